Background: an optimization exercise with open tools, aiming at small area. Do not read the settings as production practice. At most, simulation tests tie the RTL to the original design; equivalence was not proved. The runs stand in the order in which they began. Some may have run side by side, so a run need not build on the results above it, and the first need not be the original design. The series may have gaps, and a smaller design here may also do less where the tests do not look. Function not checked in runs 9 to 11: the RTL went through the layout flow alone.

==> flow/design.v <==
module LCD_driver(
    input system_clk, rst, run,
    input [31:0] score,
    output reg LCD_RW, LCD_EN, LCD_RS, LCD_RST,
    output reg [7:0] LCD_DATA
);
    reg [3:0] state;
    reg [17:0] counter;
    reg [5:0] DATA_INDEX;
    wire [7:0] DATA;
    LCDM_Table LT(
        .table_index(DATA_INDEX),
        .data_out(DATA)
    );
    reg [7:0] score_ascii [0:9];
    integer i;
    reg [31:0] temp;
    always @(score) begin
        temp = score;
        for(i=9; i>=0; i=i-1) begin
            score_ascii[i] = (temp%10) + 8'h30;
            temp = temp/10;
        end
    end
    reg [3:0] SCORE_ASCII_INDEX;
    always @(posedge system_clk) begin
        if(rst) begin
            LCD_DATA <= 8'd0;
            LCD_RW <= 1'b1;
            LCD_EN <= 1'b1;
            LCD_RS <= 1'b0;
            state <= 4'd0;
            counter <= 18'd0;
            DATA_INDEX <= 6'd0;
            LCD_RST <= 1'd1;
            SCORE_ASCII_INDEX <= 4'd0;
        end
        else begin
            case(state)
                4'd0: begin
                    if(run && DATA_INDEX < 6'd32) begin
                        state <= 4'd4;
                    end
                    else if(DATA_INDEX == 6'd32)
                        state <= 4'd4;
                    else if(DATA_INDEX == 6'd38 && SCORE_ASCII_INDEX == 4'd10) begin
                        state <= 4'd4;
                        SCORE_ASCII_INDEX <= 4'd0;
                    end
                    else
                        state <= 4'd1;
                    LCD_RST <= 1'd0;
                end
                4'd1: begin
                    LCD_EN <= 1'b1;
                    LCD_RS <= 1'b1;
                    LCD_RW <= 1'b0;
                    LCD_RST <= 1'b0;
                    if(DATA_INDEX < 6'd38)
                        LCD_DATA <= DATA[7:0];
                    else
                        LCD_DATA <= score_ascii[SCORE_ASCII_INDEX];
                    state <= 4'd2;
                end
                4'd2: begin
                    if(counter < 18'd1) counter <= counter + 18'd1;
                    else state <= 4'd3;
                end
                4'd3: begin
                    LCD_EN <= 1'b0;
                    counter <= 18'd0;
                    if(DATA_INDEX < 6'd38)
                        DATA_INDEX <= DATA_INDEX + 6'd1;
                    else if(SCORE_ASCII_INDEX < 4'd10)
                        SCORE_ASCII_INDEX <= SCORE_ASCII_INDEX + 4'd1;
                    state <= 4'd0;
                end
                4'd4: begin
                    if(run) begin
                        state <= 4'd1;
                        LCD_RST <= 1'b1;
                        DATA_INDEX <= 6'd32;
                    end
                    else state <= 4'd4;
                end
            endcase
        end
    end
endmodule
module LCDM_Table(
    input [5:0] table_index,
    output reg [7:0] data_out
);
    always @(table_index) begin
        case(table_index) 
            6'd0: data_out = 8'h28;  
            6'd1: data_out = 8'h45;  
            6'd2: data_out = 8'h4C;  
            6'd3: data_out = 8'h4C;  
            6'd4: data_out = 8'h4F;  
            6'd5: data_out = 8'h01;  
            6'd6: data_out = 8'h5F;  
            6'd7: data_out = 8'h5F;  
            6'd8: data_out = 8'h5F;  
            6'd9: data_out = 8'h5F;  
            6'd10: data_out = 8'h5F;  
            6'd11: data_out = 8'h5F;  
            6'd12: data_out = 8'h5F;  
            6'd13: data_out = 8'h5F;  
            6'd14: data_out = 8'h5F;  
            6'd15: data_out = 8'h5F;  
            6'd16: data_out = 8'h30;  
            6'd17: data_out = 8'h52;  
            6'd18: data_out = 8'h45;  
            6'd19: data_out = 8'h53;  
            6'd20: data_out = 8'h53;  
            6'd21: data_out = 8'h5F;  
            6'd22: data_out = 8'h52;  
            6'd23: data_out = 8'h55;  
            6'd24: data_out = 8'h4E;  
            6'd25: data_out = 8'h01;  
            6'd26: data_out = 8'h5F;  
            6'd27: data_out = 8'h5F;  
            6'd28: data_out = 8'h5F;  
            6'd29: data_out = 8'h5F;  
            6'd30: data_out = 8'h5F;  
            6'd31: data_out = 8'h5F;  
            6'd32: data_out = 8'h33;  
            6'd33: data_out = 8'h43;  
            6'd34: data_out = 8'h4F;  
            6'd35: data_out = 8'h52;  
            6'd36: data_out = 8'h45;  
            6'd37: data_out = 8'h1A;  
            default: data_out = 8'h00;
        endcase
    end
endmodule
==> flow/run.sh <==
#!/bin/bash
# synth_recipe.tcl (not shown) runs the flow's synth.tcl, then flattens the netlist and writes it again
# the make line also repeats each setting of config.mk as NAME=value (left out here)
make -C /OpenROAD-flow-scripts/flow DESIGN_CONFIG=/design/flow/config.mk WORK_HOME=/design/flow/orfs CLKGATE_MAP_FILE= SYNTH_SCRIPT=/design/flow/synth_recipe.tcl finish
==> flow/config.mk <==
export PLATFORM = sky130hd
export DESIGN_NAME = LCD_driver
export DESIGN_NICKNAME = LCD_driver
export VERILOG_FILES = /design/flow/design.v
export SDC_FILE = /design/flow/constraint.sdc
export NUM_CORES = 4
export LEC_CHECK = 0
export CAP_MARGIN = 20
export CORE_MARGIN = 2
export CORE_UTILIZATION = 40
export SLEW_MARGIN = 20
==> flow/constraint.sdc <==
create_clock -name core_clock -period 30.0 [get_ports {system_clk}]
set_input_delay 6.0000 -clock core_clock [delete_from_list [all_inputs] [get_ports {system_clk}]]
set_output_delay 6.0000 -clock core_clock [all_outputs]
set_load 0.01 [all_outputs]
==> flow_metrics.env, run 1 <==
export IMPL_status="finished clean"
export IMPL_io_pins=47
export IMPL_synth_seq_area_share_pct=3.39
export IMPL_multiInputGateArea_um2=25700
export IMPL_area_growth_synth_to_final_pct=-0.419
export IMPL_chipWidth_um=276
export IMPL_tns_ns=0
export IMPL_critPathBufInv=6
export IMPL_period_minus_slack_ns=28.13
export IMPL_nFillCells=7671
export IMPL_synth_mux_area_share_pct=3.70
export IMPL_synth_compound_area_share_pct=47.1
export IMPL_clock_latency_ns=0.29
export IMPL_grt_overflow_total=0
export IMPL_htreeDepth=2
export IMPL_drtIter0Drc=3596
export IMPL_cts_max_path_buffers=2
export IMPL_synth_top_family_by_area="compound AO/OA/AOI/OAI gates"
export IMPL_fin_worst_skew_ns=0.00269
export IMPL_synth_seq_cells=50
export IMPL_critPathLaunchType="input port"
export IMPL_clock_sinks=50
export IMPL_grt_max_degree=35
export IMPL_cts_made_buffers=5
export IMPL_crit_top_cell="nand2_1"
export IMPL_async_reset_ff_share_pct=0
export IMPL_cts_root_buffer="clkbuf_16"
export IMPL_dr_pass1_iters=6
export IMPL_antenna_found_initial=2
export IMPL_cpPeakStageDelay_ns=1.15
export IMPL_crit_required_ns=30.21
export IMPL_tightest_slew_ns=1.14
export IMPL_post_route_drc_count=0
export IMPL_gp_congestion=0.907
export IMPL_crit_path_end_kind="flip-flop"
export IMPL_synth_edf_count=0
export IMPL_rsz0062_at_grt="false"
export IMPL_relSlewSlack_pct=24.0
export IMPL_vias=33000
export IMPL_syn_area_per_cell_um2=6.98
export IMPL_cap_violations=0
export IMPL_rows=99
export IMPL_worst_path_max_delay_cell="clkdlybuf4s50_1"
export IMPL_drt_wl_total_um=87500
export IMPL_wl_per_cell_um=17.6
export IMPL_netlist_instances=4237
export IMPL_crit_type="input port to flip-flop"
export IMPL_grt_usage_pct=21.7
export IMPL_cts_hold_buf=0
export IMPL_coreArea_um2=73100
export IMPL_synth_flop_cell="dfxtp_1"
export IMPL_hp_class="flip-flop to flip-flop"
export IMPL_synth_distinct_cells=196
export IMPL_final_min_period_over_clock_period_pct=93.8
export IMPL_grt_first_pass_wirelength_um=146000
export IMPL_hold_violations=0
export IMPL_synthXorXnorAreaFrac_pct=4.68
export IMPL_synthSimpleGateAreaFrac_pct=28.5
export IMPL_drive_above_1_share_pct=13.9
export IMPL_yosysWarnings=3
export IMPL_slew_violations=0
export IMPL_grt_pass1_vias=28900
export IMPL_path_max_fanout=29
export IMPL_max_freq_ghz=0.0356
export IMPL_syn_nets=4319
export IMPL_die_area_um2=76100
export IMPL_vias_per_cell=6.64
export IMPL_drtAntennaViolNets=0
export IMPL_synth_area_um2=29600
export IMPL_chipHeight_um=276
export IMPL_cts_tree="built"
export IMPL_nets=4097
export IMPL_seq_area_um2=1000
export IMPL_synthAdderAreaFrac_pct=2.65
export IMPL_dp_hpwl_um=64400
export IMPL_setup_viol=0
export IMPL_cp_arrival_ns=28.34
export IMPL_crit_family="compound AO/OA/AOI/OAI gates"
export IMPL_start_util_pct=40.5
export IMPL_path_clk_slew_ns=0.06
export IMPL_io_buffers=46
==> kinds of logic (layout without fill, tap and decap cells) <==
logic type      after synthesis  after routing
compound gates             1806           1806
xor+xnor                    151            151
fa+ha+maj                    66             66
buf+inv                     454            233
flops                        50             50
mux                          99             99
other cells                   0              2
simple gates               1611           1611
==> registers in the layout (all words and copies together), names as in the netlist <==
name / flops
LCD_DATA: 8
LCD_RW: 1
state: 3
DATA_INDEX: 6
DATA: 7
LCD_RS: 1
counter: 18
SCORE_ASCII_INDEX: 4
LCD_RST: 1
LCD_EN: 1
==> area by class of cell <==
cell class | instances | area share [%]
Multi-Input combinational cell | 3733 | 87.3
Sequential cell | 50 | 3.40
Inverter | 115 | 1.48
Timing Repair Buffer | 110 | 3.23
Tap cell | 959 | 4.08
Antenna cell | 2 | 0.0170
Clock inverter | 1 | 0.0170
Clock buffer | 7 | 0.485
==> through the flow <==
step                      area [um2]  hold WS [ns]  cells  worst slack [ns]  util (%)
final                          29400         0.450   4977              1.87      40.3
after global routing           29400         0.478   4977           0.00128      40.3
after CTS                      29400         0.454   4969              1.87      40.2
after detailed placement       29200         0.439   4961              1.64      40.0
after global placement         29200         0.434   4961              2.27      40.0
after floorplan                29600         0.438   4237              7.36         -
==> what timing repair did <==
action                     in CTS  in global routing
resized for setup               0                  5
setup endpoints to repair       0                  6
setup buffers                   0                  5
==> path summary, 6_finish.rpt <==
kind	slack, ns	to	from	cells past startpoint
setup / recovery	1.87	LCD_DATA[6]$_SDFFE_PP0P_	score[26]	75
hold / removal	0.45	LCD_DATA[3]$_SDFFE_PP0P_	LCD_DATA[3]$_SDFFE_PP0P_	2
setup reg to reg	26.69	LCD_DATA[6]$_SDFFE_PP0P_	SCORE_ASCII_INDEX[0]$_SDFFE_PP0P_	14
hold reg to reg	0.45	LCD_DATA[3]$_SDFFE_PP0P_	LCD_DATA[3]$_SDFFE_PP0P_	2
==> placed cells by master, fill, tap and decap left out, drive strengths merged, types with 32 or more instances in the layout <==
cell type	instances
nand2	407
nor2	393
a21oi	346
o21ai	318
nor3	188
nand3	178
xnor2	133
a211oi	123
inv	105
o211ai	94
a31oi	90
mux2i	75
and2	68
buf	64
a21o	64
nor4	62
and3	58
nand4	53
o21a	52
dfxtp	50
o22ai	50
o31ai	49
or3	49
ha	47
o221ai	46
clkdlybuf4s50	44
o2111ai	39
a221oi	39
or2	39
a2111oi	37
a211o	35
o311ai	32
==> metal layers <==
layer	global-route usage, %	part of all wire [%]	vias to the layer above
met2	33.8	44	1109
met1	33.2	50	15600
li1	-	-	16200
met3	1.10	5.3	64
met4	2.72	0.78	0
met5	0	0	-
==> cell usage after synthesis (all sizes together) (46+ instances only) <==
| master | number | area share [%] |
|---|---|---|
| o22ai | 50 | 1.2 |
| ha | 47 | 2.0 |
| o211ai | 94 | 2.7 |
| a211oi | 123 | 3.6 |
| nand4 | 53 | 1.2 |
| nand3 | 178 | 3.2 |
| buf | 140 | 4.0 |
| a21o | 64 | 1.8 |
| mux2i | 75 | 2.6 |
| inv | 105 | 1.4 |
| and3 | 58 | 1.4 |
| clkbuf | 194 | 4.3 |
| xnor2 | 133 | 4.1 |
| o21a | 52 | 1.4 |
| o21ai | 318 | 5.6 |
| dfxtp | 50 | 3.4 |
| or3 | 49 | 1.2 |
| and2 | 68 | 1.5 |
| a21oi | 346 | 6.3 |
| nand2 | 407 | 5.5 |
| o31ai | 49 | 1.5 |
| o221ai | 46 | 1.5 |
| nor2 | 393 | 5.5 |
| a31oi | 90 | 2.2 |
| nor4 | 62 | 1.5 |
| nor3 | 188 | 3.5 |
==> worst reg2reg max path, cell delays in order (launching register included) <==
cell      delay (ns)
dfxtp_1         0.36
inv_1           0.10
ha_1            0.26
o21ai_0         0.15
a22oi_1         0.42
o221ai_1        0.25
a221oi_1        0.29
o21ai_0         0.17
a221oi_1        0.44
a21o_1          0.20
ha_1            0.16
xnor2_1         0.07
o21ai_0         0.15
nand2_1         0.07
a21oi_1         0.14
Power of run 1 is left out: the tool's default activity adds up to more than one toggle a clock period on the data nets, which glitch-free logic cannot reach.
==> run 2: changes to the inputs <==
==> flow/design.v (replaced) <==
module LCD_driver(
    input system_clk, rst, run,
    input [31:0] score,
    output LCD_RW,
    output reg LCD_EN, LCD_RS, LCD_RST,
    output reg [7:0] LCD_DATA
);
    localparam S0 = 3'd0, S1 = 3'd1, S1J = 3'd5, S2A = 3'd2, S2B = 3'd3, S3 = 3'd4, S4 = 3'd6;
    reg [2:0] st;
    reg [5:0] idx;    
    reg [3:0] dreg;   
    wire [3:0] dig;
    LCD_conv conv(.x(score), .k(~idx[3:0]), .d(dig));
    wire ld  = (st == S1);
    wire ldj = (st == S1J);
    wire go4 = (run & ~idx[5]) | (idx[5] & (idx[4] | (idx[3:0] == 4'd0)));
    assign LCD_RW = ~LCD_RS;
    always @(posedge system_clk) begin
        LCD_RST <= rst | ((st == S4) & run);
        LCD_EN  <= rst | ld | ldj | (LCD_EN & ~(st == S3));
        LCD_RS  <= ~rst & (LCD_RS | ld | ldj);
        if (ld) dreg <= dig;
        if (rst) begin
            st <= S0;
            idx <= 6'd0;
        end else begin
            case (st)
                S0:  st <= go4 ? S4 : S1;
                S1:  begin st <= S2A; idx <= idx + 6'd1; end
                S1J: begin st <= S2A; idx <= 6'd33; end
                S2A: st <= S2B;
                S2B: st <= S3;
                S3:  st <= S0;
                S4:  st <= run ? S1J : S4;
                default: st <= 3'bxxx;
            endcase
        end
    end
    always @* begin
        case (idx)
            6'd0:  LCD_DATA = 8'h00;
            6'd1:  LCD_DATA = 8'h28;  
            6'd2:  LCD_DATA = 8'h45;  
            6'd3:  LCD_DATA = 8'h4C;  
            6'd4:  LCD_DATA = 8'h4C;  
            6'd5:  LCD_DATA = 8'h4F;  
            6'd6:  LCD_DATA = 8'h01;  
            6'd7, 6'd8, 6'd9, 6'd10, 6'd11, 6'd12, 6'd13, 6'd14, 6'd15, 6'd16:
                   LCD_DATA = 8'h5F;  
            6'd17: LCD_DATA = 8'h30;  
            6'd18: LCD_DATA = 8'h52;  
            6'd19: LCD_DATA = 8'h45;  
            6'd20: LCD_DATA = 8'h53;  
            6'd21: LCD_DATA = 8'h53;  
            6'd22: LCD_DATA = 8'h5F;  
            6'd23: LCD_DATA = 8'h52;  
            6'd24: LCD_DATA = 8'h55;  
            6'd25: LCD_DATA = 8'h4E;  
            6'd26: LCD_DATA = 8'h01;  
            6'd27, 6'd28, 6'd29, 6'd30, 6'd31, 6'd32:
                   LCD_DATA = 8'h5F;  
            6'd33: LCD_DATA = 8'h33;  
            6'd34: LCD_DATA = 8'h43;  
            6'd35: LCD_DATA = 8'h4F;  
            6'd36: LCD_DATA = 8'h52;  
            6'd37: LCD_DATA = 8'h45;  
            6'd38: LCD_DATA = 8'h1A;  
            default: LCD_DATA = {4'h3, dreg};
        endcase
    end
endmodule
module LCD_conv(input [31:0] x, input [3:0] k, output reg [3:0] d);
  wire [31:0] y0;
  wire [28:0] y1;
  wire [25:0] y2;
  wire [22:0] y3;
  wire [18:0] y4;
  wire [15:0] y5;
  wire [12:0] y6;
  wire [8:0] y7;
  wire [5:0] y8;
  wire [2:0] y9;
  assign y0 = x;
  wire [2:0] s_0_31; wire q_0_31;
  LCD_m5 c1(.s(3'd0), .y(y0[31]), .q(q_0_31), .o(s_0_31));
  wire [2:0] s_0_30; wire q_0_30;
  LCD_m5 c2(.s(s_0_31), .y(y0[30]), .q(q_0_30), .o(s_0_30));
  wire [2:0] s_0_29; wire q_0_29;
  LCD_m5 c3(.s(s_0_30), .y(y0[29]), .q(q_0_29), .o(s_0_29));
  wire [2:0] s_0_28; wire q_0_28;
  LCD_m5 c4(.s(s_0_29), .y(y0[28]), .q(q_0_28), .o(s_0_28));
  wire [2:0] s_0_27; wire q_0_27;
  LCD_m5 c5(.s(s_0_28), .y(y0[27]), .q(q_0_27), .o(s_0_27));
  wire [2:0] s_0_26; wire q_0_26;
  LCD_m5 c6(.s(s_0_27), .y(y0[26]), .q(q_0_26), .o(s_0_26));
  wire [2:0] s_0_25; wire q_0_25;
  LCD_m5 c7(.s(s_0_26), .y(y0[25]), .q(q_0_25), .o(s_0_25));
  wire [2:0] s_0_24; wire q_0_24;
  LCD_m5 c8(.s(s_0_25), .y(y0[24]), .q(q_0_24), .o(s_0_24));
  wire [2:0] s_0_23; wire q_0_23;
  LCD_m5 c9(.s(s_0_24), .y(y0[23]), .q(q_0_23), .o(s_0_23));
  wire [2:0] s_0_22; wire q_0_22;
  LCD_m5 c10(.s(s_0_23), .y(y0[22]), .q(q_0_22), .o(s_0_22));
  wire [2:0] s_0_21; wire q_0_21;
  LCD_m5 c11(.s(s_0_22), .y(y0[21]), .q(q_0_21), .o(s_0_21));
  wire [2:0] s_0_20; wire q_0_20;
  LCD_m5 c12(.s(s_0_21), .y(y0[20]), .q(q_0_20), .o(s_0_20));
  wire [2:0] s_0_19; wire q_0_19;
  LCD_m5 c13(.s(s_0_20), .y(y0[19]), .q(q_0_19), .o(s_0_19));
  wire [2:0] s_0_18; wire q_0_18;
  LCD_m5 c14(.s(s_0_19), .y(y0[18]), .q(q_0_18), .o(s_0_18));
  wire [2:0] s_0_17; wire q_0_17;
  LCD_m5 c15(.s(s_0_18), .y(y0[17]), .q(q_0_17), .o(s_0_17));
  wire [2:0] s_0_16; wire q_0_16;
  LCD_m5 c16(.s(s_0_17), .y(y0[16]), .q(q_0_16), .o(s_0_16));
  wire [2:0] s_0_15; wire q_0_15;
  LCD_m5 c17(.s(s_0_16), .y(y0[15]), .q(q_0_15), .o(s_0_15));
  wire [2:0] s_0_14; wire q_0_14;
  LCD_m5 c18(.s(s_0_15), .y(y0[14]), .q(q_0_14), .o(s_0_14));
  wire [2:0] s_0_13; wire q_0_13;
  LCD_m5 c19(.s(s_0_14), .y(y0[13]), .q(q_0_13), .o(s_0_13));
  wire [2:0] s_0_12; wire q_0_12;
  LCD_m5 c20(.s(s_0_13), .y(y0[12]), .q(q_0_12), .o(s_0_12));
  wire [2:0] s_0_11; wire q_0_11;
  LCD_m5 c21(.s(s_0_12), .y(y0[11]), .q(q_0_11), .o(s_0_11));
  wire [2:0] s_0_10; wire q_0_10;
  LCD_m5 c22(.s(s_0_11), .y(y0[10]), .q(q_0_10), .o(s_0_10));
  wire [2:0] s_0_9; wire q_0_9;
  LCD_m5 c23(.s(s_0_10), .y(y0[9]), .q(q_0_9), .o(s_0_9));
  wire [2:0] s_0_8; wire q_0_8;
  LCD_m5 c24(.s(s_0_9), .y(y0[8]), .q(q_0_8), .o(s_0_8));
  wire [2:0] s_0_7; wire q_0_7;
  LCD_m5 c25(.s(s_0_8), .y(y0[7]), .q(q_0_7), .o(s_0_7));
  wire [2:0] s_0_6; wire q_0_6;
  LCD_m5 c26(.s(s_0_7), .y(y0[6]), .q(q_0_6), .o(s_0_6));
  wire [2:0] s_0_5; wire q_0_5;
  LCD_m5 c27(.s(s_0_6), .y(y0[5]), .q(q_0_5), .o(s_0_5));
  wire [2:0] s_0_4; wire q_0_4;
  LCD_m5 c28(.s(s_0_5), .y(y0[4]), .q(q_0_4), .o(s_0_4));
  wire [2:0] s_0_3; wire q_0_3;
  LCD_m5 c29(.s(s_0_4), .y(y0[3]), .q(q_0_3), .o(s_0_3));
  wire [2:0] s_0_2; wire q_0_2;
  LCD_m5 c30(.s(s_0_3), .y(y0[2]), .q(q_0_2), .o(s_0_2));
  wire [2:0] s_0_1; wire q_0_1;
  LCD_m5 c31(.s(s_0_2), .y(y0[1]), .q(q_0_1), .o(s_0_1));
  assign y1[0] = q_0_1;
  assign y1[1] = q_0_2;
  assign y1[2] = q_0_3;
  assign y1[3] = q_0_4;
  assign y1[4] = q_0_5;
  assign y1[5] = q_0_6;
  assign y1[6] = q_0_7;
  assign y1[7] = q_0_8;
  assign y1[8] = q_0_9;
  assign y1[9] = q_0_10;
  assign y1[10] = q_0_11;
  assign y1[11] = q_0_12;
  assign y1[12] = q_0_13;
  assign y1[13] = q_0_14;
  assign y1[14] = q_0_15;
  assign y1[15] = q_0_16;
  assign y1[16] = q_0_17;
  assign y1[17] = q_0_18;
  assign y1[18] = q_0_19;
  assign y1[19] = q_0_20;
  assign y1[20] = q_0_21;
  assign y1[21] = q_0_22;
  assign y1[22] = q_0_23;
  assign y1[23] = q_0_24;
  assign y1[24] = q_0_25;
  assign y1[25] = q_0_26;
  assign y1[26] = q_0_27;
  assign y1[27] = q_0_28;
  assign y1[28] = q_0_29;
  wire [3:0] r0 = {s_0_1, y0[0]};
  wire [2:0] s_1_28; wire q_1_28;
  LCD_m5 c32(.s(3'd0), .y(y1[28]), .q(q_1_28), .o(s_1_28));
  wire [2:0] s_1_27; wire q_1_27;
  LCD_m5 c33(.s(s_1_28), .y(y1[27]), .q(q_1_27), .o(s_1_27));
  wire [2:0] s_1_26; wire q_1_26;
  LCD_m5 c34(.s(s_1_27), .y(y1[26]), .q(q_1_26), .o(s_1_26));
  wire [2:0] s_1_25; wire q_1_25;
  LCD_m5 c35(.s(s_1_26), .y(y1[25]), .q(q_1_25), .o(s_1_25));
  wire [2:0] s_1_24; wire q_1_24;
  LCD_m5 c36(.s(s_1_25), .y(y1[24]), .q(q_1_24), .o(s_1_24));
  wire [2:0] s_1_23; wire q_1_23;
  LCD_m5 c37(.s(s_1_24), .y(y1[23]), .q(q_1_23), .o(s_1_23));
  wire [2:0] s_1_22; wire q_1_22;
  LCD_m5 c38(.s(s_1_23), .y(y1[22]), .q(q_1_22), .o(s_1_22));
  wire [2:0] s_1_21; wire q_1_21;
  LCD_m5 c39(.s(s_1_22), .y(y1[21]), .q(q_1_21), .o(s_1_21));
  wire [2:0] s_1_20; wire q_1_20;
  LCD_m5 c40(.s(s_1_21), .y(y1[20]), .q(q_1_20), .o(s_1_20));
  wire [2:0] s_1_19; wire q_1_19;
  LCD_m5 c41(.s(s_1_20), .y(y1[19]), .q(q_1_19), .o(s_1_19));
  wire [2:0] s_1_18; wire q_1_18;
  LCD_m5 c42(.s(s_1_19), .y(y1[18]), .q(q_1_18), .o(s_1_18));
  wire [2:0] s_1_17; wire q_1_17;
  LCD_m5 c43(.s(s_1_18), .y(y1[17]), .q(q_1_17), .o(s_1_17));
  wire [2:0] s_1_16; wire q_1_16;
  LCD_m5 c44(.s(s_1_17), .y(y1[16]), .q(q_1_16), .o(s_1_16));
  wire [2:0] s_1_15; wire q_1_15;
  LCD_m5 c45(.s(s_1_16), .y(y1[15]), .q(q_1_15), .o(s_1_15));
  wire [2:0] s_1_14; wire q_1_14;
  LCD_m5 c46(.s(s_1_15), .y(y1[14]), .q(q_1_14), .o(s_1_14));
  wire [2:0] s_1_13; wire q_1_13;
  LCD_m5 c47(.s(s_1_14), .y(y1[13]), .q(q_1_13), .o(s_1_13));
  wire [2:0] s_1_12; wire q_1_12;
  LCD_m5 c48(.s(s_1_13), .y(y1[12]), .q(q_1_12), .o(s_1_12));
  wire [2:0] s_1_11; wire q_1_11;
  LCD_m5 c49(.s(s_1_12), .y(y1[11]), .q(q_1_11), .o(s_1_11));
  wire [2:0] s_1_10; wire q_1_10;
  LCD_m5 c50(.s(s_1_11), .y(y1[10]), .q(q_1_10), .o(s_1_10));
  wire [2:0] s_1_9; wire q_1_9;
  LCD_m5 c51(.s(s_1_10), .y(y1[9]), .q(q_1_9), .o(s_1_9));
  wire [2:0] s_1_8; wire q_1_8;
  LCD_m5 c52(.s(s_1_9), .y(y1[8]), .q(q_1_8), .o(s_1_8));
  wire [2:0] s_1_7; wire q_1_7;
  LCD_m5 c53(.s(s_1_8), .y(y1[7]), .q(q_1_7), .o(s_1_7));
  wire [2:0] s_1_6; wire q_1_6;
  LCD_m5 c54(.s(s_1_7), .y(y1[6]), .q(q_1_6), .o(s_1_6));
  wire [2:0] s_1_5; wire q_1_5;
  LCD_m5 c55(.s(s_1_6), .y(y1[5]), .q(q_1_5), .o(s_1_5));
  wire [2:0] s_1_4; wire q_1_4;
  LCD_m5 c56(.s(s_1_5), .y(y1[4]), .q(q_1_4), .o(s_1_4));
  wire [2:0] s_1_3; wire q_1_3;
  LCD_m5 c57(.s(s_1_4), .y(y1[3]), .q(q_1_3), .o(s_1_3));
  wire [2:0] s_1_2; wire q_1_2;
  LCD_m5 c58(.s(s_1_3), .y(y1[2]), .q(q_1_2), .o(s_1_2));
  wire [2:0] s_1_1; wire q_1_1;
  LCD_m5 c59(.s(s_1_2), .y(y1[1]), .q(q_1_1), .o(s_1_1));
  assign y2[0] = q_1_1;
  assign y2[1] = q_1_2;
  assign y2[2] = q_1_3;
  assign y2[3] = q_1_4;
  assign y2[4] = q_1_5;
  assign y2[5] = q_1_6;
  assign y2[6] = q_1_7;
  assign y2[7] = q_1_8;
  assign y2[8] = q_1_9;
  assign y2[9] = q_1_10;
  assign y2[10] = q_1_11;
  assign y2[11] = q_1_12;
  assign y2[12] = q_1_13;
  assign y2[13] = q_1_14;
  assign y2[14] = q_1_15;
  assign y2[15] = q_1_16;
  assign y2[16] = q_1_17;
  assign y2[17] = q_1_18;
  assign y2[18] = q_1_19;
  assign y2[19] = q_1_20;
  assign y2[20] = q_1_21;
  assign y2[21] = q_1_22;
  assign y2[22] = q_1_23;
  assign y2[23] = q_1_24;
  assign y2[24] = q_1_25;
  assign y2[25] = q_1_26;
  wire [3:0] r1 = {s_1_1, y1[0]};
  wire [2:0] s_2_25; wire q_2_25;
  LCD_m5 c60(.s(3'd0), .y(y2[25]), .q(q_2_25), .o(s_2_25));
  wire [2:0] s_2_24; wire q_2_24;
  LCD_m5 c61(.s(s_2_25), .y(y2[24]), .q(q_2_24), .o(s_2_24));
  wire [2:0] s_2_23; wire q_2_23;
  LCD_m5 c62(.s(s_2_24), .y(y2[23]), .q(q_2_23), .o(s_2_23));
  wire [2:0] s_2_22; wire q_2_22;
  LCD_m5 c63(.s(s_2_23), .y(y2[22]), .q(q_2_22), .o(s_2_22));
  wire [2:0] s_2_21; wire q_2_21;
  LCD_m5 c64(.s(s_2_22), .y(y2[21]), .q(q_2_21), .o(s_2_21));
  wire [2:0] s_2_20; wire q_2_20;
  LCD_m5 c65(.s(s_2_21), .y(y2[20]), .q(q_2_20), .o(s_2_20));
  wire [2:0] s_2_19; wire q_2_19;
  LCD_m5 c66(.s(s_2_20), .y(y2[19]), .q(q_2_19), .o(s_2_19));
  wire [2:0] s_2_18; wire q_2_18;
  LCD_m5 c67(.s(s_2_19), .y(y2[18]), .q(q_2_18), .o(s_2_18));
  wire [2:0] s_2_17; wire q_2_17;
  LCD_m5 c68(.s(s_2_18), .y(y2[17]), .q(q_2_17), .o(s_2_17));
  wire [2:0] s_2_16; wire q_2_16;
  LCD_m5 c69(.s(s_2_17), .y(y2[16]), .q(q_2_16), .o(s_2_16));
  wire [2:0] s_2_15; wire q_2_15;
  LCD_m5 c70(.s(s_2_16), .y(y2[15]), .q(q_2_15), .o(s_2_15));
  wire [2:0] s_2_14; wire q_2_14;
  LCD_m5 c71(.s(s_2_15), .y(y2[14]), .q(q_2_14), .o(s_2_14));
  wire [2:0] s_2_13; wire q_2_13;
  LCD_m5 c72(.s(s_2_14), .y(y2[13]), .q(q_2_13), .o(s_2_13));
  wire [2:0] s_2_12; wire q_2_12;
  LCD_m5 c73(.s(s_2_13), .y(y2[12]), .q(q_2_12), .o(s_2_12));
  wire [2:0] s_2_11; wire q_2_11;
  LCD_m5 c74(.s(s_2_12), .y(y2[11]), .q(q_2_11), .o(s_2_11));
  wire [2:0] s_2_10; wire q_2_10;
  LCD_m5 c75(.s(s_2_11), .y(y2[10]), .q(q_2_10), .o(s_2_10));
  wire [2:0] s_2_9; wire q_2_9;
  LCD_m5 c76(.s(s_2_10), .y(y2[9]), .q(q_2_9), .o(s_2_9));
  wire [2:0] s_2_8; wire q_2_8;
  LCD_m5 c77(.s(s_2_9), .y(y2[8]), .q(q_2_8), .o(s_2_8));
  wire [2:0] s_2_7; wire q_2_7;
  LCD_m5 c78(.s(s_2_8), .y(y2[7]), .q(q_2_7), .o(s_2_7));
  wire [2:0] s_2_6; wire q_2_6;
  LCD_m5 c79(.s(s_2_7), .y(y2[6]), .q(q_2_6), .o(s_2_6));
  wire [2:0] s_2_5; wire q_2_5;
  LCD_m5 c80(.s(s_2_6), .y(y2[5]), .q(q_2_5), .o(s_2_5));
  wire [2:0] s_2_4; wire q_2_4;
  LCD_m5 c81(.s(s_2_5), .y(y2[4]), .q(q_2_4), .o(s_2_4));
  wire [2:0] s_2_3; wire q_2_3;
  LCD_m5 c82(.s(s_2_4), .y(y2[3]), .q(q_2_3), .o(s_2_3));
  wire [2:0] s_2_2; wire q_2_2;
  LCD_m5 c83(.s(s_2_3), .y(y2[2]), .q(q_2_2), .o(s_2_2));
  wire [2:0] s_2_1; wire q_2_1;
  LCD_m5 c84(.s(s_2_2), .y(y2[1]), .q(q_2_1), .o(s_2_1));
  assign y3[0] = q_2_1;
  assign y3[1] = q_2_2;
  assign y3[2] = q_2_3;
  assign y3[3] = q_2_4;
  assign y3[4] = q_2_5;
  assign y3[5] = q_2_6;
  assign y3[6] = q_2_7;
  assign y3[7] = q_2_8;
  assign y3[8] = q_2_9;
  assign y3[9] = q_2_10;
  assign y3[10] = q_2_11;
  assign y3[11] = q_2_12;
  assign y3[12] = q_2_13;
  assign y3[13] = q_2_14;
  assign y3[14] = q_2_15;
  assign y3[15] = q_2_16;
  assign y3[16] = q_2_17;
  assign y3[17] = q_2_18;
  assign y3[18] = q_2_19;
  assign y3[19] = q_2_20;
  assign y3[20] = q_2_21;
  assign y3[21] = q_2_22;
  assign y3[22] = q_2_23;
  wire [3:0] r2 = {s_2_1, y2[0]};
  wire [2:0] s_3_22; wire q_3_22;
  LCD_m5 c85(.s(3'd0), .y(y3[22]), .q(q_3_22), .o(s_3_22));
  wire [2:0] s_3_21; wire q_3_21;
  LCD_m5 c86(.s(s_3_22), .y(y3[21]), .q(q_3_21), .o(s_3_21));
  wire [2:0] s_3_20; wire q_3_20;
  LCD_m5 c87(.s(s_3_21), .y(y3[20]), .q(q_3_20), .o(s_3_20));
  wire [2:0] s_3_19; wire q_3_19;
  LCD_m5 c88(.s(s_3_20), .y(y3[19]), .q(q_3_19), .o(s_3_19));
  wire [2:0] s_3_18; wire q_3_18;
  LCD_m5 c89(.s(s_3_19), .y(y3[18]), .q(q_3_18), .o(s_3_18));
  wire [2:0] s_3_17; wire q_3_17;
  LCD_m5 c90(.s(s_3_18), .y(y3[17]), .q(q_3_17), .o(s_3_17));
  wire [2:0] s_3_16; wire q_3_16;
  LCD_m5 c91(.s(s_3_17), .y(y3[16]), .q(q_3_16), .o(s_3_16));
  wire [2:0] s_3_15; wire q_3_15;
  LCD_m5 c92(.s(s_3_16), .y(y3[15]), .q(q_3_15), .o(s_3_15));
  wire [2:0] s_3_14; wire q_3_14;
  LCD_m5 c93(.s(s_3_15), .y(y3[14]), .q(q_3_14), .o(s_3_14));
  wire [2:0] s_3_13; wire q_3_13;
  LCD_m5 c94(.s(s_3_14), .y(y3[13]), .q(q_3_13), .o(s_3_13));
  wire [2:0] s_3_12; wire q_3_12;
  LCD_m5 c95(.s(s_3_13), .y(y3[12]), .q(q_3_12), .o(s_3_12));
  wire [2:0] s_3_11; wire q_3_11;
  LCD_m5 c96(.s(s_3_12), .y(y3[11]), .q(q_3_11), .o(s_3_11));
  wire [2:0] s_3_10; wire q_3_10;
  LCD_m5 c97(.s(s_3_11), .y(y3[10]), .q(q_3_10), .o(s_3_10));
  wire [2:0] s_3_9; wire q_3_9;
  LCD_m5 c98(.s(s_3_10), .y(y3[9]), .q(q_3_9), .o(s_3_9));
  wire [2:0] s_3_8; wire q_3_8;
  LCD_m5 c99(.s(s_3_9), .y(y3[8]), .q(q_3_8), .o(s_3_8));
  wire [2:0] s_3_7; wire q_3_7;
  LCD_m5 c100(.s(s_3_8), .y(y3[7]), .q(q_3_7), .o(s_3_7));
  wire [2:0] s_3_6; wire q_3_6;
  LCD_m5 c101(.s(s_3_7), .y(y3[6]), .q(q_3_6), .o(s_3_6));
  wire [2:0] s_3_5; wire q_3_5;
  LCD_m5 c102(.s(s_3_6), .y(y3[5]), .q(q_3_5), .o(s_3_5));
  wire [2:0] s_3_4; wire q_3_4;
  LCD_m5 c103(.s(s_3_5), .y(y3[4]), .q(q_3_4), .o(s_3_4));
  wire [2:0] s_3_3; wire q_3_3;
  LCD_m5 c104(.s(s_3_4), .y(y3[3]), .q(q_3_3), .o(s_3_3));
  wire [2:0] s_3_2; wire q_3_2;
  LCD_m5 c105(.s(s_3_3), .y(y3[2]), .q(q_3_2), .o(s_3_2));
  wire [2:0] s_3_1; wire q_3_1;
  LCD_m5 c106(.s(s_3_2), .y(y3[1]), .q(q_3_1), .o(s_3_1));
  assign y4[0] = q_3_1;
  assign y4[1] = q_3_2;
  assign y4[2] = q_3_3;
  assign y4[3] = q_3_4;
  assign y4[4] = q_3_5;
  assign y4[5] = q_3_6;
  assign y4[6] = q_3_7;
  assign y4[7] = q_3_8;
  assign y4[8] = q_3_9;
  assign y4[9] = q_3_10;
  assign y4[10] = q_3_11;
  assign y4[11] = q_3_12;
  assign y4[12] = q_3_13;
  assign y4[13] = q_3_14;
  assign y4[14] = q_3_15;
  assign y4[15] = q_3_16;
  assign y4[16] = q_3_17;
  assign y4[17] = q_3_18;
  assign y4[18] = q_3_19;
  wire [3:0] r3 = {s_3_1, y3[0]};
  wire [2:0] s_4_18; wire q_4_18;
  LCD_m5 c107(.s(3'd0), .y(y4[18]), .q(q_4_18), .o(s_4_18));
  wire [2:0] s_4_17; wire q_4_17;
  LCD_m5 c108(.s(s_4_18), .y(y4[17]), .q(q_4_17), .o(s_4_17));
  wire [2:0] s_4_16; wire q_4_16;
  LCD_m5 c109(.s(s_4_17), .y(y4[16]), .q(q_4_16), .o(s_4_16));
  wire [2:0] s_4_15; wire q_4_15;
  LCD_m5 c110(.s(s_4_16), .y(y4[15]), .q(q_4_15), .o(s_4_15));
  wire [2:0] s_4_14; wire q_4_14;
  LCD_m5 c111(.s(s_4_15), .y(y4[14]), .q(q_4_14), .o(s_4_14));
  wire [2:0] s_4_13; wire q_4_13;
  LCD_m5 c112(.s(s_4_14), .y(y4[13]), .q(q_4_13), .o(s_4_13));
  wire [2:0] s_4_12; wire q_4_12;
  LCD_m5 c113(.s(s_4_13), .y(y4[12]), .q(q_4_12), .o(s_4_12));
  wire [2:0] s_4_11; wire q_4_11;
  LCD_m5 c114(.s(s_4_12), .y(y4[11]), .q(q_4_11), .o(s_4_11));
  wire [2:0] s_4_10; wire q_4_10;
  LCD_m5 c115(.s(s_4_11), .y(y4[10]), .q(q_4_10), .o(s_4_10));
  wire [2:0] s_4_9; wire q_4_9;
  LCD_m5 c116(.s(s_4_10), .y(y4[9]), .q(q_4_9), .o(s_4_9));
  wire [2:0] s_4_8; wire q_4_8;
  LCD_m5 c117(.s(s_4_9), .y(y4[8]), .q(q_4_8), .o(s_4_8));
  wire [2:0] s_4_7; wire q_4_7;
  LCD_m5 c118(.s(s_4_8), .y(y4[7]), .q(q_4_7), .o(s_4_7));
  wire [2:0] s_4_6; wire q_4_6;
  LCD_m5 c119(.s(s_4_7), .y(y4[6]), .q(q_4_6), .o(s_4_6));
  wire [2:0] s_4_5; wire q_4_5;
  LCD_m5 c120(.s(s_4_6), .y(y4[5]), .q(q_4_5), .o(s_4_5));
  wire [2:0] s_4_4; wire q_4_4;
  LCD_m5 c121(.s(s_4_5), .y(y4[4]), .q(q_4_4), .o(s_4_4));
  wire [2:0] s_4_3; wire q_4_3;
  LCD_m5 c122(.s(s_4_4), .y(y4[3]), .q(q_4_3), .o(s_4_3));
  wire [2:0] s_4_2; wire q_4_2;
  LCD_m5 c123(.s(s_4_3), .y(y4[2]), .q(q_4_2), .o(s_4_2));
  wire [2:0] s_4_1; wire q_4_1;
  LCD_m5 c124(.s(s_4_2), .y(y4[1]), .q(q_4_1), .o(s_4_1));
  assign y5[0] = q_4_1;
  assign y5[1] = q_4_2;
  assign y5[2] = q_4_3;
  assign y5[3] = q_4_4;
  assign y5[4] = q_4_5;
  assign y5[5] = q_4_6;
  assign y5[6] = q_4_7;
  assign y5[7] = q_4_8;
  assign y5[8] = q_4_9;
  assign y5[9] = q_4_10;
  assign y5[10] = q_4_11;
  assign y5[11] = q_4_12;
  assign y5[12] = q_4_13;
  assign y5[13] = q_4_14;
  assign y5[14] = q_4_15;
  assign y5[15] = q_4_16;
  wire [3:0] r4 = {s_4_1, y4[0]};
  wire [2:0] s_5_15; wire q_5_15;
  LCD_m5 c125(.s(3'd0), .y(y5[15]), .q(q_5_15), .o(s_5_15));
  wire [2:0] s_5_14; wire q_5_14;
  LCD_m5 c126(.s(s_5_15), .y(y5[14]), .q(q_5_14), .o(s_5_14));
  wire [2:0] s_5_13; wire q_5_13;
  LCD_m5 c127(.s(s_5_14), .y(y5[13]), .q(q_5_13), .o(s_5_13));
  wire [2:0] s_5_12; wire q_5_12;
  LCD_m5 c128(.s(s_5_13), .y(y5[12]), .q(q_5_12), .o(s_5_12));
  wire [2:0] s_5_11; wire q_5_11;
  LCD_m5 c129(.s(s_5_12), .y(y5[11]), .q(q_5_11), .o(s_5_11));
  wire [2:0] s_5_10; wire q_5_10;
  LCD_m5 c130(.s(s_5_11), .y(y5[10]), .q(q_5_10), .o(s_5_10));
  wire [2:0] s_5_9; wire q_5_9;
  LCD_m5 c131(.s(s_5_10), .y(y5[9]), .q(q_5_9), .o(s_5_9));
  wire [2:0] s_5_8; wire q_5_8;
  LCD_m5 c132(.s(s_5_9), .y(y5[8]), .q(q_5_8), .o(s_5_8));
  wire [2:0] s_5_7; wire q_5_7;
  LCD_m5 c133(.s(s_5_8), .y(y5[7]), .q(q_5_7), .o(s_5_7));
  wire [2:0] s_5_6; wire q_5_6;
  LCD_m5 c134(.s(s_5_7), .y(y5[6]), .q(q_5_6), .o(s_5_6));
  wire [2:0] s_5_5; wire q_5_5;
  LCD_m5 c135(.s(s_5_6), .y(y5[5]), .q(q_5_5), .o(s_5_5));
  wire [2:0] s_5_4; wire q_5_4;
  LCD_m5 c136(.s(s_5_5), .y(y5[4]), .q(q_5_4), .o(s_5_4));
  wire [2:0] s_5_3; wire q_5_3;
  LCD_m5 c137(.s(s_5_4), .y(y5[3]), .q(q_5_3), .o(s_5_3));
  wire [2:0] s_5_2; wire q_5_2;
  LCD_m5 c138(.s(s_5_3), .y(y5[2]), .q(q_5_2), .o(s_5_2));
  wire [2:0] s_5_1; wire q_5_1;
  LCD_m5 c139(.s(s_5_2), .y(y5[1]), .q(q_5_1), .o(s_5_1));
  assign y6[0] = q_5_1;
  assign y6[1] = q_5_2;
  assign y6[2] = q_5_3;
  assign y6[3] = q_5_4;
  assign y6[4] = q_5_5;
  assign y6[5] = q_5_6;
  assign y6[6] = q_5_7;
  assign y6[7] = q_5_8;
  assign y6[8] = q_5_9;
  assign y6[9] = q_5_10;
  assign y6[10] = q_5_11;
  assign y6[11] = q_5_12;
  assign y6[12] = q_5_13;
  wire [3:0] r5 = {s_5_1, y5[0]};
  wire [2:0] s_6_12; wire q_6_12;
  LCD_m5 c140(.s(3'd0), .y(y6[12]), .q(q_6_12), .o(s_6_12));
  wire [2:0] s_6_11; wire q_6_11;
  LCD_m5 c141(.s(s_6_12), .y(y6[11]), .q(q_6_11), .o(s_6_11));
  wire [2:0] s_6_10; wire q_6_10;
  LCD_m5 c142(.s(s_6_11), .y(y6[10]), .q(q_6_10), .o(s_6_10));
  wire [2:0] s_6_9; wire q_6_9;
  LCD_m5 c143(.s(s_6_10), .y(y6[9]), .q(q_6_9), .o(s_6_9));
  wire [2:0] s_6_8; wire q_6_8;
  LCD_m5 c144(.s(s_6_9), .y(y6[8]), .q(q_6_8), .o(s_6_8));
  wire [2:0] s_6_7; wire q_6_7;
  LCD_m5 c145(.s(s_6_8), .y(y6[7]), .q(q_6_7), .o(s_6_7));
  wire [2:0] s_6_6; wire q_6_6;
  LCD_m5 c146(.s(s_6_7), .y(y6[6]), .q(q_6_6), .o(s_6_6));
  wire [2:0] s_6_5; wire q_6_5;
  LCD_m5 c147(.s(s_6_6), .y(y6[5]), .q(q_6_5), .o(s_6_5));
  wire [2:0] s_6_4; wire q_6_4;
  LCD_m5 c148(.s(s_6_5), .y(y6[4]), .q(q_6_4), .o(s_6_4));
  wire [2:0] s_6_3; wire q_6_3;
  LCD_m5 c149(.s(s_6_4), .y(y6[3]), .q(q_6_3), .o(s_6_3));
  wire [2:0] s_6_2; wire q_6_2;
  LCD_m5 c150(.s(s_6_3), .y(y6[2]), .q(q_6_2), .o(s_6_2));
  wire [2:0] s_6_1; wire q_6_1;
  LCD_m5 c151(.s(s_6_2), .y(y6[1]), .q(q_6_1), .o(s_6_1));
  assign y7[0] = q_6_1;
  assign y7[1] = q_6_2;
  assign y7[2] = q_6_3;
  assign y7[3] = q_6_4;
  assign y7[4] = q_6_5;
  assign y7[5] = q_6_6;
  assign y7[6] = q_6_7;
  assign y7[7] = q_6_8;
  assign y7[8] = q_6_9;
  wire [3:0] r6 = {s_6_1, y6[0]};
  wire [2:0] s_7_8; wire q_7_8;
  LCD_m5 c152(.s(3'd0), .y(y7[8]), .q(q_7_8), .o(s_7_8));
  wire [2:0] s_7_7; wire q_7_7;
  LCD_m5 c153(.s(s_7_8), .y(y7[7]), .q(q_7_7), .o(s_7_7));
  wire [2:0] s_7_6; wire q_7_6;
  LCD_m5 c154(.s(s_7_7), .y(y7[6]), .q(q_7_6), .o(s_7_6));
  wire [2:0] s_7_5; wire q_7_5;
  LCD_m5 c155(.s(s_7_6), .y(y7[5]), .q(q_7_5), .o(s_7_5));
  wire [2:0] s_7_4; wire q_7_4;
  LCD_m5 c156(.s(s_7_5), .y(y7[4]), .q(q_7_4), .o(s_7_4));
  wire [2:0] s_7_3; wire q_7_3;
  LCD_m5 c157(.s(s_7_4), .y(y7[3]), .q(q_7_3), .o(s_7_3));
  wire [2:0] s_7_2; wire q_7_2;
  LCD_m5 c158(.s(s_7_3), .y(y7[2]), .q(q_7_2), .o(s_7_2));
  wire [2:0] s_7_1; wire q_7_1;
  LCD_m5 c159(.s(s_7_2), .y(y7[1]), .q(q_7_1), .o(s_7_1));
  assign y8[0] = q_7_1;
  assign y8[1] = q_7_2;
  assign y8[2] = q_7_3;
  assign y8[3] = q_7_4;
  assign y8[4] = q_7_5;
  assign y8[5] = q_7_6;
  wire [3:0] r7 = {s_7_1, y7[0]};
  wire [2:0] s_8_5; wire q_8_5;
  LCD_m5 c160(.s(3'd0), .y(y8[5]), .q(q_8_5), .o(s_8_5));
  wire [2:0] s_8_4; wire q_8_4;
  LCD_m5 c161(.s(s_8_5), .y(y8[4]), .q(q_8_4), .o(s_8_4));
  wire [2:0] s_8_3; wire q_8_3;
  LCD_m5 c162(.s(s_8_4), .y(y8[3]), .q(q_8_3), .o(s_8_3));
  wire [2:0] s_8_2; wire q_8_2;
  LCD_m5 c163(.s(s_8_3), .y(y8[2]), .q(q_8_2), .o(s_8_2));
  wire [2:0] s_8_1; wire q_8_1;
  LCD_m5 c164(.s(s_8_2), .y(y8[1]), .q(q_8_1), .o(s_8_1));
  assign y9[0] = q_8_1;
  assign y9[1] = q_8_2;
  assign y9[2] = q_8_3;
  wire [3:0] r8 = {s_8_1, y8[0]};
  wire [3:0] r9 = y9;
  always @* begin
    case (k)
      4'd0: d = r0;
      4'd1: d = r1;
      4'd2: d = r2;
      4'd3: d = r3;
      4'd4: d = r4;
      4'd5: d = r5;
      4'd6: d = r6;
      4'd7: d = r7;
      4'd8: d = r8;
      4'd9: d = r9;
      default: d = 4'bxxxx;
    endcase
  end
endmodule
module LCD_m5(input [2:0] s, input y, output q, output [2:0] o);
  assign q = s[2] | (s[1] & (s[0] | y));
  assign o[2] = (s[1] & ~s[0] & ~y) | (s[2] & y);
  assign o[1] = (s[0] & (~s[1] | y)) | (s[2] & ~y);
  assign o[0] = y ? ~(s[2] | s[1]) : (s[2] | (s[1] & s[0]));
endmodule
--- a/flow/config.mk
+++ b/flow/config.mk
@@ -5,6 +5,7 @@
 export SDC_FILE = /design/flow/constraint.sdc
 export NUM_CORES = 4
 export LEC_CHECK = 0
+export ABC_AREA = 1
 export CAP_MARGIN = 20
 export CORE_MARGIN = 2
 export CORE_UTILIZATION = 40
==> run 2 against run 1 <==
- sequential cell count down 34
- die area shrank 53%
- still clean
- first-iteration DRC count decreased by 82%
- final area decreased by 50%
- largest cell class unchanged
- via count fell by 49%
- core utilization is 3.5 points higher
- hold slack better by 0.016 ns
- sequential share of layout area shrank 0.95 points
- highest routed layer unchanged
- wire length decreased by 64%
- clock skew increased by 0.0034 ns
- global-route usage is 4.5 points lower
==> flow_metrics.env, run 2 <==
export IMPL_post_dp_cell_area_um2=14600
export IMPL_grt_usage_pct=17.2
export IMPL_final_common_cell="nand2_1"
export IMPL_syn_nets=3010
export IMPL_chipWidth_um=188
export IMPL_start_util_pct=40.5
export IMPL_cap_violations=0
export IMPL_vias=16800
export IMPL_cp_arrival_ns=14.51
export IMPL_max_freq_ghz=0.0688
export IMPL_fin_worst_skew_ns=0.00605
export IMPL_path_clk_slew_ns=0.05
export IMPL_synth_area_leaders="nand2_1 (38%), nand2_2 (13%), nand3_1 (13%)"
export IMPL_final_min_period_over_clock_period_pct=48.4
export IMPL_vias_per_cell=4.85
export IMPL_post_cts_resized=0
export IMPL_synth_flop_cell="dfxtp_1"
export IMPL_clock_latency_ns=0.25
export IMPL_io_pins=47
export IMPL_syn_area_per_cell_um2=4.57
export IMPL_io_buffers=45
export IMPL_cts_root_buffer="clkbuf_16"
export IMPL_nets=3059
export IMPL_netlist_instances=2971
export IMPL_area_growth_synth_to_final_pct=8.04
export IMPL_chipHeight_um=188
export IMPL_nFillCells=3741
export IMPL_synth_largest_area_cell="nand2_1"
export IMPL_die_area_um2=35500
export IMPL_period_minus_slack_ns=14.53
export IMPL_cts_max_path_buffers=2
export IMPL_synth_distinct_cells=48
export IMPL_crit_path_end_kind="flip-flop"
export IMPL_post_route_drc_count=0
export IMPL_regMostFlops="idx"
export IMPL_gp_congestion=0.878
export IMPL_final_area_um2=14700
export IMPL_dp_hpwl_um=27100
export IMPL_cts_made_buffers=3
export IMPL_drt_wl_total_um=31300
export IMPL_cts_tree="built"
export IMPL_final_cell_mix="nand2_1 (1362), nand3_1 (343), nand2_2 (291)"
export IMPL_crit_required_ns=29.98
export IMPL_tns_ns=0
export IMPL_synth_seq_cells=16
export IMPL_synth_seq_area_share_pct=2.65
export IMPL_slew_violations=0
export IMPL_grt_pass1_vias=14600
export IMPL_wl_per_cell_um=9.03
export IMPL_drtAntennaViolNets=0
export IMPL_antenna_cells=0
export IMPL_synth_common_cells="nand2_1 (1362), nand3_1 (343), nand2_2 (291), nor2_1 (242), inv_1 (212)"
export IMPL_rows=67
export IMPL_grt_max_degree=10
export IMPL_yosysWarnings=2
export IMPL_synth_area_um2=13600
export IMPL_synth_edf_count=4
export IMPL_relSlewSlack_pct=66.9
export IMPL_grt_first_pass_wirelength_um=56900
export IMPL_synthDominantCellAreaShare_pct=37.6
export IMPL_crit_type="input port to flip-flop"
export IMPL_async_reset_ff_share_pct=0
export IMPL_coreArea_um2=33500
export IMPL_critPathLaunchType="input port"
export IMPL_worst_path_max_delay_cell="clkdlybuf4s50_1"
export IMPL_setup_viol=0
export IMPL_dr_pass1_iters=6
export IMPL_clock_sinks=16
export IMPL_drive_above_1_share_pct=19.0
export IMPL_grt_overflow_total=0
export IMPL_cpPeakStageDelay_ns=0.50
export IMPL_antenna_found_initial=0
export IMPL_post_route_util_pct=43.8
export IMPL_status="finished clean"
export IMPL_yosysMostFrequentCell="nand2_1"
export IMPL_cts_hold_buf=0
export IMPL_drtIter0Drc=652
export IMPL_hold_violations=0
export IMPL_rsz0062_at_grt="false"
export IMPL_hp_class="flip-flop to flip-flop"
export IMPL_htreeDepth=1
export IMPL_tightest_slew_ns=0.491
export IMPL_path_max_fanout=6
export IMPL_largest_reg_flops=6
export IMPL_crit_top_cell="nand2_1"
export IMPL_cts_setup_buffers=0
## run 2: cell count changes after synthesis, sizes merged, moves of 87 or more
cell and change:
a211oi -121, a31oi -87, inv +286, o21ai -218, nor2 -120, o211ai -90
a21oi -272, xnor2 -133, nand3 +190, clkbuf -194, nand2 +1256, nor3 -180
buf -139
## run 2: path summary, 6_finish.rpt
path	from	to	slack, ns	depth (start not counted)
hold / removal	LCD_RS$_DFF_P_	LCD_RS$_DFF_P_	0.47	2
setup reg to reg	idx[0]$_SDFFE_PP0N_	dreg[2]$_DFFE_PP_	27.83	9
hold reg to reg	LCD_RS$_DFF_P_	LCD_RS$_DFF_P_	0.47	2
setup / recovery	score[28]	dreg[1]$_DFFE_PP_	15.47	78
## run 2: cells by family after synthesis
logic type / synth area share, %
flip-flops: 2.65
AND/OR/NAND/NOR: 76.7
adder cells (fa/ha/maj): 0.368
other: 0.0276
buffers and inverters: 11.1
AO/OA/AOI/OAI: 9.13
## run 2: final cells by class
type / instances / area, um2 / area share (%)
multi-input combinational: 2558 / 11700 / 79.8
inverter: 396 / 1500 / 10.2
tap: 448 / 561 / 3.82
timing repair buffer: 45 / 450 / 3.07
sequential: 16 / 360 / 2.45
clock buffer: 4 / 88.8 / 0.605
## run 2: metrics by stage
step | cells | worst slack [ns] | hold WS (ns)
after floorplan | 2971 | 17.09 | 0.463
after global placement | 3463 | 15.46 | 0.456
after detailed placement | 3463 | 15.28 | 0.467
after CTS | 3467 | 15.52 | 0.474
after global routing | 3467 | 14.15 | 0.507
final | 3467 | 15.47 | 0.467
## run 2: routing by layer
| metal | wire [um] | vias to the layer above | track usage, % |
|---|---|---|---|
| met1 | 16200 | 7252 | 23.0 |
| li1 | - | 9384 | - |
| met3 | 498 | 15 | 0.186 |
| met4 | 112 | 0 | 1.41 |
| met2 | 14400 | 176 | 31.9 |
| met5 | 0 | - | 0 |
## run 2: critical path: cells and delay by family
kind | cells | cell delay, ns
simple gates | 68 | 6.92
compound gates | 3 | 0.56
buf+inv | 7 | 1.03
Power of run 2 is left out for the same reason.
==> run 3: changes to the inputs <==
--- a/flow/config.mk
+++ b/flow/config.mk
@@ -5,7 +5,6 @@
 export SDC_FILE = /design/flow/constraint.sdc
 export NUM_CORES = 4
 export LEC_CHECK = 0
-export ABC_AREA = 1
 export CAP_MARGIN = 20
 export CORE_MARGIN = 2
 export CORE_UTILIZATION = 40
==> run 3 against run 2 <==
- sequential cell count unchanged
- core utilization down 2.4 points
- via count up 57%
- final area up 49%
- highest routed layer unchanged
- global-route usage up 4.5 points
- cell count up 12%
- largest cell class unchanged
==> flow_metrics.env, run 3 <==
export IMPL_cpPeakStageDelay_ns=0.90
export IMPL_place_inst=3885
export IMPL_cp_arrival_ns=21.39
export IMPL_io_buffers=45
export IMPL_cts_tree="built"
export IMPL_max_freq_ghz=0.0470
export IMPL_hp_start="LCD_EN$_DFF_P_"
export IMPL_crit_path_end_kind="flip-flop"
export IMPL_seq_area_um2=360
export IMPL_relSlewSlack_pct=30.0
export IMPL_synth_largest_area_cell="nor2_1"
export IMPL_period_minus_slack_ns=21.30
export IMPL_crit_required_ns=30.09
export IMPL_cts_made_buffers=3
export IMPL_fin_worst_skew_ns=0.00584
export IMPL_slew_violations=0
export IMPL_dp_slack_ns=8.68
export IMPL_coreArea_um2=52900
export IMPL_drtAntennaViolNets=0
export IMPL_yosysMostFrequentCell="nor2_1"
export IMPL_drive_above_1_share_pct=7.90
export IMPL_vias_per_cell=6.80
export IMPL_chipHeight_um=236
export IMPL_critPathLaunchType="input port"
export IMPL_hp_class="flip-flop to flip-flop"
export IMPL_chipWidth_um=236
export IMPL_reg2reg_slack_ns=26.69
export IMPL_tightest_slew_ns=1.05
export IMPL_io_pins=47
export IMPL_async_reset_ff_share_pct=0
export IMPL_reg2reg_depth=8
export IMPL_worst_path_max_delay_cell="clkdlybuf4s50_1"
export IMPL_grt_overflow_total=0
export IMPL_syn_nets=3435
export IMPL_cap_violations=0
export IMPL_regMostFlops="idx"
export IMPL_r2r_end="dreg[3]$_DFFE_PP_"
export IMPL_synth_seq_cells=16
export IMPL_final_cell_mix="nor2_1 (344), nand2_1 (333), a21oi_1 (252)"
export IMPL_synth_distinct_cells=151
export IMPL_largest_reg_flops=6
export IMPL_path_max_fanout=32
export IMPL_post_route_drc_count=0
export IMPL_r2r_start="idx[0]$_SDFFE_PP0N_"
export IMPL_post_cts_resized=0
export IMPL_die_area_um2=55600
export IMPL_dr_pass1_iters=6
export IMPL_syn_area_per_cell_um2=6.32
export IMPL_grt_first_pass_wirelength_um=110000
export IMPL_synthDominantCellAreaShare_pct=6.01
export IMPL_cts_setup_buffers=0
export IMPL_wl_per_cell_um=16.7
export IMPL_clock_latency_ns=0.25
export IMPL_setup_viol=0
export IMPL_synth_area_leaders="nor2_1 (6.0%), a21oi_1 (5.9%), nand2_1 (5.8%)"
export IMPL_path_clk_slew_ns=0.05
export IMPL_grt_usage_pct=21.7
export IMPL_nets=3241
export IMPL_final_min_period_over_clock_period_pct=71.0
export IMPL_drtIter0Drc=2836
export IMPL_synth_edf_count=4
export IMPL_rows=84
export IMPL_crit_type="input port to flip-flop"
export IMPL_rsz0062_at_grt="false"
export IMPL_grt_pass1_vias=22700
export IMPL_cts_hold_buf=0
export IMPL_yosysWarnings=2
export IMPL_synth_flop_cell="dfxtp_1"
export IMPL_nFillCells=5579
export IMPL_htreeDepth=1
export IMPL_final_common_cell="nor2_1"
export IMPL_antenna_found_initial=0
export IMPL_synth_common_cells="nor2_1 (344), nand2_1 (333), a21oi_1 (253), o21ai_0 (196), clkbuf_1 (163)"
export IMPL_hold_depth=2
export IMPL_drt_wl_total_um=64800
export IMPL_synth_seq_area_share_pct=1.68
export IMPL_netlist_instances=3396
export IMPL_dp_hpwl_um=46900
export IMPL_status="finished clean"
export IMPL_synth_area_um2=21500
export IMPL_cts_root_buffer="clkbuf_16"
export IMPL_antenna_cells=0
export IMPL_timing_final_ws_setup_ns=8.70
export IMPL_cts_max_path_buffers=2
export IMPL_clock_sinks=16
export IMPL_min_to="LCD_EN$_DFF_P_"
export IMPL_hold_violations=0
export IMPL_area_growth_synth_to_final_pct=1.84
export IMPL_multiInputGateArea_um2=19600
export IMPL_gp_congestion=0.889
export IMPL_final_cells=3889
export IMPL_vias=26500
export IMPL_start_util_pct=40.6
export IMPL_tns_ns=0
export IMPL_grt_max_degree=33
-- run 3: cell types whose count changed after synthesis, moves of 73 or more --
cell,delta
nor2_1,+102
nand2_1,-1029
clkbuf_1,+163
a21oi_1,+187
nand2_2,-287
buf_2,+79
a211oi_1,+73
o21ai_0,+164
inv_2,-176
nor3_1,+151
nand3_1,-190
inv_1,-154
-- run 3: how the worst max path moves through the flow --
stage | from | to | slack, ns | cells past startpoint
after floorplan | score[26] | dreg[3]$_DFFE_PP_ | 12.92 | 47
after global placement | score[26] | dreg[1]$_DFFE_PP_ | 8.97 | 41
after detailed placement | score[26] | dreg[2]$_DFFE_PP_ | 8.68 | 44
after CTS | score[26] | dreg[2]$_DFFE_PP_ | 8.93 | 43
after global routing | score[29] | dreg[2]$_DFFE_PP_ | 7.10 | 44
final | score[31] | dreg[2]$_DFFE_PP_ | 8.70 | 44
-- run 3: layer usage --
metal  GRT usage [%]  vias to the layer above  share of wire (%)
met4            3.30                        0                1.0
met2            36.1                      938                 47
met5               0                        -                  0
met1            31.5                    12300                 48
li1                -                    13100                  -
met3           0.657                       76                4.8
-- run 3: layout make-up --
cell class,count,share of cell area [%]
multi-input combinational,3039,89.8
tap,688,3.94
clock buffer,4,0.406
inverter,67,1.15
timing repair buffer,75,3.09
sequential,16,1.65
-- run 3: worst max-delay path: cells and delay by family --
kind | cells | cell delay, ns
muxes | 2 | 0.57
AOI/OAI and AO/OA | 26 | 9.29
xor gates and xnor gates | 1 | 0.30
and+or+nand+nor | 12 | 3.79
adders and majority gates | 1 | 0.38
buffers and inverters | 2 | 1.03
-- run 3: cell families after synthesis --
kind of cell | Yosys count | synth area share [%]
adder cells (fa/ha/maj) | 37 | 1.82
AND/OR/NAND/NOR | 1409 | 33.0
multiplexers | 61 | 2.94
XOR/XNOR | 37 | 1.51
other | 1 | 0.0175
buffers and inverters | 341 | 6.98
flip-flops | 16 | 1.68
AO/OA/AOI/OAI | 1494 | 52.1
-- run 3: metrics by stage --
stage / hold slack (ns) / utilization (%) / cell area, um2
6_report: 0.467 / 41.4 / 21900
2_1_floorplan: 0.480 / - / 21500
3_3_place_gp: 0.454 / 41.2 / 21800
4_1_cts: 0.467 / 41.4 / 21900
3_5_place_dp: 0.460 / 41.2 / 21800
5_1_grt: 0.493 / 41.4 / 21900
Power of run 3 is left out for the same reason.
==> run 4: changes to the inputs <==
==> flow/flow/run.sh (new file) <==
#!/bin/bash
set -euo pipefail
W=$(pwd)
cat > "$W/area_synth.tcl" <<EOT
proc abc {args} {
  set i [lsearch -exact \$args -script]
  if {\$i >= 0} { lset args [expr {\$i + 1}] {$W/flow/area.abc} }
  yosys abc {*}\$args
}
source {$W/synth_recipe.tcl}
EOT
bash standard.sh SYNTH_SCRIPT="$W/area_synth.tcl" finish > "$W/standard_flow.log" 2>&1
==> flow/flow/area.abc (new file) <==
strash
balance -l
resub -K 6 -l
rewrite -l
resub -K 6 -N 2 -l
refactor -l
resub -K 8 -l
balance -l
resub -K 8 -N 2 -l
rewrite -l
resub -K 10 -l
rewrite -z -l
resub -K 10 -N 2 -l
balance -l
resub -K 12 -l
refactor -z -l
resub -K 12 -N 2 -l
rewrite -z -l
balance -l
balance -l
resub -K 6 -l
rewrite -l
resub -K 6 -N 2 -l
refactor -l
resub -K 8 -l
balance -l
resub -K 8 -N 2 -l
rewrite -l
resub -K 10 -l
rewrite -z -l
resub -K 10 -N 2 -l
balance -l
resub -K 12 -l
refactor -z -l
resub -K 12 -N 2 -l
rewrite -z -l
balance -l
dch -f
amap
topo
==> flow/standard.sh (new file) <==
#!/bin/bash
# synth_recipe.tcl (not shown) runs the flow's synth.tcl, then flattens the netlist and writes it again
# the make line also repeats each setting of config.mk as NAME=value (left out here)
make -C /OpenROAD-flow-scripts/flow DESIGN_CONFIG=/design/flow/config.mk WORK_HOME=/design/flow/orfs CLKGATE_MAP_FILE= SYNTH_SCRIPT=/design/flow/synth_recipe.tcl "${@:-finish}"
--- a/flow/config.mk
+++ b/flow/config.mk
@@ -5,6 +5,7 @@
 export SDC_FILE = /design/flow/constraint.sdc
 export NUM_CORES = 4
 export LEC_CHECK = 0
+export ABC_AREA = 1
 export CAP_MARGIN = 20
 export CORE_MARGIN = 2
 export CORE_UTILIZATION = 40
removed: flow/run.sh
==> run 4 against run 3 <==
- synthesized area is 67% lower
- final area is 60% lower
- cell count fell by 57%
- largest cell class unchanged
- critical endpoint unchanged
- non-clock buffer count increased by 36
- still clean on timing, DRC and antenna
==> flow_metrics.env, run 4 <==
export IMPL_status="finished clean"
export IMPL_critPathBufInv=41
export IMPL_synth_seq_area_share_pct=5.01
export IMPL_vias_per_cell=5.51
export IMPL_regMostFlops="idx"
export IMPL_die_area_um2=19100
export IMPL_nets=1496
export IMPL_tightest_slew_ns=0.753
export IMPL_hp_class="flip-flop to flip-flop"
export IMPL_synth_flop_cell="dfxtp_1"
export IMPL_final_cell_mix="nor2_1 (360), clkinv_1 (214), o22a_1 (154)"
export IMPL_final_cells=1685
export IMPL_gp_congestion=0.850
export IMPL_final_common_cell="nor2_1"
export IMPL_cts_tree="built"
export IMPL_critPathLaunchType="input port"
export IMPL_area_growth_synth_to_final_pct=22.5
export IMPL_cp_arrival_ns=27.21
export IMPL_cap_violations=0
export IMPL_yosysMostFrequentCell="nor2_1"
export IMPL_coreArea_um2=17800
export IMPL_vias=9292
export IMPL_post_route_drc_count=0
export IMPL_synth_distinct_cells=40
export IMPL_synth_seq_cells=16
export IMPL_rows=49
export IMPL_synth_largest_area_cell="nor2_1"
export IMPL_multiInputGateArea_um2=6280
export IMPL_async_reset_ff_share_pct=0
export IMPL_grt_pass1_vias=8237
export IMPL_nFillCells=1926
export IMPL_synthDominantCellAreaShare_pct=18.9
export IMPL_chipHeight_um=138
export IMPL_cts_made_buffers=3
export IMPL_synth_common_cells="nor2_1 (362), clkinv_1 (226), o22a_1 (154), o21ai_0 (148), o22ai_1 (87)"
export IMPL_setup_viol=0
export IMPL_clock_latency_ns=0.25
export IMPL_path_max_fanout=5
export IMPL_worst_path_max_delay_cell="clkdlybuf4s50_1"
export IMPL_grt_first_pass_wirelength_um=32200
export IMPL_netlist_instances=1342
export IMPL_chipWidth_um=138
export IMPL_antenna_cells=0
export IMPL_dr_pass1_iters=6
export IMPL_relSlewSlack_pct=49.4
export IMPL_start_util_pct=40.4
export IMPL_fin_worst_skew_ns=0.00476
export IMPL_drive_above_1_share_pct=10.6
export IMPL_grt_overflow_total=0
export IMPL_hold_violations=0
export IMPL_path_clk_slew_ns=0.05
export IMPL_dp_hpwl_um=15500
export IMPL_cts_root_buffer="clkbuf_16"
export IMPL_grt_usage_pct=18.1
export IMPL_crit_required_ns=30.00
export IMPL_tns_ns=0
export IMPL_synth_area_um2=7190
export IMPL_htreeDepth=1
export IMPL_drt_wl_total_um=18400
export IMPL_cts_max_path_buffers=2
export IMPL_final_min_period_over_clock_period_pct=90.7
export IMPL_drtAntennaViolNets=0
export IMPL_slew_violations=0
export IMPL_period_minus_slack_ns=27.21
export IMPL_largest_reg_flops=6
export IMPL_synth_area_leaders="nor2_1 (19%), o22a_1 (19%), clkinv_1 (12%)"
export IMPL_grt_max_degree=12
export IMPL_clock_sinks=16
export IMPL_syn_area_per_cell_um2=5.36
export IMPL_crit_path_end_kind="flip-flop"
export IMPL_seq_area_um2=360
export IMPL_io_buffers=45
export IMPL_crit_top_cell="clkinv_1"
export IMPL_crit_family="compound AO/OA/AOI/OAI gates"
export IMPL_antenna_found_initial=0
export IMPL_wl_per_cell_um=10.9
export IMPL_syn_nets=1381
export IMPL_max_freq_ghz=0.0368
export IMPL_place_inst=1670
export IMPL_io_pins=47
export IMPL_cpPeakStageDelay_ns=0.49
export IMPL_drtIter0Drc=353
export IMPL_yosysWarnings=2
export IMPL_synth_edf_count=4
export IMPL_crit_type="input port to flip-flop"
-- run 4: tightest hold or removal path, delay by kind of cell, from the launching register on --
family | cells | cell delay [ns]
buffers and inverters | 1 | 0.05
AO/OA/AOI/OAI | 1 | 0.05
flip-flops | 1 | 0.31
-- run 4: layout make-up --
| type | instances | area share [%] |
|---|---|---|
| sequential | 16 | 4.09 |
| timing repair buffer | 111 | 10.7 |
| clock inverter | 1 | 0.0426 |
| clock buffer | 3 | 0.853 |
| multi-input combinational | 1099 | 71.4 |
| tap | 229 | 3.25 |
| inverter | 226 | 9.63 |
-- run 4: worst paths after layout --
check	from	endpoint	cells past startpoint	slack, ns
worst max-delay path	score[31]	dreg[2]$_DFFE_PP_	155	2.79
worst min-delay path	LCD_RS$_DFF_P_	LCD_RS$_DFF_P_	2	0.46
worst max register to register	idx[3]$_SDFFE_PP0N_	dreg[3]$_DFFE_PP_	10	27.15
worst min register to register	LCD_RS$_DFF_P_	LCD_RS$_DFF_P_	2	0.46
-- run 4: repair_timing --
action,CTS,global route
hold buffers,0,0
endpoints found under the setup margin,4,4
pin swaps,0,8
buffers inserted,0,11
gates resized for setup,30,155
-- run 4: through the flow --
| stage | setup WS [ns] | hold WS, ns | cell area [um2] | utilization (%) |
|---|---|---|---|---|
| 6_report | 2.79 | 0.464 | 8800 | 49.5 |
| 5_1_grt | -0.205 | 0.491 | 8800 | 49.5 |
| 4_1_cts | 0.0364 | 0.472 | 8410 | 47.3 |
| 3_5_place_dp | -1.91 | 0.458 | 8330 | 46.8 |
| 3_3_place_gp | -1.26 | 0.459 | 8330 | 46.8 |
| 2_1_floorplan | 0.139 | 0.466 | 7190 | - |
-- run 4: cell families (layout without fill, tap and decap cells) --
| family | Yosys count | after routing | synth area share [%] |
|---|---|---|---|
| compound gates | 523 | 523 | 48.4 |
| fa+ha+maj | 4 | 4 | 0.696 |
| buf+inv | 227 | 341 | 11.9 |
| flops | 16 | 16 | 5.01 |
| other cells | 1 | 1 | 0.0522 |
| simple gates | 571 | 571 | 33.9 |
-- run 4: routing by layer --
layer / GRT usage, % / vias to the layer above / wire [um]
met5: 0 / - / 0
met4: 2.36 / 0 / 177
met3: 0.520 / 16 / 272
met2: 37.2 / 84 / 9640
met1: 21.1 / 4164 / 8360
li1: - / 5028 / -
Power of run 4 is left out for the same reason.
==> run 5: changes to the inputs <==
==> flow/design.v (replaced) <==
module LCD_driver(
    input system_clk, rst, run,
    input [31:0] score,
    output LCD_RW,
    output reg LCD_EN, LCD_RS, LCD_RST,
    output reg [7:0] LCD_DATA
);
    localparam S0 = 3'd0, S1 = 3'd1, S1J = 3'd5, S2A = 3'd2, S2B = 3'd3, S3 = 3'd4, S4 = 3'd6;
    reg [2:0] st;
    reg [5:0] idx;    
    reg [3:0] dreg;   
    wire [3:0] dig;
    LCD_conv conv(.x(score), .k(~idx[3:0]), .d(dig));
    wire ld  = (st == S1);
    wire ldj = (st == S1J);
    wire go4 = (run & ~idx[5]) | (idx[5] & (idx[4] | (idx[3:0] == 4'd0)));
    assign LCD_RW = ~LCD_RS;
    always @(posedge system_clk) begin
        LCD_RST <= rst | ((st == S4) & run);
        LCD_EN  <= rst | ld | ldj | (LCD_EN & ~(st == S3));
        LCD_RS  <= ~rst & (LCD_RS | ld | ldj);
        if (ld) dreg <= dig;
        if (rst) begin
            st <= S0;
            idx <= 6'd0;
        end else begin
            case (st)
                S0:  st <= go4 ? S4 : S1;
                S1:  begin st <= S2A; idx <= idx + 6'd1; end
                S1J: begin st <= S2A; idx <= 6'd33; end
                S2A: st <= S2B;
                S2B: st <= S3;
                S3:  st <= S0;
                S4:  st <= run ? S1J : S4;
                default: st <= 3'bxxx;
            endcase
        end
    end
    always @* begin
        case (idx)
            6'd0:  LCD_DATA = 8'h00;
            6'd1:  LCD_DATA = 8'h28;  
            6'd2:  LCD_DATA = 8'h45;  
            6'd3:  LCD_DATA = 8'h4C;  
            6'd4:  LCD_DATA = 8'h4C;  
            6'd5:  LCD_DATA = 8'h4F;  
            6'd6:  LCD_DATA = 8'h01;  
            6'd7, 6'd8, 6'd9, 6'd10, 6'd11, 6'd12, 6'd13, 6'd14, 6'd15, 6'd16:
                   LCD_DATA = 8'h5F;  
            6'd17: LCD_DATA = 8'h30;  
            6'd18: LCD_DATA = 8'h52;  
            6'd19: LCD_DATA = 8'h45;  
            6'd20: LCD_DATA = 8'h53;  
            6'd21: LCD_DATA = 8'h53;  
            6'd22: LCD_DATA = 8'h5F;  
            6'd23: LCD_DATA = 8'h52;  
            6'd24: LCD_DATA = 8'h55;  
            6'd25: LCD_DATA = 8'h4E;  
            6'd26: LCD_DATA = 8'h01;  
            6'd27, 6'd28, 6'd29, 6'd30, 6'd31, 6'd32:
                   LCD_DATA = 8'h5F;  
            6'd33: LCD_DATA = 8'h33;  
            6'd34: LCD_DATA = 8'h43;  
            6'd35: LCD_DATA = 8'h4F;  
            6'd36: LCD_DATA = 8'h52;  
            6'd37: LCD_DATA = 8'h45;  
            6'd38: LCD_DATA = 8'h1A;  
            default: LCD_DATA = {4'h3, dreg};
        endcase
    end
endmodule
module LCD_conv(input [31:0] x, input [3:0] k, output reg [3:0] d);
  wire [31:0] y0;
  wire [28:0] y1;
  wire [25:0] y2;
  wire [22:0] y3;
  wire [18:0] y4;
  wire [15:0] y5;
  wire [12:0] y6;
  wire [8:0] y7;
  wire [5:0] y8;
  wire [2:0] y9;
  assign y0 = x;
  wire [2:0] s_0_30;
  LCD_e5 e0(.b(y0[31:30]), .s(s_0_30));
  wire [2:0] s_0_29; wire q_0_29;
  LCD_m5 c1(.s(s_0_30), .y(y0[29]), .q(q_0_29), .o(s_0_29));
  wire [2:0] s_0_28; wire q_0_28;
  LCD_m5 c2(.s(s_0_29), .y(y0[28]), .q(q_0_28), .o(s_0_28));
  wire [2:0] s_0_27; wire q_0_27;
  LCD_m5 c3(.s(s_0_28), .y(y0[27]), .q(q_0_27), .o(s_0_27));
  wire [2:0] s_0_26; wire q_0_26;
  LCD_m5 c4(.s(s_0_27), .y(y0[26]), .q(q_0_26), .o(s_0_26));
  wire [2:0] s_0_25; wire q_0_25;
  LCD_m5 c5(.s(s_0_26), .y(y0[25]), .q(q_0_25), .o(s_0_25));
  wire [2:0] s_0_24; wire q_0_24;
  LCD_m5 c6(.s(s_0_25), .y(y0[24]), .q(q_0_24), .o(s_0_24));
  wire [2:0] s_0_23; wire q_0_23;
  LCD_m5 c7(.s(s_0_24), .y(y0[23]), .q(q_0_23), .o(s_0_23));
  wire [2:0] s_0_22; wire q_0_22;
  LCD_m5 c8(.s(s_0_23), .y(y0[22]), .q(q_0_22), .o(s_0_22));
  wire [2:0] s_0_21; wire q_0_21;
  LCD_m5 c9(.s(s_0_22), .y(y0[21]), .q(q_0_21), .o(s_0_21));
  wire [2:0] s_0_20; wire q_0_20;
  LCD_m5 c10(.s(s_0_21), .y(y0[20]), .q(q_0_20), .o(s_0_20));
  wire [2:0] s_0_19; wire q_0_19;
  LCD_m5 c11(.s(s_0_20), .y(y0[19]), .q(q_0_19), .o(s_0_19));
  wire [2:0] s_0_18; wire q_0_18;
  LCD_m5 c12(.s(s_0_19), .y(y0[18]), .q(q_0_18), .o(s_0_18));
  wire [2:0] s_0_17; wire q_0_17;
  LCD_m5 c13(.s(s_0_18), .y(y0[17]), .q(q_0_17), .o(s_0_17));
  wire [2:0] s_0_16; wire q_0_16;
  LCD_m5 c14(.s(s_0_17), .y(y0[16]), .q(q_0_16), .o(s_0_16));
  wire [2:0] s_0_15; wire q_0_15;
  LCD_m5 c15(.s(s_0_16), .y(y0[15]), .q(q_0_15), .o(s_0_15));
  wire [2:0] s_0_14; wire q_0_14;
  LCD_m5 c16(.s(s_0_15), .y(y0[14]), .q(q_0_14), .o(s_0_14));
  wire [2:0] s_0_13; wire q_0_13;
  LCD_m5 c17(.s(s_0_14), .y(y0[13]), .q(q_0_13), .o(s_0_13));
  wire [2:0] s_0_12; wire q_0_12;
  LCD_m5 c18(.s(s_0_13), .y(y0[12]), .q(q_0_12), .o(s_0_12));
  wire [2:0] s_0_11; wire q_0_11;
  LCD_m5 c19(.s(s_0_12), .y(y0[11]), .q(q_0_11), .o(s_0_11));
  wire [2:0] s_0_10; wire q_0_10;
  LCD_m5 c20(.s(s_0_11), .y(y0[10]), .q(q_0_10), .o(s_0_10));
  wire [2:0] s_0_9; wire q_0_9;
  LCD_m5 c21(.s(s_0_10), .y(y0[9]), .q(q_0_9), .o(s_0_9));
  wire [2:0] s_0_8; wire q_0_8;
  LCD_m5 c22(.s(s_0_9), .y(y0[8]), .q(q_0_8), .o(s_0_8));
  wire [2:0] s_0_7; wire q_0_7;
  LCD_m5 c23(.s(s_0_8), .y(y0[7]), .q(q_0_7), .o(s_0_7));
  wire [2:0] s_0_6; wire q_0_6;
  LCD_m5 c24(.s(s_0_7), .y(y0[6]), .q(q_0_6), .o(s_0_6));
  wire [2:0] s_0_5; wire q_0_5;
  LCD_m5 c25(.s(s_0_6), .y(y0[5]), .q(q_0_5), .o(s_0_5));
  wire [2:0] s_0_4; wire q_0_4;
  LCD_m5 c26(.s(s_0_5), .y(y0[4]), .q(q_0_4), .o(s_0_4));
  wire [2:0] s_0_3; wire q_0_3;
  LCD_m5 c27(.s(s_0_4), .y(y0[3]), .q(q_0_3), .o(s_0_3));
  wire [2:0] s_0_2; wire q_0_2;
  LCD_m5 c28(.s(s_0_3), .y(y0[2]), .q(q_0_2), .o(s_0_2));
  wire [2:0] s_0_1; wire q_0_1;
  LCD_m5 c29(.s(s_0_2), .y(y0[1]), .q(q_0_1), .o(s_0_1));
  assign y1[0] = q_0_1;
  assign y1[1] = q_0_2;
  assign y1[2] = q_0_3;
  assign y1[3] = q_0_4;
  assign y1[4] = q_0_5;
  assign y1[5] = q_0_6;
  assign y1[6] = q_0_7;
  assign y1[7] = q_0_8;
  assign y1[8] = q_0_9;
  assign y1[9] = q_0_10;
  assign y1[10] = q_0_11;
  assign y1[11] = q_0_12;
  assign y1[12] = q_0_13;
  assign y1[13] = q_0_14;
  assign y1[14] = q_0_15;
  assign y1[15] = q_0_16;
  assign y1[16] = q_0_17;
  assign y1[17] = q_0_18;
  assign y1[18] = q_0_19;
  assign y1[19] = q_0_20;
  assign y1[20] = q_0_21;
  assign y1[21] = q_0_22;
  assign y1[22] = q_0_23;
  assign y1[23] = q_0_24;
  assign y1[24] = q_0_25;
  assign y1[25] = q_0_26;
  assign y1[26] = q_0_27;
  assign y1[27] = q_0_28;
  assign y1[28] = q_0_29;
  wire [2:0] f0 = s_0_1;
  wire [2:0] s_1_27;
  LCD_e5 e1(.b(y1[28:27]), .s(s_1_27));
  wire [2:0] s_1_26; wire q_1_26;
  LCD_m5 c30(.s(s_1_27), .y(y1[26]), .q(q_1_26), .o(s_1_26));
  wire [2:0] s_1_25; wire q_1_25;
  LCD_m5 c31(.s(s_1_26), .y(y1[25]), .q(q_1_25), .o(s_1_25));
  wire [2:0] s_1_24; wire q_1_24;
  LCD_m5 c32(.s(s_1_25), .y(y1[24]), .q(q_1_24), .o(s_1_24));
  wire [2:0] s_1_23; wire q_1_23;
  LCD_m5 c33(.s(s_1_24), .y(y1[23]), .q(q_1_23), .o(s_1_23));
  wire [2:0] s_1_22; wire q_1_22;
  LCD_m5 c34(.s(s_1_23), .y(y1[22]), .q(q_1_22), .o(s_1_22));
  wire [2:0] s_1_21; wire q_1_21;
  LCD_m5 c35(.s(s_1_22), .y(y1[21]), .q(q_1_21), .o(s_1_21));
  wire [2:0] s_1_20; wire q_1_20;
  LCD_m5 c36(.s(s_1_21), .y(y1[20]), .q(q_1_20), .o(s_1_20));
  wire [2:0] s_1_19; wire q_1_19;
  LCD_m5 c37(.s(s_1_20), .y(y1[19]), .q(q_1_19), .o(s_1_19));
  wire [2:0] s_1_18; wire q_1_18;
  LCD_m5 c38(.s(s_1_19), .y(y1[18]), .q(q_1_18), .o(s_1_18));
  wire [2:0] s_1_17; wire q_1_17;
  LCD_m5 c39(.s(s_1_18), .y(y1[17]), .q(q_1_17), .o(s_1_17));
  wire [2:0] s_1_16; wire q_1_16;
  LCD_m5 c40(.s(s_1_17), .y(y1[16]), .q(q_1_16), .o(s_1_16));
  wire [2:0] s_1_15; wire q_1_15;
  LCD_m5 c41(.s(s_1_16), .y(y1[15]), .q(q_1_15), .o(s_1_15));
  wire [2:0] s_1_14; wire q_1_14;
  LCD_m5 c42(.s(s_1_15), .y(y1[14]), .q(q_1_14), .o(s_1_14));
  wire [2:0] s_1_13; wire q_1_13;
  LCD_m5 c43(.s(s_1_14), .y(y1[13]), .q(q_1_13), .o(s_1_13));
  wire [2:0] s_1_12; wire q_1_12;
  LCD_m5 c44(.s(s_1_13), .y(y1[12]), .q(q_1_12), .o(s_1_12));
  wire [2:0] s_1_11; wire q_1_11;
  LCD_m5 c45(.s(s_1_12), .y(y1[11]), .q(q_1_11), .o(s_1_11));
  wire [2:0] s_1_10; wire q_1_10;
  LCD_m5 c46(.s(s_1_11), .y(y1[10]), .q(q_1_10), .o(s_1_10));
  wire [2:0] s_1_9; wire q_1_9;
  LCD_m5 c47(.s(s_1_10), .y(y1[9]), .q(q_1_9), .o(s_1_9));
  wire [2:0] s_1_8; wire q_1_8;
  LCD_m5 c48(.s(s_1_9), .y(y1[8]), .q(q_1_8), .o(s_1_8));
  wire [2:0] s_1_7; wire q_1_7;
  LCD_m5 c49(.s(s_1_8), .y(y1[7]), .q(q_1_7), .o(s_1_7));
  wire [2:0] s_1_6; wire q_1_6;
  LCD_m5 c50(.s(s_1_7), .y(y1[6]), .q(q_1_6), .o(s_1_6));
  wire [2:0] s_1_5; wire q_1_5;
  LCD_m5 c51(.s(s_1_6), .y(y1[5]), .q(q_1_5), .o(s_1_5));
  wire [2:0] s_1_4; wire q_1_4;
  LCD_m5 c52(.s(s_1_5), .y(y1[4]), .q(q_1_4), .o(s_1_4));
  wire [2:0] s_1_3; wire q_1_3;
  LCD_m5 c53(.s(s_1_4), .y(y1[3]), .q(q_1_3), .o(s_1_3));
  wire [2:0] s_1_2; wire q_1_2;
  LCD_m5 c54(.s(s_1_3), .y(y1[2]), .q(q_1_2), .o(s_1_2));
  wire [2:0] s_1_1; wire q_1_1;
  LCD_m5 c55(.s(s_1_2), .y(y1[1]), .q(q_1_1), .o(s_1_1));
  assign y2[0] = q_1_1;
  assign y2[1] = q_1_2;
  assign y2[2] = q_1_3;
  assign y2[3] = q_1_4;
  assign y2[4] = q_1_5;
  assign y2[5] = q_1_6;
  assign y2[6] = q_1_7;
  assign y2[7] = q_1_8;
  assign y2[8] = q_1_9;
  assign y2[9] = q_1_10;
  assign y2[10] = q_1_11;
  assign y2[11] = q_1_12;
  assign y2[12] = q_1_13;
  assign y2[13] = q_1_14;
  assign y2[14] = q_1_15;
  assign y2[15] = q_1_16;
  assign y2[16] = q_1_17;
  assign y2[17] = q_1_18;
  assign y2[18] = q_1_19;
  assign y2[19] = q_1_20;
  assign y2[20] = q_1_21;
  assign y2[21] = q_1_22;
  assign y2[22] = q_1_23;
  assign y2[23] = q_1_24;
  assign y2[24] = q_1_25;
  assign y2[25] = q_1_26;
  wire [2:0] f1 = s_1_1;
  wire [2:0] s_2_24;
  LCD_e5 e2(.b(y2[25:24]), .s(s_2_24));
  wire [2:0] s_2_23; wire q_2_23;
  LCD_m5 c56(.s(s_2_24), .y(y2[23]), .q(q_2_23), .o(s_2_23));
  wire [2:0] s_2_22; wire q_2_22;
  LCD_m5 c57(.s(s_2_23), .y(y2[22]), .q(q_2_22), .o(s_2_22));
  wire [2:0] s_2_21; wire q_2_21;
  LCD_m5 c58(.s(s_2_22), .y(y2[21]), .q(q_2_21), .o(s_2_21));
  wire [2:0] s_2_20; wire q_2_20;
  LCD_m5 c59(.s(s_2_21), .y(y2[20]), .q(q_2_20), .o(s_2_20));
  wire [2:0] s_2_19; wire q_2_19;
  LCD_m5 c60(.s(s_2_20), .y(y2[19]), .q(q_2_19), .o(s_2_19));
  wire [2:0] s_2_18; wire q_2_18;
  LCD_m5 c61(.s(s_2_19), .y(y2[18]), .q(q_2_18), .o(s_2_18));
  wire [2:0] s_2_17; wire q_2_17;
  LCD_m5 c62(.s(s_2_18), .y(y2[17]), .q(q_2_17), .o(s_2_17));
  wire [2:0] s_2_16; wire q_2_16;
  LCD_m5 c63(.s(s_2_17), .y(y2[16]), .q(q_2_16), .o(s_2_16));
  wire [2:0] s_2_15; wire q_2_15;
  LCD_m5 c64(.s(s_2_16), .y(y2[15]), .q(q_2_15), .o(s_2_15));
  wire [2:0] s_2_14; wire q_2_14;
  LCD_m5 c65(.s(s_2_15), .y(y2[14]), .q(q_2_14), .o(s_2_14));
  wire [2:0] s_2_13; wire q_2_13;
  LCD_m5 c66(.s(s_2_14), .y(y2[13]), .q(q_2_13), .o(s_2_13));
  wire [2:0] s_2_12; wire q_2_12;
  LCD_m5 c67(.s(s_2_13), .y(y2[12]), .q(q_2_12), .o(s_2_12));
  wire [2:0] s_2_11; wire q_2_11;
  LCD_m5 c68(.s(s_2_12), .y(y2[11]), .q(q_2_11), .o(s_2_11));
  wire [2:0] s_2_10; wire q_2_10;
  LCD_m5 c69(.s(s_2_11), .y(y2[10]), .q(q_2_10), .o(s_2_10));
  wire [2:0] s_2_9; wire q_2_9;
  LCD_m5 c70(.s(s_2_10), .y(y2[9]), .q(q_2_9), .o(s_2_9));
  wire [2:0] s_2_8; wire q_2_8;
  LCD_m5 c71(.s(s_2_9), .y(y2[8]), .q(q_2_8), .o(s_2_8));
  wire [2:0] s_2_7; wire q_2_7;
  LCD_m5 c72(.s(s_2_8), .y(y2[7]), .q(q_2_7), .o(s_2_7));
  wire [2:0] s_2_6; wire q_2_6;
  LCD_m5 c73(.s(s_2_7), .y(y2[6]), .q(q_2_6), .o(s_2_6));
  wire [2:0] s_2_5; wire q_2_5;
  LCD_m5 c74(.s(s_2_6), .y(y2[5]), .q(q_2_5), .o(s_2_5));
  wire [2:0] s_2_4; wire q_2_4;
  LCD_m5 c75(.s(s_2_5), .y(y2[4]), .q(q_2_4), .o(s_2_4));
  wire [2:0] s_2_3; wire q_2_3;
  LCD_m5 c76(.s(s_2_4), .y(y2[3]), .q(q_2_3), .o(s_2_3));
  wire [2:0] s_2_2; wire q_2_2;
  LCD_m5 c77(.s(s_2_3), .y(y2[2]), .q(q_2_2), .o(s_2_2));
  wire [2:0] s_2_1; wire q_2_1;
  LCD_m5 c78(.s(s_2_2), .y(y2[1]), .q(q_2_1), .o(s_2_1));
  assign y3[0] = q_2_1;
  assign y3[1] = q_2_2;
  assign y3[2] = q_2_3;
  assign y3[3] = q_2_4;
  assign y3[4] = q_2_5;
  assign y3[5] = q_2_6;
  assign y3[6] = q_2_7;
  assign y3[7] = q_2_8;
  assign y3[8] = q_2_9;
  assign y3[9] = q_2_10;
  assign y3[10] = q_2_11;
  assign y3[11] = q_2_12;
  assign y3[12] = q_2_13;
  assign y3[13] = q_2_14;
  assign y3[14] = q_2_15;
  assign y3[15] = q_2_16;
  assign y3[16] = q_2_17;
  assign y3[17] = q_2_18;
  assign y3[18] = q_2_19;
  assign y3[19] = q_2_20;
  assign y3[20] = q_2_21;
  assign y3[21] = q_2_22;
  assign y3[22] = q_2_23;
  wire [2:0] f2 = s_2_1;
  wire [2:0] s_3_21;
  LCD_e5 e3(.b(y3[22:21]), .s(s_3_21));
  wire [2:0] s_3_20; wire q_3_20;
  LCD_m5 c79(.s(s_3_21), .y(y3[20]), .q(q_3_20), .o(s_3_20));
  wire [2:0] s_3_19; wire q_3_19;
  LCD_m5 c80(.s(s_3_20), .y(y3[19]), .q(q_3_19), .o(s_3_19));
  wire [2:0] s_3_18; wire q_3_18;
  LCD_m5 c81(.s(s_3_19), .y(y3[18]), .q(q_3_18), .o(s_3_18));
  wire [2:0] s_3_17; wire q_3_17;
  LCD_m5 c82(.s(s_3_18), .y(y3[17]), .q(q_3_17), .o(s_3_17));
  wire [2:0] s_3_16; wire q_3_16;
  LCD_m5 c83(.s(s_3_17), .y(y3[16]), .q(q_3_16), .o(s_3_16));
  wire [2:0] s_3_15; wire q_3_15;
  LCD_m5 c84(.s(s_3_16), .y(y3[15]), .q(q_3_15), .o(s_3_15));
  wire [2:0] s_3_14; wire q_3_14;
  LCD_m5 c85(.s(s_3_15), .y(y3[14]), .q(q_3_14), .o(s_3_14));
  wire [2:0] s_3_13; wire q_3_13;
  LCD_m5 c86(.s(s_3_14), .y(y3[13]), .q(q_3_13), .o(s_3_13));
  wire [2:0] s_3_12; wire q_3_12;
  LCD_m5 c87(.s(s_3_13), .y(y3[12]), .q(q_3_12), .o(s_3_12));
  wire [2:0] s_3_11; wire q_3_11;
  LCD_m5 c88(.s(s_3_12), .y(y3[11]), .q(q_3_11), .o(s_3_11));
  wire [2:0] s_3_10; wire q_3_10;
  LCD_m5 c89(.s(s_3_11), .y(y3[10]), .q(q_3_10), .o(s_3_10));
  wire [2:0] s_3_9; wire q_3_9;
  LCD_m5 c90(.s(s_3_10), .y(y3[9]), .q(q_3_9), .o(s_3_9));
  wire [2:0] s_3_8; wire q_3_8;
  LCD_m5 c91(.s(s_3_9), .y(y3[8]), .q(q_3_8), .o(s_3_8));
  wire [2:0] s_3_7; wire q_3_7;
  LCD_m5 c92(.s(s_3_8), .y(y3[7]), .q(q_3_7), .o(s_3_7));
  wire [2:0] s_3_6; wire q_3_6;
  LCD_m5 c93(.s(s_3_7), .y(y3[6]), .q(q_3_6), .o(s_3_6));
  wire [2:0] s_3_5; wire q_3_5;
  LCD_m5 c94(.s(s_3_6), .y(y3[5]), .q(q_3_5), .o(s_3_5));
  wire [2:0] s_3_4; wire q_3_4;
  LCD_m5 c95(.s(s_3_5), .y(y3[4]), .q(q_3_4), .o(s_3_4));
  wire [2:0] s_3_3; wire q_3_3;
  LCD_m5 c96(.s(s_3_4), .y(y3[3]), .q(q_3_3), .o(s_3_3));
  wire [2:0] s_3_2; wire q_3_2;
  LCD_m5 c97(.s(s_3_3), .y(y3[2]), .q(q_3_2), .o(s_3_2));
  wire [2:0] s_3_1; wire q_3_1;
  LCD_m5 c98(.s(s_3_2), .y(y3[1]), .q(q_3_1), .o(s_3_1));
  assign y4[0] = q_3_1;
  assign y4[1] = q_3_2;
  assign y4[2] = q_3_3;
  assign y4[3] = q_3_4;
  assign y4[4] = q_3_5;
  assign y4[5] = q_3_6;
  assign y4[6] = q_3_7;
  assign y4[7] = q_3_8;
  assign y4[8] = q_3_9;
  assign y4[9] = q_3_10;
  assign y4[10] = q_3_11;
  assign y4[11] = q_3_12;
  assign y4[12] = q_3_13;
  assign y4[13] = q_3_14;
  assign y4[14] = q_3_15;
  assign y4[15] = q_3_16;
  assign y4[16] = q_3_17;
  assign y4[17] = q_3_18;
  assign y4[18] = q_3_19;
  wire [2:0] f3 = s_3_1;
  wire [2:0] s_4_17;
  LCD_e5 e4(.b(y4[18:17]), .s(s_4_17));
  wire [2:0] s_4_16; wire q_4_16;
  LCD_m5 c99(.s(s_4_17), .y(y4[16]), .q(q_4_16), .o(s_4_16));
  wire [2:0] s_4_15; wire q_4_15;
  LCD_m5 c100(.s(s_4_16), .y(y4[15]), .q(q_4_15), .o(s_4_15));
  wire [2:0] s_4_14; wire q_4_14;
  LCD_m5 c101(.s(s_4_15), .y(y4[14]), .q(q_4_14), .o(s_4_14));
  wire [2:0] s_4_13; wire q_4_13;
  LCD_m5 c102(.s(s_4_14), .y(y4[13]), .q(q_4_13), .o(s_4_13));
  wire [2:0] s_4_12; wire q_4_12;
  LCD_m5 c103(.s(s_4_13), .y(y4[12]), .q(q_4_12), .o(s_4_12));
  wire [2:0] s_4_11; wire q_4_11;
  LCD_m5 c104(.s(s_4_12), .y(y4[11]), .q(q_4_11), .o(s_4_11));
  wire [2:0] s_4_10; wire q_4_10;
  LCD_m5 c105(.s(s_4_11), .y(y4[10]), .q(q_4_10), .o(s_4_10));
  wire [2:0] s_4_9; wire q_4_9;
  LCD_m5 c106(.s(s_4_10), .y(y4[9]), .q(q_4_9), .o(s_4_9));
  wire [2:0] s_4_8; wire q_4_8;
  LCD_m5 c107(.s(s_4_9), .y(y4[8]), .q(q_4_8), .o(s_4_8));
  wire [2:0] s_4_7; wire q_4_7;
  LCD_m5 c108(.s(s_4_8), .y(y4[7]), .q(q_4_7), .o(s_4_7));
  wire [2:0] s_4_6; wire q_4_6;
  LCD_m5 c109(.s(s_4_7), .y(y4[6]), .q(q_4_6), .o(s_4_6));
  wire [2:0] s_4_5; wire q_4_5;
  LCD_m5 c110(.s(s_4_6), .y(y4[5]), .q(q_4_5), .o(s_4_5));
  wire [2:0] s_4_4; wire q_4_4;
  LCD_m5 c111(.s(s_4_5), .y(y4[4]), .q(q_4_4), .o(s_4_4));
  wire [2:0] s_4_3; wire q_4_3;
  LCD_m5 c112(.s(s_4_4), .y(y4[3]), .q(q_4_3), .o(s_4_3));
  wire [2:0] s_4_2; wire q_4_2;
  LCD_m5 c113(.s(s_4_3), .y(y4[2]), .q(q_4_2), .o(s_4_2));
  wire [2:0] s_4_1; wire q_4_1;
  LCD_m5 c114(.s(s_4_2), .y(y4[1]), .q(q_4_1), .o(s_4_1));
  assign y5[0] = q_4_1;
  assign y5[1] = q_4_2;
  assign y5[2] = q_4_3;
  assign y5[3] = q_4_4;
  assign y5[4] = q_4_5;
  assign y5[5] = q_4_6;
  assign y5[6] = q_4_7;
  assign y5[7] = q_4_8;
  assign y5[8] = q_4_9;
  assign y5[9] = q_4_10;
  assign y5[10] = q_4_11;
  assign y5[11] = q_4_12;
  assign y5[12] = q_4_13;
  assign y5[13] = q_4_14;
  assign y5[14] = q_4_15;
  assign y5[15] = q_4_16;
  wire [2:0] f4 = s_4_1;
  wire [2:0] s_5_14;
  LCD_e5 e5(.b(y5[15:14]), .s(s_5_14));
  wire [2:0] s_5_13; wire q_5_13;
  LCD_m5 c115(.s(s_5_14), .y(y5[13]), .q(q_5_13), .o(s_5_13));
  wire [2:0] s_5_12; wire q_5_12;
  LCD_m5 c116(.s(s_5_13), .y(y5[12]), .q(q_5_12), .o(s_5_12));
  wire [2:0] s_5_11; wire q_5_11;
  LCD_m5 c117(.s(s_5_12), .y(y5[11]), .q(q_5_11), .o(s_5_11));
  wire [2:0] s_5_10; wire q_5_10;
  LCD_m5 c118(.s(s_5_11), .y(y5[10]), .q(q_5_10), .o(s_5_10));
  wire [2:0] s_5_9; wire q_5_9;
  LCD_m5 c119(.s(s_5_10), .y(y5[9]), .q(q_5_9), .o(s_5_9));
  wire [2:0] s_5_8; wire q_5_8;
  LCD_m5 c120(.s(s_5_9), .y(y5[8]), .q(q_5_8), .o(s_5_8));
  wire [2:0] s_5_7; wire q_5_7;
  LCD_m5 c121(.s(s_5_8), .y(y5[7]), .q(q_5_7), .o(s_5_7));
  wire [2:0] s_5_6; wire q_5_6;
  LCD_m5 c122(.s(s_5_7), .y(y5[6]), .q(q_5_6), .o(s_5_6));
  wire [2:0] s_5_5; wire q_5_5;
  LCD_m5 c123(.s(s_5_6), .y(y5[5]), .q(q_5_5), .o(s_5_5));
  wire [2:0] s_5_4; wire q_5_4;
  LCD_m5 c124(.s(s_5_5), .y(y5[4]), .q(q_5_4), .o(s_5_4));
  wire [2:0] s_5_3; wire q_5_3;
  LCD_m5 c125(.s(s_5_4), .y(y5[3]), .q(q_5_3), .o(s_5_3));
  wire [2:0] s_5_2; wire q_5_2;
  LCD_m5 c126(.s(s_5_3), .y(y5[2]), .q(q_5_2), .o(s_5_2));
  wire [2:0] s_5_1; wire q_5_1;
  LCD_m5 c127(.s(s_5_2), .y(y5[1]), .q(q_5_1), .o(s_5_1));
  assign y6[0] = q_5_1;
  assign y6[1] = q_5_2;
  assign y6[2] = q_5_3;
  assign y6[3] = q_5_4;
  assign y6[4] = q_5_5;
  assign y6[5] = q_5_6;
  assign y6[6] = q_5_7;
  assign y6[7] = q_5_8;
  assign y6[8] = q_5_9;
  assign y6[9] = q_5_10;
  assign y6[10] = q_5_11;
  assign y6[11] = q_5_12;
  assign y6[12] = q_5_13;
  wire [2:0] f5 = s_5_1;
  wire [2:0] s_6_11;
  LCD_e5 e6(.b(y6[12:11]), .s(s_6_11));
  wire [2:0] s_6_10; wire q_6_10;
  LCD_m5 c128(.s(s_6_11), .y(y6[10]), .q(q_6_10), .o(s_6_10));
  wire [2:0] s_6_9; wire q_6_9;
  LCD_m5 c129(.s(s_6_10), .y(y6[9]), .q(q_6_9), .o(s_6_9));
  wire [2:0] s_6_8; wire q_6_8;
  LCD_m5 c130(.s(s_6_9), .y(y6[8]), .q(q_6_8), .o(s_6_8));
  wire [2:0] s_6_7; wire q_6_7;
  LCD_m5 c131(.s(s_6_8), .y(y6[7]), .q(q_6_7), .o(s_6_7));
  wire [2:0] s_6_6; wire q_6_6;
  LCD_m5 c132(.s(s_6_7), .y(y6[6]), .q(q_6_6), .o(s_6_6));
  wire [2:0] s_6_5; wire q_6_5;
  LCD_m5 c133(.s(s_6_6), .y(y6[5]), .q(q_6_5), .o(s_6_5));
  wire [2:0] s_6_4; wire q_6_4;
  LCD_m5 c134(.s(s_6_5), .y(y6[4]), .q(q_6_4), .o(s_6_4));
  wire [2:0] s_6_3; wire q_6_3;
  LCD_m5 c135(.s(s_6_4), .y(y6[3]), .q(q_6_3), .o(s_6_3));
  wire [2:0] s_6_2; wire q_6_2;
  LCD_m5 c136(.s(s_6_3), .y(y6[2]), .q(q_6_2), .o(s_6_2));
  wire [2:0] s_6_1; wire q_6_1;
  LCD_m5 c137(.s(s_6_2), .y(y6[1]), .q(q_6_1), .o(s_6_1));
  assign y7[0] = q_6_1;
  assign y7[1] = q_6_2;
  assign y7[2] = q_6_3;
  assign y7[3] = q_6_4;
  assign y7[4] = q_6_5;
  assign y7[5] = q_6_6;
  assign y7[6] = q_6_7;
  assign y7[7] = q_6_8;
  assign y7[8] = q_6_9;
  wire [2:0] f6 = s_6_1;
  wire [2:0] s_7_7;
  LCD_e5 e7(.b(y7[8:7]), .s(s_7_7));
  wire [2:0] s_7_6; wire q_7_6;
  LCD_m5 c138(.s(s_7_7), .y(y7[6]), .q(q_7_6), .o(s_7_6));
  wire [2:0] s_7_5; wire q_7_5;
  LCD_m5 c139(.s(s_7_6), .y(y7[5]), .q(q_7_5), .o(s_7_5));
  wire [2:0] s_7_4; wire q_7_4;
  LCD_m5 c140(.s(s_7_5), .y(y7[4]), .q(q_7_4), .o(s_7_4));
  wire [2:0] s_7_3; wire q_7_3;
  LCD_m5 c141(.s(s_7_4), .y(y7[3]), .q(q_7_3), .o(s_7_3));
  wire [2:0] s_7_2; wire q_7_2;
  LCD_m5 c142(.s(s_7_3), .y(y7[2]), .q(q_7_2), .o(s_7_2));
  wire [2:0] s_7_1; wire q_7_1;
  LCD_m5 c143(.s(s_7_2), .y(y7[1]), .q(q_7_1), .o(s_7_1));
  assign y8[0] = q_7_1;
  assign y8[1] = q_7_2;
  assign y8[2] = q_7_3;
  assign y8[3] = q_7_4;
  assign y8[4] = q_7_5;
  assign y8[5] = q_7_6;
  wire [2:0] f7 = s_7_1;
  wire [2:0] s_8_4;
  LCD_e5 e8(.b(y8[5:4]), .s(s_8_4));
  wire [2:0] s_8_3; wire q_8_3;
  LCD_m5 c144(.s(s_8_4), .y(y8[3]), .q(q_8_3), .o(s_8_3));
  wire [2:0] s_8_2; wire q_8_2;
  LCD_m5 c145(.s(s_8_3), .y(y8[2]), .q(q_8_2), .o(s_8_2));
  wire [2:0] s_8_1; wire q_8_1;
  LCD_m5 c146(.s(s_8_2), .y(y8[1]), .q(q_8_1), .o(s_8_1));
  assign y9[0] = q_8_1;
  assign y9[1] = q_8_2;
  assign y9[2] = q_8_3;
  wire [2:0] f8 = s_8_1;
  reg [2:0] fs; reg fb;
  always @* begin
    case (k)
      4'd0: begin fs = f0; fb = y0[0]; end
      4'd1: begin fs = f1; fb = y1[0]; end
      4'd2: begin fs = f2; fb = y2[0]; end
      4'd3: begin fs = f3; fb = y3[0]; end
      4'd4: begin fs = f4; fb = y4[0]; end
      4'd5: begin fs = f5; fb = y5[0]; end
      4'd6: begin fs = f6; fb = y6[0]; end
      4'd7: begin fs = f7; fb = y7[0]; end
      4'd8: begin fs = f8; fb = y8[0]; end
      default: begin fs = {1'b0, y9[2:1]}; fb = y9[0]; end
    endcase
  end
  wire [2:0] fr;
  LCD_d5 dd(.c(fs), .r(fr));
  always @* d = (k == 4'd9) ? y9 : {fr, fb};
endmodule
module LCD_m5(input [2:0] s, input y, output q, output [2:0] o);
  assign q = (s[2]) | (y & s[1]);
  assign o[0] = (~y & s[2]) | (y & ~s[1] & ~s[2]);
  assign o[1] = (~y & s[0] & ~s[2]) | (y & s[0] & s[2]);
  assign o[2] = (~s[0] & s[2]) | (~y & s[1]) | (y & s[0] & ~s[2]);
endmodule
module LCD_e5(input [1:0] b, output [2:0] s);
  assign s[0] = (b[0]);
  assign s[1] = (~b[0] & b[1]);
  assign s[2] = (b[0] & b[1]);
endmodule
module LCD_d5(input [2:0] c, output [2:0] r);
  assign r[0] = (c[0]);
  assign r[1] = (c[1]) | (c[0] & c[2]);
  assign r[2] = (~c[0] & c[2]);
endmodule
==> run 5 against run 4 <==
- hold slack worse by 0.014 ns
- critical path depth is 31 lower
- sequential cell count stayed put
- final area is 14% lower
- synthesized area is 12% lower
- core utilization is 0.069 points lower
- sequential share of layout area is 0.67 points higher
- largest cell class unchanged
==> flow_metrics.env, run 5 <==
export IMPL_netlist_instances=1228
export IMPL_yosysWarnings=2
export IMPL_io_pins=47
export IMPL_synth_top_family_by_area="compound AO/OA/AOI/OAI gates"
export IMPL_vias_per_cell=5.49
export IMPL_final_common_cell="nor2_1"
export IMPL_drtAntennaViolNets=0
export IMPL_drtIter0Drc=440
export IMPL_place_inst=1488
export IMPL_tightest_slew_ns=0.992
export IMPL_crit_required_ns=30.00
export IMPL_path_clk_slew_ns=0.05
export IMPL_setup_viol=0
export IMPL_clock_latency_ns=0.25
export IMPL_grtUsageMet2_pct=28.6
export IMPL_chipHeight_um=129
export IMPL_dr_pass1_iters=5
export IMPL_fin_worst_skew_ns=0.00130
export IMPL_htreeDepth=1
export IMPL_path_max_fanout=5
export IMPL_synth_distinct_cells=50
export IMPL_cts_root_buffer="clkbuf_16"
export IMPL_vias=8258
export IMPL_cap_violations=0
export IMPL_chipWidth_um=129
export IMPL_final_area_um2=7570
export IMPL_worst_path_max_delay_cell="clkdlybuf4s50_1"
export IMPL_cp_arrival_ns=27.34
export IMPL_hp_start="LCD_RS$_DFF_P_"
export IMPL_dp_hpwl_um=13100
export IMPL_antenna_cells=0
export IMPL_wl_per_cell_um=10.6
export IMPL_critPathLaunchType="input port"
export IMPL_reg2reg_depth=14
export IMPL_drt_wl_total_um=16000
export IMPL_met3_usage_pct=0.661
export IMPL_syn_nets=1267
export IMPL_cpPeakStageDelay_ns=0.54
export IMPL_synth_area_um2=6300
export IMPL_synth_edf_count=4
export IMPL_area_growth_synth_to_final_pct=20.3
export IMPL_gp_congestion=0.922
export IMPL_nets=1333
export IMPL_clock_sinks=16
export IMPL_timing_final_ws_setup_ns=2.66
export IMPL_rows=45
export IMPL_start_util_pct=41.1
export IMPL_crit_family="compound AO/OA/AOI/OAI gates"
export IMPL_grt_max_degree=10
export IMPL_grt_overflow_total=0
export IMPL_synthXorXnorAreaFrac_pct=0
export IMPL_dp_slack_ns=-0.439
export IMPL_hold_violations=0
export IMPL_grt_first_pass_wirelength_um=27500
export IMPL_period_minus_slack_ns=27.34
export IMPL_multiInputGateArea_um2=5430
export IMPL_grt_usage_pct=18.3
export IMPL_synth_flop_cell="dfxtp_1"
export IMPL_gr_max_usage_layer="met2"
export IMPL_crit_top_cell="o21ai_0"
export IMPL_critPathBufInv=22
export IMPL_synthAdderAreaFrac_pct=0.795
export IMPL_seq_area_um2=360
export IMPL_cts_made_buffers=3
export IMPL_hold_depth=2
export IMPL_min_to="LCD_RS$_DFF_P_"
export IMPL_r2r_end="dreg[0]$_DFFE_PP_"
export IMPL_final_cells=1504
export IMPL_reg2reg_slack_ns=26.90
export IMPL_status="finished clean"
export IMPL_synth_common_cells="nor2_1 (230), clkinv_1 (227), o21ai_0 (214), nand2_1 (125), a21oi_1 (111)"
export IMPL_grtUsageMet1_pct=28.6
export IMPL_coreArea_um2=15300
export IMPL_antenna_found_initial=0
export IMPL_synthDominantCellAreaShare_pct=17.0
export IMPL_nFillCells=1676
export IMPL_crit_path_end_kind="flip-flop"
export IMPL_synthSimpleGateAreaFrac_pct=29.6
export IMPL_yosysMostFrequentCell="nor2_1"
export IMPL_crit_type="input port to flip-flop"
export IMPL_cts_max_path_buffers=2
export IMPL_final_cell_mix="nor2_1 (227), clkinv_1 (225), o21ai_0 (160)"
export IMPL_synth_largest_area_cell="o21ai_0"
export IMPL_synth_mux_area_share_pct=0
export IMPL_synth_seq_area_share_pct=5.72
export IMPL_grt_pass1_vias=6700
export IMPL_r2r_start="idx[0]$_SDFFE_PP0N_"
export IMPL_post_route_drc_count=0
export IMPL_async_reset_ff_share_pct=0
export IMPL_cts_hold_buf=0
export IMPL_hp_class="flip-flop to flip-flop"
export IMPL_relSlewSlack_pct=33.1
export IMPL_post_dp_cell_area_um2=7040
export IMPL_startpoint="score[31]"
export IMPL_final_min_period_over_clock_period_pct=91.1
export IMPL_synth_seq_cells=16
export IMPL_synth_area_leaders="o21ai_0 (17%), nor2_1 (14%), clkinv_1 (14%)"
export IMPL_syn_area_per_cell_um2=5.13
export IMPL_largest_reg_flops=6
export IMPL_synth_compound_area_share_pct=50.1
export IMPL_die_area_um2=16800
export IMPL_regMostFlops="idx"
export IMPL_max_freq_ghz=0.0366
export IMPL_tns_ns=0
export IMPL_drive_above_1_share_pct=7.12
export IMPL_slew_violations=0
export IMPL_io_buffers=45
export IMPL_cts_tree="built"
run 5: final cells by class:
cell class | instances | share of cell area (%)
Inverter | 227 | 11.3
Multi-Input combinational cell | 984 | 71.7
Clock buffer | 4 | 1.17
Tap cell | 211 | 3.49
Sequential cell | 16 | 4.76
Timing Repair Buffer | 62 | 7.63
run 5: logic make-up after synthesis:
kind of cell	Yosys count
other	1
buffers and inverters	228
adders and majority gates	4
and+or+nand+nor	446
DFF	16
AOI/OAI and AO/OA	533
run 5: worst register-to-register path: stages (launching register included):
cell and delay, ns:
dfxtp_1 0.34, clkinv_1 0.10, ha_1 0.15, clkinv_1 0.12, nor2_1 0.22, clkinv_1 0.18
o2111ai_1 0.19, nor2_1 0.13, nor2_1 0.16, clkinv_1 0.16, a211oi_1 0.27, o221ai_1 0.15
a2111oi_1 0.36, o221a_1 0.28, a31oi_1 0.05
run 5: worst max path at each step:
stage / endpoint / depth (start not counted)
floorplan: dreg[2]$_DFFE_PP_ / 111
global placement: dreg[0]$_DFFE_PP_ / 109
detailed placement: dreg[2]$_DFFE_PP_ / 111
CTS: dreg[2]$_DFFE_PP_ / 115
global route: dreg[2]$_DFFE_PP_ / 127
finish: dreg[2]$_DFFE_PP_ / 124
run 5: metal layers:
metal | up-vias | part of all wire [%]
li1 | 4548 | -
met1 | 3560 | 55
met2 | 134 | 41
met3 | 16 | 3.0
met4 | 0 | 0.70
met5 | - | 0
run 5: repair_timing:
action	4_1_cts	5_1_grt
pin swaps	0	10
resized for setup	4	132
setup endpoints to repair	4	4
hold endpoints to repair	0	0
setup buffers	0	12
run 5: per-stage QoR:
stage                     utilization [%]  hold WS [ns]
after floorplan                         -         0.490
after global placement               46.0         0.441
after detailed placement             46.0         0.447
after CTS                            46.6         0.456
after global routing                 49.5         0.467
final                                49.5         0.450
Power of run 5 is left out for the same reason.
==> run 6: changes to the inputs <==
--- a/flow/flow/run.sh
+++ b/flow/flow/run.sh
@@ -9,4 +9,4 @@
 }
 source {$W/synth_recipe.tcl}
 EOT
-bash standard.sh SYNTH_SCRIPT="$W/area_synth.tcl" finish > "$W/standard_flow.log" 2>&1
+bash standard.sh SYNTH_SCRIPT="$W/area_synth.tcl" "BUFFER_PORTS_ARGS=-buffer_cell sky130_fd_sc_hd__buf_1" finish > "$W/standard_flow.log" 2>&1
--- a/flow/config.mk
+++ b/flow/config.mk
@@ -9,4 +9,5 @@
 export CAP_MARGIN = 20
 export CORE_MARGIN = 2
 export CORE_UTILIZATION = 40
+export CTS_BUF_LIST = sky130_fd_sc_hd__clkbuf_4
 export SLEW_MARGIN = 20
==> run 6 against run 5 <==
- synthesized area unchanged
- via count decreased by 1.3%
- non-clock buffer count decreased by 6
- hold slack improved by 0.016 ns
- count of clock-buffer cells in the layout decreased by 1
==> flow_metrics.env, run 6 <==
export IMPL_status="finished clean"
export IMPL_synthDominantCellAreaShare_pct=17.0
export IMPL_slew_violations=0
export IMPL_syn_nets=1267
export IMPL_start_util_pct=41.1
export IMPL_synth_largest_area_cell="o21ai_0"
export IMPL_setup_viol=0
export IMPL_reg2reg_depth=14
export IMPL_crit_top_cell="nand2_1"
export IMPL_synth_area_leaders="o21ai_0 (17%), nor2_1 (14%), clkinv_1 (14%)"
export IMPL_antenna_cells=0
export IMPL_io_buffers=45
export IMPL_chipWidth_um=129
export IMPL_grt_overflow_total=0
export IMPL_r2r_start="idx[1]$_SDFFE_PP0N_"
export IMPL_final_min_period_over_clock_period_pct=91.2
export IMPL_cpPeakStageDelay_ns=0.36
export IMPL_cts_root_buffer="clkbuf_4"
export IMPL_syn_area_per_cell_um2=5.13
export IMPL_area_growth_synth_to_final_pct=14.0
export IMPL_timing_final_ws_setup_ns=2.65
export IMPL_grt_pass1_vias=6773
export IMPL_nets=1327
export IMPL_largest_reg_flops=6
export IMPL_worst_path_max_delay_cell="o211ai_1"
export IMPL_drive_above_1_share_pct=6.45
export IMPL_relSlewSlack_pct=39.4
export IMPL_yosysWarnings=2
export IMPL_hold_violations=0
export IMPL_grt_usage_pct=18.1
export IMPL_synth_common_cells="nor2_1 (230), clkinv_1 (227), o21ai_0 (214), nand2_1 (125), a21oi_1 (111)"
export IMPL_cts_max_path_buffers=2
export IMPL_synth_distinct_cells=50
export IMPL_grt_first_pass_wirelength_um=27400
export IMPL_dp_slack_ns=-0.448
export IMPL_cp_arrival_ns=27.41
export IMPL_cap_violations=0
export IMPL_fin_worst_skew_ns=0.00158
export IMPL_final_common_cell="nor2_1"
export IMPL_cts_hold_buf=0
export IMPL_cts_tree="built"
export IMPL_gp_congestion=0.898
export IMPL_cts_made_buffers=3
export IMPL_chipHeight_um=129
export IMPL_min_to="LCD_RS$_DFF_P_"
export IMPL_r2r_end="dreg[0]$_DFFE_PP_"
export IMPL_die_area_um2=16800
export IMPL_io_pins=47
export IMPL_wl_per_cell_um=10.4
export IMPL_tightest_slew_ns=0.897
export IMPL_synth_edf_count=4
export IMPL_coreArea_um2=15300
export IMPL_drtIter0Drc=453
export IMPL_clock_sinks=16
export IMPL_crit_path_end_kind="flip-flop"
export IMPL_max_freq_ghz=0.0366
export IMPL_synth_flop_cell="dfxtp_1"
export IMPL_post_route_drc_count=0
export IMPL_dr_pass1_iters=5
export IMPL_clock_latency_ns=0.30
export IMPL_grt_max_degree=10
export IMPL_reg2reg_slack_ns=26.76
export IMPL_crit_required_ns=30.06
export IMPL_path_clk_slew_ns=0.10
export IMPL_drt_wl_total_um=15500
export IMPL_drtAntennaViolNets=0
export IMPL_path_max_fanout=5
export IMPL_crit_type="input port to flip-flop"
export IMPL_synth_seq_area_share_pct=5.72
export IMPL_regMostFlops="idx"
export IMPL_hp_class="flip-flop to flip-flop"
export IMPL_vias_per_cell=5.44
export IMPL_synth_area_um2=6300
export IMPL_hp_start="LCD_RS$_DFF_P_"
export IMPL_yosysMostFrequentCell="nor2_1"
export IMPL_hold_depth=2
export IMPL_final_cell_mix="nor2_1 (227), clkinv_1 (225), o21ai_0 (158)"
export IMPL_htreeDepth=1
export IMPL_netlist_instances=1228
export IMPL_rows=45
export IMPL_vias=8150
export IMPL_post_route_util_pct=46.9
export IMPL_synth_seq_cells=16
export IMPL_async_reset_ff_share_pct=0
export IMPL_dp_hpwl_um=12800
export IMPL_period_minus_slack_ns=27.35
export IMPL_critPathLaunchType="input port"
export IMPL_antenna_found_initial=0
[run 6: cell count changes in the layout (fill, tap and decap cells not counted), sizes merged]
cell and change:
buf +39, clkbuf -1, clkdlybuf4s50 -45, inv +1
[run 6: cells by family after synthesis]
logic type / after synthesis / synth area share, %
other: 1 / 0.0595
and+or+nand+nor: 446 / 29.6
DFF: 16 / 5.72
AOI/OAI and AO/OA: 533 / 50.1
buffers and inverters: 228 / 13.6
adders and majority gates: 4 / 0.795
[run 6: cell type report]
cell class	instances	area, um2
flip-flops and latches	16	360
fillers	1727	8140
clock buffers	3	22.5
multi-input cells	984	5430
well taps	211	264
inverters	227	852
clock inverters	1	3.75
repair buffers	56	251
[run 6: how the worst max path moves through the flow]
stage | from | to | cells after the start
floorplan | score[31] | dreg[2]$_DFFE_PP_ | 111
global placement | score[31] | dreg[2]$_DFFE_PP_ | 111
detailed placement | score[31] | dreg[2]$_DFFE_PP_ | 111
CTS | score[31] | dreg[2]$_DFFE_PP_ | 113
global route | score[31] | dreg[2]$_DFFE_PP_ | 130
finish | score[31] | dreg[2]$_DFFE_PP_ | 130
[run 6: worst max-delay path: cells and delay by family]
kind,cells,cell delay (ns)
AND/OR/NAND/NOR,44,7.41
AO/OA/AOI/OAI,68,11.71
buffers and inverters,18,2.27
[run 6: stage by stage]
step                      TNS, ns  area (um2)  cells  hold slack (ns)
after floorplan                 0        6300   1228            0.490
after global placement     -0.454        6730   1484            0.443
after CTS                       0        6760   1488            0.467
after global routing       -0.815        7180   1498            0.486
final                           0        7180   1498            0.465
after detailed placement    -1.26        6730   1484            0.449
[run 6: repair_timing]
item,in CTS,in global routing
endpoints found under the hold margin,0,0
resized for setup,2,134
pin swaps,0,9
setup buffers,0,10
setup endpoints to repair,3,4
[run 6: layer usage]
metal	track usage, %	vias to the layer above	share of wire [%]
met5	0	-	0
met4	2.85	0	0.86
met3	0.413	12	2.4
met2	29.7	107	43
met1	26.9	3524	54
li1	-	4507	-
Power of run 6 is left out for the same reason.
==> run 7: changes to the inputs <==
--- a/flow/config.mk
+++ b/flow/config.mk
@@ -8,6 +8,7 @@
 export ABC_AREA = 1
 export CAP_MARGIN = 20
 export CORE_MARGIN = 2
-export CORE_UTILIZATION = 40
+export CORE_UTILIZATION = 75
 export CTS_BUF_LIST = sky130_fd_sc_hd__clkbuf_4
+export PLACE_DENSITY = 0.85
 export SLEW_MARGIN = 20
==> run 7 against run 6 <==
- still clean on timing, DRC and antenna
- fmax decreased by 4.1%
- first-iteration DRC count increased by 33%
- synthesized cell count unchanged
- global-route usage increased by 15 points
- via count increased by 7.3%
- final area decreased by 3.3%
- core utilization increased by 38 points
- setup slack got worse by 1.2 ns
==> flow_metrics.env, run 7 <==
export IMPL_period_minus_slack_ns=28.52
export IMPL_vias=8747
export IMPL_chipHeight_um=95.6
export IMPL_largest_reg_flops=6
export IMPL_r2r_start="idx[0]$_SDFFE_PP0N_"
export IMPL_regMostFlops="idx"
export IMPL_yosysMostFrequentCell="nor2_1"
export IMPL_antenna_found_initial=0
export IMPL_synth_area_leaders="o21ai_0 (17%), nor2_1 (14%), clkinv_1 (14%)"
export IMPL_gp_congestion=0.920
export IMPL_grt_first_pass_wirelength_um=26000
export IMPL_drtIter0Drc=602
export IMPL_io_buffers=45
export IMPL_final_common_cell="nor2_1"
export IMPL_synth_largest_area_cell="o21ai_0"
export IMPL_post_route_drc_count=0
export IMPL_syn_nets=1267
export IMPL_coreArea_um2=8180
export IMPL_reg2reg_depth=14
export IMPL_max_freq_ghz=0.0351
export IMPL_dr_pass1_iters=6
export IMPL_area_growth_synth_to_final_pct=10.3
export IMPL_crit_type="input port to flip-flop"
export IMPL_cpPeakStageDelay_ns=0.37
export IMPL_tns_ns=0
export IMPL_htreeDepth=1
export IMPL_die_area_um2=9150
export IMPL_hold_depth=2
export IMPL_slew_violations=0
export IMPL_synthDominantCellAreaShare_pct=17.0
export IMPL_vias_per_cell=6.31
export IMPL_rows=33
export IMPL_nFillCells=587
export IMPL_crit_top_cell="o21ai_1"
export IMPL_timing_final_ws_setup_ns=1.48
export IMPL_path_clk_slew_ns=0.11
export IMPL_fin_worst_skew_ns=0.00529
export IMPL_final_cell_mix="nor2_1 (228), clkinv_1 (226), o21ai_0 (160)"
export IMPL_io_pins=47
export IMPL_r2r_end="dreg[0]$_DFFE_PP_"
export IMPL_setup_viol=0
export IMPL_cts_max_path_buffers=2
export IMPL_status="finished clean"
export IMPL_hold_violations=0
export IMPL_drt_wl_total_um=17400
export IMPL_synth_flop_cell="dfxtp_1"
export IMPL_dp_hpwl_um=13100
export IMPL_grt_pass1_vias=6717
export IMPL_synth_distinct_cells=50
export IMPL_cp_arrival_ns=28.58
export IMPL_relSlewSlack_pct=40.6
export IMPL_dp_slack_ns=-0.402
export IMPL_crit_required_ns=30.06
export IMPL_nets=1321
export IMPL_reg2reg_slack_ns=26.83
export IMPL_chipWidth_um=95.6
export IMPL_grt_overflow_total=0
export IMPL_syn_area_per_cell_um2=5.13
export IMPL_clock_sinks=16
export IMPL_antenna_cells=0
export IMPL_synth_edf_count=4
export IMPL_grt_usage_pct=32.7
export IMPL_async_reset_ff_share_pct=0
export IMPL_hp_start="LCD_RS$_DFF_P_"
export IMPL_hp_class="flip-flop to flip-flop"
export IMPL_synth_seq_cells=16
export IMPL_cap_violations=0
export IMPL_drtAntennaViolNets=0
export IMPL_tightest_slew_ns=0.880
export IMPL_drive_above_1_share_pct=5.23
export IMPL_wl_per_cell_um=12.5
export IMPL_yosysWarnings=2
export IMPL_min_to="LCD_RS$_DFF_P_"
export IMPL_critPathLaunchType="input port"
export IMPL_final_min_period_over_clock_period_pct=95.1
export IMPL_cts_tree="built"
export IMPL_crit_path_end_kind="flip-flop"
export IMPL_start_util_pct=77.0
export IMPL_netlist_instances=1228
export IMPL_seq_area_um2=360
export IMPL_synth_common_cells="nor2_1 (230), clkinv_1 (227), o21ai_0 (214), nand2_1 (125), a21oi_1 (111)"
export IMPL_multiInputGateArea_um2=5370
export IMPL_path_max_fanout=5
export IMPL_grt_max_degree=10
export IMPL_worst_path_max_delay_cell="nor4_2"
export IMPL_synth_area_um2=6300
export IMPL_cts_made_buffers=3
export IMPL_cts_root_buffer="clkbuf_4"
export IMPL_clock_latency_ns=0.31
export IMPL_synth_seq_area_share_pct=5.72
## run 7: cell types whose count changed in the layout (fill, tap and decap cells not counted), sizes merged
cell / delta
buf: -6
inv: -1
clkinv: +1
## run 7: critical path: cells and delay by family
kind	cells	cell delay (ns)
compound gates	68	13.04
buf+inv	16	2.34
simple gates	41	7.20
## run 7: layout make-up
type / count / share of cell area (%)
clock buffer: 3 / 0.324
clock inverter: 1 / 0.0540
inverter: 227 / 12.3
multi-input combinational: 984 / 77.3
sequential: 16 / 5.19
tap: 105 / 1.89
timing repair buffer: 50 / 2.97
## run 7: timing repair
item	CTS	global route
hold buffers	0	0
cloned	0	0
buffers inserted	0	5
endpoints found under the hold margin	0	0
gates resized for setup	2	121
setup endpoints to repair	4	4
pin swaps	0	6
## run 7: how the worst max path moves through the flow
stage                     startpoint                end  slack (ns)  cells after the start
after floorplan            score[31]  dreg[2]$_DFFE_PP_        3.75                    111
after global routing       score[31]  dreg[0]$_DFFE_PP_       -0.46                    132
after CTS                  score[31]  dreg[0]$_DFFE_PP_        0.07                    109
final                      score[31]  dreg[2]$_DFFE_PP_        1.48                    125
after global placement     score[31]  dreg[2]$_DFFE_PP_        0.35                    111
after detailed placement   score[31]  dreg[0]$_DFFE_PP_       -0.40                    109
## run 7: kinds of logic after synthesis
group	count (synthesis)	synth area share (%)
AO/OA/AOI/OAI	533	50.1
adder cells (fa/ha/maj)	4	0.795
buffers and inverters	228	13.6
flip-flops	16	5.72
other	1	0.0595
AND/OR/NAND/NOR	446	29.6
## run 7: metal layers
metal / track usage [%] / up-vias / share of wire, %
met2: 57.5 / 344 / 46
met3: 2.21 / 49 / 6.0
met4: 7.14 / 0 / 1.7
met1: 43.6 / 3864 / 46
li1: - / 4490 / -
met5: 0 / - / 0
## run 7: stage by stage
stage	hold WS, ns	utilization (%)	cells	area, um2
floorplan	0.490	-	1228	6300
global placement	0.442	80.6	1377	6590
detailed placement	0.486	80.6	1377	6590
CTS	0.499	81.0	1381	6620
global route	0.546	85.0	1386	6950
finish	0.506	85.0	1386	6950
Power of run 7 is left out for the same reason.
==> run 8: changes to the inputs <==
--- a/flow/config.mk
+++ b/flow/config.mk
@@ -8,7 +8,7 @@
 export ABC_AREA = 1
 export CAP_MARGIN = 20
 export CORE_MARGIN = 2
-export CORE_UTILIZATION = 75
+export CORE_UTILIZATION = 60
 export CTS_BUF_LIST = sky130_fd_sc_hd__clkbuf_4
-export PLACE_DENSITY = 0.85
+export PLACE_DENSITY = 0.7
 export SLEW_MARGIN = 20
==> run 8 against run 7 <==
- still clean on timing, DRC and antenna
- synthesized cell count unchanged
- wire length fell by 11%
- global-route usage down 6.7 points
- final area about the same
- clock skew is 0.0044 ns lower
- first-iteration DRC count fell by 22%
- die area rose by 24%
- critical path depth is 2 lower
- sequential cell count stayed put
- synthesized area did not move
==> flow_metrics.env, run 8 <==
export IMPL_die_area_um2=11300
export IMPL_grt_overflow_total=0
export IMPL_path_clk_slew_ns=0.10
export IMPL_synth_common_cells="nor2_1 (230), clkinv_1 (227), o21ai_0 (214), nand2_1 (125), a21oi_1 (111)"
export IMPL_grt_max_degree=10
export IMPL_drive_above_1_share_pct=4.52
export IMPL_hold_violations=0
export IMPL_fin_worst_skew_ns=0.000855
export IMPL_vias=8188
export IMPL_regMostFlops="idx"
export IMPL_rows=37
export IMPL_status="finished clean"
export IMPL_netlist_instances=1228
export IMPL_synth_area_um2=6300
export IMPL_wl_per_cell_um=10.9
export IMPL_period_minus_slack_ns=27.71
export IMPL_cts_hold_buf=0
export IMPL_nets=1324
export IMPL_critPathLaunchType="input port"
export IMPL_max_freq_ghz=0.0361
export IMPL_cts_max_path_buffers=2
export IMPL_largest_reg_flops=6
export IMPL_synth_seq_area_share_pct=5.72
export IMPL_clock_sinks=16
export IMPL_antenna_found_initial=0
export IMPL_synth_distinct_cells=50
export IMPL_start_util_pct=61.3
export IMPL_final_min_period_over_clock_period_pct=92.4
export IMPL_relSlewSlack_pct=41.4
export IMPL_cts_root_buffer="clkbuf_4"
export IMPL_drtAntennaViolNets=0
export IMPL_crit_type="input port to flip-flop"
export IMPL_area_growth_synth_to_final_pct=10.3
export IMPL_coreArea_um2=10300
export IMPL_cts_tree="built"
export IMPL_synth_flop_cell="dfxtp_1"
export IMPL_whs_ns=0.469
export IMPL_crit_path_end_kind="flip-flop"
export IMPL_cpPeakStageDelay_ns=0.47
export IMPL_io_buffers=45
export IMPL_synth_edf_count=4
export IMPL_vias_per_cell=5.77
export IMPL_gp_congestion=0.962
export IMPL_dp_hpwl_um=12700
export IMPL_tightest_slew_ns=0.868
export IMPL_hp_class="flip-flop to flip-flop"
export IMPL_dr_pass1_iters=5
export IMPL_antenna_cells=0
export IMPL_clock_latency_ns=0.30
export IMPL_cts_made_buffers=3
export IMPL_yosysMostFrequentCell="nor2_1"
export IMPL_grt_first_pass_wirelength_um=26600
export IMPL_synth_largest_area_cell="o21ai_0"
export IMPL_synth_area_leaders="o21ai_0 (17%), nor2_1 (14%), clkinv_1 (14%)"
export IMPL_setup_viol=0
export IMPL_path_max_fanout=5
export IMPL_final_common_cell="nor2_1"
export IMPL_slew_violations=0
export IMPL_synth_seq_cells=16
export IMPL_chipWidth_um=106
export IMPL_cp_arrival_ns=27.76
export IMPL_worst_path_max_delay_cell="a2111oi_0"
export IMPL_syn_nets=1267
export IMPL_reg2reg_slack_ns=26.89
export IMPL_crit_required_ns=30.06
export IMPL_synthDominantCellAreaShare_pct=17.0
export IMPL_syn_area_per_cell_um2=5.13
export IMPL_final_cell_mix="nor2_1 (230), clkinv_1 (226), o21ai_0 (164)"
export IMPL_crit_top_cell="nand2_1"
export IMPL_htreeDepth=1
export IMPL_chipHeight_um=106
export IMPL_grt_usage_pct=26.0
export IMPL_post_route_drc_count=0
export IMPL_cap_violations=0
export IMPL_drtIter0Drc=470
export IMPL_grt_pass1_vias=6700
export IMPL_io_pins=47
export IMPL_drt_wl_total_um=15500
export IMPL_async_reset_ff_share_pct=0
export IMPL_yosysWarnings=2
## run 8: worst paths after layout
path                             from                end  cells after the start
hold / removal         LCD_RS$_DFF_P_     LCD_RS$_DFF_P_                      2
setup / recovery            score[31]  dreg[2]$_DFFE_PP_                    123
hold reg to reg        LCD_RS$_DFF_P_     LCD_RS$_DFF_P_                      2
setup reg to reg  idx[0]$_SDFFE_PP0N_  dreg[0]$_DFFE_PP_                     14
## run 8: cell families (layout without fill, tap and decap cells)
logic type	Yosys count	after routing	share of synthesized area, %
buffers and inverters	228	284	13.6
adder cells (fa/ha/maj)	4	4	0.795
AND/OR/NAND/NOR	446	446	29.6
AO/OA/AOI/OAI	533	533	50.1
other	1	1	0.0595
flip-flops	16	16	5.72
## run 8: critical path: cells and delay by family
| family | cells | cell delay (ns) |
|---|---|---|
| buffers and inverters | 15 | 2.00 |
| AO/OA/AOI/OAI | 71 | 13.27 |
| AND/OR/NAND/NOR | 37 | 6.47 |
## run 8: what timing repair did
action,in CTS,in global routing
hold endpoints to repair,0,0
setup endpoints to repair,4,4
resized for setup,3,100
pin swaps,0,7
setup buffers,0,7
## run 8: cell type report
cell class	instances	area, um2
Fill cell	1105	3330
Clock buffer	3	22.5
Tap cell	136	170
Inverter	227	852
Clock inverter	1	3.75
Timing Repair Buffer	53	229
Multi-Input combinational cell	984	5310
Sequential cell	16	360
## run 8: per-layer routing
metal / wire, um / GRT usage [%] / part of all wire [%]
met1: 8240 / 37.4 / 53
met2: 6720 / 44.4 / 43
met3: 475 / 0.797 / 3.1
met4: 87 / 2.97 / 0.56
met5: 0 / 0 / 0
## run 8: through the flow
| step | cells | TNS, ns | worst slack, ns | cell area (um2) | utilization (%) |
|---|---|---|---|---|---|
| 6_report | 1420 | 0 | 2.29 | 6940 | 67.6 |
| 3_5_place_dp | 1409 | -1.51 | -0.464 | 6640 | 64.6 |
| 5_1_grt | 1420 | -0.294 | -0.163 | 6940 | 67.6 |
| 4_1_cts | 1413 | 0 | 0.0590 | 6670 | 64.9 |
| 2_1_floorplan | 1228 | 0 | 3.75 | 6300 | - |
| 3_3_place_gp | 1409 | -0.382 | -0.209 | 6640 | 64.6 |
Power of run 8 is left out for the same reason.
==> run 9: changes to the inputs <==
--- a/flow/design.v
+++ b/flow/design.v
@@ -1,33 +1,34 @@
 module LCD_driver(
     input system_clk, rst, run,
     input [31:0] score,
-    output LCD_RW,
-    output reg LCD_EN, LCD_RS, LCD_RST,
-    output reg [7:0] LCD_DATA
+    output LCD_RW, LCD_EN, LCD_RS, LCD_RST,
+    output [7:0] LCD_DATA
 );
-    localparam S0 = 3'd0, S1 = 3'd1, S1J = 3'd5, S2A = 3'd2, S2B = 3'd3, S3 = 3'd4, S4 = 3'd6;
+    localparam S0 = 3'd2, S1 = 3'd4, S1J = 3'd0, S2A = 3'd6, S2B = 3'd3, S3 = 3'd7, S4 = 3'd5;
     reg [2:0] st;
-    reg [5:0] idx;    
+    reg [5:0] cnt;
     reg [3:0] dreg;   
     wire [3:0] dig;
-    LCD_conv conv(.x(score), .k(~idx[3:0]), .d(dig));
-    wire ld  = (st == S1);
-    wire ldj = (st == S1J);
-    wire go4 = (run & ~idx[5]) | (idx[5] & (idx[4] | (idx[3:0] == 4'd0)));
-    assign LCD_RW = ~LCD_RS;
+    wire [3:0] k = ~cnt[3:0];   
+    LCD_conv conv(.x(score), .k(k), .d(dig));
+    wire fresh = (~cnt[0] & ~cnt[1] & ~cnt[2] & ~cnt[3] & ~cnt[4] & ~cnt[5]);
+    assign LCD_RS  = ~fresh;
+    assign LCD_RW  = fresh;
+    assign LCD_EN  = fresh | (st == S2A) | (st == S2B) | (st == S3);
+    assign LCD_RST = (fresh & (st == S0)) | (st == S1J);
+    wire welcome = (~cnt[5]);
+    wire page_end = (~cnt[0] & ~cnt[1] & ~cnt[2] & ~cnt[3] & cnt[5]);
+    wire go4 = (run & welcome) | page_end;
     always @(posedge system_clk) begin
-        LCD_RST <= rst | ((st == S4) & run);
-        LCD_EN  <= rst | ld | ldj | (LCD_EN & ~(st == S3));
-        LCD_RS  <= ~rst & (LCD_RS | ld | ldj);
-        if (ld) dreg <= dig;
+        if (st == S1) dreg <= dig;
         if (rst) begin
             st <= S0;
-            idx <= 6'd0;
+            cnt <= 6'd0;
         end else begin
             case (st)
                 S0:  st <= go4 ? S4 : S1;
-                S1:  begin st <= S2A; idx <= idx + 6'd1; end
-                S1J: begin st <= S2A; idx <= 6'd33; end
+                S1:  begin st <= S2A; cnt <= cnt + 6'd1; end
+                S1J: begin st <= S2A; cnt <= 6'd33; end
                 S2A: st <= S2B;
                 S2B: st <= S3;
                 S3:  st <= S0;
@@ -36,38 +37,16 @@
             endcase
         end
     end
-    always @* begin
-        case (idx)
-            6'd0:  LCD_DATA = 8'h00;
-            6'd1:  LCD_DATA = 8'h28;  
-            6'd2:  LCD_DATA = 8'h45;  
-            6'd3:  LCD_DATA = 8'h4C;  
-            6'd4:  LCD_DATA = 8'h4C;  
-            6'd5:  LCD_DATA = 8'h4F;  
-            6'd6:  LCD_DATA = 8'h01;  
-            6'd7, 6'd8, 6'd9, 6'd10, 6'd11, 6'd12, 6'd13, 6'd14, 6'd15, 6'd16:
-                   LCD_DATA = 8'h5F;  
-            6'd17: LCD_DATA = 8'h30;  
-            6'd18: LCD_DATA = 8'h52;  
-            6'd19: LCD_DATA = 8'h45;  
-            6'd20: LCD_DATA = 8'h53;  
-            6'd21: LCD_DATA = 8'h53;  
-            6'd22: LCD_DATA = 8'h5F;  
-            6'd23: LCD_DATA = 8'h52;  
-            6'd24: LCD_DATA = 8'h55;  
-            6'd25: LCD_DATA = 8'h4E;  
-            6'd26: LCD_DATA = 8'h01;  
-            6'd27, 6'd28, 6'd29, 6'd30, 6'd31, 6'd32:
-                   LCD_DATA = 8'h5F;  
-            6'd33: LCD_DATA = 8'h33;  
-            6'd34: LCD_DATA = 8'h43;  
-            6'd35: LCD_DATA = 8'h4F;  
-            6'd36: LCD_DATA = 8'h52;  
-            6'd37: LCD_DATA = 8'h45;  
-            6'd38: LCD_DATA = 8'h1A;  
-            default: LCD_DATA = {4'h3, dreg};
-        endcase
-    end
+    wire show_digit = (cnt[3] & cnt[5]) | (cnt[4] & cnt[5]) | (cnt[0] & cnt[1] & cnt[2] & cnt[5]);
+    wire [6:0] tbl;
+    assign tbl[0] = (cnt[3] & ~cnt[4]) | (~cnt[2] & cnt[5]) | (cnt[1] & cnt[3]) | (~cnt[0] & ~cnt[1] & cnt[4]) | (cnt[0] & ~cnt[1] & cnt[2]) | (~cnt[0] & cnt[1] & cnt[2] & ~cnt[5]) | (cnt[0] & cnt[2] & ~cnt[4]) | (~cnt[0] & cnt[1] & ~cnt[2] & ~cnt[4]) | (cnt[0] & cnt[1] & ~cnt[2] & cnt[4]);
+    assign tbl[1] = (cnt[3] & ~cnt[4]) | (cnt[2] & cnt[4]) | (~cnt[0] & cnt[5]) | (cnt[0] & cnt[3]) | (~cnt[2] & cnt[5]) | (cnt[0] & cnt[2] & ~cnt[5]) | (~cnt[0] & ~cnt[3] & cnt[4]);
+    assign tbl[2] = (cnt[3] & ~cnt[4]) | (cnt[0] & cnt[3]) | (cnt[0] & cnt[2] & ~cnt[4]) | (cnt[0] & cnt[1] & ~cnt[2]) | (~cnt[1] & cnt[3]) | (~cnt[0] & cnt[1] & cnt[2] & cnt[4]) | (~cnt[1] & cnt[2] & ~cnt[4] & ~cnt[5]) | (~cnt[0] & ~cnt[1] & ~cnt[2] & cnt[5]) | (cnt[1] & ~cnt[2] & ~cnt[4] & ~cnt[5]) | (~cnt[0] & ~cnt[1] & ~cnt[2] & cnt[4]);
+    assign tbl[3] = (cnt[3] & ~cnt[4]) | (cnt[0] & cnt[3]) | (cnt[0] & ~cnt[4] & ~cnt[5]) | (cnt[2] & cnt[3]) | (cnt[1] & cnt[2] & cnt[5]) | (cnt[0] & cnt[1] & cnt[5]) | (~cnt[1] & cnt[2] & ~cnt[4] & ~cnt[5]) | (~cnt[0] & ~cnt[1] & ~cnt[2] & cnt[5]) | (~cnt[0] & cnt[1] & cnt[2] & cnt[4]) | (~cnt[0] & ~cnt[1] & ~cnt[2] & ~cnt[3] & cnt[4]);
+    assign tbl[4] = (cnt[3] & ~cnt[4]) | (cnt[2] & cnt[4]) | (~cnt[1] & ~cnt[3] & cnt[4]) | (~cnt[0] & ~cnt[1] & cnt[5]) | (cnt[0] & cnt[1] & cnt[2]) | (~cnt[0] & ~cnt[1] & cnt[4]) | (cnt[1] & cnt[2] & cnt[5]) | (~cnt[0] & ~cnt[3] & cnt[4]) | (~cnt[1] & ~cnt[2] & cnt[5]) | (cnt[0] & cnt[1] & cnt[3]);
+    assign tbl[5] = (cnt[0] & ~cnt[1] & ~cnt[2] & ~cnt[3]);
+    assign tbl[6] = (~cnt[1] & cnt[2]) | (cnt[0] & cnt[1]) | (cnt[3] & ~cnt[4]) | (cnt[1] & ~cnt[2] & ~cnt[3]) | (~cnt[1] & cnt[3]) | (cnt[2] & cnt[4]) | (~cnt[0] & ~cnt[2] & cnt[5]) | (~cnt[0] & ~cnt[1] & cnt[4]);
+    assign LCD_DATA = show_digit ? {4'h3, dreg} : {1'b0, tbl};
 endmodule
 module LCD_conv(input [31:0] x, input [3:0] k, output reg [3:0] d);
   wire [31:0] y0;
--- a/flow/config.mk
+++ b/flow/config.mk
@@ -11,4 +11,5 @@
 export CORE_UTILIZATION = 60
 export CTS_BUF_LIST = sky130_fd_sc_hd__clkbuf_4
 export PLACE_DENSITY = 0.7
+export SETUP_SLACK_MARGIN = -1.0
 export SLEW_MARGIN = 20
==> run 9 against run 8 <==
- critical path type unchanged
- sequential share of layout area down 0.95 points
- first-iteration DRC count up 4.7%
- largest cell class unchanged
- cell count up 2.5%
- fmax down 2.1%
- sequential cell count down 3
- clock skew up 0.0095 ns
==> flow_metrics.env, run 9 <==
export IMPL_final_area_um2=7090
export IMPL_dr_pass1_iters=5
export IMPL_final_common_cell="nor2_1"
export IMPL_synth_seq_cells=13
export IMPL_worst_path_max_delay_cell="o32ai_1"
export IMPL_htreeDepth=1
export IMPL_drt_wl_total_um=16000
export IMPL_nets=1362
export IMPL_critPathLaunchType="input port"
export IMPL_yosysWarnings=2
export IMPL_synth_common_cells="nor2_1 (270), clkinv_1 (235), o21ai_0 (187), nand2_1 (116), a21oi_1 (76)"
export IMPL_synth_largest_area_cell="nor2_1"
export IMPL_die_area_um2=11700
export IMPL_cts_tree="built"
export IMPL_final_cell_mix="nor2_1 (270), clkinv_1 (228), o21ai_0 (176)"
export IMPL_yosysMostFrequentCell="nor2_1"
export IMPL_crit_path_end_kind="flip-flop"
export IMPL_drive_above_1_share_pct=3.33
export IMPL_max_freq_ghz=0.0353
export IMPL_path_max_fanout=7
export IMPL_io_buffers=45
export IMPL_grt_first_pass_wirelength_um=27000
export IMPL_tightest_slew_ns=0.759
export IMPL_drtAntennaViolNets=0
export IMPL_cpPeakStageDelay_ns=0.46
export IMPL_regMostFlops="cnt"
export IMPL_synth_flop_cell="dfxtp_1"
export IMPL_area_growth_synth_to_final_pct=9.11
export IMPL_drtIter0Drc=492
export IMPL_path_clk_slew_ns=0.09
export IMPL_vias=8450
export IMPL_vias_per_cell=5.80
export IMPL_post_dp_cell_area_um2=6830
export IMPL_clock_latency_ns=0.29
export IMPL_clock_sinks=13
export IMPL_seq_area_um2=300
export IMPL_syn_area_per_cell_um2=5.15
export IMPL_slew_violations=0
export IMPL_antenna_cells=0
export IMPL_synthDominantCellAreaShare_pct=15.6
export IMPL_grt_max_degree=14
export IMPL_synth_edf_count=4
export IMPL_io_pins=47
export IMPL_antenna_found_initial=0
export IMPL_hp_class="flip-flop to flip-flop"
export IMPL_cts_hold_buf=0
export IMPL_cts_made_buffers=3
export IMPL_final_min_period_over_clock_period_pct=94.3
export IMPL_synth_seq_area_share_pct=4.62
export IMPL_relSlewSlack_pct=48.9
export IMPL_fin_worst_skew_ns=0.0104
export IMPL_post_route_drc_count=0
export IMPL_crit_required_ns=30.04
export IMPL_cp_arrival_ns=28.33
export IMPL_cts_root_buffer="clkbuf_4"
export IMPL_status="finished clean"
export IMPL_netlist_instances=1262
export IMPL_async_reset_ff_share_pct=0
export IMPL_hold_violations=0
export IMPL_crit_top_cell="nor2_1"
export IMPL_synth_area_leaders="nor2_1 (16%), o21ai_0 (14%), clkinv_1 (14%)"
export IMPL_dp_hpwl_um=13000
export IMPL_grt_usage_pct=26.0
export IMPL_grt_overflow_total=0
export IMPL_rows=37
export IMPL_wl_per_cell_um=11.0
export IMPL_coreArea_um2=10400
export IMPL_synth_area_um2=6490
export IMPL_nFillCells=1090
export IMPL_multiInputGateArea_um2=5460
export IMPL_crit_type="input port to flip-flop"
export IMPL_start_util_pct=62.3
export IMPL_chipWidth_um=108
export IMPL_syn_nets=1303
export IMPL_grt_pass1_vias=6835
export IMPL_chipHeight_um=108
export IMPL_period_minus_slack_ns=28.29
export IMPL_gp_congestion=0.992
export IMPL_cts_max_path_buffers=2
export IMPL_cap_violations=0
export IMPL_setup_viol=0
export IMPL_synth_distinct_cells=47
export IMPL_largest_reg_flops=6
==> run 9: cells by family (layout without fill, tap and decap cells) <==
kind of cell / count (synthesis) / count (layout) / share of synthesized area, %
AO/OA/AOI/OAI: 514 / 514 / 48.8
adder cells (fa/ha/maj): 6 / 6 / 1.16
buffers and inverters: 236 / 294 / 13.7
flip-flops: 13 / 13 / 4.62
other: 1 / 1 / 0.0577
AND/OR/NAND/NOR: 492 / 492 / 31.7
==> run 9: worst paths after layout <==
check                            from                end  slack, ns  cells after the start
setup / recovery            score[30]  dreg[2]$_DFFE_PN_       1.71                    123
hold / removal       st[2]$_SDFF_PP0_   st[2]$_SDFF_PP0_       0.51                      1
setup reg to reg  cnt[3]$_SDFFE_PP0P_  dreg[2]$_DFFE_PN_      26.91                      9
hold reg to reg      st[2]$_SDFF_PP0_   st[2]$_SDFF_PP0_       0.51                      1
==> run 9: worst max-delay path, delay by kind of cell <==
kind	cells	cell delay, ns
simple gates	39	4.80
compound gates	61	14.52
buf+inv	23	3.02
==> run 9: final cells by class <==
cell class              count  area share (%)
well taps                 136            2.40
repair buffers             55            3.44
flip-flops and latches     13            4.24
inverters                 235            12.4
multi-input cells        1013            77.0
clock buffers               4           0.424
==> run 9: what timing repair did <==
action,in CTS,in global routing
resized for setup,0,44
endpoints found under the setup margin,0,4
setup buffers,0,10
==> run 9: per-stage QoR <==
step	util, %	setup TNS, ns	setup WS [ns]	hold slack [ns]	std cells
CTS	65.8	0	0.382	0.520	1446
floorplan	-	0	3.68	0.456	1262
global placement	65.5	0	0.579	0.489	1442
global route	68.0	-4.93	-1.40	0.552	1456
finish	68.0	0	1.71	0.511	1456
detailed placement	65.5	0	0.224	0.497	1442
==> run 9: layer usage <==
| layer | vias up | part of all wire (%) | GRT usage [%] |
|---|---|---|---|
| met3 | 16 | 3.4 | 1.15 |
| met5 | - | 0 | 0 |
| li1 | 4663 | - | - |
| met4 | 0 | 0.75 | 2.84 |
| met2 | 162 | 43 | 44.0 |
| met1 | 3609 | 53 | 37.6 |
Power of run 9 is left out for the same reason.
==> run 10: changes to the inputs <==
--- a/flow/config.mk
+++ b/flow/config.mk
@@ -11,5 +11,5 @@
 export CORE_UTILIZATION = 60
 export CTS_BUF_LIST = sky130_fd_sc_hd__clkbuf_4
 export PLACE_DENSITY = 0.7
-export SETUP_SLACK_MARGIN = -1.0
+export SETUP_SLACK_MARGIN = -1.5
 export SLEW_MARGIN = 20
==> run 10 against run 9 <==
- clock skew shrank 0.0018 ns
- non-clock buffer count fell by 2
- global-route usage is the same
- largest cell class unchanged
==> flow_metrics.env, run 10 <==
export IMPL_io_buffers=45
export IMPL_grt_pass1_vias=6835
export IMPL_status="finished clean"
export IMPL_wl_per_cell_um=11.0
export IMPL_die_area_um2=11700
export IMPL_rows=37
export IMPL_post_route_drc_count=0
export IMPL_chipWidth_um=108
export IMPL_cp_arrival_ns=28.72
export IMPL_max_freq_ghz=0.0349
export IMPL_crit_path_end_kind="flip-flop"
export IMPL_crit_required_ns=30.04
export IMPL_cap_violations=0
export IMPL_synth_distinct_cells=47
export IMPL_synth_flop_cell="dfxtp_1"
export IMPL_relSlewSlack_pct=48.3
export IMPL_cts_made_buffers=3
export IMPL_cpPeakStageDelay_ns=0.48
export IMPL_path_max_fanout=7
export IMPL_final_common_cell="nor2_1"
export IMPL_io_pins=47
export IMPL_largest_reg_flops=6
export IMPL_critPathLaunchType="input port"
export IMPL_drtAntennaViolNets=0
export IMPL_synth_area_leaders="nor2_1 (16%), o21ai_0 (14%), clkinv_1 (14%)"
export IMPL_regMostFlops="cnt"
export IMPL_cts_max_path_buffers=2
export IMPL_period_minus_slack_ns=28.68
export IMPL_cts_root_buffer="clkbuf_4"
export IMPL_synth_common_cells="nor2_1 (270), clkinv_1 (235), o21ai_0 (187), nand2_1 (116), a21oi_1 (76)"
export IMPL_gp_congestion=0.992
export IMPL_start_util_pct=62.3
export IMPL_nets=1360
export IMPL_syn_area_per_cell_um2=5.15
export IMPL_dp_hpwl_um=13000
export IMPL_synth_edf_count=4
export IMPL_final_area_um2=7040
export IMPL_clock_latency_ns=0.29
export IMPL_grt_first_pass_wirelength_um=27000
export IMPL_path_clk_slew_ns=0.08
export IMPL_hp_class="flip-flop to flip-flop"
export IMPL_yosysWarnings=2
export IMPL_drt_wl_total_um=16000
export IMPL_antenna_found_initial=0
export IMPL_vias_per_cell=5.81
export IMPL_drive_above_1_share_pct=2.81
export IMPL_drtIter0Drc=548
export IMPL_timing_final_ws_setup_ns=1.32
export IMPL_setup_viol=0
export IMPL_dp_slack_ns=0.224
export IMPL_grt_overflow_total=0
export IMPL_worst_path_max_delay_cell="o31ai_1"
export IMPL_grt_max_degree=14
export IMPL_htreeDepth=1
export IMPL_synth_seq_area_share_pct=4.62
export IMPL_crit_type="input port to flip-flop"
export IMPL_coreArea_um2=10400
export IMPL_area_growth_synth_to_final_pct=8.42
export IMPL_final_min_period_over_clock_period_pct=95.6
export IMPL_netlist_instances=1262
export IMPL_final_cell_mix="nor2_1 (270), clkinv_1 (230), o21ai_0 (178)"
export IMPL_chipHeight_um=108
export IMPL_dr_pass1_iters=5
export IMPL_crit_top_cell="nor2_1"
export IMPL_post_dp_cell_area_um2=6830
export IMPL_cts_tree="built"
export IMPL_fin_worst_skew_ns=0.00858
export IMPL_grt_usage_pct=26.0
export IMPL_yosysMostFrequentCell="nor2_1"
export IMPL_hold_violations=0
export IMPL_async_reset_ff_share_pct=0
export IMPL_clock_sinks=13
export IMPL_tightest_slew_ns=0.767
export IMPL_synth_largest_area_cell="nor2_1"
export IMPL_syn_nets=1303
export IMPL_antenna_cells=0
export IMPL_vias=8454
export IMPL_synth_area_um2=6490
export IMPL_slew_violations=0
export IMPL_cts_hold_buf=0
export IMPL_synthDominantCellAreaShare_pct=15.6
export IMPL_synth_seq_cells=13
==> run 10: cell counts after synthesis <==
Identical to the previous run, type by type.
==> run 10: worst max-delay path: cells and delay by family <==
kind	cells	cell delay, ns
compound gates	62	15.33
buf+inv	21	2.85
simple gates	37	4.56
==> run 10: cell type report <==
cell class	instances	area, um2
clock buffer	4	30.0
fill	1094	3380
inverter	235	882
multi-input combinational	1013	5430
sequential	13	300
tap	136	170
timing repair buffer	53	229
==> run 10: path summary, 6_finish.rpt <==
check	start	end	slack (ns)	cells after the start
max	score[30]	dreg[2]$_DFFE_PN_	1.32	120
min	st[2]$_SDFF_PP0_	st[2]$_SDFF_PP0_	0.51	1
max reg2reg	cnt[3]$_SDFFE_PP0P_	dreg[2]$_DFFE_PN_	26.92	9
min reg2reg	st[2]$_SDFF_PP0_	st[2]$_SDFF_PP0_	0.51	1
==> run 10: what timing repair did <==
item	4_1_cts	5_1_grt
endpoints found under the setup margin	0	4
setup buffers	0	8
resized for setup	0	35
==> run 10: cells by family after synthesis <==
group | synth area share, %
AOI/OAI and AO/OA | 48.8
adders and majority gates | 1.16
buffers and inverters | 13.7
DFF | 4.62
other | 0.0577
and+or+nand+nor | 31.7
==> run 10: per-layer routing <==
| layer | GRT usage [%] | wire [um] | vias up |
|---|---|---|---|
| met5 | 0 | 0 | - |
| met4 | 2.84 | 108 | 0 |
| met3 | 1.15 | 559 | 13 |
| met2 | 44.0 | 6910 | 165 |
| met1 | 37.6 | 8390 | 3616 |
| li1 | - | - | 4660 |
==> run 10: stage by stage <==
step | TNS (ns) | util [%] | hold slack [ns] | instances
floorplan | 0 | - | 0.456 | 1262
global placement | 0 | 65.5 | 0.489 | 1442
detailed placement | 0 | 65.5 | 0.497 | 1442
CTS | 0 | 65.8 | 0.520 | 1446
global route | -6.61 | 67.6 | 0.552 | 1454
finish | 0 | 67.6 | 0.511 | 1454
Power of run 10 is left out for the same reason.
==> run 11: changes to the inputs <==
--- a/flow/design.v
+++ b/flow/design.v
@@ -544,17 +544,17 @@
 endmodule
 module LCD_m5(input [2:0] s, input y, output q, output [2:0] o);
   assign q = (s[2]) | (y & s[1]);
-  assign o[0] = (~y & s[2]) | (y & ~s[1] & ~s[2]);
-  assign o[1] = (~y & s[0] & ~s[2]) | (y & s[0] & s[2]);
-  assign o[2] = (~s[0] & s[2]) | (~y & s[1]) | (y & s[0] & ~s[2]);
+  assign o[0] = (~s[1] & s[2]) | (y & ~s[0] & ~s[1]) | (~y & s[0] & ~s[1]);
+  assign o[1] = (~y & s[0]) | (y & s[2]);
+  assign o[2] = (~y & s[1]) | (s[1] & s[2]) | (y & s[0] & ~s[1]);
 endmodule
 module LCD_e5(input [1:0] b, output [2:0] s);
-  assign s[0] = (b[0]);
+  assign s[0] = (~b[0] & b[1]) | (b[0] & ~b[1]);
   assign s[1] = (~b[0] & b[1]);
   assign s[2] = (b[0] & b[1]);
 endmodule
 module LCD_d5(input [2:0] c, output [2:0] r);
-  assign r[0] = (c[0]);
-  assign r[1] = (c[1]) | (c[0] & c[2]);
-  assign r[2] = (~c[0] & c[2]);
+  assign r[0] = (~c[1] & c[2]) | (c[0] & ~c[1]);
+  assign r[1] = (~c[1] & c[2]) | (c[0] & c[1]);
+  assign r[2] = (c[1] & c[2]);
 endmodule
--- a/flow/config.mk
+++ b/flow/config.mk
@@ -11,5 +11,4 @@
 export CORE_UTILIZATION = 60
 export CTS_BUF_LIST = sky130_fd_sc_hd__clkbuf_4
 export PLACE_DENSITY = 0.7
-export SETUP_SLACK_MARGIN = -1.5
 export SLEW_MARGIN = 20
==> run 11 against run 10 <==
- sequential cell count did not move
- setup slack better by 9.6 ns
- via count is 3.4% higher
- non-clock buffer count decreased by 7
- critical path depth down 50
- cell count rose by 4.7%
- clock skew fell by 0.0031 ns
- global-route usage fell by 2.2 points
- wire length down 5.5%
==> flow_metrics.env, run 11 <==
export IMPL_fin_worst_skew_ns=0.00552
export IMPL_nets=1439
export IMPL_rsz0062_at_grt="false"
export IMPL_clock_sinks=13
export IMPL_netlist_instances=1330
export IMPL_drive_above_1_share_pct=0.363
export IMPL_worst_path_max_delay_cell="nor4_1"
export IMPL_synth_area_um2=6890
export IMPL_syn_area_per_cell_um2=5.18
export IMPL_synthAdderAreaFrac_pct=4.36
export IMPL_synthXorXnorAreaFrac_pct=0
export IMPL_rows=39
export IMPL_area_growth_synth_to_final_pct=5.48
export IMPL_cts_hold_buf=0
export IMPL_synth_flop_cell="dfxtp_1"
export IMPL_dr_pass1_iters=5
export IMPL_cp_arrival_ns=19.12
export IMPL_dp_hpwl_um=13000
export IMPL_tightest_slew_ns=0.588
export IMPL_antenna_found_initial=0
export IMPL_synth_mux_area_share_pct=0
export IMPL_synth_seq_area_share_pct=4.36
export IMPL_crit_path_end_kind="flip-flop"
export IMPL_drtIter0Drc=356
export IMPL_synth_largest_area_cell="nor2_1"
export IMPL_period_minus_slack_ns=19.07
export IMPL_drt_wl_total_um=15100
export IMPL_crit_required_ns=30.05
export IMPL_htreeDepth=1
export IMPL_antenna_cells=0
export IMPL_synthDominantCellAreaShare_pct=20.0
export IMPL_die_area_um2=12400
export IMPL_final_common_cell="nor2_1"
export IMPL_post_route_drc_count=0
export IMPL_synth_area_leaders="nor2_1 (20%), o21ai_0 (18%), o21a_1 (13%)"
export IMPL_drtAntennaViolNets=0
export IMPL_path_max_fanout=5
export IMPL_io_pins=47
export IMPL_async_reset_ff_share_pct=0
export IMPL_cts_setup_buffers=0
export IMPL_path_clk_slew_ns=0.09
export IMPL_critPathLaunchType="input port"
export IMPL_grt_first_pass_wirelength_um=27400
export IMPL_cpPeakStageDelay_ns=0.34
export IMPL_synth_edf_count=4
export IMPL_largest_reg_flops=6
export IMPL_vias=8744
export IMPL_synth_top_family_by_area="compound AO/OA/AOI/OAI gates"
export IMPL_cts_root_buffer="clkbuf_4"
export IMPL_hold_violations=0
export IMPL_hp_class="flip-flop to flip-flop"
export IMPL_yosysMostFrequentCell="nor2_1"
export IMPL_crit_top_cell="nor2_1"
export IMPL_grt_overflow_total=0
export IMPL_yosysWarnings=2
export IMPL_final_cell_mix="nor2_1 (368), o21ai_0 (251), nor3_1 (142)"
export IMPL_chipWidth_um=111
export IMPL_relSlewSlack_pct=60.7
export IMPL_setup_viol=0
export IMPL_cts_max_path_buffers=2
export IMPL_io_buffers=45
export IMPL_synth_seq_cells=13
export IMPL_coreArea_um2=11300
export IMPL_grt_pass1_vias=7393
export IMPL_regMostFlops="cnt"
export IMPL_syn_nets=1389
export IMPL_multiInputGateArea_um2=6220
export IMPL_nFillCells=1198
export IMPL_synth_compound_area_share_pct=43.3
export IMPL_gp_congestion=0.948
export IMPL_synth_distinct_cells=44
export IMPL_grt_usage_pct=23.8
export IMPL_clock_latency_ns=0.29
export IMPL_status="finished clean"
export IMPL_seq_area_um2=300
export IMPL_chipHeight_um=111
export IMPL_grt_max_degree=18
export IMPL_slew_violations=0
export IMPL_crit_type="input port to flip-flop"
export IMPL_max_freq_ghz=0.0524
export IMPL_start_util_pct=60.9
export IMPL_synth_common_cells="nor2_1 (368), o21ai_0 (251), nor3_1 (142), nand2_1 (136), o21a_1 (118)"
export IMPL_cts_tree="built"
export IMPL_synthSimpleGateAreaFrac_pct=42.5
export IMPL_wl_per_cell_um=9.91
export IMPL_post_cts_resized=0
export IMPL_vias_per_cell=5.75
export IMPL_final_min_period_over_clock_period_pct=63.6
export IMPL_cap_violations=0
export IMPL_tns_ns=0
export IMPL_cts_made_buffers=3
-- run 11: final timing paths --
kind                                          start           endpoint  slack, ns  cells after the start
worst min register to register     st[2]$_SDFF_PP0_   st[2]$_SDFF_PP0_       0.50                      1
worst max-delay path                      score[30]  dreg[2]$_DFFE_PN_      10.93                     70
worst min-delay path               st[2]$_SDFF_PP0_   st[2]$_SDFF_PP0_       0.50                      1
worst max register to register  cnt[2]$_SDFFE_PP0P_  dreg[1]$_DFFE_PN_      26.74                     13
-- run 11: cell families (layout without fill, tap and decap cells) --
kind of cell,Yosys count,in the layout
AO/OA/AOI/OAI,494,494
AND/OR/NAND/NOR,699,699
flip-flops,13,13
buffers and inverters,99,148
other,1,1
adder cells (fa/ha/maj),24,24
-- run 11: final cells by class --
type	instances	share of cell area, %
sequential	13	4.13
tap	143	2.46
clock buffer	4	0.413
multi-input combinational	1218	85.5
timing repair buffer	46	2.43
inverter	98	5.06
-- run 11: critical path: cells and delay by family --
| family | cells | cell delay, ns |
|---|---|---|
| buffers and inverters | 3 | 0.34 |
| and+or+nand+nor | 53 | 10.24 |
| adders and majority gates | 1 | 0.33 |
| AOI/OAI and AO/OA | 13 | 2.20 |
-- run 11: routing by layer --
metal	GRT usage (%)	routed length (um)	vias to the layer above
met5	0	0	-
met4	2.72	95	0
met3	1.53	365	14
met2	46.2	7120	100
met1	29.4	7510	3740
li1	-	-	4890
-- run 11: per-stage QoR --
stage | area, um2 | utilization, % | hold slack, ns | setup slack [ns] | cells
5_1_grt | 7270 | 64.2 | 0.540 | 8.89 | 1522
3_3_place_gp | 7240 | 64.0 | 0.491 | 10.95 | 1518
4_1_cts | 7270 | 64.2 | 0.511 | 10.97 | 1522
3_5_place_dp | 7240 | 64.0 | 0.491 | 10.75 | 1518
6_report | 7270 | 64.2 | 0.505 | 10.93 | 1522
2_1_floorplan | 6890 | - | 0.456 | 12.31 | 1330
Power of run 11 is left out for the same reason.
==> run 12: changes to the inputs <==
--- a/flow/design.v
+++ b/flow/design.v
@@ -2,33 +2,30 @@
     input system_clk, rst, run,
     input [31:0] score,
     output LCD_RW, LCD_EN, LCD_RS, LCD_RST,
-    output [7:0] LCD_DATA
+    output reg [7:0] LCD_DATA
 );
-    localparam S0 = 3'd2, S1 = 3'd4, S1J = 3'd0, S2A = 3'd6, S2B = 3'd3, S3 = 3'd7, S4 = 3'd5;
+    localparam S0 = 3'd0, S1 = 3'd1, S1J = 3'd5, S2A = 3'd2, S2B = 3'd3, S3 = 3'd4, S4 = 3'd6;
     reg [2:0] st;
-    reg [5:0] cnt;
+    reg [5:0] idx;
     reg [3:0] dreg;   
     wire [3:0] dig;
-    wire [3:0] k = ~cnt[3:0];   
-    LCD_conv conv(.x(score), .k(k), .d(dig));
-    wire fresh = (~cnt[0] & ~cnt[1] & ~cnt[2] & ~cnt[3] & ~cnt[4] & ~cnt[5]);
+    LCD_conv conv(.x(score), .k(~idx[3:0]), .d(dig));
+    wire fresh = (idx == 6'd0);
     assign LCD_RS  = ~fresh;
     assign LCD_RW  = fresh;
     assign LCD_EN  = fresh | (st == S2A) | (st == S2B) | (st == S3);
     assign LCD_RST = (fresh & (st == S0)) | (st == S1J);
-    wire welcome = (~cnt[5]);
-    wire page_end = (~cnt[0] & ~cnt[1] & ~cnt[2] & ~cnt[3] & cnt[5]);
-    wire go4 = (run & welcome) | page_end;
+    wire go4 = (run & ~idx[5]) | (idx[5] & (idx[4] | (idx[3:0] == 4'd0)));
     always @(posedge system_clk) begin
         if (st == S1) dreg <= dig;
         if (rst) begin
             st <= S0;
-            cnt <= 6'd0;
+            idx <= 6'd0;
         end else begin
             case (st)
                 S0:  st <= go4 ? S4 : S1;
-                S1:  begin st <= S2A; cnt <= cnt + 6'd1; end
-                S1J: begin st <= S2A; cnt <= 6'd33; end
+                S1:  begin st <= S2A; idx <= idx + 6'd1; end
+                S1J: begin st <= S2A; idx <= 6'd33; end
                 S2A: st <= S2B;
                 S2B: st <= S3;
                 S3:  st <= S0;
@@ -37,16 +34,38 @@
             endcase
         end
     end
-    wire show_digit = (cnt[3] & cnt[5]) | (cnt[4] & cnt[5]) | (cnt[0] & cnt[1] & cnt[2] & cnt[5]);
-    wire [6:0] tbl;
-    assign tbl[0] = (cnt[3] & ~cnt[4]) | (~cnt[2] & cnt[5]) | (cnt[1] & cnt[3]) | (~cnt[0] & ~cnt[1] & cnt[4]) | (cnt[0] & ~cnt[1] & cnt[2]) | (~cnt[0] & cnt[1] & cnt[2] & ~cnt[5]) | (cnt[0] & cnt[2] & ~cnt[4]) | (~cnt[0] & cnt[1] & ~cnt[2] & ~cnt[4]) | (cnt[0] & cnt[1] & ~cnt[2] & cnt[4]);
-    assign tbl[1] = (cnt[3] & ~cnt[4]) | (cnt[2] & cnt[4]) | (~cnt[0] & cnt[5]) | (cnt[0] & cnt[3]) | (~cnt[2] & cnt[5]) | (cnt[0] & cnt[2] & ~cnt[5]) | (~cnt[0] & ~cnt[3] & cnt[4]);
-    assign tbl[2] = (cnt[3] & ~cnt[4]) | (cnt[0] & cnt[3]) | (cnt[0] & cnt[2] & ~cnt[4]) | (cnt[0] & cnt[1] & ~cnt[2]) | (~cnt[1] & cnt[3]) | (~cnt[0] & cnt[1] & cnt[2] & cnt[4]) | (~cnt[1] & cnt[2] & ~cnt[4] & ~cnt[5]) | (~cnt[0] & ~cnt[1] & ~cnt[2] & cnt[5]) | (cnt[1] & ~cnt[2] & ~cnt[4] & ~cnt[5]) | (~cnt[0] & ~cnt[1] & ~cnt[2] & cnt[4]);
-    assign tbl[3] = (cnt[3] & ~cnt[4]) | (cnt[0] & cnt[3]) | (cnt[0] & ~cnt[4] & ~cnt[5]) | (cnt[2] & cnt[3]) | (cnt[1] & cnt[2] & cnt[5]) | (cnt[0] & cnt[1] & cnt[5]) | (~cnt[1] & cnt[2] & ~cnt[4] & ~cnt[5]) | (~cnt[0] & ~cnt[1] & ~cnt[2] & cnt[5]) | (~cnt[0] & cnt[1] & cnt[2] & cnt[4]) | (~cnt[0] & ~cnt[1] & ~cnt[2] & ~cnt[3] & cnt[4]);
-    assign tbl[4] = (cnt[3] & ~cnt[4]) | (cnt[2] & cnt[4]) | (~cnt[1] & ~cnt[3] & cnt[4]) | (~cnt[0] & ~cnt[1] & cnt[5]) | (cnt[0] & cnt[1] & cnt[2]) | (~cnt[0] & ~cnt[1] & cnt[4]) | (cnt[1] & cnt[2] & cnt[5]) | (~cnt[0] & ~cnt[3] & cnt[4]) | (~cnt[1] & ~cnt[2] & cnt[5]) | (cnt[0] & cnt[1] & cnt[3]);
-    assign tbl[5] = (cnt[0] & ~cnt[1] & ~cnt[2] & ~cnt[3]);
-    assign tbl[6] = (~cnt[1] & cnt[2]) | (cnt[0] & cnt[1]) | (cnt[3] & ~cnt[4]) | (cnt[1] & ~cnt[2] & ~cnt[3]) | (~cnt[1] & cnt[3]) | (cnt[2] & cnt[4]) | (~cnt[0] & ~cnt[2] & cnt[5]) | (~cnt[0] & ~cnt[1] & cnt[4]);
-    assign LCD_DATA = show_digit ? {4'h3, dreg} : {1'b0, tbl};
+    always @* begin
+        case (idx)
+            6'd0:  LCD_DATA = 8'h00;
+            6'd1:  LCD_DATA = 8'h28;  
+            6'd2:  LCD_DATA = 8'h45;  
+            6'd3:  LCD_DATA = 8'h4C;  
+            6'd4:  LCD_DATA = 8'h4C;  
+            6'd5:  LCD_DATA = 8'h4F;  
+            6'd6:  LCD_DATA = 8'h01;  
+            6'd7, 6'd8, 6'd9, 6'd10, 6'd11, 6'd12, 6'd13, 6'd14, 6'd15, 6'd16:
+                   LCD_DATA = 8'h5F;  
+            6'd17: LCD_DATA = 8'h30;  
+            6'd18: LCD_DATA = 8'h52;  
+            6'd19: LCD_DATA = 8'h45;  
+            6'd20: LCD_DATA = 8'h53;  
+            6'd21: LCD_DATA = 8'h53;  
+            6'd22: LCD_DATA = 8'h5F;  
+            6'd23: LCD_DATA = 8'h52;  
+            6'd24: LCD_DATA = 8'h55;  
+            6'd25: LCD_DATA = 8'h4E;  
+            6'd26: LCD_DATA = 8'h01;  
+            6'd27, 6'd28, 6'd29, 6'd30, 6'd31, 6'd32:
+                   LCD_DATA = 8'h5F;  
+            6'd33: LCD_DATA = 8'h33;  
+            6'd34: LCD_DATA = 8'h43;  
+            6'd35: LCD_DATA = 8'h4F;  
+            6'd36: LCD_DATA = 8'h52;  
+            6'd37: LCD_DATA = 8'h45;  
+            6'd38: LCD_DATA = 8'h1A;  
+            default: LCD_DATA = {4'h3, dreg};
+        endcase
+    end
 endmodule
 module LCD_conv(input [31:0] x, input [3:0] k, output reg [3:0] d);
   wire [31:0] y0;
@@ -544,17 +563,17 @@
 endmodule
 module LCD_m5(input [2:0] s, input y, output q, output [2:0] o);
   assign q = (s[2]) | (y & s[1]);
-  assign o[0] = (~s[1] & s[2]) | (y & ~s[0] & ~s[1]) | (~y & s[0] & ~s[1]);
-  assign o[1] = (~y & s[0]) | (y & s[2]);
-  assign o[2] = (~y & s[1]) | (s[1] & s[2]) | (y & s[0] & ~s[1]);
+  assign o[0] = (~y & s[2]) | (y & ~s[1] & ~s[2]);
+  assign o[1] = (~y & s[0] & ~s[2]) | (y & s[0] & s[2]);
+  assign o[2] = (~s[0] & s[2]) | (~y & s[1]) | (y & s[0] & ~s[2]);
 endmodule
 module LCD_e5(input [1:0] b, output [2:0] s);
-  assign s[0] = (~b[0] & b[1]) | (b[0] & ~b[1]);
+  assign s[0] = (b[0]);
   assign s[1] = (~b[0] & b[1]);
   assign s[2] = (b[0] & b[1]);
 endmodule
 module LCD_d5(input [2:0] c, output [2:0] r);
-  assign r[0] = (~c[1] & c[2]) | (c[0] & ~c[1]);
-  assign r[1] = (~c[1] & c[2]) | (c[0] & c[1]);
-  assign r[2] = (c[1] & c[2]);
+  assign r[0] = (c[0]);
+  assign r[1] = (c[1]) | (c[0] & c[2]);
+  assign r[2] = (~c[0] & c[2]);
 endmodule
--- a/flow/config.mk
+++ b/flow/config.mk
@@ -11,4 +11,5 @@
 export CORE_UTILIZATION = 60
 export CTS_BUF_LIST = sky130_fd_sc_hd__clkbuf_4
 export PLACE_DENSITY = 0.7
+export SETUP_SLACK_MARGIN = -1.0
 export SLEW_MARGIN = 20
==> run 12 against run 11 <==
- sequential cell count did not move
- non-clock buffer count grew 4
- fmax decreased by 33%
- critical path type unchanged
- highest routed layer unchanged
==> flow_metrics.env, run 12 <==
export IMPL_grt_pass1_vias=6775
export IMPL_largest_reg_flops=6
export IMPL_chipHeight_um=106
export IMPL_slew_violations=0
export IMPL_tightest_slew_ns=0.908
export IMPL_setup_viol=0
export IMPL_chipWidth_um=106
export IMPL_hp_class="flip-flop to flip-flop"
export IMPL_hold_violations=0
export IMPL_regMostFlops="idx"
export IMPL_syn_nets=1246
export IMPL_whs_ns=0.515
export IMPL_critPathLaunchType="input port"
export IMPL_syn_area_per_cell_um2=5.14
export IMPL_grt_max_degree=9
export IMPL_crit_path_end_kind="flip-flop"
export IMPL_netlist_instances=1207
export IMPL_antenna_found_initial=0
export IMPL_grt_usage_pct=26.1
export IMPL_synth_seq_area_share_pct=4.84
export IMPL_clock_sinks=13
export IMPL_io_pins=47
export IMPL_crit_type="input port to flip-flop"
export IMPL_rows=37
export IMPL_synth_compound_area_share_pct=51.3
export IMPL_cpPeakStageDelay_ns=0.38
export IMPL_final_common_cell="clkinv_1"
export IMPL_nFillCells=1075
export IMPL_cts_made_buffers=3
export IMPL_start_util_pct=60.9
export IMPL_synthAdderAreaFrac_pct=0.807
export IMPL_drt_wl_total_um=15400
export IMPL_cts_tree="built"
export IMPL_wl_per_cell_um=11.1
export IMPL_synthDominantCellAreaShare_pct=16.6
export IMPL_drtAntennaViolNets=0
export IMPL_max_freq_ghz=0.0351
export IMPL_vias=8232
export IMPL_clock_latency_ns=0.29
export IMPL_cts_hold_buf=0
export IMPL_synth_area_leaders="o21ai_0 (17%), clkinv_1 (14%), nor2_1 (13%)"
export IMPL_final_cell_mix="clkinv_1 (223), nor2_1 (216), o21ai_0 (163)"
export IMPL_die_area_um2=11200
export IMPL_crit_top_cell="o21ai_1"
export IMPL_period_minus_slack_ns=28.51
export IMPL_synthXorXnorAreaFrac_pct=0
export IMPL_nets=1300
export IMPL_crit_required_ns=30.04
export IMPL_dr_pass1_iters=6
export IMPL_yosysWarnings=2
export IMPL_crit_family="compound AO/OA/AOI/OAI gates"
export IMPL_grt_overflow_total=0
export IMPL_area_growth_synth_to_final_pct=9.51
export IMPL_relSlewSlack_pct=38.7
export IMPL_drtIter0Drc=557
export IMPL_vias_per_cell=5.90
export IMPL_cp_arrival_ns=28.55
export IMPL_synth_flop_cell="dfxtp_1"
export IMPL_synth_distinct_cells=48
export IMPL_gp_congestion=0.949
export IMPL_post_route_drc_count=0
export IMPL_dp_hpwl_um=12600
export IMPL_cap_violations=0
export IMPL_worst_path_max_delay_cell="or3_1"
export IMPL_path_clk_slew_ns=0.10
export IMPL_final_min_period_over_clock_period_pct=95.0
export IMPL_synth_common_cells="clkinv_1 (224), nor2_1 (218), o21ai_0 (205), nand2_1 (115), a21oi_1 (108)"
export IMPL_synth_largest_area_cell="o21ai_0"
export IMPL_critPathBufInv=16
export IMPL_cts_root_buffer="clkbuf_4"
export IMPL_yosysMostFrequentCell="clkinv_1"
export IMPL_fin_worst_skew_ns=0.0124
export IMPL_htreeDepth=1
export IMPL_synth_edf_count=4
export IMPL_antenna_cells=0
export IMPL_io_buffers=45
export IMPL_async_reset_ff_share_pct=0
export IMPL_cts_max_path_buffers=2
export IMPL_grt_first_pass_wirelength_um=26600
export IMPL_synth_top_family_by_area="compound AO/OA/AOI/OAI gates"
export IMPL_synth_area_um2=6200
export IMPL_synthSimpleGateAreaFrac_pct=29.3
export IMPL_synth_seq_cells=13
export IMPL_path_max_fanout=7
export IMPL_synth_mux_area_share_pct=0
export IMPL_status="finished clean"
export IMPL_coreArea_um2=10200
export IMPL_drive_above_1_share_pct=3.97
-- run 12: cell types whose count changed after synthesis, sizes merged, moves of 24 or more --
cell | previous run | this run
clkinv | 98 | 224
a31oi | 7 | 31
o21a | 118 | 20
a21oi | 39 | 108
o22ai | 29 | 67
o21ai | 251 | 205
nor2 | 368 | 218
nor3 | 142 | 19
-- run 12: final cells by class --
| type | instances | area [um2] | share of cell area, % |
|---|---|---|---|
| clock buffers | 4 | 30.0 | 0.442 |
| inverters | 224 | 841 | 12.4 |
| multi-input cells | 969 | 5240 | 77.2 |
| flip-flops and latches | 13 | 300 | 4.42 |
| well taps | 136 | 170 | 2.51 |
| repair buffers | 50 | 208 | 3.06 |
-- run 12: path summary, 6_finish.rpt --
path / slack (ns) / depth (start not counted) / from / to
setup reg to reg: 26.65 / 14 / idx[0]$_SDFFE_PP0P_ / dreg[0]$_DFFE_PP_
hold / removal: 0.51 / 2 / st[1]$_SDFF_PP0_ / st[2]$_SDFF_PP0_
setup / recovery: 1.49 / 123 / score[31] / dreg[2]$_DFFE_PP_
hold reg to reg: 0.51 / 2 / st[1]$_SDFF_PP0_ / st[2]$_SDFF_PP0_
-- run 12: through the flow --
step           setup TNS (ns)  setup WS [ns]  util, %  instance area [um2]  cells
6_report                    0           1.49     66.6                 6790   1396
5_1_grt                 -4.60          -1.31     66.6                 6790   1396
4_1_cts                 -2.64         -0.934     64.5                 6570   1392
3_5_place_dp            -3.60          -1.19     64.2                 6540   1388
3_3_place_gp            -2.35         -0.781     64.2                 6540   1388
2_1_floorplan               0           3.03        -                 6200   1207
-- run 12: what timing repair did --
item                                    4_1_cts  5_1_grt
endpoints found under the setup margin        1        4
setup buffers                                 0        4
pin swaps                                     0        4
gates resized for setup                       1       90
-- run 12: cells by family after synthesis --
| kind of cell | after synthesis |
|---|---|
| AOI/OAI and AO/OA | 536 |
| adders and majority gates | 4 |
| buffers and inverters | 225 |
| DFF | 13 |
| other | 1 |
| and+or+nand+nor | 428 |
-- run 12: worst reg2reg max path, stage by stage (launching register included) --
cell and delay, ns:
dfxtp_1 0.35, clkinv_1 0.10, ha_1 0.20, clkinv_1 0.10, nor2_1 0.21, clkinv_1 0.20
o2111ai_1 0.20, nor4_1 0.13, nor2_1 0.22, clkinv_1 0.13, a2111oi_0 0.45, o221ai_1 0.21
a311oi_1 0.28, o21ai_0 0.15, o32a_1 0.19
-- run 12: layer usage --
metal / GRT usage, % / vias up / routed length [um]
li1: - / 4461 / -
met1: 37.2 / 3583 / 8010
met2: 44.8 / 171 / 6710
met3: 0.866 / 17 / 590
met4: 3.67 / 0 / 145
met5: 0 / - / 0
Power of run 12 is left out for the same reason.
==> run 13: changes to the inputs <==
==> flow/design.v (replaced) <==
module LCD_driver(
    input system_clk, rst, run,
    input [31:0] score,
    output LCD_RW, LCD_EN, LCD_RS, LCD_RST,
    output reg [7:0] LCD_DATA
);
    localparam S0 = 3'd0, S1 = 3'd1, S1J = 3'd5, S2A = 3'd2, S2B = 3'd3, S3 = 3'd4, S4 = 3'd6;
    reg [2:0] st;
    reg [5:0] idx;
    reg [3:0] dreg;   
    wire [3:0] dig;
    LCD_conv conv(.x(score), .k(~idx[3:0]), .d(dig));
    wire fresh = (idx == 6'd0);
    assign LCD_RS  = ~fresh;
    assign LCD_RW  = fresh;
    assign LCD_EN  = fresh | (st == S2A) | (st == S2B) | (st == S3);
    assign LCD_RST = (fresh & (st == S0)) | (st == S1J);
    wire go4 = (run & ~idx[5]) | (idx[5] & (idx[4] | (idx[3:0] == 4'd0)));
    always @(posedge system_clk) begin
        if (st == S1) dreg <= dig;
        if (rst) begin
            st <= S0;
            idx <= 6'd0;
        end else begin
            case (st)
                S0:  st <= go4 ? S4 : S1;
                S1:  begin st <= S2A; idx <= idx + 6'd1; end
                S1J: begin st <= S2A; idx <= 6'd33; end
                S2A: st <= S2B;
                S2B: st <= S3;
                S3:  st <= S0;
                S4:  st <= run ? S1J : S4;
                default: st <= 3'bxxx;
            endcase
        end
    end
    always @* begin
        case (idx)
            6'd0:  LCD_DATA = 8'h00;
            6'd1:  LCD_DATA = 8'h28;  
            6'd2:  LCD_DATA = 8'h45;  
            6'd3:  LCD_DATA = 8'h4C;  
            6'd4:  LCD_DATA = 8'h4C;  
            6'd5:  LCD_DATA = 8'h4F;  
            6'd6:  LCD_DATA = 8'h01;  
            6'd7, 6'd8, 6'd9, 6'd10, 6'd11, 6'd12, 6'd13, 6'd14, 6'd15, 6'd16:
                   LCD_DATA = 8'h5F;  
            6'd17: LCD_DATA = 8'h30;  
            6'd18: LCD_DATA = 8'h52;  
            6'd19: LCD_DATA = 8'h45;  
            6'd20: LCD_DATA = 8'h53;  
            6'd21: LCD_DATA = 8'h53;  
            6'd22: LCD_DATA = 8'h5F;  
            6'd23: LCD_DATA = 8'h52;  
            6'd24: LCD_DATA = 8'h55;  
            6'd25: LCD_DATA = 8'h4E;  
            6'd26: LCD_DATA = 8'h01;  
            6'd27, 6'd28, 6'd29, 6'd30, 6'd31, 6'd32:
                   LCD_DATA = 8'h5F;  
            6'd33: LCD_DATA = 8'h33;  
            6'd34: LCD_DATA = 8'h43;  
            6'd35: LCD_DATA = 8'h4F;  
            6'd36: LCD_DATA = 8'h52;  
            6'd37: LCD_DATA = 8'h45;  
            6'd38: LCD_DATA = 8'h1A;  
            default: LCD_DATA = {4'h3, dreg};
        endcase
    end
endmodule
module LCD_conv(input [31:0] x, input [3:0] k, output reg [3:0] d);
  wire [31:0] y0;
  wire [28:0] y1;
  wire [25:0] y2;
  wire [22:0] y3;
  wire [18:0] y4;
  wire [15:0] y5;
  wire [12:0] y6;
  wire [8:0] y7;
  wire [5:0] y8;
  wire [2:0] y9;
  assign y0 = x;
  wire [2:0] s_0_30;
  LCD_e5 e0(.b(y0[31:30]), .s(s_0_30));
  wire [2:0] s_0_29; wire q_0_29;
  LCD_m5 c0_29(.s(s_0_30), .y(y0[29]), .q(q_0_29), .o(s_0_29));
  wire [2:0] s_0_28; wire q_0_28;
  LCD_m5 c0_28(.s(s_0_29), .y(y0[28]), .q(q_0_28), .o(s_0_28));
  wire [2:0] s_0_27; wire q_0_27;
  LCD_m5 c0_27(.s(s_0_28), .y(y0[27]), .q(q_0_27), .o(s_0_27));
  wire [2:0] s_0_26; wire q_0_26;
  LCD_m5 c0_26(.s(s_0_27), .y(y0[26]), .q(q_0_26), .o(s_0_26));
  wire [2:0] s_0_25; wire q_0_25;
  LCD_m5 c0_25(.s(s_0_26), .y(y0[25]), .q(q_0_25), .o(s_0_25));
  wire [2:0] s_0_24; wire q_0_24;
  LCD_m5 c0_24(.s(s_0_25), .y(y0[24]), .q(q_0_24), .o(s_0_24));
  wire [2:0] s_0_23; wire q_0_23;
  LCD_m5 c0_23(.s(s_0_24), .y(y0[23]), .q(q_0_23), .o(s_0_23));
  wire [2:0] s_0_22; wire q_0_22;
  LCD_m5 c0_22(.s(s_0_23), .y(y0[22]), .q(q_0_22), .o(s_0_22));
  wire [2:0] s_0_21; wire q_0_21;
  LCD_m5 c0_21(.s(s_0_22), .y(y0[21]), .q(q_0_21), .o(s_0_21));
  wire [2:0] s_0_20; wire q_0_20;
  LCD_m5 c0_20(.s(s_0_21), .y(y0[20]), .q(q_0_20), .o(s_0_20));
  wire [2:0] s_0_19; wire q_0_19;
  LCD_m5 c0_19(.s(s_0_20), .y(y0[19]), .q(q_0_19), .o(s_0_19));
  wire [2:0] s_0_18; wire q_0_18;
  LCD_m5 c0_18(.s(s_0_19), .y(y0[18]), .q(q_0_18), .o(s_0_18));
  wire [2:0] s_0_17; wire q_0_17;
  LCD_m5 c0_17(.s(s_0_18), .y(y0[17]), .q(q_0_17), .o(s_0_17));
  wire [2:0] s_0_16; wire q_0_16;
  LCD_m5 c0_16(.s(s_0_17), .y(y0[16]), .q(q_0_16), .o(s_0_16));
  wire [2:0] s_0_15; wire q_0_15;
  LCD_m5 c0_15(.s(s_0_16), .y(y0[15]), .q(q_0_15), .o(s_0_15));
  wire [2:0] s_0_14; wire q_0_14;
  LCD_m5 c0_14(.s(s_0_15), .y(y0[14]), .q(q_0_14), .o(s_0_14));
  wire [2:0] s_0_13; wire q_0_13;
  LCD_m5 c0_13(.s(s_0_14), .y(y0[13]), .q(q_0_13), .o(s_0_13));
  wire [2:0] s_0_12; wire q_0_12;
  LCD_m5 c0_12(.s(s_0_13), .y(y0[12]), .q(q_0_12), .o(s_0_12));
  wire [2:0] s_0_11; wire q_0_11;
  LCD_m5 c0_11(.s(s_0_12), .y(y0[11]), .q(q_0_11), .o(s_0_11));
  wire [2:0] s_0_10; wire q_0_10;
  LCD_m5 c0_10(.s(s_0_11), .y(y0[10]), .q(q_0_10), .o(s_0_10));
  wire [2:0] s_0_9; wire q_0_9;
  LCD_m5 c0_9(.s(s_0_10), .y(y0[9]), .q(q_0_9), .o(s_0_9));
  wire [2:0] s_0_8; wire q_0_8;
  LCD_m5 c0_8(.s(s_0_9), .y(y0[8]), .q(q_0_8), .o(s_0_8));
  wire [2:0] s_0_7; wire q_0_7;
  LCD_m5 c0_7(.s(s_0_8), .y(y0[7]), .q(q_0_7), .o(s_0_7));
  wire [2:0] s_0_6; wire q_0_6;
  LCD_m5 c0_6(.s(s_0_7), .y(y0[6]), .q(q_0_6), .o(s_0_6));
  wire [2:0] s_0_5; wire q_0_5;
  LCD_m5 c0_5(.s(s_0_6), .y(y0[5]), .q(q_0_5), .o(s_0_5));
  wire [2:0] s_0_4; wire q_0_4;
  LCD_m5 c0_4(.s(s_0_5), .y(y0[4]), .q(q_0_4), .o(s_0_4));
  wire [2:0] s_0_3; wire q_0_3;
  LCD_m5 c0_3(.s(s_0_4), .y(y0[3]), .q(q_0_3), .o(s_0_3));
  wire [2:0] s_0_2; wire q_0_2;
  LCD_m5 c0_2(.s(s_0_3), .y(y0[2]), .q(q_0_2), .o(s_0_2));
  wire [2:0] last_o_0; wire q_0_1;
  LCD_m5 c0_1(.s(s_0_2), .y(y0[1]), .q(q_0_1), .o(last_o_0));
  assign y1[0] = q_0_1;
  assign y1[1] = q_0_2;
  assign y1[2] = q_0_3;
  assign y1[3] = q_0_4;
  assign y1[4] = q_0_5;
  assign y1[5] = q_0_6;
  assign y1[6] = q_0_7;
  assign y1[7] = q_0_8;
  assign y1[8] = q_0_9;
  assign y1[9] = q_0_10;
  assign y1[10] = q_0_11;
  assign y1[11] = q_0_12;
  assign y1[12] = q_0_13;
  assign y1[13] = q_0_14;
  assign y1[14] = q_0_15;
  assign y1[15] = q_0_16;
  assign y1[16] = q_0_17;
  assign y1[17] = q_0_18;
  assign y1[18] = q_0_19;
  assign y1[19] = q_0_20;
  assign y1[20] = q_0_21;
  assign y1[21] = q_0_22;
  assign y1[22] = q_0_23;
  assign y1[23] = q_0_24;
  assign y1[24] = q_0_25;
  assign y1[25] = q_0_26;
  assign y1[26] = q_0_27;
  assign y1[27] = q_0_28;
  assign y1[28] = q_0_29;
  wire [2:0] pen0 = s_0_2;
  wire [2:0] s_1_27;
  LCD_e5 e1(.b(y1[28:27]), .s(s_1_27));
  wire [2:0] s_1_26; wire q_1_26;
  LCD_m5 c1_26(.s(s_1_27), .y(y1[26]), .q(q_1_26), .o(s_1_26));
  wire [2:0] s_1_25; wire q_1_25;
  LCD_m5 c1_25(.s(s_1_26), .y(y1[25]), .q(q_1_25), .o(s_1_25));
  wire [2:0] s_1_24; wire q_1_24;
  LCD_m5 c1_24(.s(s_1_25), .y(y1[24]), .q(q_1_24), .o(s_1_24));
  wire [2:0] s_1_23; wire q_1_23;
  LCD_m5 c1_23(.s(s_1_24), .y(y1[23]), .q(q_1_23), .o(s_1_23));
  wire [2:0] s_1_22; wire q_1_22;
  LCD_m5 c1_22(.s(s_1_23), .y(y1[22]), .q(q_1_22), .o(s_1_22));
  wire [2:0] s_1_21; wire q_1_21;
  LCD_m5 c1_21(.s(s_1_22), .y(y1[21]), .q(q_1_21), .o(s_1_21));
  wire [2:0] s_1_20; wire q_1_20;
  LCD_m5 c1_20(.s(s_1_21), .y(y1[20]), .q(q_1_20), .o(s_1_20));
  wire [2:0] s_1_19; wire q_1_19;
  LCD_m5 c1_19(.s(s_1_20), .y(y1[19]), .q(q_1_19), .o(s_1_19));
  wire [2:0] s_1_18; wire q_1_18;
  LCD_m5 c1_18(.s(s_1_19), .y(y1[18]), .q(q_1_18), .o(s_1_18));
  wire [2:0] s_1_17; wire q_1_17;
  LCD_m5 c1_17(.s(s_1_18), .y(y1[17]), .q(q_1_17), .o(s_1_17));
  wire [2:0] s_1_16; wire q_1_16;
  LCD_m5 c1_16(.s(s_1_17), .y(y1[16]), .q(q_1_16), .o(s_1_16));
  wire [2:0] s_1_15; wire q_1_15;
  LCD_m5 c1_15(.s(s_1_16), .y(y1[15]), .q(q_1_15), .o(s_1_15));
  wire [2:0] s_1_14; wire q_1_14;
  LCD_m5 c1_14(.s(s_1_15), .y(y1[14]), .q(q_1_14), .o(s_1_14));
  wire [2:0] s_1_13; wire q_1_13;
  LCD_m5 c1_13(.s(s_1_14), .y(y1[13]), .q(q_1_13), .o(s_1_13));
  wire [2:0] s_1_12; wire q_1_12;
  LCD_m5 c1_12(.s(s_1_13), .y(y1[12]), .q(q_1_12), .o(s_1_12));
  wire [2:0] s_1_11; wire q_1_11;
  LCD_m5 c1_11(.s(s_1_12), .y(y1[11]), .q(q_1_11), .o(s_1_11));
  wire [2:0] s_1_10; wire q_1_10;
  LCD_m5 c1_10(.s(s_1_11), .y(y1[10]), .q(q_1_10), .o(s_1_10));
  wire [2:0] s_1_9; wire q_1_9;
  LCD_m5 c1_9(.s(s_1_10), .y(y1[9]), .q(q_1_9), .o(s_1_9));
  wire [2:0] s_1_8; wire q_1_8;
  LCD_m5 c1_8(.s(s_1_9), .y(y1[8]), .q(q_1_8), .o(s_1_8));
  wire [2:0] s_1_7; wire q_1_7;
  LCD_m5 c1_7(.s(s_1_8), .y(y1[7]), .q(q_1_7), .o(s_1_7));
  wire [2:0] s_1_6; wire q_1_6;
  LCD_m5 c1_6(.s(s_1_7), .y(y1[6]), .q(q_1_6), .o(s_1_6));
  wire [2:0] s_1_5; wire q_1_5;
  LCD_m5 c1_5(.s(s_1_6), .y(y1[5]), .q(q_1_5), .o(s_1_5));
  wire [2:0] s_1_4; wire q_1_4;
  LCD_m5 c1_4(.s(s_1_5), .y(y1[4]), .q(q_1_4), .o(s_1_4));
  wire [2:0] s_1_3; wire q_1_3;
  LCD_m5 c1_3(.s(s_1_4), .y(y1[3]), .q(q_1_3), .o(s_1_3));
  wire [2:0] s_1_2; wire q_1_2;
  LCD_m5 c1_2(.s(s_1_3), .y(y1[2]), .q(q_1_2), .o(s_1_2));
  wire [2:0] last_o_1; wire q_1_1;
  LCD_m5 c1_1(.s(s_1_2), .y(y1[1]), .q(q_1_1), .o(last_o_1));
  assign y2[0] = q_1_1;
  assign y2[1] = q_1_2;
  assign y2[2] = q_1_3;
  assign y2[3] = q_1_4;
  assign y2[4] = q_1_5;
  assign y2[5] = q_1_6;
  assign y2[6] = q_1_7;
  assign y2[7] = q_1_8;
  assign y2[8] = q_1_9;
  assign y2[9] = q_1_10;
  assign y2[10] = q_1_11;
  assign y2[11] = q_1_12;
  assign y2[12] = q_1_13;
  assign y2[13] = q_1_14;
  assign y2[14] = q_1_15;
  assign y2[15] = q_1_16;
  assign y2[16] = q_1_17;
  assign y2[17] = q_1_18;
  assign y2[18] = q_1_19;
  assign y2[19] = q_1_20;
  assign y2[20] = q_1_21;
  assign y2[21] = q_1_22;
  assign y2[22] = q_1_23;
  assign y2[23] = q_1_24;
  assign y2[24] = q_1_25;
  assign y2[25] = q_1_26;
  wire [2:0] pen1 = s_1_2;
  wire [2:0] s_2_24;
  LCD_e5 e2(.b(y2[25:24]), .s(s_2_24));
  wire [2:0] s_2_23; wire q_2_23;
  LCD_m5 c2_23(.s(s_2_24), .y(y2[23]), .q(q_2_23), .o(s_2_23));
  wire [2:0] s_2_22; wire q_2_22;
  LCD_m5 c2_22(.s(s_2_23), .y(y2[22]), .q(q_2_22), .o(s_2_22));
  wire [2:0] s_2_21; wire q_2_21;
  LCD_m5 c2_21(.s(s_2_22), .y(y2[21]), .q(q_2_21), .o(s_2_21));
  wire [2:0] s_2_20; wire q_2_20;
  LCD_m5 c2_20(.s(s_2_21), .y(y2[20]), .q(q_2_20), .o(s_2_20));
  wire [2:0] s_2_19; wire q_2_19;
  LCD_m5 c2_19(.s(s_2_20), .y(y2[19]), .q(q_2_19), .o(s_2_19));
  wire [2:0] s_2_18; wire q_2_18;
  LCD_m5 c2_18(.s(s_2_19), .y(y2[18]), .q(q_2_18), .o(s_2_18));
  wire [2:0] s_2_17; wire q_2_17;
  LCD_m5 c2_17(.s(s_2_18), .y(y2[17]), .q(q_2_17), .o(s_2_17));
  wire [2:0] s_2_16; wire q_2_16;
  LCD_m5 c2_16(.s(s_2_17), .y(y2[16]), .q(q_2_16), .o(s_2_16));
  wire [2:0] s_2_15; wire q_2_15;
  LCD_m5 c2_15(.s(s_2_16), .y(y2[15]), .q(q_2_15), .o(s_2_15));
  wire [2:0] s_2_14; wire q_2_14;
  LCD_m5 c2_14(.s(s_2_15), .y(y2[14]), .q(q_2_14), .o(s_2_14));
  wire [2:0] s_2_13; wire q_2_13;
  LCD_m5 c2_13(.s(s_2_14), .y(y2[13]), .q(q_2_13), .o(s_2_13));
  wire [2:0] s_2_12; wire q_2_12;
  LCD_m5 c2_12(.s(s_2_13), .y(y2[12]), .q(q_2_12), .o(s_2_12));
  wire [2:0] s_2_11; wire q_2_11;
  LCD_m5 c2_11(.s(s_2_12), .y(y2[11]), .q(q_2_11), .o(s_2_11));
  wire [2:0] s_2_10; wire q_2_10;
  LCD_m5 c2_10(.s(s_2_11), .y(y2[10]), .q(q_2_10), .o(s_2_10));
  wire [2:0] s_2_9; wire q_2_9;
  LCD_m5 c2_9(.s(s_2_10), .y(y2[9]), .q(q_2_9), .o(s_2_9));
  wire [2:0] s_2_8; wire q_2_8;
  LCD_m5 c2_8(.s(s_2_9), .y(y2[8]), .q(q_2_8), .o(s_2_8));
  wire [2:0] s_2_7; wire q_2_7;
  LCD_m5 c2_7(.s(s_2_8), .y(y2[7]), .q(q_2_7), .o(s_2_7));
  wire [2:0] s_2_6; wire q_2_6;
  LCD_m5 c2_6(.s(s_2_7), .y(y2[6]), .q(q_2_6), .o(s_2_6));
  wire [2:0] s_2_5; wire q_2_5;
  LCD_m5 c2_5(.s(s_2_6), .y(y2[5]), .q(q_2_5), .o(s_2_5));
  wire [2:0] s_2_4; wire q_2_4;
  LCD_m5 c2_4(.s(s_2_5), .y(y2[4]), .q(q_2_4), .o(s_2_4));
  wire [2:0] s_2_3; wire q_2_3;
  LCD_m5 c2_3(.s(s_2_4), .y(y2[3]), .q(q_2_3), .o(s_2_3));
  wire [2:0] s_2_2; wire q_2_2;
  LCD_m5 c2_2(.s(s_2_3), .y(y2[2]), .q(q_2_2), .o(s_2_2));
  wire [2:0] last_o_2; wire q_2_1;
  LCD_m5 c2_1(.s(s_2_2), .y(y2[1]), .q(q_2_1), .o(last_o_2));
  assign y3[0] = q_2_1;
  assign y3[1] = q_2_2;
  assign y3[2] = q_2_3;
  assign y3[3] = q_2_4;
  assign y3[4] = q_2_5;
  assign y3[5] = q_2_6;
  assign y3[6] = q_2_7;
  assign y3[7] = q_2_8;
  assign y3[8] = q_2_9;
  assign y3[9] = q_2_10;
  assign y3[10] = q_2_11;
  assign y3[11] = q_2_12;
  assign y3[12] = q_2_13;
  assign y3[13] = q_2_14;
  assign y3[14] = q_2_15;
  assign y3[15] = q_2_16;
  assign y3[16] = q_2_17;
  assign y3[17] = q_2_18;
  assign y3[18] = q_2_19;
  assign y3[19] = q_2_20;
  assign y3[20] = q_2_21;
  assign y3[21] = q_2_22;
  assign y3[22] = q_2_23;
  wire [2:0] pen2 = s_2_2;
  wire [2:0] s_3_21;
  LCD_e5 e3(.b(y3[22:21]), .s(s_3_21));
  wire [2:0] s_3_20; wire q_3_20;
  LCD_m5 c3_20(.s(s_3_21), .y(y3[20]), .q(q_3_20), .o(s_3_20));
  wire [2:0] s_3_19; wire q_3_19;
  LCD_m5 c3_19(.s(s_3_20), .y(y3[19]), .q(q_3_19), .o(s_3_19));
  wire [2:0] s_3_18; wire q_3_18;
  LCD_m5 c3_18(.s(s_3_19), .y(y3[18]), .q(q_3_18), .o(s_3_18));
  wire [2:0] s_3_17; wire q_3_17;
  LCD_m5 c3_17(.s(s_3_18), .y(y3[17]), .q(q_3_17), .o(s_3_17));
  wire [2:0] s_3_16; wire q_3_16;
  LCD_m5 c3_16(.s(s_3_17), .y(y3[16]), .q(q_3_16), .o(s_3_16));
  wire [2:0] s_3_15; wire q_3_15;
  LCD_m5 c3_15(.s(s_3_16), .y(y3[15]), .q(q_3_15), .o(s_3_15));
  wire [2:0] s_3_14; wire q_3_14;
  LCD_m5 c3_14(.s(s_3_15), .y(y3[14]), .q(q_3_14), .o(s_3_14));
  wire [2:0] s_3_13; wire q_3_13;
  LCD_m5 c3_13(.s(s_3_14), .y(y3[13]), .q(q_3_13), .o(s_3_13));
  wire [2:0] s_3_12; wire q_3_12;
  LCD_m5 c3_12(.s(s_3_13), .y(y3[12]), .q(q_3_12), .o(s_3_12));
  wire [2:0] s_3_11; wire q_3_11;
  LCD_m5 c3_11(.s(s_3_12), .y(y3[11]), .q(q_3_11), .o(s_3_11));
  wire [2:0] s_3_10; wire q_3_10;
  LCD_m5 c3_10(.s(s_3_11), .y(y3[10]), .q(q_3_10), .o(s_3_10));
  wire [2:0] s_3_9; wire q_3_9;
  LCD_m5 c3_9(.s(s_3_10), .y(y3[9]), .q(q_3_9), .o(s_3_9));
  wire [2:0] s_3_8; wire q_3_8;
  LCD_m5 c3_8(.s(s_3_9), .y(y3[8]), .q(q_3_8), .o(s_3_8));
  wire [2:0] s_3_7; wire q_3_7;
  LCD_m5 c3_7(.s(s_3_8), .y(y3[7]), .q(q_3_7), .o(s_3_7));
  wire [2:0] s_3_6; wire q_3_6;
  LCD_m5 c3_6(.s(s_3_7), .y(y3[6]), .q(q_3_6), .o(s_3_6));
  wire [2:0] s_3_5; wire q_3_5;
  LCD_m5 c3_5(.s(s_3_6), .y(y3[5]), .q(q_3_5), .o(s_3_5));
  wire [2:0] s_3_4; wire q_3_4;
  LCD_m5 c3_4(.s(s_3_5), .y(y3[4]), .q(q_3_4), .o(s_3_4));
  wire [2:0] s_3_3; wire q_3_3;
  LCD_m5 c3_3(.s(s_3_4), .y(y3[3]), .q(q_3_3), .o(s_3_3));
  wire [2:0] s_3_2; wire q_3_2;
  LCD_m5 c3_2(.s(s_3_3), .y(y3[2]), .q(q_3_2), .o(s_3_2));
  wire [2:0] last_o_3; wire q_3_1;
  LCD_m5 c3_1(.s(s_3_2), .y(y3[1]), .q(q_3_1), .o(last_o_3));
  assign y4[0] = q_3_1;
  assign y4[1] = q_3_2;
  assign y4[2] = q_3_3;
  assign y4[3] = q_3_4;
  assign y4[4] = q_3_5;
  assign y4[5] = q_3_6;
  assign y4[6] = q_3_7;
  assign y4[7] = q_3_8;
  assign y4[8] = q_3_9;
  assign y4[9] = q_3_10;
  assign y4[10] = q_3_11;
  assign y4[11] = q_3_12;
  assign y4[12] = q_3_13;
  assign y4[13] = q_3_14;
  assign y4[14] = q_3_15;
  assign y4[15] = q_3_16;
  assign y4[16] = q_3_17;
  assign y4[17] = q_3_18;
  assign y4[18] = q_3_19;
  wire [2:0] pen3 = s_3_2;
  wire [2:0] s_4_17;
  LCD_e5 e4(.b(y4[18:17]), .s(s_4_17));
  wire [2:0] s_4_16; wire q_4_16;
  LCD_m5 c4_16(.s(s_4_17), .y(y4[16]), .q(q_4_16), .o(s_4_16));
  wire [2:0] s_4_15; wire q_4_15;
  LCD_m5 c4_15(.s(s_4_16), .y(y4[15]), .q(q_4_15), .o(s_4_15));
  wire [2:0] s_4_14; wire q_4_14;
  LCD_m5 c4_14(.s(s_4_15), .y(y4[14]), .q(q_4_14), .o(s_4_14));
  wire [2:0] s_4_13; wire q_4_13;
  LCD_m5 c4_13(.s(s_4_14), .y(y4[13]), .q(q_4_13), .o(s_4_13));
  wire [2:0] s_4_12; wire q_4_12;
  LCD_m5 c4_12(.s(s_4_13), .y(y4[12]), .q(q_4_12), .o(s_4_12));
  wire [2:0] s_4_11; wire q_4_11;
  LCD_m5 c4_11(.s(s_4_12), .y(y4[11]), .q(q_4_11), .o(s_4_11));
  wire [2:0] s_4_10; wire q_4_10;
  LCD_m5 c4_10(.s(s_4_11), .y(y4[10]), .q(q_4_10), .o(s_4_10));
  wire [2:0] s_4_9; wire q_4_9;
  LCD_m5 c4_9(.s(s_4_10), .y(y4[9]), .q(q_4_9), .o(s_4_9));
  wire [2:0] s_4_8; wire q_4_8;
  LCD_m5 c4_8(.s(s_4_9), .y(y4[8]), .q(q_4_8), .o(s_4_8));
  wire [2:0] s_4_7; wire q_4_7;
  LCD_m5 c4_7(.s(s_4_8), .y(y4[7]), .q(q_4_7), .o(s_4_7));
  wire [2:0] s_4_6; wire q_4_6;
  LCD_m5 c4_6(.s(s_4_7), .y(y4[6]), .q(q_4_6), .o(s_4_6));
  wire [2:0] s_4_5; wire q_4_5;
  LCD_m5 c4_5(.s(s_4_6), .y(y4[5]), .q(q_4_5), .o(s_4_5));
  wire [2:0] s_4_4; wire q_4_4;
  LCD_m5 c4_4(.s(s_4_5), .y(y4[4]), .q(q_4_4), .o(s_4_4));
  wire [2:0] s_4_3; wire q_4_3;
  LCD_m5 c4_3(.s(s_4_4), .y(y4[3]), .q(q_4_3), .o(s_4_3));
  wire [2:0] s_4_2; wire q_4_2;
  LCD_m5 c4_2(.s(s_4_3), .y(y4[2]), .q(q_4_2), .o(s_4_2));
  wire [2:0] last_o_4; wire q_4_1;
  LCD_m5 c4_1(.s(s_4_2), .y(y4[1]), .q(q_4_1), .o(last_o_4));
  assign y5[0] = q_4_1;
  assign y5[1] = q_4_2;
  assign y5[2] = q_4_3;
  assign y5[3] = q_4_4;
  assign y5[4] = q_4_5;
  assign y5[5] = q_4_6;
  assign y5[6] = q_4_7;
  assign y5[7] = q_4_8;
  assign y5[8] = q_4_9;
  assign y5[9] = q_4_10;
  assign y5[10] = q_4_11;
  assign y5[11] = q_4_12;
  assign y5[12] = q_4_13;
  assign y5[13] = q_4_14;
  assign y5[14] = q_4_15;
  assign y5[15] = q_4_16;
  wire [2:0] pen4 = s_4_2;
  wire [2:0] s_5_14;
  LCD_e5 e5(.b(y5[15:14]), .s(s_5_14));
  wire [2:0] s_5_13; wire q_5_13;
  LCD_m5 c5_13(.s(s_5_14), .y(y5[13]), .q(q_5_13), .o(s_5_13));
  wire [2:0] s_5_12; wire q_5_12;
  LCD_m5 c5_12(.s(s_5_13), .y(y5[12]), .q(q_5_12), .o(s_5_12));
  wire [2:0] s_5_11; wire q_5_11;
  LCD_m5 c5_11(.s(s_5_12), .y(y5[11]), .q(q_5_11), .o(s_5_11));
  wire [2:0] s_5_10; wire q_5_10;
  LCD_m5 c5_10(.s(s_5_11), .y(y5[10]), .q(q_5_10), .o(s_5_10));
  wire [2:0] s_5_9; wire q_5_9;
  LCD_m5 c5_9(.s(s_5_10), .y(y5[9]), .q(q_5_9), .o(s_5_9));
  wire [2:0] s_5_8; wire q_5_8;
  LCD_m5 c5_8(.s(s_5_9), .y(y5[8]), .q(q_5_8), .o(s_5_8));
  wire [2:0] s_5_7; wire q_5_7;
  LCD_m5 c5_7(.s(s_5_8), .y(y5[7]), .q(q_5_7), .o(s_5_7));
  wire [2:0] s_5_6; wire q_5_6;
  LCD_m5 c5_6(.s(s_5_7), .y(y5[6]), .q(q_5_6), .o(s_5_6));
  wire [2:0] s_5_5; wire q_5_5;
  LCD_m5 c5_5(.s(s_5_6), .y(y5[5]), .q(q_5_5), .o(s_5_5));
  wire [2:0] s_5_4; wire q_5_4;
  LCD_m5 c5_4(.s(s_5_5), .y(y5[4]), .q(q_5_4), .o(s_5_4));
  wire [2:0] s_5_3; wire q_5_3;
  LCD_m5 c5_3(.s(s_5_4), .y(y5[3]), .q(q_5_3), .o(s_5_3));
  wire [2:0] s_5_2; wire q_5_2;
  LCD_m5 c5_2(.s(s_5_3), .y(y5[2]), .q(q_5_2), .o(s_5_2));
  wire [2:0] last_o_5; wire q_5_1;
  LCD_m5 c5_1(.s(s_5_2), .y(y5[1]), .q(q_5_1), .o(last_o_5));
  assign y6[0] = q_5_1;
  assign y6[1] = q_5_2;
  assign y6[2] = q_5_3;
  assign y6[3] = q_5_4;
  assign y6[4] = q_5_5;
  assign y6[5] = q_5_6;
  assign y6[6] = q_5_7;
  assign y6[7] = q_5_8;
  assign y6[8] = q_5_9;
  assign y6[9] = q_5_10;
  assign y6[10] = q_5_11;
  assign y6[11] = q_5_12;
  assign y6[12] = q_5_13;
  wire [2:0] pen5 = s_5_2;
  wire [2:0] s_6_11;
  LCD_e5 e6(.b(y6[12:11]), .s(s_6_11));
  wire [2:0] s_6_10; wire q_6_10;
  LCD_m5 c6_10(.s(s_6_11), .y(y6[10]), .q(q_6_10), .o(s_6_10));
  wire [2:0] s_6_9; wire q_6_9;
  LCD_m5 c6_9(.s(s_6_10), .y(y6[9]), .q(q_6_9), .o(s_6_9));
  wire [2:0] s_6_8; wire q_6_8;
  LCD_m5 c6_8(.s(s_6_9), .y(y6[8]), .q(q_6_8), .o(s_6_8));
  wire [2:0] s_6_7; wire q_6_7;
  LCD_m5 c6_7(.s(s_6_8), .y(y6[7]), .q(q_6_7), .o(s_6_7));
  wire [2:0] s_6_6; wire q_6_6;
  LCD_m5 c6_6(.s(s_6_7), .y(y6[6]), .q(q_6_6), .o(s_6_6));
  wire [2:0] s_6_5; wire q_6_5;
  LCD_m5 c6_5(.s(s_6_6), .y(y6[5]), .q(q_6_5), .o(s_6_5));
  wire [2:0] s_6_4; wire q_6_4;
  LCD_m5 c6_4(.s(s_6_5), .y(y6[4]), .q(q_6_4), .o(s_6_4));
  wire [2:0] s_6_3; wire q_6_3;
  LCD_m5 c6_3(.s(s_6_4), .y(y6[3]), .q(q_6_3), .o(s_6_3));
  wire [2:0] s_6_2; wire q_6_2;
  LCD_m5 c6_2(.s(s_6_3), .y(y6[2]), .q(q_6_2), .o(s_6_2));
  wire [2:0] last_o_6; wire q_6_1;
  LCD_m5 c6_1(.s(s_6_2), .y(y6[1]), .q(q_6_1), .o(last_o_6));
  assign y7[0] = q_6_1;
  assign y7[1] = q_6_2;
  assign y7[2] = q_6_3;
  assign y7[3] = q_6_4;
  assign y7[4] = q_6_5;
  assign y7[5] = q_6_6;
  assign y7[6] = q_6_7;
  assign y7[7] = q_6_8;
  assign y7[8] = q_6_9;
  wire [2:0] pen6 = s_6_2;
  wire [2:0] s_7_7;
  LCD_e5 e7(.b(y7[8:7]), .s(s_7_7));
  wire [2:0] s_7_6; wire q_7_6;
  LCD_m5 c7_6(.s(s_7_7), .y(y7[6]), .q(q_7_6), .o(s_7_6));
  wire [2:0] s_7_5; wire q_7_5;
  LCD_m5 c7_5(.s(s_7_6), .y(y7[5]), .q(q_7_5), .o(s_7_5));
  wire [2:0] s_7_4; wire q_7_4;
  LCD_m5 c7_4(.s(s_7_5), .y(y7[4]), .q(q_7_4), .o(s_7_4));
  wire [2:0] s_7_3; wire q_7_3;
  LCD_m5 c7_3(.s(s_7_4), .y(y7[3]), .q(q_7_3), .o(s_7_3));
  wire [2:0] s_7_2; wire q_7_2;
  LCD_m5 c7_2(.s(s_7_3), .y(y7[2]), .q(q_7_2), .o(s_7_2));
  wire [2:0] last_o_7; wire q_7_1;
  LCD_m5 c7_1(.s(s_7_2), .y(y7[1]), .q(q_7_1), .o(last_o_7));
  assign y8[0] = q_7_1;
  assign y8[1] = q_7_2;
  assign y8[2] = q_7_3;
  assign y8[3] = q_7_4;
  assign y8[4] = q_7_5;
  assign y8[5] = q_7_6;
  wire [2:0] pen7 = s_7_2;
  wire [2:0] s_8_4;
  LCD_e5 e8(.b(y8[5:4]), .s(s_8_4));
  wire [2:0] s_8_3; wire q_8_3;
  LCD_m5 c8_3(.s(s_8_4), .y(y8[3]), .q(q_8_3), .o(s_8_3));
  wire [2:0] s_8_2; wire q_8_2;
  LCD_m5 c8_2(.s(s_8_3), .y(y8[2]), .q(q_8_2), .o(s_8_2));
  wire [2:0] last_o_8; wire q_8_1;
  LCD_m5 c8_1(.s(s_8_2), .y(y8[1]), .q(q_8_1), .o(last_o_8));
  assign y9[0] = q_8_1;
  assign y9[1] = q_8_2;
  assign y9[2] = q_8_3;
  wire [2:0] pen8 = s_8_2;
  wire [2:0] pen9;
  LCD_e5 e9(.b({1'b0, y9[2]}), .s(pen9));
  reg [2:0] ms; reg my1, my0;
  always @* begin
    case (k)
      4'd0: begin ms = pen0; my1 = y0[1]; my0 = y0[0]; end
      4'd1: begin ms = pen1; my1 = y1[1]; my0 = y1[0]; end
      4'd2: begin ms = pen2; my1 = y2[1]; my0 = y2[0]; end
      4'd3: begin ms = pen3; my1 = y3[1]; my0 = y3[0]; end
      4'd4: begin ms = pen4; my1 = y4[1]; my0 = y4[0]; end
      4'd5: begin ms = pen5; my1 = y5[1]; my0 = y5[0]; end
      4'd6: begin ms = pen6; my1 = y6[1]; my0 = y6[0]; end
      4'd7: begin ms = pen7; my1 = y7[1]; my0 = y7[0]; end
      4'd8: begin ms = pen8; my1 = y8[1]; my0 = y8[0]; end
      4'd9: begin ms = pen9; my1 = y9[1]; my0 = y9[0]; end
      default: begin ms = 3'bxxx; my1 = 1'bx; my0 = 1'bx; end
    endcase
  end
  wire [2:0] fs, fr; wire unused_q;
  LCD_m5 cl(.s(ms), .y(my1), .q(unused_q), .o(fs));
  LCD_d5 dd(.c(fs), .r(fr));
  always @* d = {fr, my0};
endmodule
module LCD_m5(input [2:0] s, input y, output q, output [2:0] o);
  assign q = (s[2]) | (y & s[1]);
  assign o[0] = (~y & s[2]) | (y & ~s[1] & ~s[2]);
  assign o[1] = (~y & s[0] & ~s[2]) | (y & s[0] & s[2]);
  assign o[2] = (~s[0] & s[2]) | (~y & s[1]) | (y & s[0] & ~s[2]);
endmodule
module LCD_e5(input [1:0] b, output [2:0] s);
  assign s[0] = (b[0]);
  assign s[1] = (~b[0] & b[1]);
  assign s[2] = (b[0] & b[1]);
endmodule
module LCD_d5(input [2:0] c, output [2:0] r);
  assign r[0] = (c[0]);
  assign r[1] = (c[1]) | (c[0] & c[2]);
  assign r[2] = (~c[0] & c[2]);
endmodule
--- a/flow/config.mk
+++ b/flow/config.mk
@@ -11,5 +11,5 @@
 export CORE_UTILIZATION = 60
 export CTS_BUF_LIST = sky130_fd_sc_hd__clkbuf_4
 export PLACE_DENSITY = 0.7
-export SETUP_SLACK_MARGIN = -1.0
+export SETUP_SLACK_MARGIN = -1.5
 export SLEW_MARGIN = 20
==> run 13 against run 12 <==
- setup slack improved by 0.35 ns
- critical path type unchanged
- cell count increased by 1.1%
- largest cell class unchanged
- hold slack got worse by 0.014 ns
- critical path depth increased by 29
- core utilization increased by 0.33 points
- global-route usage increased by 0.35 points
- highest routed layer unchanged
- still clean
==> flow_metrics.env, run 13 <==
export IMPL_critPathLaunchType="input port"
export IMPL_synth_edf_count=4
export IMPL_cts_max_path_buffers=2
export IMPL_io_pins=47
export IMPL_cts_hold_buf=0
export IMPL_path_clk_slew_ns=0.09
export IMPL_async_reset_ff_share_pct=0
export IMPL_io_buffers=45
export IMPL_antenna_cells=0
export IMPL_gp_congestion=0.990
export IMPL_cp_arrival_ns=28.19
export IMPL_synth_seq_area_share_pct=4.87
export IMPL_reg2reg_depth=14
export IMPL_synth_compound_area_share_pct=44.6
export IMPL_cts_tree="built"
export IMPL_dp_hpwl_um=12400
export IMPL_top_layer="met4"
export IMPL_grt_usage_pct=26.5
export IMPL_setup_viol=0
export IMPL_synth_flop_cell="dfxtp_1"
export IMPL_netlist_instances=1217
export IMPL_area_growth_synth_to_final_pct=10.0
export IMPL_synth_mux_area_share_pct=0
export IMPL_yosysMostFrequentCell="nor2_1"
export IMPL_synth_seq_cells=13
export IMPL_crit_required_ns=30.04
export IMPL_rows=37
export IMPL_cpPeakStageDelay_ns=0.37
export IMPL_final_cell_mix="nor2_1 (279), clkinv_1 (236), o21ai_0 (178)"
export IMPL_htreeDepth=1
export IMPL_grt_max_degree=10
export IMPL_r2r_start="idx[0]$_SDFFE_PP0P_"
export IMPL_hp_class="flip-flop to flip-flop"
export IMPL_relSlewSlack_pct=41.1
export IMPL_synth_top_family_by_area="compound AO/OA/AOI/OAI gates"
export IMPL_drtAntennaViolNets=0
export IMPL_coreArea_um2=10100
export IMPL_synth_largest_area_cell="nor2_1"
export IMPL_grt_first_pass_wirelength_um=26700
export IMPL_nFillCells=1066
export IMPL_path_max_fanout=7
export IMPL_wl_met1_um=7840
export IMPL_wl_per_cell_um=10.6
export IMPL_cts_made_buffers=3
export IMPL_grt_overflow_total=0
export IMPL_vias=8045
export IMPL_synth_common_cells="nor2_1 (280), clkinv_1 (241), o21ai_0 (196), nand2_1 (93), a21oi_1 (59)"
export IMPL_synthDominantCellAreaShare_pct=17.0
export IMPL_post_route_drc_count=0
export IMPL_post_dp_cell_area_um2=6510
export IMPL_largest_reg_flops=6
export IMPL_dr_pass1_iters=5
export IMPL_hold_depth=2
export IMPL_wl_met3_um=542
export IMPL_synthAdderAreaFrac_pct=0.811
export IMPL_drive_above_1_share_pct=3.84
export IMPL_final_min_period_over_clock_period_pct=93.9
export IMPL_vias_per_cell=5.70
export IMPL_cap_violations=0
export IMPL_start_util_pct=60.9
export IMPL_crit_path_end_kind="flip-flop"
export IMPL_max_freq_ghz=0.0355
export IMPL_crit_top_cell="clkinv_1"
export IMPL_die_area_um2=11100
export IMPL_startpoint="score[31]"
export IMPL_syn_area_per_cell_um2=5.07
export IMPL_crit_type="input port to flip-flop"
export IMPL_synthXorXnorAreaFrac_pct=0
export IMPL_period_minus_slack_ns=28.16
export IMPL_worst_path_max_delay_cell="o31ai_2"
export IMPL_status="finished clean"
export IMPL_hold_violations=0
export IMPL_drt_wl_total_um=14900
export IMPL_syn_nets=1256
export IMPL_dr_wl_met2_um=6460
export IMPL_final_area_um2=6790
export IMPL_clock_sinks=13
export IMPL_antenna_found_initial=0
export IMPL_tightest_slew_ns=0.875
export IMPL_fin_worst_skew_ns=0.00342
export IMPL_min_to="st[2]$_SDFF_PP0_"
export IMPL_synth_area_um2=6170
export IMPL_cts_root_buffer="clkbuf_4"
export IMPL_synth_distinct_cells=50
export IMPL_grt_pass1_vias=6805
export IMPL_chipWidth_um=105
export IMPL_reg2reg_slack_ns=26.43
export IMPL_yosysWarnings=2
export IMPL_slew_violations=0
export IMPL_final_common_cell="nor2_1"
export IMPL_r2r_end="dreg[2]$_DFFE_PP_"
export IMPL_hp_start="st[1]$_SDFF_PP0_"
export IMPL_clock_latency_ns=0.30
export IMPL_synthSimpleGateAreaFrac_pct=34.8
export IMPL_chipHeight_um=105
export IMPL_regMostFlops="idx"
export IMPL_synth_area_leaders="nor2_1 (17%), o21ai_0 (16%), clkinv_1 (15%)"
export IMPL_nets=1315
export IMPL_drtIter0Drc=400
-- run 13: cell types whose count changed after synthesis, sizes merged, moves of 13 or more --
cell,change
nand2,-22
o22ai,-26
nor2,+62
a21oi,-49
nor2b,+13
clkinv,+17
a31oi,+13
-- run 13: worst max-delay path by stage --
stage	end	slack [ns]	cells after the start
final	dreg[2]$_DFFE_PP_	1.84	152
after global routing	dreg[2]$_DFFE_PP_	-1.66	152
after CTS	dreg[2]$_DFFE_PP_	0.62	151
after detailed placement	dreg[2]$_DFFE_PP_	0.45	151
after global placement	dreg[2]$_DFFE_PP_	0.70	151
after floorplan	dreg[2]$_DFFE_PP_	4.08	150
-- run 13: cell families after synthesis --
family | Yosys count
AOI/OAI and AO/OA | 456
DFF | 13
and+or+nand+nor | 501
buffers and inverters | 242
other | 1
adders and majority gates | 4
-- run 13: per-stage QoR --
step / hold WS [ns] / cells / utilization [%] / TNS, ns / setup WS, ns
6_report: 0.501 / 1411 / 67.0 / 0 / 1.84
5_1_grt: 0.524 / 1411 / 67.0 / -5.87 / -1.66
4_1_cts: 0.505 / 1402 / 64.5 / 0 / 0.619
3_5_place_dp: 0.486 / 1398 / 64.2 / 0 / 0.453
3_3_place_gp: 0.489 / 1398 / 64.2 / 0 / 0.696
2_1_floorplan: 0.460 / 1217 / - / 0 / 4.08
-- run 13: repair_timing --
item / 4_1_cts / 5_1_grt
endpoints found under the setup margin: 0 / 4
resized for setup: 0 / 57
setup buffers: 0 / 9
-- run 13: critical path, delay by kind of cell --
family,cells,cell delay [ns]
compound gates,75,13.48
buf+inv,44,4.88
simple gates,33,3.82
-- run 13: cell type report --
cell class              instances  area [um2]  share of cell area, %
multi-input cells             962        5140                   75.7
inverters                     241         905                   13.3
flip-flops and latches         13         300                   4.42
repair buffers                 55         245                   3.61
well taps                     136         170                   2.51
clock buffers                   3        22.5                  0.332
clock inverters                 1        5.00                 0.0737
-- run 13: metal layers --
layer  GRT usage [%]  vias to the layer above
li1                -                     4413
met1            37.7                     3482
met5               0                        -
met4            3.62                        0
met2            44.9                      141
met3            1.55                        9
Power of run 13 is left out for the same reason.
==> run 14: changes to the inputs <==
--- a/flow/config.mk
+++ b/flow/config.mk
@@ -11,5 +11,5 @@
 export CORE_UTILIZATION = 60
 export CTS_BUF_LIST = sky130_fd_sc_hd__clkbuf_4
 export PLACE_DENSITY = 0.7
-export SETUP_SLACK_MARGIN = -1.5
+export SETUP_SLACK_MARGIN = -2.0
 export SLEW_MARGIN = 20
==> run 14 against run 13 <==
- still clean
- via count grew 0.34%
- critical path depth shrank 37
- clock skew grew 0.0017 ns
- fmax shrank 2.1%
- core utilization shrank 0.41 points
- hold slack gained 0.0026 ns
- count of clock-buffer cells in the layout is the same
- wire length shrank 0.36%
- register-to-register slack lost 0.05 ns
- cell count shrank 0.14%
- sequential cell count is the same
- first-iteration DRC count grew 4.0%
- critical path type unchanged
==> flow_metrics.env, run 14 <==
export IMPL_synthDominantCellAreaShare_pct=17.0
export IMPL_multiInputGateArea_um2=5120
export IMPL_start_util_pct=60.9
export IMPL_crit_type="input port to flip-flop"
export IMPL_path_clk_slew_ns=0.09
export IMPL_hold_violations=0
export IMPL_vias_per_cell=5.73
export IMPL_min_to="st[2]$_SDFF_PP0_"
export IMPL_syn_area_per_cell_um2=5.07
export IMPL_critPathLaunchType="input port"
export IMPL_drive_above_1_share_pct=3.06
export IMPL_grtUsageMet2_pct=44.9
export IMPL_synth_common_cells="nor2_1 (280), clkinv_1 (241), o21ai_0 (196), nand2_1 (93), a21oi_1 (59)"
export IMPL_period_minus_slack_ns=28.75
export IMPL_path_max_fanout=5
export IMPL_nets=1313
export IMPL_rows=37
export IMPL_worst_path_max_delay_cell="o41ai_2"
export IMPL_final_common_cell="nor2_1"
export IMPL_clock_latency_ns=0.30
export IMPL_dp_slack_ns=0.453
export IMPL_area_growth_synth_to_final_pct=9.35
export IMPL_drt_wl_total_um=14900
export IMPL_cts_root_buffer="clkbuf_4"
export IMPL_synth_edf_count=4
export IMPL_grt_max_degree=10
export IMPL_tns_ns=0
export IMPL_met3_usage_pct=1.55
export IMPL_max_freq_ghz=0.0348
export IMPL_regMostFlops="idx"
export IMPL_gp_congestion=0.990
export IMPL_whs_ns=0.504
export IMPL_grt_usage_pct=26.5
export IMPL_largest_reg_flops=6
export IMPL_synth_largest_area_cell="nor2_1"
export IMPL_cts_made_buffers=3
export IMPL_chipHeight_um=105
export IMPL_post_dp_cell_area_um2=6510
export IMPL_critPathBufInv=18
export IMPL_chipWidth_um=105
export IMPL_synth_area_leaders="nor2_1 (17%), o21ai_0 (16%), clkinv_1 (15%)"
export IMPL_crit_family="compound AO/OA/AOI/OAI gates"
export IMPL_status="finished clean"
export IMPL_gr_max_usage_layer="met2"
export IMPL_synth_flop_cell="dfxtp_1"
export IMPL_hp_start="st[1]$_SDFF_PP0_"
export IMPL_slew_violations=0
export IMPL_r2r_start="idx[0]$_SDFFE_PP0P_"
export IMPL_fin_worst_skew_ns=0.00509
export IMPL_die_area_um2=11100
export IMPL_synth_distinct_cells=50
export IMPL_crit_required_ns=30.04
export IMPL_seq_area_um2=300
export IMPL_synth_area_um2=6170
export IMPL_relSlewSlack_pct=42.9
export IMPL_cp_arrival_ns=28.79
export IMPL_netlist_instances=1217
export IMPL_dr_pass1_iters=6
export IMPL_synth_seq_cells=13
export IMPL_syn_nets=1256
export IMPL_cap_violations=0
export IMPL_grtUsageMet1_pct=37.7
export IMPL_io_pins=47
export IMPL_grt_overflow_total=0
export IMPL_cts_max_path_buffers=2
export IMPL_htreeDepth=1
export IMPL_setup_viol=0
export IMPL_coreArea_um2=10100
export IMPL_async_reset_ff_share_pct=0
export IMPL_grt_pass1_vias=6805
export IMPL_reg2reg_slack_ns=26.38
export IMPL_yosysWarnings=2
export IMPL_nFillCells=1072
export IMPL_wl_per_cell_um=10.6
export IMPL_hp_class="flip-flop to flip-flop"
export IMPL_vias=8072
export IMPL_timing_final_ws_setup_ns=1.25
export IMPL_drtIter0Drc=416
export IMPL_cpPeakStageDelay_ns=0.44
export IMPL_cts_tree="built"
export IMPL_tightest_slew_ns=0.849
export IMPL_reg2reg_depth=15
export IMPL_crit_top_cell="o21ai_0"
export IMPL_final_min_period_over_clock_period_pct=95.8
export IMPL_r2r_end="dreg[2]$_DFFE_PP_"
export IMPL_yosysMostFrequentCell="nor2_1"
export IMPL_grt_first_pass_wirelength_um=26700
export IMPL_crit_path_end_kind="flip-flop"
export IMPL_dp_hpwl_um=12400
export IMPL_drtAntennaViolNets=0
export IMPL_clock_sinks=13
export IMPL_antenna_cells=0
export IMPL_io_buffers=45
export IMPL_antenna_found_initial=0
export IMPL_post_route_drc_count=0
export IMPL_final_cell_mix="nor2_1 (279), clkinv_1 (239), o21ai_0 (185)"
export IMPL_synth_seq_area_share_pct=4.87
export IMPL_final_area_um2=6750
export IMPL_hold_depth=2
run 14: changes by cell type in the layout (fill, tap and decap cells not counted):
cell,delta
a211oi_2,-1
a31oi_1,+2
o21ai_2,-1
a211oi_1,+1
clkinv_1,+3
o31ai_2,-1
inv_2,-3
o21ai_1,-6
o21ai_0,+7
buf_4,-2
a31oi_2,-2
o31ai_1,+1
run 14: worst max-delay path by stage:
stage,from,end,slack (ns),cells past startpoint
6_report,score[29],dreg[2]$_DFFE_PP_,1.25,115
5_1_grt,score[29],dreg[2]$_DFFE_PP_,-2.24,152
4_1_cts,score[31],dreg[2]$_DFFE_PP_,0.62,151
3_5_place_dp,score[31],dreg[2]$_DFFE_PP_,0.45,151
3_3_place_gp,score[31],dreg[2]$_DFFE_PP_,0.70,151
2_1_floorplan,score[29],dreg[2]$_DFFE_PP_,4.08,150
run 14: cell families (layout without fill, tap and decap cells):
group	count (synthesis)	count (layout)	share of synthesized area, %
adders and majority gates	4	4	0.811
buffers and inverters	242	298	14.8
other	1	1	0.0608
AOI/OAI and AO/OA	456	456	44.6
DFF	13	13	4.87
and+or+nand+nor	501	501	34.8
run 14: final cells by class:
cell class | instances | share of cell area, %
repair buffers | 53 | 3.41
flip-flops and latches | 13 | 4.45
inverters | 241 | 13.4
multi-input cells | 962 | 75.8
clock buffers | 3 | 0.334
clock inverters | 1 | 0.0742
well taps | 136 | 2.52
run 14: timing repair:
action / CTS / global route
setup endpoints to repair: 0 / 4
setup buffers: 0 / 7
resized for setup: 0 / 42
hold buffers: 0 / 0
run 14: stage by stage:
step / cells / util [%]
2_1_floorplan: 1217 / -
3_3_place_gp: 1398 / 64.2
3_5_place_dp: 1398 / 64.2
4_1_cts: 1402 / 64.5
5_1_grt: 1409 / 66.6
6_report: 1409 / 66.6
run 14: layer usage:
metal  up-vias  part of all wire [%]
met3        17                   3.8
li1       4402                     -
met1      3494                    53
met4         0                  0.75
met5         -                     0
met2       159                    43
run 14: worst register-to-register path: stages (launching register included):
cell       delay [ns]
dfxtp_1          0.35
clkinv_1         0.10
ha_1             0.19
clkinv_1         0.13
nor2_1           0.32
clkinv_1         0.23
nand4_1          0.16
nor3_1           0.13
clkinv_1         0.15
o221ai_1         0.13
a2111oi_1        0.52
o2111ai_1        0.18
o21ai_0          0.14
clkinv_1         0.13
a222oi_1         0.37
o32ai_1          0.12
Power of run 14 is left out for the same reason.
==> run 15: changes to the inputs <==
--- a/flow/config.mk
+++ b/flow/config.mk
@@ -10,6 +10,6 @@
 export CORE_MARGIN = 2
 export CORE_UTILIZATION = 60
 export CTS_BUF_LIST = sky130_fd_sc_hd__clkbuf_4
-export PLACE_DENSITY = 0.7
+export PLACE_DENSITY = 0.85
 export SETUP_SLACK_MARGIN = -2.0
 export SLEW_MARGIN = 20
==> run 15 against run 14 <==
- sequential cell count unchanged
- synthesized cell count unchanged
- highest routed layer unchanged
- cell count down 0.14%
- clock skew down 0.0036 ns
- fmax down 1.3%
==> flow_metrics.env, run 15 <==
export IMPL_place_inst=1397
export IMPL_dp_slack_ns=0.496
export IMPL_post_route_drc_count=0
export IMPL_vias=8262
export IMPL_startpoint="score[29]"
export IMPL_grt_pass1_vias=6892
export IMPL_path_max_fanout=5
export IMPL_tightest_slew_ns=0.805
export IMPL_synth_seq_area_share_pct=4.87
export IMPL_clock_sinks=13
export IMPL_cap_violations=0
export IMPL_grt_overflow_total=0
export IMPL_nFillCells=968
export IMPL_synth_edf_count=4
export IMPL_fin_worst_skew_ns=0.00151
export IMPL_final_cells=1407
export IMPL_grt_max_degree=10
export IMPL_chipWidth_um=105
export IMPL_gp_congestion=1.02
export IMPL_seq_area_um2=300
export IMPL_syn_area_per_cell_um2=5.07
export IMPL_chipHeight_um=105
export IMPL_final_min_period_over_clock_period_pct=97.1
export IMPL_yosysMostFrequentCell="nor2_1"
export IMPL_hp_start="st[1]$_SDFF_PP0_"
export IMPL_final_cell_mix="nor2_1 (280), clkinv_1 (241), o21ai_0 (188)"
export IMPL_drive_above_1_share_pct=2.44
export IMPL_dr_pass1_iters=6
export IMPL_drtIter0Drc=610
export IMPL_drtAntennaViolNets=0
export IMPL_dp_hpwl_um=12300
export IMPL_io_buffers=45
export IMPL_clock_latency_ns=0.29
export IMPL_coreArea_um2=10100
export IMPL_netlist_instances=1217
export IMPL_synth_seq_cells=13
export IMPL_grt_first_pass_wirelength_um=26200
export IMPL_vias_per_cell=5.87
export IMPL_r2r_start="idx[0]$_SDFFE_PP0P_"
export IMPL_max_freq_ghz=0.0343
export IMPL_cts_made_buffers=3
export IMPL_cpPeakStageDelay_ns=0.39
export IMPL_worst_path_max_delay_cell="o31ai_2"
export IMPL_wl_per_cell_um=10.8
export IMPL_grt_usage_pct=25.7
export IMPL_antenna_found_initial=0
export IMPL_setup_viol=0
export IMPL_crit_top_cell="clkinv_1"
export IMPL_critPathLaunchType="input port"
export IMPL_synth_largest_area_cell="nor2_1"
export IMPL_relSlewSlack_pct=45.9
export IMPL_io_pins=47
export IMPL_start_util_pct=60.9
export IMPL_status="finished clean"
export IMPL_crit_required_ns=30.04
export IMPL_crit_path_end_kind="flip-flop"
export IMPL_synth_flop_cell="dfxtp_1"
export IMPL_yosysWarnings=2
export IMPL_htreeDepth=1
export IMPL_synth_distinct_cells=50
export IMPL_reg2reg_slack_ns=26.37
export IMPL_area_growth_synth_to_final_pct=8.72
export IMPL_hp_class="flip-flop to flip-flop"
export IMPL_nets=1311
export IMPL_synth_common_cells="nor2_1 (280), clkinv_1 (241), o21ai_0 (196), nand2_1 (93), a21oi_1 (59)"
export IMPL_cts_root_buffer="clkbuf_4"
export IMPL_antenna_cells=0
export IMPL_final_common_cell="nor2_1"
export IMPL_die_area_um2=11100
export IMPL_synth_area_um2=6170
export IMPL_drt_wl_total_um=15200
export IMPL_regMostFlops="idx"
export IMPL_period_minus_slack_ns=29.14
export IMPL_whs_ns=0.517
export IMPL_timing_final_ws_setup_ns=0.860
export IMPL_syn_nets=1256
export IMPL_cts_tree="built"
export IMPL_tns_ns=0
export IMPL_rows=37
export IMPL_cp_arrival_ns=29.18
export IMPL_multiInputGateArea_um2=5090
export IMPL_async_reset_ff_share_pct=0
export IMPL_cts_max_path_buffers=2
export IMPL_path_clk_slew_ns=0.09
export IMPL_hold_violations=0
export IMPL_crit_type="input port to flip-flop"
export IMPL_slew_violations=0
export IMPL_synthDominantCellAreaShare_pct=17.0
export IMPL_synth_area_leaders="nor2_1 (17%), o21ai_0 (16%), clkinv_1 (15%)"
export IMPL_largest_reg_flops=6
==> run 15: cell counts after synthesis <==
No cell type changed its count.
==> run 15: layout make-up <==
| class | count | share of cell area (%) |
|---|---|---|
| clock buffers | 3 | 0.336 |
| clock inverters | 1 | 0.0746 |
| inverters | 241 | 13.5 |
| multi-input cells | 962 | 75.9 |
| flip-flops and latches | 13 | 4.48 |
| well taps | 136 | 2.54 |
| repair buffers | 51 | 3.21 |
==> run 15: critical path: cells and delay by family <==
kind                   cells  cell delay, ns
AO/OA/AOI/OAI             75           13.97
buffers and inverters     44            5.19
AND/OR/NAND/NOR           33            4.00
==> run 15: timing repair <==
action | 4_1_cts | 5_1_grt
endpoints found under the setup margin | 0 | 4
buffers inserted | 0 | 6
hold buffers | 0 | 0
gates resized for setup | 0 | 31
==> run 15: metrics by stage <==
stage                     utilization, %  instance area [um2]
final                               66.2                 6710
after CTS                           64.4                 6530
after global routing                66.2                 6710
after global placement              64.1                 6500
after detailed placement            64.1                 6500
after floorplan                        -                 6170
==> run 15: final timing paths <==
kind	end	cells after the start
max	dreg[2]$_DFFE_PP_	152
min	st[2]$_SDFF_PP0_	2
max reg2reg	dreg[2]$_DFFE_PP_	14
min reg2reg	st[2]$_SDFF_PP0_	2
==> run 15: cells by family after synthesis <==
family	synth area share, %
buf+inv	14.8
fa+ha+maj	0.811
compound gates	44.6
flops	4.87
simple gates	34.8
other cells	0.0608
==> run 15: metal layers <==
metal	GRT usage, %	up-vias	part of all wire [%]
met4	2.38	0	0.39
met2	45.9	224	46
met1	34.8	3616	48
met3	2.10	12	5.3
met5	0	-	0
li1	-	4410	-
Power of run 15 is left out for the same reason.
==> run 16: changes to the inputs <==
==> flow/design.v (replaced) <==
module LCD_driver(
    input system_clk, rst, run,
    input [31:0] score,
    output LCD_RW, LCD_EN, LCD_RS, LCD_RST,
    output reg [7:0] LCD_DATA
);
    localparam S0 = 3'd0, S1 = 3'd1, S1J = 3'd5, S2A = 3'd2, S2B = 3'd3, S3 = 3'd4, S4 = 3'd6;
    reg [2:0] st;
    reg [5:0] idx;
    reg [3:0] dreg;
    wire [3:0] dig;
    wire [2:0] dhi;
    LCD_conv conv(.x(score), .k(~idx[3:0]), .d(dig));
    LCD_d5 dd(.c(dreg[3:1]), .r(dhi));
    wire fresh = (idx == 6'd0);
    assign LCD_RS  = ~fresh;
    assign LCD_RW  = fresh;
    assign LCD_EN  = fresh | (st == S2A) | (st == S2B) | (st == S3);
    assign LCD_RST = (fresh & (st == S0)) | (st == S1J);
    wire go4 = (run & ~idx[5]) | (idx[5] & (idx[4] | (idx[3:0] == 4'd0)));
    always @(posedge system_clk) begin
        if (st == S1) dreg <= dig;
        if (rst) begin
            st <= S0;
            idx <= 6'd0;
        end else begin
            case (st)
                S0:  st <= go4 ? S4 : S1;
                S1:  begin st <= S2A; idx <= idx + 6'd1; end
                S1J: begin st <= S2A; idx <= 6'd33; end
                S2A: st <= S2B;
                S2B: st <= S3;
                S3:  st <= S0;
                S4:  st <= run ? S1J : S4;
                default: st <= 3'bxxx;
            endcase
        end
    end
    always @* begin
        case (idx)
            6'd0:  LCD_DATA = 8'h00;
            6'd1:  LCD_DATA = 8'h28;  
            6'd2:  LCD_DATA = 8'h45;  
            6'd3:  LCD_DATA = 8'h4C;  
            6'd4:  LCD_DATA = 8'h4C;  
            6'd5:  LCD_DATA = 8'h4F;  
            6'd6:  LCD_DATA = 8'h01;  
            6'd7, 6'd8, 6'd9, 6'd10, 6'd11, 6'd12, 6'd13, 6'd14, 6'd15, 6'd16:
                   LCD_DATA = 8'h5F;  
            6'd17: LCD_DATA = 8'h30;  
            6'd18: LCD_DATA = 8'h52;  
            6'd19: LCD_DATA = 8'h45;  
            6'd20: LCD_DATA = 8'h53;  
            6'd21: LCD_DATA = 8'h53;  
            6'd22: LCD_DATA = 8'h5F;  
            6'd23: LCD_DATA = 8'h52;  
            6'd24: LCD_DATA = 8'h55;  
            6'd25: LCD_DATA = 8'h4E;  
            6'd26: LCD_DATA = 8'h01;  
            6'd27, 6'd28, 6'd29, 6'd30, 6'd31, 6'd32:
                   LCD_DATA = 8'h5F;  
            6'd33: LCD_DATA = 8'h33;  
            6'd34: LCD_DATA = 8'h43;  
            6'd35: LCD_DATA = 8'h4F;  
            6'd36: LCD_DATA = 8'h52;  
            6'd37: LCD_DATA = 8'h45;  
            6'd38: LCD_DATA = 8'h1A;  
            default: LCD_DATA = {4'h3, dhi, dreg[0]};
        endcase
    end
endmodule
module LCD_conv(input [31:0] x, input [3:0] k, output reg [3:0] d);
    wire [31:0] y0;
    wire [28:0] y1;
    wire [25:0] y2;
    wire [22:0] y3;
    wire [18:0] y4;
    wire [15:0] y5;
    wire [12:0] y6;
    wire [8:0] y7;
    wire [5:0] y8;
    wire [2:0] y9;
    assign y0 = x;
    wire [2:0] s_0_30;
    LCD_e5 e0(.b(y0[31:30]), .s(s_0_30));
    wire [2:0] s_0_29; wire q_0_29;
    LCD_m5 c0_29(.s(s_0_30), .y(y0[29]), .q(q_0_29), .o(s_0_29));
    wire [2:0] s_0_28; wire q_0_28;
    LCD_m5 c0_28(.s(s_0_29), .y(y0[28]), .q(q_0_28), .o(s_0_28));
    wire [2:0] s_0_27; wire q_0_27;
    LCD_m5 c0_27(.s(s_0_28), .y(y0[27]), .q(q_0_27), .o(s_0_27));
    wire [2:0] s_0_26; wire q_0_26;
    LCD_m5 c0_26(.s(s_0_27), .y(y0[26]), .q(q_0_26), .o(s_0_26));
    wire [2:0] s_0_25; wire q_0_25;
    LCD_m5 c0_25(.s(s_0_26), .y(y0[25]), .q(q_0_25), .o(s_0_25));
    wire [2:0] s_0_24; wire q_0_24;
    LCD_m5 c0_24(.s(s_0_25), .y(y0[24]), .q(q_0_24), .o(s_0_24));
    wire [2:0] s_0_23; wire q_0_23;
    LCD_m5 c0_23(.s(s_0_24), .y(y0[23]), .q(q_0_23), .o(s_0_23));
    wire [2:0] s_0_22; wire q_0_22;
    LCD_m5 c0_22(.s(s_0_23), .y(y0[22]), .q(q_0_22), .o(s_0_22));
    wire [2:0] s_0_21; wire q_0_21;
    LCD_m5 c0_21(.s(s_0_22), .y(y0[21]), .q(q_0_21), .o(s_0_21));
    wire [2:0] s_0_20; wire q_0_20;
    LCD_m5 c0_20(.s(s_0_21), .y(y0[20]), .q(q_0_20), .o(s_0_20));
    wire [2:0] s_0_19; wire q_0_19;
    LCD_m5 c0_19(.s(s_0_20), .y(y0[19]), .q(q_0_19), .o(s_0_19));
    wire [2:0] s_0_18; wire q_0_18;
    LCD_m5 c0_18(.s(s_0_19), .y(y0[18]), .q(q_0_18), .o(s_0_18));
    wire [2:0] s_0_17; wire q_0_17;
    LCD_m5 c0_17(.s(s_0_18), .y(y0[17]), .q(q_0_17), .o(s_0_17));
    wire [2:0] s_0_16; wire q_0_16;
    LCD_m5 c0_16(.s(s_0_17), .y(y0[16]), .q(q_0_16), .o(s_0_16));
    wire [2:0] s_0_15; wire q_0_15;
    LCD_m5 c0_15(.s(s_0_16), .y(y0[15]), .q(q_0_15), .o(s_0_15));
    wire [2:0] s_0_14; wire q_0_14;
    LCD_m5 c0_14(.s(s_0_15), .y(y0[14]), .q(q_0_14), .o(s_0_14));
    wire [2:0] s_0_13; wire q_0_13;
    LCD_m5 c0_13(.s(s_0_14), .y(y0[13]), .q(q_0_13), .o(s_0_13));
    wire [2:0] s_0_12; wire q_0_12;
    LCD_m5 c0_12(.s(s_0_13), .y(y0[12]), .q(q_0_12), .o(s_0_12));
    wire [2:0] s_0_11; wire q_0_11;
    LCD_m5 c0_11(.s(s_0_12), .y(y0[11]), .q(q_0_11), .o(s_0_11));
    wire [2:0] s_0_10; wire q_0_10;
    LCD_m5 c0_10(.s(s_0_11), .y(y0[10]), .q(q_0_10), .o(s_0_10));
    wire [2:0] s_0_9; wire q_0_9;
    LCD_m5 c0_9(.s(s_0_10), .y(y0[9]), .q(q_0_9), .o(s_0_9));
    wire [2:0] s_0_8; wire q_0_8;
    LCD_m5 c0_8(.s(s_0_9), .y(y0[8]), .q(q_0_8), .o(s_0_8));
    wire [2:0] s_0_7; wire q_0_7;
    LCD_m5 c0_7(.s(s_0_8), .y(y0[7]), .q(q_0_7), .o(s_0_7));
    wire [2:0] s_0_6; wire q_0_6;
    LCD_m5 c0_6(.s(s_0_7), .y(y0[6]), .q(q_0_6), .o(s_0_6));
    wire [2:0] s_0_5; wire q_0_5;
    LCD_m5 c0_5(.s(s_0_6), .y(y0[5]), .q(q_0_5), .o(s_0_5));
    wire [2:0] s_0_4; wire q_0_4;
    LCD_m5 c0_4(.s(s_0_5), .y(y0[4]), .q(q_0_4), .o(s_0_4));
    wire [2:0] s_0_3; wire q_0_3;
    LCD_m5 c0_3(.s(s_0_4), .y(y0[3]), .q(q_0_3), .o(s_0_3));
    wire [2:0] s_0_2; wire q_0_2;
    LCD_m5 c0_2(.s(s_0_3), .y(y0[2]), .q(q_0_2), .o(s_0_2));
    wire [2:0] last_o_0; wire q_0_1;   
    LCD_m5 c0_1(.s(s_0_2), .y(y0[1]), .q(q_0_1), .o(last_o_0));
    assign y1[0] = q_0_1;
    assign y1[1] = q_0_2;
    assign y1[2] = q_0_3;
    assign y1[3] = q_0_4;
    assign y1[4] = q_0_5;
    assign y1[5] = q_0_6;
    assign y1[6] = q_0_7;
    assign y1[7] = q_0_8;
    assign y1[8] = q_0_9;
    assign y1[9] = q_0_10;
    assign y1[10] = q_0_11;
    assign y1[11] = q_0_12;
    assign y1[12] = q_0_13;
    assign y1[13] = q_0_14;
    assign y1[14] = q_0_15;
    assign y1[15] = q_0_16;
    assign y1[16] = q_0_17;
    assign y1[17] = q_0_18;
    assign y1[18] = q_0_19;
    assign y1[19] = q_0_20;
    assign y1[20] = q_0_21;
    assign y1[21] = q_0_22;
    assign y1[22] = q_0_23;
    assign y1[23] = q_0_24;
    assign y1[24] = q_0_25;
    assign y1[25] = q_0_26;
    assign y1[26] = q_0_27;
    assign y1[27] = q_0_28;
    assign y1[28] = q_0_29;
    wire [2:0] pen0 = s_0_2;
    wire [2:0] s_1_27;
    LCD_e5 e1(.b(y1[28:27]), .s(s_1_27));
    wire [2:0] s_1_26; wire q_1_26;
    LCD_m5 c1_26(.s(s_1_27), .y(y1[26]), .q(q_1_26), .o(s_1_26));
    wire [2:0] s_1_25; wire q_1_25;
    LCD_m5 c1_25(.s(s_1_26), .y(y1[25]), .q(q_1_25), .o(s_1_25));
    wire [2:0] s_1_24; wire q_1_24;
    LCD_m5 c1_24(.s(s_1_25), .y(y1[24]), .q(q_1_24), .o(s_1_24));
    wire [2:0] s_1_23; wire q_1_23;
    LCD_m5 c1_23(.s(s_1_24), .y(y1[23]), .q(q_1_23), .o(s_1_23));
    wire [2:0] s_1_22; wire q_1_22;
    LCD_m5 c1_22(.s(s_1_23), .y(y1[22]), .q(q_1_22), .o(s_1_22));
    wire [2:0] s_1_21; wire q_1_21;
    LCD_m5 c1_21(.s(s_1_22), .y(y1[21]), .q(q_1_21), .o(s_1_21));
    wire [2:0] s_1_20; wire q_1_20;
    LCD_m5 c1_20(.s(s_1_21), .y(y1[20]), .q(q_1_20), .o(s_1_20));
    wire [2:0] s_1_19; wire q_1_19;
    LCD_m5 c1_19(.s(s_1_20), .y(y1[19]), .q(q_1_19), .o(s_1_19));
    wire [2:0] s_1_18; wire q_1_18;
    LCD_m5 c1_18(.s(s_1_19), .y(y1[18]), .q(q_1_18), .o(s_1_18));
    wire [2:0] s_1_17; wire q_1_17;
    LCD_m5 c1_17(.s(s_1_18), .y(y1[17]), .q(q_1_17), .o(s_1_17));
    wire [2:0] s_1_16; wire q_1_16;
    LCD_m5 c1_16(.s(s_1_17), .y(y1[16]), .q(q_1_16), .o(s_1_16));
    wire [2:0] s_1_15; wire q_1_15;
    LCD_m5 c1_15(.s(s_1_16), .y(y1[15]), .q(q_1_15), .o(s_1_15));
    wire [2:0] s_1_14; wire q_1_14;
    LCD_m5 c1_14(.s(s_1_15), .y(y1[14]), .q(q_1_14), .o(s_1_14));
    wire [2:0] s_1_13; wire q_1_13;
    LCD_m5 c1_13(.s(s_1_14), .y(y1[13]), .q(q_1_13), .o(s_1_13));
    wire [2:0] s_1_12; wire q_1_12;
    LCD_m5 c1_12(.s(s_1_13), .y(y1[12]), .q(q_1_12), .o(s_1_12));
    wire [2:0] s_1_11; wire q_1_11;
    LCD_m5 c1_11(.s(s_1_12), .y(y1[11]), .q(q_1_11), .o(s_1_11));
    wire [2:0] s_1_10; wire q_1_10;
    LCD_m5 c1_10(.s(s_1_11), .y(y1[10]), .q(q_1_10), .o(s_1_10));
    wire [2:0] s_1_9; wire q_1_9;
    LCD_m5 c1_9(.s(s_1_10), .y(y1[9]), .q(q_1_9), .o(s_1_9));
    wire [2:0] s_1_8; wire q_1_8;
    LCD_m5 c1_8(.s(s_1_9), .y(y1[8]), .q(q_1_8), .o(s_1_8));
    wire [2:0] s_1_7; wire q_1_7;
    LCD_m5 c1_7(.s(s_1_8), .y(y1[7]), .q(q_1_7), .o(s_1_7));
    wire [2:0] s_1_6; wire q_1_6;
    LCD_m5 c1_6(.s(s_1_7), .y(y1[6]), .q(q_1_6), .o(s_1_6));
    wire [2:0] s_1_5; wire q_1_5;
    LCD_m5 c1_5(.s(s_1_6), .y(y1[5]), .q(q_1_5), .o(s_1_5));
    wire [2:0] s_1_4; wire q_1_4;
    LCD_m5 c1_4(.s(s_1_5), .y(y1[4]), .q(q_1_4), .o(s_1_4));
    wire [2:0] s_1_3; wire q_1_3;
    LCD_m5 c1_3(.s(s_1_4), .y(y1[3]), .q(q_1_3), .o(s_1_3));
    wire [2:0] s_1_2; wire q_1_2;
    LCD_m5 c1_2(.s(s_1_3), .y(y1[2]), .q(q_1_2), .o(s_1_2));
    wire [2:0] last_o_1; wire q_1_1;   
    LCD_m5 c1_1(.s(s_1_2), .y(y1[1]), .q(q_1_1), .o(last_o_1));
    assign y2[0] = q_1_1;
    assign y2[1] = q_1_2;
    assign y2[2] = q_1_3;
    assign y2[3] = q_1_4;
    assign y2[4] = q_1_5;
    assign y2[5] = q_1_6;
    assign y2[6] = q_1_7;
    assign y2[7] = q_1_8;
    assign y2[8] = q_1_9;
    assign y2[9] = q_1_10;
    assign y2[10] = q_1_11;
    assign y2[11] = q_1_12;
    assign y2[12] = q_1_13;
    assign y2[13] = q_1_14;
    assign y2[14] = q_1_15;
    assign y2[15] = q_1_16;
    assign y2[16] = q_1_17;
    assign y2[17] = q_1_18;
    assign y2[18] = q_1_19;
    assign y2[19] = q_1_20;
    assign y2[20] = q_1_21;
    assign y2[21] = q_1_22;
    assign y2[22] = q_1_23;
    assign y2[23] = q_1_24;
    assign y2[24] = q_1_25;
    assign y2[25] = q_1_26;
    wire [2:0] pen1 = s_1_2;
    wire [2:0] s_2_24;
    LCD_e5 e2(.b(y2[25:24]), .s(s_2_24));
    wire [2:0] s_2_23; wire q_2_23;
    LCD_m5 c2_23(.s(s_2_24), .y(y2[23]), .q(q_2_23), .o(s_2_23));
    wire [2:0] s_2_22; wire q_2_22;
    LCD_m5 c2_22(.s(s_2_23), .y(y2[22]), .q(q_2_22), .o(s_2_22));
    wire [2:0] s_2_21; wire q_2_21;
    LCD_m5 c2_21(.s(s_2_22), .y(y2[21]), .q(q_2_21), .o(s_2_21));
    wire [2:0] s_2_20; wire q_2_20;
    LCD_m5 c2_20(.s(s_2_21), .y(y2[20]), .q(q_2_20), .o(s_2_20));
    wire [2:0] s_2_19; wire q_2_19;
    LCD_m5 c2_19(.s(s_2_20), .y(y2[19]), .q(q_2_19), .o(s_2_19));
    wire [2:0] s_2_18; wire q_2_18;
    LCD_m5 c2_18(.s(s_2_19), .y(y2[18]), .q(q_2_18), .o(s_2_18));
    wire [2:0] s_2_17; wire q_2_17;
    LCD_m5 c2_17(.s(s_2_18), .y(y2[17]), .q(q_2_17), .o(s_2_17));
    wire [2:0] s_2_16; wire q_2_16;
    LCD_m5 c2_16(.s(s_2_17), .y(y2[16]), .q(q_2_16), .o(s_2_16));
    wire [2:0] s_2_15; wire q_2_15;
    LCD_m5 c2_15(.s(s_2_16), .y(y2[15]), .q(q_2_15), .o(s_2_15));
    wire [2:0] s_2_14; wire q_2_14;
    LCD_m5 c2_14(.s(s_2_15), .y(y2[14]), .q(q_2_14), .o(s_2_14));
    wire [2:0] s_2_13; wire q_2_13;
    LCD_m5 c2_13(.s(s_2_14), .y(y2[13]), .q(q_2_13), .o(s_2_13));
    wire [2:0] s_2_12; wire q_2_12;
    LCD_m5 c2_12(.s(s_2_13), .y(y2[12]), .q(q_2_12), .o(s_2_12));
    wire [2:0] s_2_11; wire q_2_11;
    LCD_m5 c2_11(.s(s_2_12), .y(y2[11]), .q(q_2_11), .o(s_2_11));
    wire [2:0] s_2_10; wire q_2_10;
    LCD_m5 c2_10(.s(s_2_11), .y(y2[10]), .q(q_2_10), .o(s_2_10));
    wire [2:0] s_2_9; wire q_2_9;
    LCD_m5 c2_9(.s(s_2_10), .y(y2[9]), .q(q_2_9), .o(s_2_9));
    wire [2:0] s_2_8; wire q_2_8;
    LCD_m5 c2_8(.s(s_2_9), .y(y2[8]), .q(q_2_8), .o(s_2_8));
    wire [2:0] s_2_7; wire q_2_7;
    LCD_m5 c2_7(.s(s_2_8), .y(y2[7]), .q(q_2_7), .o(s_2_7));
    wire [2:0] s_2_6; wire q_2_6;
    LCD_m5 c2_6(.s(s_2_7), .y(y2[6]), .q(q_2_6), .o(s_2_6));
    wire [2:0] s_2_5; wire q_2_5;
    LCD_m5 c2_5(.s(s_2_6), .y(y2[5]), .q(q_2_5), .o(s_2_5));
    wire [2:0] s_2_4; wire q_2_4;
    LCD_m5 c2_4(.s(s_2_5), .y(y2[4]), .q(q_2_4), .o(s_2_4));
    wire [2:0] s_2_3; wire q_2_3;
    LCD_m5 c2_3(.s(s_2_4), .y(y2[3]), .q(q_2_3), .o(s_2_3));
    wire [2:0] s_2_2; wire q_2_2;
    LCD_m5 c2_2(.s(s_2_3), .y(y2[2]), .q(q_2_2), .o(s_2_2));
    wire [2:0] last_o_2; wire q_2_1;   
    LCD_m5 c2_1(.s(s_2_2), .y(y2[1]), .q(q_2_1), .o(last_o_2));
    assign y3[0] = q_2_1;
    assign y3[1] = q_2_2;
    assign y3[2] = q_2_3;
    assign y3[3] = q_2_4;
    assign y3[4] = q_2_5;
    assign y3[5] = q_2_6;
    assign y3[6] = q_2_7;
    assign y3[7] = q_2_8;
    assign y3[8] = q_2_9;
    assign y3[9] = q_2_10;
    assign y3[10] = q_2_11;
    assign y3[11] = q_2_12;
    assign y3[12] = q_2_13;
    assign y3[13] = q_2_14;
    assign y3[14] = q_2_15;
    assign y3[15] = q_2_16;
    assign y3[16] = q_2_17;
    assign y3[17] = q_2_18;
    assign y3[18] = q_2_19;
    assign y3[19] = q_2_20;
    assign y3[20] = q_2_21;
    assign y3[21] = q_2_22;
    assign y3[22] = q_2_23;
    wire [2:0] pen2 = s_2_2;
    wire [2:0] s_3_21;
    LCD_e5 e3(.b(y3[22:21]), .s(s_3_21));
    wire [2:0] s_3_20; wire q_3_20;
    LCD_m5 c3_20(.s(s_3_21), .y(y3[20]), .q(q_3_20), .o(s_3_20));
    wire [2:0] s_3_19; wire q_3_19;
    LCD_m5 c3_19(.s(s_3_20), .y(y3[19]), .q(q_3_19), .o(s_3_19));
    wire [2:0] s_3_18; wire q_3_18;
    LCD_m5 c3_18(.s(s_3_19), .y(y3[18]), .q(q_3_18), .o(s_3_18));
    wire [2:0] s_3_17; wire q_3_17;
    LCD_m5 c3_17(.s(s_3_18), .y(y3[17]), .q(q_3_17), .o(s_3_17));
    wire [2:0] s_3_16; wire q_3_16;
    LCD_m5 c3_16(.s(s_3_17), .y(y3[16]), .q(q_3_16), .o(s_3_16));
    wire [2:0] s_3_15; wire q_3_15;
    LCD_m5 c3_15(.s(s_3_16), .y(y3[15]), .q(q_3_15), .o(s_3_15));
    wire [2:0] s_3_14; wire q_3_14;
    LCD_m5 c3_14(.s(s_3_15), .y(y3[14]), .q(q_3_14), .o(s_3_14));
    wire [2:0] s_3_13; wire q_3_13;
    LCD_m5 c3_13(.s(s_3_14), .y(y3[13]), .q(q_3_13), .o(s_3_13));
    wire [2:0] s_3_12; wire q_3_12;
    LCD_m5 c3_12(.s(s_3_13), .y(y3[12]), .q(q_3_12), .o(s_3_12));
    wire [2:0] s_3_11; wire q_3_11;
    LCD_m5 c3_11(.s(s_3_12), .y(y3[11]), .q(q_3_11), .o(s_3_11));
    wire [2:0] s_3_10; wire q_3_10;
    LCD_m5 c3_10(.s(s_3_11), .y(y3[10]), .q(q_3_10), .o(s_3_10));
    wire [2:0] s_3_9; wire q_3_9;
    LCD_m5 c3_9(.s(s_3_10), .y(y3[9]), .q(q_3_9), .o(s_3_9));
    wire [2:0] s_3_8; wire q_3_8;
    LCD_m5 c3_8(.s(s_3_9), .y(y3[8]), .q(q_3_8), .o(s_3_8));
    wire [2:0] s_3_7; wire q_3_7;
    LCD_m5 c3_7(.s(s_3_8), .y(y3[7]), .q(q_3_7), .o(s_3_7));
    wire [2:0] s_3_6; wire q_3_6;
    LCD_m5 c3_6(.s(s_3_7), .y(y3[6]), .q(q_3_6), .o(s_3_6));
    wire [2:0] s_3_5; wire q_3_5;
    LCD_m5 c3_5(.s(s_3_6), .y(y3[5]), .q(q_3_5), .o(s_3_5));
    wire [2:0] s_3_4; wire q_3_4;
    LCD_m5 c3_4(.s(s_3_5), .y(y3[4]), .q(q_3_4), .o(s_3_4));
    wire [2:0] s_3_3; wire q_3_3;
    LCD_m5 c3_3(.s(s_3_4), .y(y3[3]), .q(q_3_3), .o(s_3_3));
    wire [2:0] s_3_2; wire q_3_2;
    LCD_m5 c3_2(.s(s_3_3), .y(y3[2]), .q(q_3_2), .o(s_3_2));
    wire [2:0] last_o_3; wire q_3_1;   
    LCD_m5 c3_1(.s(s_3_2), .y(y3[1]), .q(q_3_1), .o(last_o_3));
    assign y4[0] = q_3_1;
    assign y4[1] = q_3_2;
    assign y4[2] = q_3_3;
    assign y4[3] = q_3_4;
    assign y4[4] = q_3_5;
    assign y4[5] = q_3_6;
    assign y4[6] = q_3_7;
    assign y4[7] = q_3_8;
    assign y4[8] = q_3_9;
    assign y4[9] = q_3_10;
    assign y4[10] = q_3_11;
    assign y4[11] = q_3_12;
    assign y4[12] = q_3_13;
    assign y4[13] = q_3_14;
    assign y4[14] = q_3_15;
    assign y4[15] = q_3_16;
    assign y4[16] = q_3_17;
    assign y4[17] = q_3_18;
    assign y4[18] = q_3_19;
    wire [2:0] pen3 = s_3_2;
    wire [2:0] s_4_17;
    LCD_e5 e4(.b(y4[18:17]), .s(s_4_17));
    wire [2:0] s_4_16; wire q_4_16;
    LCD_m5 c4_16(.s(s_4_17), .y(y4[16]), .q(q_4_16), .o(s_4_16));
    wire [2:0] s_4_15; wire q_4_15;
    LCD_m5 c4_15(.s(s_4_16), .y(y4[15]), .q(q_4_15), .o(s_4_15));
    wire [2:0] s_4_14; wire q_4_14;
    LCD_m5 c4_14(.s(s_4_15), .y(y4[14]), .q(q_4_14), .o(s_4_14));
    wire [2:0] s_4_13; wire q_4_13;
    LCD_m5 c4_13(.s(s_4_14), .y(y4[13]), .q(q_4_13), .o(s_4_13));
    wire [2:0] s_4_12; wire q_4_12;
    LCD_m5 c4_12(.s(s_4_13), .y(y4[12]), .q(q_4_12), .o(s_4_12));
    wire [2:0] s_4_11; wire q_4_11;
    LCD_m5 c4_11(.s(s_4_12), .y(y4[11]), .q(q_4_11), .o(s_4_11));
    wire [2:0] s_4_10; wire q_4_10;
    LCD_m5 c4_10(.s(s_4_11), .y(y4[10]), .q(q_4_10), .o(s_4_10));
    wire [2:0] s_4_9; wire q_4_9;
    LCD_m5 c4_9(.s(s_4_10), .y(y4[9]), .q(q_4_9), .o(s_4_9));
    wire [2:0] s_4_8; wire q_4_8;
    LCD_m5 c4_8(.s(s_4_9), .y(y4[8]), .q(q_4_8), .o(s_4_8));
    wire [2:0] s_4_7; wire q_4_7;
    LCD_m5 c4_7(.s(s_4_8), .y(y4[7]), .q(q_4_7), .o(s_4_7));
    wire [2:0] s_4_6; wire q_4_6;
    LCD_m5 c4_6(.s(s_4_7), .y(y4[6]), .q(q_4_6), .o(s_4_6));
    wire [2:0] s_4_5; wire q_4_5;
    LCD_m5 c4_5(.s(s_4_6), .y(y4[5]), .q(q_4_5), .o(s_4_5));
    wire [2:0] s_4_4; wire q_4_4;
    LCD_m5 c4_4(.s(s_4_5), .y(y4[4]), .q(q_4_4), .o(s_4_4));
    wire [2:0] s_4_3; wire q_4_3;
    LCD_m5 c4_3(.s(s_4_4), .y(y4[3]), .q(q_4_3), .o(s_4_3));
    wire [2:0] s_4_2; wire q_4_2;
    LCD_m5 c4_2(.s(s_4_3), .y(y4[2]), .q(q_4_2), .o(s_4_2));
    wire [2:0] last_o_4; wire q_4_1;   
    LCD_m5 c4_1(.s(s_4_2), .y(y4[1]), .q(q_4_1), .o(last_o_4));
    assign y5[0] = q_4_1;
    assign y5[1] = q_4_2;
    assign y5[2] = q_4_3;
    assign y5[3] = q_4_4;
    assign y5[4] = q_4_5;
    assign y5[5] = q_4_6;
    assign y5[6] = q_4_7;
    assign y5[7] = q_4_8;
    assign y5[8] = q_4_9;
    assign y5[9] = q_4_10;
    assign y5[10] = q_4_11;
    assign y5[11] = q_4_12;
    assign y5[12] = q_4_13;
    assign y5[13] = q_4_14;
    assign y5[14] = q_4_15;
    assign y5[15] = q_4_16;
    wire [2:0] pen4 = s_4_2;
    wire [2:0] s_5_14;
    LCD_e5 e5(.b(y5[15:14]), .s(s_5_14));
    wire [2:0] s_5_13; wire q_5_13;
    LCD_m5 c5_13(.s(s_5_14), .y(y5[13]), .q(q_5_13), .o(s_5_13));
    wire [2:0] s_5_12; wire q_5_12;
    LCD_m5 c5_12(.s(s_5_13), .y(y5[12]), .q(q_5_12), .o(s_5_12));
    wire [2:0] s_5_11; wire q_5_11;
    LCD_m5 c5_11(.s(s_5_12), .y(y5[11]), .q(q_5_11), .o(s_5_11));
    wire [2:0] s_5_10; wire q_5_10;
    LCD_m5 c5_10(.s(s_5_11), .y(y5[10]), .q(q_5_10), .o(s_5_10));
    wire [2:0] s_5_9; wire q_5_9;
    LCD_m5 c5_9(.s(s_5_10), .y(y5[9]), .q(q_5_9), .o(s_5_9));
    wire [2:0] s_5_8; wire q_5_8;
    LCD_m5 c5_8(.s(s_5_9), .y(y5[8]), .q(q_5_8), .o(s_5_8));
    wire [2:0] s_5_7; wire q_5_7;
    LCD_m5 c5_7(.s(s_5_8), .y(y5[7]), .q(q_5_7), .o(s_5_7));
    wire [2:0] s_5_6; wire q_5_6;
    LCD_m5 c5_6(.s(s_5_7), .y(y5[6]), .q(q_5_6), .o(s_5_6));
    wire [2:0] s_5_5; wire q_5_5;
    LCD_m5 c5_5(.s(s_5_6), .y(y5[5]), .q(q_5_5), .o(s_5_5));
    wire [2:0] s_5_4; wire q_5_4;
    LCD_m5 c5_4(.s(s_5_5), .y(y5[4]), .q(q_5_4), .o(s_5_4));
    wire [2:0] s_5_3; wire q_5_3;
    LCD_m5 c5_3(.s(s_5_4), .y(y5[3]), .q(q_5_3), .o(s_5_3));
    wire [2:0] s_5_2; wire q_5_2;
    LCD_m5 c5_2(.s(s_5_3), .y(y5[2]), .q(q_5_2), .o(s_5_2));
    wire [2:0] last_o_5; wire q_5_1;   
    LCD_m5 c5_1(.s(s_5_2), .y(y5[1]), .q(q_5_1), .o(last_o_5));
    assign y6[0] = q_5_1;
    assign y6[1] = q_5_2;
    assign y6[2] = q_5_3;
    assign y6[3] = q_5_4;
    assign y6[4] = q_5_5;
    assign y6[5] = q_5_6;
    assign y6[6] = q_5_7;
    assign y6[7] = q_5_8;
    assign y6[8] = q_5_9;
    assign y6[9] = q_5_10;
    assign y6[10] = q_5_11;
    assign y6[11] = q_5_12;
    assign y6[12] = q_5_13;
    wire [2:0] pen5 = s_5_2;
    wire [2:0] s_6_11;
    LCD_e5 e6(.b(y6[12:11]), .s(s_6_11));
    wire [2:0] s_6_10; wire q_6_10;
    LCD_m5 c6_10(.s(s_6_11), .y(y6[10]), .q(q_6_10), .o(s_6_10));
    wire [2:0] s_6_9; wire q_6_9;
    LCD_m5 c6_9(.s(s_6_10), .y(y6[9]), .q(q_6_9), .o(s_6_9));
    wire [2:0] s_6_8; wire q_6_8;
    LCD_m5 c6_8(.s(s_6_9), .y(y6[8]), .q(q_6_8), .o(s_6_8));
    wire [2:0] s_6_7; wire q_6_7;
    LCD_m5 c6_7(.s(s_6_8), .y(y6[7]), .q(q_6_7), .o(s_6_7));
    wire [2:0] s_6_6; wire q_6_6;
    LCD_m5 c6_6(.s(s_6_7), .y(y6[6]), .q(q_6_6), .o(s_6_6));
    wire [2:0] s_6_5; wire q_6_5;
    LCD_m5 c6_5(.s(s_6_6), .y(y6[5]), .q(q_6_5), .o(s_6_5));
    wire [2:0] s_6_4; wire q_6_4;
    LCD_m5 c6_4(.s(s_6_5), .y(y6[4]), .q(q_6_4), .o(s_6_4));
    wire [2:0] s_6_3; wire q_6_3;
    LCD_m5 c6_3(.s(s_6_4), .y(y6[3]), .q(q_6_3), .o(s_6_3));
    wire [2:0] s_6_2; wire q_6_2;
    LCD_m5 c6_2(.s(s_6_3), .y(y6[2]), .q(q_6_2), .o(s_6_2));
    wire [2:0] last_o_6; wire q_6_1;   
    LCD_m5 c6_1(.s(s_6_2), .y(y6[1]), .q(q_6_1), .o(last_o_6));
    assign y7[0] = q_6_1;
    assign y7[1] = q_6_2;
    assign y7[2] = q_6_3;
    assign y7[3] = q_6_4;
    assign y7[4] = q_6_5;
    assign y7[5] = q_6_6;
    assign y7[6] = q_6_7;
    assign y7[7] = q_6_8;
    assign y7[8] = q_6_9;
    wire [2:0] pen6 = s_6_2;
    wire [2:0] s_7_7;
    LCD_e5 e7(.b(y7[8:7]), .s(s_7_7));
    wire [2:0] s_7_6; wire q_7_6;
    LCD_m5 c7_6(.s(s_7_7), .y(y7[6]), .q(q_7_6), .o(s_7_6));
    wire [2:0] s_7_5; wire q_7_5;
    LCD_m5 c7_5(.s(s_7_6), .y(y7[5]), .q(q_7_5), .o(s_7_5));
    wire [2:0] s_7_4; wire q_7_4;
    LCD_m5 c7_4(.s(s_7_5), .y(y7[4]), .q(q_7_4), .o(s_7_4));
    wire [2:0] s_7_3; wire q_7_3;
    LCD_m5 c7_3(.s(s_7_4), .y(y7[3]), .q(q_7_3), .o(s_7_3));
    wire [2:0] s_7_2; wire q_7_2;
    LCD_m5 c7_2(.s(s_7_3), .y(y7[2]), .q(q_7_2), .o(s_7_2));
    wire [2:0] last_o_7; wire q_7_1;   
    LCD_m5 c7_1(.s(s_7_2), .y(y7[1]), .q(q_7_1), .o(last_o_7));
    assign y8[0] = q_7_1;
    assign y8[1] = q_7_2;
    assign y8[2] = q_7_3;
    assign y8[3] = q_7_4;
    assign y8[4] = q_7_5;
    assign y8[5] = q_7_6;
    wire [2:0] pen7 = s_7_2;
    wire [2:0] s_8_4;
    LCD_e5 e8(.b(y8[5:4]), .s(s_8_4));
    wire [2:0] s_8_3; wire q_8_3;
    LCD_m5 c8_3(.s(s_8_4), .y(y8[3]), .q(q_8_3), .o(s_8_3));
    wire [2:0] s_8_2; wire q_8_2;
    LCD_m5 c8_2(.s(s_8_3), .y(y8[2]), .q(q_8_2), .o(s_8_2));
    wire [2:0] last_o_8; wire q_8_1;   
    LCD_m5 c8_1(.s(s_8_2), .y(y8[1]), .q(q_8_1), .o(last_o_8));
    assign y9[0] = q_8_1;
    assign y9[1] = q_8_2;
    assign y9[2] = q_8_3;
    wire [2:0] pen8 = s_8_2;
    wire [2:0] pen9;
    LCD_e5 e9(.b({1'b0, y9[2]}), .s(pen9));
    reg [2:0] ms; reg my1, my0;
    always @* begin
        case (k)
            4'd0: begin ms = pen0; my1 = y0[1]; my0 = y0[0]; end
            4'd1: begin ms = pen1; my1 = y1[1]; my0 = y1[0]; end
            4'd2: begin ms = pen2; my1 = y2[1]; my0 = y2[0]; end
            4'd3: begin ms = pen3; my1 = y3[1]; my0 = y3[0]; end
            4'd4: begin ms = pen4; my1 = y4[1]; my0 = y4[0]; end
            4'd5: begin ms = pen5; my1 = y5[1]; my0 = y5[0]; end
            4'd6: begin ms = pen6; my1 = y6[1]; my0 = y6[0]; end
            4'd7: begin ms = pen7; my1 = y7[1]; my0 = y7[0]; end
            4'd8: begin ms = pen8; my1 = y8[1]; my0 = y8[0]; end
            4'd9: begin ms = pen9; my1 = y9[1]; my0 = y9[0]; end
            default: begin ms = 3'bxxx; my1 = 1'bx; my0 = 1'bx; end
        endcase
    end
    wire [2:0] fs; wire unused_q;
    LCD_m5 cl(.s(ms), .y(my1), .q(unused_q), .o(fs));
    always @* d = {fs, my0};
endmodule
module LCD_m5(input [2:0] s, input y, output q, output [2:0] o);
    assign q = (s[2]) | (y & s[1]);
    assign o[0] = (~y & s[2]) | (y & ~s[1] & ~s[2]);
    assign o[1] = (~y & s[0] & ~s[2]) | (y & s[0] & s[2]);
    assign o[2] = (~s[0] & s[2]) | (~y & s[1]) | (y & s[0] & ~s[2]);
endmodule
module LCD_e5(input [1:0] b, output [2:0] s);
    assign s[0] = (b[0]);
    assign s[1] = (~b[0] & b[1]);
    assign s[2] = (b[0] & b[1]);
endmodule
module LCD_d5(input [2:0] c, output [2:0] r);
    assign r[0] = (c[0]);
    assign r[1] = (c[1]) | (c[0] & c[2]);
    assign r[2] = (~c[0] & c[2]);
endmodule
--- a/flow/config.mk
+++ b/flow/config.mk
@@ -10,6 +10,6 @@
 export CORE_MARGIN = 2
 export CORE_UTILIZATION = 60
 export CTS_BUF_LIST = sky130_fd_sc_hd__clkbuf_4
-export PLACE_DENSITY = 0.85
+export PLACE_DENSITY = 0.7
 export SETUP_SLACK_MARGIN = -2.0
 export SLEW_MARGIN = 20
==> run 16 against run 15 <==
- still clean on timing, DRC and antenna
- non-clock buffer count is 3 higher
- via count is 3.7% lower
- hold slack better by 0.0020 ns
- sequential share of layout area about the same
- synthesized area fell by 0.22%
- cell count unchanged
- wire length down 2.8%
- core utilization increased by 1.8 points
- setup slack improved by 0.33 ns
- first-iteration DRC count decreased by 38%
- fmax rose by 1.1%
- critical path depth down 31
- critical endpoint is now dreg[3]$_DFFE_PP_
==> flow_metrics.env, run 16 <==
export IMPL_drt_wl_total_um=14800
export IMPL_yosysWarnings=2
export IMPL_synth_area_um2=6160
export IMPL_die_area_um2=11100
export IMPL_crit_type="input port to flip-flop"
export IMPL_synth_common_cells="nor2_1 (285), clkinv_1 (238), o21ai_0 (196), nand2_1 (89), a21oi_1 (58)"
export IMPL_synth_flop_cell="dfxtp_1"
export IMPL_hold_violations=0
export IMPL_cp_arrival_ns=28.84
export IMPL_cts_made_buffers=3
export IMPL_drtIter0Drc=378
export IMPL_largest_reg_flops=6
export IMPL_post_route_util_pct=68.0
export IMPL_htreeDepth=1
export IMPL_rows=36
export IMPL_gp_congestion=0.916
export IMPL_clock_latency_ns=0.28
export IMPL_cts_root_buffer="clkbuf_4"
export IMPL_relSlewSlack_pct=43.8
export IMPL_syn_nets=1256
export IMPL_vias=7957
export IMPL_regMostFlops="idx"
export IMPL_nets=1314
export IMPL_start_util_pct=62.4
export IMPL_antenna_cells=0
export IMPL_chipWidth_um=105
export IMPL_syn_area_per_cell_um2=5.06
export IMPL_coreArea_um2=9860
export IMPL_tns_ns=0
export IMPL_drive_above_1_share_pct=2.75
export IMPL_drtAntennaViolNets=0
export IMPL_antenna_found_initial=0
export IMPL_area_growth_synth_to_final_pct=8.94
export IMPL_grt_usage_pct=25.6
export IMPL_crit_top_cell="clkinv_1"
export IMPL_final_cell_mix="nor2_1 (285), clkinv_1 (237), o21ai_0 (190)"
export IMPL_synth_edf_count=4
export IMPL_tightest_slew_ns=0.832
export IMPL_synthDominantCellAreaShare_pct=17.4
export IMPL_final_min_period_over_clock_period_pct=96.0
export IMPL_crit_required_ns=30.03
export IMPL_clock_sinks=13
export IMPL_cts_max_path_buffers=2
export IMPL_cpPeakStageDelay_ns=0.58
export IMPL_synth_seq_cells=13
export IMPL_grt_max_degree=10
export IMPL_grt_pass1_vias=6863
export IMPL_vias_per_cell=5.66
export IMPL_post_dp_cell_area_um2=6490
export IMPL_whs_ns=0.519
export IMPL_io_pins=47
export IMPL_post_route_drc_count=0
export IMPL_setup_viol=0
export IMPL_critPathLaunchType="input port"
export IMPL_synth_seq_area_share_pct=4.88
export IMPL_status="finished clean"
export IMPL_final_area_um2=6710
export IMPL_yosysMostFrequentCell="nor2_1"
export IMPL_cts_tree="built"
export IMPL_path_clk_slew_ns=0.08
export IMPL_async_reset_ff_share_pct=0
export IMPL_synth_distinct_cells=48
export IMPL_grt_overflow_total=0
export IMPL_crit_path_end_kind="flip-flop"
export IMPL_final_common_cell="nor2_1"
export IMPL_dp_hpwl_um=12200
export IMPL_io_buffers=45
export IMPL_cap_violations=0
export IMPL_period_minus_slack_ns=28.81
export IMPL_hp_class="flip-flop to flip-flop"
export IMPL_wl_per_cell_um=10.5
export IMPL_synth_largest_area_cell="nor2_1"
export IMPL_dr_pass1_iters=5
export IMPL_grt_first_pass_wirelength_um=26200
export IMPL_worst_path_max_delay_cell="o41ai_1"
export IMPL_slew_violations=0
export IMPL_max_freq_ghz=0.0347
export IMPL_path_max_fanout=5
export IMPL_netlist_instances=1217
export IMPL_cts_hold_buf=0
export IMPL_synth_area_leaders="nor2_1 (17%), o21ai_0 (16%), clkinv_1 (15%)"
export IMPL_chipHeight_um=105
export IMPL_fin_worst_skew_ns=0.00674
==> run 16: cell count changes in the layout (fill, tap and decap cells not counted), sizes merged, moves of 3 or more <==
| cell | change |
|---|---|
| o31ai | +3 |
| clkinv | -5 |
| nor3 | +7 |
| nor2 | +5 |
| nand2 | -4 |
| buf | +3 |
==> run 16: final timing paths <==
kind                             from  cells past startpoint  slack, ns                 to
hold reg to reg      st[1]$_SDFF_PP0_                      2       0.52   st[2]$_SDFF_PP0_
setup reg to reg  idx[2]$_SDFFE_PP0P_                     12      26.74  dreg[3]$_DFFE_PP_
hold / removal       st[1]$_SDFF_PP0_                      2       0.52   st[2]$_SDFF_PP0_
setup / recovery            score[29]                    121       1.19  dreg[3]$_DFFE_PP_
==> run 16: logic make-up after synthesis <==
logic type,count (synthesis),share of synthesized area (%)
compound gates,451,44.1
fa+ha+maj,4,0.813
buf+inv,239,14.6
flops,13,4.88
other cells,1,0.0609
simple gates,509,35.5
==> run 16: routing by layer <==
| layer | track usage (%) | up-vias | wire, um |
|---|---|---|---|
| li1 | - | 4405 | - |
| met1 | 35.2 | 3436 | 7990 |
| met2 | 45.4 | 108 | 6320 |
| met3 | 1.67 | 8 | 422 |
| met4 | 2.19 | 0 | 49 |
| met5 | 0 | - | 0 |
==> run 16: cell type report <==
cell class	count	area [um2]
clock buffers	4	30.0
fillers	1019	3160
inverters	238	893
multi-input cells	965	5080
flip-flops and latches	13	300
well taps	133	166
repair buffers	54	238
==> run 16: worst max-delay path, delay by kind of cell <==
family / cells / cell delay [ns]
AND/OR/NAND/NOR: 42 / 6.58
AO/OA/AOI/OAI: 56 / 13.21
buffers and inverters: 23 / 3.01
==> run 16: repair_timing <==
item	CTS	global route
setup endpoints to repair	0	4
setup buffers	0	9
gates resized for setup	0	29
==> run 16: through the flow <==
| step | instances | setup slack, ns |
|---|---|---|
| detailed placement | 1394 | 0.286 |
| global placement | 1394 | 0.741 |
| finish | 1407 | 1.19 |
| floorplan | 1217 | 4.10 |
| global route | 1407 | -2.26 |
| CTS | 1398 | 0.418 |
Power of run 16 is left out for the same reason.
==> run 17: changes to the inputs <==
--- a/flow/flow/run.sh
+++ b/flow/flow/run.sh
@@ -9,4 +9,4 @@
 }
 source {$W/synth_recipe.tcl}
 EOT
-bash standard.sh SYNTH_SCRIPT="$W/area_synth.tcl" "BUFFER_PORTS_ARGS=-buffer_cell sky130_fd_sc_hd__buf_1" finish > "$W/standard_flow.log" 2>&1
+bash standard.sh SYNTH_SCRIPT="$W/area_synth.tcl" "BUFFER_PORTS_ARGS=-buffer_cell sky130_fd_sc_hd__buf_1" SETUP_SLACK_MARGIN=-2.5 finish > "$W/standard_flow.log" 2>&1
--- a/flow/config.mk
+++ b/flow/config.mk
@@ -11,5 +11,4 @@
 export CORE_UTILIZATION = 60
 export CTS_BUF_LIST = sky130_fd_sc_hd__clkbuf_4
 export PLACE_DENSITY = 0.7
-export SETUP_SLACK_MARGIN = -2.0
 export SLEW_MARGIN = 20
==> run 17 against run 16 <==
- setup slack got worse by 0.21 ns
- critical path depth rose by 31
- clock skew barely moved
- critical endpoint unchanged
- die area did not move
- cell count fell by 0.36%
- synthesized cell count did not move
- count of clock-buffer cells in the layout did not move
- sequential share of layout area barely moved
==> flow_metrics.env, run 17 <==
export IMPL_status="finished clean"
export IMPL_final_cell_mix="nor2_1 (285), clkinv_1 (238), o21ai_0 (192)"
export IMPL_critPathBufInv=44
export IMPL_crit_top_cell="clkinv_1"
export IMPL_max_freq_ghz=0.0345
export IMPL_drtIter0Drc=399
export IMPL_worst_path_max_delay_cell="o31ai_2"
export IMPL_crit_path_end_kind="flip-flop"
export IMPL_chipHeight_um=105
export IMPL_coreArea_um2=9860
export IMPL_die_area_um2=11100
export IMPL_dp_hpwl_um=12200
export IMPL_synth_flop_cell="dfxtp_1"
export IMPL_regMostFlops="idx"
export IMPL_netlist_instances=1217
export IMPL_nets=1309
export IMPL_slew_violations=0
export IMPL_area_growth_synth_to_final_pct=8.13
export IMPL_path_max_fanout=5
export IMPL_dp_slack_ns=0.286
export IMPL_wl_per_cell_um=10.5
export IMPL_crit_family="compound AO/OA/AOI/OAI gates"
export IMPL_drive_above_1_share_pct=2.21
export IMPL_tightest_slew_ns=0.821
export IMPL_synth_seq_area_share_pct=4.88
export IMPL_min_to="st[2]$_SDFF_PP0_"
export IMPL_synth_common_cells="nor2_1 (285), clkinv_1 (238), o21ai_0 (196), nand2_1 (89), a21oi_1 (58)"
export IMPL_fin_worst_skew_ns=0.00660
export IMPL_io_buffers=45
export IMPL_yosysMostFrequentCell="nor2_1"
export IMPL_gp_congestion=0.916
export IMPL_antenna_found_initial=0
export IMPL_r2r_end="dreg[3]$_DFFE_PP_"
export IMPL_grt_max_degree=10
export IMPL_synth_area_leaders="nor2_1 (17%), o21ai_0 (16%), clkinv_1 (15%)"
export IMPL_chipWidth_um=105
export IMPL_grt_usage_pct=25.6
export IMPL_final_common_cell="nor2_1"
export IMPL_htreeDepth=1
export IMPL_post_route_drc_count=0
export IMPL_grt_pass1_vias=6863
export IMPL_synth_area_um2=6160
export IMPL_drtAntennaViolNets=0
export IMPL_synth_edf_count=4
export IMPL_cts_tree="built"
export IMPL_synth_distinct_cells=48
export IMPL_grt_overflow_total=0
export IMPL_largest_reg_flops=6
export IMPL_cts_made_buffers=3
export IMPL_clock_sinks=13
export IMPL_start_util_pct=62.4
export IMPL_vias=7921
export IMPL_cts_root_buffer="clkbuf_4"
export IMPL_clock_latency_ns=0.28
export IMPL_async_reset_ff_share_pct=0
export IMPL_syn_nets=1256
export IMPL_hp_start="st[1]$_SDFF_PP0_"
export IMPL_path_clk_slew_ns=0.08
export IMPL_timing_final_ws_setup_ns=0.985
export IMPL_final_min_period_over_clock_period_pct=96.7
export IMPL_crit_required_ns=30.03
export IMPL_critPathLaunchType="input port"
export IMPL_synth_seq_cells=13
export IMPL_cts_max_path_buffers=2
export IMPL_hold_depth=2
export IMPL_hold_violations=0
export IMPL_synthDominantCellAreaShare_pct=17.4
export IMPL_syn_area_per_cell_um2=5.06
export IMPL_vias_per_cell=5.65
export IMPL_yosysWarnings=2
export IMPL_dr_pass1_iters=5
export IMPL_r2r_start="idx[3]$_SDFFE_PP0P_"
export IMPL_hp_class="flip-flop to flip-flop"
export IMPL_reg2reg_depth=12
export IMPL_antenna_cells=0
export IMPL_cp_arrival_ns=29.04
export IMPL_setup_viol=0
export IMPL_crit_type="input port to flip-flop"
export IMPL_synth_largest_area_cell="nor2_1"
export IMPL_cpPeakStageDelay_ns=0.38
export IMPL_grt_first_pass_wirelength_um=26200
export IMPL_io_pins=47
export IMPL_cts_hold_buf=0
export IMPL_relSlewSlack_pct=44.6
export IMPL_rows=36
export IMPL_period_minus_slack_ns=29.01
export IMPL_drt_wl_total_um=14700
export IMPL_reg2reg_slack_ns=26.73
export IMPL_cap_violations=0
## run 17: cell counts after synthesis
No cell type changed its count.
## run 17: cell type report
| type | instances | area, um2 |
|---|---|---|
| multi-input combinational | 965 | 5070 |
| tap | 133 | 166 |
| timing repair buffer | 49 | 200 |
| sequential | 13 | 300 |
| inverter | 238 | 893 |
| clock buffer | 4 | 30.0 |
| fill | 1023 | 3210 |
## run 17: logic make-up after synthesis
logic type                 synth area share (%)
other                                    0.0609
AOI/OAI and AO/OA                          44.1
and+or+nand+nor                            35.5
buffers and inverters                      14.6
adders and majority gates                 0.813
DFF                                        4.88
## run 17: metal layers
| metal | track usage [%] | share of wire [%] |
|---|---|---|
| met1 | 35.2 | 54 |
| met3 | 1.67 | 3.0 |
| met4 | 2.19 | 0.33 |
| met5 | 0 | 0 |
| met2 | 45.4 | 43 |
## run 17: worst max-delay path by stage
stage,cells after the start,slack (ns),start,endpoint
after detailed placement,151,0.29,score[31],dreg[3]$_DFFE_PP_
after floorplan,150,4.10,score[29],dreg[3]$_DFFE_PP_
after CTS,151,0.42,score[31],dreg[3]$_DFFE_PP_
final,152,0.99,score[29],dreg[3]$_DFFE_PP_
after global routing,152,-2.60,score[29],dreg[3]$_DFFE_PP_
after global placement,151,0.74,score[31],dreg[3]$_DFFE_PP_
## run 17: tightest hold or removal path, delay by kind of cell (launching register included)
kind	cells	cell delay, ns
and+or+nand+nor	1	0.07
AOI/OAI and AO/OA	1	0.08
DFF	1	0.32
## run 17: timing repair
action,CTS,global route
gates resized for setup,0,24
setup buffers,0,4
setup endpoints to repair,0,4
## run 17: stage by stage
stage / cells / utilization (%) / area, um2 / hold slack, ns / TNS [ns]
2_1_floorplan: 1217 / - / 6160 / 0.460 / 0
3_3_place_gp: 1394 / 65.8 / 6490 / 0.501 / 0
3_5_place_dp: 1394 / 65.8 / 6490 / 0.497 / 0
4_1_cts: 1398 / 66.1 / 6520 / 0.511 / 0
5_1_grt: 1402 / 67.5 / 6660 / 0.531 / -9.85
6_report: 1402 / 67.5 / 6660 / 0.519 / 0
Power of run 17 is left out for the same reason.
==> run 18: changes to the inputs <==
==> flow/flow/run.sh (replaced) <==
#!/bin/bash
set -euo pipefail
W=$(pwd)
cat > "$W/area_synth.tcl" <<EOT
proc abc {args} {
  set i [lsearch -exact \$args -script]
  if {\$i >= 0} { lset args [expr {\$i + 1}] {$W/flow/area.abc} }
  yosys abc {*}\$args
}
source {$W/synth_recipe.tcl}
EOT
bash standard.sh SYNTH_SCRIPT="$W/area_synth.tcl" "BUFFER_PORTS_ARGS=-buffer_cell sky130_fd_sc_hd__buf_1" SETUP_SLACK_MARGIN=-2.0 finish > "$W/standard_flow.log" 2>&1
--- a/flow/flow/area.abc
+++ b/flow/flow/area.abc
@@ -36,5 +36,5 @@
 rewrite -z -l
 balance -l
 dch -f
-amap
+amap -x
 topo
==> run 18 against run 17 <==
- synthesized cell count fell by 3.1%
- critical path depth fell by 28
- register-to-register slack got worse by 0.07 ns
- via count fell by 2.6%
- synthesized area fell by 1.7%
- non-clock buffer count fell by 4
- clock skew fell by 0.0047 ns
- die area fell by 1.7%
- final area fell by 2.8%
- cell count fell by 3.0%
==> flow_metrics.env, run 18 <==
export IMPL_drtIter0Drc=446
export IMPL_post_route_drc_count=0
export IMPL_cts_max_path_buffers=2
export IMPL_tightest_slew_ns=0.815
export IMPL_dp_hpwl_um=11600
export IMPL_reg2reg_slack_ns=26.66
export IMPL_crit_family="compound AO/OA/AOI/OAI gates"
export IMPL_fin_worst_skew_ns=0.00187
export IMPL_path_max_fanout=7
export IMPL_grt_overflow_total=0
export IMPL_chipWidth_um=104
export IMPL_hold_depth=2
export IMPL_async_reset_ff_share_pct=0
export IMPL_cts_made_buffers=3
export IMPL_hold_violations=0
export IMPL_r2r_end="dreg[3]$_DFFE_PP_"
export IMPL_synth_common_cells="nor2_1 (249), clkinv_1 (197), o21ai_0 (185), nand2_1 (113), a21oi_1 (75)"
export IMPL_synth_seq_cells=13
export IMPL_setup_viol=0
export IMPL_cp_arrival_ns=28.53
export IMPL_cpPeakStageDelay_ns=0.61
export IMPL_area_growth_synth_to_final_pct=6.95
export IMPL_synth_distinct_cells=48
export IMPL_cts_tree="built"
export IMPL_max_freq_ghz=0.0351
export IMPL_yosysMostFrequentCell="nor2_1"
export IMPL_rows=36
export IMPL_start_util_pct=61.9
export IMPL_synth_top_family_by_area="compound AO/OA/AOI/OAI gates"
export IMPL_coreArea_um2=9770
export IMPL_die_area_um2=10900
export IMPL_r2r_start="idx[3]$_SDFFE_PP0P_"
export IMPL_syn_area_per_cell_um2=5.13
export IMPL_largest_reg_flops=6
export IMPL_synth_largest_area_cell="nor2_1"
export IMPL_grt_first_pass_wirelength_um=25800
export IMPL_hp_class="flip-flop to flip-flop"
export IMPL_dr_pass1_iters=5
export IMPL_io_buffers=45
export IMPL_netlist_instances=1179
export IMPL_nets=1267
export IMPL_hp_start="st[1]$_SDFF_PP0_"
export IMPL_crit_required_ns=30.04
export IMPL_grt_usage_pct=25.6
export IMPL_reg2reg_depth=12
export IMPL_synth_mux_area_share_pct=0
export IMPL_final_min_period_over_clock_period_pct=95.0
export IMPL_antenna_found_initial=0
export IMPL_final_common_cell="nor2_1"
export IMPL_synth_flop_cell="dfxtp_1"
export IMPL_cts_root_buffer="clkbuf_4"
export IMPL_grt_pass1_vias=6481
export IMPL_critPathBufInv=24
export IMPL_status="finished clean"
export IMPL_syn_nets=1218
export IMPL_synthDominantCellAreaShare_pct=15.4
export IMPL_synthXorXnorAreaFrac_pct=0
export IMPL_synthAdderAreaFrac_pct=0.827
export IMPL_clock_latency_ns=0.28
export IMPL_synth_compound_area_share_pct=45.3
export IMPL_gp_congestion=0.917
export IMPL_drive_above_1_share_pct=1.30
export IMPL_synth_area_leaders="nor2_1 (15%), o21ai_0 (15%), clkinv_1 (12%)"
export IMPL_grt_max_degree=11
export IMPL_nFillCells=1017
export IMPL_synthSimpleGateAreaFrac_pct=36.5
export IMPL_io_pins=47
export IMPL_regMostFlops="idx"
export IMPL_htreeDepth=1
export IMPL_min_to="st[2]$_SDFF_PP0_"
export IMPL_drt_wl_total_um=14000
export IMPL_seq_area_um2=300
export IMPL_synth_seq_area_share_pct=4.96
export IMPL_drtAntennaViolNets=0
export IMPL_synth_area_um2=6050
export IMPL_vias=7719
export IMPL_multiInputGateArea_um2=5070
export IMPL_relSlewSlack_pct=44.9
export IMPL_worst_path_max_delay_cell="o41ai_1"
export IMPL_tns_ns=0
export IMPL_whs_ns=0.503
export IMPL_chipHeight_um=104
export IMPL_slew_violations=0
export IMPL_crit_top_cell="clkinv_1"
export IMPL_synth_edf_count=4
export IMPL_wl_per_cell_um=10.3
export IMPL_final_cell_mix="nor2_1 (249), clkinv_1 (197), o21ai_0 (167)"
export IMPL_path_clk_slew_ns=0.08
export IMPL_cts_setup_buffers=0
export IMPL_crit_path_end_kind="flip-flop"
export IMPL_antenna_cells=0
export IMPL_period_minus_slack_ns=28.49
export IMPL_vias_per_cell=5.68
export IMPL_critPathLaunchType="input port"
export IMPL_yosysWarnings=2
export IMPL_cap_violations=0
export IMPL_crit_type="input port to flip-flop"
export IMPL_clock_sinks=13
## run 18: changes by cell type in the layout (fill, tap and decap cells not counted), sizes merged, moves of 3 or more
cell	change
clkinv	-41
nor2	-36
nand2	+24
a21oi	+17
o21ai	-11
a31oi	-9
or2	+7
o21a	+5
nor2b	+4
buf	-3
## run 18: metal layers
| layer | up-vias | routed length, um | GRT usage [%] | share of wire, % |
|---|---|---|---|---|
| met5 | - | 0 | 0 | 0 |
| met4 | 0 | 53 | 2.32 | 0.38 |
| met3 | 8 | 438 | 0.689 | 3.1 |
| met2 | 129 | 6020 | 43.7 | 43 |
| met1 | 3296 | 7490 | 37.0 | 53 |
| li1 | 4286 | - | - | - |
## run 18: layout make-up
class                      count  share of cell area [%]
clock buffer                   4                   0.464
multi-input combinational    968                    78.3
inverter                     197                    11.4
timing repair buffer          45                    2.61
tap                          133                    2.57
sequential                    13                    4.64
## run 18: cell families (layout without fill, tap and decap cells)
logic type | Yosys count | in the layout
adders and majority gates | 4 | 4
other | 1 | 1
DFF | 13 | 13
buffers and inverters | 198 | 246
and+or+nand+nor | 508 | 508
AOI/OAI and AO/OA | 455 | 455
## run 18: worst max path at each step
| stage | start | to | slack (ns) | cells past startpoint |
|---|---|---|---|---|
| 6_report | score[31] | dreg[3]$_DFFE_PP_ | 1.51 | 124 |
| 5_1_grt | score[31] | dreg[3]$_DFFE_PP_ | -2.05 | 126 |
| 2_1_floorplan | score[29] | dreg[3]$_DFFE_PP_ | 3.79 | 107 |
| 3_5_place_dp | score[31] | dreg[3]$_DFFE_PP_ | -0.21 | 108 |
| 3_3_place_gp | score[31] | dreg[3]$_DFFE_PP_ | 0.37 | 108 |
| 4_1_cts | score[31] | dreg[3]$_DFFE_PP_ | 0.05 | 108 |
## run 18: stage by stage
stage                     area (um2)  util, %  instances  worst slack, ns
final                           6470     66.2       1360             1.51
after global routing            6470     66.2       1360            -2.05
after CTS                       6410     65.6       1360           0.0525
after detailed placement        6380     65.3       1356           -0.207
after global placement          6380     65.3       1356            0.373
after floorplan                 6050        -       1179             3.79
## run 18: what timing repair did
action / 4_1_cts / 5_1_grt
hold buffers: 0 / 0
gates resized for setup: 0 / 30
endpoints found under the setup margin: 0 / 4
## run 18: worst min-delay path: stages (launching register included)
cell and delay [ns]:
dfxtp_1 0.32, nand3_1 0.06, a31oi_1 0.08
Power of run 18 is left out for the same reason.
==> run 19: changes to the inputs <==
==> flow/flow/run.sh (replaced) <==
#!/bin/bash
set -euo pipefail
W=$(pwd)
cat > "$W/area_synth.tcl" <<EOT
proc abc {args} {
  set i [lsearch -exact \$args -script]
  if {\$i >= 0} { lset args [expr {\$i + 1}] {$W/flow/area.abc} }
  yosys abc {*}\$args
}
source {$W/synth_recipe.tcl}
EOT
bash standard.sh SYNTH_SCRIPT="$W/area_synth.tcl" "BUFFER_PORTS_ARGS=-buffer_cell sky130_fd_sc_hd__buf_1" SETUP_SLACK_MARGIN=-2.5 finish > "$W/standard_flow.log" 2>&1
==> run 19 against run 18 <==
- still clean on timing, DRC and antenna
- hold slack hardly changed
- fmax is 0.80% lower
- wire length is 0.29% lower
- setup slack worse by 0.23 ns
- synthesized cell count stayed put
- sequential cell count stayed put
- non-clock buffer count stayed put
- core utilization is 0.36 points lower
- register-to-register slack hardly changed
- sequential share of layout area hardly changed
- cell count stayed put
- global-route usage stayed put
- critical path type unchanged
- critical endpoint unchanged
==> flow_metrics.env, run 19 <==
export IMPL_netlist_instances=1179
export IMPL_grt_max_degree=11
export IMPL_vias=7674
export IMPL_cts_tree="built"
export IMPL_antenna_cells=0
export IMPL_cts_setup_buffers=0
export IMPL_crit_required_ns=30.04
export IMPL_largest_reg_flops=6
export IMPL_setup_viol=0
export IMPL_crit_top_cell="o21ai_0"
export IMPL_status="finished clean"
export IMPL_synthDominantCellAreaShare_pct=15.4
export IMPL_die_area_um2=10900
export IMPL_worst_path_max_delay_cell="o41ai_1"
export IMPL_slew_violations=0
export IMPL_grt_first_pass_wirelength_um=25800
export IMPL_tns_ns=0
export IMPL_crit_family="compound AO/OA/AOI/OAI gates"
export IMPL_path_max_fanout=7
export IMPL_synth_distinct_cells=48
export IMPL_drtAntennaViolNets=0
export IMPL_drtIter0Drc=436
export IMPL_max_freq_ghz=0.0348
export IMPL_htreeDepth=1
export IMPL_async_reset_ff_share_pct=0
export IMPL_cts_made_buffers=3
export IMPL_hold_violations=0
export IMPL_final_cells=1360
export IMPL_place_inst=1356
export IMPL_dr_pass1_iters=5
export IMPL_hp_class="flip-flop to flip-flop"
export IMPL_rows=36
export IMPL_cts_hold_buf=0
export IMPL_synth_edf_count=4
export IMPL_relSlewSlack_pct=40.1
export IMPL_synth_area_um2=6050
export IMPL_io_pins=47
export IMPL_synth_seq_area_share_pct=4.96
export IMPL_regMostFlops="idx"
export IMPL_cp_arrival_ns=28.76
export IMPL_crit_type="input port to flip-flop"
export IMPL_vias_per_cell=5.64
export IMPL_period_minus_slack_ns=28.71
export IMPL_syn_nets=1218
export IMPL_clock_latency_ns=0.29
export IMPL_drive_above_1_share_pct=0.733
export IMPL_synth_common_cells="nor2_1 (249), clkinv_1 (197), o21ai_0 (185), nand2_1 (113), a21oi_1 (75)"
export IMPL_final_cell_mix="nor2_1 (249), clkinv_1 (197), o21ai_0 (173)"
export IMPL_gp_congestion=0.917
export IMPL_chipHeight_um=104
export IMPL_cts_max_path_buffers=2
export IMPL_io_buffers=45
export IMPL_fin_worst_skew_ns=0.00192
export IMPL_reg2reg_slack_ns=26.66
export IMPL_synth_seq_cells=13
export IMPL_start_util_pct=61.9
export IMPL_cts_root_buffer="clkbuf_4"
export IMPL_path_clk_slew_ns=0.08
export IMPL_critPathBufInv=16
export IMPL_post_route_drc_count=0
export IMPL_final_min_period_over_clock_period_pct=95.7
export IMPL_tightest_slew_ns=0.887
export IMPL_synth_area_leaders="nor2_1 (15%), o21ai_0 (15%), clkinv_1 (12%)"
export IMPL_synth_largest_area_cell="nor2_1"
export IMPL_nets=1267
export IMPL_clock_sinks=13
export IMPL_antenna_found_initial=0
export IMPL_synth_flop_cell="dfxtp_1"
export IMPL_cpPeakStageDelay_ns=0.60
export IMPL_area_growth_synth_to_final_pct=6.37
export IMPL_critPathLaunchType="input port"
export IMPL_yosysMostFrequentCell="nor2_1"
export IMPL_grt_overflow_total=0
export IMPL_cap_violations=0
export IMPL_final_common_cell="nor2_1"
export IMPL_grt_usage_pct=25.6
export IMPL_chipWidth_um=104
export IMPL_yosysWarnings=2
export IMPL_grt_pass1_vias=6481
export IMPL_post_route_util_pct=65.9
export IMPL_nFillCells=1020
export IMPL_wl_per_cell_um=10.3
export IMPL_syn_area_per_cell_um2=5.13
export IMPL_drt_wl_total_um=14000
export IMPL_crit_path_end_kind="flip-flop"
export IMPL_dp_hpwl_um=11600
export IMPL_coreArea_um2=9770
-- run 19: worst paths after layout --
check	from	endpoint	cells after the start
setup reg to reg	idx[2]$_SDFFE_PP0P_	dreg[3]$_DFFE_PP_	12
setup / recovery	score[31]	dreg[3]$_DFFE_PP_	112
hold / removal	st[1]$_SDFF_PP0_	st[2]$_SDFF_PP0_	2
hold reg to reg	st[1]$_SDFF_PP0_	st[2]$_SDFF_PP0_	2
-- run 19: per-layer routing --
layer	GRT usage (%)	wire, um
met5	0	0
met4	2.32	51
met3	0.689	457
met2	43.7	5990
met1	37.0	7470
-- run 19: layout make-up --
type / count / area, um2 / share of cell area, %
inverters: 197 / 739 / 11.5
well taps: 133 / 166 / 2.59
flip-flops and latches: 13 / 300 / 4.66
clock buffers: 4 / 30.0 / 0.466
multi-input cells: 968 / 5030 / 78.2
repair buffers: 45 / 169 / 2.62
-- run 19: worst register-to-register path, delay by kind of cell, from the launching register on --
| family | cells | cell delay (ns) |
|---|---|---|
| buffers and inverters | 2 | 0.49 |
| flip-flops | 1 | 0.46 |
| AND/OR/NAND/NOR | 6 | 1.05 |
| AO/OA/AOI/OAI | 4 | 1.09 |
-- run 19: stage by stage --
| step | hold slack (ns) | setup WS (ns) | cell area, um2 |
|---|---|---|---|
| 3_3_place_gp | 0.491 | 0.373 | 6380 |
| 4_1_cts | 0.497 | 0.0525 | 6410 |
| 3_5_place_dp | 0.490 | -0.207 | 6380 |
| 2_1_floorplan | 0.460 | 3.79 | 6050 |
| 5_1_grt | 0.547 | -2.54 | 6440 |
| 6_report | 0.503 | 1.29 | 6440 |
-- run 19: cells by family (layout without fill, tap and decap cells) --
logic type / count (synthesis) / count (layout) / share of synthesized area [%]
adder cells (fa/ha/maj): 4 / 4 / 0.827
buffers and inverters: 198 / 246 / 12.3
AO/OA/AOI/OAI: 455 / 455 / 45.3
AND/OR/NAND/NOR: 508 / 508 / 36.5
other: 1 / 1 / 0.0620
flip-flops: 13 / 13 / 4.96
-- run 19: timing repair --
action	CTS	global route
hold endpoints to repair	0	0
resized for setup	0	17
setup endpoints to repair	0	4
Power of run 19 is left out for the same reason.
==> run 20: changes to the inputs <==
--- a/flow/flow/run.sh
+++ b/flow/flow/run.sh
@@ -1,4 +1,5 @@
 #!/bin/bash
+
 set -euo pipefail
 W=$(pwd)
 cat > "$W/area_synth.tcl" <<EOT
==> run 20 against run 19 <==
- critical path depth unchanged
- register-to-register slack about the same
- still clean on timing, DRC and antenna
- non-clock buffer count did not move
- critical endpoint unchanged
==> flow_metrics.env, run 20 <==
export IMPL_cp_arrival_ns=28.76
export IMPL_critPathLaunchType="input port"
export IMPL_synth_seq_cells=13
export IMPL_coreArea_um2=9770
export IMPL_worst_path_max_delay_cell="o41ai_1"
export IMPL_start_util_pct=61.9
export IMPL_syn_nets=1218
export IMPL_startpoint="score[31]"
export IMPL_hp_class="flip-flop to flip-flop"
export IMPL_chipHeight_um=104
export IMPL_syn_area_per_cell_um2=5.13
export IMPL_vias=7674
export IMPL_tns_ns=0
export IMPL_synth_flop_cell="dfxtp_1"
export IMPL_final_min_period_over_clock_period_pct=95.7
export IMPL_drtAntennaViolNets=0
export IMPL_antenna_cells=0
export IMPL_yosysWarnings=2
export IMPL_final_common_cell="nor2_1"
export IMPL_reg2reg_slack_ns=26.66
export IMPL_crit_path_end_kind="flip-flop"
export IMPL_grt_overflow_total=0
export IMPL_max_freq_ghz=0.0348
export IMPL_relSlewSlack_pct=40.1
export IMPL_clock_sinks=13
export IMPL_hold_violations=0
export IMPL_whs_ns=0.503
export IMPL_dp_hpwl_um=11600
export IMPL_gp_congestion=0.917
export IMPL_wl_per_cell_um=10.3
export IMPL_rows=36
export IMPL_synth_common_cells="nor2_1 (249), clkinv_1 (197), o21ai_0 (185), nand2_1 (113), a21oi_1 (75)"
export IMPL_path_max_fanout=7
export IMPL_vias_per_cell=5.64
export IMPL_cpPeakStageDelay_ns=0.60
export IMPL_regMostFlops="idx"
export IMPL_io_buffers=45
export IMPL_nets=1267
export IMPL_path_clk_slew_ns=0.08
export IMPL_slew_violations=0
export IMPL_die_area_um2=10900
export IMPL_cap_violations=0
export IMPL_grt_max_degree=11
export IMPL_cts_setup_buffers=0
export IMPL_synth_seq_area_share_pct=4.96
export IMPL_dr_pass1_iters=5
export IMPL_post_dp_cell_area_um2=6380
export IMPL_multiInputGateArea_um2=5030
export IMPL_drtIter0Drc=436
export IMPL_area_growth_synth_to_final_pct=6.37
export IMPL_r2r_start="idx[2]$_SDFFE_PP0P_"
export IMPL_seq_area_um2=300
export IMPL_tightest_slew_ns=0.887
export IMPL_yosysMostFrequentCell="nor2_1"
export IMPL_crit_top_cell="o21ai_0"
export IMPL_grt_usage_pct=25.6
export IMPL_netlist_instances=1179
export IMPL_setup_viol=0
export IMPL_clock_latency_ns=0.29
export IMPL_status="finished clean"
export IMPL_nFillCells=1020
export IMPL_largest_reg_flops=6
export IMPL_crit_type="input port to flip-flop"
export IMPL_crit_required_ns=30.04
export IMPL_final_cell_mix="nor2_1 (249), clkinv_1 (197), o21ai_0 (173)"
export IMPL_cts_max_path_buffers=2
export IMPL_chipWidth_um=104
export IMPL_post_route_drc_count=0
export IMPL_cts_made_buffers=3
export IMPL_antenna_found_initial=0
export IMPL_r2r_end="dreg[3]$_DFFE_PP_"
export IMPL_synth_area_leaders="nor2_1 (15%), o21ai_0 (15%), clkinv_1 (12%)"
export IMPL_grt_first_pass_wirelength_um=25800
export IMPL_async_reset_ff_share_pct=0
export IMPL_reg2reg_depth=12
export IMPL_fin_worst_skew_ns=0.00192
export IMPL_synth_area_um2=6050
export IMPL_synth_edf_count=4
export IMPL_io_pins=47
export IMPL_final_area_um2=6440
export IMPL_drt_wl_total_um=14000
export IMPL_htreeDepth=1
export IMPL_drive_above_1_share_pct=0.733
export IMPL_synth_largest_area_cell="nor2_1"
export IMPL_synth_distinct_cells=48
export IMPL_grt_pass1_vias=6481
export IMPL_cts_tree="built"
export IMPL_synthDominantCellAreaShare_pct=15.4
export IMPL_period_minus_slack_ns=28.71
export IMPL_crit_end="dreg[3]$_DFFE_PP_"
export IMPL_cts_root_buffer="clkbuf_4"
run 20: cell counts after synthesis:
Identical to the previous run, type by type.
run 20: critical path: cells and delay by family:
kind                   cells  cell delay, ns
buffers and inverters     16            2.37
AOI/OAI and AO/OA         60           15.05
and+or+nand+nor           36            5.32
run 20: logic make-up after synthesis:
kind of cell / count (synthesis) / synth area share, %
other: 1 / 0.0620
DFF: 13 / 4.96
and+or+nand+nor: 508 / 36.5
AOI/OAI and AO/OA: 455 / 45.3
buffers and inverters: 198 / 12.3
adders and majority gates: 4 / 0.827
run 20: cell type report:
class / instances / area share (%)
multi-input combinational: 968 / 78.2
inverter: 197 / 11.5
sequential: 13 / 4.66
timing repair buffer: 45 / 2.62
tap: 133 / 2.59
clock buffer: 4 / 0.466
run 20: how the worst min path moves through the flow:
stage,from,endpoint,cells past startpoint
after detailed placement,st[1]$_SDFF_PP0_,st[2]$_SDFF_PP0_,2
after CTS,st[1]$_SDFF_PP0_,st[2]$_SDFF_PP0_,2
after global routing,st[1]$_SDFF_PP0_,st[2]$_SDFF_PP0_,2
after floorplan,st[1]$_SDFF_PP0_,st[2]$_SDFF_PP0_,2
after global placement,st[1]$_SDFF_PP0_,st[2]$_SDFF_PP0_,2
final,st[1]$_SDFF_PP0_,st[2]$_SDFF_PP0_,2
run 20: metal layers:
metal / wire length, um / vias up / GRT usage [%]
li1: - / 4273 / -
met1: 7470 / 3262 / 37.0
met2: 5990 / 133 / 43.7
met3: 457 / 6 / 0.689
met4: 51 / 0 / 2.32
met5: 0 / - / 0
run 20: repair_timing:
item | 4_1_cts | 5_1_grt
endpoints found under the hold margin | 0 | 0
endpoints found under the setup margin | 0 | 4
gates resized for setup | 0 | 17
hold buffers | 0 | 0
run 20: through the flow:
stage	cells	utilization [%]	worst slack, ns
floorplan	1179	-	3.79
global placement	1356	65.3	0.373
detailed placement	1356	65.3	-0.207
CTS	1360	65.6	0.0525
global route	1360	65.9	-2.54
finish	1360	65.9	1.29
Power of run 20 is left out for the same reason.
==> run 21: changes to the inputs <==
==> flow/flow/run.sh (replaced) <==
#!/bin/bash

set -euo pipefail
W=$(pwd)
cat > "$W/area_synth.tcl" <<EOT
proc abc {args} {
  set i [lsearch -exact \$args -script]
  if {\$i >= 0} { lset args [expr {\$i + 1}] {$W/flow/area.abc} }
  yosys abc {*}\$args
}
source {$W/synth_recipe.tcl}
EOT
bash standard.sh SYNTH_SCRIPT="$W/area_synth.tcl" "BUFFER_PORTS_ARGS=-buffer_cell sky130_fd_sc_hd__buf_1" SKIP_INCREMENTAL_REPAIR=1 finish > "$W/standard_flow.log" 2>&1
==> run 21 against run 20 <==
- now fails the layout checks on negative setup slack
- core utilization down 0.28 points
- synthesized cell count stayed put
- fmax shrank 4.3%
- die area is the same
- critical path depth shrank 4
- final area is 0.43% lower
- setup slack worse by 1.3 ns
- sequential share of layout area hardly changed
- register-to-register slack better by 0.02 ns
==> flow_metrics.env, run 21 <==
export IMPL_status="failed layout checks"
export IMPL_so_faults="negative setup slack"
export IMPL_final_cell_mix="nor2_1 (249), clkinv_1 (197), o21ai_0 (185)"
export IMPL_period_minus_slack_ns=30.01
export IMPL_synth_distinct_cells=48
export IMPL_wl_per_cell_um=10.2
export IMPL_dp_slack_ns=-0.207
export IMPL_synth_flop_cell="dfxtp_1"
export IMPL_chipWidth_um=104
export IMPL_regMostFlops="idx"
export IMPL_max_freq_ghz=0.0333
export IMPL_grt_pass1_vias=6481
export IMPL_cp_arrival_ns=30.05
export IMPL_synth_seq_cells=13
export IMPL_io_pins=47
export IMPL_vias_per_cell=5.61
export IMPL_nFillCells=1022
export IMPL_nets=1267
export IMPL_synth_area_um2=6050
export IMPL_final_common_cell="nor2_1"
export IMPL_cts_tree="built"
export IMPL_yosysWarnings=2
export IMPL_drtIter0Drc=479
export IMPL_area_growth_synth_to_final_pct=5.91
export IMPL_io_buffers=45
export IMPL_post_cts_resized=0
export IMPL_synth_common_cells="nor2_1 (249), clkinv_1 (197), o21ai_0 (185), nand2_1 (113), a21oi_1 (75)"
export IMPL_grt_first_pass_wirelength_um=25800
export IMPL_grt_usage_pct=25.6
export IMPL_crit_type="input port to flip-flop"
export IMPL_worst_path_max_delay_cell="o21ai_0"
export IMPL_coreArea_um2=9770
export IMPL_cts_setup_buffers=0
export IMPL_synth_largest_area_cell="nor2_1"
export IMPL_critPathLaunchType="input port"
export IMPL_setup_viol=1
export IMPL_cts_max_path_buffers=2
export IMPL_vias=7636
export IMPL_gp_congestion=0.917
export IMPL_synthDominantCellAreaShare_pct=15.4
export IMPL_async_reset_ff_share_pct=0
export IMPL_fin_worst_skew_ns=0.000394
export IMPL_cpPeakStageDelay_ns=0.41
export IMPL_clock_sinks=13
export IMPL_dp_hpwl_um=11600
export IMPL_synth_area_leaders="nor2_1 (15%), o21ai_0 (15%), clkinv_1 (12%)"
export IMPL_drive_above_1_share_pct=0.326
export IMPL_rows=36
export IMPL_drt_wl_total_um=13800
export IMPL_hp_class="flip-flop to flip-flop"
export IMPL_post_route_drc_count=0
export IMPL_slew_violations=0
export IMPL_syn_nets=1218
export IMPL_netlist_instances=1179
export IMPL_clock_latency_ns=0.28
export IMPL_tightest_slew_ns=0.888
export IMPL_yosysMostFrequentCell="nor2_1"
export IMPL_start_util_pct=61.9
export IMPL_drtAntennaViolNets=0
export IMPL_cts_root_buffer="clkbuf_4"
export IMPL_grt_max_degree=11
export IMPL_final_min_period_over_clock_period_pct=100
export IMPL_cts_hold_buf=0
export IMPL_path_clk_slew_ns=0.08
export IMPL_timing_final_ws_setup_ns=-0.0107
export IMPL_dr_pass1_iters=5
export IMPL_synth_seq_area_share_pct=4.96
export IMPL_antenna_found_initial=0
export IMPL_grt_overflow_total=0
export IMPL_hold_violations=0
export IMPL_crit_required_ns=30.04
export IMPL_crit_top_cell="o21ai_0"
export IMPL_syn_area_per_cell_um2=5.13
export IMPL_htreeDepth=1
export IMPL_largest_reg_flops=6
export IMPL_cts_made_buffers=3
export IMPL_antenna_cells=0
export IMPL_die_area_um2=10900
export IMPL_chipHeight_um=104
export IMPL_cap_violations=0
export IMPL_relSlewSlack_pct=40.0
export IMPL_synth_edf_count=4
export IMPL_path_max_fanout=7
export IMPL_crit_path_end_kind="flip-flop"
[run 21: layer usage]
metal	share of wire, %	track usage, %	wire [um]	up-vias
li1	-	-	-	4277
met1	54	37.0	7460	3239
met2	43	43.7	5900	116
met3	3.1	0.689	435	4
met4	0.26	2.32	36	0
met5	0	0	0	-
[run 21: worst paths after layout]
| path | endpoint | from | slack (ns) | cells after the start |
|---|---|---|---|---|
| setup / recovery | dreg[3]$_DFFE_PP_ | score[31] | -0.01 | 108 |
| hold / removal | st[2]$_SDFF_PP0_ | st[1]$_SDFF_PP0_ | 0.51 | 2 |
| setup reg to reg | dreg[3]$_DFFE_PP_ | idx[3]$_SDFFE_PP0P_ | 26.68 | 12 |
| hold reg to reg | st[2]$_SDFF_PP0_ | st[1]$_SDFF_PP0_ | 0.51 | 2 |
[run 21: per-stage QoR]
stage	area, um2	instances	hold slack (ns)	TNS [ns]	util (%)
after floorplan	6050	1179	0.460	0	-
after global placement	6380	1356	0.491	0	65.3
after detailed placement	6380	1356	0.490	-0.335	65.3
after CTS	6410	1360	0.497	0	65.6
after global routing	6410	1360	0.547	-16.62	65.6
final	6410	1360	0.506	-0.0107	65.6
[run 21: cell families after synthesis]
group                    count (synthesis)  synth area share (%)
AO/OA/AOI/OAI                          455                  45.3
adder cells (fa/ha/maj)                  4                 0.827
buffers and inverters                  198                  12.3
flip-flops                              13                  4.96
other                                    1                0.0620
AND/OR/NAND/NOR                        508                  36.5
[run 21: cell type report]
cell class | instances | area (um2) | share of cell area [%]
multi-input combinational | 968 | 5000 | 78.1
sequential | 13 | 300 | 4.68
inverter | 197 | 739 | 11.5
tap | 133 | 166 | 2.60
clock buffer | 4 | 30.0 | 0.468
timing repair buffer | 45 | 169 | 2.64
[run 21: worst max-delay path, delay by kind of cell]
kind,cells,cell delay (ns)
simple gates,25,5.12
buf+inv,18,2.60
compound gates,65,16.29
Power of run 21 is left out for the same reason.
==> run 22: changes to the inputs <==
==> flow/flow/run.sh (replaced) <==
#!/bin/bash

set -euo pipefail
W=$(pwd)
cat > "$W/area_synth.tcl" <<EOT
proc abc {args} {
  set i [lsearch -exact \$args -script]
  if {\$i >= 0} { lset args [expr {\$i + 1}] {$W/flow/area.abc} }
  yosys abc {*}\$args
}
source {$W/synth_recipe.tcl}
EOT
bash standard.sh SYNTH_SCRIPT="$W/area_synth.tcl" "BUFFER_PORTS_ARGS=-buffer_cell sky130_fd_sc_hd__buf_1" SETUP_SLACK_MARGIN=-3.0 finish > "$W/standard_flow.log" 2>&1
==> run 22 against run 21 <==
- now clean on timing, DRC and antenna
- highest routed layer unchanged
- wire length increased by 0.20%
- via count is 0.18% higher
- critical path depth increased by 8
==> flow_metrics.env, run 22 <==
export IMPL_status="finished clean"
export IMPL_io_buffers=45
export IMPL_wl_per_cell_um=10.2
export IMPL_synthDominantCellAreaShare_pct=15.4
export IMPL_regMostFlops="idx"
export IMPL_rows=36
export IMPL_cpPeakStageDelay_ns=0.39
export IMPL_cts_made_buffers=3
export IMPL_yosysMostFrequentCell="nor2_1"
export IMPL_coreArea_um2=9770
export IMPL_drt_wl_total_um=13900
export IMPL_grt_max_degree=11
export IMPL_path_clk_slew_ns=0.08
export IMPL_synth_seq_cells=13
export IMPL_reg2reg_depth=12
export IMPL_post_route_drc_count=0
export IMPL_largest_reg_flops=6
export IMPL_hp_class="flip-flop to flip-flop"
export IMPL_cts_tree="built"
export IMPL_synth_common_cells="nor2_1 (249), clkinv_1 (197), o21ai_0 (185), nand2_1 (113), a21oi_1 (75)"
export IMPL_path_max_fanout=7
export IMPL_synth_flop_cell="dfxtp_1"
export IMPL_crit_type="input port to flip-flop"
export IMPL_final_cells=1360
export IMPL_place_inst=1356
export IMPL_drive_above_1_share_pct=0.407
export IMPL_drtIter0Drc=517
export IMPL_slew_violations=0
export IMPL_io_pins=47
export IMPL_clock_latency_ns=0.28
export IMPL_whs_ns=0.506
export IMPL_async_reset_ff_share_pct=0
export IMPL_dp_hpwl_um=11600
export IMPL_netlist_instances=1179
export IMPL_yosysWarnings=2
export IMPL_cp_arrival_ns=28.92
export IMPL_grt_overflow_total=0
export IMPL_area_growth_synth_to_final_pct=6.00
export IMPL_cap_violations=0
export IMPL_gp_congestion=0.917
export IMPL_post_route_util_pct=65.6
export IMPL_drtAntennaViolNets=0
export IMPL_nets=1267
export IMPL_tns_ns=0
export IMPL_dr_pass1_iters=5
export IMPL_syn_nets=1218
export IMPL_htreeDepth=1
export IMPL_crit_top_cell="o21ai_0"
export IMPL_hold_violations=0
export IMPL_die_area_um2=10900
export IMPL_synth_largest_area_cell="nor2_1"
export IMPL_clock_sinks=13
export IMPL_final_common_cell="nor2_1"
export IMPL_cts_root_buffer="clkbuf_4"
export IMPL_nFillCells=1020
export IMPL_grt_pass1_vias=6481
export IMPL_synth_distinct_cells=48
export IMPL_start_util_pct=61.9
export IMPL_synth_edf_count=4
export IMPL_max_freq_ghz=0.0346
export IMPL_grt_usage_pct=25.6
export IMPL_period_minus_slack_ns=28.88
export IMPL_crit_required_ns=30.04
export IMPL_final_cell_mix="nor2_1 (249), clkinv_1 (197), o21ai_0 (176)"
export IMPL_synth_area_leaders="nor2_1 (15%), o21ai_0 (15%), clkinv_1 (12%)"
export IMPL_vias_per_cell=5.63
export IMPL_synth_seq_area_share_pct=4.96
export IMPL_antenna_found_initial=0
export IMPL_tightest_slew_ns=0.885
export IMPL_chipWidth_um=104
export IMPL_chipHeight_um=104
export IMPL_grt_first_pass_wirelength_um=25800
export IMPL_fin_worst_skew_ns=0.000446
export IMPL_relSlewSlack_pct=40.2
export IMPL_hold_depth=2
export IMPL_vias=7650
export IMPL_cts_max_path_buffers=2
export IMPL_antenna_cells=0
export IMPL_syn_area_per_cell_um2=5.13
export IMPL_synth_area_um2=6050
export IMPL_worst_path_max_delay_cell="o31ai_1"
export IMPL_final_min_period_over_clock_period_pct=96.3
export IMPL_setup_viol=0
export IMPL_crit_path_end_kind="flip-flop"
export IMPL_critPathLaunchType="input port"
run 22: cell types whose count changed in the layout (fill, tap and decap cells not counted):
cell	change
o31ai_2	+1
o21ai_1	+9
o21ai_0	-9
o31ai_1	-1
run 22: final timing paths:
| check | from | end | slack, ns |
|---|---|---|---|
| hold reg to reg | st[1]$_SDFF_PP0_ | st[2]$_SDFF_PP0_ | 0.51 |
| setup / recovery | score[31] | dreg[3]$_DFFE_PP_ | 1.12 |
| setup reg to reg | idx[3]$_SDFFE_PP0P_ | dreg[3]$_DFFE_PP_ | 26.64 |
| hold / removal | st[1]$_SDFF_PP0_ | st[2]$_SDFF_PP0_ | 0.51 |
run 22: cells by family (layout without fill, tap and decap cells):
group | after synthesis | count (layout) | synth area share, %
flops | 13 | 13 | 4.96
simple gates | 508 | 508 | 36.5
buf+inv | 198 | 246 | 12.3
other cells | 1 | 1 | 0.0620
compound gates | 455 | 455 | 45.3
fa+ha+maj | 4 | 4 | 0.827
run 22: what timing repair did:
item                                    CTS  global route
resized for setup                         0            10
hold buffers                              0             0
setup buffers                             0             0
endpoints found under the setup margin    0             4
run 22: worst max-delay path: cells and delay by family:
kind / cells / cell delay (ns)
AND/OR/NAND/NOR: 33 / 5.98
buffers and inverters: 18 / 2.62
AO/OA/AOI/OAI: 65 / 14.29
run 22: routing by layer:
metal	vias up	wire [um]	part of all wire (%)	track usage [%]
li1	4273	-	-	-
met1	3233	7390	53	37.0
met2	136	5920	43	43.7
met3	8	482	3.5	0.689
met4	0	59	0.43	2.32
met5	-	0	0	0
run 22: stage by stage:
step,setup slack [ns],instance area (um2)
final,1.12,6410
after CTS,0.0525,6410
after global routing,-2.96,6410
after detailed placement,-0.207,6380
after floorplan,3.79,6050
after global placement,0.373,6380
run 22: layout make-up:
| cell class | count | area [um2] | area share [%] |
|---|---|---|---|
| repair buffers | 45 | 169 | 2.63 |
| well taps | 133 | 166 | 2.59 |
| inverters | 197 | 739 | 11.5 |
| flip-flops and latches | 13 | 300 | 4.68 |
| multi-input cells | 968 | 5010 | 78.1 |
| clock buffers | 4 | 30.0 | 0.468 |
Power of run 22 is left out for the same reason.

==> afterwards: timing with drivers on the ports <==
How much do the figures lean on ideal ports? The routed layouts below were timed once more, with nothing changed but the port constraints. Step 1 (the two cells are an assumption about what drives the block):
set clk [get_ports {system_clk}]
set_driving_cell -lib_cell sky130_fd_sc_hd__clkbuf_16 $clk
set_driving_cell -lib_cell sky130_fd_sc_hd__buf_2 [delete_from_list [all_inputs] $clk]
Step 2 also shifts input and output timing later by t, the mid clock arrival at the registers, as if the neighbouring blocks saw the same clock. a / b / c = ideal ports / drivers / drivers and shift; a / b = the first two.
run | shift t [ns] | slack for setup (ns) | worst setup path at the end | cell pins on the clock port's net
run 1 | 0.324 | 1.871 / 1.883 / 1.559 | input to register | 1
run 2 | 0.275 | 15.468 / 15.475 / 15.200 | input to register | 1
run 3 | 0.277 | 8.704 / 8.712 / 8.435 | input to register | 1
run 4 | 0.274 | 2.792 / 2.795 / 2.521 | input to register | 1
run 5 | 0.280 | 2.659 / 2.662 / 2.382 | input to register | 1
run 6 | 0.322 | 2.648 / 2.644 / 2.322 | input to register | 1
run 7 | 0.329 | 1.476 / 1.479 / 1.151 | input to register | 1
run 8 | 0.319 | 2.294 / 2.293 / 1.974 | input to register | 1
run 9 | 0.304 | 1.707 / 1.707 / 1.403 | input to register | 1
run 10 | 0.304 | 1.320 / 1.320 / 1.016 | input to register | 1
run 11 | 0.304 | 10.928 / 10.927 / 10.622 | input to register | 1
run 12 | 0.307 | 1.491 / 1.487 / 1.180 | input to register | 1
run 13 | 0.322 | 1.844 / 1.846 / 1.524 | input to register | 1
run 14 | 0.322 | 1.249 / 1.254 / 0.933 | input to register | 1
run 15 | 0.313 | 0.860 / 0.855 / 0.542 | input to register | 1
run 16 | 0.296 | 1.192 / 1.188 / 0.891 | input to register | 1
run 17 | 0.296 | 0.985 / 0.982 / 0.685 | input to register | 1
run 18 | 0.304 | 1.515 / 1.515 / 1.211 | input to register | 1
run 19 | 0.306 | 1.285 / 1.285 / 0.979 | input to register | 1
run 20 | 0.306 | 1.285 / 1.285 / 0.979 | input to register | 1
run 21 | 0.304 | -0.011 / -0.010 / -0.314 | input to register | 1
run 22 | 0.303 | 1.123 / 1.124 / 0.820 | input to register | 1
For run 6, which loses most, drivers alone change the setup slack by -0.004 ns; drivers and shift together by -0.326 ns.
